Background: an optimization exercise with open tools, aiming at small area and a short achievable clock period. Do not read the settings as production practice. RTL that was checked went through simulation tests only; none was proved equivalent to the original. Runs are listed by start time; runs that overlapped did not see each other's results, and the first one shown may already differ from the original design. Some runs may be left out. An edit can pass the tests and still lose a function that they never use. For runs 3 to 8, 15, 16, 18 to 20, 27, 29 and 36, only the layout was checked, not whether the RTL still works. Power figures rest on the tool's default switching activity, not on a simulated workload.

==> flow/design.v <==
module control(
    input logic [6:0]op_cc, 
    input logic [2:0]fun3_c, 
    input logic [6:0]fun7_c, 
    input logic calu_br, 
    output logic cmem_wr, 
    output logic cbr, 
    output logic cmem_rd, 
    output logic creg_wr, 
    output logic cmem_reg, 
    output logic [5:0] calu_op, 
    output logic [2:0] cop_a, 
    output logic cop_b, 
    output logic i_type,  
    output logic r_type,
    output logic s_type,
    output logic sb_type,
    output logic u_type,
    output logic uj_type
);
    localparam  
                R_TYPE = 7'b0110011 , 
                R_TYPEW = 7'b0111011 , 
                I_TYPEL = 7'b0000011 , 
                I_TYPE = 7'b0010011 , 
                I_TYPEW = 7'b0011011 , 
                I_TYPEJ = 7'b1100111 , 
                I_TYPEE = 7'b1100111 , 
                S_TYPE = 7'b0100011 , 
                SB_TYPE = 7'b1100011 , 
                U_TYPE = 7'b0010111 , 
                UJ_TYPE = 7'b1101111 ; 
    assign creg_wr = ( (op_cc == R_TYPE) | (op_cc == R_TYPEW) | (op_cc == I_TYPE) | (op_cc == I_TYPEW)
                        | (op_cc == I_TYPEJ) | (op_cc == I_TYPEL) | (op_cc == U_TYPE) | (op_cc == UJ_TYPE)
                        | (op_cc == 7'h37)  
                      ) ? 1'b1 : 1'b0 ;
    assign cop_a = ( (op_cc == R_TYPE) | (op_cc == R_TYPEW) | (op_cc == I_TYPE) | (op_cc == I_TYPEW) | (op_cc == I_TYPEJ)
                        | (op_cc == I_TYPEL) | (op_cc == SB_TYPE)
                    ) ? 1'b1 : 1'b0 ;
    assign cop_b = ( (op_cc == R_TYPE) | (op_cc == R_TYPEW) | (op_cc == SB_TYPE) | (op_cc == S_TYPE)
                    ) ? 1'b1 : 1'b0 ;
    assign cmem_wr = (op_cc == S_TYPE) ? 1'b1 : 1'b0 ;
    assign cmem_rd = (op_cc == I_TYPEL) ? 1'b1 : 1'b0 ;
    assign cmem_reg = (op_cc == I_TYPEL) ? 1'b1 : 1'b0 ;
    assign cbr = (op_cc == SB_TYPE) && (calu_br == 1'b1) ? 1'b1 : 1'b0 ;
    assign i_type = ( (op_cc == I_TYPE) | (op_cc == I_TYPEE) | (op_cc == I_TYPEJ) | (op_cc == I_TYPEL)
                     | (op_cc == I_TYPEW) ) ? 1'b1 : 1'b0 ; 
    assign r_type = ( (op_cc == R_TYPE) | (op_cc == R_TYPEW) ) ? 1'b1 : 1'b0 ;
    assign s_type = (op_cc == S_TYPE) ? 1'b1 : 1'b0 ;
    assign sb_type = (op_cc == SB_TYPE) ? 1'b1 : 1'b0 ;
    assign u_type = (op_cc == U_TYPE) ? 1'b1 : 1'b0 ;
    assign uj_type = (op_cc == UJ_TYPE) ? 1'b1 : 1'b0 ;
    assign calu_op =   ((op_cc == 7'h03) && (fun3_c == 3'h0)) ? 6'd1 :  
                       ((op_cc == 7'h03) && (fun3_c == 3'h1)) ? 6'd2 :   
                       ((op_cc == 7'h03) && (fun3_c == 3'h2)) ? 6'd3 :   
                       ((op_cc == 7'h03) && (fun3_c == 3'h3)) ? 6'd4 :   
                       ((op_cc == 7'h03) && (fun3_c == 3'h4)) ? 6'd5 :   
                       ((op_cc == 7'h03) && (fun3_c == 3'h5)) ? 6'd6 :   
                       ((op_cc == 7'h03) && (fun3_c == 3'h6)) ? 6'd7 :   
                       ((op_cc == 7'h13) && (fun3_c == 3'h0)) ? 6'd8 :   
                       ((op_cc == 7'h13) && (fun3_c == 3'h1) && (fun7_c == 7'h0)) ? 6'd9 :   
                       ((op_cc == 7'h13) && (fun3_c == 3'h2)) ? 6'd10 :   
                       ((op_cc == 7'h13) && (fun3_c == 3'h3)) ? 6'd11 :   
                       ((op_cc == 7'h13) && (fun3_c == 3'h4)) ? 6'd12 :   
                       ((op_cc == 7'h13) && (fun3_c == 3'h5) && (fun7_c == 7'h00)) ? 6'd13 :   
                       ((op_cc == 7'h13) && (fun3_c == 3'h5) && (fun7_c == 7'h20)) ? 6'd14 :   
                       ((op_cc == 7'h13) && (fun3_c == 3'h6)) ? 6'd15 :   
                       ((op_cc == 7'h13) && (fun3_c == 3'h7)) ? 6'd16 :   
                       ((op_cc == 7'h17)) ? 6'd17 :   
                       ((op_cc == 7'h23) && (fun3_c == 3'h0)) ? 6'd18 :   
                       ((op_cc == 7'h23) && (fun3_c == 3'h1)) ? 6'd19 :   
                       ((op_cc == 7'h23) && (fun3_c == 3'h2)) ? 6'd20 :   
                       ((op_cc == 7'h23) && (fun3_c == 3'h3)) ? 6'd21 :   
                       ((op_cc == 7'h33) && (fun3_c == 3'h0) && (fun7_c == 7'h00)) ? 6'd22 :   
                       ((op_cc == 7'h33) && (fun3_c == 3'h0) && (fun7_c == 7'h20)) ? 6'd23 :   
                       ((op_cc == 7'h33) && (fun3_c == 3'h1) && (fun7_c == 7'h00)) ? 6'd24 :   
                       ((op_cc == 7'h33) && (fun3_c == 3'h2) && (fun7_c == 7'h00)) ? 6'd25 :   
                       ((op_cc == 7'h33) && (fun3_c == 3'h3) && (fun7_c == 7'h00)) ? 6'd26 :   
                       ((op_cc == 7'h33) && (fun3_c == 3'h4) && (fun7_c == 7'h00)) ? 6'd27 :   
                       ((op_cc == 7'h33) && (fun3_c == 3'h5) && (fun7_c == 7'h00)) ? 6'd28 :   
                       ((op_cc == 7'h33) && (fun3_c == 3'h5) && (fun7_c == 7'h20)) ? 6'd29 :   
                       ((op_cc == 7'h33) && (fun3_c == 3'h6) && (fun7_c == 7'h00)) ? 6'd30 :   
                       ((op_cc == 7'h33) && (fun3_c == 3'h7) && (fun7_c == 7'h00)) ? 6'd31 :   
                       ((op_cc == 7'h37)) ? 6'd32 :   
                       ((op_cc == 7'h63) && (fun3_c == 3'h0)) ? 6'd33 :   
                       ((op_cc == 7'h63) && (fun3_c == 3'h1)) ? 6'd34 :   
                       ((op_cc == 7'h63) && (fun3_c == 3'h4)) ? 6'd35 :   
                       ((op_cc == 7'h63) && (fun3_c == 3'h5)) ? 6'd36 :   
                       ((op_cc == 7'h63) && (fun3_c == 3'h6)) ? 6'd37 :   
                       ((op_cc == 7'h63) && (fun3_c == 3'h7)) ? 6'd38 :   
                       ((op_cc == 7'h67) && (fun3_c == 3'h0)) ? 6'd39 :   
                       ((op_cc == 7'h6F)) ? 6'd40 : 6'd0 ;  
endmodule
module imm_gen(
        input logic [31:0] instr,  
        output logic [31:0] imm  
    );
    always_comb begin
        imm = 32'd0;
        if (instr[6:0] == 7'h03 || instr[6:0] == 7'h13 || instr[6:0] == 7'h1B || instr[6:0] == 7'h67 || instr[6:0] == 7'h73)begin  
            imm = {{20{instr[31]}}, {instr [31:20]}};
        end
        else if (instr[6:0] == 7'h23)begin  
            imm = { {20{instr[31]}}, {instr [31:25],instr [11:7]}};
        end
        else if (instr[6:0] == 7'h63)begin  
            imm = { {19{instr[31]}},instr[31],instr[7],instr [30:25] ,instr[11:8],1'b0 };
        end
        else if (instr[6:0] == 7'h17 || instr[6:0] == 7'h37)begin  
            imm = {instr[31:12],12'b0};
        end
        else if (instr[6:0] == 7'h6F)begin  
            imm = { {11{instr[31]}}, instr[31], instr[19:12], instr[20], instr[30:21], 1'b0};
        end
    end
endmodule
module alu(
    input logic clk,
    input logic rst,  
    input logic [31:0] aop_a,
    input logic [31:0] aop_b,
    input logic [31:0] aimm,
    input logic [5:0] alu_op,
    input logic [31:0] apc,
    output logic cond,  
    output logic branch,
    output logic [31:0] result
);
always_comb begin
    cond = 1'b0;
    if (alu_op ==  6'd33)begin  
        if (aop_a == aop_b)begin
            cond = 1'b1;
        end 
    end
    if (alu_op ==  6'd34)begin  
        if (aop_a != aop_b)begin
            cond = 1'b1;
        end 
    end
    if (alu_op == 6'd35)begin  
        if ($signed(aop_a) < $signed(aop_b))begin
            cond = 1'b1;
        end 
    end
    if (alu_op == 6'd36)begin  
        if ($signed(aop_a) >= $signed(aop_b))begin
            cond = 1'b1;
        end     
    end
    if ($unsigned(alu_op) == $unsigned(6'd37))begin  
        if (aop_a < aop_b)begin
            cond = 1'b1;
        end 
    end
    if ($unsigned(alu_op) ==  $unsigned(6'd38))begin  
        if (aop_a >= aop_b)begin
            cond = 1'b1;
        end 
    end
end
always_ff @(posedge clk) begin
    if (rst == 1'b1)begin
        result <= 32'd0;
        branch <= 1'b0;
    end
    else begin
    branch <= cond;
    if (alu_op ==  6'd1)begin  
        result <= aop_a + aimm;
    end
    if (alu_op ==  6'd2)begin  
        result <= aop_a + aimm;
    end
    if (alu_op ==  6'd3)begin  
        result <= aop_a + aimm;
    end
    if (alu_op ==  6'd4)begin  
        result <= aop_a + aimm;
    end
    if (alu_op ==  6'd5)begin  
        result <= aop_a + aimm;
    end
    if (alu_op ==  6'd6)begin  
        result <= aop_a + aimm;
    end
    if (alu_op ==  6'd7)begin  
        result <= aop_a + aimm;
    end
    if (alu_op ==  6'd8)begin  
        result <= aop_a + aimm;
    end
    if (alu_op ==  6'd9)begin  
        result <= aop_a << aimm[4:0];
    end
    if (alu_op ==  6'd10)begin  
        result <= $signed(aop_a) < $signed(aimm) ? 32'd1 : 32'd0;
    end
    if ($unsigned(alu_op) == $unsigned(6'd11))begin  
        result <= aop_a < aimm ? 32'd1 : 32'd0;
    end
    if (alu_op ==  6'd12)begin  
        result <= aop_a ^ aimm;
    end
    if (alu_op ==  6'd13)begin  
        result <= aop_a >> aimm[4:0];
    end
    if (alu_op ==  6'd14)begin  
        result <= $signed(aop_a) >>> aimm[4:0];
    end
    if (alu_op ==  6'd15)begin  
        result <= aop_a | aimm;
    end
    if (alu_op ==  6'd16)begin  
        result <= aop_a & aimm;
    end
    if (alu_op ==  6'd17)begin  
        result <= apc + aimm;
    end
    if (alu_op ==  6'd18)begin  
        result <= aop_a + aimm;
    end
    if (alu_op ==  6'd19)begin  
        result <= aop_a + aimm;
    end
    if (alu_op ==  6'd20)begin  
        result <= aop_a + aimm;
    end
    if (alu_op ==  6'd21)begin  
        result <= aop_a + aimm;
    end
    if (alu_op ==  6'd22)begin  
        result <= aop_a + aop_b;
    end
    if (alu_op ==  6'd23)begin  
        result <= aop_a - aop_b;
    end
    if (alu_op ==  6'd24)begin  
        result <= aop_a << aop_b[4:0];
    end
    if (alu_op ==  6'd25)begin  
        result <= $signed(aop_a) < $signed(aop_b) ? 32'd1 : 32'd0;
    end
    if ($unsigned(alu_op) ==  $unsigned(6'd26))begin  
        result <= aop_a < aop_b ? 32'd1 : 32'd0;
    end
    if (alu_op ==  6'd27)begin  
        result <= aop_a ^ aop_b;
    end
    if (alu_op ==  6'd28)begin  
        result <= aop_a >> aop_b[4:0];
    end
    if (alu_op ==  6'd29)begin  
        result <= $signed(aop_a) >>> aop_b[4:0];
    end
    if (alu_op ==  6'd30)begin  
        result <= aop_a | aop_b;
    end
    if (alu_op ==  6'd31)begin  
        result <= aop_a & aop_b;
    end
    if (alu_op ==  6'd32)begin  
        result <= aimm;
    end
    if (alu_op ==  6'd39)begin  
        result <= apc + 32'd4;
    end
    if (alu_op ==  6'd40)begin  
        result <= apc + 32'd4;
    end
    end
end
endmodule
module ifu(
    input logic ibranch,  
    input logic i_typej,  
    input logic sb_type,  
    input logic uj_type,  
    input logic [31:0] iop_a,  
    input logic [31:0] imm,
    input logic [31:0] pci,  
    input logic clk, 
    input logic rst,  
    output logic [31:0] pc  
);
always_ff @(posedge clk) begin
    if (rst == 1'b1)begin
    pc <= 32'd0;
    end
    else if (sb_type == 1'b1 && ibranch == 1'b1)begin  
    pc <= pci + imm;
    end
    else if (i_typej == 1'b1)begin  
    pc <= (iop_a + imm) & 32'hFFFF_FFFE;
    end
    else if (uj_type == 1'b1)begin  
    pc <= pci + imm;
    end
    else begin
        pc <= pci + 32'd4;
    end
end
endmodule
module bolt_exec(
    input logic clk,
    input logic rst,  
    input logic [31:0] instr,  
    input logic [31:0] rs1,  
    input logic [31:0] rs2,  
    input logic [31:0] pc,  
    output logic [31:0] result,  
    output logic [31:0] next_pc,  
    output logic branch,  
    output logic reg_wr,  
    output logic mem_wr,  
    output logic mem_rd  
);
    logic cmem_wr, cbr, cmem_rd, creg_wr, cmem_reg, cop_b;
    logic [2:0] cop_a;
    logic [5:0] calu_op;
    logic i_type, r_type, s_type, sb_type, u_type, uj_type;
    logic [31:0] imm;
    logic cond;
    control u_control (
        .op_cc(instr[6:0]), .fun3_c(instr[14:12]), .fun7_c(instr[31:25]), .calu_br(cond),
        .cmem_wr(cmem_wr), .cbr(cbr), .cmem_rd(cmem_rd), .creg_wr(creg_wr), .cmem_reg(cmem_reg),
        .calu_op(calu_op), .cop_a(cop_a), .cop_b(cop_b),
        .i_type(i_type), .r_type(r_type), .s_type(s_type), .sb_type(sb_type), .u_type(u_type),
        .uj_type(uj_type)
    );
    imm_gen u_imm_gen (.instr(instr), .imm(imm));
    alu u_alu (
        .clk(clk), .rst(rst), .aop_a(rs1), .aop_b(rs2), .aimm(imm), .alu_op(calu_op), .apc(pc),
        .cond(cond), .branch(branch), .result(result)
    );
    ifu u_ifu (
        .ibranch(cbr), .i_typej(calu_op == 6'd39), .sb_type(sb_type), .uj_type(calu_op == 6'd40),
        .iop_a(rs1), .imm(imm), .pci(pc), .clk(clk), .rst(rst), .pc(next_pc)
    );
    always_ff @(posedge clk) begin
        if (rst == 1'b1)begin
            reg_wr <= 1'b0;
            mem_wr <= 1'b0;
            mem_rd <= 1'b0;
        end
        else begin
            reg_wr <= creg_wr;
            mem_wr <= cmem_wr;
            mem_rd <= cmem_rd;
        end
    end
endmodule
==> flow/run.sh <==
#!/bin/bash
# synth_recipe.tcl (not shown) runs the flow's synth.tcl, then flattens the netlist and writes it again
# the make line also repeats each setting of config.mk as NAME=value (left out here)
make -C /OpenROAD-flow-scripts/flow DESIGN_CONFIG=/design/flow/config.mk WORK_HOME=/design/flow/orfs CLKGATE_MAP_FILE= SYNTH_SCRIPT=/design/flow/synth_recipe.tcl finish
==> flow/config.mk <==
export PLATFORM = sky130hd
export DESIGN_NAME = bolt_exec
export DESIGN_NICKNAME = bolt_exec
export VERILOG_FILES = /design/flow/design.v
export SDC_FILE = /design/flow/constraint.sdc
export NUM_CORES = 4
export LEC_CHECK = 0
export CAP_MARGIN = 20
export CORE_MARGIN = 2
export CORE_UTILIZATION = 28
export SETUP_SLACK_MARGIN = 0.5
export SLEW_MARGIN = 20
==> flow/constraint.sdc <==
create_clock -name core_clock -period 6.5 [get_ports {clk}]
set_input_delay 1.3000 -clock core_clock [delete_from_list [all_inputs] [get_ports {clk}]]
set_output_delay 1.3000 -clock core_clock [all_outputs]
set_load 0.01 [all_outputs]
==> parameters.txt, run 1 <==
Parameter                              Value

Timing
  Final setup violating endpoints ... 0
  Period utilisation layout ... 0.9186
  Setup repair after global routing missed its margin ... yes
  Post-route worst hold slack ... 540.7 ps
  FMAX ... about 170 MHz
  Final critical-path required period ... between 5000 and 6000 ps
  Max Slew Vio Count ... 0
  Max-Slew Margin vs Limit ... 0.1273
  Tightest Pin Transition ... approximately 1300 ps
  Final hold violations ... 0
  Worst setup skew after layout ... 0 ps

CTS
  CTS tree ... done
  Max Buffers Root-to-Sink ... 2
  Clock-pin slew reported for the worst setup and hold paths after clock tree synthesis ... 90 ps
  Root Driver ... sky130_fd_sc_hd__clkbuf_16
  TritonCTS buffer count ... 9
  Insertion delay of the later-clocked pin in the worst-skew pair ... around 400 ps
  Num Clock Sinks ... 68
  CTS hold repair buffers ... 0
  Maximum level of the CTS H-tree ... 3

Routing
  DRC violation count after routing ... 0
  Routed wire per std cell ... 44.26 um
  Post-detailed-route count of antenna-violating nets ... 0
  Vias ... 38430
  Vias per inst ... between 6 and 7
  Iteration count of the initial detailed-routing pass ... 7
  Detailed Route Iter0 Violations ... ~6400
  Overall routed net length ... approximately 250000 um

Finish
  Layout Area Growth over Synthesis ... 35.41%
  Share of cells above drive strength 1 ... 0.2309
  Count of placed standard cells in the final layout, fillers left out ... ~5600
  Layout Cell Area excl Fill ... between 30000 and 40000 um^2
  Layout fillers ... 9766
  Nets@finish ... 4808

Critical path
  Worst setup path start ... instr[5]
  Largest driver fanout on the critical path ... 12
  Biggest cell delay along the critical path ... approximately 400 ps
  Critical path required time ... just under 7000 ps
  Critical Setup Path Class ... input port to flip-flop
  Category of the worst setup path launch point ... input port
  Critical path's slowest cell ... sky130_fd_sc_hd__clkdlybuf4s50_1
  Reg-to-Reg Start ... u_alu.result[31]
  Critical path data arrival time ... between 6000 and 7000 ps
  Crit-path most repeated cell ... sky130_fd_sc_hd__buf_4
  Endpoint type of the worst setup path ... flip-flop

Synth
  Area share of and/or/nand/nor cells after synthesis ... 0.2280
  Synth Register Bits ... a little under 70
  Multiplexer fraction of the synthesized cell area ... 0.1117
  Total of warnings raised by yosys ... 4
  Cell with the most instances after synthesis ... sky130_fd_sc_hd__nor2_1
  Adder-cell area share of the yosys netlist ... 0.1235
  Share of Yosys cell area claimed by the top area cell type ... 0.1203
  Dominant combinational cell family by area after synthesis ... compound AO/OA/AOI/OAI gates
  Area leader, netlist ... sky130_fd_sc_hd__ha_1
  Main area contributors after synthesis ... sky130_fd_sc_hd__ha_1 (12%), sky130_fd_sc_hd__a21oi_1 (7.9%), sky130_fd_sc_hd__nor2_1 (6.0%)
  List of most frequent post-synthesis cells ... sky130_fd_sc_hd__nor2_1 (406), sky130_fd_sc_hd__a21oi_1 (402), sky130_fd_sc_hd__nand2_1 (322), sky130_fd_sc_hd__o21ai_0 (294), sky130_fd_sc_hd__ha_1 (245)
  Net count after synthesis ... approximately 4100
  Post-Synth XOR/XNOR Area ... 0.03884
  Post-synthesis async set-or-reset flop share ... 0
  Average instance area after synthesis ... 6.760 um^2
  Gate count of the mapped netlist ... about 3800
  Proportion of synthesized chip area in sequential cells ... 0.05343
  Synth Area in Compound Gates ... 0.3728
  Distinct cells, synth ... 106
  Mapped cell area ... roughly 25000 um^2
  Most instantiated flip-flop cell in the synthesis netlist ... sky130_fd_sc_hd__dfxtp_1
  Number of flops mapped to enable cells by yosys ... 0

Run status
  Run status ... no timing/DRC/antenna violations

GRT
  Maximum number of pins on one net before global-route repair ... 60
  Aggregate global-route resource usage ... 0.5132
  Initial antenna violation count ... 33
  Grt total ovfl ... 0
  Global-route wire length before repair ... roughly 330000 um
  Via count of the first global-routing pass ... 35870

Placement
  Placed Area ... 33550 um^2
  Cell count after placement ... approximately 5600
  Input/output buffers ... 197
  Post-DP HPWL ... about 200000 um
  Final weighted congestion in routability-driven placement ... roughly 1.1

Die
  Std-Cell Core Area ... approximately 90000 um^2
  Die width ... a little over 300 um
  Area of the die ... slightly above 90000 um^2
  Starting utilization of the core area ... 0.2826
  Boundary Pins ... approximately 200
  Cell row count ... 110
  Vert. Die Dim ... roughly 300 um

Power
  Static leakage ... ~15 nW
  Post-route total power ... 3.766 mW
  Worst vdd rail ir drop ... roughly 0.00015 V
  Pwr per Cell Area ... ~110 nW/um^2

Hold path
  Classification of the worst-slack hold path ... flip-flop to flip-flop
  Worst Hold Launch ... u_alu.result[4]

Job
  Number of maximum-capacitance constraint violations ... 0
## per-stage QoR
step / setup TNS, ps / utilization / worst slack [ps]
6_report: 0 / 0.3827 / 529.1
3_5_place_dp: -3934 / 0.3722 / -592.3
4_1_cts: 0 / 0.3779 / 401.0
5_1_grt: 0 / 0.3823 / 417.1
2_1_floorplan: 0 / - / 446.2
3_3_place_gp: -2363 / 0.3722 / -431.4
## power by group
group          internal (mW)  switching (mW)  total (mW)
logic                  0.957            1.73        2.69
registers              0.449          0.0330       0.482
clock network          0.304           0.290       0.594
## critical path, delay by kind of cell
kind            cells  cell delay [ps]
compound gates     11             2090
fa+ha+maj           1              260
buf+inv            10             1960
simple gates        4              650
## registers in the layout, summed over array words and instances, names as in the netlist
register and count:
mem_wr 1, reg_wr 1, u_alu.result 32, mem_rd 1
u_ifu.pc 32, u_alu.branch 1
## cell type report
class,instances,area [um^2],share of cell area
multi-input combinational,3246,22870,0.6628
tap,1176,1471,0.04265
clock buffer,9,225.2,0.006528
antenna,14,35.03,0.001015
timing repair buffer,947,7866,0.2280
inverter,157,594.3,0.01723
clock inverter,7,80.08,0.002321
sequential,68,1361,0.03946
## timing repair
item | 4_1_cts | 5_1_grt
setup buffers | 2 | 7
gates resized for setup | 44 | 68
cloned | 0 | 1
pin swaps | 7 | 25
endpoints found under the setup margin | 32 | 37
## cells by family (layout without fill, tap and decap cells)
kind of cell	Yosys count	after routing
xor+xnor	113	113
other cells	0	14
compound gates	1445	1445
buf+inv	455	1120
mux	202	202
flops	68	68
simple gates	1237	1237
fa+ha+maj	249	249
## per-layer routing
| layer | routed length [um] | track usage | vias up |
|---|---|---|---|
| met3 | 29340 | 0.1671 | 971 |
| li1 | - | - | 15570 |
| met1 | 90880 | 0.5998 | 18730 |
| met5 | 171 | 0 | - |
| met2 | 100600 | 0.7451 | 3144 |
| met4 | 27900 | 0.4618 | 22 |
## worst paths after layout
| path | endpoint | cells past startpoint | slack (ps) |
|---|---|---|---|
| max | u_alu.result[30] | 26 | 530 |
| min | u_alu.result[4] | 2 | 540 |
| max reg2reg | u_alu.result[31] | 4 | 5190 |
| min reg2reg | u_alu.result[4] | 2 | 540 |
## cell usage in the layout (no fill, tap or decap), types with 25 or more instances in the layout
cell type	n
sky130_fd_sc_hd__a211oi_1	119
sky130_fd_sc_hd__a21o_1	52
sky130_fd_sc_hd__a21oi_1	384
sky130_fd_sc_hd__a221oi_1	48
sky130_fd_sc_hd__a22oi_1	26
sky130_fd_sc_hd__a31oi_1	39
sky130_fd_sc_hd__and3_1	27
sky130_fd_sc_hd__buf_4	727
sky130_fd_sc_hd__clkdlybuf4s50_1	185
sky130_fd_sc_hd__dfxtp_1	68
sky130_fd_sc_hd__ha_1	238
sky130_fd_sc_hd__inv_1	147
sky130_fd_sc_hd__mux2i_1	120
sky130_fd_sc_hd__mux4_2	63
sky130_fd_sc_hd__nand2_1	319
sky130_fd_sc_hd__nand2b_1	34
sky130_fd_sc_hd__nand3_1	97
sky130_fd_sc_hd__nand4_1	28
sky130_fd_sc_hd__nor2_1	399
sky130_fd_sc_hd__nor2b_1	26
sky130_fd_sc_hd__nor3_1	131
sky130_fd_sc_hd__nor4_1	26
sky130_fd_sc_hd__o211ai_1	56
sky130_fd_sc_hd__o21a_1	37
sky130_fd_sc_hd__o21ai_0	283
sky130_fd_sc_hd__o21bai_1	25
sky130_fd_sc_hd__o221ai_1	28
sky130_fd_sc_hd__o22ai_1	38
sky130_fd_sc_hd__o31ai_1	30
sky130_fd_sc_hd__xnor2_1	68
sky130_fd_sc_hd__xor2_1	42
==> run 2, diff against run 1 <==
==> flow/design.v (replaced) <==
module bolt_exec(
    input  logic        clk,
    input  logic        rst,      
    input  logic [31:0] instr,    
    input  logic [31:0] rs1,      
    input  logic [31:0] rs2,      
    input  logic [31:0] pc,       
    output logic [31:0] result,   
    output logic [31:0] next_pc,  
    output logic        branch,   
    output logic        reg_wr,   
    output logic        mem_wr,   
    output logic        mem_rd    
);
    logic [6:0] op;
    logic [2:0] f3;
    logic [6:0] f7;
    assign op = instr[6:0];
    assign f3 = instr[14:12];
    assign f7 = instr[31:25];
    logic op03, op13, op17, op23, op33, op37, op63, op67, op6f, op1b, op3b;
    assign op03 = (op == 7'h03);
    assign op13 = (op == 7'h13);
    assign op17 = (op == 7'h17);
    assign op23 = (op == 7'h23);
    assign op33 = (op == 7'h33);
    assign op37 = (op == 7'h37);
    assign op63 = (op == 7'h63);
    assign op67 = (op == 7'h67);
    assign op6f = (op == 7'h6F);
    assign op1b = (op == 7'h1B);
    assign op3b = (op == 7'h3B);
    logic i31;
    assign i31 = instr[31];
    logic use_rs2, is_s, sub;
    assign use_rs2 = op[5] & (op[4] | (op[6] & ~op[2]));
    assign is_s    = ~op[6] & op[5] & ~op[4];
    assign sub     = (op[6] & ~op[2]) | (op[4] & ~f3[2] & f3[1])
                   | (op[4] & op[5] & ~f3[2] & ~f3[1] & ~f3[0] & instr[30]);
    logic [31:0] bv, bx;
    assign bv = use_rs2 ? rs2 : {{20{i31}}, instr[31:25], is_s ? instr[11:7] : instr[24:20]};
    assign bx = bv ^ {32{sub}};
    logic [32:0] sum;
    assign sum = {1'b0, rs1} + {1'b0, bx} + {32'd0, sub};
    logic ltu, lts, eq;
    assign ltu = ~sum[32];
    assign lts = (rs1[31] ^ bv[31]) ? rs1[31] : sum[31];
    assign eq  = (rs1 == rs2);
    logic [4:0]  sh;
    logic [31:0] shr, shl;
    assign sh  = bv[4:0];
    assign shr = $signed({instr[30] & rs1[31], rs1}) >>> sh;
    assign shl = rs1 << sh;
    logic [31:0] timm, tgt, pc4;
    assign timm[0]     = 1'b0;
    assign timm[4:1]   = ~op[6] ? 4'd0 : (op[3] ? instr[24:21] : instr[11:8]);
    assign timm[10:5]  = ~op[6] ? 6'd0 : instr[30:25];
    assign timm[11]    = ~op[6] ? 1'b0 : (op[3] ? instr[20] : instr[7]);
    assign timm[19:12] = (op[6] & ~op[3]) ? {8{i31}} : instr[19:12];
    assign timm[30:20] = ~op[6] ? instr[30:20] : {11{i31}};
    assign timm[31]    = i31;
    assign tgt = pc + timm;
    assign pc4 = pc + 32'd4;
    logic cond, taken;
    assign cond  = f3[2] ? ((f3[1] ? ltu : lts) ^ f3[0]) : (~f3[1] & (eq ^ f3[0]));
    assign taken = op63 & cond;
    logic alu_i, upd;
    assign alu_i = op13 | op33;
    always_comb begin
        upd = 1'b0;
        if (op03 && f3 != 3'd7) upd = 1'b1;
        if (op23 && !f3[2]) upd = 1'b1;
        if (op13 && (f3 != 3'd1 || f7 == 7'h00) && (f3 != 3'd5 || f7 == 7'h00 || f7 == 7'h20)) upd = 1'b1;
        if (op33 && (f7 == 7'h00 || (f7 == 7'h20 && (f3 == 3'd0 || f3 == 3'd5)))) upd = 1'b1;
        if (op17 || op37 || op6f || (op67 && f3 == 3'd0)) upd = 1'b1;
    end
    logic [31:0] rval;
    always_comb begin
        if (op17)                 rval = tgt;
        else if (op37)            rval = {instr[31:12], 12'd0};
        else if (op[6])           rval = pc4;
        else if (!alu_i)          rval = sum[31:0];
        else case (f3)
            3'd0: rval = sum[31:0];
            3'd1: rval = shl;
            3'd2: rval = {31'd0, lts};
            3'd3: rval = {31'd0, ltu};
            3'd4: rval = rs1 ^ bv;
            3'd5: rval = shr;
            3'd6: rval = rs1 | bv;
            default: rval = rs1 & bv;
        endcase
    end
    logic [31:0] npc;
    assign npc = (taken || op6f) ? tgt : (op67 && f3 == 3'd0) ? {sum[31:1], 1'b0} : pc4;
    logic wr;
    assign wr = op33 | op3b | op13 | op1b | op67 | op03 | op17 | op6f | op37;
    always_ff @(posedge clk) begin
        if (rst) begin
            result  <= 32'd0;
            next_pc <= 32'd0;
            branch  <= 1'b0;
            reg_wr  <= 1'b0;
            mem_wr  <= 1'b0;
            mem_rd  <= 1'b0;
        end else begin
            if (upd) result <= rval;
            next_pc <= npc;
            branch  <= taken;
            reg_wr  <= wr;
            mem_wr  <= op23;
            mem_rd  <= op03;
        end
    end
endmodule
==> run 2 against run 1 <==
  * First-iteration DRC count shrank 62%
  * Combinational power shrank 25%
  * Synthesized cell count shrank 45%
  * Area after synthesis shrank 43%
  * Critical path type unchanged
  * Critical endpoint is now next_pc[30]
  * Largest cell class unchanged
==> parameters.txt, run 2 <==
Parameter                              Value

Run status
  Run status ... no timing/DRC/antenna violations

Critical path
  Critical Setup Path Class ... input port to flip-flop
  Critical path's slowest cell ... sky130_fd_sc_hd__or4b_4
  Worst path top cell family by delay ... compound AO/OA/AOI/OAI gates
  Reg-to-Reg Start ... result[26]
  Critical path required time ... 6780 ps (-30 ps)
  Worst R2R Path Depth ... 5 (+1)
  Endpoint type of the worst setup path ... flip-flop
  Critical R2R Capture ... result[26]
  Category of the worst setup path launch point ... input port
  Largest driver fanout on the critical path ... 23 (+11)
  CP cell instances ... clkdlybuf4s50_1, buf_4, nand2b_2, a21oi_4, buf_4, clkbuf_16, nor2_1, a21oi_2, xnor2_1, ha_1, inv_1, or4b_4, a21oi_4, a41o_2, a311oi_1, a2111oi_4, a31oi_4, clkbuf_16, or2_2, a21oi_1
  Critical path data arrival time ... 6140 ps (-150 ps)
  Biggest cell delay along the critical path ... 570 ps (+160 ps)
  Count of buffer and inverter cells on the critical path ... 6 (-4)
  R2r setup slk ... 5070 ps (-120 ps)

Die
  Cell row count ... 83 (-25%)
  Area of the die ... 53910 um^2 (-42%)
  Boundary Pins ... 198 (unchanged)
  Vert. Die Dim ... 232.2 um (-24%)
  Starting utilization of the core area ... 0.2836 (+0.0009840)
  Die width ... 232.2 um (-24%)
  Std-Cell Core Area ... 51410 um^2 (-43%)

Timing
  Worst setup skew after layout ... 0 ps (unchanged)
  Period utilisation layout ... 0.9012 (-0.01744)
  Tightest Pin Transition ... 1134 ps (-172.4 ps)
  Max Slew Vio Count ... 0 (unchanged)
  FMAX ... 170.7 MHz (+1.9%)
  Setup repair after global routing missed its margin ... no
  Final critical-path required period ... 5858 ps (-113.3 ps)
  Setup_tns ... 0 ps (unchanged)
  Final setup violating endpoints ... 0 (unchanged)
  Max-Slew Margin vs Limit ... 0.2343 (+0.1070)
  Final hold violations ... 0 (unchanged)

Placement
  Post-DP HPWL ... 70870 um (-65%)
  Input/output buffers ... 197 (unchanged)
  Placed Area ... 17760 um^2 (-47%)
  Final weighted congestion in routability-driven placement ... 1.060 (-4.3%)

Finish
  Layout fillers ... 5497 (-44%)
  Nets@finish ... 2525 (-47%)
  Leading cell type in the layout, fill and taps excluded ... sky130_fd_sc_hd__nand2_1
  Largest registers ranked by flip-flop count ... next_pc x32, result x32
  Core utilization of the finished layout ... 0.3550 (-0.02766)
  Layout Cell Area excl Fill ... 18250 um^2 (-47%)
  Leading cell types in the layout, fill and taps excluded ... sky130_fd_sc_hd__nand2_1 (215), sky130_fd_sc_hd__clkdlybuf4s50_1 (194), sky130_fd_sc_hd__nor2_1 (191)
  Share of cells above drive strength 1 ... 0.1044 (-0.1265)
  Layout Area Growth over Synthesis ... 25.19%

GRT
  Global-route wire length before repair ... 124500 um (-62%)
  Grt total ovfl ... 0 (unchanged)
  Maximum number of pins on one net before global-route repair ... 64 (+6.7%)
  Aggregate global-route resource usage ... 0.3165 (-0.1967)
  Via count of the first global-routing pass ... 17380 (-52%)
  Initial antenna violation count ... 2 (-94%)

Synth
  Share of Yosys cell area claimed by the top area cell type ... 0.1099 (-0.01046)
  Synth Register Bits ... 68 (unchanged)
  Mapped cell area ... 14580 um^2 (-43%)
  Average instance area after synthesis ... 7.077 um^2 (+4.7%)
  Net count after synthesis ... 2320 (-44%)
  Area leader, netlist ... sky130_fd_sc_hd__ha_1
  List of most frequent post-synthesis cells ... sky130_fd_sc_hd__nand2_1 (215), sky130_fd_sc_hd__a21oi_1 (202), sky130_fd_sc_hd__nor2_1 (191), sky130_fd_sc_hd__mux2i_1 (144), sky130_fd_sc_hd__o21ai_0 (131)
  Proportion of synthesized chip area in sequential cells ... 0.09337 (+0.03994)
  Total of warnings raised by yosys ... 1 (-3)
  Gate count of the mapped netlist ... 2060 (-45%)
  Main area contributors after synthesis ... sky130_fd_sc_hd__ha_1 (11%), sky130_fd_sc_hd__mux2i_1 (9.9%), sky130_fd_sc_hd__dfxtp_1 (9.3%)
  Distinct cells, synth ... 89 (-16%)
  Most instantiated flip-flop cell in the synthesis netlist ... sky130_fd_sc_hd__dfxtp_1
  Post-synthesis async set-or-reset flop share ... 0 (unchanged)
  Number of flops mapped to enable cells by yosys ... 0 (unchanged)
  Cell with the most instances after synthesis ... sky130_fd_sc_hd__nand2_1

Routing
  Vias per inst ... 6.185 (-9.5%)
  Vias ... 18250 (-53%)
  Detailed Route Iter0 Violations ... 2427 (-62%)
  Overall routed net length ... 89110 um (-64%)
  DRC violation count after routing ... 0 (unchanged)
  Post-detailed-route count of antenna-violating nets ... 0 (unchanged)
  Met2 WL post-DR ... 38760 um (-61%)
  Routed wire length on met3 ... 8357 um (-72%)
  Highest Signal Layer ... met5
  Routed length on met1 ... 36250 um (-60%)
  Iteration count of the initial detailed-routing pass ... 6 (-1)
  Routed wire per std cell ... 30.20 um (-32%)

Power
  Net switching fraction of the power ... 0.5137 (-0.03218)
  Pwr per Cell Area ... 160.8 nW/um^2 (+47%)
  Internal power ... 1.427 mW (-17%)
  Post-route total power ... 2.934 mW (-22%)
  Portion of total power attributed to sequential cells ... 0.153 (+0.025)
  Comb pwr share ... 0.684 (-0.030)
  Portion of total power attributed to the clock network ... 0.164 (+0.006)
  Switching power total ... 1.507 mW (-27%)
  Static leakage ... 7.726 nW (-47%)
  Worst vdd rail ir drop ... 0.0001011 V (-32%)

CTS
  CTS hold repair buffers ... 0 (unchanged)
  Clock-pin slew reported for the worst setup and hold paths after clock tree synthesis ... 60 ps (-30 ps)
  Max Buffers Root-to-Sink ... 2 (unchanged)
  Num Clock Sinks ... 68 (unchanged)
  CTS tree ... done
  Insertion delay of the later-clocked pin in the worst-skew pair ... 360 ps (-40 ps)
  Root Driver ... sky130_fd_sc_hd__clkbuf_16
  TritonCTS buffer count ... 9 (unchanged)
  Maximum level of the CTS H-tree ... 3 (unchanged)

Hold path
  Classification of the worst-slack hold path ... flip-flop to flip-flop
  Hold worst-path end ... result[16]
  Worst Hold Launch ... result[16]
  Cell count of the worst hold path ... 2 (unchanged)

Job
  Number of maximum-capacitance constraint violations ... 0 (unchanged)
## run 2: changes by cell type after synthesis, sizes merged, moves of 28 or more
cell | before | now
a21oi | 404 | 204
o22ai | 38 | 8
buf | 98 | 54
nor3 | 148 | 34
ha | 245 | 128
nand2 | 325 | 215
nand2b | 34 | 6
a211oi | 129 | 35
nand3 | 99 | 46
mux4 | 63 | 7
clkbuf | 200 | 77
o21ai | 302 | 140
inv | 150 | 100
nor2 | 408 | 191
## run 2: worst max path at each step
stage / endpoint / from / cells past startpoint / slack (ps)
2_1_floorplan: next_pc[30] / instr[6] / 23 / 540
4_1_cts: next_pc[30] / instr[4] / 18 / 570
6_report: next_pc[30] / instr[2] / 20 / 640
3_3_place_gp: next_pc[30] / instr[4] / 18 / 230
3_5_place_dp: next_pc[30] / instr[4] / 18 / 210
5_1_grt: next_pc[30] / instr[2] / 21 / 490
## run 2: through the flow
step                std cells  setup slack [ps]  hold slack [ps]
detailed placement       2926             213.5            465.7
floorplan                2060             541.1            487.1
finish                   2951             642.4            493.8
global route             2950             488.5            509.9
global placement         2926             229.5            447.1
CTS                      2942             571.0            483.0
## run 2: cell families after synthesis
| kind of cell | count (synthesis) | share of synthesized area |
|---|---|---|
| adders and majority gates | 130 | 0.1126 |
| and+or+nand+nor | 600 | 0.1843 |
| xor gates and xnor gates | 148 | 0.08891 |
| muxes | 178 | 0.1305 |
| AOI/OAI and AO/OA | 702 | 0.3215 |
| DFF | 68 | 0.09337 |
| buffers and inverters | 234 | 0.06874 |
## run 2: power groups by stage
stage / registers, mW / logic [mW] / clock network [mW]
after floorplan: 0.460 / 1.15 / 0
after global placement: 0.458 / 1.92 / 0
after detailed placement: 0.458 / 1.91 / 0
after CTS: 0.448 / 1.92 / 0.481
after global routing: 0.449 / 2.11 / 0.496
final: 0.448 / 2.01 / 0.480
## run 2: worst min-delay path, cell delays in order (launching register included)
cell and delay [ps]:
sky130_fd_sc_hd__dfxtp_1 340, sky130_fd_sc_hd__a32oi_1 70, sky130_fd_sc_hd__nand2_1 60
## run 2: routing by layer
layer  vias up  global-route usage
li1       8023                   -
met1      8740              0.4121
met2      1234              0.4990
met3       254             0.04961
met4         2              0.1703
met5         -                   0
## run 2: final cells by class
class                      count  area (um^2)  share of cell area
tap                          680        850.8             0.04662
inverter                     103        389.1             0.02132
sequential                    68         1361             0.07459
clock buffer                  10        239.0             0.01309
antenna                        1        2.502           0.0001371
multi-input combinational   1758        12350              0.6764
clock inverter                 6        40.04            0.002194
timing repair buffer         325         3023              0.1656
## run 2: timing repair
action | CTS | global route
resized for setup | 0 | 28
setup endpoints to repair | 0 | 32
setup buffers | 0 | 5
==> run 3, diff against run 2 <==
==> flow/design.v (replaced) <==
module pfx #(parameter int W = 32, parameter int ARCH = 0) (
    input  logic [W-1:0] g,
    input  logic [W-1:0] p,
    output logic [W-1:0] G
);
    localparam int L  = $clog2(W);
    localparam int NL = (ARCH == 1) ? 2 * L - 1 : L;
    function automatic int partner(input int lv, input int i);
        int s;
        partner = -1;
        if (ARCH == 0) begin
            if ((i >> lv) & 1) partner = ((i >> lv) << lv) - 1;
        end else if (ARCH == 2) begin
            if (i >= (1 << lv)) partner = i - (1 << lv);
        end else begin
            if (lv < L) begin
                s = 1 << lv;
                if ((i + 1) % (2 * s) == 0) partner = i - s;
            end else begin
                s = 1 << (2 * L - 2 - lv);
                if ((i + 1) % (2 * s) == s && i > s) partner = i - s;
            end
        end
    endfunction
    function automatic logic [W-1:0] prefix(input logic [W-1:0] gi, input logic [W-1:0] pi);
        logic [W-1:0] gc, pc, gn, pn;
        gc = gi;
        pc = pi;
        for (int lv = 0; lv < NL; lv++) begin
            gn = gc;
            pn = pc;
            for (int i = 0; i < W; i++) begin
                if (partner(lv, i) >= 0) begin
                    gn[i] = gc[i] | (pc[i] & gc[partner(lv, i)]);
                    pn[i] = pc[i] & pc[partner(lv, i)];
                end
            end
            gc = gn;
            pc = pn;
        end
        prefix = gc;
    endfunction
    assign G = prefix(g, p);
endmodule
module pfx_add #(parameter int W = 32, parameter int ARCH = 0) (
    input  logic [W-1:0] p,
    input  logic [W-1:0] g,
    input  logic         cin,
    output logic [W-1:0] s,
    output logic         cout
);
    logic [W-1:0] g0, G;
    assign g0 = {g[W-1:1], g[0] | (p[0] & cin)};
    pfx #(.W(W), .ARCH(ARCH)) u_pfx (.g(g0), .p(p), .G(G));
    assign s    = p ^ {G[W-2:0], cin};
    assign cout = G[W-1];
endmodule
module bolt_exec #(parameter int ADD_ARCH = 0, parameter int TGT_ARCH = 0, parameter int INC_ARCH = 0) (
    input  logic        clk,
    input  logic        rst,      
    input  logic [31:0] instr,    
    input  logic [31:0] rs1,      
    input  logic [31:0] rs2,      
    input  logic [31:0] pc,       
    output logic [31:0] result,   
    output logic [31:0] next_pc,  
    output logic        branch,   
    output logic        reg_wr,   
    output logic        mem_wr,   
    output logic        mem_rd    
);
    logic [6:0] op;
    logic [2:0] f3;
    logic [6:0] f7;
    assign op = instr[6:0];
    assign f3 = instr[14:12];
    assign f7 = instr[31:25];
    logic op03, op13, op17, op23, op33, op37, op63, op67, op6f, op1b, op3b;
    assign op03 = (op == 7'h03);
    assign op13 = (op == 7'h13);
    assign op17 = (op == 7'h17);
    assign op23 = (op == 7'h23);
    assign op33 = (op == 7'h33);
    assign op37 = (op == 7'h37);
    assign op63 = (op == 7'h63);
    assign op67 = (op == 7'h67);
    assign op6f = (op == 7'h6F);
    assign op1b = (op == 7'h1B);
    assign op3b = (op == 7'h3B);
    logic i31, f7z, f7s;
    assign i31 = instr[31];
    assign f7z = (f7 == 7'h00);
    assign f7s = (f7 == 7'h20);
    logic use_rs2, is_s, sub;
    assign use_rs2 = op[5] & (op[4] | (op[6] & ~op[2]));
    assign is_s    = ~op[6] & op[5] & ~op[4];
    assign sub     = (op[6] & ~op[2]) | (op[4] & ~f3[2] & f3[1])
                   | (op[4] & op[5] & ~f3[2] & ~f3[1] & ~f3[0] & instr[30]);
    logic [31:0] bv, bx, ap, ag, sum;
    logic        cout;
    assign bv = use_rs2 ? rs2 : {{20{i31}}, instr[31:25], is_s ? instr[11:7] : instr[24:20]};
    assign bx = bv ^ {32{sub}};
    assign ap = rs1 ^ bx;    
    assign ag = rs1 & bx;    
    pfx_add #(.W(32), .ARCH(ADD_ARCH)) u_add (.p(ap), .g(ag), .cin(sub), .s(sum), .cout(cout));
    logic ltu, lts, eq;
    assign ltu = ~cout;
    assign lts = ltu ^ rs1[31] ^ bv[31];
    assign eq  = &ap;        
    logic        left;
    logic [31:0] shin, sho;
    logic [4:0]  sh;
    assign left = ~f3[2];
    assign sh   = bv[4:0];
    for (genvar i = 0; i < 32; i++) begin : rev
        assign shin[i] = left ? rs1[31-i] : rs1[i];
    end
    assign sho = $signed({instr[30] & rs1[31] & ~left, shin}) >>> sh;
    logic [31:0] timm, tgt, pc4;
    logic        tco;
    assign timm[0]     = 1'b0;
    assign timm[4:1]   = ~op[6] ? 4'd0 : (op[3] ? instr[24:21] : instr[11:8]);
    assign timm[10:5]  = ~op[6] ? 6'd0 : instr[30:25];
    assign timm[11]    = ~op[6] ? 1'b0 : (op[3] ? instr[20] : instr[7]);
    assign timm[19:12] = (op[6] & ~op[3]) ? {8{i31}} : instr[19:12];
    assign timm[30:20] = ~op[6] ? instr[30:20] : {11{i31}};
    assign timm[31]    = i31;
    assign tgt[0] = pc[0];
    pfx_add #(.W(31), .ARCH(TGT_ARCH)) u_tgt (.p(pc[31:1] ^ timm[31:1]), .g(pc[31:1] & timm[31:1]),
                                             .cin(1'b0), .s(tgt[31:1]), .cout(tco));
    logic ico;
    assign pc4[1:0] = pc[1:0];
    pfx_add #(.W(30), .ARCH(INC_ARCH)) u_inc (.p(pc[31:2]), .g(30'd0), .cin(1'b1), .s(pc4[31:2]), .cout(ico));
    logic cond, taken;
    assign cond  = f3[2] ? ((f3[1] ? ltu : lts) ^ f3[0]) : (~f3[1] & (eq ^ f3[0]));
    assign taken = op63 & cond;
    logic alu_i, r_ok;
    logic s_sum, s_shl, s_shr, s_slt, s_sltu, s_xor, s_or, s_and, s_tgt, s_lui, s_pc4, s_hold;
    assign alu_i = op13 | op33;
    assign r_ok  = op13 | f7z;    
    assign s_sum  = ~rst & ((op03 & (f3 != 3'd7)) | (op23 & ~f3[2])
                          | (f3 == 3'd0 & (op13 | (op33 & (f7z | f7s))))) ;
    assign s_shl  = ~rst & alu_i & (f3 == 3'd1) & f7z;
    assign s_slt  = ~rst & alu_i & (f3 == 3'd2) & r_ok;
    assign s_sltu = ~rst & alu_i & (f3 == 3'd3) & r_ok;
    assign s_xor  = ~rst & alu_i & (f3 == 3'd4) & r_ok;
    assign s_shr  = ~rst & alu_i & (f3 == 3'd5) & (f7z | f7s);
    assign s_or   = ~rst & alu_i & (f3 == 3'd6) & r_ok;
    assign s_and  = ~rst & alu_i & (f3 == 3'd7) & r_ok;
    assign s_tgt  = ~rst & op17;
    assign s_lui  = ~rst & op37;
    assign s_pc4  = ~rst & (op6f | (op67 & (f3 == 3'd0)));
    assign s_hold = ~rst & ~(s_sum | s_shl | s_slt | s_sltu | s_xor | s_shr | s_or | s_and
                             | s_tgt | s_lui | s_pc4);
    logic [31:0] rval, luiv, shl;
    assign luiv = {instr[31:12], 12'd0};
    for (genvar i = 0; i < 32; i++) begin : rshl
        assign shl[i] = sho[31-i];
    end
    assign rval = ({32{s_sum}} & sum) | ({32{s_shl}} & shl) | ({32{s_shr}} & sho)
                | ({32{s_xor}} & ap) | ({32{s_or}} & (ap | ag)) | ({32{s_and}} & ag)
                | ({32{s_tgt}} & tgt) | ({32{s_lui}} & luiv) | ({32{s_pc4}} & pc4)
                | ({32{s_hold}} & result)
                | {31'd0, (s_slt & lts) | (s_sltu & ltu)};
    logic jalr, n_tgt, n_sum, n_pc4;
    logic [31:0] nval;
    assign jalr  = op67 & (f3 == 3'd0);
    assign n_tgt = ~rst & (taken | op6f);
    assign n_sum = ~rst & jalr;
    assign n_pc4 = ~rst & ~(taken | op6f | jalr);
    assign nval  = ({32{n_tgt}} & tgt) | ({32{n_sum}} & {sum[31:1], 1'b0}) | ({32{n_pc4}} & pc4);
    logic wr;
    assign wr = op33 | op3b | op13 | op1b | op67 | op03 | op17 | op6f | op37;
    always_ff @(posedge clk) begin
        result  <= rval;
        next_pc <= nval;
        branch  <= ~rst & taken;
        reg_wr  <= ~rst & wr;
        mem_wr  <= ~rst & op23;
        mem_rd  <= ~rst & op03;
    end
endmodule
==> run 3 against run 2 <==
  * Highest routed layer is now met4
  * Worst hold slack improved by 26 ps
  * Area after synthesis fell by 24%
  * Clock power rose by 9.8%
  * Sequential cell count did not move
  * Largest cell class unchanged
  * Worst setup slack improved by 22 ps
==> parameters.txt, run 3 <==
Parameter                              Value

Run status
  Run status ... no timing/DRC/antenna violations

CTS
  TritonCTS buffer count ... 9 (unchanged)
  Max Buffers Root-to-Sink ... 2 (unchanged)
  CTS hold repair buffers ... 0 (unchanged)
  Maximum level of the CTS H-tree ... 3 (unchanged)
  Num Clock Sinks ... 68 (unchanged)
  Insertion delay of the later-clocked pin in the worst-skew pair ... 340 ps (-20 ps)
  Root Driver ... sky130_fd_sc_hd__clkbuf_16
  CTS tree ... done
  Clock-pin slew reported for the worst setup and hold paths after clock tree synthesis ... 70 ps (about the same)

Synth
  Proportion of synthesized chip area in sequential cells ... 0.1223 (+0.02897)
  Average instance area after synthesis ... 7.142 um^2 (+0.91%)
  Distinct cells, synth ... 76 (-15%)
  Main area contributors after synthesis ... sky130_fd_sc_hd__dfxtp_1 (12%), sky130_fd_sc_hd__ha_1 (11%), sky130_fd_sc_hd__mux2i_1 (7.6%)
  Synth Register Bits ... 68 (unchanged)
  Gate count of the mapped netlist ... 1558 (-24%)
  Area leader, netlist ... sky130_fd_sc_hd__dfxtp_1
  Mapped cell area ... 11130 um^2 (-24%)
  Post-synthesis async set-or-reset flop share ... 0 (unchanged)
  Most instantiated flip-flop cell in the synthesis netlist ... sky130_fd_sc_hd__dfxtp_1
  Cell with the most instances after synthesis ... sky130_fd_sc_hd__nand2_1
  Number of flops mapped to enable cells by yosys ... 0 (unchanged)
  Share of Yosys cell area claimed by the top area cell type ... 0.1223 (+0.01249)
  Net count after synthesis ... 1796 (-23%)
  Total of warnings raised by yosys ... 4 (+3)
  List of most frequent post-synthesis cells ... sky130_fd_sc_hd__nand2_1 (208), sky130_fd_sc_hd__a21oi_1 (121), sky130_fd_sc_hd__o21ai_0 (121), sky130_fd_sc_hd__nor2_1 (108), sky130_fd_sc_hd__inv_1 (99)

Critical path
  R2r setup slk ... 4930 ps (-140 ps)
  Endpoint type of the worst setup path ... flip-flop
  Reg-to-Reg Start ... result[2]
  Critical path data arrival time ... 6090 ps (-50 ps)
  Critical Setup Path Class ... input port to flip-flop
  Category of the worst setup path launch point ... input port
  Critical path required time ... 6750 ps (-30 ps)
  Worst setup path start ... instr[4]
  Critical R2R Capture ... result[2]
  Worst R2R Path Depth ... 2 (-3)
  Largest driver fanout on the critical path ... 12 (-48%)

GRT
  Via count of the first global-routing pass ... 12720 (-27%)
  Maximum number of pins on one net before global-route repair ... 61 (-4.7%)
  Grt total ovfl ... 0 (unchanged)
  Aggregate global-route resource usage ... 0.2966 (-0.01992)
  Initial antenna violation count ... 0 (-2)
  Global-route wire length before repair ... 89380 um (-28%)

Timing
  Final critical-path required period ... 5836 ps (-21.65 ps)
  FMAX ... 171.4 MHz (+0.37%)
  Final setup violating endpoints ... 0 (unchanged)
  Max Slew Vio Count ... 0 (unchanged)
  Setup_tns ... 0 ps (unchanged)
  Final hold violations ... 0 (unchanged)
  Post-route worst hold slack ... 519.6 ps (+25.80 ps)
  Max-Slew Margin vs Limit ... 0.2904 (+0.05613)
  Tightest Pin Transition ... 1059 ps (-75.57 ps)
  Setup repair after global routing missed its margin ... no
  Period utilisation layout ... 0.8978 (-0.003331)
  Worst setup skew after layout ... 0 ps (unchanged)

Hold path
  Hold worst-path end ... result[3]
  Cell count of the worst hold path ... 2 (unchanged)
  Classification of the worst-slack hold path ... flip-flop to flip-flop
  Worst Hold Launch ... result[3]

Placement
  Final weighted congestion in routability-driven placement ... 1.071 (+1.1%)
  Placed Area ... 13990 um^2 (-21%)
  Post-DP HPWL ... 52000 um (-27%)
  Input/output buffers ... 197 (unchanged)

Die
  Std-Cell Core Area ... 39460 um^2 (-23%)
  Area of the die ... 41350 um^2 (-23%)
  Boundary Pins ... 198 (unchanged)
  Die width ... 203.3 um (-12%)
  Vert. Die Dim ... 203.3 um (-12%)
  Cell row count ... 73 (-12%)
  Starting utilization of the core area ... 0.2820 (-0.001612)

Power
  Internal power ... 1.331 mW (-6.7%)
  Pwr per Cell Area ... 175.2 nW/um^2 (+9.0%)
  Static leakage ... 5.993 nW (-22%)
  Switching power total ... 1.181 mW (-22%)
  Worst vdd rail ir drop ... 0.0001323 V (+31%)
  Portion of total power attributed to sequential cells ... 0.179 (+0.026)
  Comb pwr share ... 0.612 (-0.072)
  Portion of total power attributed to the clock network ... 0.210 (+0.046)
  Net switching fraction of the power ... 0.4703 (-0.04340)

Routing
  Iteration count of the initial detailed-routing pass ... 8 (+2)
  Vias ... 13630 (-25%)
  Post-detailed-route count of antenna-violating nets ... 0 (unchanged)
  DRC violation count after routing ... 0 (unchanged)
  Vias per inst ... 6.000 (-3.0%)
  Routed wire per std cell ... 27.79 um (-8.0%)
  Overall routed net length ... 63110 um (-29%)
  Detailed Route Iter0 Violations ... 1780 (-27%)

Finish
  Leading cell types in the layout, fill and taps excluded ... sky130_fd_sc_hd__nand2_1 (208), sky130_fd_sc_hd__clkdlybuf4s50_1 (194), sky130_fd_sc_hd__a21oi_1 (120), sky130_fd_sc_hd__o21ai_0 (120), sky130_fd_sc_hd__nor2_1 (108)
  Nets@finish ... 1981 (-22%)
  Layout Cell Area excl Fill ... 14340 um^2 (-21%)
  Core utilization of the finished layout ... 0.3635 (+0.008414)
  Count of antenna diodes in the layout ... 0 (-1)
  Layout Area Growth over Synthesis ... 28.89%
  Largest registers ranked by flip-flop count ... next_pc x32, result x32
  Share of cells above drive strength 1 ... 0.09107 (-0.01334)
  Leading cell type in the layout, fill and taps excluded ... sky130_fd_sc_hd__nand2_1

Job
  Number of maximum-capacitance constraint violations ... 0 (unchanged)
run 3: power by group through the flow:
stage                     clock network [mW]  logic, mW  registers (mW)
after floorplan                            0      0.835           0.459
after global placement                     0       1.46           0.459
after detailed placement                   0       1.46           0.458
after CTS                              0.526       1.47           0.449
after global routing                   0.540       1.61           0.450
final                                  0.527       1.54           0.449
run 3: worst max-delay path by stage:
stage | end | slack (ps) | cells past startpoint
3_5_place_dp | next_pc[4] | 100 | 17
6_report | next_pc[15] | 660 | 18
3_3_place_gp | next_pc[27] | 190 | 18
2_1_floorplan | next_pc[20] | 530 | 21
4_1_cts | next_pc[4] | 670 | 17
5_1_grt | next_pc[13] | 510 | 18
run 3: cell families after synthesis:
logic type                 Yosys count  synth area share
AOI/OAI and AO/OA                  482            0.2873
adders and majority gates          108            0.1282
and+or+nand+nor                    487            0.1991
buffers and inverters              199           0.07230
xor gates and xnor gates           101           0.07950
muxes                              113            0.1112
DFF                                 68            0.1223
run 3: timing repair:
item / 4_1_cts / 5_1_grt
pin swaps: 0 / 1
setup endpoints to repair: 30 / 31
buffers inserted: 0 / 2
resized for setup: 2 / 7
run 3: critical path: stages:
cell	delay, ps
sky130_fd_sc_hd__clkdlybuf4s50_1	650
sky130_fd_sc_hd__nor3b_4	70
sky130_fd_sc_hd__buf_4	170
sky130_fd_sc_hd__nor2b_1	160
sky130_fd_sc_hd__or3_1	420
sky130_fd_sc_hd__xnor2_1	220
sky130_fd_sc_hd__fa_1	510
sky130_fd_sc_hd__nand3_1	110
sky130_fd_sc_hd__a21oi_1	110
sky130_fd_sc_hd__or3_4	420
sky130_fd_sc_hd__a221oi_4	310
sky130_fd_sc_hd__o221a_2	300
sky130_fd_sc_hd__o41ai_1	110
sky130_fd_sc_hd__or3_1	330
sky130_fd_sc_hd__nand3_2	170
sky130_fd_sc_hd__nand2_1	280
sky130_fd_sc_hd__buf_12	250
sky130_fd_sc_hd__o221ai_1	190
run 3: metal layers:
| layer | vias to the layer above | wire length, um | GRT usage | share of wire |
|---|---|---|---|---|
| met5 | - | 0 | 0 | 0 |
| met4 | 0 | 3926 | 0.1637 | 0.062 |
| met3 | 153 | 7484 | 0.05241 | 0.12 |
| met2 | 973 | 24970 | 0.4232 | 0.40 |
| met1 | 6448 | 26730 | 0.4185 | 0.42 |
| li1 | 6053 | - | - | - |
run 3: cell type report:
type                    instances  area [um^2]
repair buffers                272         2565
flip-flops and latches         68         1361
well taps                     525        656.9
inverters                     101        379.1
fillers                      4196        25120
clock buffers                  13        280.3
multi-input cells            1291         9069
clock inverters                 1        30.03
run 3: metrics by stage:
stage,std cells,setup slack [ps],total power [mW]
2_1_floorplan,1558,526.6,1.293
3_3_place_gp,2255,194.7,1.917
5_1_grt,2271,509.4,2.603
6_report,2271,664.1,2.512
3_5_place_dp,2255,100.1,1.921
4_1_cts,2269,673.6,2.447
==> run 4, diff against run 3 <==
--- a/flow/config.mk
+++ b/flow/config.mk
@@ -10,3 +10,3 @@
 export CORE_UTILIZATION = 28
-export SETUP_SLACK_MARGIN = 0.5
+export SETUP_SLACK_MARGIN = 2.5
 export SLEW_MARGIN = 20
==> run 4 against run 3 <==
  * Die area stayed put
  * Largest power group unchanged
  * Routed wire length is 7.8% higher
  * Utilization is 6.1 points higher
  * Sequential cell count stayed put
  * Non-clock buffer count is 108 higher
  * Clock power is 6.6% higher
==> parameters.txt, run 4 <==
Parameter                              Value

Timing
  Setup_tns ... 0 ps (unchanged)
  Max Slew Vio Count ... 0 (unchanged)
  Final critical-path required period ... 5027 ps (-808.8 ps)
  Worst setup margin ... 1473 ps (+808.8 ps)
  Final setup violating endpoints ... 0 (unchanged)
  Max-Slew Margin vs Limit ... 0.4052 (+0.1148)
  FMAX ... 198.9 MHz (+16%)
  Final hold violations ... 0 (unchanged)
  Setup repair after global routing missed its margin ... yes
  Tightest Pin Transition ... 882.8 ps (-175.7 ps)
  Period utilisation layout ... 0.7734 (-0.1244)
  Worst setup skew after layout ... 0 ps (unchanged)

Routing
  Post-detailed-route count of antenna-violating nets ... 0 (unchanged)
  Vias ... 14280 (+4.8%)
  Vias per inst ... 5.990 (-0.17%)
  Routed wire per std cell ... 28.53 um (+2.7%)
  DRC violation count after routing ... 0 (unchanged)
  Iteration count of the initial detailed-routing pass ... 6 (-2)
  Met2 WL post-DR ... 27950 um (+12%)
  Routed length on met1 ... 28880 um (+8.1%)
  Routed wire length on met3 ... 7271 um (-2.8%)
  Highest Signal Layer ... met4
  Overall routed net length ... 68010 um (+7.8%)
  Detailed Route Iter0 Violations ... 1703 (-4.3%)

Synth
  Most instantiated flip-flop cell in the synthesis netlist ... sky130_fd_sc_hd__dfxtp_1
  Post-synthesis async set-or-reset flop share ... 0 (unchanged)
  Area leader, netlist ... sky130_fd_sc_hd__dfxtp_1
  Cell with the most instances after synthesis ... sky130_fd_sc_hd__nand2_1
  Number of flops mapped to enable cells by yosys ... 0 (unchanged)
  Share of Yosys cell area claimed by the top area cell type ... 0.1223 (unchanged)
  Net count after synthesis ... 1796 (unchanged)
  Proportion of synthesized chip area in sequential cells ... 0.1223 (unchanged)
  Total of warnings raised by yosys ... 4 (unchanged)
  Average instance area after synthesis ... 7.142 um^2 (unchanged)
  List of most frequent post-synthesis cells ... sky130_fd_sc_hd__nand2_1 (208), sky130_fd_sc_hd__a21oi_1 (121), sky130_fd_sc_hd__o21ai_0 (121), sky130_fd_sc_hd__nor2_1 (108), sky130_fd_sc_hd__inv_1 (99)
  Main area contributors after synthesis ... sky130_fd_sc_hd__dfxtp_1 (12%), sky130_fd_sc_hd__ha_1 (11%), sky130_fd_sc_hd__mux2i_1 (7.6%)
  Synth Register Bits ... 68 (unchanged)
  Distinct cells, synth ... 76 (unchanged)
  Gate count of the mapped netlist ... 1558 (unchanged)
  Mapped cell area ... 11130 um^2 (unchanged)

Die
  Std-Cell Core Area ... 39460 um^2 (unchanged)
  Cell row count ... 73 (unchanged)
  Starting utilization of the core area ... 0.2820 (unchanged)
  Area of the die ... 41350 um^2 (unchanged)
  Vert. Die Dim ... 203.3 um (unchanged)
  Boundary Pins ... 198 (unchanged)
  Die width ... 203.3 um (unchanged)

Finish
  Layout Cell Area excl Fill ... 16740 um^2 (+17%)
  Layout Area Growth over Synthesis ... 50.46%
  Count of antenna diodes in the layout ... 0 (unchanged)
  Leading cell type in the layout, fill and taps excluded ... sky130_fd_sc_hd__nand2_1
  Largest registers ranked by flip-flop count ... next_pc x32, result x32
  Layout fillers ... 4050 (-3.5%)
  Share of cells above drive strength 1 ... 0.2561 (+0.1650)
  Nets@finish ... 2092 (+5.6%)
  Leading cell types in the layout, fill and taps excluded ... sky130_fd_sc_hd__nand2_1 (203), sky130_fd_sc_hd__clkdlybuf4s50_1 (170), sky130_fd_sc_hd__buf_4 (146)

CTS
  Root Driver ... sky130_fd_sc_hd__clkbuf_16
  TritonCTS buffer count ... 9 (unchanged)
  Clock-pin slew reported for the worst setup and hold paths after clock tree synthesis ... 70 ps (about the same)
  CTS tree ... done
  Maximum level of the CTS H-tree ... 3 (unchanged)
  Max Buffers Root-to-Sink ... 2 (unchanged)
  Insertion delay of the later-clocked pin in the worst-skew pair ... 350 ps (about the same)
  Num Clock Sinks ... 68 (unchanged)

GRT
  Via count of the first global-routing pass ... 13510 (+6.2%)
  Grt total ovfl ... 0 (unchanged)
  Initial antenna violation count ... 1 (+1)
  Global-route wire length before repair ... 95760 um (+7.1%)
  Aggregate global-route resource usage ... 0.3189 (+0.02235)
  Maximum number of pins on one net before global-route repair ... 60 (-1.6%)

Placement
  Final weighted congestion in routability-driven placement ... 1.065 (-0.60%)
  Post-DP HPWL ... 53490 um (+2.9%)
  Setup Slack @ Placement ... 173.7 ps (+73.62 ps)
  Placed Area ... 14310 um^2 (+2.2%)
  Input/output buffers ... 197 (unchanged)

Hold path
  Cell count of the worst hold path ... 2 (unchanged)
  Hold worst-path end ... result[3]
  Classification of the worst-slack hold path ... flip-flop to flip-flop
  Worst Hold Launch ... result[3]

Power
  Pwr per Cell Area ... 176.2 nW/um^2 (+0.61%)
  Static leakage ... 6.910 nW (+15%)
  Worst vdd rail ir drop ... 0.0001314 V (-0.75%)

Job
  Number of maximum-capacitance constraint violations ... 0 (unchanged)

Critical path
  Critical path data arrival time ... 5250 ps (-840 ps)
  Worst setup path start ... instr[12]
  Category of the worst setup path launch point ... input port
  Reg-to-Reg Start ... result[7]
  R2r setup slk ... 5080 ps (+150 ps)
  Worst R2R Path Depth ... 4 (+2)
  Endpoint type of the worst setup path ... flip-flop
  Critical path required time ... 6730 ps (-20 ps)
  Critical Setup Path Class ... input port to flip-flop
  Critical R2R Capture ... result[7]
  Largest driver fanout on the critical path ... 8 (-4)

Run status
  Run status ... no timing/DRC/antenna violations
==> run 4: cell counts after synthesis <==
Identical to the previous run, type by type.
==> run 4: layout make-up <==
type	instances	area [um^2]	area share
multi-input combinational	1293	10310	0.6161
timing repair buffer	380	3674	0.2194
sequential	68	1361	0.08132
tap	525	656.9	0.03924
inverter	101	401.6	0.02399
clock buffer	10	239.0	0.01427
clock inverter	6	87.58	0.005232
timing repair inverter	1	7.507	0.0004484
==> run 4: cell families (layout without fill, tap and decap cells) <==
group           after synthesis  count (layout)  synth area share
simple gates                487             488            0.1991
xor+xnor                    101             101           0.07950
mux                         113             113            0.1112
buf+inv                     199             498           0.07230
compound gates              482             483            0.2873
flops                        68              68            0.1223
fa+ha+maj                   108             108            0.1282
==> run 4: per-layer routing <==
layer | global-route usage | vias up
met4 | 0.1663 | 0
met5 | 0 | -
met2 | 0.4662 | 990
met3 | 0.06056 | 161
li1 | - | 6268
met1 | 0.4423 | 6862
==> run 4: worst max-delay path, cell delays in order <==
cell and delay [ps]:
sky130_fd_sc_hd__buf_4 100, sky130_fd_sc_hd__clkinvlp_4 180, sky130_fd_sc_hd__a31oi_4 200, sky130_fd_sc_hd__o31ai_4 90, sky130_fd_sc_hd__buf_4 160, sky130_fd_sc_hd__buf_12 120, sky130_fd_sc_hd__buf_16 140, sky130_fd_sc_hd__nor2_2 100
sky130_fd_sc_hd__a21oi_1 60, sky130_fd_sc_hd__fa_2 380, sky130_fd_sc_hd__nand3_2 90, sky130_fd_sc_hd__a21oi_2 60, sky130_fd_sc_hd__or3_4 390, sky130_fd_sc_hd__a221oi_4 320, sky130_fd_sc_hd__buf_6 150, sky130_fd_sc_hd__o221ai_4 100
sky130_fd_sc_hd__o221ai_2 250, sky130_fd_sc_hd__or3_4 180, sky130_fd_sc_hd__nand3_4 150, sky130_fd_sc_hd__buf_6 200, sky130_fd_sc_hd__and2_4 180, sky130_fd_sc_hd__a221o_1 360
==> run 4: how the worst max path moves through the flow <==
stage | endpoint | cells after the start
global placement | next_pc[27] | 17
detailed placement | next_pc[13] | 16
global route | next_pc[27] | 19
floorplan | next_pc[20] | 20
finish | next_pc[10] | 22
CTS | next_pc[27] | 19
==> run 4: stage by stage <==
| stage | cells | hold WS, ps | power (mW) | utilization |
|---|---|---|---|---|
| 6_report | 2384 | 501.4 | 2.950 | 0.4243 |
| 5_1_grt | 2384 | 531.9 | 3.047 | 0.4243 |
| 4_1_cts | 2361 | 511.6 | 2.777 | 0.4112 |
| 3_5_place_dp | 2267 | 493.4 | 1.983 | 0.3625 |
| 3_3_place_gp | 2267 | 487.2 | 1.985 | 0.3625 |
| 2_1_floorplan | 1558 | 516.5 | 1.344 | - |
==> run 4: timing repair <==
action | 4_1_cts | 5_1_grt
cloned | 9 | 0
pin swaps | 76 | 57
setup buffers | 69 | 23
hold buffers | 0 | 0
gates resized for setup | 282 | 85
setup endpoints to repair | 64 | 64
==> run 4: report_power, final <==
part | internal (mW) | switching (mW)
registers | 0.435 | 0.0139
logic | 0.793 | 1.15
clock network | 0.347 | 0.215
total | 1.57 | 1.38
==> run 5, diff against run 4 <==
--- a/flow/design.v
+++ b/flow/design.v
@@ -1,59 +1,479 @@
-module pfx #(parameter int W = 32, parameter int ARCH = 0) (
-    input  logic [W-1:0] g,
-    input  logic [W-1:0] p,
-    output logic [W-1:0] G
+module pfx_main (
+    input  logic [31:0] g,
+    input  logic [31:0] p,
+    output logic [31:0] G
 );
-    localparam int L  = $clog2(W);
-    localparam int NL = (ARCH == 1) ? 2 * L - 1 : L;
-    function automatic int partner(input int lv, input int i);
-        int s;
-        partner = -1;
-        if (ARCH == 0) begin
-            if ((i >> lv) & 1) partner = ((i >> lv) << lv) - 1;
-        end else if (ARCH == 2) begin
-            if (i >= (1 << lv)) partner = i - (1 << lv);
-        end else begin
-            if (lv < L) begin
-                s = 1 << lv;
-                if ((i + 1) % (2 * s) == 0) partner = i - s;
-            end else begin
-                s = 1 << (2 * L - 2 - lv);
-                if ((i + 1) % (2 * s) == s && i > s) partner = i - s;
-            end
-        end
-    endfunction
-    function automatic logic [W-1:0] prefix(input logic [W-1:0] gi, input logic [W-1:0] pi);
-        logic [W-1:0] gc, pc, gn, pn;
-        gc = gi;
-        pc = pi;
-        for (int lv = 0; lv < NL; lv++) begin
-            gn = gc;
-            pn = pc;
-            for (int i = 0; i < W; i++) begin
-                if (partner(lv, i) >= 0) begin
-                    gn[i] = gc[i] | (pc[i] & gc[partner(lv, i)]);
-                    pn[i] = pc[i] & pc[partner(lv, i)];
-                end
-            end
-            gc = gn;
-            pc = pn;
-        end
-        prefix = gc;
-    endfunction
-    assign G = prefix(g, p);
+    wire g1_1 = g[1] | (p[1] & g[0]);
+    wire p1_1 = p[1] & p[0];
+    wire g1_3 = g[3] | (p[3] & g[2]);
+    wire p1_3 = p[3] & p[2];
+    wire g1_5 = g[5] | (p[5] & g[4]);
+    wire p1_5 = p[5] & p[4];
+    wire g1_7 = g[7] | (p[7] & g[6]);
+    wire p1_7 = p[7] & p[6];
+    wire g1_9 = g[9] | (p[9] & g[8]);
+    wire p1_9 = p[9] & p[8];
+    wire g1_11 = g[11] | (p[11] & g[10]);
+    wire p1_11 = p[11] & p[10];
+    wire g1_13 = g[13] | (p[13] & g[12]);
+    wire p1_13 = p[13] & p[12];
+    wire g1_15 = g[15] | (p[15] & g[14]);
+    wire p1_15 = p[15] & p[14];
+    wire g1_17 = g[17] | (p[17] & g[16]);
+    wire p1_17 = p[17] & p[16];
+    wire g1_19 = g[19] | (p[19] & g[18]);
+    wire p1_19 = p[19] & p[18];
+    wire g1_21 = g[21] | (p[21] & g[20]);
+    wire p1_21 = p[21] & p[20];
+    wire g1_23 = g[23] | (p[23] & g[22]);
+    wire p1_23 = p[23] & p[22];
+    wire g1_25 = g[25] | (p[25] & g[24]);
+    wire p1_25 = p[25] & p[24];
+    wire g1_27 = g[27] | (p[27] & g[26]);
+    wire p1_27 = p[27] & p[26];
+    wire g1_29 = g[29] | (p[29] & g[28]);
+    wire p1_29 = p[29] & p[28];
+    wire g1_31 = g[31] | (p[31] & g[30]);
+    wire p1_31 = p[31] & p[30];
+    wire g2_2 = g[2] | (p[2] & g1_1);
+    wire p2_2 = p[2] & p1_1;
+    wire g2_3 = g1_3 | (p1_3 & g1_1);
+    wire p2_3 = p1_3 & p1_1;
+    wire g2_6 = g[6] | (p[6] & g1_5);
+    wire p2_6 = p[6] & p1_5;
+    wire g2_7 = g1_7 | (p1_7 & g1_5);
+    wire p2_7 = p1_7 & p1_5;
+    wire g2_10 = g[10] | (p[10] & g1_9);
+    wire p2_10 = p[10] & p1_9;
+    wire g2_11 = g1_11 | (p1_11 & g1_9);
+    wire p2_11 = p1_11 & p1_9;
+    wire g2_14 = g[14] | (p[14] & g1_13);
+    wire p2_14 = p[14] & p1_13;
+    wire g2_15 = g1_15 | (p1_15 & g1_13);
+    wire p2_15 = p1_15 & p1_13;
+    wire g2_18 = g[18] | (p[18] & g1_17);
+    wire p2_18 = p[18] & p1_17;
+    wire g2_19 = g1_19 | (p1_19 & g1_17);
+    wire p2_19 = p1_19 & p1_17;
+    wire g2_22 = g[22] | (p[22] & g1_21);
+    wire p2_22 = p[22] & p1_21;
+    wire g2_23 = g1_23 | (p1_23 & g1_21);
+    wire p2_23 = p1_23 & p1_21;
+    wire g2_26 = g[26] | (p[26] & g1_25);
+    wire p2_26 = p[26] & p1_25;
+    wire g2_27 = g1_27 | (p1_27 & g1_25);
+    wire p2_27 = p1_27 & p1_25;
+    wire g2_30 = g[30] | (p[30] & g1_29);
+    wire p2_30 = p[30] & p1_29;
+    wire g2_31 = g1_31 | (p1_31 & g1_29);
+    wire p2_31 = p1_31 & p1_29;
+    wire g3_4 = g[4] | (p[4] & g2_3);
+    wire p3_4 = p[4] & p2_3;
+    wire g3_5 = g1_5 | (p1_5 & g2_3);
+    wire p3_5 = p1_5 & p2_3;
+    wire g3_6 = g2_6 | (p2_6 & g2_3);
+    wire p3_6 = p2_6 & p2_3;
+    wire g3_7 = g2_7 | (p2_7 & g2_3);
+    wire p3_7 = p2_7 & p2_3;
+    wire g3_12 = g[12] | (p[12] & g2_11);
+    wire p3_12 = p[12] & p2_11;
+    wire g3_13 = g1_13 | (p1_13 & g2_11);
+    wire p3_13 = p1_13 & p2_11;
+    wire g3_14 = g2_14 | (p2_14 & g2_11);
+    wire p3_14 = p2_14 & p2_11;
+    wire g3_15 = g2_15 | (p2_15 & g2_11);
+    wire p3_15 = p2_15 & p2_11;
+    wire g3_20 = g[20] | (p[20] & g2_19);
+    wire p3_20 = p[20] & p2_19;
+    wire g3_21 = g1_21 | (p1_21 & g2_19);
+    wire p3_21 = p1_21 & p2_19;
+    wire g3_22 = g2_22 | (p2_22 & g2_19);
+    wire p3_22 = p2_22 & p2_19;
+    wire g3_23 = g2_23 | (p2_23 & g2_19);
+    wire p3_23 = p2_23 & p2_19;
+    wire g3_28 = g[28] | (p[28] & g2_27);
+    wire p3_28 = p[28] & p2_27;
+    wire g3_29 = g1_29 | (p1_29 & g2_27);
+    wire p3_29 = p1_29 & p2_27;
+    wire g3_30 = g2_30 | (p2_30 & g2_27);
+    wire p3_30 = p2_30 & p2_27;
+    wire g3_31 = g2_31 | (p2_31 & g2_27);
+    wire p3_31 = p2_31 & p2_27;
+    wire g4_8 = g[8] | (p[8] & g3_7);
+    wire p4_8 = p[8] & p3_7;
+    wire g4_9 = g1_9 | (p1_9 & g3_7);
+    wire p4_9 = p1_9 & p3_7;
+    wire g4_10 = g2_10 | (p2_10 & g3_7);
+    wire p4_10 = p2_10 & p3_7;
+    wire g4_11 = g2_11 | (p2_11 & g3_7);
+    wire p4_11 = p2_11 & p3_7;
+    wire g4_12 = g3_12 | (p3_12 & g3_7);
+    wire p4_12 = p3_12 & p3_7;
+    wire g4_13 = g3_13 | (p3_13 & g3_7);
+    wire p4_13 = p3_13 & p3_7;
+    wire g4_14 = g3_14 | (p3_14 & g3_7);
+    wire p4_14 = p3_14 & p3_7;
+    wire g4_15 = g3_15 | (p3_15 & g3_7);
+    wire p4_15 = p3_15 & p3_7;
+    wire g4_24 = g[24] | (p[24] & g3_23);
+    wire p4_24 = p[24] & p3_23;
+    wire g4_25 = g1_25 | (p1_25 & g3_23);
+    wire p4_25 = p1_25 & p3_23;
+    wire g4_26 = g2_26 | (p2_26 & g3_23);
+    wire p4_26 = p2_26 & p3_23;
+    wire g4_27 = g2_27 | (p2_27 & g3_23);
+    wire p4_27 = p2_27 & p3_23;
+    wire g4_28 = g3_28 | (p3_28 & g3_23);
+    wire p4_28 = p3_28 & p3_23;
+    wire g4_29 = g3_29 | (p3_29 & g3_23);
+    wire p4_29 = p3_29 & p3_23;
+    wire g4_30 = g3_30 | (p3_30 & g3_23);
+    wire p4_30 = p3_30 & p3_23;
+    wire g4_31 = g3_31 | (p3_31 & g3_23);
+    wire p4_31 = p3_31 & p3_23;
+    wire g5_16 = g[16] | (p[16] & g4_15);
+    wire p5_16 = p[16] & p4_15;
+    wire g5_17 = g1_17 | (p1_17 & g4_15);
+    wire p5_17 = p1_17 & p4_15;
+    wire g5_18 = g2_18 | (p2_18 & g4_15);
+    wire p5_18 = p2_18 & p4_15;
+    wire g5_19 = g2_19 | (p2_19 & g4_15);
+    wire p5_19 = p2_19 & p4_15;
+    wire g5_20 = g3_20 | (p3_20 & g4_15);
+    wire p5_20 = p3_20 & p4_15;
+    wire g5_21 = g3_21 | (p3_21 & g4_15);
+    wire p5_21 = p3_21 & p4_15;
+    wire g5_22 = g3_22 | (p3_22 & g4_15);
+    wire p5_22 = p3_22 & p4_15;
+    wire g5_23 = g3_23 | (p3_23 & g4_15);
+    wire p5_23 = p3_23 & p4_15;
+    wire g5_24 = g4_24 | (p4_24 & g4_15);
+    wire p5_24 = p4_24 & p4_15;
+    wire g5_25 = g4_25 | (p4_25 & g4_15);
+    wire p5_25 = p4_25 & p4_15;
+    wire g5_26 = g4_26 | (p4_26 & g4_15);
+    wire p5_26 = p4_26 & p4_15;
+    wire g5_27 = g4_27 | (p4_27 & g4_15);
+    wire p5_27 = p4_27 & p4_15;
+    wire g5_28 = g4_28 | (p4_28 & g4_15);
+    wire p5_28 = p4_28 & p4_15;
+    wire g5_29 = g4_29 | (p4_29 & g4_15);
+    wire p5_29 = p4_29 & p4_15;
+    wire g5_30 = g4_30 | (p4_30 & g4_15);
+    wire p5_30 = p4_30 & p4_15;
+    wire g5_31 = g4_31 | (p4_31 & g4_15);
+    wire p5_31 = p4_31 & p4_15;
+    assign G[0] = g[0];
+    assign G[1] = g1_1;
+    assign G[2] = g2_2;
+    assign G[3] = g2_3;
+    assign G[4] = g3_4;
+    assign G[5] = g3_5;
+    assign G[6] = g3_6;
+    assign G[7] = g3_7;
+    assign G[8] = g4_8;
+    assign G[9] = g4_9;
+    assign G[10] = g4_10;
+    assign G[11] = g4_11;
+    assign G[12] = g4_12;
+    assign G[13] = g4_13;
+    assign G[14] = g4_14;
+    assign G[15] = g4_15;
+    assign G[16] = g5_16;
+    assign G[17] = g5_17;
+    assign G[18] = g5_18;
+    assign G[19] = g5_19;
+    assign G[20] = g5_20;
+    assign G[21] = g5_21;
+    assign G[22] = g5_22;
+    assign G[23] = g5_23;
+    assign G[24] = g5_24;
+    assign G[25] = g5_25;
+    assign G[26] = g5_26;
+    assign G[27] = g5_27;
+    assign G[28] = g5_28;
+    assign G[29] = g5_29;
+    assign G[30] = g5_30;
+    assign G[31] = g5_31;
 endmodule
-module pfx_add #(parameter int W = 32, parameter int ARCH = 0) (
-    input  logic [W-1:0] p,
-    input  logic [W-1:0] g,
-    input  logic         cin,
-    output logic [W-1:0] s,
-    output logic         cout
+module pfx_tgt (
+    input  logic [30:0] g,
+    input  logic [30:0] p,
+    output logic [30:0] G
 );
-    logic [W-1:0] g0, G;
-    assign g0 = {g[W-1:1], g[0] | (p[0] & cin)};
-    pfx #(.W(W), .ARCH(ARCH)) u_pfx (.g(g0), .p(p), .G(G));
-    assign s    = p ^ {G[W-2:0], cin};
-    assign cout = G[W-1];
+    wire g1_1 = g[1] | (p[1] & g[0]);
+    wire p1_1 = p[1] & p[0];
+    wire g1_3 = g[3] | (p[3] & g[2]);
+    wire p1_3 = p[3] & p[2];
+    wire g1_5 = g[5] | (p[5] & g[4]);
+    wire p1_5 = p[5] & p[4];
+    wire g1_7 = g[7] | (p[7] & g[6]);
+    wire p1_7 = p[7] & p[6];
+    wire g1_9 = g[9] | (p[9] & g[8]);
+    wire p1_9 = p[9] & p[8];
+    wire g1_11 = g[11] | (p[11] & g[10]);
+    wire p1_11 = p[11] & p[10];
+    wire g1_13 = g[13] | (p[13] & g[12]);
+    wire p1_13 = p[13] & p[12];
+    wire g1_15 = g[15] | (p[15] & g[14]);
+    wire p1_15 = p[15] & p[14];
+    wire g1_17 = g[17] | (p[17] & g[16]);
+    wire p1_17 = p[17] & p[16];
+    wire g1_19 = g[19] | (p[19] & g[18]);
+    wire p1_19 = p[19] & p[18];
+    wire g1_21 = g[21] | (p[21] & g[20]);
+    wire p1_21 = p[21] & p[20];
+    wire g1_23 = g[23] | (p[23] & g[22]);
+    wire p1_23 = p[23] & p[22];
+    wire g1_25 = g[25] | (p[25] & g[24]);
+    wire p1_25 = p[25] & p[24];
+    wire g1_27 = g[27] | (p[27] & g[26]);
+    wire p1_27 = p[27] & p[26];
+    wire g1_29 = g[29] | (p[29] & g[28]);
+    wire p1_29 = p[29] & p[28];
+    wire g2_3 = g1_3 | (p1_3 & g1_1);
+    wire p2_3 = p1_3 & p1_1;
+    wire g2_7 = g1_7 | (p1_7 & g1_5);
+    wire p2_7 = p1_7 & p1_5;
+    wire g2_11 = g1_11 | (p1_11 & g1_9);
+    wire p2_11 = p1_11 & p1_9;
+    wire g2_15 = g1_15 | (p1_15 & g1_13);
+    wire p2_15 = p1_15 & p1_13;
+    wire g2_19 = g1_19 | (p1_19 & g1_17);
+    wire p2_19 = p1_19 & p1_17;
+    wire g2_23 = g1_23 | (p1_23 & g1_21);
+    wire p2_23 = p1_23 & p1_21;
+    wire g2_27 = g1_27 | (p1_27 & g1_25);
+    wire p2_27 = p1_27 & p1_25;
+    wire g3_7 = g2_7 | (p2_7 & g2_3);
+    wire p3_7 = p2_7 & p2_3;
+    wire g3_15 = g2_15 | (p2_15 & g2_11);
+    wire p3_15 = p2_15 & p2_11;
+    wire g3_23 = g2_23 | (p2_23 & g2_19);
+    wire p3_23 = p2_23 & p2_19;
+    wire g4_15 = g3_15 | (p3_15 & g3_7);
+    wire p4_15 = p3_15 & p3_7;
+    wire g6_23 = g3_23 | (p3_23 & g4_15);
+    wire p6_23 = p3_23 & p4_15;
+    wire g7_11 = g2_11 | (p2_11 & g3_7);
+    wire p7_11 = p2_11 & p3_7;
+    wire g7_19 = g2_19 | (p2_19 & g4_15);
+    wire p7_19 = p2_19 & p4_15;
+    wire g7_27 = g2_27 | (p2_27 & g6_23);
+    wire p7_27 = p2_27 & p6_23;
+    wire g8_5 = g1_5 | (p1_5 & g2_3);
+    wire p8_5 = p1_5 & p2_3;
+    wire g8_9 = g1_9 | (p1_9 & g3_7);
+    wire p8_9 = p1_9 & p3_7;
+    wire g8_13 = g1_13 | (p1_13 & g7_11);
+    wire p8_13 = p1_13 & p7_11;
+    wire g8_17 = g1_17 | (p1_17 & g4_15);
+    wire p8_17 = p1_17 & p4_15;
+    wire g8_21 = g1_21 | (p1_21 & g7_19);
+    wire p8_21 = p1_21 & p7_19;
+    wire g8_25 = g1_25 | (p1_25 & g6_23);
+    wire p8_25 = p1_25 & p6_23;
+    wire g8_29 = g1_29 | (p1_29 & g7_27);
+    wire p8_29 = p1_29 & p7_27;
+    wire g9_2 = g[2] | (p[2] & g1_1);
+    wire p9_2 = p[2] & p1_1;
+    wire g9_4 = g[4] | (p[4] & g2_3);
+    wire p9_4 = p[4] & p2_3;
+    wire g9_6 = g[6] | (p[6] & g8_5);
+    wire p9_6 = p[6] & p8_5;
+    wire g9_8 = g[8] | (p[8] & g3_7);
+    wire p9_8 = p[8] & p3_7;
+    wire g9_10 = g[10] | (p[10] & g8_9);
+    wire p9_10 = p[10] & p8_9;
+    wire g9_12 = g[12] | (p[12] & g7_11);
+    wire p9_12 = p[12] & p7_11;
+    wire g9_14 = g[14] | (p[14] & g8_13);
+    wire p9_14 = p[14] & p8_13;
+    wire g9_16 = g[16] | (p[16] & g4_15);
+    wire p9_16 = p[16] & p4_15;
+    wire g9_18 = g[18] | (p[18] & g8_17);
+    wire p9_18 = p[18] & p8_17;
+    wire g9_20 = g[20] | (p[20] & g7_19);
+    wire p9_20 = p[20] & p7_19;
+    wire g9_22 = g[22] | (p[22] & g8_21);
+    wire p9_22 = p[22] & p8_21;
+    wire g9_24 = g[24] | (p[24] & g6_23);
+    wire p9_24 = p[24] & p6_23;
+    wire g9_26 = g[26] | (p[26] & g8_25);
+    wire p9_26 = p[26] & p8_25;
+    wire g9_28 = g[28] | (p[28] & g7_27);
+    wire p9_28 = p[28] & p7_27;
+    wire g9_30 = g[30] | (p[30] & g8_29);
+    wire p9_30 = p[30] & p8_29;
+    assign G[0] = g[0];
+    assign G[1] = g1_1;
+    assign G[2] = g9_2;
+    assign G[3] = g2_3;
+    assign G[4] = g9_4;
+    assign G[5] = g8_5;
+    assign G[6] = g9_6;
+    assign G[7] = g3_7;
+    assign G[8] = g9_8;
+    assign G[9] = g8_9;
+    assign G[10] = g9_10;
+    assign G[11] = g7_11;
+    assign G[12] = g9_12;
+    assign G[13] = g8_13;
+    assign G[14] = g9_14;
+    assign G[15] = g4_15;
+    assign G[16] = g9_16;
+    assign G[17] = g8_17;
+    assign G[18] = g9_18;
+    assign G[19] = g7_19;
+    assign G[20] = g9_20;
+    assign G[21] = g8_21;
+    assign G[22] = g9_22;
+    assign G[23] = g6_23;
+    assign G[24] = g9_24;
+    assign G[25] = g8_25;
+    assign G[26] = g9_26;
+    assign G[27] = g7_27;
+    assign G[28] = g9_28;
+    assign G[29] = g8_29;
+    assign G[30] = g9_30;
 endmodule
-module bolt_exec #(parameter int ADD_ARCH = 0, parameter int TGT_ARCH = 0, parameter int INC_ARCH = 0) (
+module pfx_inc (
+    input  logic [29:0] g,
+    input  logic [29:0] p,
+    output logic [29:0] G
+);
+    wire g1_1 = g[1] | (p[1] & g[0]);
+    wire p1_1 = p[1] & p[0];
+    wire g1_3 = g[3] | (p[3] & g[2]);
+    wire p1_3 = p[3] & p[2];
+    wire g1_5 = g[5] | (p[5] & g[4]);
+    wire p1_5 = p[5] & p[4];
+    wire g1_7 = g[7] | (p[7] & g[6]);
+    wire p1_7 = p[7] & p[6];
+    wire g1_9 = g[9] | (p[9] & g[8]);
+    wire p1_9 = p[9] & p[8];
+    wire g1_11 = g[11] | (p[11] & g[10]);
+    wire p1_11 = p[11] & p[10];
+    wire g1_13 = g[13] | (p[13] & g[12]);
+    wire p1_13 = p[13] & p[12];
+    wire g1_15 = g[15] | (p[15] & g[14]);
+    wire p1_15 = p[15] & p[14];
+    wire g1_17 = g[17] | (p[17] & g[16]);
+    wire p1_17 = p[17] & p[16];
+    wire g1_19 = g[19] | (p[19] & g[18]);
+    wire p1_19 = p[19] & p[18];
+    wire g1_21 = g[21] | (p[21] & g[20]);
+    wire p1_21 = p[21] & p[20];
+    wire g1_23 = g[23] | (p[23] & g[22]);
+    wire p1_23 = p[23] & p[22];
+    wire g1_25 = g[25] | (p[25] & g[24]);
+    wire p1_25 = p[25] & p[24];
+    wire g1_27 = g[27] | (p[27] & g[26]);
+    wire p1_27 = p[27] & p[26];
+    wire g1_29 = g[29] | (p[29] & g[28]);
+    wire p1_29 = p[29] & p[28];
+    wire g2_3 = g1_3 | (p1_3 & g1_1);
+    wire p2_3 = p1_3 & p1_1;
+    wire g2_7 = g1_7 | (p1_7 & g1_5);
+    wire p2_7 = p1_7 & p1_5;
+    wire g2_11 = g1_11 | (p1_11 & g1_9);
+    wire p2_11 = p1_11 & p1_9;
+    wire g2_15 = g1_15 | (p1_15 & g1_13);
+    wire p2_15 = p1_15 & p1_13;
+    wire g2_19 = g1_19 | (p1_19 & g1_17);
+    wire p2_19 = p1_19 & p1_17;
+    wire g2_23 = g1_23 | (p1_23 & g1_21);
+    wire p2_23 = p1_23 & p1_21;
+    wire g2_27 = g1_27 | (p1_27 & g1_25);
+    wire p2_27 = p1_27 & p1_25;
+    wire g3_7 = g2_7 | (p2_7 & g2_3);
+    wire p3_7 = p2_7 & p2_3;
+    wire g3_15 = g2_15 | (p2_15 & g2_11);
+    wire p3_15 = p2_15 & p2_11;
+    wire g3_23 = g2_23 | (p2_23 & g2_19);
+    wire p3_23 = p2_23 & p2_19;
+    wire g4_15 = g3_15 | (p3_15 & g3_7);
+    wire p4_15 = p3_15 & p3_7;
+    wire g6_23 = g3_23 | (p3_23 & g4_15);
+    wire p6_23 = p3_23 & p4_15;
+    wire g7_11 = g2_11 | (p2_11 & g3_7);
+    wire p7_11 = p2_11 & p3_7;
+    wire g7_19 = g2_19 | (p2_19 & g4_15);
+    wire p7_19 = p2_19 & p4_15;
+    wire g7_27 = g2_27 | (p2_27 & g6_23);
+    wire p7_27 = p2_27 & p6_23;
+    wire g8_5 = g1_5 | (p1_5 & g2_3);
+    wire p8_5 = p1_5 & p2_3;
+    wire g8_9 = g1_9 | (p1_9 & g3_7);
+    wire p8_9 = p1_9 & p3_7;
+    wire g8_13 = g1_13 | (p1_13 & g7_11);
+    wire p8_13 = p1_13 & p7_11;
+    wire g8_17 = g1_17 | (p1_17 & g4_15);
+    wire p8_17 = p1_17 & p4_15;
+    wire g8_21 = g1_21 | (p1_21 & g7_19);
+    wire p8_21 = p1_21 & p7_19;
+    wire g8_25 = g1_25 | (p1_25 & g6_23);
+    wire p8_25 = p1_25 & p6_23;
+    wire g8_29 = g1_29 | (p1_29 & g7_27);
+    wire p8_29 = p1_29 & p7_27;
+    wire g9_2 = g[2] | (p[2] & g1_1);
+    wire p9_2 = p[2] & p1_1;
+    wire g9_4 = g[4] | (p[4] & g2_3);
+    wire p9_4 = p[4] & p2_3;
+    wire g9_6 = g[6] | (p[6] & g8_5);
+    wire p9_6 = p[6] & p8_5;
+    wire g9_8 = g[8] | (p[8] & g3_7);
+    wire p9_8 = p[8] & p3_7;
+    wire g9_10 = g[10] | (p[10] & g8_9);
+    wire p9_10 = p[10] & p8_9;
+    wire g9_12 = g[12] | (p[12] & g7_11);
+    wire p9_12 = p[12] & p7_11;
+    wire g9_14 = g[14] | (p[14] & g8_13);
+    wire p9_14 = p[14] & p8_13;
+    wire g9_16 = g[16] | (p[16] & g4_15);
+    wire p9_16 = p[16] & p4_15;
+    wire g9_18 = g[18] | (p[18] & g8_17);
+    wire p9_18 = p[18] & p8_17;
+    wire g9_20 = g[20] | (p[20] & g7_19);
+    wire p9_20 = p[20] & p7_19;
+    wire g9_22 = g[22] | (p[22] & g8_21);
+    wire p9_22 = p[22] & p8_21;
+    wire g9_24 = g[24] | (p[24] & g6_23);
+    wire p9_24 = p[24] & p6_23;
+    wire g9_26 = g[26] | (p[26] & g8_25);
+    wire p9_26 = p[26] & p8_25;
+    wire g9_28 = g[28] | (p[28] & g7_27);
+    wire p9_28 = p[28] & p7_27;
+    assign G[0] = g[0];
+    assign G[1] = g1_1;
+    assign G[2] = g9_2;
+    assign G[3] = g2_3;
+    assign G[4] = g9_4;
+    assign G[5] = g8_5;
+    assign G[6] = g9_6;
+    assign G[7] = g3_7;
+    assign G[8] = g9_8;
+    assign G[9] = g8_9;
+    assign G[10] = g9_10;
+    assign G[11] = g7_11;
+    assign G[12] = g9_12;
+    assign G[13] = g8_13;
+    assign G[14] = g9_14;
+    assign G[15] = g4_15;
+    assign G[16] = g9_16;
+    assign G[17] = g8_17;
+    assign G[18] = g9_18;
+    assign G[19] = g7_19;
+    assign G[20] = g9_20;
+    assign G[21] = g8_21;
+    assign G[22] = g9_22;
+    assign G[23] = g6_23;
+    assign G[24] = g9_24;
+    assign G[25] = g8_25;
+    assign G[26] = g9_26;
+    assign G[27] = g7_27;
+    assign G[28] = g9_28;
+    assign G[29] = g8_29;
+endmodule
+module bolt_exec (
     input  logic        clk,
@@ -104,3 +524,6 @@
     assign ag = rs1 & bx;    
-    pfx_add #(.W(32), .ARCH(ADD_ARCH)) u_add (.p(ap), .g(ag), .cin(sub), .s(sum), .cout(cout));
+    logic [31:0] aG;
+    pfx_main u_add (.g({ag[31:1], ag[0] | (ap[0] & sub)}), .p(ap), .G(aG));
+    assign sum  = ap ^ {aG[30:0], sub};
+    assign cout = aG[31];
     logic ltu, lts, eq;
@@ -119,3 +542,2 @@
     logic [31:0] timm, tgt, pc4;
-    logic        tco;
     assign timm[0]     = 1'b0;
@@ -128,7 +550,10 @@
     assign tgt[0] = pc[0];
-    pfx_add #(.W(31), .ARCH(TGT_ARCH)) u_tgt (.p(pc[31:1] ^ timm[31:1]), .g(pc[31:1] & timm[31:1]),
-                                             .cin(1'b0), .s(tgt[31:1]), .cout(tco));
-    logic ico;
+    logic [30:0] tp, tG;
+    assign tp = pc[31:1] ^ timm[31:1];
+    pfx_tgt u_tgt (.g(pc[31:1] & timm[31:1]), .p(tp), .G(tG));
+    assign tgt[31:1] = tp ^ {tG[29:0], 1'b0};
+    logic [29:0] iG;
     assign pc4[1:0] = pc[1:0];
-    pfx_add #(.W(30), .ARCH(INC_ARCH)) u_inc (.p(pc[31:2]), .g(30'd0), .cin(1'b1), .s(pc4[31:2]), .cout(ico));
+    pfx_inc u_inc (.g({29'd0, pc[2]}), .p(pc[31:2]), .G(iG));
+    assign pc4[31:2] = pc[31:2] ^ {iG[28:0], 1'b1};
     logic cond, taken;
--- a/flow/config.mk
+++ b/flow/config.mk
@@ -7,2 +7,3 @@
 export LEC_CHECK = 0
+export ABC_AREA = 1
 export CAP_MARGIN = 20
@@ -10,3 +11,4 @@
 export CORE_UTILIZATION = 28
-export SETUP_SLACK_MARGIN = 2.5
+export HOLD_SLACK_MARGIN = 0
+export SETUP_SLACK_MARGIN = 2.0
 export SLEW_MARGIN = 20
==> run 5 against run 4 <==
  * Still clean
  * Area after synthesis up 4.3%
  * Synthesized cell count up 29%
  * Clock skew unchanged
  * Global-route usage down 4.4 points
  * Register-to-register slack better by 360 ps
  * Largest cell class unchanged
  * Largest power group unchanged
==> parameters.txt, run 5 <==
Parameter                              Value

Timing
  Period utilisation layout ... 0.6850 (-0.08838)
  Final setup violating endpoints ... 0 (unchanged)
  Max Slew Vio Count ... 0 (unchanged)
  Tightest Pin Transition ... 1043 ps (+160.2 ps)
  Setup repair after global routing missed its margin ... yes
  Final critical-path required period ... 4453 ps (-574.5 ps)
  Worst setup margin ... 2047 ps (+574.5 ps)
  Final hold violations ... 0 (unchanged)
  FMAX ... 224.6 MHz (+13%)
  Max-Slew Margin vs Limit ... 0.3021 (-0.1032)
  Worst setup skew after layout ... 0 ps (unchanged)
  Setup_tns ... 0 ps (unchanged)

Synth
  Average instance area after synthesis ... 5.768 um^2 (-19%)
  Gate count of the mapped netlist ... 2012 (+29%)
  Synth Register Bits ... 68 (unchanged)
  Cell with the most instances after synthesis ... sky130_fd_sc_hd__nand2_1
  Number of flops mapped to enable cells by yosys ... 0 (unchanged)
  Total of warnings raised by yosys ... 1 (-3)
  Share of Yosys cell area claimed by the top area cell type ... 0.2051 (+0.08272)
  Post-synthesis async set-or-reset flop share ... 0 (unchanged)
  Area leader, netlist ... sky130_fd_sc_hd__nand2_1
  Main area contributors after synthesis ... sky130_fd_sc_hd__nand2_1 (21%), sky130_fd_sc_hd__nand3_1 (12%), sky130_fd_sc_hd__dfxtp_1 (12%)
  Proportion of synthesized chip area in sequential cells ... 0.1173 (-0.005039)
  Most instantiated flip-flop cell in the synthesis netlist ... sky130_fd_sc_hd__dfxtp_1
  List of most frequent post-synthesis cells ... sky130_fd_sc_hd__nand2_1 (634), sky130_fd_sc_hd__nand3_1 (274), sky130_fd_sc_hd__inv_1 (272), sky130_fd_sc_hd__o21ai_0 (109), sky130_fd_sc_hd__ha_1 (108)
  Net count after synthesis ... 2270 (+26%)
  Distinct cells, synth ... 50 (-34%)
  Mapped cell area ... 11600 um^2 (+4.3%)

Critical path
  Critical Setup Path Class ... input port to flip-flop
  CP cell instances ... buf_2, nor2_4, nand2_2, nor3_4, buf_4, or2_4, buf_4, xnor2_4, inv_1, ha_4, nand2_1, nor2_4, nand2_2, nand2_2, inv_1, fa_2, xnor2_2, nand2_1, o21ai_0, a211oi_2, buf_4, nand4_1
  Worst R2R Path Depth ... 3 (-1)
  Category of the worst setup path launch point ... input port
  Count of buffer and inverter cells on the critical path ... 6 (-1)
  Critical path data arrival time ... 4700 ps (-550 ps)
  Critical path required time ... 6740 ps (about the same)
  Levels on crit path ... 22 (unchanged)
  Critical path's slowest cell ... sky130_fd_sc_hd__fa_2
  Endpoint type of the worst setup path ... flip-flop
  Biggest cell delay along the critical path ... 390 ps (about the same)
  Largest driver fanout on the critical path ... 4 (-4)
  Worst path top cell family by delay ... simple AND/OR/NAND/NOR gates

GRT
  Initial antenna violation count ... 1 (unchanged)
  Maximum number of pins on one net before global-route repair ... 65 (+8.3%)
  Global-route wire length before repair ... 89830 um (-6.2%)
  Aggregate global-route resource usage ... 0.2750 (-0.04396)
  Grt total ovfl ... 0 (unchanged)
  Via count of the first global-routing pass ... 14260 (+5.6%)

Finish
  Leading cell types in the layout, fill and taps excluded ... sky130_fd_sc_hd__nand2_1 (596), sky130_fd_sc_hd__nand3_1 (265), sky130_fd_sc_hd__inv_1 (258)
  Nets@finish ... 2519 (+20%)
  Count of antenna diodes in the layout ... 0 (unchanged)
  Layout fillers ... 4319 (+6.6%)
  Largest registers ranked by flip-flop count ... next_pc x32, result x32
  Leading cell type in the layout, fill and taps excluded ... sky130_fd_sc_hd__nand2_1
  Share of cells above drive strength 1 ... 0.1717 (-0.08438)
  Layout Area Growth over Synthesis ... 41.68%

Die
  Die width ... 207.6 um (+2.1%)
  Area of the die ... 43090 um^2 (+4.2%)
  Boundary Pins ... 198 (unchanged)
  Std-Cell Core Area ... 40830 um^2 (+3.5%)
  Vert. Die Dim ... 207.6 um (+2.1%)
  Cell row count ... 74 (+1.4%)
  Starting utilization of the core area ... 0.2842 (+0.002218)

Placement
  Final weighted congestion in routability-driven placement ... 0.9755 (-8.4%)
  Setup Slack @ Placement ... 197.2 ps (+23.46 ps)
  Post-DP HPWL ... 47450 um (-11%)
  Input/output buffers ... 197 (unchanged)

CTS
  Max Buffers Root-to-Sink ... 2 (unchanged)
  CTS hold repair buffers ... 0 (unchanged)
  Insertion delay of the later-clocked pin in the worst-skew pair ... 350 ps (about the same)
  TritonCTS buffer count ... 9 (unchanged)
  Clock-pin slew reported for the worst setup and hold paths after clock tree synthesis ... 70 ps (about the same)
  Num Clock Sinks ... 68 (unchanged)
  CTS tree ... done
  Root Driver ... sky130_fd_sc_hd__clkbuf_16
  Maximum level of the CTS H-tree ... 3 (unchanged)

Power
  Static leakage ... 8.164 nW (+18%)
  Pwr per Cell Area ... 154.7 nW/um^2 (-12%)
  Worst vdd rail ir drop ... 0.0001336 V (+1.7%)

Routing
  Post-detailed-route count of antenna-violating nets ... 0 (unchanged)
  Vias ... 14830 (+3.8%)
  Vias per inst ... 5.299 (-12%)
  DRC violation count after routing ... 0 (unchanged)
  Detailed Route Iter0 Violations ... 1850 (+8.6%)
  Iteration count of the initial detailed-routing pass ... 9 (+3)
  Overall routed net length ... 60750 um (-11%)
  Routed wire per std cell ... 21.71 um (-24%)

Hold path
  Cell count of the worst hold path ... 2 (unchanged)
  Classification of the worst-slack hold path ... flip-flop to flip-flop

Run status
  Run status ... no timing/DRC/antenna violations

Job
  Number of maximum-capacitance constraint violations ... 0 (unchanged)
-- run 5: where the power goes --
| part | switching (mW) | internal, mW |
|---|---|---|
| Sequential | 0.00826 | 0.433 |
| Clock | 0.234 | 0.300 |
| Combinational | 0.948 | 0.620 |
| Total | 1.19 | 1.35 |
-- run 5: area by class of cell --
class	count	area, um^2	area share
Sequential cell	68	1361	0.08279
Timing Repair Buffer	326	3206	0.1950
Tap cell	532	665.6	0.04048
Clock inverter	7	75.07	0.004566
Multi-Input combinational cell	1569	9819	0.5972
Clock buffer	9	225.2	0.01370
Inverter	287	1090	0.06628
-- run 5: cells by family after synthesis --
family,after synthesis,share of synthesized area
xor gates and xnor gates,76,0.05736
DFF,68,0.1173
adders and majority gates,128,0.1509
buffers and inverters,377,0.1325
AOI/OAI and AO/OA,264,0.1329
and+or+nand+nor,1099,0.4089
-- run 5: final timing paths --
check	start	endpoint	slack, ps
worst max-delay path	instr[12]	result[9]	2050
worst min-delay path	result[23]	result[23]	490
worst max register to register	result[24]	result[24]	5440
worst min register to register	result[23]	result[23]	490
-- run 5: per-stage QoR --
| stage | utilization | power (mW) | hold WS, ps | std cells | cell area, um^2 |
|---|---|---|---|---|---|
| CTS | 0.3829 | 2.390 | 492.4 | 2777 | 15630 |
| floorplan | - | 1.258 | 516.7 | 2012 | 11620 |
| detailed placement | 0.3455 | 1.704 | 473.5 | 2691 | 14110 |
| global route | 0.4027 | 2.697 | 524.0 | 2798 | 16440 |
| finish | 0.4027 | 2.543 | 486.8 | 2798 | 16440 |
| global placement | 0.3455 | 1.703 | 470.4 | 2691 | 14110 |
-- run 5: metal layers --
metal,part of all wire,up-vias,GRT usage
met5,0.00016,-,0
met4,0.043,2,0.1172
met3,0.091,92,0.03918
met2,0.43,801,0.4213
met1,0.44,6925,0.3837
li1,-,7007,-
-- run 5: worst reg2reg max path, cell delays in order, from the launching register on --
cell                      delay, ps
sky130_fd_sc_hd__dfxtp_1        330
sky130_fd_sc_hd__nand2_1        160
sky130_fd_sc_hd__and3_1         340
sky130_fd_sc_hd__nand3_1        110
-- run 5: repair_timing --
| item | 4_1_cts | 5_1_grt |
|---|---|---|
| gates cloned | 5 | 0 |
| buffers inserted | 65 | 21 |
| setup endpoints to repair | 63 | 54 |
| gates resized for setup | 185 | 163 |
| pin swaps | 62 | 70 |
==> run 6, diff against run 5 <==
--- a/flow/config.mk
+++ b/flow/config.mk
@@ -12,3 +12,3 @@
 export HOLD_SLACK_MARGIN = 0
-export SETUP_SLACK_MARGIN = 2.0
+export SETUP_SLACK_MARGIN = 0.5
 export SLEW_MARGIN = 20
==> run 6 against run 5 <==
  * Critical path type unchanged
  * Global-route usage down 0.73 points
  * Design area decreased by 13%
  * Via count fell by 2.0%
  * Largest power group unchanged
  * Area after synthesis unchanged
  * Die area unchanged
  * Still clean on timing, DRC and antenna
  * First-iteration DRC count fell by 8.6%
  * Utilization shrank 5.1 points
  * Total power decreased by 12%
  * Worst setup slack got worse by 1300 ps
==> parameters.txt, run 6 <==
Parameter                              Value

Timing
  FMAX ... 174.1 MHz (-22%)
  Worst setup skew after layout ... 0 ps (unchanged)
  Max Slew Vio Count ... 0 (unchanged)
  Period utilisation layout ... 0.8835 (+0.1985)
  Setup repair after global routing missed its margin ... no
  Final critical-path required period ... 5743 ps (+1290 ps)
  Final hold violations ... 0 (unchanged)
  Final setup violating endpoints ... 0 (unchanged)
  Max-Slew Margin vs Limit ... 0.3078 (+0.005715)
  Tightest Pin Transition ... 1037 ps (-5.861 ps)
  Setup_tns ... 0 ps (unchanged)

Power
  Post-route total power ... 2.236 mW (-12%)
  Pwr per Cell Area ... 155.6 nW/um^2 (+0.56%)
  Switching power total ... 1.083 mW (-9.0%)
  Portion of total power attributed to the clock network ... 0.219 (+0.009)
  Worst vdd rail ir drop ... 0.0001012 V (-24%)
  Comb pwr share ... 0.583 (-0.034)
  Net switching fraction of the power ... 0.4844 (+0.01647)
  Static leakage ... 7.240 nW (-11%)
  Portion of total power attributed to sequential cells ... 0.198 (+0.024)
  Internal power ... 1.153 mW (-15%)

Synth
  Net count after synthesis ... 2270 (unchanged)
  Gate count of the mapped netlist ... 2012 (unchanged)
  Area leader, netlist ... sky130_fd_sc_hd__nand2_1
  Total of warnings raised by yosys ... 1 (unchanged)
  Number of flops mapped to enable cells by yosys ... 0 (unchanged)
  Main area contributors after synthesis ... sky130_fd_sc_hd__nand2_1 (21%), sky130_fd_sc_hd__nand3_1 (12%), sky130_fd_sc_hd__dfxtp_1 (12%)
  Most instantiated flip-flop cell in the synthesis netlist ... sky130_fd_sc_hd__dfxtp_1
  Share of Yosys cell area claimed by the top area cell type ... 0.2051 (unchanged)
  Proportion of synthesized chip area in sequential cells ... 0.1173 (unchanged)
  Post-synthesis async set-or-reset flop share ... 0 (unchanged)
  Synth Register Bits ... 68 (unchanged)
  Average instance area after synthesis ... 5.768 um^2 (unchanged)
  Mapped cell area ... 11600 um^2 (unchanged)
  List of most frequent post-synthesis cells ... sky130_fd_sc_hd__nand2_1 (634), sky130_fd_sc_hd__nand3_1 (274), sky130_fd_sc_hd__inv_1 (272), sky130_fd_sc_hd__o21ai_0 (109), sky130_fd_sc_hd__ha_1 (108)
  Cell with the most instances after synthesis ... sky130_fd_sc_hd__nand2_1
  Distinct cells, synth ... 50 (unchanged)

Finish
  Count of antenna diodes in the layout ... 0 (unchanged)
  Layout fillers ... 4538 (+5.1%)
  Leading cell type in the layout, fill and taps excluded ... sky130_fd_sc_hd__nand2_1
  Layout Cell Area excl Fill ... 14380 um^2 (-13%)
  Layout Area Growth over Synthesis ... 23.88%
  Leading cell types in the layout, fill and taps excluded ... sky130_fd_sc_hd__nand2_1 (634), sky130_fd_sc_hd__nand3_1 (274), sky130_fd_sc_hd__inv_1 (272)
  Largest registers ranked by flip-flop count ... next_pc x32, result x32
  Nets@finish ... 2424 (-3.8%)
  Share of cells above drive strength 1 ... 0.05067 (-0.1210)

Placement
  Post-DP HPWL ... 48440 um (+2.1%)
  Input/output buffers ... 197 (unchanged)
  Placed Area ... 14090 um^2 (-0.12%)
  Final weighted congestion in routability-driven placement ... 0.9673 (-0.84%)

Routing
  Vias ... 14530 (-2.0%)
  Overall routed net length ... 59060 um (-2.8%)
  Vias per inst ... 5.375 (+1.4%)
  Detailed Route Iter0 Violations ... 1690 (-8.6%)
  Routed length on met1 ... 27080 um (+2.2%)
  Post-detailed-route count of antenna-violating nets ... 0 (unchanged)
  Met2 WL post-DR ... 24950 um (-4.5%)
  Highest Signal Layer ... met4
  Routed wire length on met3 ... 4896 um (-11%)
  DRC violation count after routing ... 0 (unchanged)
  Routed wire per std cell ... 21.85 um (+0.64%)
  Iteration count of the initial detailed-routing pass ... 7 (-2)

Critical path
  Critical path's slowest cell ... sky130_fd_sc_hd__clkdlybuf4s50_1
  Biggest cell delay along the critical path ... 800 ps (+410 ps)
  R2r setup slk ... 5230 ps (-210 ps)
  Critical path required time ... 6730 ps (about the same)
  Critical Setup Path Class ... input port to flip-flop
  Count of buffer and inverter cells on the critical path ... 3 (-3)
  Largest driver fanout on the critical path ... 10 (+6)
  CP cell instances ... clkdlybuf4s50_1, nand3_1, nand2_1, a21oi_1, o21ai_0, o21ai_2, xnor2_1, inv_1, ha_1, nand2_1, nor2_1, nand2_1, nand2_2, nand2_1, nand2_2, inv_1, fa_1, xor2_1, o221ai_1, nor2_1, nand4_1
  Worst path top cell family by delay ... simple AND/OR/NAND/NOR gates
  Crit-path most repeated cell ... sky130_fd_sc_hd__nand2_1
  Critical path data arrival time ... 5970 ps (+1270 ps)
  Endpoint type of the worst setup path ... flip-flop
  Category of the worst setup path launch point ... input port

Run status
  Run status ... no timing/DRC/antenna violations

Die
  Boundary Pins ... 198 (unchanged)
  Area of the die ... 43090 um^2 (unchanged)
  Cell row count ... 74 (unchanged)
  Std-Cell Core Area ... 40830 um^2 (unchanged)
  Die width ... 207.6 um (unchanged)
  Vert. Die Dim ... 207.6 um (unchanged)
  Starting utilization of the core area ... 0.2842 (unchanged)

CTS
  Maximum level of the CTS H-tree ... 3 (unchanged)
  Root Driver ... sky130_fd_sc_hd__clkbuf_16
  Max Buffers Root-to-Sink ... 2 (unchanged)
  Insertion delay of the later-clocked pin in the worst-skew pair ... 350 ps (about the same)
  Num Clock Sinks ... 68 (unchanged)
  Clock-pin slew reported for the worst setup and hold paths after clock tree synthesis ... 60 ps (about the same)
  TritonCTS buffer count ... 9 (unchanged)
  CTS tree ... done
  Number of post-CTS setup repair buffers ... 0 (-100%)

Job
  Number of maximum-capacitance constraint violations ... 0 (unchanged)

GRT
  Aggregate global-route resource usage ... 0.2676 (-0.007322)
  Global-route wire length before repair ... 87310 um (-2.8%)
  Initial antenna violation count ... 1 (unchanged)
  Via count of the first global-routing pass ... 13640 (-4.3%)
  Grt total ovfl ... 0 (unchanged)
  Maximum number of pins on one net before global-route repair ... 66 (+1.5%)

Hold path
  Classification of the worst-slack hold path ... flip-flop to flip-flop
run 6: worst paths after layout:
kind | depth (start not counted) | from | endpoint
min reg2reg | 2 | result[9] | result[9]
max reg2reg | 4 | result[0] | result[0]
max | 21 | instr[6] | result[17]
min | 2 | result[9] | result[9]
run 6: worst reg2reg max path: cells and delay by family, from the launching register on:
family / cells / cell delay (ps)
simple gates: 4 / 810
flops: 1 / 320
run 6: repair_timing:
item | CTS | global route
endpoints found under the setup margin | 0 | 2
hold buffers | 0 | 0
gates resized for setup | 0 | 2
endpoints found under the hold margin | 0 | 0
run 6: power groups by stage:
stage	sequential, mW	clock, mW	combinational [mW]
floorplan	0.457	0	0.800
global placement	0.454	0	1.26
detailed placement	0.453	0	1.26
CTS	0.444	0.493	1.27
global route	0.444	0.510	1.43
finish	0.443	0.490	1.30
run 6: cell type report:
class                   instances  area, um^2  area share
well taps                     532       665.6     0.04630
flip-flops and latches         68        1361     0.09469
clock buffers                  10       239.0     0.01662
multi-input cells            1567        8717      0.6064
clock inverters                 6       38.79    0.002698
inverters                     287        1077     0.07493
repair buffers                233        2277      0.1584
run 6: through the flow:
step,worst slack (ps),hold slack (ps),std cells,util
after floorplan,1925,516.7,2012,-
after CTS,787.3,491.6,2703,0.3519
final,757.4,492.6,2703,0.3521
after global placement,371.4,478.5,2687,0.3451
after detailed placement,409.4,475.4,2687,0.3451
after global routing,538.3,524.6,2703,0.3521
run 6: routing by layer:
layer,global-route usage,vias to the layer above
li1,-,6808
met4,0.09212,0
met5,0,-
met1,0.3856,6797
met3,0.03177,73
met2,0.4100,850
run 6: cell families after synthesis:
kind of cell | synth area share
flip-flops | 0.1173
AO/OA/AOI/OAI | 0.1329
buffers and inverters | 0.1325
XOR/XNOR | 0.05736
adder cells (fa/ha/maj) | 0.1509
AND/OR/NAND/NOR | 0.4089
==> run 7, diff against run 6 <==
--- a/flow/design.v
+++ b/flow/design.v
@@ -477,2 +477,200 @@
 endmodule
+module pfx_cmp (
+    input  logic [31:0] g,
+    input  logic [31:0] p,
+    output logic [31:0] G
+);
+    wire g1_1 = g[1] | (p[1] & g[0]);
+    wire p1_1 = p[1] & p[0];
+    wire g1_3 = g[3] | (p[3] & g[2]);
+    wire p1_3 = p[3] & p[2];
+    wire g1_5 = g[5] | (p[5] & g[4]);
+    wire p1_5 = p[5] & p[4];
+    wire g1_7 = g[7] | (p[7] & g[6]);
+    wire p1_7 = p[7] & p[6];
+    wire g1_9 = g[9] | (p[9] & g[8]);
+    wire p1_9 = p[9] & p[8];
+    wire g1_11 = g[11] | (p[11] & g[10]);
+    wire p1_11 = p[11] & p[10];
+    wire g1_13 = g[13] | (p[13] & g[12]);
+    wire p1_13 = p[13] & p[12];
+    wire g1_15 = g[15] | (p[15] & g[14]);
+    wire p1_15 = p[15] & p[14];
+    wire g1_17 = g[17] | (p[17] & g[16]);
+    wire p1_17 = p[17] & p[16];
+    wire g1_19 = g[19] | (p[19] & g[18]);
+    wire p1_19 = p[19] & p[18];
+    wire g1_21 = g[21] | (p[21] & g[20]);
+    wire p1_21 = p[21] & p[20];
+    wire g1_23 = g[23] | (p[23] & g[22]);
+    wire p1_23 = p[23] & p[22];
+    wire g1_25 = g[25] | (p[25] & g[24]);
+    wire p1_25 = p[25] & p[24];
+    wire g1_27 = g[27] | (p[27] & g[26]);
+    wire p1_27 = p[27] & p[26];
+    wire g1_29 = g[29] | (p[29] & g[28]);
+    wire p1_29 = p[29] & p[28];
+    wire g1_31 = g[31] | (p[31] & g[30]);
+    wire p1_31 = p[31] & p[30];
+    wire g2_2 = g[2] | (p[2] & g1_1);
+    wire p2_2 = p[2] & p1_1;
+    wire g2_3 = g1_3 | (p1_3 & g1_1);
+    wire p2_3 = p1_3 & p1_1;
+    wire g2_6 = g[6] | (p[6] & g1_5);
+    wire p2_6 = p[6] & p1_5;
+    wire g2_7 = g1_7 | (p1_7 & g1_5);
+    wire p2_7 = p1_7 & p1_5;
+    wire g2_10 = g[10] | (p[10] & g1_9);
+    wire p2_10 = p[10] & p1_9;
+    wire g2_11 = g1_11 | (p1_11 & g1_9);
+    wire p2_11 = p1_11 & p1_9;
+    wire g2_14 = g[14] | (p[14] & g1_13);
+    wire p2_14 = p[14] & p1_13;
+    wire g2_15 = g1_15 | (p1_15 & g1_13);
+    wire p2_15 = p1_15 & p1_13;
+    wire g2_18 = g[18] | (p[18] & g1_17);
+    wire p2_18 = p[18] & p1_17;
+    wire g2_19 = g1_19 | (p1_19 & g1_17);
+    wire p2_19 = p1_19 & p1_17;
+    wire g2_22 = g[22] | (p[22] & g1_21);
+    wire p2_22 = p[22] & p1_21;
+    wire g2_23 = g1_23 | (p1_23 & g1_21);
+    wire p2_23 = p1_23 & p1_21;
+    wire g2_26 = g[26] | (p[26] & g1_25);
+    wire p2_26 = p[26] & p1_25;
+    wire g2_27 = g1_27 | (p1_27 & g1_25);
+    wire p2_27 = p1_27 & p1_25;
+    wire g2_30 = g[30] | (p[30] & g1_29);
+    wire p2_30 = p[30] & p1_29;
+    wire g2_31 = g1_31 | (p1_31 & g1_29);
+    wire p2_31 = p1_31 & p1_29;
+    wire g3_4 = g[4] | (p[4] & g2_3);
+    wire p3_4 = p[4] & p2_3;
+    wire g3_5 = g1_5 | (p1_5 & g2_3);
+    wire p3_5 = p1_5 & p2_3;
+    wire g3_6 = g2_6 | (p2_6 & g2_3);
+    wire p3_6 = p2_6 & p2_3;
+    wire g3_7 = g2_7 | (p2_7 & g2_3);
+    wire p3_7 = p2_7 & p2_3;
+    wire g3_12 = g[12] | (p[12] & g2_11);
+    wire p3_12 = p[12] & p2_11;
+    wire g3_13 = g1_13 | (p1_13 & g2_11);
+    wire p3_13 = p1_13 & p2_11;
+    wire g3_14 = g2_14 | (p2_14 & g2_11);
+    wire p3_14 = p2_14 & p2_11;
+    wire g3_15 = g2_15 | (p2_15 & g2_11);
+    wire p3_15 = p2_15 & p2_11;
+    wire g3_20 = g[20] | (p[20] & g2_19);
+    wire p3_20 = p[20] & p2_19;
+    wire g3_21 = g1_21 | (p1_21 & g2_19);
+    wire p3_21 = p1_21 & p2_19;
+    wire g3_22 = g2_22 | (p2_22 & g2_19);
+    wire p3_22 = p2_22 & p2_19;
+    wire g3_23 = g2_23 | (p2_23 & g2_19);
+    wire p3_23 = p2_23 & p2_19;
+    wire g3_28 = g[28] | (p[28] & g2_27);
+    wire p3_28 = p[28] & p2_27;
+    wire g3_29 = g1_29 | (p1_29 & g2_27);
+    wire p3_29 = p1_29 & p2_27;
+    wire g3_30 = g2_30 | (p2_30 & g2_27);
+    wire p3_30 = p2_30 & p2_27;
+    wire g3_31 = g2_31 | (p2_31 & g2_27);
+    wire p3_31 = p2_31 & p2_27;
+    wire g4_8 = g[8] | (p[8] & g3_7);
+    wire p4_8 = p[8] & p3_7;
+    wire g4_9 = g1_9 | (p1_9 & g3_7);
+    wire p4_9 = p1_9 & p3_7;
+    wire g4_10 = g2_10 | (p2_10 & g3_7);
+    wire p4_10 = p2_10 & p3_7;
+    wire g4_11 = g2_11 | (p2_11 & g3_7);
+    wire p4_11 = p2_11 & p3_7;
+    wire g4_12 = g3_12 | (p3_12 & g3_7);
+    wire p4_12 = p3_12 & p3_7;
+    wire g4_13 = g3_13 | (p3_13 & g3_7);
+    wire p4_13 = p3_13 & p3_7;
+    wire g4_14 = g3_14 | (p3_14 & g3_7);
+    wire p4_14 = p3_14 & p3_7;
+    wire g4_15 = g3_15 | (p3_15 & g3_7);
+    wire p4_15 = p3_15 & p3_7;
+    wire g4_24 = g[24] | (p[24] & g3_23);
+    wire p4_24 = p[24] & p3_23;
+    wire g4_25 = g1_25 | (p1_25 & g3_23);
+    wire p4_25 = p1_25 & p3_23;
+    wire g4_26 = g2_26 | (p2_26 & g3_23);
+    wire p4_26 = p2_26 & p3_23;
+    wire g4_27 = g2_27 | (p2_27 & g3_23);
+    wire p4_27 = p2_27 & p3_23;
+    wire g4_28 = g3_28 | (p3_28 & g3_23);
+    wire p4_28 = p3_28 & p3_23;
+    wire g4_29 = g3_29 | (p3_29 & g3_23);
+    wire p4_29 = p3_29 & p3_23;
+    wire g4_30 = g3_30 | (p3_30 & g3_23);
+    wire p4_30 = p3_30 & p3_23;
+    wire g4_31 = g3_31 | (p3_31 & g3_23);
+    wire p4_31 = p3_31 & p3_23;
+    wire g5_16 = g[16] | (p[16] & g4_15);
+    wire p5_16 = p[16] & p4_15;
+    wire g5_17 = g1_17 | (p1_17 & g4_15);
+    wire p5_17 = p1_17 & p4_15;
+    wire g5_18 = g2_18 | (p2_18 & g4_15);
+    wire p5_18 = p2_18 & p4_15;
+    wire g5_19 = g2_19 | (p2_19 & g4_15);
+    wire p5_19 = p2_19 & p4_15;
+    wire g5_20 = g3_20 | (p3_20 & g4_15);
+    wire p5_20 = p3_20 & p4_15;
+    wire g5_21 = g3_21 | (p3_21 & g4_15);
+    wire p5_21 = p3_21 & p4_15;
+    wire g5_22 = g3_22 | (p3_22 & g4_15);
+    wire p5_22 = p3_22 & p4_15;
+    wire g5_23 = g3_23 | (p3_23 & g4_15);
+    wire p5_23 = p3_23 & p4_15;
+    wire g5_24 = g4_24 | (p4_24 & g4_15);
+    wire p5_24 = p4_24 & p4_15;
+    wire g5_25 = g4_25 | (p4_25 & g4_15);
+    wire p5_25 = p4_25 & p4_15;
+    wire g5_26 = g4_26 | (p4_26 & g4_15);
+    wire p5_26 = p4_26 & p4_15;
+    wire g5_27 = g4_27 | (p4_27 & g4_15);
+    wire p5_27 = p4_27 & p4_15;
+    wire g5_28 = g4_28 | (p4_28 & g4_15);
+    wire p5_28 = p4_28 & p4_15;
+    wire g5_29 = g4_29 | (p4_29 & g4_15);
+    wire p5_29 = p4_29 & p4_15;
+    wire g5_30 = g4_30 | (p4_30 & g4_15);
+    wire p5_30 = p4_30 & p4_15;
+    wire g5_31 = g4_31 | (p4_31 & g4_15);
+    wire p5_31 = p4_31 & p4_15;
+    assign G[0] = g[0];
+    assign G[1] = g1_1;
+    assign G[2] = g2_2;
+    assign G[3] = g2_3;
+    assign G[4] = g3_4;
+    assign G[5] = g3_5;
+    assign G[6] = g3_6;
+    assign G[7] = g3_7;
+    assign G[8] = g4_8;
+    assign G[9] = g4_9;
+    assign G[10] = g4_10;
+    assign G[11] = g4_11;
+    assign G[12] = g4_12;
+    assign G[13] = g4_13;
+    assign G[14] = g4_14;
+    assign G[15] = g4_15;
+    assign G[16] = g5_16;
+    assign G[17] = g5_17;
+    assign G[18] = g5_18;
+    assign G[19] = g5_19;
+    assign G[20] = g5_20;
+    assign G[21] = g5_21;
+    assign G[22] = g5_22;
+    assign G[23] = g5_23;
+    assign G[24] = g5_24;
+    assign G[25] = g5_25;
+    assign G[26] = g5_26;
+    assign G[27] = g5_27;
+    assign G[28] = g5_28;
+    assign G[29] = g5_29;
+    assign G[30] = g5_30;
+    assign G[31] = g5_31;
+endmodule
 module bolt_exec (
@@ -516,6 +714,4 @@
     assign is_s    = ~op[6] & op[5] & ~op[4];
-    assign sub     = (op[6] & ~op[2]) | (op[4] & ~f3[2] & f3[1])
-                   | (op[4] & op[5] & ~f3[2] & ~f3[1] & ~f3[0] & instr[30]);
-    logic [31:0] bv, bx, ap, ag, sum;
-    logic        cout;
+    assign sub     = op[5] & op[4] & instr[30];
+    logic [31:0] bv, bx, ap, ag, sum, aG;
     assign bv = use_rs2 ? rs2 : {{20{i31}}, instr[31:25], is_s ? instr[11:7] : instr[24:20]};
@@ -524,10 +720,12 @@
     assign ag = rs1 & bx;    
-    logic [31:0] aG;
     pfx_main u_add (.g({ag[31:1], ag[0] | (ap[0] & sub)}), .p(ap), .G(aG));
-    assign sum  = ap ^ {aG[30:0], sub};
-    assign cout = aG[31];
+    assign sum = ap ^ {aG[30:0], sub};
+    logic [31:0] xe, cl, cG;
     logic ltu, lts, eq;
-    assign ltu = ~cout;
+    assign xe = rs1 ^ bv;
+    assign cl = xe & bv;
+    pfx_cmp u_cmp (.g(cl), .p(~xe), .G(cG));
+    assign ltu = cG[31];
     assign lts = ltu ^ rs1[31] ^ bv[31];
-    assign eq  = &ap;        
+    assign eq  = ~|xe;
     logic        left;
@@ -585,3 +783,3 @@
     assign rval = ({32{s_sum}} & sum) | ({32{s_shl}} & shl) | ({32{s_shr}} & sho)
-                | ({32{s_xor}} & ap) | ({32{s_or}} & (ap | ag)) | ({32{s_and}} & ag)
+                | ({32{s_xor | s_or}} & ap) | ({32{s_or | s_and}} & ag)
                 | ({32{s_tgt}} & tgt) | ({32{s_lui}} & luiv) | ({32{s_pc4}} & pc4)
==> flow/flow/run.sh (new file) <==
#!/bin/bash
# Layout flow: the standard layout (standard.sh), with two changes to how the
# cells are chosen:
#  - the full and half adder cells are not used, so Yosys does not pre-map adder
#    bits to them and abc maps the whole datapath itself;
#  - the buffer that buffer_ports puts on every input and output port is buf_2.
# Every tool's full output goes to standard.log (make) and the ORFS logs under orfs/logs.
set -euo pipefail
cat >> config.mk <<'CFG'
export DONT_USE_CELLS += sky130_fd_sc_hd__fa_1 sky130_fd_sc_hd__fa_2 sky130_fd_sc_hd__fa_4 sky130_fd_sc_hd__ha_1 sky130_fd_sc_hd__ha_2 sky130_fd_sc_hd__ha_4
export BUFFER_PORTS_ARGS = -buffer_cell sky130_fd_sc_hd__buf_2
CFG
bash standard.sh > standard.log 2>&1
==> flow/standard.sh (new file) <==
#!/bin/bash
# synth_recipe.tcl (not shown) runs the flow's synth.tcl, then flattens the netlist and writes it again
# the make line also repeats each setting of config.mk as NAME=value (left out here)
make -C /OpenROAD-flow-scripts/flow DESIGN_CONFIG=/design/flow/config.mk WORK_HOME=/design/flow/orfs CLKGATE_MAP_FILE= SYNTH_SCRIPT=/design/flow/synth_recipe.tcl "${@:-finish}"
--- a/flow/config.mk
+++ b/flow/config.mk
@@ -10,3 +10,3 @@
 export CORE_MARGIN = 2
-export CORE_UTILIZATION = 28
+export CORE_UTILIZATION = 40
 export HOLD_SLACK_MARGIN = 0
@@ -14 +14,3 @@
 export SLEW_MARGIN = 20
+export DONT_USE_CELLS += sky130_fd_sc_hd__fa_1 sky130_fd_sc_hd__fa_2 sky130_fd_sc_hd__fa_4 sky130_fd_sc_hd__ha_1 sky130_fd_sc_hd__ha_2 sky130_fd_sc_hd__ha_4
+export BUFFER_PORTS_ARGS = -buffer_cell sky130_fd_sc_hd__buf_2
removed: flow/run.sh
==> run 7 against run 6 <==
  * Sequential cell count unchanged
  * Count of clock-buffer cells in the layout is the same
  * Worst hold slack improved by 59 ps
  * Global-route usage up 13 points
  * Utilization increased by 11 points
  * Cell count grew 0.55%
  * Critical path depth is 3 higher
  * Area after synthesis decreased by 1.9%
  * Clock power increased by 16%
  * Critical endpoint is now next_pc[16]
==> parameters.txt, run 7 <==
Parameter                              Value

Run status
  Run status ... no timing/DRC/antenna violations

Timing
  Setup_tns ... 0 ps (unchanged)
  Final critical-path required period ... 4952 ps (-790.4 ps)
  FMAX ... 201.9 MHz (+16%)
  Max Slew Vio Count ... 0 (unchanged)
  Final hold violations ... 0 (unchanged)
  Setup repair after global routing missed its margin ... no
  Worst setup skew after layout ... 0 ps (unchanged)
  Max-Slew Margin vs Limit ... 0.2410 (-0.06674)
  Period utilisation layout ... 0.7619 (-0.1216)
  Final setup violating endpoints ... 0 (unchanged)
  Tightest Pin Transition ... 1127 ps (+89.34 ps)

Hold path
  Cell count of the worst hold path ... 2 (unchanged)
  Classification of the worst-slack hold path ... flip-flop to flip-flop

CTS
  CTS tree ... done
  Insertion delay of the later-clocked pin in the worst-skew pair ... 340 ps (about the same)
  Number of post-CTS setup repair buffers ... 0 (unchanged)
  Number of cells upsized or downsized after cts ... 0 (unchanged)
  Maximum level of the CTS H-tree ... 3 (unchanged)
  Clock-pin slew reported for the worst setup and hold paths after clock tree synthesis ... 60 ps (about the same)
  CTS hold repair buffers ... 0 (unchanged)
  Num Clock Sinks ... 68 (unchanged)
  Max Buffers Root-to-Sink ... 2 (unchanged)
  Root Driver ... sky130_fd_sc_hd__clkbuf_16
  TritonCTS buffer count ... 9 (unchanged)

Synth
  Number of flops mapped to enable cells by yosys ... 0 (unchanged)
  Proportion of synthesized chip area in sequential cells ... 0.1195 (+0.002230)
  Post-synthesis async set-or-reset flop share ... 0 (unchanged)
  Main area contributors after synthesis ... sky130_fd_sc_hd__nand2_1 (23%), sky130_fd_sc_hd__dfxtp_1 (12%), sky130_fd_sc_hd__nand3_1 (10%)
  Share of Yosys cell area claimed by the top area cell type ... 0.2307 (+0.02565)
  Average instance area after synthesis ... 5.222 um^2 (-9.5%)
  Area leader, netlist ... sky130_fd_sc_hd__nand2_1
  Cell with the most instances after synthesis ... sky130_fd_sc_hd__nand2_1
  Total of warnings raised by yosys ... 1 (unchanged)
  Synth Register Bits ... 68 (unchanged)
  Gate count of the mapped netlist ... 2181 (+8.4%)
  List of most frequent post-synthesis cells ... sky130_fd_sc_hd__nand2_1 (700), sky130_fd_sc_hd__inv_1 (293), sky130_fd_sc_hd__nand3_1 (232), sky130_fd_sc_hd__o21ai_0 (188), sky130_fd_sc_hd__nor2_1 (161)
  Most instantiated flip-flop cell in the synthesis netlist ... sky130_fd_sc_hd__dfxtp_1
  Distinct cells, synth ... 58 (+16%)
  Mapped cell area ... 11390 um^2 (-1.9%)
  Net count after synthesis ... 2311 (+1.8%)

Routing
  Vias per inst ... 5.798 (+7.9%)
  Overall routed net length ... 61040 um (+3.3%)
  Post-detailed-route count of antenna-violating nets ... 0 (unchanged)
  Routed wire per std cell ... 22.46 um (+2.8%)
  Iteration count of the initial detailed-routing pass ... 6 (-1)
  Detailed Route Iter0 Violations ... 1734 (+2.6%)
  DRC violation count after routing ... 0 (unchanged)
  Vias ... 15760 (+8.5%)

Die
  Cell row count ... 61 (-18%)
  Std-Cell Core Area ... 27930 um^2 (-32%)
  Vert. Die Dim ... 172.7 um (-17%)
  Starting utilization of the core area ... 0.4077 (+0.1235)
  Area of the die ... 29840 um^2 (-31%)
  Boundary Pins ... 198 (unchanged)
  Die width ... 172.7 um (-17%)

Power
  Static leakage ... 6.984 nW (-3.5%)
  Internal power ... 1.099 mW (-4.7%)
  Pwr per Cell Area ... 166.3 nW/um^2 (+6.9%)
  Portion of total power attributed to the clock network ... 0.263 (+0.044)
  Worst vdd rail ir drop ... 0.0001093 V (+8.1%)
  Comb pwr share ... 0.533 (-0.050)
  Portion of total power attributed to sequential cells ... 0.205 (+0.007)
  Net switching fraction of the power ... 0.4916 (+0.007174)
  Post-route total power ... 2.162 mW (-3.3%)
  Switching power total ... 1.063 mW (-1.9%)

Critical path
  Endpoint type of the worst setup path ... flip-flop
  Critical path required time ... 6780 ps (+50 ps)
  Worst R2R Path Depth ... 5 (+1)
  Critical Setup Path Class ... input port to flip-flop
  Category of the worst setup path launch point ... input port
  Critical path data arrival time ... 5230 ps (-740 ps)
  Largest driver fanout on the critical path ... 31 (+21)

Finish
  Share of cells above drive strength 1 ... 0.1335 (+0.08284)
  Nets@finish ... 2462 (+1.6%)
  Leading cell type in the layout, fill and taps excluded ... sky130_fd_sc_hd__nand2_1
  Largest registers ranked by flip-flop count ... next_pc x32, result x32
  Layout Area Growth over Synthesis ... 14.11%
  Leading cell types in the layout, fill and taps excluded ... sky130_fd_sc_hd__nand2_1 (700), sky130_fd_sc_hd__inv_1 (293), sky130_fd_sc_hd__nand3_1 (232)

Placement
  Final weighted congestion in routability-driven placement ... 1.038 (+7.3%)
  Input/output buffers ... 197 (unchanged)
  Post-DP HPWL ... 50450 um (+4.1%)

Job
  Number of maximum-capacitance constraint violations ... 0 (unchanged)

GRT
  Global-route wire length before repair ... 89660 um (+2.7%)
  Aggregate global-route resource usage ... 0.3940 (+0.1264)
  Grt total ovfl ... 0 (unchanged)
  Via count of the first global-routing pass ... 14510 (+6.4%)
  Maximum number of pins on one net before global-route repair ... 72 (+9.1%)
  Initial antenna violation count ... 4 (+3)
-- run 7: cell types whose count changed in the layout (fill, tap and decap cells not counted), moves of 33 or more --
cell,before,now
sky130_fd_sc_hd__buf_2,1,197
sky130_fd_sc_hd__o21ai_0,109,188
sky130_fd_sc_hd__xnor2_1,40,7
sky130_fd_sc_hd__nand2_1,634,700
sky130_fd_sc_hd__clkdlybuf4s50_1,195,0
sky130_fd_sc_hd__nand3_1,274,232
sky130_fd_sc_hd__nor2_1,90,159
sky130_fd_sc_hd__ha_1,108,0
-- run 7: critical path, stage by stage --
cell	delay, ps
sky130_fd_sc_hd__buf_2	250
sky130_fd_sc_hd__clkinv_2	100
sky130_fd_sc_hd__nand2_1	140
sky130_fd_sc_hd__nand3_4	330
sky130_fd_sc_hd__nand2_4	410
sky130_fd_sc_hd__o21ai_1	200
sky130_fd_sc_hd__inv_1	80
sky130_fd_sc_hd__nand2_1	120
sky130_fd_sc_hd__nand2_1	110
sky130_fd_sc_hd__inv_1	110
sky130_fd_sc_hd__nand2_1	100
sky130_fd_sc_hd__o21a_1	110
sky130_fd_sc_hd__nand2_1	50
sky130_fd_sc_hd__a21oi_1	330
sky130_fd_sc_hd__nand2_1	180
sky130_fd_sc_hd__nand2_1	110
sky130_fd_sc_hd__nand2_1	50
sky130_fd_sc_hd__nand2_1	60
sky130_fd_sc_hd__nand3_2	120
sky130_fd_sc_hd__nand2_2	590
sky130_fd_sc_hd__nand3_1	140
sky130_fd_sc_hd__nand2_1	90
sky130_fd_sc_hd__inv_1	50
sky130_fd_sc_hd__nand2_1	40
-- run 7: per-layer routing --
layer	vias to the layer above	GRT usage	wire length, um
met5	-	0	27
met4	4	0.1804	3332
met3	166	0.09389	5848
met2	885	0.6309	26670
met1	7276	0.5012	25160
li1	7428	-	-
-- run 7: layout make-up --
type                       instances  area [um^2]
fill                            3184        14940
multi-input combinational       1726         8503
sequential                        68         1361
timing repair buffer             223         1181
inverter                         304         1142
tap                              378        473.0
clock buffer                      10        239.0
clock inverter                     6        87.58
antenna                            3        7.507
-- run 7: power groups by stage --
stage	sequential [mW]	combinational, mW	clock [mW]
after detailed placement	0.451	1.11	0
after global placement	0.452	1.11	0
after CTS	0.442	1.12	0.567
after floorplan	0.456	0.724	0
after global routing	0.443	1.26	0.584
final	0.442	1.15	0.568
-- run 7: per-stage QoR --
stage / hold slack, ps / setup WS, ps / instance area, um^2 / std cells / utilization
4_1_cts: 533.3 / 1615 / 12990 / 2715 / 0.4649
5_1_grt: 594.5 / 1091 / 12990 / 2715 / 0.4649
2_1_floorplan: 528.9 / 2712 / 11390 / 2181 / -
3_3_place_gp: 522.1 / 1336 / 12660 / 2699 / 0.4532
6_report: 552.1 / 1548 / 13000 / 2718 / 0.4652
3_5_place_dp: 513.9 / 1276 / 12660 / 2699 / 0.4532
-- run 7: cells by family (layout without fill, tap and decap cells) --
| family | Yosys count | after routing | share of synthesized area |
|---|---|---|---|
| AOI/OAI and AO/OA | 419 | 419 | 0.2147 |
| xor gates and xnor gates | 73 | 73 | 0.05680 |
| buffers and inverters | 387 | 543 | 0.1357 |
| DFF | 68 | 68 | 0.1195 |
| muxes | 11 | 11 | 0.009669 |
| other | 0 | 3 | 0 |
| and+or+nand+nor | 1223 | 1223 | 0.4636 |
-- run 7: final timing paths --
kind / startpoint / to / slack [ps]
setup / recovery: instr[6] / next_pc[16] / 1550
hold / removal: result[3] / result[3] / 550
setup reg to reg: result[26] / result[26] / 5000
hold reg to reg: result[3] / result[3] / 550
==> run 8, diff against run 7 <==
--- a/flow/config.mk
+++ b/flow/config.mk
@@ -12,3 +12,3 @@
 export HOLD_SLACK_MARGIN = 0
-export SETUP_SLACK_MARGIN = 0.5
+export SETUP_SLACK_MARGIN = 2.5
 export SLEW_MARGIN = 20
==> run 8 against run 7 <==
  * Still clean on timing, DRC and antenna
  * Clock power about the same
  * First-iteration DRC count is 17% higher
  * Cell count up 2.4%
==> parameters.txt, run 8 <==
Parameter                              Value

Finish
  Share of cells above drive strength 1 ... 0.2423 (+0.1088)
  Count of placed standard cells in the final layout, fillers left out ... 2782 (+2.4%)
  Layout fillers ... 2992 (-6.0%)
  Core utilization of the finished layout ... 0.5412 (+0.07596)
  Nets@finish ... 2527 (+2.6%)
  Leading cell types in the layout, fill and taps excluded ... sky130_fd_sc_hd__nand2_1 (634), sky130_fd_sc_hd__inv_1 (286), sky130_fd_sc_hd__nand3_1 (202)
  Layout Cell Area excl Fill ... 15120 um^2 (+16%)
  Layout Area Growth over Synthesis ... 32.74%
  Leading cell type in the layout, fill and taps excluded ... sky130_fd_sc_hd__nand2_1
  Largest registers ranked by flip-flop count ... next_pc x32, result x32

CTS
  CTS tree ... done
  Root Driver ... sky130_fd_sc_hd__clkbuf_16
  Max Buffers Root-to-Sink ... 2 (unchanged)
  CTS hold repair buffers ... 0 (unchanged)
  Clock-pin slew reported for the worst setup and hold paths after clock tree synthesis ... 70 ps (about the same)
  Maximum level of the CTS H-tree ... 3 (unchanged)
  TritonCTS buffer count ... 9 (unchanged)
  Insertion delay of the later-clocked pin in the worst-skew pair ... 340 ps (about the same)
  Num Clock Sinks ... 68 (unchanged)

Synth
  Post-synthesis async set-or-reset flop share ... 0 (unchanged)
  Gate count of the mapped netlist ... 2181 (unchanged)
  Area leader, netlist ... sky130_fd_sc_hd__nand2_1
  Average instance area after synthesis ... 5.222 um^2 (unchanged)
  Mapped cell area ... 11390 um^2 (unchanged)
  Cell with the most instances after synthesis ... sky130_fd_sc_hd__nand2_1
  Number of flops mapped to enable cells by yosys ... 0 (unchanged)
  Most instantiated flip-flop cell in the synthesis netlist ... sky130_fd_sc_hd__dfxtp_1
  List of most frequent post-synthesis cells ... sky130_fd_sc_hd__nand2_1 (700), sky130_fd_sc_hd__inv_1 (293), sky130_fd_sc_hd__nand3_1 (232), sky130_fd_sc_hd__o21ai_0 (188), sky130_fd_sc_hd__nor2_1 (161)
  Share of Yosys cell area claimed by the top area cell type ... 0.2307 (unchanged)
  Synth Register Bits ... 68 (unchanged)
  Distinct cells, synth ... 58 (unchanged)
  Main area contributors after synthesis ... sky130_fd_sc_hd__nand2_1 (23%), sky130_fd_sc_hd__dfxtp_1 (12%), sky130_fd_sc_hd__nand3_1 (10%)
  Total of warnings raised by yosys ... 1 (unchanged)
  Net count after synthesis ... 2311 (unchanged)
  Proportion of synthesized chip area in sequential cells ... 0.1195 (unchanged)

Critical path
  Endpoint type of the worst setup path ... flip-flop
  Critical Setup Path Class ... input port to flip-flop
  Largest driver fanout on the critical path ... 11 (-65%)
  Critical path's slowest cell ... sky130_fd_sc_hd__o21ai_0
  CP cell instances ... buf_12, inv_6, nand2_8, nand3_4, buf_12, or2_4, nand2_8, clkbuf_16, buf_4, o21ai_0, o21ai_0, nand2_1, o21ai_0, nand2_1, nand3_1, o21ai_1, o221ai_1, nor2_1, nand3_1
  Category of the worst setup path launch point ... input port
  Biggest cell delay along the critical path ... 330 ps (-260 ps)
  Critical path data arrival time ... 4240 ps (-990 ps)
  Critical path required time ... 6730 ps (-50 ps)
  Crit-path most repeated cell ... sky130_fd_sc_hd__o21ai_0
  Worst R2R Path Depth ... 5 (unchanged)

Die
  Vert. Die Dim ... 172.7 um (unchanged)
  Die width ... 172.7 um (unchanged)
  Boundary Pins ... 198 (unchanged)
  Starting utilization of the core area ... 0.4077 (unchanged)
  Area of the die ... 29840 um^2 (unchanged)
  Std-Cell Core Area ... 27930 um^2 (unchanged)
  Cell row count ... 61 (unchanged)

Power
  Switching power total ... 1.204 mW (+13%)
  Static leakage ... 7.732 nW (+11%)
  Portion of total power attributed to sequential cells ... 0.183 (-0.022)
  Pwr per Cell Area ... 159.7 nW/um^2 (-4.0%)
  Comb pwr share ... 0.581 (+0.048)
  Portion of total power attributed to the clock network ... 0.236 (-0.027)
  Worst vdd rail ir drop ... 0.0001105 V (+1.1%)
  Internal power ... 1.210 mW (+10%)
  Post-route total power ... 2.415 mW (+12%)
  Net switching fraction of the power ... 0.4987 (+0.007162)

Placement
  Post-DP HPWL ... 50450 um (unchanged)
  Placed Area ... 12660 um^2 (unchanged)
  Cell count after placement ... 2699 (unchanged)
  Final weighted congestion in routability-driven placement ... 1.038 (unchanged)
  Input/output buffers ... 197 (unchanged)
  Setup Slack @ Placement ... 1276 ps (unchanged)

Timing
  Final setup violating endpoints ... 0 (unchanged)
  Post-route worst hold slack ... 548.4 ps (-3.706 ps)
  Worst setup margin ... 2491 ps (+943.0 ps)
  Setup repair after global routing missed its margin ... yes
  Final critical-path required period ... 4009 ps (-943.0 ps)
  Final hold violations ... 0 (unchanged)
  FMAX ... 249.4 MHz (+24%)
  Setup_tns ... 0 ps (unchanged)
  Max Slew Vio Count ... 0 (unchanged)
  Max-Slew Margin vs Limit ... 0.1967 (-0.04438)
  Worst setup skew after layout ... 0 ps (unchanged)
  Tightest Pin Transition ... 1204 ps (+77.18 ps)
  Period utilisation layout ... 0.6168 (-0.1451)

Routing
  Highest Signal Layer ... met5
  Routed wire per std cell ... 23.69 um (+5.5%)
  Overall routed net length ... 65920 um (+8.0%)
  Vias per inst ... 5.970 (+3.0%)
  DRC violation count after routing ... 0 (unchanged)
  Vias ... 16610 (+5.4%)
  Iteration count of the initial detailed-routing pass ... 9 (+3)
  Met2 WL post-DR ... 28460 um (+6.7%)
  Post-detailed-route count of antenna-violating nets ... 0 (unchanged)
  Detailed Route Iter0 Violations ... 2028 (+17%)
  Routed length on met1 ... 26270 um (+4.4%)
  Routed wire length on met3 ... 7220 um (+23%)

GRT
  Grt total ovfl ... 0 (unchanged)
  Aggregate global-route resource usage ... 0.4083 (+0.01432)
  Maximum number of pins on one net before global-route repair ... 72 (unchanged)
  Initial antenna violation count ... 3 (-1)
  Global-route wire length before repair ... 92600 um (+3.3%)
  Via count of the first global-routing pass ... 14890 (+2.6%)

Job
  Number of maximum-capacitance constraint violations ... 0 (unchanged)

Hold path
  Cell count of the worst hold path ... 2 (unchanged)
  Classification of the worst-slack hold path ... flip-flop to flip-flop

Run status
  Run status ... no timing/DRC/antenna violations
## run 8: power groups by stage
stage / clock [mW] / combinational [mW] / sequential (mW)
5_1_grt: 0.584 / 1.50 / 0.443
3_5_place_dp: 0 / 1.11 / 0.451
2_1_floorplan: 0 / 0.724 / 0.456
4_1_cts: 0.567 / 1.17 / 0.442
6_report: 0.569 / 1.40 / 0.443
3_3_place_gp: 0 / 1.11 / 0.452
## run 8: logic make-up (layout without fill, tap and decap cells)
kind of cell,Yosys count,count (layout),share of synthesized area
flops,68,68,0.1195
compound gates,419,420,0.2147
mux,11,11,0.009669
simple gates,1223,1234,0.4636
xor+xnor,73,73,0.05680
other cells,0,2,0
buf+inv,387,596,0.1357
## run 8: metal layers
metal	vias to the layer above	GRT usage
met5	-	0
met4	4	0.1977
met3	221	0.09477
met2	1056	0.6439
met1	7730	0.5248
li1	7598	-
## run 8: path summary, 6_finish.rpt
| check | startpoint | endpoint | slack, ps |
|---|---|---|---|
| worst max-delay path | instr[6] | result[30] | 2490 |
| worst min-delay path | result[3] | result[3] | 550 |
| worst max register to register | result[26] | result[26] | 5150 |
| worst min register to register | result[3] | result[3] | 550 |
## run 8: area by class of cell
cell class	instances	area [um^2]	area share
Clock inverter	6	87.58	0.005794
Multi-Input combinational cell	1738	9898	0.6548
Clock buffer	10	239.0	0.01581
Sequential cell	68	1361	0.09005
Inverter	304	1190	0.07871
Timing Repair Buffer	276	1863	0.1232
Antenna cell	2	5.005	0.0003311
Tap cell	378	473.0	0.03129
## run 8: repair_timing
item,CTS,global route
buffers inserted,11,38
pin swaps,10,50
cloned,6,10
resized for setup,91,283
setup endpoints to repair,64,63
## run 8: critical path, delay by kind of cell
family,cells,cell delay (ps)
AOI/OAI and AO/OA,5,1290
and+or+nand+nor,9,930
buffers and inverters,5,720
==> run 9, diff against run 8 <==
--- a/flow/design.v
+++ b/flow/design.v
@@ -477,200 +477,2 @@
 endmodule
-module pfx_cmp (
-    input  logic [31:0] g,
-    input  logic [31:0] p,
-    output logic [31:0] G
-);
-    wire g1_1 = g[1] | (p[1] & g[0]);
-    wire p1_1 = p[1] & p[0];
-    wire g1_3 = g[3] | (p[3] & g[2]);
-    wire p1_3 = p[3] & p[2];
-    wire g1_5 = g[5] | (p[5] & g[4]);
-    wire p1_5 = p[5] & p[4];
-    wire g1_7 = g[7] | (p[7] & g[6]);
-    wire p1_7 = p[7] & p[6];
-    wire g1_9 = g[9] | (p[9] & g[8]);
-    wire p1_9 = p[9] & p[8];
-    wire g1_11 = g[11] | (p[11] & g[10]);
-    wire p1_11 = p[11] & p[10];
-    wire g1_13 = g[13] | (p[13] & g[12]);
-    wire p1_13 = p[13] & p[12];
-    wire g1_15 = g[15] | (p[15] & g[14]);
-    wire p1_15 = p[15] & p[14];
-    wire g1_17 = g[17] | (p[17] & g[16]);
-    wire p1_17 = p[17] & p[16];
-    wire g1_19 = g[19] | (p[19] & g[18]);
-    wire p1_19 = p[19] & p[18];
-    wire g1_21 = g[21] | (p[21] & g[20]);
-    wire p1_21 = p[21] & p[20];
-    wire g1_23 = g[23] | (p[23] & g[22]);
-    wire p1_23 = p[23] & p[22];
-    wire g1_25 = g[25] | (p[25] & g[24]);
-    wire p1_25 = p[25] & p[24];
-    wire g1_27 = g[27] | (p[27] & g[26]);
-    wire p1_27 = p[27] & p[26];
-    wire g1_29 = g[29] | (p[29] & g[28]);
-    wire p1_29 = p[29] & p[28];
-    wire g1_31 = g[31] | (p[31] & g[30]);
-    wire p1_31 = p[31] & p[30];
-    wire g2_2 = g[2] | (p[2] & g1_1);
-    wire p2_2 = p[2] & p1_1;
-    wire g2_3 = g1_3 | (p1_3 & g1_1);
-    wire p2_3 = p1_3 & p1_1;
-    wire g2_6 = g[6] | (p[6] & g1_5);
-    wire p2_6 = p[6] & p1_5;
-    wire g2_7 = g1_7 | (p1_7 & g1_5);
-    wire p2_7 = p1_7 & p1_5;
-    wire g2_10 = g[10] | (p[10] & g1_9);
-    wire p2_10 = p[10] & p1_9;
-    wire g2_11 = g1_11 | (p1_11 & g1_9);
-    wire p2_11 = p1_11 & p1_9;
-    wire g2_14 = g[14] | (p[14] & g1_13);
-    wire p2_14 = p[14] & p1_13;
-    wire g2_15 = g1_15 | (p1_15 & g1_13);
-    wire p2_15 = p1_15 & p1_13;
-    wire g2_18 = g[18] | (p[18] & g1_17);
-    wire p2_18 = p[18] & p1_17;
-    wire g2_19 = g1_19 | (p1_19 & g1_17);
-    wire p2_19 = p1_19 & p1_17;
-    wire g2_22 = g[22] | (p[22] & g1_21);
-    wire p2_22 = p[22] & p1_21;
-    wire g2_23 = g1_23 | (p1_23 & g1_21);
-    wire p2_23 = p1_23 & p1_21;
-    wire g2_26 = g[26] | (p[26] & g1_25);
-    wire p2_26 = p[26] & p1_25;
-    wire g2_27 = g1_27 | (p1_27 & g1_25);
-    wire p2_27 = p1_27 & p1_25;
-    wire g2_30 = g[30] | (p[30] & g1_29);
-    wire p2_30 = p[30] & p1_29;
-    wire g2_31 = g1_31 | (p1_31 & g1_29);
-    wire p2_31 = p1_31 & p1_29;
-    wire g3_4 = g[4] | (p[4] & g2_3);
-    wire p3_4 = p[4] & p2_3;
-    wire g3_5 = g1_5 | (p1_5 & g2_3);
-    wire p3_5 = p1_5 & p2_3;
-    wire g3_6 = g2_6 | (p2_6 & g2_3);
-    wire p3_6 = p2_6 & p2_3;
-    wire g3_7 = g2_7 | (p2_7 & g2_3);
-    wire p3_7 = p2_7 & p2_3;
-    wire g3_12 = g[12] | (p[12] & g2_11);
-    wire p3_12 = p[12] & p2_11;
-    wire g3_13 = g1_13 | (p1_13 & g2_11);
-    wire p3_13 = p1_13 & p2_11;
-    wire g3_14 = g2_14 | (p2_14 & g2_11);
-    wire p3_14 = p2_14 & p2_11;
-    wire g3_15 = g2_15 | (p2_15 & g2_11);
-    wire p3_15 = p2_15 & p2_11;
-    wire g3_20 = g[20] | (p[20] & g2_19);
-    wire p3_20 = p[20] & p2_19;
-    wire g3_21 = g1_21 | (p1_21 & g2_19);
-    wire p3_21 = p1_21 & p2_19;
-    wire g3_22 = g2_22 | (p2_22 & g2_19);
-    wire p3_22 = p2_22 & p2_19;
-    wire g3_23 = g2_23 | (p2_23 & g2_19);
-    wire p3_23 = p2_23 & p2_19;
-    wire g3_28 = g[28] | (p[28] & g2_27);
-    wire p3_28 = p[28] & p2_27;
-    wire g3_29 = g1_29 | (p1_29 & g2_27);
-    wire p3_29 = p1_29 & p2_27;
-    wire g3_30 = g2_30 | (p2_30 & g2_27);
-    wire p3_30 = p2_30 & p2_27;
-    wire g3_31 = g2_31 | (p2_31 & g2_27);
-    wire p3_31 = p2_31 & p2_27;
-    wire g4_8 = g[8] | (p[8] & g3_7);
-    wire p4_8 = p[8] & p3_7;
-    wire g4_9 = g1_9 | (p1_9 & g3_7);
-    wire p4_9 = p1_9 & p3_7;
-    wire g4_10 = g2_10 | (p2_10 & g3_7);
-    wire p4_10 = p2_10 & p3_7;
-    wire g4_11 = g2_11 | (p2_11 & g3_7);
-    wire p4_11 = p2_11 & p3_7;
-    wire g4_12 = g3_12 | (p3_12 & g3_7);
-    wire p4_12 = p3_12 & p3_7;
-    wire g4_13 = g3_13 | (p3_13 & g3_7);
-    wire p4_13 = p3_13 & p3_7;
-    wire g4_14 = g3_14 | (p3_14 & g3_7);
-    wire p4_14 = p3_14 & p3_7;
-    wire g4_15 = g3_15 | (p3_15 & g3_7);
-    wire p4_15 = p3_15 & p3_7;
-    wire g4_24 = g[24] | (p[24] & g3_23);
-    wire p4_24 = p[24] & p3_23;
-    wire g4_25 = g1_25 | (p1_25 & g3_23);
-    wire p4_25 = p1_25 & p3_23;
-    wire g4_26 = g2_26 | (p2_26 & g3_23);
-    wire p4_26 = p2_26 & p3_23;
-    wire g4_27 = g2_27 | (p2_27 & g3_23);
-    wire p4_27 = p2_27 & p3_23;
-    wire g4_28 = g3_28 | (p3_28 & g3_23);
-    wire p4_28 = p3_28 & p3_23;
-    wire g4_29 = g3_29 | (p3_29 & g3_23);
-    wire p4_29 = p3_29 & p3_23;
-    wire g4_30 = g3_30 | (p3_30 & g3_23);
-    wire p4_30 = p3_30 & p3_23;
-    wire g4_31 = g3_31 | (p3_31 & g3_23);
-    wire p4_31 = p3_31 & p3_23;
-    wire g5_16 = g[16] | (p[16] & g4_15);
-    wire p5_16 = p[16] & p4_15;
-    wire g5_17 = g1_17 | (p1_17 & g4_15);
-    wire p5_17 = p1_17 & p4_15;
-    wire g5_18 = g2_18 | (p2_18 & g4_15);
-    wire p5_18 = p2_18 & p4_15;
-    wire g5_19 = g2_19 | (p2_19 & g4_15);
-    wire p5_19 = p2_19 & p4_15;
-    wire g5_20 = g3_20 | (p3_20 & g4_15);
-    wire p5_20 = p3_20 & p4_15;
-    wire g5_21 = g3_21 | (p3_21 & g4_15);
-    wire p5_21 = p3_21 & p4_15;
-    wire g5_22 = g3_22 | (p3_22 & g4_15);
-    wire p5_22 = p3_22 & p4_15;
-    wire g5_23 = g3_23 | (p3_23 & g4_15);
-    wire p5_23 = p3_23 & p4_15;
-    wire g5_24 = g4_24 | (p4_24 & g4_15);
-    wire p5_24 = p4_24 & p4_15;
-    wire g5_25 = g4_25 | (p4_25 & g4_15);
-    wire p5_25 = p4_25 & p4_15;
-    wire g5_26 = g4_26 | (p4_26 & g4_15);
-    wire p5_26 = p4_26 & p4_15;
-    wire g5_27 = g4_27 | (p4_27 & g4_15);
-    wire p5_27 = p4_27 & p4_15;
-    wire g5_28 = g4_28 | (p4_28 & g4_15);
-    wire p5_28 = p4_28 & p4_15;
-    wire g5_29 = g4_29 | (p4_29 & g4_15);
-    wire p5_29 = p4_29 & p4_15;
-    wire g5_30 = g4_30 | (p4_30 & g4_15);
-    wire p5_30 = p4_30 & p4_15;
-    wire g5_31 = g4_31 | (p4_31 & g4_15);
-    wire p5_31 = p4_31 & p4_15;
-    assign G[0] = g[0];
-    assign G[1] = g1_1;
-    assign G[2] = g2_2;
-    assign G[3] = g2_3;
-    assign G[4] = g3_4;
-    assign G[5] = g3_5;
-    assign G[6] = g3_6;
-    assign G[7] = g3_7;
-    assign G[8] = g4_8;
-    assign G[9] = g4_9;
-    assign G[10] = g4_10;
-    assign G[11] = g4_11;
-    assign G[12] = g4_12;
-    assign G[13] = g4_13;
-    assign G[14] = g4_14;
-    assign G[15] = g4_15;
-    assign G[16] = g5_16;
-    assign G[17] = g5_17;
-    assign G[18] = g5_18;
-    assign G[19] = g5_19;
-    assign G[20] = g5_20;
-    assign G[21] = g5_21;
-    assign G[22] = g5_22;
-    assign G[23] = g5_23;
-    assign G[24] = g5_24;
-    assign G[25] = g5_25;
-    assign G[26] = g5_26;
-    assign G[27] = g5_27;
-    assign G[28] = g5_28;
-    assign G[29] = g5_29;
-    assign G[30] = g5_30;
-    assign G[31] = g5_31;
-endmodule
 module bolt_exec (
@@ -714,4 +516,6 @@
     assign is_s    = ~op[6] & op[5] & ~op[4];
-    assign sub     = op[5] & op[4] & instr[30];
-    logic [31:0] bv, bx, ap, ag, sum, aG;
+    assign sub     = (op[6] & ~op[2]) | (op[4] & ~f3[2] & f3[1])
+                   | (op[4] & op[5] & ~f3[2] & ~f3[1] & ~f3[0] & instr[30]);
+    logic [31:0] bv, bx, ap, ag, sum;
+    logic        cout;
     assign bv = use_rs2 ? rs2 : {{20{i31}}, instr[31:25], is_s ? instr[11:7] : instr[24:20]};
@@ -720,12 +524,10 @@
     assign ag = rs1 & bx;    
+    logic [31:0] aG;
     pfx_main u_add (.g({ag[31:1], ag[0] | (ap[0] & sub)}), .p(ap), .G(aG));
-    assign sum = ap ^ {aG[30:0], sub};
-    logic [31:0] xe, cl, cG;
+    assign sum  = ap ^ {aG[30:0], sub};
+    assign cout = aG[31];
     logic ltu, lts, eq;
-    assign xe = rs1 ^ bv;
-    assign cl = xe & bv;
-    pfx_cmp u_cmp (.g(cl), .p(~xe), .G(cG));
-    assign ltu = cG[31];
+    assign ltu = ~cout;
     assign lts = ltu ^ rs1[31] ^ bv[31];
-    assign eq  = ~|xe;
+    assign eq  = &ap;        
     logic        left;
==> run 9 against run 8 <==
  * Area after synthesis is 3.9% lower
  * Still clean
  * Sequential power hardly changed
  * Die area is 3.8% lower
  * Critical endpoint is now next_pc[22]
  * Worst setup slack worse by 190 ps
  * Synthesized cell count is 2.8% lower
  * Register-to-register slack better by 20 ps
  * Clock power is 7.9% lower
  * Via count is 2.5% lower
  * First-iteration DRC count is 4.4% higher
  * Largest power group unchanged
  * Largest cell class unchanged
  * Critical path depth is 9 higher
  * Clock skew stayed put
  * Total power is 2.0% higher
==> parameters.txt, run 9 <==
Parameter                              Value

Critical path
  Largest driver fanout on the critical path ... 7 (-4)
  R2r setup slk ... 5170 ps (+20 ps)
  Levels on crit path ... 28 (+9)
  Critical path's slowest cell ... sky130_fd_sc_hd__nand3_4
  Critical Setup Path Class ... input port to flip-flop
  Category of the worst setup path launch point ... input port
  Count of buffer and inverter cells on the critical path ... 7 (+2)
  Biggest cell delay along the critical path ... 250 ps (-80 ps)
  Worst R2R Path Depth ... 3 (-2)
  Critical R2R Capture ... result[1]
  Capture point of the worst path ... next_pc[22]
  Crit-path most repeated cell ... sky130_fd_sc_hd__nand2_2
  Worst setup path start ... instr[14]
  Endpoint type of the worst setup path ... flip-flop
  Reg-to-Reg Start ... result[1]
  Critical path data arrival time ... 4450 ps (+210 ps)
  Critical path required time ... 6750 ps (+20 ps)
  Worst path top cell family by delay ... simple AND/OR/NAND/NOR gates

GRT
  Maximum number of pins on one net before global-route repair ... 67 (-6.9%)
  Grt total ovfl ... 0 (unchanged)
  Aggregate global-route resource usage ... 0.3957 (-0.01265)
  Via count of the first global-routing pass ... 13720 (-7.9%)
  Global-route wire length before repair ... 85130 um (-8.1%)
  Initial antenna violation count ... 3 (unchanged)

Die
  Die width ... 169.4 um (-1.9%)
  Area of the die ... 28700 um^2 (-3.8%)
  Vert. Die Dim ... 169.4 um (-1.9%)
  Starting utilization of the core area ... 0.4072 (-0.0005166)
  Std-Cell Core Area ... 26880 um^2 (-3.8%)
  Cell row count ... 60 (-1.6%)
  Boundary Pins ... 198 (unchanged)

Hold path
  Classification of the worst-slack hold path ... flip-flop to flip-flop
  Worst Hold Launch ... result[5]

Power
  Portion of total power attributed to sequential cells ... 0.179 (-0.004)
  Comb pwr share ... 0.608 (+0.027)
  Worst vdd rail ir drop ... 0.0001041 V (-5.8%)
  Net switching fraction of the power ... 0.4941 (-0.004603)
  Pwr per Cell Area ... 160.3 nW/um^2 (+0.38%)
  Static leakage ... 8.119 nW (+5.0%)
  Internal power ... 1.246 mW (+2.9%)
  Switching power total ... 1.217 mW (+1.0%)
  Portion of total power attributed to the clock network ... 0.213 (-0.023)

Synth
  Total of warnings raised by yosys ... 1 (unchanged)
  Share of Yosys cell area claimed by the top area cell type ... 0.2655 (+0.03477)
  Main area contributors after synthesis ... sky130_fd_sc_hd__nand2_1 (27%), sky130_fd_sc_hd__dfxtp_1 (12%), sky130_fd_sc_hd__inv_1 (10%)
  Cell with the most instances after synthesis ... sky130_fd_sc_hd__nand2_1
  Synth Register Bits ... 68 (unchanged)
  Area share of and/or/nand/nor cells after synthesis ... 0.4452 (-0.01840)
  Most instantiated flip-flop cell in the synthesis netlist ... sky130_fd_sc_hd__dfxtp_1
  Distinct cells, synth ... 54 (-6.9%)
  Proportion of synthesized chip area in sequential cells ... 0.1244 (+0.004866)
  Net count after synthesis ... 2249 (-2.7%)
  Synth Area in Compound Gates ... 0.2224 (+0.007709)
  Average instance area after synthesis ... 5.164 um^2 (-1.1%)
  Mapped cell area ... 10940 um^2 (-3.9%)
  List of most frequent post-synthesis cells ... sky130_fd_sc_hd__nand2_1 (774), sky130_fd_sc_hd__inv_1 (305), sky130_fd_sc_hd__o21ai_0 (190), sky130_fd_sc_hd__nand3_1 (168), sky130_fd_sc_hd__nor2_1 (120)
  Adder-cell area share of the yosys netlist ... 0 (unchanged)
  Dominant combinational cell family by area after synthesis ... simple AND/OR/NAND/NOR gates
  Gate count of the mapped netlist ... 2119 (-2.8%)
  Multiplexer fraction of the synthesized cell area ... 0.004574 (-0.005095)
  Area leader, netlist ... sky130_fd_sc_hd__nand2_1
  Number of flops mapped to enable cells by yosys ... 0 (unchanged)
  Post-Synth XOR/XNOR Area ... 0.05420 (-0.002604)
  Post-synthesis async set-or-reset flop share ... 0 (unchanged)

CTS
  Max Buffers Root-to-Sink ... 2 (unchanged)
  Clock-pin slew reported for the worst setup and hold paths after clock tree synthesis ... 70 ps (about the same)
  TritonCTS buffer count ... 9 (unchanged)
  Insertion delay of the later-clocked pin in the worst-skew pair ... 350 ps (about the same)
  CTS tree ... done
  Maximum level of the CTS H-tree ... 3 (unchanged)
  Root Driver ... sky130_fd_sc_hd__clkbuf_16
  Num Clock Sinks ... 68 (unchanged)
  CTS hold repair buffers ... 0 (unchanged)

Placement
  Post-DP HPWL ... 46490 um (-7.8%)
  Cell count after placement ... 2610 (-3.3%)
  Final weighted congestion in routability-driven placement ... 1.130 (+8.8%)
  Input/output buffers ... 197 (unchanged)

Routing
  Post-detailed-route count of antenna-violating nets ... 0 (unchanged)
  Vias ... 16200 (-2.5%)
  Iteration count of the initial detailed-routing pass ... 6 (-3)
  DRC violation count after routing ... 0 (unchanged)
  Vias per inst ... 5.852 (-2.0%)
  Detailed Route Iter0 Violations ... 2118 (+4.4%)
  Routed wire per std cell ... 22.55 um (-4.8%)
  Overall routed net length ... 62430 um (-5.3%)

Timing
  Worst setup skew after layout ... 0 ps (unchanged)
  Tightest Pin Transition ... 695.5 ps (-508.2 ps)
  Final hold violations ... 0 (unchanged)
  Setup_tns ... 0 ps (unchanged)
  Max-Slew Margin vs Limit ... 0.5328 (+0.3361)
  Period utilisation layout ... 0.6464 (+0.02964)
  Max Slew Vio Count ... 0 (unchanged)
  Final setup violating endpoints ... 0 (unchanged)
  FMAX ... 238.0 MHz (-4.6%)
  Setup repair after global routing missed its margin ... yes
  Final critical-path required period ... 4202 ps (+192.7 ps)

Finish
  Layout Area Growth over Synthesis ... 40.34%
  Share of cells above drive strength 1 ... 0.2877 (+0.04542)
  Leading cell type in the layout, fill and taps excluded ... sky130_fd_sc_hd__nand2_1
  Nets@finish ... 2551 (+0.95%)
  Layout fillers ... 2824 (-5.6%)
  Count of placed standard cells in the final layout, fillers left out ... 2768 (-0.50%)
  Largest registers ranked by flip-flop count ... next_pc x32, result x32
  Leading cell types in the layout, fill and taps excluded ... sky130_fd_sc_hd__nand2_1 (687), sky130_fd_sc_hd__inv_1 (282), sky130_fd_sc_hd__buf_2 (188)

Run status
  Run status ... no timing/DRC/antenna violations

Job
  Number of maximum-capacitance constraint violations ... 0 (unchanged)
run 9: cell count changes in the layout (fill, tap and decap cells not counted), moves of 14 or more:
cell / delta
sky130_fd_sc_hd__nand3b_1: -14
sky130_fd_sc_hd__nand3_1: -80
sky130_fd_sc_hd__nand2_2: +22
sky130_fd_sc_hd__buf_4: +83
sky130_fd_sc_hd__nand2_1: +53
sky130_fd_sc_hd__nor2_1: -31
run 9: worst min-delay path by stage:
| stage | to | slack (ps) | cells past startpoint |
|---|---|---|---|
| final | result[5] | 550 | 2 |
| after floorplan | result[0] | 510 | 2 |
| after global routing | result[5] | 570 | 2 |
| after global placement | result[5] | 530 | 2 |
| after CTS | result[5] | 540 | 2 |
| after detailed placement | result[5] | 520 | 2 |
run 9: metal layers:
layer,track usage,wire (um)
met1,0.5521,25230
met4,0.1843,4033
met5,0,24
met3,0.06856,6981
met2,0.5904,26160
run 9: through the flow:
step	hold slack (ps)	worst slack, ps	instance area (um^2)	power, mW	util
global placement	525.0	1008	12290	1.551	0.4572
finish	553.0	2298	15360	2.462	0.5714
global route	572.1	2180	15360	2.568	0.5714
detailed placement	523.8	935.7	12290	1.549	0.4572
CTS	538.8	2413	13430	2.174	0.4995
floorplan	513.9	2661	10940	1.153	-
run 9: cells by family after synthesis:
logic type | Yosys count
multiplexers | 5
AND/OR/NAND/NOR | 1164
buffers and inverters | 409
flip-flops | 68
AO/OA/AOI/OAI | 407
XOR/XNOR | 66
run 9: area by class of cell:
type | count | area (um^2) | area share
repair buffers | 368 | 2710 | 0.1765
clock buffers | 12 | 246.5 | 0.01605
multi-input cells | 1650 | 9275 | 0.6040
flip-flops and latches | 68 | 1361 | 0.08864
repair inverters | 2 | 12.51 | 0.0008147
clock inverters | 4 | 48.80 | 0.003177
inverters | 322 | 1274 | 0.08294
well taps | 341 | 426.7 | 0.02778
diodes | 1 | 2.502 | 0.0001629
run 9: worst register-to-register path: stages (launching register included):
cell                        delay (ps)
sky130_fd_sc_hd__dfxtp_1           350
sky130_fd_sc_hd__a2111oi_1         430
sky130_fd_sc_hd__buf_4             220
sky130_fd_sc_hd__o211ai_1          170
run 9: what timing repair did:
item	in CTS	in global routing
gates cloned	5	17
buffers inserted	41	78
endpoints found under the setup margin	64	64
pin swaps	19	109
endpoints found under the hold margin	0	0
gates resized for setup	125	292
run 9: power by group through the flow:
stage	sequential, mW	combinational (mW)	clock (mW)
3_3_place_gp	0.451	1.10	0
4_1_cts	0.441	1.21	0.519
6_report	0.442	1.50	0.524
2_1_floorplan	0.456	0.697	0
5_1_grt	0.442	1.59	0.537
3_5_place_dp	0.450	1.10	0
==> run 10, diff against run 9 <==
--- a/flow/config.mk
+++ b/flow/config.mk
@@ -12,3 +12,3 @@
 export HOLD_SLACK_MARGIN = 0
-export SETUP_SLACK_MARGIN = 2.5
+export SETUP_SLACK_MARGIN = 2.0
 export SLEW_MARGIN = 20
==> run 10 against run 9 <==
  * Total power fell by 12%
  * Clock skew did not move
  * Worst setup slack got worse by 180 ps
  * Global-route usage fell by 0.90 points
  * First-iteration DRC count fell by 12%
  * Die area did not move
  * Sequential power barely moved
  * Routed wire length fell by 8.0%
  * Non-clock buffer count fell by 105
==> parameters.txt, run 10 <==
Parameter                              Value

Run status
  Run status ... no timing/DRC/antenna violations

GRT
  Maximum number of pins on one net before global-route repair ... 67 (unchanged)
  Aggregate global-route resource usage ... 0.3867 (-0.009005)
  Initial antenna violation count ... 4 (+1)
  Global-route wire length before repair ... 83140 um (-2.3%)
  Grt total ovfl ... 0 (unchanged)
  Via count of the first global-routing pass ... 13420 (-2.2%)

Synth
  Share of Yosys cell area claimed by the top area cell type ... 0.2655 (unchanged)
  Proportion of synthesized chip area in sequential cells ... 0.1244 (unchanged)
  Main area contributors after synthesis ... sky130_fd_sc_hd__nand2_1 (27%), sky130_fd_sc_hd__dfxtp_1 (12%), sky130_fd_sc_hd__inv_1 (10%)
  Net count after synthesis ... 2249 (unchanged)
  List of most frequent post-synthesis cells ... sky130_fd_sc_hd__nand2_1 (774), sky130_fd_sc_hd__inv_1 (305), sky130_fd_sc_hd__o21ai_0 (190), sky130_fd_sc_hd__nand3_1 (168), sky130_fd_sc_hd__nor2_1 (120)
  Average instance area after synthesis ... 5.164 um^2 (unchanged)
  Area leader, netlist ... sky130_fd_sc_hd__nand2_1
  Cell with the most instances after synthesis ... sky130_fd_sc_hd__nand2_1
  Distinct cells, synth ... 54 (unchanged)
  Number of flops mapped to enable cells by yosys ... 0 (unchanged)
  Synth Register Bits ... 68 (unchanged)
  Gate count of the mapped netlist ... 2119 (unchanged)
  Post-synthesis async set-or-reset flop share ... 0 (unchanged)
  Total of warnings raised by yosys ... 1 (unchanged)
  Most instantiated flip-flop cell in the synthesis netlist ... sky130_fd_sc_hd__dfxtp_1
  Mapped cell area ... 10940 um^2 (unchanged)

Power
  Static leakage ... 7.250 nW (-11%)
  Worst vdd rail ir drop ... 0.00009480 V (-8.9%)
  Pwr per Cell Area ... 165.7 nW/um^2 (+3.3%)

Critical path
  Critical path's slowest cell ... sky130_fd_sc_hd__o21ai_0
  Worst setup path start ... instr[6]
  R2r setup slk ... 5200 ps (+30 ps)
  Critical Setup Path Class ... input port to flip-flop
  Critical path data arrival time ... 4680 ps (+230 ps)
  Biggest cell delay along the critical path ... 770 ps (+520 ps)
  Largest driver fanout on the critical path ... 17 (+10)
  Worst R2R Path Depth ... 3 (unchanged)
  Crit-path most repeated cell ... sky130_fd_sc_hd__o21ai_0
  Category of the worst setup path launch point ... input port
  CP cell instances ... buf_6, nand2_4, nand2_4, nand2_4, or2_2, nand2_2, clkinvlp_4, buf_4, nand2_1, o21ai_0, o21ai_0, nand2_1, o211ai_1, o21ai_0, o21ai_0, nand2_1, o2111ai_1, a21oi_1, nand3_1
  Endpoint type of the worst setup path ... flip-flop
  Capture point of the worst path ... result[26]
  Reg-to-Reg Start ... result[1]
  Critical R2R Capture ... result[1]
  Critical path required time ... 6790 ps (+40 ps)

Die
  Std-Cell Core Area ... 26880 um^2 (unchanged)
  Boundary Pins ... 198 (unchanged)
  Area of the die ... 28700 um^2 (unchanged)
  Starting utilization of the core area ... 0.4072 (unchanged)
  Die width ... 169.4 um (unchanged)
  Cell row count ... 60 (unchanged)
  Vert. Die Dim ... 169.4 um (unchanged)

Timing
  Max Slew Vio Count ... 0 (unchanged)
  Final hold violations ... 0 (unchanged)
  Final setup violating endpoints ... 0 (unchanged)
  Setup_tns ... 0 ps (unchanged)
  Worst setup skew after layout ... 0 ps (unchanged)
  Max-Slew Margin vs Limit ... 0.3746 (-0.1582)
  Worst setup margin ... 2114 ps (-183.7 ps)
  Tightest Pin Transition ... 928.3 ps (+232.8 ps)
  Period utilisation layout ... 0.6747 (+0.02826)
  FMAX ... 228.0 MHz (-4.2%)
  Final critical-path required period ... 4386 ps (+183.7 ps)
  Setup repair after global routing missed its margin ... no

CTS
  TritonCTS buffer count ... 9 (unchanged)
  Num Clock Sinks ... 68 (unchanged)
  Maximum level of the CTS H-tree ... 3 (unchanged)
  Clock-pin slew reported for the worst setup and hold paths after clock tree synthesis ... 70 ps (about the same)
  Insertion delay of the later-clocked pin in the worst-skew pair ... 350 ps (about the same)
  CTS hold repair buffers ... 0 (unchanged)
  CTS tree ... done
  Max Buffers Root-to-Sink ... 2 (unchanged)
  Root Driver ... sky130_fd_sc_hd__clkbuf_16

Finish
  FF+latch area ... 1361 um^2 (unchanged)
  Layout Area Growth over Synthesis ... 19.52%
  Share of cells above drive strength 1 ... 0.1664 (-0.1213)
  Layout fillers ... 3030 (+7.3%)
  Leading cell types in the layout, fill and taps excluded ... sky130_fd_sc_hd__nand2_1 (769), sky130_fd_sc_hd__inv_1 (301), sky130_fd_sc_hd__buf_2 (194)
  Count of antenna diodes in the layout ... 0 (-1)
  Largest registers ranked by flip-flop count ... next_pc x32, result x32
  Nets@finish ... 2439 (-4.4%)
  Leading cell type in the layout, fill and taps excluded ... sky130_fd_sc_hd__nand2_1
  Area of the multi-input gates ... 8205 um^2 (-12%)

Placement
  Post-DP HPWL ... 46490 um (unchanged)
  Setup Slack @ Placement ... 935.7 ps (unchanged)
  Input/output buffers ... 197 (unchanged)
  Final weighted congestion in routability-driven placement ... 1.130 (unchanged)

Routing
  DRC violation count after routing ... 0 (unchanged)
  Routed wire per std cell ... 21.64 um (-4.1%)
  Overall routed net length ... 57450 um (-8.0%)
  Iteration count of the initial detailed-routing pass ... 6 (unchanged)
  Vias ... 15140 (-6.5%)
  Vias per inst ... 5.702 (-2.5%)
  Detailed Route Iter0 Violations ... 1868 (-12%)
  Post-detailed-route count of antenna-violating nets ... 0 (unchanged)

Job
  Number of maximum-capacitance constraint violations ... 0 (unchanged)

Hold path
  Classification of the worst-slack hold path ... flip-flop to flip-flop
==> run 10: cell counts after synthesis <==
No cell type changed its count.
==> run 10: cells by family (layout without fill, tap and decap cells) <==
kind of cell              count (synthesis)  count (layout)  synth area share
DFF                                      68              68            0.1244
muxes                                     5               5          0.004574
AOI/OAI and AO/OA                       407             407            0.2224
xor gates and xnor gates                 66              66           0.05420
and+or+nand+nor                        1164            1167            0.4452
buffers and inverters                   409             601            0.1492
==> run 10: how the worst min path moves through the flow <==
stage	from	endpoint	depth (start not counted)
floorplan	result[0]	result[0]	2
global placement	result[5]	result[5]	2
detailed placement	result[5]	result[5]	2
CTS	result[5]	result[5]	2
global route	result[5]	result[5]	2
finish	result[5]	result[5]	2
==> run 10: worst max-delay path, delay by kind of cell <==
family,cells,cell delay [ps]
compound gates,7,1550
buf+inv,3,600
simple gates,9,1180
==> run 10: layer usage <==
layer  share of wire  global-route usage  up-vias
met5         0.00087                   0        -
met4           0.055              0.1910        8
met3            0.11             0.06903      138
met2            0.41              0.5682      976
met1            0.43              0.5411     6810
li1                -                   -     7208
==> run 10: cell type report <==
| cell class | instances | share of cell area |
|---|---|---|
| multi-input combinational | 1645 | 0.6274 |
| timing repair buffer | 263 | 0.1195 |
| sequential | 68 | 0.1041 |
| inverter | 322 | 0.09385 |
| tap | 341 | 0.03262 |
| clock buffer | 12 | 0.01885 |
| clock inverter | 4 | 0.003731 |
==> run 10: power by group <==
group	leakage [nW]	internal [mW]	switching [mW]
Sequential	0.557	0.433	0.00799
Clock	0.147	0.308	0.214
Combinational	6.55	0.347	0.856
Total	7.25	1.09	1.08
==> run 10: timing repair <==
action / 4_1_cts / 5_1_grt
buffers inserted: 15 / 11
pin swaps: 2 / 9
setup endpoints to repair: 59 / 57
gates cloned: 1 / 2
gates resized for setup: 20 / 49
==> run 10: metrics by stage <==
stage	cell area (um^2)	power, mW	std cells	hold WS [ps]	util
final	13080	2.167	2655	541.3	0.4866
after floorplan	10940	1.153	2119	513.9	-
after CTS	12780	2.086	2642	538.8	0.4756
after detailed placement	12290	1.549	2610	523.8	0.4572
after global routing	13080	2.279	2655	571.9	0.4866
after global placement	12290	1.551	2610	525.0	0.4572
==> run 11, diff against run 10 <==
--- a/flow/config.mk
+++ b/flow/config.mk
@@ -12,3 +12,3 @@
 export HOLD_SLACK_MARGIN = 0
-export SETUP_SLACK_MARGIN = 2.0
+export SETUP_SLACK_MARGIN = 1.5
 export SLEW_MARGIN = 20
==> run 11 against run 10 <==
  * Worst hold slack improved by 18 ps
  * Highest routed layer unchanged
  * Critical path type unchanged
  * Largest cell class unchanged
  * Critical endpoint is now result[10]
  * Register-to-register slack barely moved
  * Still clean
  * Total power fell by 2.6%
==> parameters.txt, run 11 <==
Parameter                              Value

Run status
  Run status ... no timing/DRC/antenna violations

Power
  Switching power total ... 1.048 mW (-2.8%)
  Post-route total power ... 2.110 mW (-2.6%)
  Comb pwr share ... 0.545 (-0.010)
  Worst vdd rail ir drop ... 0.00009361 V (-1.2%)
  Internal power ... 1.062 mW (-2.4%)
  Static leakage ... 7.055 nW (-2.7%)
  Portion of total power attributed to sequential cells ... 0.209 (+0.005)
  Net switching fraction of the power ... 0.4969 (-0.0009468)
  Portion of total power attributed to the clock network ... 0.246 (+0.005)
  Pwr per Cell Area ... 166.4 nW/um^2 (+0.43%)

GRT
  Global-route wire length before repair ... 82410 um (-0.88%)
  Maximum number of pins on one net before global-route repair ... 67 (unchanged)
  Initial antenna violation count ... 4 (unchanged)
  Aggregate global-route resource usage ... 0.3827 (-0.004004)
  Grt total ovfl ... 0 (unchanged)
  Via count of the first global-routing pass ... 13290 (-0.97%)

Finish
  Layout Cell Area excl Fill ... 12680 um^2 (-3.0%)
  Layout Area Growth over Synthesis ... 15.88%
  Core utilization of the finished layout ... 0.4718 (-0.01481)
  Share of cells above drive strength 1 ... 0.1494 (-0.01697)
  Leading cell types in the layout, fill and taps excluded ... sky130_fd_sc_hd__nand2_1 (773), sky130_fd_sc_hd__inv_1 (303), sky130_fd_sc_hd__buf_2 (196)
  Nets@finish ... 2414 (-1.0%)
  Area of the multi-input gates ... 8019 um^2 (-2.3%)
  Leading cell type in the layout, fill and taps excluded ... sky130_fd_sc_hd__nand2_1
  Layout fillers ... 3062 (+1.1%)
  Largest registers ranked by flip-flop count ... next_pc x32, result x32
  FF+latch area ... 1361 um^2 (unchanged)

Timing
  Final setup violating endpoints ... 0 (unchanged)
  Period utilisation layout ... 0.7311 (+0.05636)
  Max-Slew Margin vs Limit ... 0.3812 (+0.006626)
  Max Slew Vio Count ... 0 (unchanged)
  Tightest Pin Transition ... 918.5 ps (-9.836 ps)
  Final critical-path required period ... 4752 ps (+366.3 ps)
  FMAX ... 210.4 MHz (-7.7%)
  Post-route worst hold slack ... 558.8 ps (+17.53 ps)
  Setup repair after global routing missed its margin ... no
  Final hold violations ... 0 (unchanged)
  Worst setup skew after layout ... 0 ps (unchanged)
  Setup_tns ... 0 ps (unchanged)

Placement
  Input/output buffers ... 197 (unchanged)
  Post-DP HPWL ... 46490 um (unchanged)
  Placed Area ... 12290 um^2 (unchanged)
  Final weighted congestion in routability-driven placement ... 1.130 (unchanged)

Die
  Area of the die ... 28700 um^2 (unchanged)
  Die width ... 169.4 um (unchanged)
  Std-Cell Core Area ... 26880 um^2 (unchanged)
  Cell row count ... 60 (unchanged)
  Vert. Die Dim ... 169.4 um (unchanged)
  Starting utilization of the core area ... 0.4072 (unchanged)
  Boundary Pins ... 198 (unchanged)

Routing
  DRC violation count after routing ... 0 (unchanged)
  Iteration count of the initial detailed-routing pass ... 6 (unchanged)
  Vias per inst ... 5.684 (-0.32%)
  Overall routed net length ... 56310 um (-2.0%)
  Vias ... 14960 (-1.2%)
  Post-detailed-route count of antenna-violating nets ... 0 (unchanged)
  Detailed Route Iter0 Violations ... 1891 (+1.2%)
  Routed wire per std cell ... 21.40 um (-1.1%)

CTS
  Root Driver ... sky130_fd_sc_hd__clkbuf_16
  Clock-pin slew reported for the worst setup and hold paths after clock tree synthesis ... 60 ps (about the same)
  TritonCTS buffer count ... 9 (unchanged)
  Insertion delay of the later-clocked pin in the worst-skew pair ... 340 ps (about the same)
  Maximum level of the CTS H-tree ... 3 (unchanged)
  CTS tree ... done
  Max Buffers Root-to-Sink ... 2 (unchanged)
  Num Clock Sinks ... 68 (unchanged)

Synth
  Distinct cells, synth ... 54 (unchanged)
  Main area contributors after synthesis ... sky130_fd_sc_hd__nand2_1 (27%), sky130_fd_sc_hd__dfxtp_1 (12%), sky130_fd_sc_hd__inv_1 (10%)
  Synth Register Bits ... 68 (unchanged)
  Average instance area after synthesis ... 5.164 um^2 (unchanged)
  Mapped cell area ... 10940 um^2 (unchanged)
  List of most frequent post-synthesis cells ... sky130_fd_sc_hd__nand2_1 (774), sky130_fd_sc_hd__inv_1 (305), sky130_fd_sc_hd__o21ai_0 (190), sky130_fd_sc_hd__nand3_1 (168), sky130_fd_sc_hd__nor2_1 (120)
  Gate count of the mapped netlist ... 2119 (unchanged)
  Total of warnings raised by yosys ... 1 (unchanged)
  Number of flops mapped to enable cells by yosys ... 0 (unchanged)
  Share of Yosys cell area claimed by the top area cell type ... 0.2655 (unchanged)
  Most instantiated flip-flop cell in the synthesis netlist ... sky130_fd_sc_hd__dfxtp_1
  Area leader, netlist ... sky130_fd_sc_hd__nand2_1
  Net count after synthesis ... 2249 (unchanged)
  Post-synthesis async set-or-reset flop share ... 0 (unchanged)
  Proportion of synthesized chip area in sequential cells ... 0.1244 (unchanged)
  Cell with the most instances after synthesis ... sky130_fd_sc_hd__nand2_1

Critical path
  Critical path required time ... 6700 ps (-90 ps)
  Endpoint type of the worst setup path ... flip-flop
  Critical path data arrival time ... 4950 ps (+270 ps)
  Largest driver fanout on the critical path ... 19 (+2)
  Category of the worst setup path launch point ... input port
  Critical Setup Path Class ... input port to flip-flop

Job
  Number of maximum-capacitance constraint violations ... 0 (unchanged)

Hold path
  Classification of the worst-slack hold path ... flip-flop to flip-flop
[run 11: cell count changes in the layout (fill, tap and decap cells not counted), sizes merged]
cell      delta
inv          +2
diode        +1
clkinv       -1
buf         -22
nand2        -3
clkinvlp     -1
[run 11: routing by layer]
layer | vias to the layer above | GRT usage | wire length [um] | part of all wire
li1 | 7155 | - | - | -
met1 | 6729 | 0.5411 | 24610 | 0.44
met2 | 935 | 0.5633 | 22860 | 0.41
met3 | 130 | 0.06320 | 5853 | 0.10
met4 | 6 | 0.1806 | 2951 | 0.052
met5 | - | 0 | 32 | 0.00057
[run 11: area by class of cell]
| cell class | count | share of cell area |
|---|---|---|
| Multi-Input combinational cell | 1642 | 0.6324 |
| Sequential cell | 68 | 0.1074 |
| Timing Repair Buffer | 241 | 0.1073 |
| Inverter | 322 | 0.09591 |
| Tap cell | 341 | 0.03365 |
| Clock buffer | 12 | 0.01944 |
| Clock inverter | 4 | 0.003848 |
| Antenna cell | 1 | 0.0001973 |
[run 11: worst paths after layout]
path | startpoint | to | slack (ps) | cells past startpoint
setup / recovery | instr[6] | result[10] | 1750 | 20
hold / removal | result[5] | result[5] | 560 | 2
setup reg to reg | result[1] | result[1] | 5200 | 3
hold reg to reg | result[5] | result[5] | 560 | 2
[run 11: logic make-up after synthesis]
| family | share of synthesized area |
|---|---|
| xor gates and xnor gates | 0.05420 |
| buffers and inverters | 0.1492 |
| DFF | 0.1244 |
| and+or+nand+nor | 0.4452 |
| muxes | 0.004574 |
| AOI/OAI and AO/OA | 0.2224 |
[run 11: timing repair]
action,in CTS,in global routing
setup endpoints to repair,31,46
resized for setup,0,18
setup buffers,4,0
pin swaps,1,0
hold buffers,0,0
[run 11: worst max-delay path, cell delays in order]
cell and delay [ps]:
sky130_fd_sc_hd__clkbuf_4 280, sky130_fd_sc_hd__nand2_4 120, sky130_fd_sc_hd__nand2_2 90, sky130_fd_sc_hd__nand2_4 170
sky130_fd_sc_hd__or2_2 370, sky130_fd_sc_hd__nand2_2 130, sky130_fd_sc_hd__clkinvlp_4 320, sky130_fd_sc_hd__buf_4 280
sky130_fd_sc_hd__nand2_1 50, sky130_fd_sc_hd__o21ai_0 130, sky130_fd_sc_hd__o21ai_0 240, sky130_fd_sc_hd__inv_1 90
sky130_fd_sc_hd__nand2_1 60, sky130_fd_sc_hd__o21ai_0 120, sky130_fd_sc_hd__o21ai_0 180, sky130_fd_sc_hd__inv_1 70
sky130_fd_sc_hd__o21ai_0 440, sky130_fd_sc_hd__o21ai_0 150, sky130_fd_sc_hd__a21oi_1 180, sky130_fd_sc_hd__o221ai_1 160
[run 11: power by group through the flow]
| stage | Clock (mW) | Sequential (mW) | Combinational [mW] |
|---|---|---|---|
| after floorplan | 0 | 0.456 | 0.697 |
| after global placement | 0 | 0.451 | 1.10 |
| after detailed placement | 0 | 0.450 | 1.10 |
| after CTS | 0.519 | 0.441 | 1.11 |
| after global routing | 0.538 | 0.442 | 1.25 |
| final | 0.518 | 0.441 | 1.15 |
[run 11: metrics by stage]
| step | setup slack (ps) | std cells |
|---|---|---|
| final | 1748 | 2631 |
| after floorplan | 2661 | 2119 |
| after detailed placement | 935.7 | 2610 |
| after CTS | 1481 | 2630 |
| after global routing | 1502 | 2630 |
| after global placement | 1008 | 2610 |
==> run 12, diff against run 11 <==
--- a/flow/flow/run.sh
+++ b/flow/flow/run.sh
@@ -5,3 +5,3 @@
 #    bits to them and abc maps the whole datapath itself;
-#  - the buffer that buffer_ports puts on every input and output port is buf_2.
+#  - the buffer that buffer_ports puts on every input and output port is buf_1.
 # Every tool's full output goes to standard.log (make) and the ORFS logs under orfs/logs.
@@ -10,3 +10,3 @@
 export DONT_USE_CELLS += sky130_fd_sc_hd__fa_1 sky130_fd_sc_hd__fa_2 sky130_fd_sc_hd__fa_4 sky130_fd_sc_hd__ha_1 sky130_fd_sc_hd__ha_2 sky130_fd_sc_hd__ha_4
-export BUFFER_PORTS_ARGS = -buffer_cell sky130_fd_sc_hd__buf_2
+export BUFFER_PORTS_ARGS = -buffer_cell sky130_fd_sc_hd__buf_1
 CFG
--- a/flow/config.mk
+++ b/flow/config.mk
@@ -10,7 +10,8 @@
 export CORE_MARGIN = 2
-export CORE_UTILIZATION = 40
+export CORE_UTILIZATION = 60
+export CTS_BUF_LIST = sky130_fd_sc_hd__clkbuf_4 sky130_fd_sc_hd__clkbuf_8
 export HOLD_SLACK_MARGIN = 0
-export SETUP_SLACK_MARGIN = 1.5
+export SETUP_SLACK_MARGIN = 2.0
 export SLEW_MARGIN = 20
 export DONT_USE_CELLS += sky130_fd_sc_hd__fa_1 sky130_fd_sc_hd__fa_2 sky130_fd_sc_hd__fa_4 sky130_fd_sc_hd__ha_1 sky130_fd_sc_hd__ha_2 sky130_fd_sc_hd__ha_4
-export BUFFER_PORTS_ARGS = -buffer_cell sky130_fd_sc_hd__buf_2
+export BUFFER_PORTS_ARGS = -buffer_cell sky130_fd_sc_hd__buf_1
==> run 12 against run 11 <==
  * Still clean
  * Maximum frequency is 1.9% higher
  * First-iteration DRC count is 66% higher
  * Utilization is 23 points higher
  * Total power is 4.8% lower
  * Via count is 9.5% higher
  * Design area is 0.63% lower
  * Sequential cell count stayed put
  * Count of clock-buffer cells in the layout is 3 lower
  * Highest routed layer unchanged
==> parameters.txt, run 12 <==
Parameter                              Value

Run status
  Run status ... no timing/DRC/antenna violations

Critical path
  Critical path data arrival time ... 4990 ps (+40 ps)
  Largest driver fanout on the critical path ... 29 (+10)
  Critical Setup Path Class ... input port to flip-flop
  Count of buffer and inverter cells on the critical path ... 3 (-2)
  Critical path's slowest cell ... sky130_fd_sc_hd__nor4_2
  Worst path top cell family by delay ... simple AND/OR/NAND/NOR gates
  Category of the worst setup path launch point ... input port
  Biggest cell delay along the critical path ... 580 ps (+140 ps)
  Endpoint type of the worst setup path ... flip-flop
  Crit-path most repeated cell ... sky130_fd_sc_hd__nand2_1
  CP cell instances ... buf_1, inv_2, nand2_4, nand2_4, nand2_8, or2_2, nand2_2, clkinvlp_4, nand2_1, nand2_1, nand2_1, nand2_1, nor4_2, nand4_1, xor2_1, nor2_1, nor2_1, nand3_2, nand2_8, nand2_1, nand2_1
  Critical path required time ... 6830 ps (+130 ps)

Timing
  Tightest Pin Transition ... 890.9 ps (-27.62 ps)
  Max Slew Vio Count ... 0 (unchanged)
  Worst setup skew after layout ... 0 ps (unchanged)
  Final critical-path required period ... 4662 ps (-90.18 ps)
  Final hold violations ... 0 (unchanged)
  FMAX ... 214.5 MHz (+1.9%)
  Setup repair after global routing missed its margin ... yes
  Final setup violating endpoints ... 0 (unchanged)
  Max-Slew Margin vs Limit ... 0.3998 (+0.01861)
  Setup_tns ... 0 ps (unchanged)
  Period utilisation layout ... 0.7172 (-0.01387)

Synth
  Synth Register Bits ... 68 (unchanged)
  Net count after synthesis ... 2249 (unchanged)
  Distinct cells, synth ... 54 (unchanged)
  Number of flops mapped to enable cells by yosys ... 0 (unchanged)
  Post-synthesis async set-or-reset flop share ... 0 (unchanged)
  Area leader, netlist ... sky130_fd_sc_hd__nand2_1
  Average instance area after synthesis ... 5.164 um^2 (unchanged)
  Cell with the most instances after synthesis ... sky130_fd_sc_hd__nand2_1
  Main area contributors after synthesis ... sky130_fd_sc_hd__nand2_1 (27%), sky130_fd_sc_hd__dfxtp_1 (12%), sky130_fd_sc_hd__inv_1 (10%)
  Total of warnings raised by yosys ... 1 (unchanged)
  Gate count of the mapped netlist ... 2119 (unchanged)
  List of most frequent post-synthesis cells ... sky130_fd_sc_hd__nand2_1 (774), sky130_fd_sc_hd__inv_1 (305), sky130_fd_sc_hd__o21ai_0 (190), sky130_fd_sc_hd__nand3_1 (168), sky130_fd_sc_hd__nor2_1 (120)
  Mapped cell area ... 10940 um^2 (unchanged)
  Share of Yosys cell area claimed by the top area cell type ... 0.2655 (unchanged)
  Proportion of synthesized chip area in sequential cells ... 0.1244 (unchanged)
  Most instantiated flip-flop cell in the synthesis netlist ... sky130_fd_sc_hd__dfxtp_1

CTS
  CTS hold repair buffers ... 0 (unchanged)
  Root Driver ... sky130_fd_sc_hd__clkbuf_8
  Insertion delay of the later-clocked pin in the worst-skew pair ... 370 ps (+30 ps)
  Maximum level of the CTS H-tree ... 3 (unchanged)
  TritonCTS buffer count ... 9 (unchanged)
  CTS tree ... done
  Max Buffers Root-to-Sink ... 2 (unchanged)
  Clock-pin slew reported for the worst setup and hold paths after clock tree synthesis ... 100 ps (+40 ps)
  Num Clock Sinks ... 68 (unchanged)

Placement
  Input/output buffers ... 197 (unchanged)
  Final weighted congestion in routability-driven placement ... 1.185 (+4.9%)
  Post-DP HPWL ... 41440 um (-11%)
  Placed Area ... 11800 um^2 (-4.0%)

Hold path
  Classification of the worst-slack hold path ... flip-flop to flip-flop

Die
  Cell row count ... 49 (-18%)
  Die width ... 139.1 um (-18%)
  Area of the die ... 19330 um^2 (-33%)
  Starting utilization of the core area ... 0.6113 (+0.2041)
  Boundary Pins ... 198 (unchanged)
  Vert. Die Dim ... 139.1 um (-18%)
  Std-Cell Core Area ... 17900 um^2 (-33%)

Finish
  Layout fillers ... 1672 (-45%)
  Nets@finish ... 2432 (+0.75%)
  Leading cell types in the layout, fill and taps excluded ... sky130_fd_sc_hd__nand2_1 (767), sky130_fd_sc_hd__inv_1 (299), sky130_fd_sc_hd__buf_1 (189)
  Largest registers ranked by flip-flop count ... next_pc x32, result x32
  Layout Cell Area excl Fill ... 12600 um^2 (-0.63%)
  Layout Area Growth over Synthesis ... 15.15%
  Share of cells above drive strength 1 ... 0.08583 (-0.06358)
  Leading cell type in the layout, fill and taps excluded ... sky130_fd_sc_hd__nand2_1

GRT
  Initial antenna violation count ... 3 (-1)
  Global-route wire length before repair ... 79360 um (-3.7%)
  Grt total ovfl ... 0 (unchanged)
  Maximum number of pins on one net before global-route repair ... 67 (unchanged)
  Via count of the first global-routing pass ... 14120 (+6.3%)
  Aggregate global-route resource usage ... 0.5260 (+0.1434)

Power
  Worst vdd rail ir drop ... 0.0001267 V (+35%)
  Net switching fraction of the power ... 0.5333 (+0.03641)
  Switching power total ... 1.071 mW (+2.2%)
  Portion of total power attributed to sequential cells ... 0.219 (+0.010)
  Portion of total power attributed to the clock network ... 0.199 (-0.047)
  Static leakage ... 6.563 nW (-7.0%)
  Internal power ... 937.4 uW (-12%)
  Pwr per Cell Area ... 159.4 nW/um^2 (-4.2%)
  Comb pwr share ... 0.582 (+0.037)

Routing
  Post-detailed-route count of antenna-violating nets ... 0 (unchanged)
  Detailed Route Iter0 Violations ... 3133 (+66%)
  Overall routed net length ... 54740 um (-2.8%)
  Vias ... 16370 (+9.5%)
  DRC violation count after routing ... 0 (unchanged)
  Iteration count of the initial detailed-routing pass ... 17 (+11)
  Routed wire per std cell ... 21.57 um (+0.76%)
  Vias per inst ... 6.452 (+14%)

Job
  Number of maximum-capacitance constraint violations ... 0 (unchanged)
run 12: cell counts after synthesis:
No cell type changed its count.
run 12: tightest hold or removal path, stage by stage (launching register included):
cell and delay [ps]:
sky130_fd_sc_hd__dfxtp_1 370, sky130_fd_sc_hd__nand2_1 70, sky130_fd_sc_hd__o2111ai_1 80
run 12: cell type report:
cell class / count / area, um^2 / area share
clock buffer: 9 / 123.9 / 0.009830
timing repair inverter: 2 / 12.51 / 0.0009930
multi-input combinational: 1646 / 8220 / 0.6524
clock inverter: 7 / 75.07 / 0.005958
antenna: 2 / 5.005 / 0.0003972
inverter: 322 / 1230 / 0.09761
tap: 229 / 286.5 / 0.02274
sequential: 68 / 1361 / 0.1080
timing repair buffer: 253 / 1286 / 0.1021
run 12: metrics by stage:
step                total power [mW]  hold slack, ps    util  setup WS (ps)  std cells
floorplan                      1.153           513.9       -           2661       2119
global placement               1.465           510.2  0.6591          986.5       2489
detailed placement             1.474           517.7  0.6591          825.6       2489
CTS                            1.867           537.7  0.6777           2019       2513
global route                   2.081           566.1  0.7036           1847       2536
finish                         2.009           554.2  0.7039           1838       2538
run 12: cell families (layout without fill, tap and decap cells):
kind of cell | count (synthesis) | count (layout) | share of synthesized area
buffers and inverters | 409 | 593 | 0.1492
AOI/OAI and AO/OA | 407 | 407 | 0.2224
DFF | 68 | 68 | 0.1244
muxes | 5 | 5 | 0.004574
and+or+nand+nor | 1164 | 1168 | 0.4452
other | 0 | 2 | 0
xor gates and xnor gates | 66 | 66 | 0.05420
run 12: final timing paths:
path                    from          to  slack [ps]  depth (start not counted)
setup / recovery    instr[2]  next_pc[9]        1840                         21
hold / removal     result[8]   result[8]         550                          2
setup reg to reg  result[13]  result[13]        5130                          4
hold reg to reg    result[8]   result[8]         550                          2
run 12: timing repair:
| action | CTS | global route |
|---|---|---|
| pin swaps | 1 | 10 |
| gates resized for setup | 21 | 60 |
| endpoints found under the setup margin | 58 | 59 |
| gates cloned | 1 | 7 |
| buffers inserted | 7 | 16 |
run 12: metal layers:
layer	up-vias	global-route usage	share of wire
li1	7209	-	-
met1	7058	0.6472	0.34
met2	1635	0.7656	0.39
met3	470	0.2044	0.18
met4	2	0.3365	0.098
met5	-	0	0.00020
run 12: power by group through the flow:
stage | Clock, mW | Combinational (mW) | Sequential, mW
after global placement | 0 | 1.01 | 0.450
after floorplan | 0 | 0.697 | 0.456
after detailed placement | 0 | 1.02 | 0.450
after CTS | 0.387 | 1.04 | 0.440
after global routing | 0.402 | 1.24 | 0.441
final | 0.399 | 1.17 | 0.440
==> run 13, diff against run 12 <==
--- a/flow/design.v
+++ b/flow/design.v
@@ -516,4 +516,3 @@
     assign is_s    = ~op[6] & op[5] & ~op[4];
-    assign sub     = (op[6] & ~op[2]) | (op[4] & ~f3[2] & f3[1])
-                   | (op[4] & op[5] & ~f3[2] & ~f3[1] & ~f3[0] & instr[30]);
+    assign sub     = (op[6] & ~op[2]) | (op[4] & ~f3[2] & f3[1]) | (op[4] & op[5] & instr[30]);
     logic [31:0] bv, bx, ap, ag, sum;
--- a/flow/flow/run.sh
+++ b/flow/flow/run.sh
@@ -5,3 +5,3 @@
 #    bits to them and abc maps the whole datapath itself;
-#  - the buffer that buffer_ports puts on every input and output port is buf_1.
+#  - the buffer that buffer_ports puts on every input and output port is buf_2.
 # Every tool's full output goes to standard.log (make) and the ORFS logs under orfs/logs.
@@ -10,3 +10,3 @@
 export DONT_USE_CELLS += sky130_fd_sc_hd__fa_1 sky130_fd_sc_hd__fa_2 sky130_fd_sc_hd__fa_4 sky130_fd_sc_hd__ha_1 sky130_fd_sc_hd__ha_2 sky130_fd_sc_hd__ha_4
-export BUFFER_PORTS_ARGS = -buffer_cell sky130_fd_sc_hd__buf_1
+export BUFFER_PORTS_ARGS = -buffer_cell sky130_fd_sc_hd__buf_2
 CFG
--- a/flow/config.mk
+++ b/flow/config.mk
@@ -10,4 +10,3 @@
 export CORE_MARGIN = 2
-export CORE_UTILIZATION = 60
-export CTS_BUF_LIST = sky130_fd_sc_hd__clkbuf_4 sky130_fd_sc_hd__clkbuf_8
+export CORE_UTILIZATION = 40
 export HOLD_SLACK_MARGIN = 0
@@ -16,2 +15,2 @@
 export DONT_USE_CELLS += sky130_fd_sc_hd__fa_1 sky130_fd_sc_hd__fa_2 sky130_fd_sc_hd__fa_4 sky130_fd_sc_hd__ha_1 sky130_fd_sc_hd__ha_2 sky130_fd_sc_hd__ha_4
-export BUFFER_PORTS_ARGS = -buffer_cell sky130_fd_sc_hd__buf_1
+export BUFFER_PORTS_ARGS = -buffer_cell sky130_fd_sc_hd__buf_2
==> run 13 against run 12 <==
  * Via count shrank 9.7%
  * Non-clock buffer count shrank 13
  * Total power up 6.6%
  * Worst hold slack worse by 19 ps
  * Utilization down 23 points
  * Highest routed layer is now met4
  * Largest power group unchanged
  * Largest cell class unchanged
  * Sequential share of layout area decreased by 0.058 points
  * Global-route usage decreased by 15 points
  * Critical path type unchanged
==> parameters.txt, run 13 <==
Parameter                              Value

GRT
  Global-route wire length before repair ... 80280 um (+1.2%)
  Grt total ovfl ... 0 (unchanged)
  Initial antenna violation count ... 1 (-2)
  M3 GR Usage ... 0.06921 (-0.1352)
  Met1 GRT Util ... 0.4846 (-0.1626)
  Met2 usage in global routing ... 0.5924 (-0.1732)
  Maximum number of pins on one net before global-route repair ... 73 (+9.0%)
  Aggregate global-route resource usage ... 0.3752 (-0.1508)
  Top Usage Layer GRT ... met2
  Via count of the first global-routing pass ... 13210 (-6.4%)

CTS
  TritonCTS buffer count ... 9 (unchanged)
  Root Driver ... sky130_fd_sc_hd__clkbuf_16
  Insertion delay of the later-clocked pin in the worst-skew pair ... 350 ps (-20 ps)
  CTS tree ... done
  Clock-pin slew reported for the worst setup and hold paths after clock tree synthesis ... 70 ps (-30 ps)
  Num Clock Sinks ... 68 (unchanged)
  Max Buffers Root-to-Sink ... 2 (unchanged)
  Maximum level of the CTS H-tree ... 3 (unchanged)
  CTS hold repair buffers ... 0 (unchanged)

Routing
  Iteration count of the initial detailed-routing pass ... 6 (-11)
  Vias per inst ... 5.667 (-12%)
  Overall routed net length ... 55150 um (+0.75%)
  Routed wire per std cell ... 21.13 um (-2.0%)
  Vias ... 14790 (-9.7%)
  Detailed Route Iter0 Violations ... 1701 (-46%)
  DRC violation count after routing ... 0 (unchanged)
  Post-detailed-route count of antenna-violating nets ... 0 (unchanged)

Synth
  Share of Yosys cell area claimed by the top area cell type ... 0.2670 (+0.001528)
  Gate count of the mapped netlist ... 2099 (-0.94%)
  Average instance area after synthesis ... 5.157 um^2 (-0.14%)
  Post-synthesis async set-or-reset flop share ... 0 (unchanged)
  Mapped cell area ... 10820 um^2 (-1.1%)
  Net count after synthesis ... 2229 (-0.89%)
  Synth Register Bits ... 68 (unchanged)
  Area leader, netlist ... sky130_fd_sc_hd__nand2_1
  Number of flops mapped to enable cells by yosys ... 0 (unchanged)
  Total of warnings raised by yosys ... 1 (unchanged)
  List of most frequent post-synthesis cells ... sky130_fd_sc_hd__nand2_1 (770), sky130_fd_sc_hd__inv_1 (309), sky130_fd_sc_hd__o21ai_0 (187), sky130_fd_sc_hd__nand3_1 (149), sky130_fd_sc_hd__nor2_1 (118)
  Main area contributors after synthesis ... sky130_fd_sc_hd__nand2_1 (27%), sky130_fd_sc_hd__dfxtp_1 (13%), sky130_fd_sc_hd__inv_1 (11%)
  Distinct cells, synth ... 56 (+3.7%)
  Cell with the most instances after synthesis ... sky130_fd_sc_hd__nand2_1
  Most instantiated flip-flop cell in the synthesis netlist ... sky130_fd_sc_hd__dfxtp_1
  Proportion of synthesized chip area in sequential cells ... 0.1258 (+0.001366)

Finish
  Nets@finish ... 2394 (-1.6%)
  Largest registers ranked by flip-flop count ... next_pc x32, result x32
  Leading cell type in the layout, fill and taps excluded ... sky130_fd_sc_hd__nand2_1
  Layout fillers ... 3032 (+81%)
  FF+latch area ... 1361 um^2 (unchanged)
  Count of antenna diodes in the layout ... 0 (-2)
  Leading cell types in the layout, fill and taps excluded ... sky130_fd_sc_hd__nand2_1 (763), sky130_fd_sc_hd__inv_1 (307), sky130_fd_sc_hd__buf_2 (196)
  Area of the multi-input gates ... 7988 um^2 (-2.8%)
  Share of cells above drive strength 1 ... 0.1507 (+0.06490)
  Layout Area Growth over Synthesis ... 17.04%

Run status
  Run status ... no timing/DRC/antenna violations

Die
  Boundary Pins ... 198 (unchanged)
  Starting utilization of the core area ... 0.4050 (-0.2063)
  Vert. Die Dim ... 168.5 um (+21%)
  Cell row count ... 60 (+22%)
  Die width ... 168.5 um (+21%)
  Std-Cell Core Area ... 26730 um^2 (+49%)
  Area of the die ... 28390 um^2 (+47%)

Timing
  Period utilisation layout ... 0.6878 (-0.02940)
  Max Slew Vio Count ... 0 (unchanged)
  Setup_tns ... 0 ps (unchanged)
  Final setup violating endpoints ... 0 (unchanged)
  Max-Slew Margin vs Limit ... 0.2816 (-0.1182)
  Final hold violations ... 0 (unchanged)
  Tightest Pin Transition ... 1076 ps (+185.6 ps)
  Worst setup skew after layout ... 0 ps (unchanged)
  Final critical-path required period ... 4471 ps (-191.1 ps)
  Setup repair after global routing missed its margin ... yes
  FMAX ... 223.7 MHz (+4.3%)

Power
  Switching power total ... 1.070 mW (about the same)
  Worst vdd rail ir drop ... 0.0001430 V (+13%)
  Pwr per Cell Area ... 169.0 nW/um^2 (+6.0%)
  Net switching fraction of the power ... 0.4999 (-0.03336)
  Post-route total power ... 2.141 mW (+6.6%)
  Internal power ... 1.071 mW (+14%)
  Comb pwr share ... 0.537 (-0.045)
  Portion of total power attributed to sequential cells ... 0.205 (-0.014)
  Portion of total power attributed to the clock network ... 0.257 (+0.058)
  Static leakage ... 7.014 nW (+6.9%)

Hold path
  Hold worst-path end ... result[8]
  Worst Hold Launch ... result[8]
  Classification of the worst-slack hold path ... flip-flop to flip-flop
  Cell count of the worst hold path ... 2 (unchanged)

Critical path
  Critical Setup Path Class ... input port to flip-flop
  Category of the worst setup path launch point ... input port
  Worst R2R Path Depth ... 4 (unchanged)
  Worst setup path start ... instr[27]
  Endpoint type of the worst setup path ... flip-flop
  Critical path required time ... 6710 ps (-120 ps)
  Critical R2R Capture ... result[0]
  Critical path data arrival time ... 4690 ps (-300 ps)
  Largest driver fanout on the critical path ... 24 (-17%)
  R2r setup slk ... 4830 ps (-300 ps)
  Reg-to-Reg Start ... result[0]

Placement
  Final weighted congestion in routability-driven placement ... 1.115 (-5.9%)
  Post-DP HPWL ... 44920 um (+8.4%)
  Input/output buffers ... 197 (unchanged)

Job
  Number of maximum-capacitance constraint violations ... 0 (unchanged)
run 13: cell count changes after synthesis, moves of 6 or more:
cell	before	now
sky130_fd_sc_hd__nand3_1	168	149
sky130_fd_sc_hd__a21oi_1	71	77
sky130_fd_sc_hd__a221oi_1	24	11
sky130_fd_sc_hd__nor3_1	17	26
sky130_fd_sc_hd__buf_2	9	16
sky130_fd_sc_hd__nand2_2	18	12
run 13: stage by stage:
stage | cells | instance area (um^2) | hold slack [ps] | setup WS [ps] | utilization
2_1_floorplan | 2099 | 10820 | 525.7 | 2751 | -
3_3_place_gp | 2583 | 12070 | 508.4 | 1275 | 0.4515
3_5_place_dp | 2583 | 12070 | 521.1 | 1242 | 0.4515
4_1_cts | 2602 | 12450 | 536.0 | 2009 | 0.4660
5_1_grt | 2610 | 12670 | 572.0 | 1965 | 0.4740
6_report | 2610 | 12670 | 534.7 | 2029 | 0.4740
run 13: kinds of logic (layout without fill, tap and decap cells):
logic type / Yosys count / after routing / share of synthesized area
DFF: 68 / 68 / 0.1258
and+or+nand+nor: 1137 / 1138 / 0.4366
AOI/OAI and AO/OA: 413 / 413 / 0.2282
buffers and inverters: 410 / 579 / 0.1515
muxes: 4 / 4 / 0.003699
xor gates and xnor gates: 67 / 67 / 0.05421
run 13: area by class of cell:
class	count	share of cell area
multi-input combinational	1622	0.6305
sequential	68	0.1075
timing repair buffer	240	0.1075
inverter	322	0.09659
tap	341	0.03368
clock buffer	11	0.01916
clock inverter	5	0.004741
timing repair inverter	1	0.0003951
run 13: layer usage:
layer,vias up,part of all wire
li1,7086,-
met1,6739,0.41
met2,807,0.43
met3,158,0.094
met4,0,0.061
met5,-,0
run 13: power groups by stage:
| stage | logic, mW | clock network [mW] | registers (mW) |
|---|---|---|---|
| 2_1_floorplan | 0.693 | 0 | 0.456 |
| 6_report | 1.15 | 0.551 | 0.440 |
| 3_5_place_dp | 1.08 | 0 | 0.450 |
| 4_1_cts | 1.09 | 0.548 | 0.440 |
| 3_3_place_gp | 1.08 | 0 | 0.449 |
| 5_1_grt | 1.24 | 0.561 | 0.441 |
run 13: how the worst max path moves through the flow:
stage / endpoint / depth (start not counted)
after floorplan: next_pc[12] / 25
after global placement: next_pc[31] / 23
after detailed placement: next_pc[10] / 26
after CTS: result[27] / 14
after global routing: next_pc[22] / 23
final: result[0] / 14
run 13: timing repair:
action	4_1_cts	5_1_grt
buffers inserted	2	7
pin swaps	1	2
gates resized for setup	15	41
cloned	1	1
setup endpoints to repair	50	60
endpoints found under the hold margin	0	0
run 13: worst max-delay path, stage by stage:
cell and delay, ps:
sky130_fd_sc_hd__buf_2 250, sky130_fd_sc_hd__inv_1 210, sky130_fd_sc_hd__nand2_1 90, sky130_fd_sc_hd__nor3_1 50, sky130_fd_sc_hd__nand2_1 180, sky130_fd_sc_hd__nor2_1 90
sky130_fd_sc_hd__nor2_1 280, sky130_fd_sc_hd__nor4_2 90, sky130_fd_sc_hd__inv_1 790, sky130_fd_sc_hd__o21ai_0 170, sky130_fd_sc_hd__a211oi_1 520, sky130_fd_sc_hd__o21ai_0 210
sky130_fd_sc_hd__a21oi_2 300, sky130_fd_sc_hd__nand3_1 140
==> run 14, diff against run 13 <==
--- a/flow/config.mk
+++ b/flow/config.mk
@@ -12,3 +12,3 @@
 export HOLD_SLACK_MARGIN = 0
-export SETUP_SLACK_MARGIN = 2.0
+export SETUP_SLACK_MARGIN = 2.3
 export SLEW_MARGIN = 20
==> run 14 against run 13 <==
  * Total power grew 6.8%
  * Highest routed layer unchanged
  * Combinational power increased by 12%
  * Sequential cell count is the same
  * Sequential power hardly changed
  * Still clean
  * Critical path depth up 5
  * Die area stayed put
==> parameters.txt, run 14 <==
Parameter                              Value

Run status
  Run status ... no timing/DRC/antenna violations

Critical path
  Largest driver fanout on the critical path ... 15 (-38%)
  Critical path required time ... 6740 ps (+30 ps)
  Critical Setup Path Class ... input port to flip-flop
  R2r setup slk ... 5000 ps (+170 ps)
  Worst path top cell family by delay ... compound AO/OA/AOI/OAI gates
  Reg-to-Reg Start ... result[1]
  Count of buffer and inverter cells on the critical path ... 6 (+3)
  Worst R2R Path Depth ... 3 (-1)
  Critical path data arrival time ... 4370 ps (-320 ps)
  Crit-path most repeated cell ... sky130_fd_sc_hd__nand2_1
  CP cell instances ... buf_6, inv_2, a21oi_4, buf_12, buf_8, nand2_1, nand2_2, clkinvlp_4, buf_4, nand2_1, o21ai_0, nor2_1, o21ai_0, nand2_1, a31oi_1, a21oi_1, o21bai_1, a211oi_1, nand3_1
  Critical R2R Capture ... result[1]
  Biggest cell delay along the critical path ... 430 ps (-360 ps)
  Critical path's slowest cell ... sky130_fd_sc_hd__a21oi_1
  Category of the worst setup path launch point ... input port
  Endpoint type of the worst setup path ... flip-flop

Hold path
  Classification of the worst-slack hold path ... flip-flop to flip-flop
  Hold worst-path end ... result[8]
  Worst Hold Launch ... result[8]
  Cell count of the worst hold path ... 2 (unchanged)

Power
  Pwr per Cell Area ... 165.4 nW/um^2 (-2.1%)
  Worst vdd rail ir drop ... 0.0001441 V (+0.76%)
  Static leakage ... 7.441 nW (+6.1%)

Timing
  Period utilisation layout ... 0.6349 (-0.05290)
  Worst setup margin ... 2373 ps (+343.8 ps)
  Worst setup skew after layout ... 0 ps (unchanged)
  Max-Slew Margin vs Limit ... 0.3455 (+0.06397)
  Max Slew Vio Count ... 0 (unchanged)
  Final setup violating endpoints ... 0 (unchanged)
  Tightest Pin Transition ... 972.7 ps (-103.7 ps)
  Setup_tns ... 0 ps (unchanged)
  Final hold violations ... 0 (unchanged)
  Post-route worst hold slack ... 547.2 ps (+12.50 ps)
  FMAX ... 242.3 MHz (+8.3%)
  Setup repair after global routing missed its margin ... yes
  Final critical-path required period ... 4127 ps (-343.8 ps)

Synth
  List of most frequent post-synthesis cells ... sky130_fd_sc_hd__nand2_1 (770), sky130_fd_sc_hd__inv_1 (309), sky130_fd_sc_hd__o21ai_0 (187), sky130_fd_sc_hd__nand3_1 (149), sky130_fd_sc_hd__nor2_1 (118)
  Area leader, netlist ... sky130_fd_sc_hd__nand2_1
  Total of warnings raised by yosys ... 1 (unchanged)
  Average instance area after synthesis ... 5.157 um^2 (unchanged)
  Most instantiated flip-flop cell in the synthesis netlist ... sky130_fd_sc_hd__dfxtp_1
  Mapped cell area ... 10820 um^2 (unchanged)
  Proportion of synthesized chip area in sequential cells ... 0.1258 (unchanged)
  Main area contributors after synthesis ... sky130_fd_sc_hd__nand2_1 (27%), sky130_fd_sc_hd__dfxtp_1 (13%), sky130_fd_sc_hd__inv_1 (11%)
  Post-synthesis async set-or-reset flop share ... 0 (unchanged)
  Gate count of the mapped netlist ... 2099 (unchanged)
  Net count after synthesis ... 2229 (unchanged)
  Cell with the most instances after synthesis ... sky130_fd_sc_hd__nand2_1
  Synth Register Bits ... 68 (unchanged)
  Distinct cells, synth ... 56 (unchanged)
  Number of flops mapped to enable cells by yosys ... 0 (unchanged)
  Share of Yosys cell area claimed by the top area cell type ... 0.2670 (unchanged)

CTS
  Root Driver ... sky130_fd_sc_hd__clkbuf_16
  Insertion delay of the later-clocked pin in the worst-skew pair ... 350 ps (about the same)
  CTS tree ... done
  Max Buffers Root-to-Sink ... 2 (unchanged)
  CTS hold repair buffers ... 0 (unchanged)
  Num Clock Sinks ... 68 (unchanged)
  Clock-pin slew reported for the worst setup and hold paths after clock tree synthesis ... 70 ps (about the same)
  Maximum level of the CTS H-tree ... 3 (unchanged)
  TritonCTS buffer count ... 9 (unchanged)

Finish
  Layout Cell Area excl Fill ... 13820 um^2 (+9.1%)
  Share of cells above drive strength 1 ... 0.2187 (+0.06794)
  Count of placed standard cells in the final layout, fillers left out ... 2655 (+1.7%)
  Nets@finish ... 2439 (+1.9%)
  Leading cell types in the layout, fill and taps excluded ... sky130_fd_sc_hd__nand2_1 (698), sky130_fd_sc_hd__inv_1 (299), sky130_fd_sc_hd__buf_2 (192)
  Leading cell type in the layout, fill and taps excluded ... sky130_fd_sc_hd__nand2_1
  Count of antenna diodes in the layout ... 0 (unchanged)
  Largest registers ranked by flip-flop count ... next_pc x32, result x32
  Layout Area Growth over Synthesis ... 27.71%

GRT
  Grt total ovfl ... 0 (unchanged)
  Maximum number of pins on one net before global-route repair ... 73 (unchanged)
  Aggregate global-route resource usage ... 0.3832 (+0.007979)
  Global-route wire length before repair ... 81890 um (+2.0%)
  Via count of the first global-routing pass ... 13480 (+2.0%)
  Initial antenna violation count ... 0 (-1)

Die
  Area of the die ... 28390 um^2 (unchanged)
  Die width ... 168.5 um (unchanged)
  Vert. Die Dim ... 168.5 um (unchanged)
  Starting utilization of the core area ... 0.4050 (unchanged)
  Boundary Pins ... 198 (unchanged)
  Std-Cell Core Area ... 26730 um^2 (unchanged)
  Cell row count ... 60 (unchanged)

Routing
  Routed length on met1 ... 22880 um (+1.1%)
  Routed wire per std cell ... 21.78 um (+3.1%)
  Met2 WL post-DR ... 24920 um (+4.1%)
  Post-detailed-route count of antenna-violating nets ... 0 (unchanged)
  Vias ... 15360 (+3.8%)
  Highest Signal Layer ... met4
  DRC violation count after routing ... 0 (unchanged)
  Overall routed net length ... 57820 um (+4.9%)
  Iteration count of the initial detailed-routing pass ... 6 (unchanged)
  Vias per inst ... 5.783 (+2.1%)
  Routed wire length on met3 ... 5960 um (+15%)
  Detailed Route Iter0 Violations ... 1799 (+5.8%)

Placement
  Setup Slack @ Placement ... 1242 ps (unchanged)
  Placed Area ... 12070 um^2 (unchanged)
  Final weighted congestion in routability-driven placement ... 1.115 (unchanged)
  Post-DP HPWL ... 44920 um (unchanged)
  Cell count after placement ... 2583 (unchanged)
  Input/output buffers ... 197 (unchanged)

Job
  Number of maximum-capacitance constraint violations ... 0 (unchanged)
==> run 14: cell counts after synthesis <==
No cell type changed its count.
==> run 14: routing by layer <==
| layer | track usage | vias up |
|---|---|---|
| li1 | - | 7191 |
| met1 | 0.4917 | 7009 |
| met2 | 0.6026 | 948 |
| met3 | 0.07271 | 207 |
| met4 | 0.2196 | 0 |
| met5 | 0 | - |
==> run 14: cell families after synthesis <==
group,count (synthesis),synth area share
AOI/OAI and AO/OA,413,0.2282
xor gates and xnor gates,67,0.05421
buffers and inverters,410,0.1515
DFF,68,0.1258
muxes,4,0.003699
and+or+nand+nor,1137,0.4366
==> run 14: worst max-delay path by stage <==
stage / start / end / slack [ps] / cells after the start
after floorplan: instr[6] / next_pc[12] / 2750 / 25
after global placement: instr[6] / next_pc[31] / 1270 / 23
after detailed placement: instr[6] / next_pc[10] / 1240 / 26
after CTS: instr[2] / result[28] / 2280 / 19
after global routing: instr[2] / next_pc[10] / 2240 / 30
final: instr[5] / result[28] / 2370 / 19
==> run 14: final cells by class <==
cell class / count / area (um^2)
Timing Repair inverter: 3 / 26.28
Fill cell: 2941 / 12900
Clock buffer: 11 / 242.7
Timing Repair Buffer: 276 / 1798
Clock inverter: 5 / 60.06
Sequential cell: 68 / 1361
Tap cell: 341 / 426.7
Inverter: 322 / 1241
Multi-Input combinational cell: 1629 / 8667
==> run 14: report_power, final <==
part           total, mW  internal (mW)  leakage [nW]  switching, mW
Combinational       1.29          0.400          6.74          0.894
Clock              0.552          0.311         0.146          0.242
Sequential         0.440          0.433         0.557        0.00709
Total               2.29           1.14          7.44           1.14
==> run 14: what timing repair did <==
action,CTS,global route
gates cloned,4,12
gates resized for setup,61,186
buffers inserted,6,34
pin swaps,6,33
endpoints found under the setup margin,63,62
==> run 14: per-stage QoR <==
step                      utilization  total power, mW
after floorplan                     -            1.149
after global placement         0.4515            1.528
after detailed placement       0.4515            1.529
after CTS                      0.4748            2.099
after global routing           0.5172            2.388
final                          0.5172            2.286
==> run 14: worst register-to-register path: stages, from the launching register on <==
cell and delay (ps):
sky130_fd_sc_hd__dfxtp_1 370, sky130_fd_sc_hd__a2111oi_0 550, sky130_fd_sc_hd__buf_4 230, sky130_fd_sc_hd__o221ai_1 170
==> run 15, diff against run 14 <==
--- a/flow/design.v
+++ b/flow/design.v
@@ -477,2 +477,200 @@
 endmodule
+module pfx_cmp (
+    input  logic [31:0] g,
+    input  logic [31:0] p,
+    output logic [31:0] G
+);
+    wire g1_1 = g[1] | (p[1] & g[0]);
+    wire p1_1 = p[1] & p[0];
+    wire g1_3 = g[3] | (p[3] & g[2]);
+    wire p1_3 = p[3] & p[2];
+    wire g1_5 = g[5] | (p[5] & g[4]);
+    wire p1_5 = p[5] & p[4];
+    wire g1_7 = g[7] | (p[7] & g[6]);
+    wire p1_7 = p[7] & p[6];
+    wire g1_9 = g[9] | (p[9] & g[8]);
+    wire p1_9 = p[9] & p[8];
+    wire g1_11 = g[11] | (p[11] & g[10]);
+    wire p1_11 = p[11] & p[10];
+    wire g1_13 = g[13] | (p[13] & g[12]);
+    wire p1_13 = p[13] & p[12];
+    wire g1_15 = g[15] | (p[15] & g[14]);
+    wire p1_15 = p[15] & p[14];
+    wire g1_17 = g[17] | (p[17] & g[16]);
+    wire p1_17 = p[17] & p[16];
+    wire g1_19 = g[19] | (p[19] & g[18]);
+    wire p1_19 = p[19] & p[18];
+    wire g1_21 = g[21] | (p[21] & g[20]);
+    wire p1_21 = p[21] & p[20];
+    wire g1_23 = g[23] | (p[23] & g[22]);
+    wire p1_23 = p[23] & p[22];
+    wire g1_25 = g[25] | (p[25] & g[24]);
+    wire p1_25 = p[25] & p[24];
+    wire g1_27 = g[27] | (p[27] & g[26]);
+    wire p1_27 = p[27] & p[26];
+    wire g1_29 = g[29] | (p[29] & g[28]);
+    wire p1_29 = p[29] & p[28];
+    wire g1_31 = g[31] | (p[31] & g[30]);
+    wire p1_31 = p[31] & p[30];
+    wire g2_2 = g[2] | (p[2] & g1_1);
+    wire p2_2 = p[2] & p1_1;
+    wire g2_3 = g1_3 | (p1_3 & g1_1);
+    wire p2_3 = p1_3 & p1_1;
+    wire g2_6 = g[6] | (p[6] & g1_5);
+    wire p2_6 = p[6] & p1_5;
+    wire g2_7 = g1_7 | (p1_7 & g1_5);
+    wire p2_7 = p1_7 & p1_5;
+    wire g2_10 = g[10] | (p[10] & g1_9);
+    wire p2_10 = p[10] & p1_9;
+    wire g2_11 = g1_11 | (p1_11 & g1_9);
+    wire p2_11 = p1_11 & p1_9;
+    wire g2_14 = g[14] | (p[14] & g1_13);
+    wire p2_14 = p[14] & p1_13;
+    wire g2_15 = g1_15 | (p1_15 & g1_13);
+    wire p2_15 = p1_15 & p1_13;
+    wire g2_18 = g[18] | (p[18] & g1_17);
+    wire p2_18 = p[18] & p1_17;
+    wire g2_19 = g1_19 | (p1_19 & g1_17);
+    wire p2_19 = p1_19 & p1_17;
+    wire g2_22 = g[22] | (p[22] & g1_21);
+    wire p2_22 = p[22] & p1_21;
+    wire g2_23 = g1_23 | (p1_23 & g1_21);
+    wire p2_23 = p1_23 & p1_21;
+    wire g2_26 = g[26] | (p[26] & g1_25);
+    wire p2_26 = p[26] & p1_25;
+    wire g2_27 = g1_27 | (p1_27 & g1_25);
+    wire p2_27 = p1_27 & p1_25;
+    wire g2_30 = g[30] | (p[30] & g1_29);
+    wire p2_30 = p[30] & p1_29;
+    wire g2_31 = g1_31 | (p1_31 & g1_29);
+    wire p2_31 = p1_31 & p1_29;
+    wire g3_4 = g[4] | (p[4] & g2_3);
+    wire p3_4 = p[4] & p2_3;
+    wire g3_5 = g1_5 | (p1_5 & g2_3);
+    wire p3_5 = p1_5 & p2_3;
+    wire g3_6 = g2_6 | (p2_6 & g2_3);
+    wire p3_6 = p2_6 & p2_3;
+    wire g3_7 = g2_7 | (p2_7 & g2_3);
+    wire p3_7 = p2_7 & p2_3;
+    wire g3_12 = g[12] | (p[12] & g2_11);
+    wire p3_12 = p[12] & p2_11;
+    wire g3_13 = g1_13 | (p1_13 & g2_11);
+    wire p3_13 = p1_13 & p2_11;
+    wire g3_14 = g2_14 | (p2_14 & g2_11);
+    wire p3_14 = p2_14 & p2_11;
+    wire g3_15 = g2_15 | (p2_15 & g2_11);
+    wire p3_15 = p2_15 & p2_11;
+    wire g3_20 = g[20] | (p[20] & g2_19);
+    wire p3_20 = p[20] & p2_19;
+    wire g3_21 = g1_21 | (p1_21 & g2_19);
+    wire p3_21 = p1_21 & p2_19;
+    wire g3_22 = g2_22 | (p2_22 & g2_19);
+    wire p3_22 = p2_22 & p2_19;
+    wire g3_23 = g2_23 | (p2_23 & g2_19);
+    wire p3_23 = p2_23 & p2_19;
+    wire g3_28 = g[28] | (p[28] & g2_27);
+    wire p3_28 = p[28] & p2_27;
+    wire g3_29 = g1_29 | (p1_29 & g2_27);
+    wire p3_29 = p1_29 & p2_27;
+    wire g3_30 = g2_30 | (p2_30 & g2_27);
+    wire p3_30 = p2_30 & p2_27;
+    wire g3_31 = g2_31 | (p2_31 & g2_27);
+    wire p3_31 = p2_31 & p2_27;
+    wire g4_8 = g[8] | (p[8] & g3_7);
+    wire p4_8 = p[8] & p3_7;
+    wire g4_9 = g1_9 | (p1_9 & g3_7);
+    wire p4_9 = p1_9 & p3_7;
+    wire g4_10 = g2_10 | (p2_10 & g3_7);
+    wire p4_10 = p2_10 & p3_7;
+    wire g4_11 = g2_11 | (p2_11 & g3_7);
+    wire p4_11 = p2_11 & p3_7;
+    wire g4_12 = g3_12 | (p3_12 & g3_7);
+    wire p4_12 = p3_12 & p3_7;
+    wire g4_13 = g3_13 | (p3_13 & g3_7);
+    wire p4_13 = p3_13 & p3_7;
+    wire g4_14 = g3_14 | (p3_14 & g3_7);
+    wire p4_14 = p3_14 & p3_7;
+    wire g4_15 = g3_15 | (p3_15 & g3_7);
+    wire p4_15 = p3_15 & p3_7;
+    wire g4_24 = g[24] | (p[24] & g3_23);
+    wire p4_24 = p[24] & p3_23;
+    wire g4_25 = g1_25 | (p1_25 & g3_23);
+    wire p4_25 = p1_25 & p3_23;
+    wire g4_26 = g2_26 | (p2_26 & g3_23);
+    wire p4_26 = p2_26 & p3_23;
+    wire g4_27 = g2_27 | (p2_27 & g3_23);
+    wire p4_27 = p2_27 & p3_23;
+    wire g4_28 = g3_28 | (p3_28 & g3_23);
+    wire p4_28 = p3_28 & p3_23;
+    wire g4_29 = g3_29 | (p3_29 & g3_23);
+    wire p4_29 = p3_29 & p3_23;
+    wire g4_30 = g3_30 | (p3_30 & g3_23);
+    wire p4_30 = p3_30 & p3_23;
+    wire g4_31 = g3_31 | (p3_31 & g3_23);
+    wire p4_31 = p3_31 & p3_23;
+    wire g5_16 = g[16] | (p[16] & g4_15);
+    wire p5_16 = p[16] & p4_15;
+    wire g5_17 = g1_17 | (p1_17 & g4_15);
+    wire p5_17 = p1_17 & p4_15;
+    wire g5_18 = g2_18 | (p2_18 & g4_15);
+    wire p5_18 = p2_18 & p4_15;
+    wire g5_19 = g2_19 | (p2_19 & g4_15);
+    wire p5_19 = p2_19 & p4_15;
+    wire g5_20 = g3_20 | (p3_20 & g4_15);
+    wire p5_20 = p3_20 & p4_15;
+    wire g5_21 = g3_21 | (p3_21 & g4_15);
+    wire p5_21 = p3_21 & p4_15;
+    wire g5_22 = g3_22 | (p3_22 & g4_15);
+    wire p5_22 = p3_22 & p4_15;
+    wire g5_23 = g3_23 | (p3_23 & g4_15);
+    wire p5_23 = p3_23 & p4_15;
+    wire g5_24 = g4_24 | (p4_24 & g4_15);
+    wire p5_24 = p4_24 & p4_15;
+    wire g5_25 = g4_25 | (p4_25 & g4_15);
+    wire p5_25 = p4_25 & p4_15;
+    wire g5_26 = g4_26 | (p4_26 & g4_15);
+    wire p5_26 = p4_26 & p4_15;
+    wire g5_27 = g4_27 | (p4_27 & g4_15);
+    wire p5_27 = p4_27 & p4_15;
+    wire g5_28 = g4_28 | (p4_28 & g4_15);
+    wire p5_28 = p4_28 & p4_15;
+    wire g5_29 = g4_29 | (p4_29 & g4_15);
+    wire p5_29 = p4_29 & p4_15;
+    wire g5_30 = g4_30 | (p4_30 & g4_15);
+    wire p5_30 = p4_30 & p4_15;
+    wire g5_31 = g4_31 | (p4_31 & g4_15);
+    wire p5_31 = p4_31 & p4_15;
+    assign G[0] = g[0];
+    assign G[1] = g1_1;
+    assign G[2] = g2_2;
+    assign G[3] = g2_3;
+    assign G[4] = g3_4;
+    assign G[5] = g3_5;
+    assign G[6] = g3_6;
+    assign G[7] = g3_7;
+    assign G[8] = g4_8;
+    assign G[9] = g4_9;
+    assign G[10] = g4_10;
+    assign G[11] = g4_11;
+    assign G[12] = g4_12;
+    assign G[13] = g4_13;
+    assign G[14] = g4_14;
+    assign G[15] = g4_15;
+    assign G[16] = g5_16;
+    assign G[17] = g5_17;
+    assign G[18] = g5_18;
+    assign G[19] = g5_19;
+    assign G[20] = g5_20;
+    assign G[21] = g5_21;
+    assign G[22] = g5_22;
+    assign G[23] = g5_23;
+    assign G[24] = g5_24;
+    assign G[25] = g5_25;
+    assign G[26] = g5_26;
+    assign G[27] = g5_27;
+    assign G[28] = g5_28;
+    assign G[29] = g5_29;
+    assign G[30] = g5_30;
+    assign G[31] = g5_31;
+endmodule
 module bolt_exec (
@@ -516,3 +714,3 @@
     assign is_s    = ~op[6] & op[5] & ~op[4];
-    assign sub     = (op[6] & ~op[2]) | (op[4] & ~f3[2] & f3[1]) | (op[4] & op[5] & instr[30]);
+    assign sub     = (op[4] & ~f3[2] & f3[1]) | (op[4] & op[5] & instr[30]);
     logic [31:0] bv, bx, ap, ag, sum;
@@ -527,6 +725,12 @@
     assign cout = aG[31];
-    logic ltu, lts, eq;
+    logic ltu, lts;          
     assign ltu = ~cout;
     assign lts = ltu ^ rs1[31] ^ bv[31];
-    assign eq  = &ap;        
+    logic [31:0] bxe, bG;
+    logic bltu, blts, beq;
+    assign bxe  = rs1 ^ rs2;
+    pfx_cmp u_cmp (.g(bxe & rs2), .p(~bxe), .G(bG));
+    assign bltu = bG[31];
+    assign blts = bltu ^ rs1[31] ^ rs2[31];
+    assign beq  = ~|bxe;
     logic        left;
@@ -558,3 +762,3 @@
     logic cond, taken;
-    assign cond  = f3[2] ? ((f3[1] ? ltu : lts) ^ f3[0]) : (~f3[1] & (eq ^ f3[0]));
+    assign cond  = f3[2] ? ((f3[1] ? bltu : blts) ^ f3[0]) : (~f3[1] & (beq ^ f3[0]));
     assign taken = op63 & cond;
--- a/flow/config.mk
+++ b/flow/config.mk
@@ -12,3 +12,3 @@
 export HOLD_SLACK_MARGIN = 0
-export SETUP_SLACK_MARGIN = 2.3
+export SETUP_SLACK_MARGIN = 2.0
 export SLEW_MARGIN = 20
==> run 15 against run 14 <==
  * Design area down 3.1%
  * Die area up 8.6%
  * Critical endpoint is now result[30]
  * Cell count up 7.2%
==> parameters.txt, run 15 <==
Parameter                              Value

Finish
  Layout Cell Area excl Fill ... 13390 um^2 (-3.1%)
  Nets@finish ... 2587 (+6.1%)
  Core utilization of the finished layout ... 0.4640 (-0.05322)
  Leading cell types in the layout, fill and taps excluded ... sky130_fd_sc_hd__nand2_1 (833), sky130_fd_sc_hd__nand3_1 (340), sky130_fd_sc_hd__inv_1 (254)
  Layout Area Growth over Synthesis ... 13.67%
  Share of cells above drive strength 1 ... 0.1381 (-0.08057)
  Leading cell type in the layout, fill and taps excluded ... sky130_fd_sc_hd__nand2_1
  Largest registers ranked by flip-flop count ... next_pc x32, result x32

Routing
  Vias per inst ... 5.829 (+0.78%)
  Detailed Route Iter0 Violations ... 1843 (+2.4%)
  Routed wire per std cell ... 21.95 um (+0.78%)
  Overall routed net length ... 62490 um (+8.1%)
  DRC violation count after routing ... 0 (unchanged)
  Post-detailed-route count of antenna-violating nets ... 0 (unchanged)
  Vias ... 16590 (+8.1%)
  Iteration count of the initial detailed-routing pass ... 6 (unchanged)

GRT
  Via count of the first global-routing pass ... 15390 (+14%)
  Aggregate global-route resource usage ... 0.3962 (+0.01299)
  Maximum number of pins on one net before global-route repair ... 67 (-8.2%)
  M3 GR Usage ... 0.07316 (+0.0004457)
  Grt total ovfl ... 0 (unchanged)
  Top Usage Layer GRT ... met2
  Met2 usage in global routing ... 0.6560 (+0.05339)
  Global-route wire length before repair ... 91550 um (+12%)
  Initial antenna violation count ... 2 (+2)
  Met1 GRT Util ... 0.4898 (-0.001855)

Die
  Cell row count ... 62 (+3.3%)
  Die width ... 175.6 um (+4.2%)
  Vert. Die Dim ... 175.6 um (+4.2%)
  Std-Cell Core Area ... 28860 um^2 (+8.0%)
  Starting utilization of the core area ... 0.4082 (+0.003203)
  Boundary Pins ... 198 (unchanged)
  Area of the die ... 30840 um^2 (+8.6%)

Placement
  Input/output buffers ... 197 (unchanged)
  Placed Area ... 12970 um^2 (+7.5%)
  Post-DP HPWL ... 51480 um (+15%)
  Setup Slack @ Placement ... 1442 ps (+200.4 ps)
  Final weighted congestion in routability-driven placement ... 1.082 (-3.0%)

Timing
  FMAX ... 231.2 MHz (-4.6%)
  Max-Slew Margin vs Limit ... 0.4211 (+0.07553)
  Worst setup skew after layout ... 0 ps (unchanged)
  Setup repair after global routing missed its margin ... no
  Final critical-path required period ... 4325 ps (+198.4 ps)
  Setup_tns ... 0 ps (unchanged)
  Worst setup margin ... 2175 ps (-198.4 ps)
  Max Slew Vio Count ... 0 (unchanged)
  Final hold violations ... 0 (unchanged)
  Tightest Pin Transition ... 863.0 ps (-109.7 ps)
  Final setup violating endpoints ... 0 (unchanged)
  Period utilisation layout ... 0.6654 (+0.03053)

Power
  Switching power total ... 1.095 mW (-4.2%)
  Comb pwr share ... 0.543 (-0.023)
  Portion of total power attributed to sequential cells ... 0.204 (+0.011)
  Pwr per Cell Area ... 161.3 nW/um^2 (-2.5%)
  Portion of total power attributed to the clock network ... 0.253 (+0.011)
  Worst vdd rail ir drop ... 0.0001166 V (-19%)
  Static leakage ... 7.236 nW (-2.8%)
  Internal power ... 1.065 mW (-6.9%)
  Net switching fraction of the power ... 0.5071 (+0.007109)

Synth
  Number of flops mapped to enable cells by yosys ... 0 (unchanged)
  List of most frequent post-synthesis cells ... sky130_fd_sc_hd__nand2_1 (835), sky130_fd_sc_hd__nand3_1 (342), sky130_fd_sc_hd__inv_1 (257), sky130_fd_sc_hd__nor2_1 (161), sky130_fd_sc_hd__o21ai_0 (129)
  Proportion of synthesized chip area in sequential cells ... 0.1156 (-0.01021)
  Area leader, netlist ... sky130_fd_sc_hd__nand2_1
  Average instance area after synthesis ... 5.086 um^2 (-1.4%)
  Post-synthesis async set-or-reset flop share ... 0 (unchanged)
  Net count after synthesis ... 2446 (+9.7%)
  Distinct cells, synth ... 55 (-1.8%)
  Cell with the most instances after synthesis ... sky130_fd_sc_hd__nand2_1
  Mapped cell area ... 11780 um^2 (+8.8%)
  Main area contributors after synthesis ... sky130_fd_sc_hd__nand2_1 (27%), sky130_fd_sc_hd__nand3_1 (15%), sky130_fd_sc_hd__dfxtp_1 (12%)
  Share of Yosys cell area claimed by the top area cell type ... 0.2661 (-0.0009564)
  Most instantiated flip-flop cell in the synthesis netlist ... sky130_fd_sc_hd__dfxtp_1
  Total of warnings raised by yosys ... 1 (unchanged)
  Synth Register Bits ... 68 (unchanged)
  Gate count of the mapped netlist ... 2316 (+10%)

Critical path
  Category of the worst setup path launch point ... input port
  Critical path's slowest cell ... sky130_fd_sc_hd__clkinvlp_2
  Critical Setup Path Class ... input port to flip-flop
  Critical path data arrival time ... 4570 ps (+200 ps)
  Critical R2R Capture ... result[29]
  Biggest cell delay along the critical path ... 640 ps (+210 ps)
  Endpoint type of the worst setup path ... flip-flop
  Worst R2R Path Depth ... 8 (+5)
  Count of buffer and inverter cells on the critical path ... 5 (-1)
  Reg-to-Reg Start ... result[29]
  Crit-path most repeated cell ... sky130_fd_sc_hd__nand2_1
  CP cell instances ... clkbuf_4, inv_8, nand2_2, nand3_2, inv_4, nand2_1, nand2_1, buf_4, clkinvlp_2, nand2_1, nand3_1, nand2_1, nand2_1, nand2_1, nor2_1, nor2_1, nand4_1
  Critical path required time ... 6740 ps (about the same)
  R2r setup slk ... 5280 ps (+280 ps)
  Largest driver fanout on the critical path ... 33 (+18)
  Worst path top cell family by delay ... buffers and inverters

Hold path
  Hold worst-path end ... result[3]
  Cell count of the worst hold path ... 2 (unchanged)
  Worst Hold Launch ... result[3]
  Classification of the worst-slack hold path ... flip-flop to flip-flop

CTS
  Clock-pin slew reported for the worst setup and hold paths after clock tree synthesis ... 70 ps (about the same)
  Maximum level of the CTS H-tree ... 3 (unchanged)
  Insertion delay of the later-clocked pin in the worst-skew pair ... 360 ps (about the same)
  Root Driver ... sky130_fd_sc_hd__clkbuf_16
  Max Buffers Root-to-Sink ... 2 (unchanged)
  TritonCTS buffer count ... 9 (unchanged)
  Num Clock Sinks ... 68 (unchanged)
  CTS tree ... done

Job
  Number of maximum-capacitance constraint violations ... 0 (unchanged)

Run status
  Run status ... no timing/DRC/antenna violations
==> run 15: cell count changes after synthesis, sizes merged, moves of 21 or more <==
cell / previous run / this run
nand3: 154 / 348
inv: 318 / 274
or2: 14 / 35
o211ai: 26 / 52
o21ai: 208 / 144
nor2: 121 / 168
nand2: 784 / 847
==> run 15: routing by layer <==
layer	up-vias	routed length [um]
li1	7839	-
met5	-	0
met1	7602	24280
met3	206	6242
met2	947	28170
met4	0	3795
==> run 15: tightest hold or removal path: cells and delay by family (launching register included) <==
| kind | cells | cell delay [ps] |
|---|---|---|
| AO/OA/AOI/OAI | 2 | 200 |
| flip-flops | 1 | 360 |
==> run 15: power by group through the flow <==
| stage | combinational, mW | clock (mW) | sequential (mW) |
|---|---|---|---|
| 6_report | 1.17 | 0.546 | 0.441 |
| 5_1_grt | 1.28 | 0.558 | 0.442 |
| 4_1_cts | 1.13 | 0.544 | 0.441 |
| 3_5_place_dp | 1.13 | 0 | 0.450 |
| 3_3_place_gp | 1.12 | 0 | 0.450 |
| 2_1_floorplan | 0.752 | 0 | 0.456 |
==> run 15: cell type report <==
type / instances / area, um^2
diodes: 1 / 2.502
clock buffers: 9 / 225.2
clock inverters: 7 / 81.33
fillers: 3383 / 15470
inverters: 280 / 1081
multi-input cells: 1879 / 8984
flip-flops and latches: 68 / 1361
well taps: 384 / 480.5
repair buffers: 217 / 1162
repair inverters: 2 / 12.51
==> run 15: worst max-delay path by stage <==
stage                  start          end  slack, ps  depth (start not counted)
finish              instr[6]   result[30]       2170                         17
global route        instr[6]   result[20]       2000                         21
CTS                 instr[6]   result[20]       2050                         21
detailed placement  instr[6]   result[20]       1440                         22
global placement    instr[6]  next_pc[23]       1470                         22
floorplan           instr[4]   result[29]       3150                         23
==> run 15: what timing repair did <==
action	CTS	global route
gates cloned	0	2
setup buffers	0	1
gates resized for setup	4	23
endpoints found under the setup margin	35	54
hold buffers	0	0
==> run 15: cell families (layout without fill, tap and decap cells) <==
| family | after synthesis | after routing | share of synthesized area |
|---|---|---|---|
| DFF | 68 | 68 | 0.1156 |
| and+or+nand+nor | 1468 | 1468 | 0.5353 |
| other | 0 | 1 | 0 |
| AOI/OAI and AO/OA | 351 | 351 | 0.1784 |
| buffers and inverters | 369 | 515 | 0.1260 |
| xor gates and xnor gates | 59 | 59 | 0.04387 |
| muxes | 1 | 1 | 0.0008497 |
==> run 15: stage by stage <==
| stage | total power [mW] | instances | hold WS (ps) |
|---|---|---|---|
| CTS | 2.116 | 2843 | 580.7 |
| global placement | 1.569 | 2827 | 560.4 |
| floorplan | 1.209 | 2316 | 517.9 |
| finish | 2.160 | 2847 | 598.9 |
| detailed placement | 1.575 | 2827 | 560.2 |
| global route | 2.284 | 2846 | 622.9 |
==> run 16, diff against run 15 <==
--- a/flow/config.mk
+++ b/flow/config.mk
@@ -12,3 +12,3 @@
 export HOLD_SLACK_MARGIN = 0
-export SETUP_SLACK_MARGIN = 2.0
+export SETUP_SLACK_MARGIN = 2.6
 export SLEW_MARGIN = 20
==> run 16 against run 15 <==
  * Sequential power hardly changed
  * Sequential share of layout area is 0.57 points lower
  * Maximum frequency is 13% higher
  * Utilization is 2.8 points higher
  * Critical path depth is 4 higher
==> parameters.txt, run 16 <==
Parameter                              Value

Run status
  Run status ... no timing/DRC/antenna violations

Critical path
  Worst path top cell family by delay ... simple AND/OR/NAND/NOR gates
  Largest driver fanout on the critical path ... 22 (-33%)
  Critical path required time ... 6740 ps (about the same)
  Category of the worst setup path launch point ... input port
  R2r setup slk ... 5300 ps (+20 ps)
  Critical path's slowest cell ... sky130_fd_sc_hd__nor3_2
  Critical path data arrival time ... 4070 ps (-500 ps)
  CP cell instances ... buf_12, inv_8, nand2_2, nand3_4, buf_12, buf_16, nand2_1, o211ai_1, buf_4, nand3_2, nand2_2, nor2_1, nand2_1, nor3_2, nand2_4, nand2_8, nand3_1, nand2_1, nand2_1, nand3_2, nand3_1
  Endpoint type of the worst setup path ... flip-flop
  Crit-path most repeated cell ... sky130_fd_sc_hd__nand2_1
  Critical Setup Path Class ... input port to flip-flop
  Count of buffer and inverter cells on the critical path ... 5 (unchanged)
  Biggest cell delay along the critical path ... 280 ps (-360 ps)

CTS
  Root Driver ... sky130_fd_sc_hd__clkbuf_16
  Num Clock Sinks ... 68 (unchanged)
  Maximum level of the CTS H-tree ... 3 (unchanged)
  Insertion delay of the later-clocked pin in the worst-skew pair ... 360 ps (about the same)
  Max Buffers Root-to-Sink ... 2 (unchanged)
  Clock-pin slew reported for the worst setup and hold paths after clock tree synthesis ... 70 ps (about the same)
  TritonCTS buffer count ... 9 (unchanged)
  CTS tree ... done

Die
  Die width ... 175.6 um (unchanged)
  Std-Cell Core Area ... 28860 um^2 (unchanged)
  Cell row count ... 62 (unchanged)
  Area of the die ... 30840 um^2 (unchanged)
  Starting utilization of the core area ... 0.4082 (unchanged)
  Vert. Die Dim ... 175.6 um (unchanged)
  Boundary Pins ... 198 (unchanged)

Synth
  Cell with the most instances after synthesis ... sky130_fd_sc_hd__nand2_1
  Average instance area after synthesis ... 5.086 um^2 (unchanged)
  Total of warnings raised by yosys ... 1 (unchanged)
  Gate count of the mapped netlist ... 2316 (unchanged)
  Main area contributors after synthesis ... sky130_fd_sc_hd__nand2_1 (27%), sky130_fd_sc_hd__nand3_1 (15%), sky130_fd_sc_hd__dfxtp_1 (12%)
  Number of flops mapped to enable cells by yosys ... 0 (unchanged)
  List of most frequent post-synthesis cells ... sky130_fd_sc_hd__nand2_1 (835), sky130_fd_sc_hd__nand3_1 (342), sky130_fd_sc_hd__inv_1 (257), sky130_fd_sc_hd__nor2_1 (161), sky130_fd_sc_hd__o21ai_0 (129)
  Mapped cell area ... 11780 um^2 (unchanged)
  Most instantiated flip-flop cell in the synthesis netlist ... sky130_fd_sc_hd__dfxtp_1
  Distinct cells, synth ... 55 (unchanged)
  Synth Register Bits ... 68 (unchanged)
  Net count after synthesis ... 2446 (unchanged)
  Post-synthesis async set-or-reset flop share ... 0 (unchanged)
  Area leader, netlist ... sky130_fd_sc_hd__nand2_1
  Proportion of synthesized chip area in sequential cells ... 0.1156 (unchanged)
  Share of Yosys cell area claimed by the top area cell type ... 0.2661 (unchanged)

Finish
  Core utilization of the finished layout ... 0.4917 (+0.02771)
  Layout fillers ... 3311 (-2.1%)
  Leading cell types in the layout, fill and taps excluded ... sky130_fd_sc_hd__nand2_1 (814), sky130_fd_sc_hd__nand3_1 (335), sky130_fd_sc_hd__inv_1 (248)
  Leading cell type in the layout, fill and taps excluded ... sky130_fd_sc_hd__nand2_1
  Layout Area Growth over Synthesis ... 20.46%
  Nets@finish ... 2625 (+1.5%)
  Largest registers ranked by flip-flop count ... next_pc x32, result x32
  Share of cells above drive strength 1 ... 0.1728 (+0.03470)

Placement
  Input/output buffers ... 197 (unchanged)
  Final weighted congestion in routability-driven placement ... 1.082 (unchanged)
  Post-DP HPWL ... 51480 um (unchanged)

Timing
  Setup_tns ... 0 ps (unchanged)
  Setup repair after global routing missed its margin ... yes
  Post-route worst hold slack ... 605.5 ps (+6.606 ps)
  Tightest Pin Transition ... 853.9 ps (-9.177 ps)
  Final setup violating endpoints ... 0 (unchanged)
  Period utilisation layout ... 0.5905 (-0.07495)
  Worst setup skew after layout ... 0 ps (unchanged)
  Final hold violations ... 0 (unchanged)
  Max Slew Vio Count ... 0 (unchanged)
  Max-Slew Margin vs Limit ... 0.4272 (+0.006155)
  Final critical-path required period ... 3838 ps (-487.2 ps)
  FMAX ... 260.6 MHz (+13%)

GRT
  Global-route wire length before repair ... 92450 um (+0.98%)
  Maximum number of pins on one net before global-route repair ... 67 (unchanged)
  Via count of the first global-routing pass ... 15490 (+0.68%)
  Initial antenna violation count ... 3 (+1)
  Grt total ovfl ... 0 (unchanged)
  Aggregate global-route resource usage ... 0.4000 (+0.003848)

Power
  Pwr per Cell Area ... 159.7 nW/um^2 (-1.0%)
  Net switching fraction of the power ... 0.5066 (about the same)
  Portion of total power attributed to sequential cells ... 0.195 (-0.009)
  Worst vdd rail ir drop ... 0.0001160 V (-0.56%)
  Comb pwr share ... 0.563 (+0.020)
  Static leakage ... 7.531 nW (+4.1%)
  Switching power total ... 1.148 mW (+4.8%)
  Portion of total power attributed to the clock network ... 0.242 (-0.011)
  Internal power ... 1.118 mW (+5.0%)

Routing
  Routed wire per std cell ... 22.32 um (+1.7%)
  Detailed Route Iter0 Violations ... 2021 (+9.7%)
  Iteration count of the initial detailed-routing pass ... 7 (+1)
  DRC violation count after routing ... 0 (unchanged)
  Overall routed net length ... 64390 um (+3.0%)
  Vias per inst ... 5.894 (+1.1%)
  Vias ... 17000 (+2.5%)
  Post-detailed-route count of antenna-violating nets ... 0 (unchanged)

Job
  Number of maximum-capacitance constraint violations ... 0 (unchanged)

Hold path
  Classification of the worst-slack hold path ... flip-flop to flip-flop
-- run 16: changes by cell type in the layout (fill, tap and decap cells not counted), sizes merged --
cell,before,now
buf,216,245
clkinvlp,7,14
inv,274,268
clkbuf,10,15
clkinv,7,9
nand2,847,848
-- run 16: metrics by stage --
step	cells	setup WS (ps)	instance area, um^2	power (mW)
floorplan	2316	3146	11780	1.209
global placement	2827	1472	12970	1.569
detailed placement	2827	1442	12970	1.575
CTS	2852	2542	13520	2.147
global route	2884	2535	14190	2.384
finish	2885	2662	14190	2.265
-- run 16: cell families after synthesis --
kind of cell / after synthesis / synth area share
and+or+nand+nor: 1468 / 0.5353
DFF: 68 / 0.1156
muxes: 1 / 0.0008497
xor gates and xnor gates: 59 / 0.04387
AOI/OAI and AO/OA: 351 / 0.1784
buffers and inverters: 369 / 0.1260
-- run 16: final cells by class --
cell class	instances	area, um^2	area share
antenna	1	2.502	0.0001764
clock buffer	9	225.2	0.01587
clock inverter	7	81.33	0.005731
inverter	280	1122	0.07909
multi-input combinational	1880	9275	0.6536
sequential	68	1361	0.09594
tap	384	480.5	0.03386
timing repair buffer	251	1604	0.1130
timing repair inverter	5	37.54	0.002645
-- run 16: power groups by stage --
stage          Clock, mW  Sequential, mW  Combinational [mW]
2_1_floorplan          0           0.456               0.752
3_3_place_gp           0           0.450                1.12
3_5_place_dp           0           0.450                1.13
4_1_cts            0.544           0.441                1.16
5_1_grt            0.559           0.442                1.38
6_report           0.549           0.441                1.28
-- run 16: metal layers --
layer | track usage | vias up | part of all wire
li1 | - | 7912 | -
met1 | 0.4930 | 7855 | 0.39
met2 | 0.6655 | 1032 | 0.46
met3 | 0.07771 | 202 | 0.10
met4 | 0.1987 | 2 | 0.052
met5 | 0 | - | 0.00020
-- run 16: what timing repair did --
item	CTS	global route
pin swaps	2	19
hold buffers	0	0
endpoints found under the setup margin	62	63
setup buffers	5	25
endpoints found under the hold margin	0	0
cloned	4	7
resized for setup	51	91
-- run 16: worst paths after layout --
kind	from	end	cells past startpoint
max	instr[6]	next_pc[23]	21
min	result[5]	result[5]	3
max reg2reg	result[0]	result[0]	6
min reg2reg	result[5]	result[5]	3
-- run 16: worst register-to-register path, stage by stage, from the launching register on --
cell,delay (ps)
sky130_fd_sc_hd__dfxtp_1,370
sky130_fd_sc_hd__a21oi_1,400
sky130_fd_sc_hd__nand2_1,90
sky130_fd_sc_hd__nor2_1,100
sky130_fd_sc_hd__nand2_1,50
sky130_fd_sc_hd__inv_1,50
sky130_fd_sc_hd__nand2_1,50
==> run 17, diff against run 16 <==
==> flow/design.v: back to that of run 13 <==
--- a/flow/flow/run.sh
+++ b/flow/flow/run.sh
@@ -5,3 +5,3 @@
 #    bits to them and abc maps the whole datapath itself;
-#  - the buffer that buffer_ports puts on every input and output port is buf_2.
+#  - the buffer that buffer_ports puts on every input and output port is buf_1.
 # Every tool's full output goes to standard.log (make) and the ORFS logs under orfs/logs.
@@ -10,3 +10,3 @@
 export DONT_USE_CELLS += sky130_fd_sc_hd__fa_1 sky130_fd_sc_hd__fa_2 sky130_fd_sc_hd__fa_4 sky130_fd_sc_hd__ha_1 sky130_fd_sc_hd__ha_2 sky130_fd_sc_hd__ha_4
-export BUFFER_PORTS_ARGS = -buffer_cell sky130_fd_sc_hd__buf_2
+export BUFFER_PORTS_ARGS = -buffer_cell sky130_fd_sc_hd__buf_1
 CFG
--- a/flow/config.mk
+++ b/flow/config.mk
@@ -12,5 +12,5 @@
 export HOLD_SLACK_MARGIN = 0
-export SETUP_SLACK_MARGIN = 2.6
+export SETUP_SLACK_MARGIN = 2.0
 export SLEW_MARGIN = 20
 export DONT_USE_CELLS += sky130_fd_sc_hd__fa_1 sky130_fd_sc_hd__fa_2 sky130_fd_sc_hd__fa_4 sky130_fd_sc_hd__ha_1 sky130_fd_sc_hd__ha_2 sky130_fd_sc_hd__ha_4
-export BUFFER_PORTS_ARGS = -buffer_cell sky130_fd_sc_hd__buf_2
+export BUFFER_PORTS_ARGS = -buffer_cell sky130_fd_sc_hd__buf_1
==> run 17 against run 16 <==
  * Die area decreased by 7.9%
  * Utilization is 2.3 points lower
  * Count of clock-buffer cells in the layout stayed put
==> parameters.txt, run 17 <==
Parameter                              Value

Hold path
  Classification of the worst-slack hold path ... flip-flop to flip-flop
  Worst Hold Launch ... result[26]
  Hold worst-path end ... result[26]
  Cell count of the worst hold path ... 2 (-1)

GRT
  Initial antenna violation count ... 0 (-3)
  Global-route wire length before repair ... 80990 um (-12%)
  Via count of the first global-routing pass ... 13610 (-12%)
  Grt total ovfl ... 0 (unchanged)
  Aggregate global-route resource usage ... 0.3773 (-0.02274)
  Maximum number of pins on one net before global-route repair ... 73 (+9.0%)

Critical path
  Reg-to-Reg Start ... result[0]
  Largest driver fanout on the critical path ... 44 (+100%)
  Endpoint type of the worst setup path ... flip-flop
  Critical path data arrival time ... 4600 ps (+530 ps)
  R2r setup slk ... 4990 ps (-310 ps)
  Category of the worst setup path launch point ... input port
  Critical path required time ... 6700 ps (-40 ps)
  Critical Setup Path Class ... input port to flip-flop
  Worst R2R Path Depth ... 4 (-2)
  Critical R2R Capture ... result[0]

Die
  Die width ... 168.5 um (-4.0%)
  Cell row count ... 60 (-3.2%)
  Starting utilization of the core area ... 0.4050 (-0.003203)
  Area of the die ... 28390 um^2 (-7.9%)
  Std-Cell Core Area ... 26730 um^2 (-7.4%)
  Vert. Die Dim ... 168.5 um (-4.0%)
  Boundary Pins ... 198 (unchanged)

Routing
  Post-detailed-route count of antenna-violating nets ... 0 (unchanged)
  Vias per inst ... 5.759 (-2.3%)
  Detailed Route Iter0 Violations ... 1601 (-21%)
  Met2 WL post-DR ... 24140 um (-18%)
  Overall routed net length ... 55570 um (-14%)
  Iteration count of the initial detailed-routing pass ... 8 (+1)
  Vias ... 15080 (-11%)
  Routed wire length on met3 ... 5992 um (-7.2%)
  DRC violation count after routing ... 0 (unchanged)
  Routed wire per std cell ... 21.22 um (-4.9%)
  Routed length on met1 ... 21720 um (-13%)
  Highest Signal Layer ... met4

Synth
  Distinct cells, synth ... 56 (+1.8%)
  Net count after synthesis ... 2229 (-8.9%)
  List of most frequent post-synthesis cells ... sky130_fd_sc_hd__nand2_1 (770), sky130_fd_sc_hd__inv_1 (309), sky130_fd_sc_hd__o21ai_0 (187), sky130_fd_sc_hd__nand3_1 (149), sky130_fd_sc_hd__nor2_1 (118)
  Mapped cell area ... 10820 um^2 (-8.1%)
  Share of Yosys cell area claimed by the top area cell type ... 0.2670 (+0.0009564)
  Number of flops mapped to enable cells by yosys ... 0 (unchanged)
  Cell with the most instances after synthesis ... sky130_fd_sc_hd__nand2_1
  Main area contributors after synthesis ... sky130_fd_sc_hd__nand2_1 (27%), sky130_fd_sc_hd__dfxtp_1 (13%), sky130_fd_sc_hd__inv_1 (11%)
  Synth Register Bits ... 68 (unchanged)
  Average instance area after synthesis ... 5.157 um^2 (+1.4%)
  Proportion of synthesized chip area in sequential cells ... 0.1258 (+0.01021)
  Post-synthesis async set-or-reset flop share ... 0 (unchanged)
  Most instantiated flip-flop cell in the synthesis netlist ... sky130_fd_sc_hd__dfxtp_1
  Total of warnings raised by yosys ... 1 (unchanged)
  Gate count of the mapped netlist ... 2099 (-9.4%)
  Area leader, netlist ... sky130_fd_sc_hd__nand2_1

CTS
  TritonCTS buffer count ... 9 (unchanged)
  Root Driver ... sky130_fd_sc_hd__clkbuf_16
  CTS hold repair buffers ... 0 (unchanged)
  Insertion delay of the later-clocked pin in the worst-skew pair ... 340 ps (-20 ps)
  Clock-pin slew reported for the worst setup and hold paths after clock tree synthesis ... 70 ps (about the same)
  CTS tree ... done
  Num Clock Sinks ... 68 (unchanged)
  Max Buffers Root-to-Sink ... 2 (unchanged)
  Maximum level of the CTS H-tree ... 3 (unchanged)

Finish
  Largest registers ranked by flip-flop count ... next_pc x32, result x32
  Nets@finish ... 2403 (-8.5%)
  Layout Area Growth over Synthesis ... 15.82%
  Share of cells above drive strength 1 ... 0.07024 (-0.1026)
  Leading cell types in the layout, fill and taps excluded ... sky130_fd_sc_hd__nand2_1 (764), sky130_fd_sc_hd__inv_1 (306), sky130_fd_sc_hd__buf_1 (189)
  Core utilization of the finished layout ... 0.4691 (-0.02262)
  Area of the multi-input gates ... 8039 um^2 (-13%)
  Layout fillers ... 2977 (-10%)
  Count of antenna diodes in the layout ... 0 (-1)
  Leading cell type in the layout, fill and taps excluded ... sky130_fd_sc_hd__nand2_1
  FF+latch area ... 1361 um^2 (unchanged)

Placement
  Input/output buffers ... 197 (unchanged)
  Final weighted congestion in routability-driven placement ... 1.104 (+2.0%)
  Post-DP HPWL ... 44120 um (-14%)

Timing
  Final setup violating endpoints ... 0 (unchanged)
  Setup repair after global routing missed its margin ... yes
  Final hold violations ... 0 (unchanged)
  Worst setup skew after layout ... 0 ps (unchanged)
  Setup_tns ... 0 ps (unchanged)
  Period utilisation layout ... 0.6764 (+0.08598)
  Post-route worst hold slack ... 556.5 ps (-49.04 ps)
  FMAX ... 227.4 MHz (-13%)
  Max Slew Vio Count ... 0 (unchanged)
  Max-Slew Margin vs Limit ... 0.2261 (-0.2011)
  Tightest Pin Transition ... 1150 ps (+296.4 ps)
  Final critical-path required period ... 4397 ps (+558.9 ps)

Power
  Static leakage ... 6.448 nW (-14%)
  Worst vdd rail ir drop ... 0.0001249 V (+7.7%)
  Post-route total power ... 2.090 mW (-7.8%)
  Pwr per Cell Area ... 166.7 nW/um^2 (+4.4%)

Run status
  Run status ... no timing/DRC/antenna violations

Job
  Number of maximum-capacitance constraint violations ... 0 (unchanged)
-- run 17: cell count changes in the layout (fill, tap and decap cells not counted), sizes merged, moves of 14 or more --
| cell | change |
|---|---|
| nand3 | -194 |
| o21ai | +64 |
| nand2 | -61 |
| inv | +50 |
| nor2 | -47 |
| o211ai | -26 |
| or2 | -21 |
| o2111ai | +14 |
-- run 17: metrics by stage --
step,cells,worst slack [ps],instance area [um^2]
final,2619,2103,12540
after global routing,2619,1993,12540
after CTS,2610,2047,12280
after detailed placement,2588,1103,11860
after global placement,2588,1165,11860
after floorplan,2099,2751,10820
-- run 17: cell families (layout without fill, tap and decap cells) --
family / Yosys count / in the layout / share of synthesized area
AND/OR/NAND/NOR: 1137 / 1140 / 0.4366
AO/OA/AOI/OAI: 413 / 414 / 0.2282
buffers and inverters: 410 / 585 / 0.1515
flip-flops: 68 / 68 / 0.1258
XOR/XNOR: 67 / 67 / 0.05421
multiplexers: 4 / 4 / 0.003699
-- run 17: how the worst max path moves through the flow --
stage | cells after the start | endpoint | slack [ps] | from
2_1_floorplan | 25 | next_pc[12] | 2750 | instr[6]
3_3_place_gp | 27 | next_pc[19] | 1170 | instr[5]
3_5_place_dp | 27 | next_pc[31] | 1100 | instr[5]
4_1_cts | 24 | next_pc[27] | 2050 | instr[6]
5_1_grt | 24 | next_pc[24] | 1990 | instr[5]
6_report | 17 | result[10] | 2100 | instr[2]
-- run 17: layout make-up --
cell class,instances,share of cell area
multi-input combinational,1625,0.6412
timing repair buffer,246,0.09601
inverter,322,0.09780
clock buffer,9,0.01796
clock inverter,7,0.003992
tap,341,0.03403
sequential,68,0.1086
timing repair inverter,1,0.0003992
-- run 17: critical path: stages --
cell                        delay [ps]
sky130_fd_sc_hd__buf_1             110
sky130_fd_sc_hd__inv_2             120
sky130_fd_sc_hd__nand2_8            90
sky130_fd_sc_hd__nand2_2           120
sky130_fd_sc_hd__nand2_8           120
sky130_fd_sc_hd__or2_2             330
sky130_fd_sc_hd__nand2_2           140
sky130_fd_sc_hd__buf_8             240
sky130_fd_sc_hd__o21ai_0           170
sky130_fd_sc_hd__nand2_1            90
sky130_fd_sc_hd__o21ai_0           150
sky130_fd_sc_hd__o21ai_0           340
sky130_fd_sc_hd__o21ai_0           190
sky130_fd_sc_hd__o21ai_1           550
sky130_fd_sc_hd__nor2_1            100
sky130_fd_sc_hd__a221oi_1          260
sky130_fd_sc_hd__o2111ai_1         170
-- run 17: power breakdown --
group / internal [mW] / leakage, nW / switching [mW]
logic: 0.320 / 5.75 / 0.833
clock network: 0.261 / 0.140 / 0.234
registers: 0.433 / 0.557 / 0.00863
total: 1.01 / 6.45 / 1.08
-- run 17: timing repair --
item                       CTS  global route
setup endpoints to repair   52            57
gates resized for setup     26            46
gates cloned                 2             3
setup buffers                4             6
pin swaps                    0             6
-- run 17: layer usage --
metal / vias to the layer above / GRT usage
met4: 0 / 0.2253
met1: 6842 / 0.4882
met3: 183 / 0.05027
met2: 954 / 0.6003
met5: - / 0
li1: 7105 / -
==> run 18, diff against run 17 <==
==> flow/design.v: back to that of run 15 <==
--- a/flow/config.mk
+++ b/flow/config.mk
@@ -12,3 +12,3 @@
 export HOLD_SLACK_MARGIN = 0
-export SETUP_SLACK_MARGIN = 2.0
+export SETUP_SLACK_MARGIN = 2.8
 export SLEW_MARGIN = 20
==> run 18 against run 17 <==
  * Combinational power up 25%
  * Worst setup slack better by 700 ps
  * Still clean on timing, DRC and antenna
  * Die area up 8.6%
  * Critical endpoint is now result[24]
  * Largest power group unchanged
==> parameters.txt, run 18 <==
Parameter                              Value

Run status
  Run status ... no timing/DRC/antenna violations

Placement
  Input/output buffers ... 197 (unchanged)
  Final weighted congestion in routability-driven placement ... 1.116 (+1.1%)
  Post-DP HPWL ... 49880 um (+13%)

Timing
  FMAX ... 270.4 MHz (+19%)
  Setup_tns ... 0 ps (unchanged)
  Final hold violations ... 0 (unchanged)
  Final setup violating endpoints ... 0 (unchanged)
  Final critical-path required period ... 3698 ps (-698.6 ps)
  Period utilisation layout ... 0.5690 (-0.1075)
  Setup repair after global routing missed its margin ... yes
  Tightest Pin Transition ... 589.8 ps (-560.4 ps)
  Max-Slew Margin vs Limit ... 0.6056 (+0.3795)
  Post-route worst hold slack ... 559.5 ps (+2.991 ps)
  Worst setup skew after layout ... 0 ps (unchanged)
  Max Slew Vio Count ... 0 (unchanged)

Power
  Static leakage ... 7.519 nW (+17%)
  Worst vdd rail ir drop ... 0.0001115 V (-11%)
  Pwr per Cell Area ... 156.8 nW/um^2 (-5.9%)

Synth
  Distinct cells, synth ... 55 (-1.8%)
  Cell with the most instances after synthesis ... sky130_fd_sc_hd__nand2_1
  Average instance area after synthesis ... 5.086 um^2 (-1.4%)
  Main area contributors after synthesis ... sky130_fd_sc_hd__nand2_1 (27%), sky130_fd_sc_hd__nand3_1 (15%), sky130_fd_sc_hd__dfxtp_1 (12%)
  Number of flops mapped to enable cells by yosys ... 0 (unchanged)
  List of most frequent post-synthesis cells ... sky130_fd_sc_hd__nand2_1 (835), sky130_fd_sc_hd__nand3_1 (342), sky130_fd_sc_hd__inv_1 (257), sky130_fd_sc_hd__nor2_1 (161), sky130_fd_sc_hd__o21ai_0 (129)
  Total of warnings raised by yosys ... 1 (unchanged)
  Mapped cell area ... 11780 um^2 (+8.8%)
  Area leader, netlist ... sky130_fd_sc_hd__nand2_1
  Proportion of synthesized chip area in sequential cells ... 0.1156 (-0.01021)
  Synth Register Bits ... 68 (unchanged)
  Gate count of the mapped netlist ... 2316 (+10%)
  Most instantiated flip-flop cell in the synthesis netlist ... sky130_fd_sc_hd__dfxtp_1
  Net count after synthesis ... 2446 (+9.7%)
  Post-synthesis async set-or-reset flop share ... 0 (unchanged)
  Share of Yosys cell area claimed by the top area cell type ... 0.2661 (-0.0009564)

Finish
  Nets@finish ... 2689 (+12%)
  Share of cells above drive strength 1 ... 0.1821 (+0.1119)
  Leading cell type in the layout, fill and taps excluded ... sky130_fd_sc_hd__nand2_1
  Layout Area Growth over Synthesis ... 31.17%
  Count of antenna diodes in the layout ... 0 (unchanged)
  Largest registers ranked by flip-flop count ... next_pc x32, result x32
  Leading cell types in the layout, fill and taps excluded ... sky130_fd_sc_hd__nand2_1 (752), sky130_fd_sc_hd__nand3_1 (301), sky130_fd_sc_hd__inv_1 (239)

Critical path
  Endpoint type of the worst setup path ... flip-flop
  Critical path required time ... 6800 ps (+100 ps)
  Largest driver fanout on the critical path ... 14 (-68%)
  Critical path data arrival time ... 4000 ps (-600 ps)
  Critical Setup Path Class ... input port to flip-flop
  Category of the worst setup path launch point ... input port

GRT
  Maximum number of pins on one net before global-route repair ... 67 (-8.2%)
  Initial antenna violation count ... 5 (+5)
  Global-route wire length before repair ... 94090 um (+16%)
  Grt total ovfl ... 0 (unchanged)
  Aggregate global-route resource usage ... 0.4065 (+0.02925)
  Via count of the first global-routing pass ... 16000 (+18%)

CTS
  Clock-pin slew reported for the worst setup and hold paths after clock tree synthesis ... 70 ps (about the same)
  Insertion delay of the later-clocked pin in the worst-skew pair ... 360 ps (+20 ps)
  Num Clock Sinks ... 68 (unchanged)
  Max Buffers Root-to-Sink ... 2 (unchanged)
  Maximum level of the CTS H-tree ... 3 (unchanged)
  TritonCTS buffer count ... 9 (unchanged)
  CTS tree ... done
  Root Driver ... sky130_fd_sc_hd__clkbuf_16

Die
  Starting utilization of the core area ... 0.4082 (+0.003203)
  Cell row count ... 62 (+3.3%)
  Boundary Pins ... 198 (unchanged)
  Die width ... 175.6 um (+4.2%)
  Std-Cell Core Area ... 28860 um^2 (+8.0%)
  Vert. Die Dim ... 175.6 um (+4.2%)
  Area of the die ... 30840 um^2 (+8.6%)

Routing
  Post-detailed-route count of antenna-violating nets ... 0 (unchanged)
  Detailed Route Iter0 Violations ... 2107 (+32%)
  Overall routed net length ... 66390 um (+19%)
  DRC violation count after routing ... 0 (unchanged)
  Routed wire per std cell ... 22.52 um (+6.1%)
  Iteration count of the initial detailed-routing pass ... 6 (-2)
  Routed length on met1 ... 25380 um (+17%)
  Highest Signal Layer ... met5
  Routed wire length on met3 ... 7040 um (+17%)
  Vias ... 17610 (+17%)
  Met2 WL post-DR ... 30000 um (+24%)
  Vias per inst ... 5.973 (+3.7%)

Job
  Number of maximum-capacitance constraint violations ... 0 (unchanged)

Hold path
  Classification of the worst-slack hold path ... flip-flop to flip-flop
[run 18: logic make-up after synthesis]
group,Yosys count,synth area share
AND/OR/NAND/NOR,1468,0.5353
buffers and inverters,369,0.1260
AO/OA/AOI/OAI,351,0.1784
flip-flops,68,0.1156
XOR/XNOR,59,0.04387
multiplexers,1,0.0008497
[run 18: area by class of cell]
class	instances	area, um^2
clock inverter	7	81.33
sequential	68	1361
inverter	280	1170
timing repair inverter	9	68.82
timing repair buffer	307	1972
clock buffer	9	225.2
multi-input combinational	1884	10090
tap	384	480.5
fill	3163	13410
[run 18: metrics by stage]
step	worst slack [ps]	power (mW)	util	cells	instance area [um^2]
2_1_floorplan	3146	1.209	-	2316	11780
3_3_place_gp	1265	1.550	0.4413	2828	12730
3_5_place_dp	1207	1.557	0.4413	2828	12730
4_1_cts	2745	2.222	0.4911	2893	14170
5_1_grt	2745	2.553	0.5355	2948	15450
6_report	2802	2.423	0.5355	2948	15450
[run 18: per-layer routing]
layer / global-route usage / up-vias
met5: 0 / -
met4: 0.2159 / 6
met3: 0.08636 / 245
met2: 0.6667 / 1121
met1: 0.4989 / 8172
li1: - / 8063
[run 18: final timing paths]
path / start / end / slack (ps) / depth (start not counted)
setup / recovery: instr[6] / result[24] / 2800 / 19
hold / removal: result[2] / result[2] / 560 / 2
setup reg to reg: result[18] / result[18] / 5330 / 6
hold reg to reg: result[2] / result[2] / 560 / 2
[run 18: power breakdown]
part / internal (mW) / switching, mW / total [mW]
sequential: 0.433 / 0.00763 / 0.441
combinational: 0.460 / 0.984 / 1.44
clock: 0.303 / 0.235 / 0.538
total: 1.20 / 1.23 / 2.42
[run 18: worst max-delay path, stage by stage]
cell                         delay, ps
sky130_fd_sc_hd__buf_8             100
sky130_fd_sc_hd__buf_12            140
sky130_fd_sc_hd__nor2_4            180
sky130_fd_sc_hd__nand3_1           200
sky130_fd_sc_hd__nand2_1           120
sky130_fd_sc_hd__nand2_1           120
sky130_fd_sc_hd__nand2_4           120
sky130_fd_sc_hd__buf_12            160
sky130_fd_sc_hd__clkinvlp_4        160
sky130_fd_sc_hd__buf_4             170
sky130_fd_sc_hd__o21ai_0           200
sky130_fd_sc_hd__nand2_1           100
sky130_fd_sc_hd__nand3_1            90
sky130_fd_sc_hd__nand2_1            90
sky130_fd_sc_hd__a21oi_1           290
sky130_fd_sc_hd__nand2_1           170
sky130_fd_sc_hd__nand3b_1          140
sky130_fd_sc_hd__nor2_1             50
sky130_fd_sc_hd__nand3_1            60
[run 18: repair_timing]
action,4_1_cts,5_1_grt
pin swaps,23,56
gates cloned,15,8
hold buffers,0,0
setup endpoints to repair,64,64
setup buffers,34,47
gates resized for setup,190,226
==> run 19, diff against run 18 <==
==> flow/flow/run.sh (replaced) <==
#!/bin/bash
# Layout flow: the standard layout (standard.sh), with these changes to how the
# cells are chosen:
#  - the full and half adder cells are not used, so Yosys does not pre-map adder
#    bits to them and abc maps the whole datapath itself;
#  - the weakest (_0) variants of a few gates are not used either;
#  - the buffer that buffer_ports puts on every input and output port is buf_1.
# Every tool's full output goes to standard.log (make) and the ORFS logs under orfs/logs.
set -euo pipefail
cat >> config.mk <<'CFG'
export DONT_USE_CELLS += sky130_fd_sc_hd__fa_1 sky130_fd_sc_hd__fa_2 sky130_fd_sc_hd__fa_4 sky130_fd_sc_hd__ha_1 sky130_fd_sc_hd__ha_2 sky130_fd_sc_hd__ha_4 sky130_fd_sc_hd__a2111oi_0 sky130_fd_sc_hd__a21boi_0 sky130_fd_sc_hd__and2_0 sky130_fd_sc_hd__o21ai_0 sky130_fd_sc_hd__o311ai_0 sky130_fd_sc_hd__or2_0
export BUFFER_PORTS_ARGS = -buffer_cell sky130_fd_sc_hd__buf_1
CFG
bash standard.sh > standard.log 2>&1
--- a/flow/config.mk
+++ b/flow/config.mk
@@ -14,3 +14,3 @@
 export SLEW_MARGIN = 20
-export DONT_USE_CELLS += sky130_fd_sc_hd__fa_1 sky130_fd_sc_hd__fa_2 sky130_fd_sc_hd__fa_4 sky130_fd_sc_hd__ha_1 sky130_fd_sc_hd__ha_2 sky130_fd_sc_hd__ha_4
+export DONT_USE_CELLS += sky130_fd_sc_hd__fa_1 sky130_fd_sc_hd__fa_2 sky130_fd_sc_hd__fa_4 sky130_fd_sc_hd__ha_1 sky130_fd_sc_hd__ha_2 sky130_fd_sc_hd__ha_4 sky130_fd_sc_hd__a2111oi_0 sky130_fd_sc_hd__a21boi_0 sky130_fd_sc_hd__and2_0 sky130_fd_sc_hd__o21ai_0 sky130_fd_sc_hd__o311ai_0 sky130_fd_sc_hd__or2_0
 export BUFFER_PORTS_ARGS = -buffer_cell sky130_fd_sc_hd__buf_1
==> run 19 against run 18 <==
  * Still clean
  * Maximum frequency up 0.43%
  * Sequential power barely moved
  * Critical path depth shrank 4
  * Global-route usage rose by 0.81 points
  * Register-to-register slack improved by 60 ps
  * Cell count rose by 0.54%
  * Sequential cell count stayed put
  * Combinational power hardly changed
  * Utilization is 0.16 points higher
  * Sequential share of layout area barely moved
  * Total power decreased by 1.3%
  * Critical endpoint is now result[10]
  * Largest power group unchanged
==> parameters.txt, run 19 <==
Parameter                              Value

Run status
  Run status ... no timing/DRC/antenna violations

CTS
  Max Buffers Root-to-Sink ... 2 (unchanged)
  Maximum level of the CTS H-tree ... 3 (unchanged)
  Root Driver ... sky130_fd_sc_hd__clkbuf_16
  TritonCTS buffer count ... 9 (unchanged)
  Clock-pin slew reported for the worst setup and hold paths after clock tree synthesis ... 60 ps (about the same)
  Num Clock Sinks ... 68 (unchanged)
  Insertion delay of the later-clocked pin in the worst-skew pair ... 360 ps (about the same)
  CTS tree ... done

Timing
  Setup repair after global routing missed its margin ... yes
  FMAX ... 271.6 MHz (+0.43%)
  Final critical-path required period ... 3683 ps (-15.70 ps)
  Final hold violations ... 0 (unchanged)
  Worst setup margin ... 2817 ps (+15.70 ps)
  Max Slew Vio Count ... 0 (unchanged)
  Post-route worst hold slack ... 549.7 ps (-9.789 ps)
  Max-Slew Margin vs Limit ... 0.5773 (-0.02835)
  Final setup violating endpoints ... 0 (unchanged)
  Tightest Pin Transition ... 633.4 ps (+43.61 ps)
  Period utilisation layout ... 0.5665 (-0.002415)
  Worst setup skew after layout ... 0 ps (unchanged)
  Setup_tns ... 0 ps (unchanged)

Synth
  Average instance area after synthesis ... 5.090 um^2 (about the same)
  Distinct cells, synth ... 53 (-3.6%)
  Area leader, netlist ... sky130_fd_sc_hd__nand2_1
  Number of flops mapped to enable cells by yosys ... 0 (unchanged)
  Gate count of the mapped netlist ... 2316 (unchanged)
  List of most frequent post-synthesis cells ... sky130_fd_sc_hd__nand2_1 (842), sky130_fd_sc_hd__nand3_1 (340), sky130_fd_sc_hd__inv_1 (261), sky130_fd_sc_hd__nor2_1 (155), sky130_fd_sc_hd__o21ai_1 (139)
  Main area contributors after synthesis ... sky130_fd_sc_hd__nand2_1 (27%), sky130_fd_sc_hd__nand3_1 (14%), sky130_fd_sc_hd__dfxtp_1 (12%)
  Post-synthesis async set-or-reset flop share ... 0 (unchanged)
  Proportion of synthesized chip area in sequential cells ... 0.1155 (about the same)
  Mapped cell area ... 11790 um^2 (about the same)
  Share of Yosys cell area claimed by the top area cell type ... 0.2681 (+0.002031)
  Synth Register Bits ... 68 (unchanged)
  Cell with the most instances after synthesis ... sky130_fd_sc_hd__nand2_1
  Net count after synthesis ... 2446 (unchanged)
  Most instantiated flip-flop cell in the synthesis netlist ... sky130_fd_sc_hd__dfxtp_1
  Total of warnings raised by yosys ... 1 (unchanged)

Die
  Cell row count ... 62 (unchanged)
  Boundary Pins ... 198 (unchanged)
  Std-Cell Core Area ... 28860 um^2 (unchanged)
  Starting utilization of the core area ... 0.4085 (about the same)
  Die width ... 175.7 um (about the same)
  Vert. Die Dim ... 175.7 um (about the same)
  Area of the die ... 30860 um^2 (about the same)

Routing
  Vias per inst ... 5.839 (-2.2%)
  Overall routed net length ... 66430 um (about the same)
  Vias ... 17310 (-1.7%)
  Post-detailed-route count of antenna-violating nets ... 0 (unchanged)
  DRC violation count after routing ... 0 (unchanged)
  Iteration count of the initial detailed-routing pass ... 6 (unchanged)
  Routed wire per std cell ... 22.41 um (-0.48%)
  Detailed Route Iter0 Violations ... 1830 (-13%)

Critical path
  Critical path data arrival time ... 3910 ps (-90 ps)
  CP cell instances ... buf_1, buf_6, clkinvlp_4, nand4_1, nor2_2, nor2_4, nor4_2, buf_4, nor2_1, nand2_1, clkinvlp_4, buf_6, a21oi_2, and3_1, o211ai_1
  Endpoint type of the worst setup path ... flip-flop
  Critical path required time ... 6730 ps (-70 ps)
  Biggest cell delay along the critical path ... 300 ps (about the same)
  Critical Setup Path Class ... input port to flip-flop
  Critical path's slowest cell ... sky130_fd_sc_hd__nor4_2
  Category of the worst setup path launch point ... input port
  Largest driver fanout on the critical path ... 19 (+5)

Power
  Static leakage ... 7.550 nW (+0.41%)
  Pwr per Cell Area ... 154.3 nW/um^2 (-1.6%)
  Post-route total power ... 2.391 mW (-1.3%)
  Worst vdd rail ir drop ... 0.0001181 V (+6.0%)

Finish
  Share of cells above drive strength 1 ... 0.1907 (+0.008560)
  Largest registers ranked by flip-flop count ... next_pc x32, result x32
  Count of antenna diodes in the layout ... 0 (unchanged)
  Count of placed standard cells in the final layout, fillers left out ... 2964 (+0.54%)
  Core utilization of the finished layout ... 0.5371 (+0.001647)
  Layout Area Growth over Synthesis ... 31.48%
  Leading cell type in the layout, fill and taps excluded ... sky130_fd_sc_hd__nand2_1
  Layout Cell Area excl Fill ... 15500 um^2 (+0.31%)
  Leading cell types in the layout, fill and taps excluded ... sky130_fd_sc_hd__nand2_1 (762), sky130_fd_sc_hd__nand3_1 (287), sky130_fd_sc_hd__inv_1 (243)
  Nets@finish ... 2705 (+0.60%)

Placement
  Setup Slack @ Placement ... 1304 ps (+96.77 ps)
  Post-DP HPWL ... 51330 um (+2.9%)
  Cell count after placement ... 2842 (+0.50%)
  Placed Area ... 12830 um^2 (+0.77%)
  Final weighted congestion in routability-driven placement ... 1.051 (-5.8%)
  Input/output buffers ... 197 (unchanged)

GRT
  Global-route wire length before repair ... 95600 um (+1.6%)
  Initial antenna violation count ... 1 (-4)
  Grt total ovfl ... 0 (unchanged)
  Maximum number of pins on one net before global-route repair ... 67 (unchanged)
  Aggregate global-route resource usage ... 0.4146 (+0.008094)
  Via count of the first global-routing pass ... 15880 (-0.73%)

Hold path
  Classification of the worst-slack hold path ... flip-flop to flip-flop

Job
  Number of maximum-capacitance constraint violations ... 0 (unchanged)
-- run 19: cell count changes in the layout (fill, tap and decap cells not counted), sizes merged, moves of 4 or more --
cell	previous run	this run
buf	284	312
or2	35	31
clkinvlp	21	16
clkbuf	31	21
nand2	850	859
nor2	168	164
-- run 19: critical path: cells and delay by family --
family / cells / cell delay [ps]
and+or+nand+nor: 7 / 1330
buffers and inverters: 6 / 940
AOI/OAI and AO/OA: 2 / 320
-- run 19: path summary, 6_finish.rpt --
kind                    from          to  slack, ps  cells after the start
hold / removal     result[3]   result[3]        550                      2
setup reg to reg  result[20]  result[20]       5390                      8
hold reg to reg    result[3]   result[3]        550                      2
setup / recovery   instr[31]  result[10]       2820                     15
-- run 19: repair_timing --
action | in CTS | in global routing
pin swaps | 27 | 59
hold buffers | 0 | 0
gates cloned | 12 | 2
setup endpoints to repair | 64 | 64
hold endpoints to repair | 0 | 0
gates resized for setup | 163 | 211
buffers inserted | 37 | 55
-- run 19: area by class of cell --
class,count,area [um^2]
flip-flops and latches,68,1361
well taps,384,480.5
repair buffers,327,2088
fillers,3176,13360
inverters,282,1155
clock inverters,7,52.55
multi-input cells,1885,10120
clock buffers,9,225.2
repair inverters,2,16.27
-- run 19: kinds of logic after synthesis --
kind of cell | count (synthesis) | share of synthesized area
buffers and inverters | 369 | 0.1273
DFF | 68 | 0.1155
muxes | 1 | 0.0008491
and+or+nand+nor | 1465 | 0.5345
xor gates and xnor gates | 59 | 0.04383
AOI/OAI and AO/OA | 354 | 0.1781
-- run 19: layer usage --
layer	global-route usage	up-vias	part of all wire
li1	-	8115	-
met1	0.4958	7999	0.38
met2	0.6765	980	0.45
met3	0.1149	212	0.10
met4	0.2190	2	0.064
met5	0	-	0.00020
-- run 19: power breakdown --
group	internal, mW	switching (mW)
clock	0.260	0.235
sequential	0.433	0.00907
combinational	0.470	0.984
total	1.16	1.23
==> run 20, diff against run 19 <==
==> flow/flow/run.sh (replaced) <==
#!/bin/bash
# Layout flow: the standard layout (standard.sh), with two changes to how the
# cells are chosen:
#  - the full and half adder cells are not used, so Yosys does not pre-map adder
#    bits to them and abc maps the whole datapath itself;
#  - the buffer that buffer_ports puts on every input and output port is buf_1.
# Every tool's full output goes to standard.log (make) and the ORFS logs under orfs/logs.
set -euo pipefail
cat >> config.mk <<'CFG'
export DONT_USE_CELLS += sky130_fd_sc_hd__fa_1 sky130_fd_sc_hd__fa_2 sky130_fd_sc_hd__fa_4 sky130_fd_sc_hd__ha_1 sky130_fd_sc_hd__ha_2 sky130_fd_sc_hd__ha_4
export BUFFER_PORTS_ARGS = -buffer_cell sky130_fd_sc_hd__buf_1
CFG
bash standard.sh > standard.log 2>&1
==> flow/config.mk (replaced) <==
export PLATFORM = sky130hd
export DESIGN_NAME = bolt_exec
export DESIGN_NICKNAME = bolt_exec
export VERILOG_FILES = /design/flow/design.v
export SDC_FILE = /design/flow/constraint.sdc
export NUM_CORES = 4
export LEC_CHECK = 0
export ABC_AREA = 1
export CAP_MARGIN = 20
export CORE_MARGIN = 2
export CORE_UTILIZATION = 40
export HOLD_SLACK_MARGIN = 0
export SETUP_SLACK_MARGIN = 2.5
export SLEW_MARGIN = 20
export DONT_USE_CELLS += sky130_fd_sc_hd__fa_1 sky130_fd_sc_hd__fa_2 sky130_fd_sc_hd__fa_4 sky130_fd_sc_hd__ha_1 sky130_fd_sc_hd__ha_2 sky130_fd_sc_hd__ha_4
export BUFFER_PORTS_ARGS = -buffer_cell sky130_fd_sc_hd__buf_1
==> run 20 against run 19 <==
  * Sequential cell count did not move
  * Design area fell by 9.7%
  * Global-route usage fell by 1.8 points
  * Largest power group unchanged
==> parameters.txt, run 20 <==
Parameter                              Value

Routing
  Vias per inst ... 5.907 (+1.2%)
  Iteration count of the initial detailed-routing pass ... 6 (unchanged)
  Routed wire per std cell ... 22.28 um (-0.57%)
  DRC violation count after routing ... 0 (unchanged)
  Detailed Route Iter0 Violations ... 2087 (+14%)
  Vias ... 17060 (-1.4%)
  Post-detailed-route count of antenna-violating nets ... 0 (unchanged)
  Overall routed net length ... 64360 um (-3.1%)

CTS
  CTS tree ... done
  Maximum level of the CTS H-tree ... 3 (unchanged)
  Insertion delay of the later-clocked pin in the worst-skew pair ... 370 ps (about the same)
  TritonCTS buffer count ... 9 (unchanged)
  CTS hold repair buffers ... 0 (unchanged)
  Num Clock Sinks ... 68 (unchanged)
  Clock-pin slew reported for the worst setup and hold paths after clock tree synthesis ... 70 ps (about the same)
  Root Driver ... sky130_fd_sc_hd__clkbuf_16
  Max Buffers Root-to-Sink ... 2 (unchanged)

Die
  Cell row count ... 62 (unchanged)
  Die width ... 175.6 um (about the same)
  Area of the die ... 30840 um^2 (about the same)
  Starting utilization of the core area ... 0.4082 (about the same)
  Boundary Pins ... 198 (unchanged)
  Std-Cell Core Area ... 28860 um^2 (unchanged)
  Vert. Die Dim ... 175.6 um (about the same)

Finish
  Largest registers ranked by flip-flop count ... next_pc x32, result x32
  Layout Cell Area excl Fill ... 13990 um^2 (-9.7%)
  Layout Area Growth over Synthesis ... 18.80%
  Layout fillers ... 3322 (+4.6%)
  Leading cell type in the layout, fill and taps excluded ... sky130_fd_sc_hd__nand2_1
  Core utilization of the finished layout ... 0.4850 (-0.05216)
  Leading cell types in the layout, fill and taps excluded ... sky130_fd_sc_hd__nand2_1 (810), sky130_fd_sc_hd__nand3_1 (332), sky130_fd_sc_hd__inv_1 (248)
  Share of cells above drive strength 1 ... 0.1030 (-0.08766)
  Nets@finish ... 2629 (-2.8%)
  Count of antenna diodes in the layout ... 0 (unchanged)
  Count of placed standard cells in the final layout, fillers left out ... 2888 (-2.6%)

Placement
  Placed Area ... 12730 um^2 (-0.76%)
  Final weighted congestion in routability-driven placement ... 1.116 (+6.1%)
  Post-DP HPWL ... 49880 um (-2.8%)
  Cell count after placement ... 2828 (-0.49%)
  Input/output buffers ... 197 (unchanged)

Synth
  Net count after synthesis ... 2446 (unchanged)
  Proportion of synthesized chip area in sequential cells ... 0.1156 (about the same)
  Cell with the most instances after synthesis ... sky130_fd_sc_hd__nand2_1
  Total of warnings raised by yosys ... 1 (unchanged)
  Post-synthesis async set-or-reset flop share ... 0 (unchanged)
  Synth Register Bits ... 68 (unchanged)
  Gate count of the mapped netlist ... 2316 (unchanged)
  Most instantiated flip-flop cell in the synthesis netlist ... sky130_fd_sc_hd__dfxtp_1
  Main area contributors after synthesis ... sky130_fd_sc_hd__nand2_1 (27%), sky130_fd_sc_hd__nand3_1 (15%), sky130_fd_sc_hd__dfxtp_1 (12%)
  Mapped cell area ... 11780 um^2 (about the same)
  Area leader, netlist ... sky130_fd_sc_hd__nand2_1
  Average instance area after synthesis ... 5.086 um^2 (about the same)
  Share of Yosys cell area claimed by the top area cell type ... 0.2661 (-0.002031)
  List of most frequent post-synthesis cells ... sky130_fd_sc_hd__nand2_1 (835), sky130_fd_sc_hd__nand3_1 (342), sky130_fd_sc_hd__inv_1 (257), sky130_fd_sc_hd__nor2_1 (161), sky130_fd_sc_hd__o21ai_0 (129)
  Distinct cells, synth ... 55 (+3.8%)
  Number of flops mapped to enable cells by yosys ... 0 (unchanged)

Critical path
  Worst path top cell family by delay ... simple AND/OR/NAND/NOR gates
  Category of the worst setup path launch point ... input port
  Critical path required time ... 6730 ps (about the same)
  Count of buffer and inverter cells on the critical path ... 7 (+1)
  Critical path's slowest cell ... sky130_fd_sc_hd__bufbuf_16
  CP cell instances ... clkbuf_2, buf_8, clkinv_8, nand2_4, nand3_4, buf_12, buf_12, bufbuf_16, o21ai_2, nand2_1, nand2_1, nand2_1, nand2_2, inv_1, nand2_2, nor2_2, a21oi_4, nand2_4, nand3_1, nand3_1, nand3_1, nand3_2
  Endpoint type of the worst setup path ... flip-flop
  Largest driver fanout on the critical path ... 20 (+1)
  Biggest cell delay along the critical path ... 300 ps (about the same)
  Critical path data arrival time ... 4210 ps (+300 ps)
  Critical Setup Path Class ... input port to flip-flop

Job
  Number of maximum-capacitance constraint violations ... 0 (unchanged)

Power
  Pwr per Cell Area ... 160.9 nW/um^2 (+4.3%)
  Static leakage ... 6.954 nW (-7.9%)
  Worst vdd rail ir drop ... 0.0001139 V (-3.5%)

Hold path
  Classification of the worst-slack hold path ... flip-flop to flip-flop

Timing
  Setup_tns ... 0 ps (unchanged)
  Final hold violations ... 0 (unchanged)
  Final critical-path required period ... 3977 ps (+294.4 ps)
  Max Slew Vio Count ... 0 (unchanged)
  Worst setup skew after layout ... 0 ps (unchanged)
  Tightest Pin Transition ... 887.6 ps (+254.2 ps)
  FMAX ... 251.4 MHz (-7.4%)
  Final setup violating endpoints ... 0 (unchanged)
  Max-Slew Margin vs Limit ... 0.4046 (-0.1726)
  Period utilisation layout ... 0.6118 (+0.04530)
  Post-route worst hold slack ... 553.9 ps (+4.244 ps)
  Setup repair after global routing missed its margin ... yes

GRT
  Via count of the first global-routing pass ... 15560 (-2.1%)
  Global-route wire length before repair ... 91740 um (-4.0%)
  Aggregate global-route resource usage ... 0.3964 (-0.01821)
  Maximum number of pins on one net before global-route repair ... 67 (unchanged)
  Initial antenna violation count ... 5 (+4)
  Grt total ovfl ... 0 (unchanged)

Run status
  Run status ... no timing/DRC/antenna violations
run 20: metal layers:
metal / global-route usage / part of all wire / vias up / routed length (um)
li1: - / - / 7943 / -
met2: 0.6504 / 0.45 / 1051 / 28810
met1: 0.4870 / 0.38 / 7847 / 24650
met3: 0.08074 / 0.11 / 216 / 6983
met5: 0 / 0.00017 / - / 11
met4: 0.2138 / 0.061 / 2 / 3904
run 20: area by class of cell:
type	count	area [um^2]	area share
timing repair inverter	8	58.81	0.004202
clock inverter	7	81.33	0.005811
timing repair buffer	249	1290	0.09218
clock buffer	9	225.2	0.01609
multi-input combinational	1883	9385	0.6706
sequential	68	1361	0.09727
inverter	280	1112	0.07948
tap	384	480.5	0.03433
run 20: tightest hold or removal path: stages (launching register included):
cell	delay, ps
sky130_fd_sc_hd__dfxtp_1	340
sky130_fd_sc_hd__a21oi_1	90
sky130_fd_sc_hd__o2111ai_1	90
run 20: kinds of logic (layout without fill, tap and decap cells):
| family | Yosys count | in the layout | synth area share |
|---|---|---|---|
| AO/OA/AOI/OAI | 351 | 351 | 0.1784 |
| XOR/XNOR | 59 | 59 | 0.04387 |
| buffers and inverters | 369 | 553 | 0.1260 |
| flip-flops | 68 | 68 | 0.1156 |
| multiplexers | 1 | 1 | 0.0008497 |
| AND/OR/NAND/NOR | 1468 | 1472 | 0.5353 |
run 20: path summary, 6_finish.rpt:
check	endpoint	depth (start not counted)	slack (ps)	start
worst max-delay path	next_pc[23]	22	2520	instr[6]
worst min-delay path	result[2]	2	550	result[2]
worst max register to register	result[30]	6	5310	result[30]
worst min register to register	result[2]	2	550	result[2]
run 20: power breakdown:
group          switching, mW  internal (mW)  total [mW]
sequential           0.00763          0.433       0.441
combinational          0.901          0.365        1.27
clock                  0.242          0.303       0.545
run 20: stage by stage:
| step | power, mW | setup WS [ps] |
|---|---|---|
| after CTS | 2.136 | 2493 |
| after floorplan | 1.209 | 3146 |
| after global routing | 2.371 | 2320 |
| final | 2.252 | 2523 |
| after global placement | 1.550 | 1265 |
| after detailed placement | 1.557 | 1207 |
run 20: repair_timing:
item                       4_1_cts  5_1_grt
resized for setup               64       99
gates cloned                     9        7
pin swaps                        5       13
setup endpoints to repair       64       64
buffers inserted                 8       20
==> run 21, diff against run 20 <==
--- a/flow/design.v
+++ b/flow/design.v
@@ -712,4 +712,4 @@
     logic use_rs2, is_s, sub;
-    assign use_rs2 = op[5] & (op[4] | (op[6] & ~op[2]));
-    assign is_s    = ~op[6] & op[5] & ~op[4];
+    assign use_rs2 = op[5] & op[4];
+    assign is_s    = ~op[6] & op[5];
     assign sub     = (op[4] & ~f3[2] & f3[1]) | (op[4] & op[5] & instr[30]);
==> run 21 against run 20 <==
  * Sequential cell count unchanged
  * Utilization down 2.1 points
  * Total power down 0.23%
  * Register-to-register slack better by 50 ps
  * Die area down 1.5%
  * Clock power up 14%
  * Routed wire length down 4.3%
  * Sequential power about the same
  * Cell count down 4.9%
  * Critical path type unchanged
  * Largest cell class unchanged
  * Largest power group unchanged
==> parameters.txt, run 21 <==
Parameter                              Value

Run status
  Run status ... no timing/DRC/antenna violations

CTS
  Insertion delay of the later-clocked pin in the worst-skew pair ... 360 ps (about the same)
  Clock-pin slew reported for the worst setup and hold paths after clock tree synthesis ... 60 ps (about the same)
  Maximum level of the CTS H-tree ... 3 (unchanged)
  TritonCTS buffer count ... 9 (unchanged)
  Root Driver ... sky130_fd_sc_hd__clkbuf_16
  CTS tree ... done
  CTS hold repair buffers ... 0 (unchanged)
  Num Clock Sinks ... 68 (unchanged)
  Max Buffers Root-to-Sink ... 2 (unchanged)

Die
  Boundary Pins ... 198 (unchanged)
  Cell row count ... 62 (unchanged)
  Area of the die ... 30370 um^2 (-1.5%)
  Die width ... 174.3 um (-0.76%)
  Std-Cell Core Area ... 28630 um^2 (-0.81%)
  Vert. Die Dim ... 174.3 um (-0.76%)
  Starting utilization of the core area ... 0.4051 (-0.003063)

Finish
  Leading cell type in the layout, fill and taps excluded ... sky130_fd_sc_hd__nand2_1
  Layout Cell Area excl Fill ... 13280 um^2 (-5.1%)
  Layout Area Growth over Synthesis ... 14.51%
  Share of cells above drive strength 1 ... 0.09229 (-0.01074)
  Layout fillers ... 3261 (-1.8%)
  Nets@finish ... 2487 (-5.4%)
  Count of antenna diodes in the layout ... 0 (unchanged)
  Leading cell types in the layout, fill and taps excluded ... sky130_fd_sc_hd__nand2_1 (709), sky130_fd_sc_hd__nand3_1 (290), sky130_fd_sc_hd__inv_1 (235)
  Largest registers ranked by flip-flop count ... next_pc x32, result x32

Routing
  Vias ... 15860 (-7.0%)
  Iteration count of the initial detailed-routing pass ... 6 (unchanged)
  DRC violation count after routing ... 0 (unchanged)
  Overall routed net length ... 61570 um (-4.3%)
  Detailed Route Iter0 Violations ... 1793 (-14%)
  Vias per inst ... 5.775 (-2.2%)
  Routed wire per std cell ... 22.42 um (+0.62%)
  Post-detailed-route count of antenna-violating nets ... 0 (unchanged)

Timing
  Final hold violations ... 0 (unchanged)
  Setup repair after global routing missed its margin ... yes
  Tightest Pin Transition ... 859.9 ps (-27.63 ps)
  Period utilisation layout ... 0.6085 (-0.003314)
  Worst setup skew after layout ... 0 ps (unchanged)
  Setup_tns ... 0 ps (unchanged)
  Final critical-path required period ... 3955 ps (-21.54 ps)
  Final setup violating endpoints ... 0 (unchanged)
  FMAX ... 252.8 MHz (+0.54%)
  Max-Slew Margin vs Limit ... 0.4246 (+0.01996)
  Max Slew Vio Count ... 0 (unchanged)

Synth
  Proportion of synthesized chip area in sequential cells ... 0.1174 (+0.001820)
  Area leader, netlist ... sky130_fd_sc_hd__nand2_1
  Distinct cells, synth ... 55 (unchanged)
  Share of Yosys cell area claimed by the top area cell type ... 0.2327 (-0.03335)
  List of most frequent post-synthesis cells ... sky130_fd_sc_hd__nand2_1 (719), sky130_fd_sc_hd__nand3_1 (293), sky130_fd_sc_hd__inv_1 (239), sky130_fd_sc_hd__nor2_1 (169), sky130_fd_sc_hd__o21ai_0 (160)
  Most instantiated flip-flop cell in the synthesis netlist ... sky130_fd_sc_hd__dfxtp_1
  Net count after synthesis ... 2325 (-4.9%)
  Cell with the most instances after synthesis ... sky130_fd_sc_hd__nand2_1
  Mapped cell area ... 11600 um^2 (-1.6%)
  Synth Register Bits ... 68 (unchanged)
  Main area contributors after synthesis ... sky130_fd_sc_hd__nand2_1 (23%), sky130_fd_sc_hd__nand3_1 (13%), sky130_fd_sc_hd__dfxtp_1 (12%)
  Total of warnings raised by yosys ... 1 (unchanged)
  Number of flops mapped to enable cells by yosys ... 0 (unchanged)
  Post-synthesis async set-or-reset flop share ... 0 (unchanged)
  Average instance area after synthesis ... 5.284 um^2 (+3.9%)
  Gate count of the mapped netlist ... 2195 (-5.2%)

Critical path
  Critical path required time ... 6800 ps (+70 ps)
  Category of the worst setup path launch point ... input port
  Largest driver fanout on the critical path ... 12 (-40%)
  Endpoint type of the worst setup path ... flip-flop
  Critical path data arrival time ... 4260 ps (+50 ps)
  Critical Setup Path Class ... input port to flip-flop
  R2r setup slk ... 5360 ps (+50 ps)

GRT
  Maximum number of pins on one net before global-route repair ... 72 (+7.5%)
  Grt total ovfl ... 0 (unchanged)
  Via count of the first global-routing pass ... 13930 (-10%)
  M3 GR Usage ... 0.07524 (-0.005495)
  Global-route wire length before repair ... 88420 um (-3.6%)
  Initial antenna violation count ... 1 (-4)
  Met2 usage in global routing ... 0.5701 (-0.08032)
  Top Usage Layer GRT ... met2
  Aggregate global-route resource usage ... 0.3894 (-0.007083)
  Met1 GRT Util ... 0.5487 (+0.06167)

Placement
  Placed Area ... 12540 um^2 (-1.6%)
  Post-DP HPWL ... 49270 um (-1.2%)
  Final weighted congestion in routability-driven placement ... 1.093 (-2.0%)
  Input/output buffers ... 197 (unchanged)

Power
  Static leakage ... 6.468 nW (-7.0%)
  Pwr per Cell Area ... 169.2 nW/um^2 (+5.1%)
  Worst vdd rail ir drop ... 0.0001007 V (-12%)

Job
  Number of maximum-capacitance constraint violations ... 0 (unchanged)

Hold path
  Classification of the worst-slack hold path ... flip-flop to flip-flop
run 21: path summary, 6_finish.rpt:
| path | start | end | depth (start not counted) |
|---|---|---|---|
| max | instr[2] | result[20] | 12 |
| min | result[3] | result[3] | 2 |
| max reg2reg | result[20] | result[20] | 5 |
| min reg2reg | result[3] | result[3] | 2 |
run 21: power by group:
part | internal [mW] | total, mW | switching (mW) | leakage (nW)
logic | 0.330 | 1.19 | 0.857 | 5.74
clock network | 0.396 | 0.619 | 0.222 | 0.173
registers | 0.434 | 0.441 | 0.00731 | 0.557
total | 1.16 | 2.25 | 1.09 | 6.47
run 21: per-stage QoR:
stage / cells / hold slack [ps] / utilization / worst slack (ps) / total power, mW
after floorplan: 2195 / 528.2 / - / 3200 / 1.217
after global placement: 2717 / 498.4 / 0.4379 / 772.7 / 1.552
after detailed placement: 2717 / 500.3 / 0.4379 / 830.7 / 1.551
after CTS: 2737 / 515.0 / 0.4549 / 2483 / 2.178
after global routing: 2746 / 531.1 / 0.4639 / 2474 / 2.364
final: 2746 / 516.2 / 0.4639 / 2545 / 2.247
run 21: layout make-up:
type / instances / area [um^2] / share of cell area
Inverter: 264 / 1036 / 0.07801
Clock buffer: 12 / 256.5 / 0.01931
Tap cell: 384 / 480.5 / 0.03618
Multi-Input combinational cell: 1782 / 8999 / 0.6776
Timing Repair Buffer: 230 / 1037 / 0.07810
Clock inverter: 4 / 95.09 / 0.007160
Timing Repair inverter: 2 / 15.01 / 0.001131
Sequential cell: 68 / 1361 / 0.1025
run 21: metal layers:
layer  wire [um]  share of wire
met5           0              0
met4        3041          0.049
met3        7089           0.12
met2       25210           0.41
met1       26230           0.43
run 21: logic make-up (layout without fill, tap and decap cells):
family	after synthesis	after routing	share of synthesized area
AO/OA/AOI/OAI	365	365	0.1834
XOR/XNOR	81	81	0.06570
buffers and inverters	349	512	0.1282
flip-flops	68	68	0.1174
multiplexers	6	6	0.005179
AND/OR/NAND/NOR	1326	1330	0.5002
run 21: timing repair:
action                                  CTS  global route
endpoints found under the setup margin   63            61
hold endpoints to repair                  0             0
resized for setup                        38            52
buffers inserted                          1             6
pin swaps                                 1             5
gates cloned                              3             3
run 21: worst max-delay path, cell delays in order:
cell and delay, ps:
sky130_fd_sc_hd__buf_1 230, sky130_fd_sc_hd__nand3_1 240, sky130_fd_sc_hd__nor2_1 260, sky130_fd_sc_hd__nand2_1 180, sky130_fd_sc_hd__nor3_2 640, sky130_fd_sc_hd__inv_1 500, sky130_fd_sc_hd__o22ai_1 290, sky130_fd_sc_hd__a21oi_1 90
sky130_fd_sc_hd__nand2_1 160, sky130_fd_sc_hd__nand3b_1 210, sky130_fd_sc_hd__nor2_1 60, sky130_fd_sc_hd__nand3_1 80
==> run 22, diff against run 21 <==
--- a/flow/config.mk
+++ b/flow/config.mk
@@ -12,3 +12,3 @@
 export HOLD_SLACK_MARGIN = 0
-export SETUP_SLACK_MARGIN = 2.5
+export SETUP_SLACK_MARGIN = 2.8
 export SLEW_MARGIN = 20
==> run 22 against run 21 <==
  * Via count up 2.4%
  * Worst setup slack better by 190 ps
  * Die area unchanged
  * Count of clock-buffer cells in the layout unchanged
  * Clock skew unchanged
  * Total power up 3.7%
  * Maximum frequency up 5.1%
  * Synthesized cell count unchanged
  * First-iteration DRC count up 21%
  * Sequential power about the same
  * Combinational power up 7%
  * Design area up 6.4%
==> parameters.txt, run 22 <==
Parameter                              Value

Synth
  Area leader, netlist ... sky130_fd_sc_hd__nand2_1
  Number of flops mapped to enable cells by yosys ... 0 (unchanged)
  Main area contributors after synthesis ... sky130_fd_sc_hd__nand2_1 (23%), sky130_fd_sc_hd__nand3_1 (13%), sky130_fd_sc_hd__dfxtp_1 (12%)
  Most instantiated flip-flop cell in the synthesis netlist ... sky130_fd_sc_hd__dfxtp_1
  Proportion of synthesized chip area in sequential cells ... 0.1174 (unchanged)
  Post-synthesis async set-or-reset flop share ... 0 (unchanged)
  Net count after synthesis ... 2325 (unchanged)
  Share of Yosys cell area claimed by the top area cell type ... 0.2327 (unchanged)
  Distinct cells, synth ... 55 (unchanged)
  Synth Register Bits ... 68 (unchanged)
  Cell with the most instances after synthesis ... sky130_fd_sc_hd__nand2_1
  List of most frequent post-synthesis cells ... sky130_fd_sc_hd__nand2_1 (719), sky130_fd_sc_hd__nand3_1 (293), sky130_fd_sc_hd__inv_1 (239), sky130_fd_sc_hd__nor2_1 (169), sky130_fd_sc_hd__o21ai_0 (160)
  Mapped cell area ... 11600 um^2 (unchanged)
  Total of warnings raised by yosys ... 1 (unchanged)
  Average instance area after synthesis ... 5.284 um^2 (unchanged)
  Gate count of the mapped netlist ... 2195 (unchanged)

Timing
  Final hold violations ... 0 (unchanged)
  Final setup violating endpoints ... 0 (unchanged)
  Final critical-path required period ... 3764 ps (-191.3 ps)
  Max Slew Vio Count ... 0 (unchanged)
  Worst setup skew after layout ... 0 ps (unchanged)
  FMAX ... 265.7 MHz (+5.1%)
  Tightest Pin Transition ... 728.3 ps (-131.6 ps)
  Period utilisation layout ... 0.5791 (-0.02944)
  Setup_tns ... 0 ps (unchanged)
  Max-Slew Margin vs Limit ... 0.5139 (+0.08932)
  Setup repair after global routing missed its margin ... yes

GRT
  Maximum number of pins on one net before global-route repair ... 72 (unchanged)
  Via count of the first global-routing pass ... 14120 (+1.3%)
  Grt total ovfl ... 0 (unchanged)
  Aggregate global-route resource usage ... 0.3955 (+0.006110)
  Global-route wire length before repair ... 89750 um (+1.5%)
  Initial antenna violation count ... 0 (-1)

CTS
  Root Driver ... sky130_fd_sc_hd__clkbuf_16
  Maximum level of the CTS H-tree ... 3 (unchanged)
  Clock-pin slew reported for the worst setup and hold paths after clock tree synthesis ... 60 ps (about the same)
  TritonCTS buffer count ... 9 (unchanged)
  Insertion delay of the later-clocked pin in the worst-skew pair ... 360 ps (about the same)
  CTS tree ... done
  Num Clock Sinks ... 68 (unchanged)
  Max Buffers Root-to-Sink ... 2 (unchanged)

Finish
  Largest registers ranked by flip-flop count ... next_pc x32, result x32
  Leading cell type in the layout, fill and taps excluded ... sky130_fd_sc_hd__nand2_1
  Share of cells above drive strength 1 ... 0.1326 (+0.04029)
  Leading cell types in the layout, fill and taps excluded ... sky130_fd_sc_hd__nand2_1 (694), sky130_fd_sc_hd__nand3_1 (285), sky130_fd_sc_hd__inv_1 (229)
  Layout fillers ... 3178 (-2.5%)
  Layout Cell Area excl Fill ... 14120 um^2 (+6.4%)
  Count of antenna diodes in the layout ... 0 (unchanged)
  Layout Area Growth over Synthesis ... 21.79%
  Nets@finish ... 2531 (+1.8%)

Critical path
  R2r setup slk ... 5320 ps (-40 ps)
  Category of the worst setup path launch point ... input port
  Endpoint type of the worst setup path ... flip-flop
  Critical Setup Path Class ... input port to flip-flop
  Critical path data arrival time ... 4010 ps (-250 ps)
  Critical path required time ... 6740 ps (-60 ps)
  Largest driver fanout on the critical path ... 11 (-1)

Power
  Pwr per Cell Area ... 165.0 nW/um^2 (-2.5%)
  Post-route total power ... 2.330 mW (+3.7%)
  Static leakage ... 6.826 nW (+5.5%)
  Worst vdd rail ir drop ... 0.00009990 V (-0.81%)

Routing
  Overall routed net length ... 64140 um (+4.2%)
  Iteration count of the initial detailed-routing pass ... 6 (unchanged)
  DRC violation count after routing ... 0 (unchanged)
  Post-detailed-route count of antenna-violating nets ... 0 (unchanged)
  Vias ... 16240 (+2.4%)
  Detailed Route Iter0 Violations ... 2176 (+21%)
  Routed wire per std cell ... 22.99 um (+2.5%)
  Vias per inst ... 5.822 (+0.81%)

Die
  Area of the die ... 30370 um^2 (unchanged)
  Std-Cell Core Area ... 28630 um^2 (unchanged)
  Starting utilization of the core area ... 0.4051 (unchanged)
  Die width ... 174.3 um (unchanged)
  Cell row count ... 62 (unchanged)
  Vert. Die Dim ... 174.3 um (unchanged)
  Boundary Pins ... 198 (unchanged)

Placement
  Input/output buffers ... 197 (unchanged)
  Placed Area ... 12540 um^2 (unchanged)
  Final weighted congestion in routability-driven placement ... 1.093 (unchanged)
  Post-DP HPWL ... 49270 um (unchanged)

Run status
  Run status ... no timing/DRC/antenna violations

Hold path
  Classification of the worst-slack hold path ... flip-flop to flip-flop

Job
  Number of maximum-capacitance constraint violations ... 0 (unchanged)
==> run 22: changes by cell type in the layout (fill, tap and decap cells not counted), moves of 9 or more <==
cell                      previous run  this run
sky130_fd_sc_hd__nand2_2            28        38
sky130_fd_sc_hd__o21ai_1            27        41
sky130_fd_sc_hd__o21ai_0           148       128
sky130_fd_sc_hd__buf_4              28        54
sky130_fd_sc_hd__nand2_8             5        14
sky130_fd_sc_hd__buf_1             187       178
sky130_fd_sc_hd__nand2_1           709       694
==> run 22: repair_timing <==
item                       4_1_cts  5_1_grt
cloned                           6       11
resized for setup               92      127
setup buffers                    9       31
hold buffers                     0        0
setup endpoints to repair       63       61
pin swaps                       10       27
==> run 22: cell type report <==
| cell class | count | area (um^2) | area share |
|---|---|---|---|
| Timing Repair inverter | 4 | 31.28 | 0.002215 |
| Inverter | 264 | 1077 | 0.07627 |
| Sequential cell | 68 | 1361 | 0.09638 |
| Timing Repair Buffer | 264 | 1416 | 0.1003 |
| Multi-Input combinational cell | 1790 | 9407 | 0.6660 |
| Clock inverter | 4 | 95.09 | 0.006732 |
| Clock buffer | 12 | 256.5 | 0.01816 |
| Tap cell | 384 | 480.5 | 0.03402 |
==> run 22: where the power goes <==
group	total [mW]	switching [mW]	internal, mW
registers	0.441	0.00732	0.434
logic	1.27	0.904	0.366
clock network	0.619	0.222	0.396
total	2.33	1.13	1.20
==> run 22: cell families (layout without fill, tap and decap cells) <==
logic type,after synthesis,in the layout,synth area share
and+or+nand+nor,1326,1338,0.5002
DFF,68,68,0.1174
buffers and inverters,349,548,0.1282
AOI/OAI and AO/OA,365,365,0.1834
muxes,6,6,0.005179
xor gates and xnor gates,81,81,0.06570
==> run 22: critical path: stages <==
cell and delay (ps):
sky130_fd_sc_hd__buf_1 70, sky130_fd_sc_hd__buf_4 180, sky130_fd_sc_hd__inv_1 280, sky130_fd_sc_hd__nand4_1 330, sky130_fd_sc_hd__o22ai_2 300, sky130_fd_sc_hd__nand3_1 150, sky130_fd_sc_hd__buf_12 170, sky130_fd_sc_hd__nand4_1 70
sky130_fd_sc_hd__nor2_1 70, sky130_fd_sc_hd__nand2_2 100, sky130_fd_sc_hd__clkinv_4 100, sky130_fd_sc_hd__buf_6 160, sky130_fd_sc_hd__nand2_1 100, sky130_fd_sc_hd__nand2_1 80, sky130_fd_sc_hd__nand3b_1 290, sky130_fd_sc_hd__nor2_1 160
sky130_fd_sc_hd__nand3_1 80
==> run 22: per-layer routing <==
layer	part of all wire	vias to the layer above	GRT usage	wire, um
met5	0	-	0	0
met4	0.056	0	0.1961	3594
met3	0.12	140	0.08399	7520
met2	0.41	1053	0.5757	26220
met1	0.42	7435	0.5487	26810
li1	-	7615	-	-
==> run 22: path summary, 6_finish.rpt <==
| kind | startpoint | end | cells past startpoint |
|---|---|---|---|
| setup reg to reg | result[20] | result[20] | 5 |
| setup / recovery | instr[27] | result[20] | 17 |
| hold reg to reg | result[3] | result[3] | 2 |
| hold / removal | result[3] | result[3] | 2 |
==> run 22: stage by stage <==
| step | utilization | hold slack, ps | cells | worst slack (ps) |
|---|---|---|---|---|
| after detailed placement | 0.4379 | 500.3 | 2717 | 830.7 |
| final | 0.4934 | 514.7 | 2790 | 2736 |
| after global routing | 0.4934 | 531.1 | 2790 | 2754 |
| after CTS | 0.4652 | 515.0 | 2748 | 2804 |
| after global placement | 0.4379 | 498.4 | 2717 | 772.7 |
| after floorplan | - | 528.2 | 2195 | 3200 |
==> run 23, diff against run 22 <==
--- a/flow/config.mk
+++ b/flow/config.mk
@@ -12,3 +12,3 @@
 export HOLD_SLACK_MARGIN = 0
-export SETUP_SLACK_MARGIN = 2.8
+export SETUP_SLACK_MARGIN = 3.1
 export SLEW_MARGIN = 20
==> run 23 against run 22 <==
  * Largest cell class unchanged
  * Register-to-register slack gained 60 ps
  * Die area unchanged
  * Non-clock buffer count is 81 higher
  * Sequential share of layout area fell by 1.3 points
  * Critical path type unchanged
  * Critical endpoint is now result[17]
==> parameters.txt, run 23 <==
Parameter                              Value

Run status
  Run status ... no timing/DRC/antenna violations

Critical path
  Critical path required time ... 6800 ps (+60 ps)
  Category of the worst setup path launch point ... input port
  Reg-to-Reg Start ... result[20]
  Largest driver fanout on the critical path ... 11 (unchanged)
  Count of buffer and inverter cells on the critical path ... 2 (-4)
  Critical Setup Path Class ... input port to flip-flop
  Levels on crit path ... 15 (-2)
  R2r setup slk ... 5380 ps (+60 ps)
  Critical path's slowest cell ... sky130_fd_sc_hd__or2_2
  Endpoint type of the worst setup path ... flip-flop
  Critical path data arrival time ... 3790 ps (-220 ps)
  Biggest cell delay along the critical path ... 360 ps (+30 ps)
  Critical R2R Capture ... result[20]
  Worst R2R Path Depth ... 5 (unchanged)
  CP cell instances ... buf_2, inv_1, nand2_2, nand3_4, nand2_4, nand2_1, o21ai_0, or2_2, o211ai_1, nand3_2, nand3_2, nand2_1, o21ai_1, a21oi_1, nand3_1
  Worst path top cell family by delay ... simple AND/OR/NAND/NOR gates

Die
  Cell row count ... 62 (unchanged)
  Std-Cell Core Area ... 28630 um^2 (unchanged)
  Die width ... 174.3 um (unchanged)
  Vert. Die Dim ... 174.3 um (unchanged)
  Starting utilization of the core area ... 0.4051 (unchanged)
  Boundary Pins ... 198 (unchanged)
  Area of the die ... 30370 um^2 (unchanged)

Timing
  Final critical-path required period ... 3485 ps (-278.7 ps)
  Worst setup margin ... 3015 ps (+278.7 ps)
  Setup_tns ... 0 ps (unchanged)
  Tightest Pin Transition ... 609.9 ps (-118.4 ps)
  Final hold violations ... 0 (unchanged)
  Max Slew Vio Count ... 0 (unchanged)
  Post-route worst hold slack ... 519.5 ps (+4.818 ps)
  Worst setup skew after layout ... 0 ps (unchanged)
  Period utilisation layout ... 0.5362 (-0.04288)
  FMAX ... 286.9 MHz (+8.0%)
  Setup repair after global routing missed its margin ... yes
  Final setup violating endpoints ... 0 (unchanged)
  Max-Slew Margin vs Limit ... 0.5919 (+0.07799)

Finish
  Count of antenna diodes in the layout ... 0 (unchanged)
  Share of cells above drive strength 1 ... 0.2567 (+0.1241)
  Count of placed standard cells in the final layout, fillers left out ... 2885 (+3.4%)
  Leading cell types in the layout, fill and taps excluded ... sky130_fd_sc_hd__nand2_1 (631), sky130_fd_sc_hd__nand3_1 (249), sky130_fd_sc_hd__inv_1 (207)
  Layout Cell Area excl Fill ... 16350 um^2 (+16%)
  Layout Area Growth over Synthesis ... 41.00%
  Leading cell type in the layout, fill and taps excluded ... sky130_fd_sc_hd__nand2_1
  Core utilization of the finished layout ... 0.5712 (+0.07780)
  Nets@finish ... 2626 (+3.8%)
  Largest registers ranked by flip-flop count ... next_pc x32, result x32

Synth
  Net count after synthesis ... 2325 (unchanged)
  Proportion of synthesized chip area in sequential cells ... 0.1174 (unchanged)
  Number of flops mapped to enable cells by yosys ... 0 (unchanged)
  Area leader, netlist ... sky130_fd_sc_hd__nand2_1
  Total of warnings raised by yosys ... 1 (unchanged)
  Main area contributors after synthesis ... sky130_fd_sc_hd__nand2_1 (23%), sky130_fd_sc_hd__nand3_1 (13%), sky130_fd_sc_hd__dfxtp_1 (12%)
  List of most frequent post-synthesis cells ... sky130_fd_sc_hd__nand2_1 (719), sky130_fd_sc_hd__nand3_1 (293), sky130_fd_sc_hd__inv_1 (239), sky130_fd_sc_hd__nor2_1 (169), sky130_fd_sc_hd__o21ai_0 (160)
  Synth Area in Compound Gates ... 0.1834 (unchanged)
  Share of Yosys cell area claimed by the top area cell type ... 0.2327 (unchanged)
  Adder-cell area share of the yosys netlist ... 0 (unchanged)
  Multiplexer fraction of the synthesized cell area ... 0.005179 (unchanged)
  Synth Register Bits ... 68 (unchanged)
  Post-synthesis async set-or-reset flop share ... 0 (unchanged)
  Most instantiated flip-flop cell in the synthesis netlist ... sky130_fd_sc_hd__dfxtp_1
  Gate count of the mapped netlist ... 2195 (unchanged)
  Average instance area after synthesis ... 5.284 um^2 (unchanged)
  Area share of and/or/nand/nor cells after synthesis ... 0.5002 (unchanged)
  Post-Synth XOR/XNOR Area ... 0.06570 (unchanged)
  Distinct cells, synth ... 55 (unchanged)
  Dominant combinational cell family by area after synthesis ... simple AND/OR/NAND/NOR gates
  Mapped cell area ... 11600 um^2 (unchanged)
  Cell with the most instances after synthesis ... sky130_fd_sc_hd__nand2_1

Placement
  Cell count after placement ... 2717 (unchanged)
  Placed Area ... 12540 um^2 (unchanged)
  Final weighted congestion in routability-driven placement ... 1.093 (unchanged)
  Input/output buffers ... 197 (unchanged)
  Post-DP HPWL ... 49270 um (unchanged)
  Setup Slack @ Placement ... 830.7 ps (unchanged)

Routing
  Overall routed net length ... 69120 um (+7.8%)
  Vias per inst ... 5.960 (+2.4%)
  Vias ... 17200 (+5.9%)
  DRC violation count after routing ... 0 (unchanged)
  Iteration count of the initial detailed-routing pass ... 8 (+2)
  Routed wire per std cell ... 23.96 um (+4.2%)
  Post-detailed-route count of antenna-violating nets ... 0 (unchanged)
  Detailed Route Iter0 Violations ... 2282 (+4.9%)

Hold path
  Hold worst-path end ... result[3]
  Cell count of the worst hold path ... 2 (unchanged)
  Classification of the worst-slack hold path ... flip-flop to flip-flop
  Worst Hold Launch ... result[3]

CTS
  Max Buffers Root-to-Sink ... 2 (unchanged)
  TritonCTS buffer count ... 9 (unchanged)
  Maximum level of the CTS H-tree ... 3 (unchanged)
  Insertion delay of the later-clocked pin in the worst-skew pair ... 360 ps (about the same)
  CTS tree ... done
  Root Driver ... sky130_fd_sc_hd__clkbuf_16
  Num Clock Sinks ... 68 (unchanged)
  Clock-pin slew reported for the worst setup and hold paths after clock tree synthesis ... 70 ps (about the same)

Power
  Worst vdd rail ir drop ... 0.0001013 V (+1.4%)
  Pwr per Cell Area ... 160.6 nW/um^2 (-2.7%)
  Static leakage ... 7.683 nW (+13%)
  Post-route total power ... 2.626 mW (+13%)

GRT
  Aggregate global-route resource usage ... 0.4217 (+0.02628)
  Maximum number of pins on one net before global-route repair ... 72 (unchanged)
  Global-route wire length before repair ... 95160 um (+6.0%)
  Via count of the first global-routing pass ... 14800 (+4.9%)
  Grt total ovfl ... 0 (unchanged)
  Initial antenna violation count ... 0 (unchanged)

Job
  Number of maximum-capacitance constraint violations ... 0 (unchanged)
[run 23: cell count changes in the layout (fill, tap and decap cells not counted), moves of 14 or more]
cell,before,now
sky130_fd_sc_hd__nand2_4,18,44
sky130_fd_sc_hd__o21ai_2,18,51
sky130_fd_sc_hd__o21ai_1,41,56
sky130_fd_sc_hd__nand2_2,38,80
sky130_fd_sc_hd__nand3_2,7,38
sky130_fd_sc_hd__buf_4,54,119
sky130_fd_sc_hd__nand3_1,285,249
sky130_fd_sc_hd__nand2_1,694,631
sky130_fd_sc_hd__nor2_1,159,135
sky130_fd_sc_hd__inv_1,229,207
sky130_fd_sc_hd__o21ai_0,128,79
sky130_fd_sc_hd__inv_2,16,30
[run 23: worst max-delay path by stage]
stage,from,end,slack (ps)
floorplan,instr[14],result[27],3200
global placement,instr[5],result[29],770
detailed placement,instr[5],result[29],830
CTS,instr[1],result[20],3060
global route,instr[6],result[29],3000
finish,instr[20],result[17],3010
[run 23: where the power goes]
part	total, mW	switching (mW)	internal [mW]	leakage (nW)
logic	1.57	1.06	0.510	6.95
clock network	0.619	0.223	0.396	0.173
registers	0.441	0.00743	0.434	0.557
total	2.63	1.29	1.34	7.68
[run 23: layout make-up]
type	instances	area [um^2]
clock inverter	4	95.09
tap	384	480.5
timing repair buffer	345	2327
timing repair inverter	7	56.30
multi-input combinational	1801	10650
fill	2969	12270
inverter	264	1127
clock buffer	12	256.5
sequential	68	1361
[run 23: what timing repair did]
item,4_1_cts,5_1_grt
endpoints found under the setup margin,63,63
hold endpoints to repair,0,0
setup buffers,59,58
hold buffers,0,0
resized for setup,239,362
gates cloned,22,13
pin swaps,45,86
[run 23: cell families after synthesis]
logic type      Yosys count
compound gates          365
xor+xnor                 81
buf+inv                 349
flops                    68
mux                       6
simple gates           1326
[run 23: tightest hold or removal path: cells and delay by family (launching register included)]
kind | cells | cell delay, ps
AND/OR/NAND/NOR | 1 | 80
flip-flops | 1 | 330
AO/OA/AOI/OAI | 1 | 70
[run 23: layer usage]
layer	global-route usage	vias to the layer above	routed length, um
li1	-	7820	-
met1	0.5786	7846	27480
met2	0.6101	1277	27690
met3	0.08552	252	8666
met4	0.2412	0	5285
met5	0	-	0
==> run 24, diff against run 23 <==
--- a/flow/config.mk
+++ b/flow/config.mk
@@ -11,4 +11,5 @@
 export CORE_UTILIZATION = 40
+export CTS_BUF_LIST = sky130_fd_sc_hd__clkbuf_8
 export HOLD_SLACK_MARGIN = 0
-export SETUP_SLACK_MARGIN = 3.1
+export SETUP_SLACK_MARGIN = 2.6
 export SLEW_MARGIN = 20
==> run 24 against run 23 <==
  * Still clean
  * Clock power is 23% lower
  * Register-to-register slack worse by 20 ps
  * Combinational power is 24% lower
  * Sequential power hardly changed
  * Critical endpoint is now result[20]
  * Largest cell class unchanged
  * Highest routed layer unchanged
==> parameters.txt, run 24 <==
Parameter                              Value

Run status
  Run status ... no timing/DRC/antenna violations

CTS
  Root Driver ... sky130_fd_sc_hd__clkbuf_8
  TritonCTS buffer count ... 9 (unchanged)
  Max Buffers Root-to-Sink ... 2 (unchanged)
  Maximum level of the CTS H-tree ... 3 (unchanged)
  Num Clock Sinks ... 68 (unchanged)
  Clock-pin slew reported for the worst setup and hold paths after clock tree synthesis ... 90 ps (+20 ps)
  CTS tree ... done
  Insertion delay of the later-clocked pin in the worst-skew pair ... 390 ps (+30 ps)

Synth
  Cell with the most instances after synthesis ... sky130_fd_sc_hd__nand2_1
  Proportion of synthesized chip area in sequential cells ... 0.1174 (unchanged)
  Area leader, netlist ... sky130_fd_sc_hd__nand2_1
  Mapped cell area ... 11600 um^2 (unchanged)
  Most instantiated flip-flop cell in the synthesis netlist ... sky130_fd_sc_hd__dfxtp_1
  Gate count of the mapped netlist ... 2195 (unchanged)
  Net count after synthesis ... 2325 (unchanged)
  Synth Register Bits ... 68 (unchanged)
  Share of Yosys cell area claimed by the top area cell type ... 0.2327 (unchanged)
  Average instance area after synthesis ... 5.284 um^2 (unchanged)
  Main area contributors after synthesis ... sky130_fd_sc_hd__nand2_1 (23%), sky130_fd_sc_hd__nand3_1 (13%), sky130_fd_sc_hd__dfxtp_1 (12%)
  List of most frequent post-synthesis cells ... sky130_fd_sc_hd__nand2_1 (719), sky130_fd_sc_hd__nand3_1 (293), sky130_fd_sc_hd__inv_1 (239), sky130_fd_sc_hd__nor2_1 (169), sky130_fd_sc_hd__o21ai_0 (160)
  Total of warnings raised by yosys ... 1 (unchanged)
  Post-synthesis async set-or-reset flop share ... 0 (unchanged)
  Distinct cells, synth ... 55 (unchanged)
  Number of flops mapped to enable cells by yosys ... 0 (unchanged)

Timing
  Max Slew Vio Count ... 0 (unchanged)
  Post-route worst hold slack ... 525.0 ps (+5.461 ps)
  Setup_tns ... 0 ps (unchanged)
  Final setup violating endpoints ... 0 (unchanged)
  Final critical-path required period ... 3845 ps (+359.1 ps)
  Setup repair after global routing missed its margin ... yes
  Tightest Pin Transition ... 870.3 ps (+260.4 ps)
  Worst setup margin ... 2655 ps (-359.1 ps)
  Max-Slew Margin vs Limit ... 0.4176 (-0.1743)
  Period utilisation layout ... 0.5915 (+0.05525)
  Worst setup skew after layout ... 0 ps (unchanged)
  Final hold violations ... 0 (unchanged)
  FMAX ... 260.1 MHz (-9.3%)

Routing
  Vias ... 15820 (-8.0%)
  Overall routed net length ... 61550 um (-11%)
  DRC violation count after routing ... 0 (unchanged)
  Detailed Route Iter0 Violations ... 1926 (-16%)
  Routed wire per std cell ... 22.38 um (-6.6%)
  Iteration count of the initial detailed-routing pass ... 5 (-3)
  Post-detailed-route count of antenna-violating nets ... 0 (unchanged)
  Vias per inst ... 5.753 (-3.5%)

Critical path
  Largest driver fanout on the critical path ... 22 (+11)
  Category of the worst setup path launch point ... input port
  Critical path required time ... 6780 ps (-20 ps)
  Critical Setup Path Class ... input port to flip-flop
  Endpoint type of the worst setup path ... flip-flop
  Critical path data arrival time ... 4130 ps (+340 ps)

Power
  Post-route total power ... 2.115 mW (-19%)
  Internal power ... 1.042 mW (-22%)
  Worst vdd rail ir drop ... 0.00009277 V (-8.4%)
  Portion of total power attributed to sequential cells ... 0.208 (+0.040)
  Pwr per Cell Area ... 159.4 nW/um^2 (-0.74%)
  Static leakage ... 6.464 nW (-16%)
  Portion of total power attributed to the clock network ... 0.226 (-0.010)
  Net switching fraction of the power ... 0.5073 (+0.01781)
  Comb pwr share ... 0.565 (-0.031)
  Switching power total ... 1.073 mW (-17%)

Hold path
  Classification of the worst-slack hold path ... flip-flop to flip-flop

Placement
  Post-DP HPWL ... 49270 um (unchanged)
  Input/output buffers ... 197 (unchanged)
  Final weighted congestion in routability-driven placement ... 1.093 (unchanged)
  Setup Slack @ Placement ... 830.7 ps (unchanged)
  Placed Area ... 12540 um^2 (unchanged)

GRT
  Via count of the first global-routing pass ... 13950 (-5.8%)
  Maximum number of pins on one net before global-route repair ... 72 (unchanged)
  Global-route wire length before repair ... 88670 um (-6.8%)
  Grt total ovfl ... 0 (unchanged)
  Aggregate global-route resource usage ... 0.3905 (-0.03124)
  Initial antenna violation count ... 0 (unchanged)

Finish
  Share of cells above drive strength 1 ... 0.09594 (-0.1608)
  FF+latch area ... 1361 um^2 (unchanged)
  Leading cell type in the layout, fill and taps excluded ... sky130_fd_sc_hd__nand2_1
  Leading cell types in the layout, fill and taps excluded ... sky130_fd_sc_hd__nand2_1 (708), sky130_fd_sc_hd__nand3_1 (290), sky130_fd_sc_hd__inv_1 (236)
  Layout Area Growth over Synthesis ... 14.44%
  Largest registers ranked by flip-flop count ... next_pc x32, result x32
  Count of antenna diodes in the layout ... 0 (unchanged)
  Layout fillers ... 3279 (+10%)
  Area of the multi-input gates ... 9042 um^2 (-15%)
  Layout Cell Area excl Fill ... 13270 um^2 (-19%)
  Nets@finish ... 2491 (-5.1%)

Die
  Std-Cell Core Area ... 28630 um^2 (unchanged)
  Vert. Die Dim ... 174.3 um (unchanged)
  Area of the die ... 30370 um^2 (unchanged)
  Starting utilization of the core area ... 0.4051 (unchanged)
  Die width ... 174.3 um (unchanged)
  Boundary Pins ... 198 (unchanged)
  Cell row count ... 62 (unchanged)

Job
  Number of maximum-capacitance constraint violations ... 0 (unchanged)
run 24: path summary, 6_finish.rpt:
| path | cells after the start | start | slack, ps | to |
|---|---|---|---|---|
| worst max-delay path | 17 | instr[27] | 2660 | result[20] |
| worst min-delay path | 2 | result[3] | 520 | result[3] |
| worst max register to register | 5 | result[20] | 5360 | result[20] |
| worst min register to register | 2 | result[3] | 520 | result[3] |
run 24: kinds of logic after synthesis:
kind of cell              after synthesis  synth area share
muxes                                   6          0.005179
buffers and inverters                 349            0.1282
and+or+nand+nor                      1326            0.5002
xor gates and xnor gates               81           0.06570
AOI/OAI and AO/OA                     365            0.1834
DFF                                    68            0.1174
run 24: power by group through the flow:
| stage | sequential, mW | combinational, mW | clock (mW) |
|---|---|---|---|
| 6_report | 0.441 | 1.20 | 0.479 |
| 5_1_grt | 0.442 | 1.30 | 0.496 |
| 4_1_cts | 0.441 | 1.12 | 0.480 |
| 3_5_place_dp | 0.450 | 1.10 | 0 |
| 3_3_place_gp | 0.450 | 1.10 | 0 |
| 2_1_floorplan | 0.457 | 0.760 | 0 |
run 24: cell type report:
class	count	share of cell area
inverter	264	0.07844
timing repair inverter	2	0.001131
tap	384	0.03620
sequential	68	0.1026
clock inverter	5	0.007448
multi-input combinational	1782	0.6813
timing repair buffer	234	0.08146
clock buffer	11	0.01141
run 24: repair_timing:
action / in CTS / in global routing
setup endpoints to repair: 63 / 61
cloned: 3 / 3
gates resized for setup: 42 / 61
hold buffers: 0 / 0
pin swaps: 1 / 6
setup buffers: 2 / 9
endpoints found under the hold margin: 0 / 0
run 24: stage by stage:
stage / utilization / std cells
5_1_grt: 0.4636 / 2750
3_5_place_dp: 0.4379 / 2717
4_1_cts: 0.4524 / 2738
6_report: 0.4636 / 2750
3_3_place_gp: 0.4379 / 2717
2_1_floorplan: - / 2195
run 24: critical path, cell delays in order:
cell and delay [ps]:
sky130_fd_sc_hd__buf_1 70, sky130_fd_sc_hd__buf_4 180, sky130_fd_sc_hd__inv_1 270, sky130_fd_sc_hd__nand4_1 310, sky130_fd_sc_hd__o22ai_2 340, sky130_fd_sc_hd__nand3_1 130, sky130_fd_sc_hd__buf_6 210, sky130_fd_sc_hd__nand4_1 100
sky130_fd_sc_hd__nor2_1 50, sky130_fd_sc_hd__nand2_1 110, sky130_fd_sc_hd__inv_4 130, sky130_fd_sc_hd__buf_4 230, sky130_fd_sc_hd__nand2_1 100, sky130_fd_sc_hd__nand2_1 90, sky130_fd_sc_hd__nand3b_1 270, sky130_fd_sc_hd__nor2_1 140
sky130_fd_sc_hd__nand3_1 80
run 24: per-layer routing:
layer / routed length, um / up-vias / GRT usage
li1: - / 7508 / -
met1: 26190 / 7228 / 0.5494
met2: 25330 / 970 / 0.5762
met3: 7103 / 115 / 0.07677
met4: 2917 / 0 / 0.1674
met5: 0 / - / 0
==> run 25, diff against run 24 <==
--- a/flow/config.mk
+++ b/flow/config.mk
@@ -13,3 +13,3 @@
 export HOLD_SLACK_MARGIN = 0
-export SETUP_SLACK_MARGIN = 2.6
+export SETUP_SLACK_MARGIN = 3.0
 export SLEW_MARGIN = 20
==> run 25 against run 24 <==
  * Via count rose by 5.3%
  * Combinational power rose by 18%
  * Count of clock-buffer cells in the layout did not move
  * Utilization rose by 6.3 points
  * Sequential share of layout area fell by 1.2 points
  * Clock skew did not move
  * Still clean
  * Non-clock buffer count rose by 72
  * Critical endpoint unchanged
==> parameters.txt, run 25 <==
Parameter                              Value

Synth
  Number of flops mapped to enable cells by yosys ... 0 (unchanged)
  Most instantiated flip-flop cell in the synthesis netlist ... sky130_fd_sc_hd__dfxtp_1
  Post-synthesis async set-or-reset flop share ... 0 (unchanged)
  Synth Register Bits ... 68 (unchanged)
  Proportion of synthesized chip area in sequential cells ... 0.1174 (unchanged)
  Distinct cells, synth ... 55 (unchanged)
  Net count after synthesis ... 2325 (unchanged)
  Mapped cell area ... 11600 um^2 (unchanged)
  List of most frequent post-synthesis cells ... sky130_fd_sc_hd__nand2_1 (719), sky130_fd_sc_hd__nand3_1 (293), sky130_fd_sc_hd__inv_1 (239), sky130_fd_sc_hd__nor2_1 (169), sky130_fd_sc_hd__o21ai_0 (160)
  Total of warnings raised by yosys ... 1 (unchanged)
  Gate count of the mapped netlist ... 2195 (unchanged)
  Share of Yosys cell area claimed by the top area cell type ... 0.2327 (unchanged)
  Cell with the most instances after synthesis ... sky130_fd_sc_hd__nand2_1
  Main area contributors after synthesis ... sky130_fd_sc_hd__nand2_1 (23%), sky130_fd_sc_hd__nand3_1 (13%), sky130_fd_sc_hd__dfxtp_1 (12%)
  Area leader, netlist ... sky130_fd_sc_hd__nand2_1
  Average instance area after synthesis ... 5.284 um^2 (unchanged)

CTS
  Insertion delay of the later-clocked pin in the worst-skew pair ... 390 ps (about the same)
  Num Clock Sinks ... 68 (unchanged)
  Maximum level of the CTS H-tree ... 3 (unchanged)
  Root Driver ... sky130_fd_sc_hd__clkbuf_8
  CTS tree ... done
  Max Buffers Root-to-Sink ... 2 (unchanged)
  Clock-pin slew reported for the worst setup and hold paths after clock tree synthesis ... 90 ps (about the same)
  TritonCTS buffer count ... 9 (unchanged)

Hold path
  Classification of the worst-slack hold path ... flip-flop to flip-flop
  Hold worst-path end ... result[3]
  Cell count of the worst hold path ... 2 (unchanged)
  Worst Hold Launch ... result[3]

Routing
  Iteration count of the initial detailed-routing pass ... 6 (+1)
  Vias per inst ... 5.863 (+1.9%)
  Detailed Route Iter0 Violations ... 2239 (+16%)
  Overall routed net length ... 66670 um (+8.3%)
  Post-detailed-route count of antenna-violating nets ... 0 (unchanged)
  Vias ... 16660 (+5.3%)
  Routed wire per std cell ... 23.47 um (+4.9%)
  DRC violation count after routing ... 0 (unchanged)

Power
  Static leakage ... 7.209 nW (+12%)
  Post-route total power ... 2.341 mW (+11%)
  Pwr per Cell Area ... 155.3 nW/um^2 (-2.5%)
  Worst vdd rail ir drop ... 0.00009449 V (+1.9%)

Job
  Number of maximum-capacitance constraint violations ... 0 (unchanged)

Timing
  Max-Slew Margin vs Limit ... 0.5129 (+0.09531)
  Tightest Pin Transition ... 729.8 ps (-140.6 ps)
  Period utilisation layout ... 0.5482 (-0.04325)
  Setup repair after global routing missed its margin ... yes
  Final setup violating endpoints ... 0 (unchanged)
  Setup_tns ... 0 ps (unchanged)
  FMAX ... 280.6 MHz (+7.9%)
  Max Slew Vio Count ... 0 (unchanged)
  Worst setup skew after layout ... 0 ps (unchanged)
  Final hold violations ... 0 (unchanged)
  Final critical-path required period ... 3563 ps (-281.2 ps)

Finish
  Layout fillers ... 3128 (-4.6%)
  Share of cells above drive strength 1 ... 0.1913 (+0.09535)
  Largest registers ranked by flip-flop count ... next_pc x32, result x32
  Count of antenna diodes in the layout ... 0 (unchanged)
  Layout Area Growth over Synthesis ... 29.96%
  Leading cell type in the layout, fill and taps excluded ... sky130_fd_sc_hd__nand2_1
  Nets@finish ... 2582 (+3.7%)
  Leading cell types in the layout, fill and taps excluded ... sky130_fd_sc_hd__nand2_1 (668), sky130_fd_sc_hd__nand3_1 (269), sky130_fd_sc_hd__inv_1 (219)

Die
  Std-Cell Core Area ... 28630 um^2 (unchanged)
  Vert. Die Dim ... 174.3 um (unchanged)
  Area of the die ... 30370 um^2 (unchanged)
  Starting utilization of the core area ... 0.4051 (unchanged)
  Cell row count ... 62 (unchanged)
  Boundary Pins ... 198 (unchanged)
  Die width ... 174.3 um (unchanged)

Critical path
  Endpoint type of the worst setup path ... flip-flop
  R2r setup slk ... 5340 ps (-20 ps)
  Worst setup path start ... instr[27]
  Biggest cell delay along the critical path ... 540 ps (+200 ps)
  Critical R2R Capture ... result[20]
  Critical Setup Path Class ... input port to flip-flop
  Worst R2R Path Depth ... 5 (unchanged)
  Largest driver fanout on the critical path ... 13 (-41%)
  Critical path data arrival time ... 3910 ps (-220 ps)
  Critical path required time ... 6840 ps (+60 ps)
  Category of the worst setup path launch point ... input port
  Reg-to-Reg Start ... result[20]
  Critical path's slowest cell ... sky130_fd_sc_hd__inv_1
  CP cell instances ... buf_1, buf_4, clkinvlp_4, nand4_1, o22ai_2, buf_4, nand3_1, inv_1, a21oi_1, nand2_1, nand3b_1, nor2_1, nand3_1

GRT
  Aggregate global-route resource usage ... 0.4097 (+0.01921)
  Grt total ovfl ... 0 (unchanged)
  Global-route wire length before repair ... 92660 um (+4.5%)
  Via count of the first global-routing pass ... 14340 (+2.8%)
  Initial antenna violation count ... 0 (unchanged)
  Maximum number of pins on one net before global-route repair ... 72 (unchanged)

Placement
  Post-DP HPWL ... 49270 um (unchanged)
  Input/output buffers ... 197 (unchanged)
  Final weighted congestion in routability-driven placement ... 1.093 (unchanged)

Run status
  Run status ... no timing/DRC/antenna violations
==> run 25: layout make-up <==
| class | count | area [um^2] | area share |
|---|---|---|---|
| repair buffers | 306 | 1863 | 0.1236 |
| flip-flops and latches | 68 | 1361 | 0.09032 |
| inverters | 264 | 1102 | 0.07314 |
| clock inverters | 5 | 98.84 | 0.006558 |
| clock buffers | 11 | 151.4 | 0.01004 |
| well taps | 384 | 480.5 | 0.03188 |
| repair inverters | 8 | 57.56 | 0.003819 |
| multi-input cells | 1795 | 9957 | 0.6606 |
==> run 25: critical path, delay by kind of cell <==
family | cells | cell delay (ps)
and+or+nand+nor | 6 | 920
buffers and inverters | 5 | 1150
AOI/OAI and AO/OA | 2 | 520
==> run 25: cell families (layout without fill, tap and decap cells) <==
| group | count (synthesis) | in the layout | synth area share |
|---|---|---|---|
| flip-flops | 68 | 68 | 0.1174 |
| AND/OR/NAND/NOR | 1326 | 1343 | 0.5002 |
| multiplexers | 6 | 6 | 0.005179 |
| XOR/XNOR | 81 | 81 | 0.06570 |
| buffers and inverters | 349 | 594 | 0.1282 |
| AO/OA/AOI/OAI | 365 | 365 | 0.1834 |
==> run 25: how the worst max path moves through the flow <==
stage                            end  depth (start not counted)
after detailed placement  result[29]                         16
after CTS                 result[29]                         17
after floorplan           result[27]                         21
after global routing      result[29]                         23
final                     result[20]                         13
after global placement    result[29]                         18
==> run 25: where the power goes <==
| group | internal [mW] | switching (mW) |
|---|---|---|
| Clock | 0.274 | 0.210 |
| Combinational | 0.438 | 0.978 |
| Sequential | 0.433 | 0.00736 |
==> run 25: layer usage <==
metal	wire, um	share of wire	global-route usage
met4	4267	0.064	0.2055
met5	0	0	0
met3	8555	0.13	0.08618
met1	26510	0.40	0.5618
met2	27330	0.41	0.6043
==> run 25: what timing repair did <==
action | CTS | global route
gates cloned | 15 | 12
resized for setup | 137 | 257
endpoints found under the setup margin | 63 | 63
pin swaps | 16 | 57
buffers inserted | 16 | 65
hold endpoints to repair | 0 | 0
hold buffers | 0 | 0
==> run 25: metrics by stage <==
stage	instance area [um^2]	hold WS (ps)	utilization	instances	worst slack, ps
floorplan	11600	528.2	-	2195	3200
global placement	12540	498.4	0.4379	2717	772.7
detailed placement	12540	500.3	0.4379	2717	830.7
CTS	13500	520.5	0.4716	2764	2968
global route	15070	537.2	0.5265	2841	2915
finish	15070	526.0	0.5265	2841	2937
==> run 26, diff against run 25 <==
--- a/flow/config.mk
+++ b/flow/config.mk
@@ -13,3 +13,3 @@
 export HOLD_SLACK_MARGIN = 0
-export SETUP_SLACK_MARGIN = 3.0
+export SETUP_SLACK_MARGIN = 2.8
 export SLEW_MARGIN = 20
==> run 26 against run 25 <==
  * Sequential share of layout area rose by 0.85 points
  * Worst setup slack got worse by 99 ps
  * First-iteration DRC count fell by 7.1%
  * Highest routed layer unchanged
  * Sequential power barely moved
  * Non-clock buffer count fell by 52
  * Register-to-register slack improved by 20 ps
  * Still clean
  * Sequential cell count did not move
  * Count of clock-buffer cells in the layout did not move
  * Synthesized cell count did not move
  * Maximum frequency fell by 2.7%
  * Worst hold slack got worse by 3.4 ps
  * Total power fell by 6.8%
==> parameters.txt, run 26 <==
Parameter                              Value

Run status
  Run status ... no timing/DRC/antenna violations

Routing
  Vias ... 16230 (-2.6%)
  DRC violation count after routing ... 0 (unchanged)
  Vias per inst ... 5.844 (-0.32%)
  Overall routed net length ... 63590 um (-4.6%)
  Routed wire per std cell ... 22.90 um (-2.4%)
  Post-detailed-route count of antenna-violating nets ... 0 (unchanged)
  Iteration count of the initial detailed-routing pass ... 8 (+2)
  Detailed Route Iter0 Violations ... 2081 (-7.1%)

Synth
  Dominant combinational cell family by area after synthesis ... simple AND/OR/NAND/NOR gates
  Share of Yosys cell area claimed by the top area cell type ... 0.2327 (unchanged)
  Proportion of synthesized chip area in sequential cells ... 0.1174 (unchanged)
  List of most frequent post-synthesis cells ... sky130_fd_sc_hd__nand2_1 (719), sky130_fd_sc_hd__nand3_1 (293), sky130_fd_sc_hd__inv_1 (239), sky130_fd_sc_hd__nor2_1 (169), sky130_fd_sc_hd__o21ai_0 (160)
  Post-synthesis async set-or-reset flop share ... 0 (unchanged)
  Net count after synthesis ... 2325 (unchanged)
  Total of warnings raised by yosys ... 1 (unchanged)
  Adder-cell area share of the yosys netlist ... 0 (unchanged)
  Distinct cells, synth ... 55 (unchanged)
  Number of flops mapped to enable cells by yosys ... 0 (unchanged)
  Cell with the most instances after synthesis ... sky130_fd_sc_hd__nand2_1
  Average instance area after synthesis ... 5.284 um^2 (unchanged)
  Area share of and/or/nand/nor cells after synthesis ... 0.5002 (unchanged)
  Gate count of the mapped netlist ... 2195 (unchanged)
  Mapped cell area ... 11600 um^2 (unchanged)
  Area leader, netlist ... sky130_fd_sc_hd__nand2_1
  Post-Synth XOR/XNOR Area ... 0.06570 (unchanged)
  Most instantiated flip-flop cell in the synthesis netlist ... sky130_fd_sc_hd__dfxtp_1
  Synth Register Bits ... 68 (unchanged)
  Main area contributors after synthesis ... sky130_fd_sc_hd__nand2_1 (23%), sky130_fd_sc_hd__nand3_1 (13%), sky130_fd_sc_hd__dfxtp_1 (12%)
  Synth Area in Compound Gates ... 0.1834 (unchanged)
  Multiplexer fraction of the synthesized cell area ... 0.005179 (unchanged)

Finish
  Layout Area Growth over Synthesis ... 18.74%
  Leading cell types in the layout, fill and taps excluded ... sky130_fd_sc_hd__nand2_1 (698), sky130_fd_sc_hd__nand3_1 (287), sky130_fd_sc_hd__inv_1 (232)
  Core utilization of the finished layout ... 0.4811 (-0.04546)
  Count of antenna diodes in the layout ... 0 (unchanged)
  Share of cells above drive strength 1 ... 0.1212 (-0.07010)
  Largest registers ranked by flip-flop count ... next_pc x32, result x32
  Nets@finish ... 2518 (-2.5%)
  Leading cell type in the layout, fill and taps excluded ... sky130_fd_sc_hd__nand2_1

Timing
  Setup repair after global routing missed its margin ... yes
  Period utilisation layout ... 0.5635 (+0.01525)
  Max-Slew Margin vs Limit ... 0.5318 (+0.01884)
  Worst setup skew after layout ... 0 ps (unchanged)
  Final setup violating endpoints ... 0 (unchanged)
  Tightest Pin Transition ... 701.6 ps (-28.23 ps)
  Final critical-path required period ... 3663 ps (+99.14 ps)
  Max Slew Vio Count ... 0 (unchanged)
  Final hold violations ... 0 (unchanged)
  Setup_tns ... 0 ps (unchanged)
  FMAX ... 273.0 MHz (-2.7%)

Job
  Number of maximum-capacitance constraint violations ... 0 (unchanged)

CTS
  Insertion delay of the later-clocked pin in the worst-skew pair ... 400 ps (about the same)
  CTS hold repair buffers ... 0 (unchanged)
  Num Clock Sinks ... 68 (unchanged)
  Max Buffers Root-to-Sink ... 2 (unchanged)
  Root Driver ... sky130_fd_sc_hd__clkbuf_8
  Clock-pin slew reported for the worst setup and hold paths after clock tree synthesis ... 90 ps (about the same)
  Maximum level of the CTS H-tree ... 3 (unchanged)
  TritonCTS buffer count ... 9 (unchanged)
  CTS tree ... done

Placement
  Input/output buffers ... 197 (unchanged)
  Final weighted congestion in routability-driven placement ... 1.093 (unchanged)
  Post-DP HPWL ... 49270 um (unchanged)

Critical path
  Biggest cell delay along the critical path ... 360 ps (-180 ps)
  Category of the worst setup path launch point ... input port
  Endpoint type of the worst setup path ... flip-flop
  Largest driver fanout on the critical path ... 11 (-2)
  R2r setup slk ... 5360 ps (+20 ps)
  Crit-path most repeated cell ... sky130_fd_sc_hd__nand2_1
  Critical path required time ... 6790 ps (-50 ps)
  Critical Setup Path Class ... input port to flip-flop
  Critical path data arrival time ... 3950 ps (+40 ps)
  Critical path's slowest cell ... sky130_fd_sc_hd__a21oi_4
  CP cell instances ... buf_1, buf_4, inv_1, nand4_1, nand2_1, nand4_1, a21oi_4, nor2_1, nand2_2, clkinv_4, buf_6, nand2_1, nand2_1, nand3b_1, nor2_1, nand3_1

Die
  Starting utilization of the core area ... 0.4051 (unchanged)
  Boundary Pins ... 198 (unchanged)
  Std-Cell Core Area ... 28630 um^2 (unchanged)
  Vert. Die Dim ... 174.3 um (unchanged)
  Area of the die ... 30370 um^2 (unchanged)
  Cell row count ... 62 (unchanged)
  Die width ... 174.3 um (unchanged)

GRT
  Top Usage Layer GRT ... met2
  Grt total ovfl ... 0 (unchanged)
  M3 GR Usage ... 0.08071 (-0.005468)
  Aggregate global-route resource usage ... 0.3961 (-0.01365)
  Maximum number of pins on one net before global-route repair ... 72 (unchanged)
  Met2 usage in global routing ... 0.5800 (-0.02431)
  Initial antenna violation count ... 0 (unchanged)
  Met1 GRT Util ... 0.5516 (-0.01013)
  Global-route wire length before repair ... 89850 um (-3.0%)
  Via count of the first global-routing pass ... 14120 (-1.6%)

Power
  Worst vdd rail ir drop ... 0.00009364 V (-0.90%)
  Post-route total power ... 2.183 mW (-6.8%)
  Pwr per Cell Area ... 158.5 nW/um^2 (+2.1%)
  Static leakage ... 6.688 nW (-7.2%)

Hold path
  Classification of the worst-slack hold path ... flip-flop to flip-flop
==> run 26: worst paths after layout <==
kind,end,from,depth (start not counted)
setup / recovery,result[20],instr[27],16
hold / removal,result[3],result[3],2
setup reg to reg,result[20],result[20],5
hold reg to reg,result[3],result[3],2
==> run 26: what timing repair did <==
| action | in CTS | in global routing |
|---|---|---|
| gates cloned | 6 | 8 |
| resized for setup | 78 | 113 |
| pin swaps | 6 | 21 |
| setup endpoints to repair | 63 | 61 |
| buffers inserted | 7 | 23 |
==> run 26: cell families (layout without fill, tap and decap cells) <==
kind of cell,Yosys count,in the layout
multiplexers,6,6
flip-flops,68,68
AND/OR/NAND/NOR,1326,1336
XOR/XNOR,81,81
buffers and inverters,349,537
AO/OA/AOI/OAI,365,365
==> run 26: final cells by class <==
type / instances / area [um^2]
tap: 384 / 480.5
multi-input combinational: 1788 / 9278
clock inverter: 5 / 98.84
fill: 3219 / 14850
timing repair inverter: 3 / 20.02
sequential: 68 / 1361
clock buffer: 11 / 151.4
inverter: 264 / 1069
timing repair buffer: 254 / 1313
==> run 26: power by group <==
part	leakage (nW)	switching (mW)	total, mW	internal [mW]
logic	6.00	0.898	1.26	0.359
clock network	0.131	0.211	0.486	0.274
registers	0.557	0.00740	0.441	0.433
==> run 26: per-layer routing <==
metal	routed length, um	vias up
met5	0	-
met4	3497	0
met3	7007	134
met2	26030	1027
met1	27060	7488
li1	-	7580
==> run 26: through the flow <==
step / setup slack, ps / cell area, um^2 / hold slack [ps] / cells
floorplan: 3200 / 11600 / 528.2 / 2195
detailed placement: 830.7 / 12540 / 500.3 / 2717
finish: 2837 / 13770 / 522.6 / 2777
global placement: 772.7 / 12540 / 498.4 / 2717
CTS: 2810 / 13160 / 520.5 / 2746
global route: 2734 / 13770 / 537.3 / 2777
==> run 26: critical path, delay by kind of cell <==
kind	cells	cell delay (ps)
compound gates	1	360
buf+inv	5	770
simple gates	10	1510
==> run 27, diff against run 26 <==
--- a/flow/design.v
+++ b/flow/design.v
@@ -37,161 +37,115 @@
     wire p1_31 = p[31] & p[30];
-    wire g2_2 = g[2] | (p[2] & g1_1);
-    wire p2_2 = p[2] & p1_1;
     wire g2_3 = g1_3 | (p1_3 & g1_1);
     wire p2_3 = p1_3 & p1_1;
-    wire g2_6 = g[6] | (p[6] & g1_5);
-    wire p2_6 = p[6] & p1_5;
     wire g2_7 = g1_7 | (p1_7 & g1_5);
     wire p2_7 = p1_7 & p1_5;
-    wire g2_10 = g[10] | (p[10] & g1_9);
-    wire p2_10 = p[10] & p1_9;
     wire g2_11 = g1_11 | (p1_11 & g1_9);
     wire p2_11 = p1_11 & p1_9;
-    wire g2_14 = g[14] | (p[14] & g1_13);
-    wire p2_14 = p[14] & p1_13;
     wire g2_15 = g1_15 | (p1_15 & g1_13);
     wire p2_15 = p1_15 & p1_13;
-    wire g2_18 = g[18] | (p[18] & g1_17);
-    wire p2_18 = p[18] & p1_17;
     wire g2_19 = g1_19 | (p1_19 & g1_17);
     wire p2_19 = p1_19 & p1_17;
-    wire g2_22 = g[22] | (p[22] & g1_21);
-    wire p2_22 = p[22] & p1_21;
     wire g2_23 = g1_23 | (p1_23 & g1_21);
     wire p2_23 = p1_23 & p1_21;
-    wire g2_26 = g[26] | (p[26] & g1_25);
-    wire p2_26 = p[26] & p1_25;
     wire g2_27 = g1_27 | (p1_27 & g1_25);
     wire p2_27 = p1_27 & p1_25;
-    wire g2_30 = g[30] | (p[30] & g1_29);
-    wire p2_30 = p[30] & p1_29;
     wire g2_31 = g1_31 | (p1_31 & g1_29);
     wire p2_31 = p1_31 & p1_29;
-    wire g3_4 = g[4] | (p[4] & g2_3);
-    wire p3_4 = p[4] & p2_3;
-    wire g3_5 = g1_5 | (p1_5 & g2_3);
-    wire p3_5 = p1_5 & p2_3;
-    wire g3_6 = g2_6 | (p2_6 & g2_3);
-    wire p3_6 = p2_6 & p2_3;
     wire g3_7 = g2_7 | (p2_7 & g2_3);
     wire p3_7 = p2_7 & p2_3;
-    wire g3_12 = g[12] | (p[12] & g2_11);
-    wire p3_12 = p[12] & p2_11;
-    wire g3_13 = g1_13 | (p1_13 & g2_11);
-    wire p3_13 = p1_13 & p2_11;
-    wire g3_14 = g2_14 | (p2_14 & g2_11);
-    wire p3_14 = p2_14 & p2_11;
     wire g3_15 = g2_15 | (p2_15 & g2_11);
     wire p3_15 = p2_15 & p2_11;
-    wire g3_20 = g[20] | (p[20] & g2_19);
-    wire p3_20 = p[20] & p2_19;
-    wire g3_21 = g1_21 | (p1_21 & g2_19);
-    wire p3_21 = p1_21 & p2_19;
-    wire g3_22 = g2_22 | (p2_22 & g2_19);
-    wire p3_22 = p2_22 & p2_19;
     wire g3_23 = g2_23 | (p2_23 & g2_19);
     wire p3_23 = p2_23 & p2_19;
-    wire g3_28 = g[28] | (p[28] & g2_27);
-    wire p3_28 = p[28] & p2_27;
-    wire g3_29 = g1_29 | (p1_29 & g2_27);
-    wire p3_29 = p1_29 & p2_27;
-    wire g3_30 = g2_30 | (p2_30 & g2_27);
-    wire p3_30 = p2_30 & p2_27;
     wire g3_31 = g2_31 | (p2_31 & g2_27);
     wire p3_31 = p2_31 & p2_27;
-    wire g4_8 = g[8] | (p[8] & g3_7);
-    wire p4_8 = p[8] & p3_7;
-    wire g4_9 = g1_9 | (p1_9 & g3_7);
-    wire p4_9 = p1_9 & p3_7;
-    wire g4_10 = g2_10 | (p2_10 & g3_7);
-    wire p4_10 = p2_10 & p3_7;
-    wire g4_11 = g2_11 | (p2_11 & g3_7);
-    wire p4_11 = p2_11 & p3_7;
-    wire g4_12 = g3_12 | (p3_12 & g3_7);
-    wire p4_12 = p3_12 & p3_7;
-    wire g4_13 = g3_13 | (p3_13 & g3_7);
-    wire p4_13 = p3_13 & p3_7;
-    wire g4_14 = g3_14 | (p3_14 & g3_7);
-    wire p4_14 = p3_14 & p3_7;
     wire g4_15 = g3_15 | (p3_15 & g3_7);
     wire p4_15 = p3_15 & p3_7;
-    wire g4_24 = g[24] | (p[24] & g3_23);
-    wire p4_24 = p[24] & p3_23;
-    wire g4_25 = g1_25 | (p1_25 & g3_23);
-    wire p4_25 = p1_25 & p3_23;
-    wire g4_26 = g2_26 | (p2_26 & g3_23);
-    wire p4_26 = p2_26 & p3_23;
-    wire g4_27 = g2_27 | (p2_27 & g3_23);
-    wire p4_27 = p2_27 & p3_23;
-    wire g4_28 = g3_28 | (p3_28 & g3_23);
-    wire p4_28 = p3_28 & p3_23;
-    wire g4_29 = g3_29 | (p3_29 & g3_23);
-    wire p4_29 = p3_29 & p3_23;
-    wire g4_30 = g3_30 | (p3_30 & g3_23);
-    wire p4_30 = p3_30 & p3_23;
     wire g4_31 = g3_31 | (p3_31 & g3_23);
     wire p4_31 = p3_31 & p3_23;
-    wire g5_16 = g[16] | (p[16] & g4_15);
-    wire p5_16 = p[16] & p4_15;
-    wire g5_17 = g1_17 | (p1_17 & g4_15);
-    wire p5_17 = p1_17 & p4_15;
-    wire g5_18 = g2_18 | (p2_18 & g4_15);
-    wire p5_18 = p2_18 & p4_15;
-    wire g5_19 = g2_19 | (p2_19 & g4_15);
-    wire p5_19 = p2_19 & p4_15;
-    wire g5_20 = g3_20 | (p3_20 & g4_15);
-    wire p5_20 = p3_20 & p4_15;
-    wire g5_21 = g3_21 | (p3_21 & g4_15);
-    wire p5_21 = p3_21 & p4_15;
-    wire g5_22 = g3_22 | (p3_22 & g4_15);
-    wire p5_22 = p3_22 & p4_15;
-    wire g5_23 = g3_23 | (p3_23 & g4_15);
-    wire p5_23 = p3_23 & p4_15;
-    wire g5_24 = g4_24 | (p4_24 & g4_15);
-    wire p5_24 = p4_24 & p4_15;
-    wire g5_25 = g4_25 | (p4_25 & g4_15);
-    wire p5_25 = p4_25 & p4_15;
-    wire g5_26 = g4_26 | (p4_26 & g4_15);
-    wire p5_26 = p4_26 & p4_15;
-    wire g5_27 = g4_27 | (p4_27 & g4_15);
-    wire p5_27 = p4_27 & p4_15;
-    wire g5_28 = g4_28 | (p4_28 & g4_15);
-    wire p5_28 = p4_28 & p4_15;
-    wire g5_29 = g4_29 | (p4_29 & g4_15);
-    wire p5_29 = p4_29 & p4_15;
-    wire g5_30 = g4_30 | (p4_30 & g4_15);
-    wire p5_30 = p4_30 & p4_15;
     wire g5_31 = g4_31 | (p4_31 & g4_15);
     wire p5_31 = p4_31 & p4_15;
+    wire g6_23 = g3_23 | (p3_23 & g4_15);
+    wire p6_23 = p3_23 & p4_15;
+    wire g7_11 = g2_11 | (p2_11 & g3_7);
+    wire p7_11 = p2_11 & p3_7;
+    wire g7_19 = g2_19 | (p2_19 & g4_15);
+    wire p7_19 = p2_19 & p4_15;
+    wire g7_27 = g2_27 | (p2_27 & g6_23);
+    wire p7_27 = p2_27 & p6_23;
+    wire g8_5 = g1_5 | (p1_5 & g2_3);
+    wire p8_5 = p1_5 & p2_3;
+    wire g8_9 = g1_9 | (p1_9 & g3_7);
+    wire p8_9 = p1_9 & p3_7;
+    wire g8_13 = g1_13 | (p1_13 & g7_11);
+    wire p8_13 = p1_13 & p7_11;
+    wire g8_17 = g1_17 | (p1_17 & g4_15);
+    wire p8_17 = p1_17 & p4_15;
+    wire g8_21 = g1_21 | (p1_21 & g7_19);
+    wire p8_21 = p1_21 & p7_19;
+    wire g8_25 = g1_25 | (p1_25 & g6_23);
+    wire p8_25 = p1_25 & p6_23;
+    wire g8_29 = g1_29 | (p1_29 & g7_27);
+    wire p8_29 = p1_29 & p7_27;
+    wire g9_2 = g[2] | (p[2] & g1_1);
+    wire p9_2 = p[2] & p1_1;
+    wire g9_4 = g[4] | (p[4] & g2_3);
+    wire p9_4 = p[4] & p2_3;
+    wire g9_6 = g[6] | (p[6] & g8_5);
+    wire p9_6 = p[6] & p8_5;
+    wire g9_8 = g[8] | (p[8] & g3_7);
+    wire p9_8 = p[8] & p3_7;
+    wire g9_10 = g[10] | (p[10] & g8_9);
+    wire p9_10 = p[10] & p8_9;
+    wire g9_12 = g[12] | (p[12] & g7_11);
+    wire p9_12 = p[12] & p7_11;
+    wire g9_14 = g[14] | (p[14] & g8_13);
+    wire p9_14 = p[14] & p8_13;
+    wire g9_16 = g[16] | (p[16] & g4_15);
+    wire p9_16 = p[16] & p4_15;
+    wire g9_18 = g[18] | (p[18] & g8_17);
+    wire p9_18 = p[18] & p8_17;
+    wire g9_20 = g[20] | (p[20] & g7_19);
+    wire p9_20 = p[20] & p7_19;
+    wire g9_22 = g[22] | (p[22] & g8_21);
+    wire p9_22 = p[22] & p8_21;
+    wire g9_24 = g[24] | (p[24] & g6_23);
+    wire p9_24 = p[24] & p6_23;
+    wire g9_26 = g[26] | (p[26] & g8_25);
+    wire p9_26 = p[26] & p8_25;
+    wire g9_28 = g[28] | (p[28] & g7_27);
+    wire p9_28 = p[28] & p7_27;
+    wire g9_30 = g[30] | (p[30] & g8_29);
+    wire p9_30 = p[30] & p8_29;
     assign G[0] = g[0];
     assign G[1] = g1_1;
-    assign G[2] = g2_2;
+    assign G[2] = g9_2;
     assign G[3] = g2_3;
-    assign G[4] = g3_4;
-    assign G[5] = g3_5;
-    assign G[6] = g3_6;
+    assign G[4] = g9_4;
+    assign G[5] = g8_5;
+    assign G[6] = g9_6;
     assign G[7] = g3_7;
-    assign G[8] = g4_8;
-    assign G[9] = g4_9;
-    assign G[10] = g4_10;
-    assign G[11] = g4_11;
-    assign G[12] = g4_12;
-    assign G[13] = g4_13;
-    assign G[14] = g4_14;
+    assign G[8] = g9_8;
+    assign G[9] = g8_9;
+    assign G[10] = g9_10;
+    assign G[11] = g7_11;
+    assign G[12] = g9_12;
+    assign G[13] = g8_13;
+    assign G[14] = g9_14;
     assign G[15] = g4_15;
-    assign G[16] = g5_16;
-    assign G[17] = g5_17;
-    assign G[18] = g5_18;
-    assign G[19] = g5_19;
-    assign G[20] = g5_20;
-    assign G[21] = g5_21;
-    assign G[22] = g5_22;
-    assign G[23] = g5_23;
-    assign G[24] = g5_24;
-    assign G[25] = g5_25;
-    assign G[26] = g5_26;
-    assign G[27] = g5_27;
-    assign G[28] = g5_28;
-    assign G[29] = g5_29;
-    assign G[30] = g5_30;
+    assign G[16] = g9_16;
+    assign G[17] = g8_17;
+    assign G[18] = g9_18;
+    assign G[19] = g7_19;
+    assign G[20] = g9_20;
+    assign G[21] = g8_21;
+    assign G[22] = g9_22;
+    assign G[23] = g6_23;
+    assign G[24] = g9_24;
+    assign G[25] = g8_25;
+    assign G[26] = g9_26;
+    assign G[27] = g7_27;
+    assign G[28] = g9_28;
+    assign G[29] = g8_29;
+    assign G[30] = g9_30;
     assign G[31] = g5_31;
==> run 27 against run 26 <==
  * Clock skew unchanged
  * Critical path depth up 3
  * Area after synthesis is 7.2% lower
  * Sequential cell count unchanged
  * Die area decreased by 7.1%
  * Highest routed layer is now met5
  * Count of clock-buffer cells in the layout stayed put
  * Largest cell class unchanged
  * Largest power group unchanged
  * First-iteration DRC count shrank 4.8%
==> parameters.txt, run 27 <==
Parameter                              Value

Timing
  FMAX ... 264.7 MHz (-3.0%)
  Max-Slew Margin vs Limit ... 0.2358 (-0.2960)
  Final critical-path required period ... 3777 ps (+114.9 ps)
  Max Slew Vio Count ... 0 (unchanged)
  Period utilisation layout ... 0.5811 (+0.01768)
  Setup repair after global routing missed its margin ... yes
  Worst setup skew after layout ... 0 ps (unchanged)
  Post-route worst hold slack ... 523.4 ps (+0.8190 ps)
  Final hold violations ... 0 (unchanged)
  Tightest Pin Transition ... 1142 ps (+440.5 ps)
  Setup_tns ... 0 ps (unchanged)
  Final setup violating endpoints ... 0 (unchanged)

Routing
  Routed wire per std cell ... 24.64 um (+7.6%)
  Overall routed net length ... 63300 um (-0.46%)
  Vias ... 15530 (-4.3%)
  Post-detailed-route count of antenna-violating nets ... 0 (unchanged)
  Iteration count of the initial detailed-routing pass ... 8 (unchanged)
  Detailed Route Iter0 Violations ... 1981 (-4.8%)
  Vias per inst ... 6.044 (+3.4%)
  DRC violation count after routing ... 0 (unchanged)

Job
  Number of maximum-capacitance constraint violations ... 0 (unchanged)

Finish
  Layout fillers ... 2880 (-11%)
  Area of the multi-input gates ... 9196 um^2 (-0.88%)
  Leading cell type in the layout, fill and taps excluded ... sky130_fd_sc_hd__nand2_1
  Largest registers ranked by flip-flop count ... next_pc x32, result x32
  Count of placed standard cells in the final layout, fillers left out ... 2569 (-7.5%)
  Layout Area Growth over Synthesis ... 32.05%
  Leading cell types in the layout, fill and taps excluded ... sky130_fd_sc_hd__nand2_1 (552), sky130_fd_sc_hd__inv_1 (210), sky130_fd_sc_hd__buf_1 (175)
  Layout Cell Area excl Fill ... 14200 um^2 (+3.1%)
  Nets@finish ... 2352 (-6.6%)
  Share of cells above drive strength 1 ... 0.1994 (+0.07818)
  FF+latch area ... 1361 um^2 (unchanged)

Power
  Static leakage ... 6.514 nW (-2.6%)
  Pwr per Cell Area ... 166.1 nW/um^2 (+4.8%)
  Net switching fraction of the power ... 0.5047 (-0.006852)
  Worst vdd rail ir drop ... 0.00007536 V (-20%)
  Switching power total ... 1.190 mW (+6.6%)
  Comb pwr share ... 0.609 (+0.033)
  Internal power ... 1.168 mW (+9.6%)
  Portion of total power attributed to the clock network ... 0.204 (-0.019)
  Portion of total power attributed to sequential cells ... 0.187 (-0.015)
  Post-route total power ... 2.359 mW (+8.1%)

Hold path
  Classification of the worst-slack hold path ... flip-flop to flip-flop

Die
  Die width ... 168.0 um (-3.6%)
  Std-Cell Core Area ... 26650 um^2 (-6.9%)
  Area of the die ... 28220 um^2 (-7.1%)
  Boundary Pins ... 198 (unchanged)
  Vert. Die Dim ... 168.0 um (-3.6%)
  Starting utilization of the core area ... 0.4036 (-0.001534)
  Cell row count ... 60 (-3.2%)

GRT
  Initial antenna violation count ... 1 (+1)
  Grt total ovfl ... 0 (unchanged)
  Aggregate global-route resource usage ... 0.4259 (+0.02982)
  Via count of the first global-routing pass ... 13690 (-3.0%)
  Maximum number of pins on one net before global-route repair ... 66 (-8.3%)
  Global-route wire length before repair ... 89290 um (-0.62%)

Synth
  Total of warnings raised by yosys ... 1 (unchanged)
  Area leader, netlist ... sky130_fd_sc_hd__nand2_1
  Number of flops mapped to enable cells by yosys ... 0 (unchanged)
  Average instance area after synthesis ... 5.463 um^2 (+3.4%)
  Cell with the most instances after synthesis ... sky130_fd_sc_hd__nand2_1
  Synth Register Bits ... 68 (unchanged)
  Mapped cell area ... 10760 um^2 (-7.2%)
  Post-synthesis async set-or-reset flop share ... 0 (unchanged)
  Proportion of synthesized chip area in sequential cells ... 0.1266 (+0.009175)
  Distinct cells, synth ... 58 (+5.5%)
  Most instantiated flip-flop cell in the synthesis netlist ... sky130_fd_sc_hd__dfxtp_1
  Gate count of the mapped netlist ... 1969 (-10%)
  Share of Yosys cell area claimed by the top area cell type ... 0.2132 (-0.01950)
  Net count after synthesis ... 2099 (-9.7%)
  Main area contributors after synthesis ... sky130_fd_sc_hd__nand2_1 (21%), sky130_fd_sc_hd__dfxtp_1 (13%), sky130_fd_sc_hd__o21ai_0 (9.1%)
  List of most frequent post-synthesis cells ... sky130_fd_sc_hd__nand2_1 (611), sky130_fd_sc_hd__inv_1 (231), sky130_fd_sc_hd__o21ai_0 (195), sky130_fd_sc_hd__nor2_1 (145), sky130_fd_sc_hd__nand3_1 (115)

Placement
  Cell count after placement ... 2464 (-9.3%)
  Final weighted congestion in routability-driven placement ... 1.095 (+0.14%)
  Post-DP HPWL ... 49450 um (+0.36%)
  Input/output buffers ... 197 (unchanged)
  Placed Area ... 11800 um^2 (-5.9%)

Critical path
  Category of the worst setup path launch point ... input port
  Critical path data arrival time ... 4010 ps (+60 ps)
  Critical Setup Path Class ... input port to flip-flop
  Endpoint type of the worst setup path ... flip-flop
  Largest driver fanout on the critical path ... 27 (+16)
  Critical path required time ... 6740 ps (-50 ps)

CTS
  CTS tree ... done
  Maximum level of the CTS H-tree ... 3 (unchanged)
  Insertion delay of the later-clocked pin in the worst-skew pair ... 380 ps (-20 ps)
  Max Buffers Root-to-Sink ... 2 (unchanged)
  TritonCTS buffer count ... 9 (unchanged)
  Num Clock Sinks ... 68 (unchanged)
  Root Driver ... sky130_fd_sc_hd__clkbuf_8
  Clock-pin slew reported for the worst setup and hold paths after clock tree synthesis ... 90 ps (about the same)

Run status
  Run status ... no timing/DRC/antenna violations
==> run 27: area by class of cell <==
type,count,share of cell area
inverters,247,0.06915
diodes,1,0.0001762
clock buffers,11,0.01066
well taps,341,0.03004
repair buffers,310,0.1373
repair inverters,4,0.001850
flip-flops and latches,68,0.09584
clock inverters,5,0.007488
multi-input cells,1582,0.6475
==> run 27: cell families (layout without fill, tap and decap cells) <==
| kind of cell | Yosys count | in the layout | synth area share |
|---|---|---|---|
| AND/OR/NAND/NOR | 998 | 1002 | 0.3925 |
| AO/OA/AOI/OAI | 481 | 481 | 0.2759 |
| buffers and inverters | 323 | 577 | 0.1216 |
| XOR/XNOR | 92 | 92 | 0.07700 |
| flip-flops | 68 | 68 | 0.1266 |
| multiplexers | 7 | 7 | 0.006514 |
| other | 0 | 1 | 0 |
==> run 27: worst paths after layout <==
| check | from | end | slack (ps) | cells after the start |
|---|---|---|---|---|
| worst max register to register | result[30] | result[30] | 5220 | 4 |
| worst max-delay path | instr[27] | result[26] | 2720 | 19 |
| worst min register to register | result[2] | result[2] | 520 | 2 |
| worst min-delay path | result[2] | result[2] | 520 | 2 |
==> run 27: per-stage QoR <==
step,setup WS (ps),util
CTS,2757,0.4969
global route,2604,0.5329
finish,2723,0.5330
global placement,1181,0.4427
detailed placement,1066,0.4427
floorplan,2960,-
==> run 27: power by group through the flow <==
stage                     logic, mW  clock network (mW)  registers [mW]
after floorplan               0.701                   0           0.456
after global placement         1.11                   0           0.450
after detailed placement       1.10                   0           0.450
after CTS                      1.24               0.477           0.440
after global routing           1.52               0.492           0.441
final                          1.44               0.481           0.440
==> run 27: what timing repair did <==
item / CTS / global route
cloned: 10 / 2
endpoints found under the setup margin: 63 / 60
buffers inserted: 41 / 35
endpoints found under the hold margin: 0 / 0
pin swaps: 24 / 56
gates resized for setup: 194 / 184
hold buffers: 0 / 0
==> run 27: worst max-delay path: stages <==
cell and delay (ps):
sky130_fd_sc_hd__buf_2 170, sky130_fd_sc_hd__inv_2 170, sky130_fd_sc_hd__nand2_1 80, sky130_fd_sc_hd__nor3_1 140, sky130_fd_sc_hd__nand3_1 190, sky130_fd_sc_hd__o21ai_2 230, sky130_fd_sc_hd__nand2_1 110, sky130_fd_sc_hd__nor2_1 130
sky130_fd_sc_hd__buf_6 130, sky130_fd_sc_hd__inv_4 110, sky130_fd_sc_hd__nand3b_1 180, sky130_fd_sc_hd__nor3_4 80, sky130_fd_sc_hd__buf_8 180, sky130_fd_sc_hd__nand2_1 80, sky130_fd_sc_hd__nand2_1 120, sky130_fd_sc_hd__a211oi_2 250
sky130_fd_sc_hd__o21ai_0 130, sky130_fd_sc_hd__a21oi_1 120, sky130_fd_sc_hd__o21ai_0 90
==> run 27: per-layer routing <==
| metal | global-route usage | part of all wire | vias up |
|---|---|---|---|
| li1 | - | - | 7058 |
| met1 | 0.5874 | 0.42 | 7204 |
| met2 | 0.6285 | 0.41 | 1064 |
| met3 | 0.07522 | 0.11 | 198 |
| met4 | 0.2318 | 0.064 | 2 |
| met5 | 0 | 0.00025 | - |
==> run 28, diff against run 27 <==
==> flow/design.v: back to that of run 21 <==
==> flow/flow/run.sh (replaced) <==
#!/bin/bash
# Layout flow: the standard layout (standard.sh), with these changes to how the
# cells are chosen:
#  - the full and half adder cells are not used, so Yosys does not pre-map adder
#    bits to them and abc maps the whole datapath itself;
#  - the weakest (_0) variants of a few gates are not used either;
#  - the buffer that buffer_ports puts on every input and output port is buf_1.
# Every tool's full output goes to standard.log (make) and the ORFS logs under orfs/logs.
set -euo pipefail
cat >> config.mk <<'CFG'
export DONT_USE_CELLS += sky130_fd_sc_hd__fa_1 sky130_fd_sc_hd__fa_2 sky130_fd_sc_hd__fa_4 sky130_fd_sc_hd__ha_1 sky130_fd_sc_hd__ha_2 sky130_fd_sc_hd__ha_4 sky130_fd_sc_hd__a2111oi_0 sky130_fd_sc_hd__a21boi_0 sky130_fd_sc_hd__and2_0 sky130_fd_sc_hd__o21ai_0 sky130_fd_sc_hd__o311ai_0 sky130_fd_sc_hd__or2_0
export BUFFER_PORTS_ARGS = -buffer_cell sky130_fd_sc_hd__buf_1
CFG
bash standard.sh > standard.log 2>&1
--- a/flow/config.mk
+++ b/flow/config.mk
@@ -15,3 +15,3 @@
 export SLEW_MARGIN = 20
-export DONT_USE_CELLS += sky130_fd_sc_hd__fa_1 sky130_fd_sc_hd__fa_2 sky130_fd_sc_hd__fa_4 sky130_fd_sc_hd__ha_1 sky130_fd_sc_hd__ha_2 sky130_fd_sc_hd__ha_4
+export DONT_USE_CELLS += sky130_fd_sc_hd__fa_1 sky130_fd_sc_hd__fa_2 sky130_fd_sc_hd__fa_4 sky130_fd_sc_hd__ha_1 sky130_fd_sc_hd__ha_2 sky130_fd_sc_hd__ha_4 sky130_fd_sc_hd__a2111oi_0 sky130_fd_sc_hd__a21boi_0 sky130_fd_sc_hd__and2_0 sky130_fd_sc_hd__o21ai_0 sky130_fd_sc_hd__o311ai_0 sky130_fd_sc_hd__or2_0
 export BUFFER_PORTS_ARGS = -buffer_cell sky130_fd_sc_hd__buf_1
==> run 28 against run 27 <==
  * Clock skew is the same
  * Critical path depth grew 1
  * Still clean on timing, DRC and antenna
  * Largest power group unchanged
  * Global-route usage shrank 1.9 points
  * Design area grew 0.86%
  * Via count grew 6.0%
==> parameters.txt, run 28 <==
Parameter                              Value

Timing
  Final hold violations ... 0 (unchanged)
  Post-route worst hold slack ... 499.0 ps (-24.39 ps)
  Tightest Pin Transition ... 764.4 ps (-377.6 ps)
  Max-Slew Margin vs Limit ... 0.4898 (+0.2540)
  Worst setup skew after layout ... 0 ps (unchanged)
  Setup_tns ... 0 ps (unchanged)
  Setup repair after global routing missed its margin ... yes
  Final setup violating endpoints ... 0 (unchanged)
  Worst setup margin ... 2866 ps (+143.7 ps)
  Final critical-path required period ... 3634 ps (-143.7 ps)
  Period utilisation layout ... 0.5590 (-0.02210)
  Max Slew Vio Count ... 0 (unchanged)
  FMAX ... 275.2 MHz (+4.0%)

Routing
  Vias per inst ... 5.807 (-3.9%)
  Iteration count of the initial detailed-routing pass ... 6 (-2)
  Routed wire per std cell ... 22.97 um (-6.8%)
  Detailed Route Iter0 Violations ... 1954 (-1.4%)
  Post-detailed-route count of antenna-violating nets ... 0 (unchanged)
  Vias ... 16460 (+6.0%)
  Overall routed net length ... 65090 um (+2.8%)
  DRC violation count after routing ... 0 (unchanged)

Critical path
  Critical Setup Path Class ... input port to flip-flop
  Biggest cell delay along the critical path ... 350 ps (+100 ps)
  Endpoint type of the worst setup path ... flip-flop
  Worst path top cell family by delay ... simple AND/OR/NAND/NOR gates
  Count of buffer and inverter cells on the critical path ... 5 (unchanged)
  Crit-path most repeated cell ... sky130_fd_sc_hd__nand2_1
  Critical path's slowest cell ... sky130_fd_sc_hd__a21oi_1
  Category of the worst setup path launch point ... input port
  CP cell instances ... buf_6, inv_2, buf_12, nand2_4, nand2_1, nand3_2, nand2_4, buf_12, nand2_1, o21ai_1, inv_1, o211ai_1, nand2_1, nand2_1, nand2_1, a21oi_1, nand2_1, nand3b_1, nor2_1, nand3_1
  Critical path data arrival time ... 3980 ps (-30 ps)
  Largest driver fanout on the critical path ... 22 (-19%)
  Critical path required time ... 6840 ps (+100 ps)

CTS
  CTS tree ... done
  Max Buffers Root-to-Sink ... 2 (unchanged)
  TritonCTS buffer count ... 9 (unchanged)
  CTS hold repair buffers ... 0 (unchanged)
  Num Clock Sinks ... 68 (unchanged)
  Insertion delay of the later-clocked pin in the worst-skew pair ... 400 ps (+20 ps)
  Clock-pin slew reported for the worst setup and hold paths after clock tree synthesis ... 120 ps (+30 ps)
  Maximum level of the CTS H-tree ... 3 (unchanged)
  Root Driver ... sky130_fd_sc_hd__clkbuf_8

Finish
  Count of antenna diodes in the layout ... 0 (-1)
  Layout Area Growth over Synthesis ... 21.43%
  Layout fillers ... 3241 (+13%)
  FF+latch area ... 1361 um^2 (unchanged)
  Nets@finish ... 2575 (+9.5%)
  Layout Cell Area excl Fill ... 14330 um^2 (+0.86%)
  Leading cell type in the layout, fill and taps excluded ... sky130_fd_sc_hd__nand2_1
  Leading cell types in the layout, fill and taps excluded ... sky130_fd_sc_hd__nand2_1 (701), sky130_fd_sc_hd__nand3_1 (298), sky130_fd_sc_hd__inv_1 (247)
  Area of the multi-input gates ... 9510 um^2 (+3.4%)
  Largest registers ranked by flip-flop count ... next_pc x32, result x32
  Share of cells above drive strength 1 ... 0.1408 (-0.05856)

Power
  Worst vdd rail ir drop ... 0.00009886 V (+31%)
  Post-route total power ... 2.305 mW (-2.3%)
  Static leakage ... 6.959 nW (+6.8%)
  Pwr per Cell Area ... 160.9 nW/um^2 (-3.1%)

Placement
  Post-DP HPWL ... 52060 um (+5.3%)
  Setup Slack @ Placement ... 1472 ps (+405.6 ps)
  Placed Area ... 12770 um^2 (+8.3%)
  Final weighted congestion in routability-driven placement ... 1.095 (about the same)
  Input/output buffers ... 197 (unchanged)

GRT
  Via count of the first global-routing pass ... 14720 (+7.5%)
  Initial antenna violation count ... 1 (unchanged)
  Maximum number of pins on one net before global-route repair ... 71 (+7.6%)
  Grt total ovfl ... 0 (unchanged)
  Global-route wire length before repair ... 93140 um (+4.3%)
  Aggregate global-route resource usage ... 0.4070 (-0.01890)

Die
  Boundary Pins ... 198 (unchanged)
  Area of the die ... 30880 um^2 (+9.4%)
  Starting utilization of the core area ... 0.4088 (+0.005204)
  Std-Cell Core Area ... 28860 um^2 (+8.3%)
  Vert. Die Dim ... 175.7 um (+4.6%)
  Cell row count ... 62 (+3.3%)
  Die width ... 175.7 um (+4.6%)

Synth
  Proportion of synthesized chip area in sequential cells ... 0.1154 (-0.01117)
  Number of flops mapped to enable cells by yosys ... 0 (unchanged)
  Post-synthesis async set-or-reset flop share ... 0 (unchanged)
  Net count after synthesis ... 2365 (+13%)
  Synth Register Bits ... 68 (unchanged)
  Main area contributors after synthesis ... sky130_fd_sc_hd__nand2_1 (23%), sky130_fd_sc_hd__nand3_1 (13%), sky130_fd_sc_hd__dfxtp_1 (12%)
  Distinct cells, synth ... 56 (-3.4%)
  Gate count of the mapped netlist ... 2235 (+14%)
  Cell with the most instances after synthesis ... sky130_fd_sc_hd__nand2_1
  Average instance area after synthesis ... 5.279 um^2 (-3.4%)
  List of most frequent post-synthesis cells ... sky130_fd_sc_hd__nand2_1 (731), sky130_fd_sc_hd__nand3_1 (312), sky130_fd_sc_hd__inv_1 (258), sky130_fd_sc_hd__nor2_1 (175), sky130_fd_sc_hd__o21ai_1 (156)
  Most instantiated flip-flop cell in the synthesis netlist ... sky130_fd_sc_hd__dfxtp_1
  Total of warnings raised by yosys ... 1 (unchanged)
  Share of Yosys cell area claimed by the top area cell type ... 0.2326 (+0.01937)
  Mapped cell area ... 11800 um^2 (+9.7%)
  Area leader, netlist ... sky130_fd_sc_hd__nand2_1

Job
  Number of maximum-capacitance constraint violations ... 0 (unchanged)

Hold path
  Classification of the worst-slack hold path ... flip-flop to flip-flop

Run status
  Run status ... no timing/DRC/antenna violations
-- run 28: final timing paths --
kind              start    endpoint  slack [ps]  cells after the start
min           result[5]   result[5]         500                      2
min reg2reg   result[5]   result[5]         500                      2
max reg2reg  result[30]  result[30]        5440                      6
max            instr[6]  result[28]        2870                     20
-- run 28: layer usage --
metal,up-vias,global-route usage,share of wire
met5,-,0,0.00020
met4,2,0.1894,0.054
met3,198,0.09048,0.11
met2,1022,0.6427,0.44
met1,7510,0.5268,0.40
li1,7725,-,-
-- run 28: final cells by class --
cell class	instances	area share
multi-input cells	1812	0.6638
repair buffers	275	0.1125
flip-flops and latches	68	0.09502
inverters	275	0.07624
well taps	384	0.03354
clock buffers	9	0.008646
clock inverters	7	0.008122
repair inverters	4	0.002096
-- run 28: per-stage QoR --
stage	std cells	util
after floorplan	2235	-
after global placement	2763	0.4427
after detailed placement	2763	0.4427
after CTS	2804	0.4693
after global routing	2834	0.4964
final	2834	0.4964
-- run 28: report_power, final --
part           switching [mW]  leakage, nW  internal [mW]  total (mW)
Combinational           0.965         6.28          0.417        1.38
Clock                   0.227        0.125          0.255       0.482
Sequential            0.00843        0.557          0.433       0.442
-- run 28: logic make-up (layout without fill, tap and decap cells) --
kind of cell,Yosys count,in the layout,synth area share
flip-flops,68,68,0.1154
AND/OR/NAND/NOR,1377,1380,0.5127
AO/OA/AOI/OAI,345,345,0.1736
XOR/XNOR,84,84,0.06713
multiplexers,3,3,0.002545
buffers and inverters,358,570,0.1286
-- run 28: worst min-delay path: cells and delay by family (launching register included) --
family             cells  cell delay [ps]
and+or+nand+nor        1               60
DFF                    1              350
AOI/OAI and AO/OA      1               70
-- run 28: timing repair --
action	4_1_cts	5_1_grt
endpoints found under the setup margin	63	58
gates cloned	8	2
gates resized for setup	68	130
setup buffers	17	28
pin swaps	7	27
==> run 29, diff against run 28 <==
--- a/flow/design.v
+++ b/flow/design.v
@@ -764,21 +764,25 @@
     assign taken = op63 & cond;
-    logic alu_i, r_ok;
-    logic s_sum, s_shl, s_shr, s_slt, s_sltu, s_xor, s_or, s_and, s_tgt, s_lui, s_pc4, s_hold;
-    assign alu_i = op13 | op33;
-    assign r_ok  = op13 | f7z;    
-    assign s_sum  = ~rst & ((op03 & (f3 != 3'd7)) | (op23 & ~f3[2])
-                          | (f3 == 3'd0 & (op13 | (op33 & (f7z | f7s))))) ;
-    assign s_shl  = ~rst & alu_i & (f3 == 3'd1) & f7z;
-    assign s_slt  = ~rst & alu_i & (f3 == 3'd2) & r_ok;
-    assign s_sltu = ~rst & alu_i & (f3 == 3'd3) & r_ok;
-    assign s_xor  = ~rst & alu_i & (f3 == 3'd4) & r_ok;
-    assign s_shr  = ~rst & alu_i & (f3 == 3'd5) & (f7z | f7s);
-    assign s_or   = ~rst & alu_i & (f3 == 3'd6) & r_ok;
-    assign s_and  = ~rst & alu_i & (f3 == 3'd7) & r_ok;
-    assign s_tgt  = ~rst & op17;
-    assign s_lui  = ~rst & op37;
-    assign s_pc4  = ~rst & (op6f | (op67 & (f3 == 3'd0)));
-    assign s_hold = ~rst & ~(s_sum | s_shl | s_slt | s_sltu | s_xor | s_shr | s_or | s_and
-                             | s_tgt | s_lui | s_pc4);
-    logic [31:0] rval, luiv, shl;
+    logic upd;
+    assign upd = (op03 & (f3 != 3'd7)) | (op23 & ~f3[2])
+               | (op13 & (f3 != 3'd1 | f7z) & (f3 != 3'd5 | f7z | f7s))
+               | (op33 & (f7z | (f7s & (f3 == 3'd0 | f3 == 3'd5))))
+               | op17 | op37 | op6f | (op67 & (f3 == 3'd0));
+    logic v_alu, v_ar, v_pc;
+    logic s_sum, s_shl, s_shr, s_slt, s_sltu, s_xor, s_or, s_and, s_tgt, s_lui, s_pc4;
+    assign v_pc   = op[2];                  
+    assign v_alu  = ~op[2] & op[4];         
+    assign v_ar   = ~op[2] & ~op[4];        
+    assign s_sum  = v_ar | (v_alu & (f3 == 3'd0));
+    assign s_shl  = v_alu & (f3 == 3'd1);
+    assign s_slt  = v_alu & (f3 == 3'd2);
+    assign s_sltu = v_alu & (f3 == 3'd3);
+    assign s_xor  = v_alu & (f3 == 3'd4);
+    assign s_shr  = v_alu & (f3 == 3'd5);
+    assign s_or   = v_alu & (f3 == 3'd6);
+    assign s_and  = v_alu & (f3 == 3'd7);
+    assign s_tgt  = v_pc & ~op[6] & ~op[5];    
+    assign s_lui  = v_pc & ~op[6] & op[5];     
+    assign s_pc4  = v_pc & op[6];              
+    logic [31:0] val, rval, luiv, shl;
+    logic        r_new, r_old;
     assign luiv = {instr[31:12], 12'd0};
@@ -787,7 +791,9 @@
     end
-    assign rval = ({32{s_sum}} & sum) | ({32{s_shl}} & shl) | ({32{s_shr}} & sho)
+    assign val  = ({32{s_sum}} & sum) | ({32{s_shl}} & shl) | ({32{s_shr}} & sho)
                 | ({32{s_xor | s_or}} & ap) | ({32{s_or | s_and}} & ag)
                 | ({32{s_tgt}} & tgt) | ({32{s_lui}} & luiv) | ({32{s_pc4}} & pc4)
-                | ({32{s_hold}} & result)
                 | {31'd0, (s_slt & lts) | (s_sltu & ltu)};
+    assign r_new = ~rst & upd;
+    assign r_old = ~rst & ~upd;
+    assign rval  = ({32{r_new}} & val) | ({32{r_old}} & result);
     logic jalr, n_tgt, n_sum, n_pc4;
==> flow/flow/run.sh (replaced) <==
#!/bin/bash
# Layout flow: the standard layout (standard.sh), with two changes to how the
# cells are chosen:
#  - the full and half adder cells are not used, so Yosys does not pre-map adder
#    bits to them and abc maps the whole datapath itself;
#  - the buffer that buffer_ports puts on every input and output port is buf_1.
# Every tool's full output goes to standard.log (make) and the ORFS logs under orfs/logs.
set -euo pipefail
cat >> config.mk <<'CFG'
export DONT_USE_CELLS += sky130_fd_sc_hd__fa_1 sky130_fd_sc_hd__fa_2 sky130_fd_sc_hd__fa_4 sky130_fd_sc_hd__ha_1 sky130_fd_sc_hd__ha_2 sky130_fd_sc_hd__ha_4
export BUFFER_PORTS_ARGS = -buffer_cell sky130_fd_sc_hd__buf_1
CFG
bash standard.sh > standard.log 2>&1
--- a/flow/config.mk
+++ b/flow/config.mk
@@ -15,3 +15,3 @@
 export SLEW_MARGIN = 20
-export DONT_USE_CELLS += sky130_fd_sc_hd__fa_1 sky130_fd_sc_hd__fa_2 sky130_fd_sc_hd__fa_4 sky130_fd_sc_hd__ha_1 sky130_fd_sc_hd__ha_2 sky130_fd_sc_hd__ha_4 sky130_fd_sc_hd__a2111oi_0 sky130_fd_sc_hd__a21boi_0 sky130_fd_sc_hd__and2_0 sky130_fd_sc_hd__o21ai_0 sky130_fd_sc_hd__o311ai_0 sky130_fd_sc_hd__or2_0
+export DONT_USE_CELLS += sky130_fd_sc_hd__fa_1 sky130_fd_sc_hd__fa_2 sky130_fd_sc_hd__fa_4 sky130_fd_sc_hd__ha_1 sky130_fd_sc_hd__ha_2 sky130_fd_sc_hd__ha_4
 export BUFFER_PORTS_ARGS = -buffer_cell sky130_fd_sc_hd__buf_1
==> run 29 against run 28 <==
  * Still clean
  * Sequential cell count unchanged
  * Worst hold slack worse by 45 ps
  * Worst setup slack got worse by 82 ps
  * Total power decreased by 3.4%
  * Critical endpoint is now result[2]
==> parameters.txt, run 29 <==
Parameter                              Value

Synth
  Area leader, netlist ... sky130_fd_sc_hd__nand2_1
  Number of flops mapped to enable cells by yosys ... 0 (unchanged)
  Mapped cell area ... 11650 um^2 (-1.3%)
  Gate count of the mapped netlist ... 2222 (-0.58%)
  Total of warnings raised by yosys ... 1 (unchanged)
  Share of Yosys cell area claimed by the top area cell type ... 0.2484 (+0.01584)
  Average instance area after synthesis ... 5.243 um^2 (-0.67%)
  Distinct cells, synth ... 58 (+3.6%)
  Main area contributors after synthesis ... sky130_fd_sc_hd__nand2_1 (25%), sky130_fd_sc_hd__nand3_1 (12%), sky130_fd_sc_hd__dfxtp_1 (12%)
  Synth Register Bits ... 68 (unchanged)
  Net count after synthesis ... 2352 (-0.55%)
  List of most frequent post-synthesis cells ... sky130_fd_sc_hd__nand2_1 (771), sky130_fd_sc_hd__nand3_1 (284), sky130_fd_sc_hd__inv_1 (226), sky130_fd_sc_hd__o21ai_0 (171), sky130_fd_sc_hd__nor2_1 (147)
  Proportion of synthesized chip area in sequential cells ... 0.1169 (+0.001462)
  Most instantiated flip-flop cell in the synthesis netlist ... sky130_fd_sc_hd__dfxtp_1
  Post-synthesis async set-or-reset flop share ... 0 (unchanged)
  Cell with the most instances after synthesis ... sky130_fd_sc_hd__nand2_1

Timing
  Worst setup margin ... 2785 ps (-81.62 ps)
  Period utilisation layout ... 0.5716 (+0.01256)
  Final hold violations ... 0 (unchanged)
  Setup_tns ... 0 ps (unchanged)
  Worst setup skew after layout ... 0 ps (unchanged)
  FMAX ... 269.1 MHz (-2.2%)
  Post-route worst hold slack ... 454.2 ps (-44.88 ps)
  Max Slew Vio Count ... 0 (unchanged)
  Final setup violating endpoints ... 0 (unchanged)
  Max-Slew Margin vs Limit ... 0.3173 (-0.1725)
  Setup repair after global routing missed its margin ... yes
  Tightest Pin Transition ... 1023 ps (+258.4 ps)
  Final critical-path required period ... 3715 ps (+81.62 ps)

Power
  Portion of total power attributed to sequential cells ... 0.198 (+0.006)
  Portion of total power attributed to the clock network ... 0.158 (-0.051)
  Comb pwr share ... 0.644 (+0.045)
  Static leakage ... 6.775 nW (-2.7%)
  Net switching fraction of the power ... 0.5328 (+0.01219)
  Pwr per Cell Area ... 156.4 nW/um^2 (-2.8%)
  Post-route total power ... 2.226 mW (-3.4%)
  Worst vdd rail ir drop ... 0.00007613 V (-23%)
  Switching power total ... 1.186 mW (-1.2%)
  Internal power ... 1.040 mW (-5.9%)

Finish
  Core utilization of the finished layout ... 0.4958 (-0.0006730)
  Nets@finish ... 2551 (-0.93%)
  Layout Area Growth over Synthesis ... 22.15%
  Leading cell type in the layout, fill and taps excluded ... sky130_fd_sc_hd__nand2_1
  Layout fillers ... 3218 (-0.71%)
  Count of placed standard cells in the final layout, fillers left out ... 2812 (-0.78%)
  Largest registers ranked by flip-flop count ... next_pc x32, result x32
  Leading cell types in the layout, fill and taps excluded ... sky130_fd_sc_hd__nand2_1 (720), sky130_fd_sc_hd__nand3_1 (271), sky130_fd_sc_hd__inv_1 (213)
  Layout Cell Area excl Fill ... 14230 um^2 (-0.67%)
  Share of cells above drive strength 1 ... 0.1427 (+0.001923)

CTS
  Insertion delay of the later-clocked pin in the worst-skew pair ... 390 ps (about the same)
  Clock-pin slew reported for the worst setup and hold paths after clock tree synthesis ... 80 ps (-40 ps)
  Num Clock Sinks ... 68 (unchanged)
  Root Driver ... sky130_fd_sc_hd__clkbuf_8
  Max Buffers Root-to-Sink ... 2 (unchanged)
  Maximum level of the CTS H-tree ... 3 (unchanged)
  TritonCTS buffer count ... 9 (unchanged)
  CTS tree ... done

Job
  Number of maximum-capacitance constraint violations ... 0 (unchanged)

Critical path
  Critical Setup Path Class ... input port to flip-flop
  Category of the worst setup path launch point ... input port
  Endpoint type of the worst setup path ... flip-flop
  Critical path data arrival time ... 3990 ps (about the same)
  Critical path required time ... 6770 ps (-70 ps)
  Largest driver fanout on the critical path ... 34 (+55%)

Die
  Die width ... 174.7 um (-0.61%)
  Vert. Die Dim ... 174.7 um (-0.61%)
  Cell row count ... 62 (unchanged)
  Std-Cell Core Area ... 28700 um^2 (-0.54%)
  Boundary Pins ... 198 (unchanged)
  Starting utilization of the core area ... 0.4059 (-0.002934)
  Area of the die ... 30510 um^2 (-1.2%)

GRT
  Aggregate global-route resource usage ... 0.3983 (-0.008681)
  Initial antenna violation count ... 1 (unchanged)
  Maximum number of pins on one net before global-route repair ... 65 (-8.5%)
  Grt total ovfl ... 0 (unchanged)
  Global-route wire length before repair ... 90980 um (-2.3%)
  Via count of the first global-routing pass ... 14530 (-1.3%)

Hold path
  Classification of the worst-slack hold path ... flip-flop to flip-flop

Routing
  Vias ... 16760 (+1.8%)
  Detailed Route Iter0 Violations ... 2350 (+20%)
  Post-detailed-route count of antenna-violating nets ... 0 (unchanged)
  Vias per inst ... 5.958 (+2.6%)
  DRC violation count after routing ... 0 (unchanged)
  Routed wire per std cell ... 23.12 um (+0.66%)
  Iteration count of the initial detailed-routing pass ... 8 (+2)
  Overall routed net length ... 65010 um (-0.12%)

Placement
  Cell count after placement ... 2739 (-0.87%)
  Setup Slack @ Placement ... 1496 ps (+24.26 ps)
  Post-DP HPWL ... 49780 um (-4.4%)
  Placed Area ... 12610 um^2 (-1.3%)
  Input/output buffers ... 197 (unchanged)
  Final weighted congestion in routability-driven placement ... 1.086 (-0.84%)

Run status
  Run status ... no timing/DRC/antenna violations
-- run 29: changes by cell type after synthesis, sizes merged, moves of 14 or more --
cell,previous run,this run
o21ai,172,201
nand2,763,804
nor2,189,165
clkbuf,40,54
xor2,62,38
inv,269,245
nand3,319,287
o22ai,16,33
-- run 29: power groups by stage --
stage / clock network (mW) / registers (mW) / logic (mW)
2_1_floorplan: 0 / 0.457 / 0.818
3_3_place_gp: 0 / 0.450 / 1.20
3_5_place_dp: 0 / 0.450 / 1.20
4_1_cts: 0.354 / 0.441 / 1.27
5_1_grt: 0.369 / 0.442 / 1.53
6_report: 0.352 / 0.441 / 1.43
-- run 29: final timing paths --
kind	startpoint	end	slack, ps	cells after the start
min	result[25]	result[25]	450	2
max	instr[24]	result[2]	2780	16
min reg2reg	result[25]	result[25]	450	2
max reg2reg	result[0]	result[0]	5710	2
-- run 29: critical path: stages --
cell and delay, ps:
sky130_fd_sc_hd__clkbuf_2 140, sky130_fd_sc_hd__clkinvlp_4 190, sky130_fd_sc_hd__buf_4 210, sky130_fd_sc_hd__nand2_1 100
sky130_fd_sc_hd__nand2_1 70, sky130_fd_sc_hd__nand2_1 60, sky130_fd_sc_hd__nand2_1 60, sky130_fd_sc_hd__buf_4 260
sky130_fd_sc_hd__nor2_4 300, sky130_fd_sc_hd__clkinvlp_4 340, sky130_fd_sc_hd__nand3_1 220, sky130_fd_sc_hd__nand3_1 140
sky130_fd_sc_hd__a31oi_1 260, sky130_fd_sc_hd__o21ai_0 150, sky130_fd_sc_hd__nand2_1 90, sky130_fd_sc_hd__nand2_1 50
-- run 29: repair_timing --
item	4_1_cts	5_1_grt
pin swaps	7	29
buffers inserted	11	27
hold buffers	0	0
endpoints found under the setup margin	64	64
gates cloned	9	8
resized for setup	97	168
-- run 29: routing by layer --
metal,up-vias,GRT usage,part of all wire
li1,7706,-,-
met1,7630,0.5395,0.41
met2,1228,0.5667,0.40
met3,191,0.1127,0.13
met4,0,0.2163,0.065
met5,-,0,0
-- run 29: final cells by class --
cell class | instances | area [um^2] | area share
inverters | 252 | 1005 | 0.07061
diodes | 4 | 10.01 | 0.0007034
repair inverters | 6 | 41.29 | 0.002902
multi-input cells | 1822 | 9691 | 0.6810
clock inverters | 5 | 47.55 | 0.003341
well taps | 384 | 480.5 | 0.03376
flip-flops and latches | 68 | 1361 | 0.09567
clock buffers | 9 | 123.9 | 0.008705
repair buffers | 262 | 1470 | 0.1033
-- run 29: cells by family after synthesis --
logic type	Yosys count	share of synthesized area
simple gates	1335	0.4961
compound gates	400	0.2019
buf+inv	339	0.1193
xor+xnor	72	0.05896
flops	68	0.1169
mux	8	0.006874
==> run 30, diff against run 29 <==
==> flow/design.v: back to that of run 21 <==
--- a/flow/config.mk
+++ b/flow/config.mk
@@ -13,3 +13,3 @@
 export HOLD_SLACK_MARGIN = 0
-export SETUP_SLACK_MARGIN = 2.8
+export SETUP_SLACK_MARGIN = 2.7
 export SLEW_MARGIN = 20
==> run 30 against run 29 <==
  * Sequential cell count unchanged
  * Non-clock buffer count decreased by 24
  * Maximum frequency decreased by 1.7%
  * Count of clock-buffer cells in the layout increased by 2
  * Cell count decreased by 2.0%
  * Sequential share of layout area increased by 0.54 points
  * Synthesized cell count decreased by 1.2%
  * Largest power group unchanged
  * Highest routed layer is now met5
==> parameters.txt, run 30 <==
Parameter                              Value

Run status
  Run status ... no timing/DRC/antenna violations

Timing
  Setup repair after global routing missed its margin ... yes
  Period utilisation layout ... 0.5812 (+0.009640)
  Max Slew Vio Count ... 0 (unchanged)
  Final critical-path required period ... 3778 ps (+62.66 ps)
  Worst setup skew after layout ... 0 ps (unchanged)
  Tightest Pin Transition ... 727.7 ps (-295.1 ps)
  FMAX ... 264.7 MHz (-1.7%)
  Post-route worst hold slack ... 527.0 ps (+72.85 ps)
  Final hold violations ... 0 (unchanged)
  Setup_tns ... 0 ps (unchanged)
  Max-Slew Margin vs Limit ... 0.5143 (+0.1970)
  Final setup violating endpoints ... 0 (unchanged)

Finish
  Leading cell type in the layout, fill and taps excluded ... sky130_fd_sc_hd__nand2_1
  Largest registers ranked by flip-flop count ... next_pc x32, result x32
  Count of antenna diodes in the layout ... 0 (-4)
  Count of placed standard cells in the final layout, fillers left out ... 2757 (-2.0%)
  Leading cell types in the layout, fill and taps excluded ... sky130_fd_sc_hd__nand2_1 (703), sky130_fd_sc_hd__nand3_1 (288), sky130_fd_sc_hd__inv_1 (235)
  Core utilization of the finished layout ... 0.4708 (-0.02501)
  Nets@finish ... 2498 (-2.1%)
  Layout Area Growth over Synthesis ... 16.19%
  Share of cells above drive strength 1 ... 0.1062 (-0.03654)

Die
  Area of the die ... 30370 um^2 (-0.44%)
  Boundary Pins ... 198 (unchanged)
  Cell row count ... 62 (unchanged)
  Die width ... 174.3 um (-0.22%)
  Std-Cell Core Area ... 28630 um^2 (-0.27%)
  Starting utilization of the core area ... 0.4051 (-0.0007359)
  Vert. Die Dim ... 174.3 um (-0.22%)

Synth
  Post-synthesis async set-or-reset flop share ... 0 (unchanged)
  Net count after synthesis ... 2325 (-1.1%)
  Total of warnings raised by yosys ... 1 (unchanged)
  Distinct cells, synth ... 55 (-5.2%)
  Number of flops mapped to enable cells by yosys ... 0 (unchanged)
  Main area contributors after synthesis ... sky130_fd_sc_hd__nand2_1 (23%), sky130_fd_sc_hd__nand3_1 (13%), sky130_fd_sc_hd__dfxtp_1 (12%)
  Average instance area after synthesis ... 5.284 um^2 (+0.77%)
  Gate count of the mapped netlist ... 2195 (-1.2%)
  Share of Yosys cell area claimed by the top area cell type ... 0.2327 (-0.01570)
  Cell with the most instances after synthesis ... sky130_fd_sc_hd__nand2_1
  Area leader, netlist ... sky130_fd_sc_hd__nand2_1
  Mapped cell area ... 11600 um^2 (-0.45%)
  Proportion of synthesized chip area in sequential cells ... 0.1174 (+0.0005295)
  Most instantiated flip-flop cell in the synthesis netlist ... sky130_fd_sc_hd__dfxtp_1
  List of most frequent post-synthesis cells ... sky130_fd_sc_hd__nand2_1 (719), sky130_fd_sc_hd__nand3_1 (293), sky130_fd_sc_hd__inv_1 (239), sky130_fd_sc_hd__nor2_1 (169), sky130_fd_sc_hd__o21ai_0 (160)
  Synth Register Bits ... 68 (unchanged)

CTS
  Num Clock Sinks ... 68 (unchanged)
  Max Buffers Root-to-Sink ... 2 (unchanged)
  Maximum level of the CTS H-tree ... 3 (unchanged)
  Clock-pin slew reported for the worst setup and hold paths after clock tree synthesis ... 90 ps (about the same)
  Insertion delay of the later-clocked pin in the worst-skew pair ... 390 ps (about the same)
  TritonCTS buffer count ... 9 (unchanged)
  CTS hold repair buffers ... 0 (unchanged)
  CTS tree ... done
  Root Driver ... sky130_fd_sc_hd__clkbuf_8

Power
  Static leakage ... 6.554 nW (-3.3%)
  Pwr per Cell Area ... 159.3 nW/um^2 (+1.8%)
  Worst vdd rail ir drop ... 0.00009292 V (+22%)
  Post-route total power ... 2.147 mW (-3.6%)

GRT
  Grt total ovfl ... 0 (unchanged)
  Aggregate global-route resource usage ... 0.3929 (-0.005386)
  Maximum number of pins on one net before global-route repair ... 72 (+11%)
  Initial antenna violation count ... 1 (unchanged)
  Via count of the first global-routing pass ... 14000 (-3.6%)
  Global-route wire length before repair ... 89180 um (-2.0%)

Placement
  Cell count after placement ... 2717 (-0.80%)
  Final weighted congestion in routability-driven placement ... 1.093 (+0.69%)
  Input/output buffers ... 197 (unchanged)
  Post-DP HPWL ... 49270 um (-1.0%)

Routing
  Detailed Route Iter0 Violations ... 2079 (-12%)
  DRC violation count after routing ... 0 (unchanged)
  Post-detailed-route count of antenna-violating nets ... 0 (unchanged)
  Vias ... 15920 (-5.0%)
  Iteration count of the initial detailed-routing pass ... 9 (+1)
  Vias per inst ... 5.773 (-3.1%)
  Routed wire per std cell ... 22.78 um (-1.5%)
  Overall routed net length ... 62790 um (-3.4%)

Critical path
  Category of the worst setup path launch point ... input port
  Critical path data arrival time ... 4070 ps (+80 ps)
  R2r setup slk ... 5360 ps (-350 ps)
  Critical path required time ... 6790 ps (+20 ps)
  Endpoint type of the worst setup path ... flip-flop
  Largest driver fanout on the critical path ... 27 (-21%)
  Critical Setup Path Class ... input port to flip-flop

Hold path
  Classification of the worst-slack hold path ... flip-flop to flip-flop

Job
  Number of maximum-capacitance constraint violations ... 0 (unchanged)
[run 30: cell types whose count changed after synthesis, moves of 5 or more]
cell and delta:
sky130_fd_sc_hd__clkbuf_1 -12, sky130_fd_sc_hd__xnor2_1 -10, sky130_fd_sc_hd__inv_1 +13, sky130_fd_sc_hd__xor2_1 +18, sky130_fd_sc_hd__nand2_1 -52, sky130_fd_sc_hd__or2_2 +13, sky130_fd_sc_hd__o22ai_1 -14, sky130_fd_sc_hd__nor3_1 -5
sky130_fd_sc_hd__nor2_1 +22, sky130_fd_sc_hd__nand4_1 +6, sky130_fd_sc_hd__o21ai_0 -11, sky130_fd_sc_hd__nand3_1 +9, sky130_fd_sc_hd__xor2_2 +6
[run 30: report_power, final]
group	internal (mW)	switching (mW)	leakage, nW
combinational	0.346	0.879	5.87
clock	0.274	0.208	0.131
sequential	0.433	0.00737	0.557
[run 30: worst paths after layout]
kind                            startpoint          to  cells after the start
worst min register to register   result[3]   result[3]                      2
worst min-delay path             result[3]   result[3]                      2
worst max register to register  result[20]  result[20]                      5
worst max-delay path              instr[6]  result[20]                     20
[run 30: timing repair]
action                                  4_1_cts  5_1_grt
buffers inserted                              2       12
endpoints found under the setup margin       63       61
pin swaps                                     3       16
cloned                                        4        6
hold endpoints to repair                      0        0
gates resized for setup                      59       88
[run 30: cell type report]
class	count	area, um^2
Tap cell	384	480.5
Clock inverter	5	98.84
Timing Repair Buffer	238	1140
Multi-Input combinational cell	1785	9178
Fill cell	3248	15150
Sequential cell	68	1361
Inverter	264	1051
Clock buffer	11	151.4
Timing Repair inverter	2	15.01
[run 30: per-stage QoR]
stage	worst slack (ps)	area, um^2
2_1_floorplan	3200	11600
3_3_place_gp	772.7	12540
3_5_place_dp	830.7	12540
4_1_cts	2667	13010
5_1_grt	2638	13480
6_report	2722	13480
[run 30: cell families (layout without fill, tap and decap cells)]
group,Yosys count,after routing,synth area share
xor+xnor,81,81,0.06570
flops,68,68,0.1174
compound gates,365,365,0.1834
buf+inv,349,520,0.1282
mux,6,6,0.005179
simple gates,1326,1333,0.5002
[run 30: worst max-delay path: stages]
cell and delay (ps):
sky130_fd_sc_hd__clkbuf_2 150, sky130_fd_sc_hd__buf_12 190, sky130_fd_sc_hd__inv_16 130, sky130_fd_sc_hd__nand2_1 80, sky130_fd_sc_hd__inv_2 110, sky130_fd_sc_hd__nand2_2 110
sky130_fd_sc_hd__nor2_4 130, sky130_fd_sc_hd__inv_1 110, sky130_fd_sc_hd__nor2_1 220, sky130_fd_sc_hd__nand3_4 200, sky130_fd_sc_hd__nand4_1 140, sky130_fd_sc_hd__nor2_1 50
sky130_fd_sc_hd__nand2_1 140, sky130_fd_sc_hd__inv_6 120, sky130_fd_sc_hd__buf_6 180, sky130_fd_sc_hd__nand2_1 100, sky130_fd_sc_hd__nand2_1 90, sky130_fd_sc_hd__nand3b_1 260
sky130_fd_sc_hd__nor2_1 130, sky130_fd_sc_hd__nand3_1 80
[run 30: per-layer routing]
layer  share of wire  GRT usage  vias to the layer above  wire [um]
li1                -          -                     7528          -
met4           0.049     0.1733                        2       3073
met3            0.12    0.07918                      131       7260
met5         0.00021          0                        -         13
met2            0.41     0.5784                      961      25930
met1            0.42     0.5508                     7293      26510
==> run 31, diff against run 30 <==
--- a/flow/config.mk
+++ b/flow/config.mk
@@ -13,3 +13,3 @@
 export HOLD_SLACK_MARGIN = 0
-export SETUP_SLACK_MARGIN = 2.7
+export SETUP_SLACK_MARGIN = 2.9
 export SLEW_MARGIN = 20
==> run 31 against run 30 <==
  * Routed wire length rose by 3.3%
  * Global-route usage rose by 0.69 points
  * Clock skew did not move
  * Synthesized cell count did not move
  * Maximum frequency rose by 3.2%
  * Critical path type unchanged
  * Critical endpoint unchanged
==> parameters.txt, run 31 <==
Parameter                              Value

Timing
  Final setup violating endpoints ... 0 (unchanged)
  Max Slew Vio Count ... 0 (unchanged)
  Final critical-path required period ... 3661 ps (-117.1 ps)
  FMAX ... 273.2 MHz (+3.2%)
  Setup repair after global routing missed its margin ... no
  Period utilisation layout ... 0.5632 (-0.01802)
  Final hold violations ... 0 (unchanged)
  Setup_tns ... 0 ps (unchanged)
  Tightest Pin Transition ... 737.2 ps (+9.466 ps)
  Max-Slew Margin vs Limit ... 0.5080 (-0.006318)
  Worst setup skew after layout ... 0 ps (unchanged)

Synth
  Synth Register Bits ... 68 (unchanged)
  Proportion of synthesized chip area in sequential cells ... 0.1174 (unchanged)
  Area leader, netlist ... sky130_fd_sc_hd__nand2_1
  Net count after synthesis ... 2325 (unchanged)
  Average instance area after synthesis ... 5.284 um^2 (unchanged)
  Total of warnings raised by yosys ... 1 (unchanged)
  Number of flops mapped to enable cells by yosys ... 0 (unchanged)
  Most instantiated flip-flop cell in the synthesis netlist ... sky130_fd_sc_hd__dfxtp_1
  Main area contributors after synthesis ... sky130_fd_sc_hd__nand2_1 (23%), sky130_fd_sc_hd__nand3_1 (13%), sky130_fd_sc_hd__dfxtp_1 (12%)
  Share of Yosys cell area claimed by the top area cell type ... 0.2327 (unchanged)
  Mapped cell area ... 11600 um^2 (unchanged)
  Distinct cells, synth ... 55 (unchanged)
  Cell with the most instances after synthesis ... sky130_fd_sc_hd__nand2_1
  List of most frequent post-synthesis cells ... sky130_fd_sc_hd__nand2_1 (719), sky130_fd_sc_hd__nand3_1 (293), sky130_fd_sc_hd__inv_1 (239), sky130_fd_sc_hd__nor2_1 (169), sky130_fd_sc_hd__o21ai_0 (160)
  Post-synthesis async set-or-reset flop share ... 0 (unchanged)
  Gate count of the mapped netlist ... 2195 (unchanged)

Finish
  Layout Area Growth over Synthesis ... 23.51%
  Leading cell type in the layout, fill and taps excluded ... sky130_fd_sc_hd__nand2_1
  Core utilization of the finished layout ... 0.5004 (+0.02963)
  Share of cells above drive strength 1 ... 0.1489 (+0.04267)
  Count of antenna diodes in the layout ... 0 (unchanged)
  Count of placed standard cells in the final layout, fillers left out ... 2809 (+1.9%)
  Largest registers ranked by flip-flop count ... next_pc x32, result x32
  Nets@finish ... 2550 (+2.1%)
  Leading cell types in the layout, fill and taps excluded ... sky130_fd_sc_hd__nand2_1 (688), sky130_fd_sc_hd__nand3_1 (282), sky130_fd_sc_hd__inv_1 (228)
  Layout fillers ... 3192 (-1.7%)

CTS
  TritonCTS buffer count ... 9 (unchanged)
  Num Clock Sinks ... 68 (unchanged)
  Max Buffers Root-to-Sink ... 2 (unchanged)
  Maximum level of the CTS H-tree ... 3 (unchanged)
  Insertion delay of the later-clocked pin in the worst-skew pair ... 400 ps (about the same)
  CTS tree ... done
  CTS hold repair buffers ... 0 (unchanged)
  Clock-pin slew reported for the worst setup and hold paths after clock tree synthesis ... 90 ps (about the same)
  Root Driver ... sky130_fd_sc_hd__clkbuf_8

Routing
  Routed wire per std cell ... 23.10 um (+1.4%)
  Iteration count of the initial detailed-routing pass ... 7 (-2)
  Vias ... 16420 (+3.2%)
  Overall routed net length ... 64890 um (+3.3%)
  DRC violation count after routing ... 0 (unchanged)
  Vias per inst ... 5.847 (+1.3%)
  Post-detailed-route count of antenna-violating nets ... 0 (unchanged)
  Detailed Route Iter0 Violations ... 2257 (+8.6%)

Power
  Worst vdd rail ir drop ... 0.00009405 V (+1.2%)
  Static leakage ... 6.916 nW (+5.5%)
  Pwr per Cell Area ... 156.5 nW/um^2 (-1.8%)

Die
  Die width ... 174.3 um (unchanged)
  Starting utilization of the core area ... 0.4051 (unchanged)
  Cell row count ... 62 (unchanged)
  Boundary Pins ... 198 (unchanged)
  Std-Cell Core Area ... 28630 um^2 (unchanged)
  Vert. Die Dim ... 174.3 um (unchanged)
  Area of the die ... 30370 um^2 (unchanged)

Critical path
  Critical path's slowest cell ... sky130_fd_sc_hd__nor3_4
  Biggest cell delay along the critical path ... 470 ps (+210 ps)
  Critical path required time ... 6840 ps (+50 ps)
  Worst R2R Path Depth ... 5 (unchanged)
  Crit-path most repeated cell ... sky130_fd_sc_hd__nand2_1
  Worst path top cell family by delay ... simple AND/OR/NAND/NOR gates
  Count of buffer and inverter cells on the critical path ... 2 (-5)
  Critical R2R Capture ... result[20]
  Endpoint type of the worst setup path ... flip-flop
  CP cell instances ... buf_1, nand3_2, nor2_2, nand2_1, nor3_4, inv_1, o22ai_1, a21oi_1, nand2_1, nand3b_1, nor2_1, nand3_1
  Category of the worst setup path launch point ... input port
  Reg-to-Reg Start ... result[20]
  Critical path data arrival time ... 4000 ps (-70 ps)
  Critical Setup Path Class ... input port to flip-flop
  R2r setup slk ... 5310 ps (-50 ps)
  Largest driver fanout on the critical path ... 12 (-56%)

Placement
  Input/output buffers ... 197 (unchanged)
  Post-DP HPWL ... 49270 um (unchanged)
  Final weighted congestion in routability-driven placement ... 1.093 (unchanged)
  Cell count after placement ... 2717 (unchanged)

GRT
  Top Usage Layer GRT ... met2
  Maximum number of pins on one net before global-route repair ... 72 (unchanged)
  Met1 GRT Util ... 0.5639 (+0.01306)
  Via count of the first global-routing pass ... 14160 (+1.2%)
  Aggregate global-route resource usage ... 0.3998 (+0.006850)
  Initial antenna violation count ... 0 (-1)
  Grt total ovfl ... 0 (unchanged)
  Global-route wire length before repair ... 90680 um (+1.7%)
  M3 GR Usage ... 0.06299 (-0.01619)
  Met2 usage in global routing ... 0.5880 (+0.009590)

Hold path
  Classification of the worst-slack hold path ... flip-flop to flip-flop
  Hold worst-path end ... result[3]
  Cell count of the worst hold path ... 2 (unchanged)
  Worst Hold Launch ... result[3]

Job
  Number of maximum-capacitance constraint violations ... 0 (unchanged)

Run status
  Run status ... no timing/DRC/antenna violations
## run 31: metrics by stage
step                      hold slack [ps]  total power [mW]  cell area (um^2)  setup slack (ps)
after CTS                           520.5             2.071             13250              2892
after global routing                537.3             2.352             14320              2864
after global placement              498.4             1.552             12540             772.7
after floorplan                     528.2             1.217             11600              3200
after detailed placement            500.3             1.551             12540             830.7
final                               524.9             2.242             14320              2839
## run 31: worst max-delay path by stage
stage	slack (ps)	from	cells past startpoint	to
6_report	2840	instr[2]	12	result[20]
5_1_grt	2860	instr[0]	16	result[20]
4_1_cts	2890	instr[3]	18	result[30]
3_5_place_dp	830	instr[5]	16	result[29]
3_3_place_gp	770	instr[5]	18	result[29]
2_1_floorplan	3200	instr[14]	21	result[27]
## run 31: logic make-up (layout without fill, tap and decap cells)
logic type	count (synthesis)	in the layout	synth area share
XOR/XNOR	81	81	0.06570
AO/OA/AOI/OAI	365	365	0.1834
AND/OR/NAND/NOR	1326	1339	0.5002
buffers and inverters	349	566	0.1282
flip-flops	68	68	0.1174
multiplexers	6	6	0.005179
## run 31: power by group
part	internal, mW	total (mW)	switching (mW)
Sequential	0.433	0.441	0.00742
Clock	0.274	0.483	0.209
Combinational	0.394	1.32	0.924
Total	1.10	2.24	1.14
## run 31: worst reg2reg max path, cell delays in order (launching register included)
cell	delay, ps
sky130_fd_sc_hd__dfxtp_1	360
sky130_fd_sc_hd__nand2_1	110
sky130_fd_sc_hd__nand2_1	90
sky130_fd_sc_hd__nand3b_1	300
sky130_fd_sc_hd__nor2_1	160
sky130_fd_sc_hd__nand3_1	80
## run 31: what timing repair did
item                       4_1_cts  5_1_grt
gates resized for setup         99      165
gates cloned                     8       11
setup endpoints to repair       63       62
setup buffers                   10       47
pin swaps                       11       36
## run 31: cell type report
type	count	area (um^2)	area share
multi-input combinational	1791	9533	0.6655
inverter	264	1071	0.07477
sequential	68	1361	0.09504
timing repair buffer	282	1600	0.1117
tap	384	480.5	0.03354
clock buffer	11	151.4	0.01057
clock inverter	5	98.84	0.006901
timing repair inverter	4	27.53	0.001922
## run 31: metal layers
metal  up-vias  wire length (um)
met2      1151             26360
met1      7442             26840
met5         -                 0
met4         0              4037
li1       7662                 -
met3       168              7644
==> run 32, diff against run 31 <==
--- a/flow/config.mk
+++ b/flow/config.mk
@@ -13,4 +13,5 @@
 export HOLD_SLACK_MARGIN = 0
-export SETUP_SLACK_MARGIN = 2.9
+export SETUP_SLACK_MARGIN = 2.8
 export SLEW_MARGIN = 20
+export TNS_END_PERCENT = 20
 export DONT_USE_CELLS += sky130_fd_sc_hd__fa_1 sky130_fd_sc_hd__fa_2 sky130_fd_sc_hd__fa_4 sky130_fd_sc_hd__ha_1 sky130_fd_sc_hd__ha_2 sky130_fd_sc_hd__ha_4
==> run 32 against run 31 <==
  * Global-route usage fell by 0.37 points
  * Sequential power is essentially flat
  * Largest cell class unchanged
  * Combinational power shrank 5%
  * Cell count fell by 1.2%
  * First-iteration DRC count fell by 13%
  * Critical path depth increased by 4
  * Area after synthesis stayed put
  * Utilization shrank 2.0 points
  * Count of clock-buffer cells in the layout unchanged
  * Sequential cell count unchanged
  * Synthesized cell count stayed put
  * Still clean on timing, DRC and antenna
==> parameters.txt, run 32 <==
Parameter                              Value

Timing
  FMAX ... 270.7 MHz (-0.88%)
  Worst setup skew after layout ... 0 ps (unchanged)
  Period utilisation layout ... 0.5682 (+0.005020)
  Max-Slew Margin vs Limit ... 0.5270 (+0.01905)
  Setup repair after global routing missed its margin ... yes
  Final setup violating endpoints ... 0 (unchanged)
  Tightest Pin Transition ... 708.6 ps (-28.55 ps)
  Max Slew Vio Count ... 0 (unchanged)
  Final critical-path required period ... 3694 ps (+32.63 ps)
  Final hold violations ... 0 (unchanged)
  Setup_tns ... 0 ps (unchanged)

Synth
  Mapped cell area ... 11600 um^2 (unchanged)
  List of most frequent post-synthesis cells ... sky130_fd_sc_hd__nand2_1 (719), sky130_fd_sc_hd__nand3_1 (293), sky130_fd_sc_hd__inv_1 (239), sky130_fd_sc_hd__nor2_1 (169), sky130_fd_sc_hd__o21ai_0 (160)
  Post-synthesis async set-or-reset flop share ... 0 (unchanged)
  Number of flops mapped to enable cells by yosys ... 0 (unchanged)
  Average instance area after synthesis ... 5.284 um^2 (unchanged)
  Share of Yosys cell area claimed by the top area cell type ... 0.2327 (unchanged)
  Net count after synthesis ... 2325 (unchanged)
  Area leader, netlist ... sky130_fd_sc_hd__nand2_1
  Main area contributors after synthesis ... sky130_fd_sc_hd__nand2_1 (23%), sky130_fd_sc_hd__nand3_1 (13%), sky130_fd_sc_hd__dfxtp_1 (12%)
  Total of warnings raised by yosys ... 1 (unchanged)
  Proportion of synthesized chip area in sequential cells ... 0.1174 (unchanged)
  Most instantiated flip-flop cell in the synthesis netlist ... sky130_fd_sc_hd__dfxtp_1
  Distinct cells, synth ... 55 (unchanged)
  Gate count of the mapped netlist ... 2195 (unchanged)
  Synth Register Bits ... 68 (unchanged)
  Cell with the most instances after synthesis ... sky130_fd_sc_hd__nand2_1

Finish
  Layout fillers ... 3223 (+0.97%)
  Layout Area Growth over Synthesis ... 18.59%
  Largest registers ranked by flip-flop count ... next_pc x32, result x32
  Count of antenna diodes in the layout ... 0 (unchanged)
  Leading cell type in the layout, fill and taps excluded ... sky130_fd_sc_hd__nand2_1
  Share of cells above drive strength 1 ... 0.1200 (-0.02883)
  Leading cell types in the layout, fill and taps excluded ... sky130_fd_sc_hd__nand2_1 (698), sky130_fd_sc_hd__nand3_1 (287), sky130_fd_sc_hd__inv_1 (232)
  Count of placed standard cells in the final layout, fillers left out ... 2775 (-1.2%)
  Nets@finish ... 2516 (-1.3%)

Die
  Starting utilization of the core area ... 0.4051 (unchanged)
  Std-Cell Core Area ... 28630 um^2 (unchanged)
  Vert. Die Dim ... 174.3 um (unchanged)
  Cell row count ... 62 (unchanged)
  Area of the die ... 30370 um^2 (unchanged)
  Boundary Pins ... 198 (unchanged)
  Die width ... 174.3 um (unchanged)

Power
  Static leakage ... 6.677 nW (-3.4%)
  Internal power ... 1.064 mW (-3.3%)
  Net switching fraction of the power ... 0.5104 (+0.001615)
  Portion of total power attributed to the clock network ... 0.222 (+0.006)
  Switching power total ... 1.110 mW (-2.7%)
  Portion of total power attributed to sequential cells ... 0.203 (+0.006)
  Comb pwr share ... 0.575 (-0.013)
  Worst vdd rail ir drop ... 0.00009351 V (-0.58%)
  Pwr per Cell Area ... 158.1 nW/um^2 (+0.99%)
  Post-route total power ... 2.174 mW (-3.0%)

CTS
  Clock-pin slew reported for the worst setup and hold paths after clock tree synthesis ... 90 ps (about the same)
  TritonCTS buffer count ... 9 (unchanged)
  Max Buffers Root-to-Sink ... 2 (unchanged)
  Root Driver ... sky130_fd_sc_hd__clkbuf_8
  Insertion delay of the later-clocked pin in the worst-skew pair ... 400 ps (about the same)
  CTS tree ... done
  Maximum level of the CTS H-tree ... 3 (unchanged)
  CTS hold repair buffers ... 0 (unchanged)
  Num Clock Sinks ... 68 (unchanged)

GRT
  Global-route wire length before repair ... 89850 um (-0.91%)
  Via count of the first global-routing pass ... 14120 (-0.33%)
  Maximum number of pins on one net before global-route repair ... 72 (unchanged)
  Met2 usage in global routing ... 0.5800 (-0.007937)
  Grt total ovfl ... 0 (unchanged)
  M3 GR Usage ... 0.08071 (+0.01772)
  Top Usage Layer GRT ... met2
  Initial antenna violation count ... 0 (unchanged)
  Aggregate global-route resource usage ... 0.3961 (-0.003703)
  Met1 GRT Util ... 0.5516 (-0.01226)

Critical path
  Category of the worst setup path launch point ... input port
  Largest driver fanout on the critical path ... 27 (+15)
  Endpoint type of the worst setup path ... flip-flop
  Critical path required time ... 6800 ps (-40 ps)
  Critical Setup Path Class ... input port to flip-flop
  Critical path data arrival time ... 3990 ps (about the same)

Routing
  Detailed Route Iter0 Violations ... 1955 (-13%)
  Vias per inst ... 5.800 (-0.79%)
  DRC violation count after routing ... 0 (unchanged)
  Vias ... 16100 (-2.0%)
  Iteration count of the initial detailed-routing pass ... 9 (+2)
  Overall routed net length ... 63340 um (-2.4%)
  Routed wire per std cell ... 22.82 um (-1.2%)
  Post-detailed-route count of antenna-violating nets ... 0 (unchanged)

Placement
  Post-DP HPWL ... 49270 um (unchanged)
  Final weighted congestion in routability-driven placement ... 1.093 (unchanged)
  Input/output buffers ... 197 (unchanged)
  Cell count after placement ... 2717 (unchanged)

Run status
  Run status ... no timing/DRC/antenna violations

Hold path
  Classification of the worst-slack hold path ... flip-flop to flip-flop

Job
  Number of maximum-capacitance constraint violations ... 0 (unchanged)
[run 32: cell counts after synthesis]
Identical to the previous run, type by type.
[run 32: repair_timing]
item	4_1_cts	5_1_grt
pin swaps	6	20
gates resized for setup	76	110
cloned	6	8
setup buffers	7	21
setup endpoints to repair	63	61
[run 32: metrics by stage]
step           area (um^2)  setup WS [ps]  hold WS, ps    util
2_1_floorplan        11600           3200        528.2       -
3_3_place_gp         12540          772.7        498.4  0.4379
3_5_place_dp         12540          830.7        500.3  0.4379
4_1_cts              13150           2793        520.5  0.4593
5_1_grt              13750           2737        537.3  0.4805
6_report             13750           2806        528.9  0.4805
[run 32: area by class of cell]
type                       instances  area (um^2)  area share
multi-input combinational       1788         9274      0.6743
sequential                        68         1361     0.09898
timing repair buffer             252         1299     0.09443
inverter                         264         1069     0.07769
tap                              384        480.5     0.03493
clock buffer                      11        151.4     0.01101
clock inverter                     5        98.84    0.007187
timing repair inverter             3        20.02    0.001456
[run 32: metal layers]
| metal | share of wire | vias up |
|---|---|---|
| li1 | - | 7577 |
| met1 | 0.42 | 7318 |
| met2 | 0.41 | 1068 |
| met3 | 0.11 | 133 |
| met4 | 0.055 | 0 |
| met5 | 0 | - |
[run 32: path summary, 6_finish.rpt]
kind              start          to  slack (ps)  depth (start not counted)
max            instr[6]  result[15]        2810                         16
max reg2reg  result[20]  result[20]        5360                          5
min reg2reg   result[3]   result[3]         530                          2
min           result[3]   result[3]         530                          2
[run 32: cells by family after synthesis]
kind of cell	count (synthesis)	synth area share
XOR/XNOR	81	0.06570
multiplexers	6	0.005179
buffers and inverters	349	0.1282
AO/OA/AOI/OAI	365	0.1834
AND/OR/NAND/NOR	1326	0.5002
flip-flops	68	0.1174
[run 32: worst max-delay path, cell delays in order]
cell and delay, ps:
sky130_fd_sc_hd__buf_2 170, sky130_fd_sc_hd__buf_12 170, sky130_fd_sc_hd__clkinv_16 120, sky130_fd_sc_hd__nand2_8 110
sky130_fd_sc_hd__nand2_1 100, sky130_fd_sc_hd__nand3_4 150, sky130_fd_sc_hd__nand2_2 170, sky130_fd_sc_hd__nand2_1 90
sky130_fd_sc_hd__o21ai_0 110, sky130_fd_sc_hd__o21ai_0 470, sky130_fd_sc_hd__mux2i_1 210, sky130_fd_sc_hd__o211ai_1 400
sky130_fd_sc_hd__nand3_1 140, sky130_fd_sc_hd__nand3_1 100, sky130_fd_sc_hd__nor2_1 60, sky130_fd_sc_hd__o211ai_1 110
[run 32: power groups by stage]
| stage | registers [mW] | clock network [mW] | logic (mW) |
|---|---|---|---|
| after floorplan | 0.457 | 0 | 0.760 |
| after CTS | 0.441 | 0.480 | 1.14 |
| after global placement | 0.450 | 0 | 1.10 |
| after global routing | 0.442 | 0.495 | 1.35 |
| final | 0.441 | 0.483 | 1.25 |
| after detailed placement | 0.450 | 0 | 1.10 |
==> run 33, diff against run 32 <==
--- a/flow/config.mk
+++ b/flow/config.mk
@@ -15,3 +15,3 @@
 export SLEW_MARGIN = 20
-export TNS_END_PERCENT = 20
+export TNS_END_PERCENT = 50
 export DONT_USE_CELLS += sky130_fd_sc_hd__fa_1 sky130_fd_sc_hd__fa_2 sky130_fd_sc_hd__fa_4 sky130_fd_sc_hd__ha_1 sky130_fd_sc_hd__ha_2 sky130_fd_sc_hd__ha_4
==> run 33 against run 32 <==
  * Clock power is essentially flat
  * Routed wire length is 0.29% higher
  * Die area unchanged
  * Sequential share of layout area about the same
  * Register-to-register slack about the same
  * Total power grew 0.18%
  * Synthesized cell count is the same
  * Critical path depth increased by 1
  * Area after synthesis is the same
  * Sequential cell count is the same
  * First-iteration DRC count grew 6.6%
  * Design area rose by 0.15%
  * Critical path type unchanged
  * Critical endpoint is now result[20]
  * Largest power group unchanged
==> parameters.txt, run 33 <==
Parameter                              Value

Run status
  Run status ... no timing/DRC/antenna violations

Die
  Die width ... 174.3 um (unchanged)
  Cell row count ... 62 (unchanged)
  Area of the die ... 30370 um^2 (unchanged)
  Boundary Pins ... 198 (unchanged)
  Starting utilization of the core area ... 0.4051 (unchanged)
  Vert. Die Dim ... 174.3 um (unchanged)
  Std-Cell Core Area ... 28630 um^2 (unchanged)

CTS
  TritonCTS buffer count ... 9 (unchanged)
  CTS tree ... done
  Max Buffers Root-to-Sink ... 2 (unchanged)
  Insertion delay of the later-clocked pin in the worst-skew pair ... 390 ps (about the same)
  Maximum level of the CTS H-tree ... 3 (unchanged)
  Clock-pin slew reported for the worst setup and hold paths after clock tree synthesis ... 90 ps (about the same)
  CTS hold repair buffers ... 0 (unchanged)
  Root Driver ... sky130_fd_sc_hd__clkbuf_8
  Num Clock Sinks ... 68 (unchanged)

Power
  Post-route total power ... 2.178 mW (+0.18%)
  Worst vdd rail ir drop ... 0.00009347 V (about the same)
  Pwr per Cell Area ... 158.1 nW/um^2 (about the same)
  Static leakage ... 6.689 nW (+0.17%)

Routing
  Iteration count of the initial detailed-routing pass ... 5 (-4)
  Routed wire per std cell ... 22.87 um (+0.22%)
  Vias per inst ... 5.844 (+0.76%)
  Post-detailed-route count of antenna-violating nets ... 0 (unchanged)
  Routed length on met1 ... 26810 um (+0.50%)
  Vias ... 16230 (+0.83%)
  Highest Signal Layer ... met4
  Overall routed net length ... 63520 um (+0.29%)
  DRC violation count after routing ... 0 (unchanged)
  Met2 WL post-DR ... 25890 um (about the same)
  Detailed Route Iter0 Violations ... 2085 (+6.6%)
  Routed wire length on met3 ... 7214 um (-0.80%)

GRT
  Via count of the first global-routing pass ... 14120 (unchanged)
  Maximum number of pins on one net before global-route repair ... 72 (unchanged)
  Grt total ovfl ... 0 (unchanged)
  Aggregate global-route resource usage ... 0.3961 (unchanged)
  Global-route wire length before repair ... 89850 um (unchanged)
  Initial antenna violation count ... 0 (unchanged)

Critical path
  Worst R2R Path Depth ... 5 (unchanged)
  Category of the worst setup path launch point ... input port
  Endpoint type of the worst setup path ... flip-flop
  Critical Setup Path Class ... input port to flip-flop
  Critical path data arrival time ... 3990 ps (about the same)
  Worst setup path start ... instr[27]
  Largest driver fanout on the critical path ... 17 (-37%)
  Critical R2R Capture ... result[20]
  Critical path required time ... 6790 ps (about the same)
  Reg-to-Reg Start ... result[20]
  R2r setup slk ... 5370 ps (about the same)

Finish
  Share of cells above drive strength 1 ... 0.1212 (+0.001153)
  Largest registers ranked by flip-flop count ... next_pc x32, result x32
  Layout Area Growth over Synthesis ... 18.77%
  Layout fillers ... 3218 (-0.16%)
  Area of the multi-input gates ... 9278 um^2 (about the same)
  Count of placed standard cells in the final layout, fillers left out ... 2777 (+0.072%)
  Count of antenna diodes in the layout ... 0 (unchanged)
  FF+latch area ... 1361 um^2 (unchanged)
  Layout Cell Area excl Fill ... 13770 um^2 (+0.15%)
  Nets@finish ... 2518 (+0.079%)
  Leading cell types in the layout, fill and taps excluded ... sky130_fd_sc_hd__nand2_1 (698), sky130_fd_sc_hd__nand3_1 (287), sky130_fd_sc_hd__inv_1 (232)
  Leading cell type in the layout, fill and taps excluded ... sky130_fd_sc_hd__nand2_1

Synth
  Proportion of synthesized chip area in sequential cells ... 0.1174 (unchanged)
  Distinct cells, synth ... 55 (unchanged)
  Average instance area after synthesis ... 5.284 um^2 (unchanged)
  Cell with the most instances after synthesis ... sky130_fd_sc_hd__nand2_1
  Gate count of the mapped netlist ... 2195 (unchanged)
  Main area contributors after synthesis ... sky130_fd_sc_hd__nand2_1 (23%), sky130_fd_sc_hd__nand3_1 (13%), sky130_fd_sc_hd__dfxtp_1 (12%)
  Total of warnings raised by yosys ... 1 (unchanged)
  Number of flops mapped to enable cells by yosys ... 0 (unchanged)
  Post-synthesis async set-or-reset flop share ... 0 (unchanged)
  Synth Register Bits ... 68 (unchanged)
  List of most frequent post-synthesis cells ... sky130_fd_sc_hd__nand2_1 (719), sky130_fd_sc_hd__nand3_1 (293), sky130_fd_sc_hd__inv_1 (239), sky130_fd_sc_hd__nor2_1 (169), sky130_fd_sc_hd__o21ai_0 (160)
  Area leader, netlist ... sky130_fd_sc_hd__nand2_1
  Net count after synthesis ... 2325 (unchanged)
  Mapped cell area ... 11600 um^2 (unchanged)
  Most instantiated flip-flop cell in the synthesis netlist ... sky130_fd_sc_hd__dfxtp_1
  Share of Yosys cell area claimed by the top area cell type ... 0.2327 (unchanged)

Timing
  Final hold violations ... 0 (unchanged)
  Max-Slew Margin vs Limit ... 0.5102 (-0.01681)
  Setup_tns ... 0 ps (unchanged)
  Period utilisation layout ... 0.5699 (+0.001649)
  Final setup violating endpoints ... 0 (unchanged)
  Setup repair after global routing missed its margin ... yes
  Max Slew Vio Count ... 0 (unchanged)
  FMAX ... 270.0 MHz (-0.29%)
  Final critical-path required period ... 3704 ps (+10.72 ps)
  Worst setup skew after layout ... 0 ps (unchanged)
  Worst setup margin ... 2796 ps (-10.72 ps)
  Tightest Pin Transition ... 733.8 ps (+25.18 ps)

Placement
  Final weighted congestion in routability-driven placement ... 1.093 (unchanged)
  Post-DP HPWL ... 49270 um (unchanged)
  Input/output buffers ... 197 (unchanged)
  Setup Slack @ Placement ... 830.7 ps (unchanged)
  Placed Area ... 12540 um^2 (unchanged)
  Cell count after placement ... 2717 (unchanged)

Hold path
  Cell count of the worst hold path ... 2 (unchanged)
  Worst Hold Launch ... result[3]
  Classification of the worst-slack hold path ... flip-flop to flip-flop
  Hold worst-path end ... result[3]

Job
  Number of maximum-capacitance constraint violations ... 0 (unchanged)
==> run 33: cell count changes in the layout (fill, tap and decap cells not counted), sizes merged <==
cell | previous run | this run
buf | 241 | 242
clkbuf | 22 | 23
==> run 33: area by class of cell <==
type                       instances  area share
timing repair inverter             3    0.001453
inverter                         264     0.07757
clock buffer                      11     0.01099
multi-input combinational       1788      0.6735
timing repair buffer             254     0.09556
sequential                        68     0.09883
tap                              384     0.03488
clock inverter                     5    0.007176
==> run 33: how the worst max path moves through the flow <==
stage | to | slack (ps) | cells past startpoint
floorplan | result[27] | 3200 | 21
global route | result[23] | 2730 | 19
finish | result[20] | 2800 | 17
CTS | next_pc[25] | 2790 | 22
detailed placement | result[29] | 830 | 16
global placement | result[29] | 770 | 18
==> run 33: kinds of logic after synthesis <==
logic type,count (synthesis),share of synthesized area
flip-flops,68,0.1174
multiplexers,6,0.005179
AND/OR/NAND/NOR,1326,0.5002
buffers and inverters,349,0.1282
AO/OA/AOI/OAI,365,0.1834
XOR/XNOR,81,0.06570
==> run 33: per-stage QoR <==
stage	hold slack, ps	utilization
after floorplan	528.2	-
after global placement	498.4	0.4379
after detailed placement	500.3	0.4379
after CTS	520.5	0.4593
after global routing	537.3	0.4812
final	524.8	0.4812
==> run 33: repair_timing <==
item / in CTS / in global routing
buffers inserted: 7 / 23
cloned: 6 / 8
gates resized for setup: 76 / 115
pin swaps: 6 / 21
endpoints found under the setup margin: 63 / 61
==> run 33: where the power goes <==
group	internal, mW	switching, mW	leakage, nW
sequential	0.433	0.00737	0.557
clock	0.274	0.208	0.131
combinational	0.359	0.896	6.00
==> run 33: worst max-delay path, stage by stage <==
cell                       delay [ps]
sky130_fd_sc_hd__buf_1             70
sky130_fd_sc_hd__buf_4            180
sky130_fd_sc_hd__inv_1            270
sky130_fd_sc_hd__nand4_1          340
sky130_fd_sc_hd__o22ai_2          300
sky130_fd_sc_hd__nand3_1          150
sky130_fd_sc_hd__buf_12           200
sky130_fd_sc_hd__nand4_1           80
sky130_fd_sc_hd__nor2_1            60
sky130_fd_sc_hd__nand2_2          120
sky130_fd_sc_hd__clkinv_4          90
sky130_fd_sc_hd__buf_6            160
sky130_fd_sc_hd__nand2_1           90
sky130_fd_sc_hd__nand2_1           80
sky130_fd_sc_hd__nand3b_1         260
sky130_fd_sc_hd__nor2_1           130
sky130_fd_sc_hd__nand3_1           80
==> run 33: metal layers <==
metal / GRT usage / vias to the layer above
met3: 0.08071 / 154
met4: 0.1891 / 0
met2: 0.5800 / 1058
met1: 0.5516 / 7434
met5: 0 / -
li1: - / 7584
==> run 34, diff against run 33 <==
--- a/flow/config.mk
+++ b/flow/config.mk
@@ -10,3 +10,3 @@
 export CORE_MARGIN = 2
-export CORE_UTILIZATION = 40
+export CORE_UTILIZATION = 50
 export CTS_BUF_LIST = sky130_fd_sc_hd__clkbuf_8
@@ -15,3 +15,2 @@
 export SLEW_MARGIN = 20
-export TNS_END_PERCENT = 50
 export DONT_USE_CELLS += sky130_fd_sc_hd__fa_1 sky130_fd_sc_hd__fa_2 sky130_fd_sc_hd__fa_4 sky130_fd_sc_hd__ha_1 sky130_fd_sc_hd__ha_2 sky130_fd_sc_hd__ha_4
==> run 34 against run 33 <==
  * Still clean on timing, DRC and antenna
  * Register-to-register slack got worse by 40 ps
  * Via count rose by 1.9%
  * Sequential power barely moved
  * First-iteration DRC count rose by 21%
  * Maximum frequency rose by 0.68%
  * Critical endpoint is now result[27]
==> parameters.txt, run 34 <==
Parameter                              Value

CTS
  Maximum level of the CTS H-tree ... 3 (unchanged)
  Insertion delay of the later-clocked pin in the worst-skew pair ... 400 ps (about the same)
  TritonCTS buffer count ... 9 (unchanged)
  Max Buffers Root-to-Sink ... 2 (unchanged)
  Root Driver ... sky130_fd_sc_hd__clkbuf_8
  CTS tree ... done
  CTS hold repair buffers ... 0 (unchanged)
  Clock-pin slew reported for the worst setup and hold paths after clock tree synthesis ... 100 ps (about the same)
  Num Clock Sinks ... 68 (unchanged)

Critical path
  Biggest cell delay along the critical path ... 410 ps (+70 ps)
  Worst setup path start ... instr[5]
  Worst path top cell family by delay ... simple AND/OR/NAND/NOR gates
  Critical R2R Capture ... result[23]
  Count of buffer and inverter cells on the critical path ... 6 (unchanged)
  Reg-to-Reg Start ... result[23]
  Category of the worst setup path launch point ... input port
  Largest driver fanout on the critical path ... 16 (-1)
  Critical Setup Path Class ... input port to flip-flop
  Critical path data arrival time ... 3970 ps (-20 ps)
  Critical path required time ... 6790 ps (about the same)
  Critical path's slowest cell ... sky130_fd_sc_hd__o21ai_0
  CP cell instances ... buf_1, buf_12, nand2_8, inv_4, nand2_1, nand2_2, buf_12, clkinvlp_4, buf_4, o21ai_0, o21ai_0, o21ai_0, nand2_1, nand3_1, nand4_1, nor2_1, nand3_1
  Crit-path most repeated cell ... sky130_fd_sc_hd__o21ai_0
  Endpoint type of the worst setup path ... flip-flop
  Worst R2R Path Depth ... 5 (unchanged)
  Levels on crit path ... 17 (unchanged)
  Capture point of the worst path ... result[27]
  R2r setup slk ... 5330 ps (-40 ps)

Timing
  Tightest Pin Transition ... 658.5 ps (-75.32 ps)
  Period utilisation layout ... 0.5660 (-0.003875)
  Setup_tns ... 0 ps (unchanged)
  Final critical-path required period ... 3679 ps (-25.19 ps)
  Worst setup margin ... 2821 ps (+25.19 ps)
  Setup repair after global routing missed its margin ... yes
  Final hold violations ... 0 (unchanged)
  Worst setup skew after layout ... 0 ps (unchanged)
  Final setup violating endpoints ... 0 (unchanged)
  FMAX ... 271.8 MHz (+0.68%)
  Post-route worst hold slack ... 521.3 ps (-3.484 ps)
  Max-Slew Margin vs Limit ... 0.5605 (+0.05027)
  Max Slew Vio Count ... 0 (unchanged)

Placement
  Setup Slack @ Placement ... 1249 ps (+418.3 ps)
  Placed Area ... 12350 um^2 (-1.5%)
  Final weighted congestion in routability-driven placement ... 1.100 (+0.63%)
  Input/output buffers ... 197 (unchanged)
  Post-DP HPWL ... 45190 um (-8.3%)

Synth
  Gate count of the mapped netlist ... 2195 (unchanged)
  Main area contributors after synthesis ... sky130_fd_sc_hd__nand2_1 (23%), sky130_fd_sc_hd__nand3_1 (13%), sky130_fd_sc_hd__dfxtp_1 (12%)
  Average instance area after synthesis ... 5.284 um^2 (unchanged)
  Post-synthesis async set-or-reset flop share ... 0 (unchanged)
  Total of warnings raised by yosys ... 1 (unchanged)
  Post-Synth XOR/XNOR Area ... 0.06570 (unchanged)
  Dominant combinational cell family by area after synthesis ... simple AND/OR/NAND/NOR gates
  Distinct cells, synth ... 55 (unchanged)
  Most instantiated flip-flop cell in the synthesis netlist ... sky130_fd_sc_hd__dfxtp_1
  List of most frequent post-synthesis cells ... sky130_fd_sc_hd__nand2_1 (719), sky130_fd_sc_hd__nand3_1 (293), sky130_fd_sc_hd__inv_1 (239), sky130_fd_sc_hd__nor2_1 (169), sky130_fd_sc_hd__o21ai_0 (160)
  Share of Yosys cell area claimed by the top area cell type ... 0.2327 (unchanged)
  Multiplexer fraction of the synthesized cell area ... 0.005179 (unchanged)
  Cell with the most instances after synthesis ... sky130_fd_sc_hd__nand2_1
  Synth Register Bits ... 68 (unchanged)
  Area leader, netlist ... sky130_fd_sc_hd__nand2_1
  Area share of and/or/nand/nor cells after synthesis ... 0.5002 (unchanged)
  Mapped cell area ... 11600 um^2 (unchanged)
  Synth Area in Compound Gates ... 0.1834 (unchanged)
  Adder-cell area share of the yosys netlist ... 0 (unchanged)
  Number of flops mapped to enable cells by yosys ... 0 (unchanged)
  Net count after synthesis ... 2325 (unchanged)
  Proportion of synthesized chip area in sequential cells ... 0.1174 (unchanged)

Die
  Cell row count ... 55 (-11%)
  Vert. Die Dim ... 156.3 um (-10%)
  Boundary Pins ... 198 (unchanged)
  Die width ... 156.3 um (-10%)
  Std-Cell Core Area ... 22710 um^2 (-21%)
  Starting utilization of the core area ... 0.5107 (+0.1055)
  Area of the die ... 24430 um^2 (-20%)

Finish
  Layout Cell Area excl Fill ... 13710 um^2 (-0.49%)
  Layout Area Growth over Synthesis ... 18.19%
  Leading cell type in the layout, fill and taps excluded ... sky130_fd_sc_hd__nand2_1
  Core utilization of the finished layout ... 0.6036 (+0.1224)
  Share of cells above drive strength 1 ... 0.1247 (+0.003500)
  Nets@finish ... 2523 (+0.20%)
  Largest registers ranked by flip-flop count ... next_pc x32, result x32
  Leading cell types in the layout, fill and taps excluded ... sky130_fd_sc_hd__nand2_1 (698), sky130_fd_sc_hd__nand3_1 (283), sky130_fd_sc_hd__inv_1 (231)

Routing
  Detailed Route Iter0 Violations ... 2526 (+21%)
  Routed wire per std cell ... 21.97 um (-3.9%)
  Vias per inst ... 6.160 (+5.4%)
  Iteration count of the initial detailed-routing pass ... 9 (+4)
  DRC violation count after routing ... 0 (unchanged)
  Vias ... 16540 (+1.9%)
  Overall routed net length ... 59000 um (-7.1%)
  Post-detailed-route count of antenna-violating nets ... 0 (unchanged)

GRT
  Via count of the first global-routing pass ... 14520 (+2.8%)
  Initial antenna violation count ... 3 (+3)
  Maximum number of pins on one net before global-route repair ... 72 (unchanged)
  Global-route wire length before repair ... 83630 um (-6.9%)
  Aggregate global-route resource usage ... 0.4561 (+0.06000)
  Grt total ovfl ... 0 (unchanged)

Power
  Static leakage ... 6.675 nW (-0.21%)
  Portion of total power attributed to the clock network ... 0.195 (-0.027)
  Pwr per Cell Area ... 154.6 nW/um^2 (-2.2%)
  Portion of total power attributed to sequential cells ... 0.208 (+0.006)
  Worst vdd rail ir drop ... 0.0001000 V (+7.0%)
  Comb pwr share ... 0.597 (+0.021)
  Net switching fraction of the power ... 0.5323 (+0.02196)
  Switching power total ... 1.128 mW (+1.5%)
  Internal power ... 991.2 uW (-7.1%)

Hold path
  Classification of the worst-slack hold path ... flip-flop to flip-flop
  Cell count of the worst hold path ... 2 (unchanged)

Run status
  Run status ... no timing/DRC/antenna violations

Job
  Number of maximum-capacitance constraint violations ... 0 (unchanged)
[run 34: cell count changes in the layout (fill, tap and decap cells not counted), moves of 4 or more]
cell and delta:
sky130_fd_sc_hd__inv_6 +5, sky130_fd_sc_hd__buf_12 +4, sky130_fd_sc_hd__buf_4 +5, sky130_fd_sc_hd__buf_1 +4
sky130_fd_sc_hd__xor2_1 -4, sky130_fd_sc_hd__buf_6 -5, sky130_fd_sc_hd__nand3_1 -4, sky130_fd_sc_hd__xor2_2 +4
[run 34: worst register-to-register path: cells and delay by family, from the launching register on]
| kind | cells | cell delay [ps] |
|---|---|---|
| flops | 1 | 350 |
| simple gates | 5 | 700 |
[run 34: layer usage]
layer	part of all wire	GRT usage
met1	0.37	0.5604
met2	0.43	0.7267
met3	0.13	0.1072
met4	0.078	0.2682
met5	0.00020	0
[run 34: worst min path at each step]
| stage | startpoint | to | slack (ps) |
|---|---|---|---|
| floorplan | result[3] | result[3] | 530 |
| global placement | result[3] | result[3] | 490 |
| detailed placement | result[3] | result[3] | 490 |
| CTS | result[3] | result[3] | 510 |
| global route | result[3] | result[3] | 570 |
| finish | result[3] | result[3] | 520 |
[run 34: power groups by stage]
stage          Combinational, mW  Clock (mW)  Sequential [mW]
2_1_floorplan              0.760           0            0.457
3_3_place_gp                1.07           0            0.450
3_5_place_dp                1.08           0            0.450
4_1_cts                     1.12       0.406            0.440
5_1_grt                     1.36       0.425            0.442
6_report                    1.27       0.413            0.440
[run 34: kinds of logic after synthesis]
group | Yosys count
AO/OA/AOI/OAI | 365
multiplexers | 6
buffers and inverters | 349
flip-flops | 68
AND/OR/NAND/NOR | 1326
XOR/XNOR | 81
[run 34: area by class of cell]
type	instances	area (um^2)
inverter	264	1042
timing repair buffer	258	1354
sequential	68	1361
antenna	2	5.005
multi-input combinational	1789	9360
timing repair inverter	3	21.27
tap	285	356.6
fill	2378	9002
clock inverter	7	82.58
clock buffer	9	123.9
[run 34: repair_timing]
item / CTS / global route
pin swaps: 4 / 24
setup buffers: 9 / 33
setup endpoints to repair: 63 / 63
gates resized for setup: 69 / 112
cloned: 6 / 9
hold endpoints to repair: 0 / 0
[run 34: metrics by stage]
stage	instances	total power, mW
2_1_floorplan	2195	1.217
3_3_place_gp	2610	1.518
3_5_place_dp	2610	1.527
4_1_cts	2641	1.968
5_1_grt	2683	2.224
6_report	2685	2.119
==> run 35, diff against run 34 <==
--- a/flow/config.mk
+++ b/flow/config.mk
@@ -10,5 +10,6 @@
 export CORE_MARGIN = 2
-export CORE_UTILIZATION = 50
+export CORE_UTILIZATION = 40
 export CTS_BUF_LIST = sky130_fd_sc_hd__clkbuf_8
 export HOLD_SLACK_MARGIN = 0
+export PLACE_DENSITY = 0.75
 export SETUP_SLACK_MARGIN = 2.8
==> run 35 against run 34 <==
  * Still clean
  * Sequential power barely moved
  * Register-to-register slack improved by 40 ps
  * Synthesized cell count did not move
  * Worst hold slack got worse by 5.5 ps
  * First-iteration DRC count fell by 6.0%
  * Largest power group unchanged
  * Worst setup slack got worse by 0.91 ps
  * Largest cell class unchanged
  * Global-route usage fell by 7.6 points
  * Critical endpoint is now result[22]
==> parameters.txt, run 35 <==
Parameter                              Value

GRT
  Aggregate global-route resource usage ... 0.3802 (-0.07587)
  Grt total ovfl ... 0 (unchanged)
  Maximum number of pins on one net before global-route repair ... 48 (-33%)
  Initial antenna violation count ... 1 (-2)
  Global-route wire length before repair ... 87390 um (+4.5%)
  Via count of the first global-routing pass ... 14460 (-0.37%)

Critical path
  Category of the worst setup path launch point ... input port
  Critical path data arrival time ... 4010 ps (+40 ps)
  Reg-to-Reg Start ... result[20]
  R2r setup slk ... 5370 ps (+40 ps)
  Critical path required time ... 6830 ps (+40 ps)
  Largest driver fanout on the critical path ... 12 (-4)
  Endpoint type of the worst setup path ... flip-flop
  Critical Setup Path Class ... input port to flip-flop
  Worst R2R Path Depth ... 5 (unchanged)
  Critical R2R Capture ... result[20]

CTS
  Maximum level of the CTS H-tree ... 3 (unchanged)
  Insertion delay of the later-clocked pin in the worst-skew pair ... 410 ps (about the same)
  TritonCTS buffer count ... 9 (unchanged)
  Clock-pin slew reported for the worst setup and hold paths after clock tree synthesis ... 80 ps (-20 ps)
  CTS tree ... done
  Max Buffers Root-to-Sink ... 2 (unchanged)
  CTS hold repair buffers ... 0 (unchanged)
  Num Clock Sinks ... 68 (unchanged)
  Root Driver ... sky130_fd_sc_hd__clkbuf_8

Synth
  Multiplexer fraction of the synthesized cell area ... 0.005179 (unchanged)
  Number of flops mapped to enable cells by yosys ... 0 (unchanged)
  Area leader, netlist ... sky130_fd_sc_hd__nand2_1
  Share of Yosys cell area claimed by the top area cell type ... 0.2327 (unchanged)
  Cell with the most instances after synthesis ... sky130_fd_sc_hd__nand2_1
  Total of warnings raised by yosys ... 1 (unchanged)
  Proportion of synthesized chip area in sequential cells ... 0.1174 (unchanged)
  Gate count of the mapped netlist ... 2195 (unchanged)
  Average instance area after synthesis ... 5.284 um^2 (unchanged)
  Net count after synthesis ... 2325 (unchanged)
  Most instantiated flip-flop cell in the synthesis netlist ... sky130_fd_sc_hd__dfxtp_1
  Synth Area in Compound Gates ... 0.1834 (unchanged)
  Area share of and/or/nand/nor cells after synthesis ... 0.5002 (unchanged)
  Dominant combinational cell family by area after synthesis ... simple AND/OR/NAND/NOR gates
  Adder-cell area share of the yosys netlist ... 0 (unchanged)
  Main area contributors after synthesis ... sky130_fd_sc_hd__nand2_1 (23%), sky130_fd_sc_hd__nand3_1 (13%), sky130_fd_sc_hd__dfxtp_1 (12%)
  Mapped cell area ... 11600 um^2 (unchanged)
  Distinct cells, synth ... 55 (unchanged)
  List of most frequent post-synthesis cells ... sky130_fd_sc_hd__nand2_1 (719), sky130_fd_sc_hd__nand3_1 (293), sky130_fd_sc_hd__inv_1 (239), sky130_fd_sc_hd__nor2_1 (169), sky130_fd_sc_hd__o21ai_0 (160)
  Post-Synth XOR/XNOR Area ... 0.06570 (unchanged)
  Synth Register Bits ... 68 (unchanged)
  Post-synthesis async set-or-reset flop share ... 0 (unchanged)

Finish
  Leading cell type in the layout, fill and taps excluded ... sky130_fd_sc_hd__nand2_1
  Layout Area Growth over Synthesis ... 17.47%
  Share of cells above drive strength 1 ... 0.1189 (-0.005759)
  Layout fillers ... 3144 (+32%)
  Leading cell types in the layout, fill and taps excluded ... sky130_fd_sc_hd__nand2_1 (704), sky130_fd_sc_hd__nand3_1 (288), sky130_fd_sc_hd__inv_1 (233)
  Layout Cell Area excl Fill ... 13620 um^2 (-0.61%)
  Nets@finish ... 2513 (-0.40%)
  Count of antenna diodes in the layout ... 0 (-2)
  Count of placed standard cells in the final layout, fillers left out ... 2772 (+3.2%)
  Largest registers ranked by flip-flop count ... next_pc x32, result x32

Run status
  Run status ... no timing/DRC/antenna violations

Die
  Std-Cell Core Area ... 28630 um^2 (+26%)
  Starting utilization of the core area ... 0.4051 (-0.1055)
  Area of the die ... 30370 um^2 (+24%)
  Cell row count ... 62 (+13%)
  Die width ... 174.3 um (+12%)
  Vert. Die Dim ... 174.3 um (+12%)
  Boundary Pins ... 198 (unchanged)

Routing
  Detailed Route Iter0 Violations ... 2375 (-6.0%)
  Vias ... 16440 (-0.57%)
  Iteration count of the initial detailed-routing pass ... 6 (-3)
  Routed wire per std cell ... 22.16 um (+0.85%)
  Post-detailed-route count of antenna-violating nets ... 0 (unchanged)
  DRC violation count after routing ... 0 (unchanged)
  Overall routed net length ... 61430 um (+4.1%)
  Vias per inst ... 5.932 (-3.7%)

Power
  Static leakage ... 6.631 nW (-0.65%)
  Pwr per Cell Area ... 154.5 nW/um^2 (about the same)
  Worst vdd rail ir drop ... 0.00007991 V (-20%)
  Post-route total power ... 2.105 mW (-0.67%)

Hold path
  Worst Hold Launch ... result[3]
  Cell count of the worst hold path ... 2 (unchanged)
  Classification of the worst-slack hold path ... flip-flop to flip-flop
  Hold worst-path end ... result[3]

Job
  Number of maximum-capacitance constraint violations ... 0 (unchanged)

Timing
  Setup repair after global routing missed its margin ... yes
  FMAX ... 271.7 MHz (about the same)
  Tightest Pin Transition ... 904.4 ps (+245.9 ps)
  Worst setup skew after layout ... 0 ps (unchanged)
  Max-Slew Margin vs Limit ... 0.3970 (-0.1635)
  Post-route worst hold slack ... 515.8 ps (-5.513 ps)
  Final hold violations ... 0 (unchanged)
  Final setup violating endpoints ... 0 (unchanged)
  Final critical-path required period ... 3680 ps (+0.9100 ps)
  Max Slew Vio Count ... 0 (unchanged)
  Period utilisation layout ... 0.5662 (about the same)
  Setup_tns ... 0 ps (unchanged)

Placement
  Input/output buffers ... 197 (unchanged)
  Post-DP HPWL ... 47970 um (+6.2%)
  Placed Area ... 12550 um^2 (+1.6%)
  Cell count after placement ... 2718 (+4.1%)
  Final weighted congestion in routability-driven placement ... 1.049 (-4.6%)
[run 35: repair_timing]
item | in CTS | in global routing
buffers inserted | 2 | 24
setup endpoints to repair | 63 | 63
gates cloned | 4 | 8
gates resized for setup | 67 | 109
pin swaps | 3 | 15
[run 35: worst max path at each step]
stage               startpoint         end  slack (ps)  depth (start not counted)
global placement      instr[5]  result[27]        1320                         17
floorplan            instr[14]  result[27]        3200                         21
global route             pc[3]  result[25]        2740                         18
CTS                  instr[14]  result[25]        2800                         18
detailed placement    instr[5]  result[22]        1240                         15
finish               instr[30]  result[22]        2820                         18
[run 35: cells by family after synthesis]
kind of cell	count (synthesis)
simple gates	1326
flops	68
xor+xnor	81
compound gates	365
mux	6
buf+inv	349
[run 35: metal layers]
layer,up-vias,track usage,routed length [um]
met1,7449,0.5163,25150
met3,214,0.09668,7772
met4,0,0.1947,3882
met5,-,0,0
li1,7546,-,-
met2,1235,0.5522,24620
[run 35: cell type report]
class / count / area [um^2] / share of cell area
multi-input cells: 1785 / 9189 / 0.6745
flip-flops and latches: 68 / 1361 / 0.09993
repair buffers: 251 / 1309 / 0.09607
inverters: 264 / 1046 / 0.07678
well taps: 384 / 480.5 / 0.03527
clock buffers: 12 / 165.2 / 0.01212
clock inverters: 4 / 47.55 / 0.003490
repair inverters: 4 / 25.02 / 0.001837
[run 35: critical path: stages]
cell                      delay (ps)
sky130_fd_sc_hd__buf_1            90
sky130_fd_sc_hd__buf_6           160
sky130_fd_sc_hd__nand3_4         240
sky130_fd_sc_hd__nand2_4         240
sky130_fd_sc_hd__xnor2_1         140
sky130_fd_sc_hd__nand2_1         240
sky130_fd_sc_hd__nand2_1         220
sky130_fd_sc_hd__o21ai_1         100
sky130_fd_sc_hd__nand2_1         100
sky130_fd_sc_hd__nand2_1         140
sky130_fd_sc_hd__a21oi_4         280
sky130_fd_sc_hd__nand2_8         120
sky130_fd_sc_hd__buf_4           170
sky130_fd_sc_hd__nand2_1          50
sky130_fd_sc_hd__nand2_1          50
sky130_fd_sc_hd__xnor2_1         190
sky130_fd_sc_hd__nand2_1          80
sky130_fd_sc_hd__nand3_1          80
[run 35: stage by stage]
step,setup WS (ps),util
2_1_floorplan,3200,-
3_3_place_gp,1323,0.4383
3_5_place_dp,1240,0.4383
4_1_cts,2801,0.4540
5_1_grt,2737,0.4759
6_report,2820,0.4759
[run 35: where the power goes]
| group | internal, mW | total, mW | leakage, nW | switching, mW |
|---|---|---|---|---|
| clock | 0.208 | 0.419 | 0.114 | 0.211 |
| combinational | 0.360 | 1.24 | 5.96 | 0.884 |
| sequential | 0.433 | 0.442 | 0.557 | 0.00835 |
| total | 1.00 | 2.11 | 6.63 | 1.10 |
==> run 36, diff against run 35 <==
==> flow/design.v: back to that of run 29 <==
--- a/flow/config.mk
+++ b/flow/config.mk
@@ -13,4 +13,3 @@
 export HOLD_SLACK_MARGIN = 0
-export PLACE_DENSITY = 0.75
-export SETUP_SLACK_MARGIN = 2.8
+export SETUP_SLACK_MARGIN = 2.6
 export SLEW_MARGIN = 20
==> run 36 against run 35 <==
  * Sequential power about the same
  * Global-route usage increased by 1.3 points
  * Register-to-register slack improved by 350 ps
  * Design area fell by 0.87%
  * Cell count increased by 0.40%
  * Largest cell class unchanged
  * Die area grew 0.44%
  * First-iteration DRC count unchanged
==> parameters.txt, run 36 <==
Parameter                              Value

Run status
  Run status ... no timing/DRC/antenna violations

Finish
  Layout Area Growth over Synthesis ... 15.92%
  Largest registers ranked by flip-flop count ... next_pc x32, result x32
  Leading cell types in the layout, fill and taps excluded ... sky130_fd_sc_hd__nand2_1 (753), sky130_fd_sc_hd__nand3_1 (275), sky130_fd_sc_hd__inv_1 (220)
  Layout Cell Area excl Fill ... 13500 um^2 (-0.87%)
  Area of the multi-input gates ... 9278 um^2 (+0.97%)
  Share of cells above drive strength 1 ... 0.1051 (-0.01384)
  Leading cell type in the layout, fill and taps excluded ... sky130_fd_sc_hd__nand2_1
  Nets@finish ... 2525 (+0.48%)
  Layout fillers ... 3292 (+4.7%)
  FF+latch area ... 1361 um^2 (unchanged)

Timing
  Final hold violations ... 0 (unchanged)
  FMAX ... 259.8 MHz (-4.4%)
  Setup repair after global routing missed its margin ... yes
  Final setup violating endpoints ... 0 (unchanged)
  Period utilisation layout ... 0.5923 (+0.02610)
  Tightest Pin Transition ... 1177 ps (+272.2 ps)
  Setup_tns ... 0 ps (unchanged)
  Max Slew Vio Count ... 0 (unchanged)
  Worst setup margin ... 2650 ps (-169.7 ps)
  Worst setup skew after layout ... 0 ps (unchanged)
  Final critical-path required period ... 3850 ps (+169.7 ps)
  Post-route worst hold slack ... 454.6 ps (-61.25 ps)
  Max-Slew Margin vs Limit ... 0.2148 (-0.1823)

Routing
  DRC violation count after routing ... 0 (unchanged)
  Detailed Route Iter0 Violations ... 2375 (unchanged)
  Iteration count of the initial detailed-routing pass ... 8 (+2)
  Post-detailed-route count of antenna-violating nets ... 0 (unchanged)
  Routed wire per std cell ... 22.66 um (+2.2%)
  Vias per inst ... 5.881 (-0.86%)
  Overall routed net length ... 63050 um (+2.6%)
  Vias ... 16370 (-0.47%)

Die
  Die width ... 174.7 um (+0.22%)
  Cell row count ... 62 (unchanged)
  Area of the die ... 30510 um^2 (+0.44%)
  Std-Cell Core Area ... 28700 um^2 (+0.27%)
  Boundary Pins ... 198 (unchanged)
  Vert. Die Dim ... 174.7 um (+0.22%)
  Starting utilization of the core area ... 0.4059 (+0.0007359)

GRT
  Via count of the first global-routing pass ... 14230 (-1.6%)
  Initial antenna violation count ... 1 (unchanged)
  Grt total ovfl ... 0 (unchanged)
  Maximum number of pins on one net before global-route repair ... 65 (+35%)
  Aggregate global-route resource usage ... 0.3928 (+0.01266)
  Global-route wire length before repair ... 89670 um (+2.6%)

Critical path
  Critical path data arrival time ... 4150 ps (+140 ps)
  Critical Setup Path Class ... input port to flip-flop
  R2r setup slk ... 5720 ps (+350 ps)
  Largest driver fanout on the critical path ... 22 (+10)
  Critical path required time ... 6800 ps (-30 ps)
  Worst setup path start ... instr[2]
  Endpoint type of the worst setup path ... flip-flop
  Reg-to-Reg Start ... result[0]
  Critical R2R Capture ... result[0]
  Worst R2R Path Depth ... 2 (-3)
  Category of the worst setup path launch point ... input port
  Capture point of the worst path ... result[0]

Synth
  Mapped cell area ... 11650 um^2 (+0.45%)
  Main area contributors after synthesis ... sky130_fd_sc_hd__nand2_1 (25%), sky130_fd_sc_hd__nand3_1 (12%), sky130_fd_sc_hd__dfxtp_1 (12%)
  Most instantiated flip-flop cell in the synthesis netlist ... sky130_fd_sc_hd__dfxtp_1
  Number of flops mapped to enable cells by yosys ... 0 (unchanged)
  Average instance area after synthesis ... 5.243 um^2 (-0.77%)
  Synth Register Bits ... 68 (unchanged)
  Total of warnings raised by yosys ... 1 (unchanged)
  Gate count of the mapped netlist ... 2222 (+1.2%)
  Distinct cells, synth ... 58 (+5.5%)
  Cell with the most instances after synthesis ... sky130_fd_sc_hd__nand2_1
  Share of Yosys cell area claimed by the top area cell type ... 0.2484 (+0.01570)
  Net count after synthesis ... 2352 (+1.2%)
  List of most frequent post-synthesis cells ... sky130_fd_sc_hd__nand2_1 (771), sky130_fd_sc_hd__nand3_1 (284), sky130_fd_sc_hd__inv_1 (226), sky130_fd_sc_hd__o21ai_0 (171), sky130_fd_sc_hd__nor2_1 (147)
  Proportion of synthesized chip area in sequential cells ... 0.1169 (-0.0005295)
  Area leader, netlist ... sky130_fd_sc_hd__nand2_1
  Post-synthesis async set-or-reset flop share ... 0 (unchanged)

Power
  Post-route total power ... 2.135 mW (+1.4%)
  Pwr per Cell Area ... 158.1 nW/um^2 (+2.3%)
  Internal power ... 995.9 uW (-0.57%)
  Comb pwr share ... 0.628 (+0.037)
  Switching power total ... 1.139 mW (+3.2%)
  Worst vdd rail ir drop ... 0.00007481 V (-6.4%)
  Static leakage ... 6.527 nW (-1.6%)
  Portion of total power attributed to the clock network ... 0.166 (-0.033)
  Portion of total power attributed to sequential cells ... 0.207 (-0.003)
  Net switching fraction of the power ... 0.5335 (+0.009313)

Placement
  Final weighted congestion in routability-driven placement ... 1.086 (+3.4%)
  Placed Area ... 12610 um^2 (+0.55%)
  Setup Slack @ Placement ... 1496 ps (+255.9 ps)
  Input/output buffers ... 197 (unchanged)
  Post-DP HPWL ... 49780 um (+3.8%)

CTS
  Clock-pin slew reported for the worst setup and hold paths after clock tree synthesis ... 90 ps (about the same)
  Num Clock Sinks ... 68 (unchanged)
  Insertion delay of the later-clocked pin in the worst-skew pair ... 400 ps (about the same)
  TritonCTS buffer count ... 9 (unchanged)
  Maximum level of the CTS H-tree ... 3 (unchanged)
  Root Driver ... sky130_fd_sc_hd__clkbuf_8
  Max Buffers Root-to-Sink ... 2 (unchanged)
  CTS tree ... done

Job
  Number of maximum-capacitance constraint violations ... 0 (unchanged)

Hold path
  Classification of the worst-slack hold path ... flip-flop to flip-flop
[run 36: cell count changes in the layout (fill, tap and decap cells not counted), moves of 5 or more]
cell,before,now
sky130_fd_sc_hd__nand2_1,704,753
sky130_fd_sc_hd__o21ai_0,129,153
sky130_fd_sc_hd__xor2_1,53,35
sky130_fd_sc_hd__nor2_1,158,142
sky130_fd_sc_hd__o22ai_1,18,33
sky130_fd_sc_hd__inv_1,233,220
sky130_fd_sc_hd__nand3_1,288,275
sky130_fd_sc_hd__or2_2,30,17
sky130_fd_sc_hd__xnor2_1,17,28
sky130_fd_sc_hd__buf_4,43,34
sky130_fd_sc_hd__o21ai_1,43,35
sky130_fd_sc_hd__nand4_1,28,22
sky130_fd_sc_hd__xor2_2,8,3
[run 36: per-stage QoR]
step	cells	util
final	2783	0.4705
after global routing	2782	0.4704
after CTS	2764	0.4544
after detailed placement	2739	0.4395
after global placement	2739	0.4395
after floorplan	2222	-
[run 36: worst min-delay path by stage]
stage               slack (ps)         end  cells after the start        from
finish                     450  result[24]                      2  result[24]
global route               470  result[15]                      2  result[15]
CTS                        460  result[11]                      2  result[11]
detailed placement         440  result[24]                      2  result[24]
global placement           430  result[13]                      2  result[13]
floorplan                  480   result[0]                      2   result[0]
[run 36: layer usage]
metal	track usage	routed length, um
met1	0.5368	25980
met4	0.1955	3935
met5	0	0
met2	0.5641	24740
met3	0.1079	8403
[run 36: layout make-up]
class,instances,share of cell area
repair buffers,240,0.08783
well taps,384,0.03558
diodes,1,0.0001853
repair inverters,5,0.002409
clock inverters,5,0.003521
flip-flops and latches,68,0.1008
clock buffers,9,0.009173
inverters,252,0.07347
multi-input cells,1819,0.6870
[run 36: power groups by stage]
| stage | Sequential, mW | Clock (mW) | Combinational [mW] |
|---|---|---|---|
| global placement | 0.450 | 0 | 1.20 |
| global route | 0.442 | 0.369 | 1.44 |
| floorplan | 0.457 | 0 | 0.818 |
| CTS | 0.441 | 0.354 | 1.23 |
| finish | 0.441 | 0.354 | 1.34 |
| detailed placement | 0.450 | 0 | 1.20 |
[run 36: critical path: stages]
cell	delay, ps
sky130_fd_sc_hd__buf_1	290
sky130_fd_sc_hd__nor2_1	150
sky130_fd_sc_hd__inv_1	150
sky130_fd_sc_hd__nor3_2	50
sky130_fd_sc_hd__buf_4	240
sky130_fd_sc_hd__inv_1	480
sky130_fd_sc_hd__a21oi_1	80
sky130_fd_sc_hd__a2111oi_0	830
sky130_fd_sc_hd__nand2_1	150
sky130_fd_sc_hd__nor2_1	170
sky130_fd_sc_hd__o21ai_1	80
sky130_fd_sc_hd__inv_1	50
sky130_fd_sc_hd__nand2_1	50
sky130_fd_sc_hd__nand2_1	50
sky130_fd_sc_hd__nand2_1	50
[run 36: timing repair]
action / in CTS / in global routing
pin swaps: 3 / 9
setup endpoints to repair: 63 / 64
hold buffers: 0 / 0
resized for setup: 39 / 99
gates cloned: 5 / 5
buffers inserted: 6 / 13
[run 36: cell families (layout without fill, tap and decap cells)]
kind of cell / count (synthesis) / count (layout) / synth area share
xor gates and xnor gates: 72 / 72 / 0.05896
muxes: 8 / 8 / 0.006874
buffers and inverters: 339 / 511 / 0.1193
other: 0 / 1 / 0
DFF: 68 / 68 / 0.1169
AOI/OAI and AO/OA: 400 / 400 / 0.2019
and+or+nand+nor: 1335 / 1339 / 0.4961
==> run 37, diff against run 36 <==
==> flow/design.v: back to that of run 21 <==
--- a/flow/config.mk
+++ b/flow/config.mk
@@ -13,3 +13,4 @@
 export HOLD_SLACK_MARGIN = 0
-export SETUP_SLACK_MARGIN = 2.6
+export PLACE_DENSITY = 0.85
+export SETUP_SLACK_MARGIN = 2.8
 export SLEW_MARGIN = 20
==> run 37 against run 36 <==
  * Still clean on timing, DRC and antenna
  * Routed wire length shrank 7.8%
  * Clock skew did not move
  * Sequential cell count unchanged
  * Sequential power hardly changed
  * Worst setup slack better by 69 ps
  * Critical path type unchanged
  * Largest cell class unchanged
==> parameters.txt, run 37 <==
Parameter                              Value

Synth
  Cell with the most instances after synthesis ... sky130_fd_sc_hd__nand2_1
  Number of flops mapped to enable cells by yosys ... 0 (unchanged)
  Area leader, netlist ... sky130_fd_sc_hd__nand2_1
  Share of Yosys cell area claimed by the top area cell type ... 0.2327 (-0.01570)
  Proportion of synthesized chip area in sequential cells ... 0.1174 (+0.0005295)
  Post-synthesis async set-or-reset flop share ... 0 (unchanged)
  Synth Register Bits ... 68 (unchanged)
  Main area contributors after synthesis ... sky130_fd_sc_hd__nand2_1 (23%), sky130_fd_sc_hd__nand3_1 (13%), sky130_fd_sc_hd__dfxtp_1 (12%)
  Gate count of the mapped netlist ... 2195 (-1.2%)
  Average instance area after synthesis ... 5.284 um^2 (+0.77%)
  Net count after synthesis ... 2325 (-1.1%)
  List of most frequent post-synthesis cells ... sky130_fd_sc_hd__nand2_1 (719), sky130_fd_sc_hd__nand3_1 (293), sky130_fd_sc_hd__inv_1 (239), sky130_fd_sc_hd__nor2_1 (169), sky130_fd_sc_hd__o21ai_0 (160)
  Distinct cells, synth ... 55 (-5.2%)
  Most instantiated flip-flop cell in the synthesis netlist ... sky130_fd_sc_hd__dfxtp_1
  Mapped cell area ... 11600 um^2 (-0.45%)
  Total of warnings raised by yosys ... 1 (unchanged)

Timing
  Final setup violating endpoints ... 0 (unchanged)
  Period utilisation layout ... 0.5816 (-0.01064)
  FMAX ... 264.5 MHz (+1.8%)
  Worst setup skew after layout ... 0 ps (unchanged)
  Setup repair after global routing missed its margin ... yes
  Final hold violations ... 0 (unchanged)
  Max Slew Vio Count ... 0 (unchanged)
  Final critical-path required period ... 3781 ps (-69.13 ps)
  Max-Slew Margin vs Limit ... 0.5226 (+0.3078)
  Tightest Pin Transition ... 709.6 ps (-467.0 ps)
  Setup_tns ... 0 ps (unchanged)

Hold path
  Classification of the worst-slack hold path ... flip-flop to flip-flop

CTS
  CTS tree ... done
  Root Driver ... sky130_fd_sc_hd__clkbuf_8
  Maximum level of the CTS H-tree ... 3 (unchanged)
  Max Buffers Root-to-Sink ... 2 (unchanged)
  Clock-pin slew reported for the worst setup and hold paths after clock tree synthesis ... 100 ps (about the same)
  Insertion delay of the later-clocked pin in the worst-skew pair ... 390 ps (about the same)
  CTS hold repair buffers ... 0 (unchanged)
  TritonCTS buffer count ... 9 (unchanged)
  Num Clock Sinks ... 68 (unchanged)

Critical path
  Worst setup path start ... instr[6]
  Critical path required time ... 6840 ps (+40 ps)
  R2r setup slk ... 5380 ps (-340 ps)
  Capture point of the worst path ... result[7]
  Endpoint type of the worst setup path ... flip-flop
  Category of the worst setup path launch point ... input port
  Critical path data arrival time ... 4120 ps (-30 ps)
  Reg-to-Reg Start ... result[20]
  Critical Setup Path Class ... input port to flip-flop
  Largest driver fanout on the critical path ... 19 (-14%)
  Worst R2R Path Depth ... 5 (+3)
  Critical R2R Capture ... result[20]

Finish
  Count of placed standard cells in the final layout, fillers left out ... 2787 (+0.14%)
  Core utilization of the finished layout ... 0.4826 (+0.01207)
  Leading cell type in the layout, fill and taps excluded ... sky130_fd_sc_hd__nand2_1
  Share of cells above drive strength 1 ... 0.1303 (+0.02522)
  Largest registers ranked by flip-flop count ... next_pc x32, result x32
  Leading cell types in the layout, fill and taps excluded ... sky130_fd_sc_hd__nand2_1 (690), sky130_fd_sc_hd__nand3_1 (289), sky130_fd_sc_hd__inv_1 (232)
  Nets@finish ... 2527 (+0.079%)
  Layout Area Growth over Synthesis ... 19.11%

Power
  Pwr per Cell Area ... 153.6 nW/um^2 (-2.8%)
  Worst vdd rail ir drop ... 0.0001028 V (+37%)
  Static leakage ... 6.731 nW (+3.1%)

Routing
  Vias per inst ... 5.998 (+2.0%)
  Detailed Route Iter0 Violations ... 2948 (+24%)
  Overall routed net length ... 58140 um (-7.8%)
  DRC violation count after routing ... 0 (unchanged)
  Vias ... 16720 (+2.1%)
  Iteration count of the initial detailed-routing pass ... 9 (+1)
  Post-detailed-route count of antenna-violating nets ... 0 (unchanged)
  Routed wire per std cell ... 20.86 um (-7.9%)

GRT
  Met1 GRT Util ... 0.4807 (-0.05612)
  Via count of the first global-routing pass ... 13930 (-2.1%)
  Global-route wire length before repair ... 81930 um (-8.6%)
  Grt total ovfl ... 0 (unchanged)
  Initial antenna violation count ... 2 (+1)
  Maximum number of pins on one net before global-route repair ... 41 (-37%)
  Top Usage Layer GRT ... met2
  Met2 usage in global routing ... 0.4967 (-0.06737)
  M3 GR Usage ... 0.09843 (-0.009495)
  Aggregate global-route resource usage ... 0.3511 (-0.04177)

Job
  Number of maximum-capacitance constraint violations ... 0 (unchanged)

Placement
  Final weighted congestion in routability-driven placement ... 1.149 (+5.8%)
  Post-DP HPWL ... 44480 um (-11%)
  Input/output buffers ... 197 (unchanged)
  Cell count after placement ... 2720 (-0.69%)

Die
  Cell row count ... 62 (unchanged)
  Std-Cell Core Area ... 28630 um^2 (-0.27%)
  Vert. Die Dim ... 174.3 um (-0.22%)
  Starting utilization of the core area ... 0.4051 (-0.0007359)
  Boundary Pins ... 198 (unchanged)
  Die width ... 174.3 um (-0.22%)
  Area of the die ... 30370 um^2 (-0.44%)

Run status
  Run status ... no timing/DRC/antenna violations
## run 37: cell count changes after synthesis, moves of 6 or more
cell / change
sky130_fd_sc_hd__clkbuf_1: -12
sky130_fd_sc_hd__inv_1: +13
sky130_fd_sc_hd__nand2_1: -52
sky130_fd_sc_hd__nand3_1: +9
sky130_fd_sc_hd__nand4_1: +6
sky130_fd_sc_hd__nor2_1: +22
sky130_fd_sc_hd__o21ai_0: -11
sky130_fd_sc_hd__o22ai_1: -14
sky130_fd_sc_hd__or2_2: +13
sky130_fd_sc_hd__xnor2_1: -10
sky130_fd_sc_hd__xor2_1: +18
sky130_fd_sc_hd__xor2_2: +6
## run 37: logic make-up after synthesis
family	after synthesis	share of synthesized area
XOR/XNOR	81	0.06570
multiplexers	6	0.005179
AND/OR/NAND/NOR	1326	0.5002
buffers and inverters	349	0.1282
flip-flops	68	0.1174
AO/OA/AOI/OAI	365	0.1834
## run 37: cell type report
type	count	area (um^2)
clock buffer	9	123.9
clock inverter	7	75.07
multi-input combinational	1785	9219
fill	3026	14810
sequential	68	1361
inverter	264	1045
antenna	1	2.502
timing repair inverter	2	15.01
timing repair buffer	267	1491
tap	384	480.5
## run 37: worst min-delay path by stage
| stage | start | to | slack [ps] | cells past startpoint |
|---|---|---|---|---|
| floorplan | result[3] | result[3] | 530 | 2 |
| global placement | result[3] | result[3] | 510 | 2 |
| detailed placement | result[3] | result[3] | 530 | 2 |
| CTS | result[3] | result[3] | 560 | 2 |
| global route | result[3] | result[3] | 570 | 2 |
| finish | result[3] | result[3] | 560 | 2 |
## run 37: worst max-delay path, stage by stage
cell and delay, ps:
sky130_fd_sc_hd__clkbuf_2 150, sky130_fd_sc_hd__buf_4 310, sky130_fd_sc_hd__nand3_1 160, sky130_fd_sc_hd__nor2_1 220
sky130_fd_sc_hd__nand3_1 190, sky130_fd_sc_hd__nor2_1 130, sky130_fd_sc_hd__buf_4 280, sky130_fd_sc_hd__nor2_1 90
sky130_fd_sc_hd__inv_1 290, sky130_fd_sc_hd__buf_4 310, sky130_fd_sc_hd__nand3_1 160, sky130_fd_sc_hd__o21ai_0 120
sky130_fd_sc_hd__a31oi_1 90, sky130_fd_sc_hd__o211ai_1 140, sky130_fd_sc_hd__inv_1 70, sky130_fd_sc_hd__nand4_1 80
## run 37: per-layer routing
metal / up-vias / wire length (um) / share of wire
met5: - / 96 / 0.0017
met3: 284 / 9245 / 0.16
met1: 7314 / 22180 / 0.38
met4: 6 / 4085 / 0.070
met2: 1532 / 22530 / 0.39
li1: 7581 / - / -
## run 37: repair_timing
action,in CTS,in global routing
setup buffers,4,33
gates resized for setup,48,139
pin swaps,3,18
endpoints found under the setup margin,63,59
gates cloned,3,10
## run 37: stage by stage
step                hold WS (ps)  setup WS, ps  total power, mW  instance area [um^2]
finish                     557.3          2719            2.122                 13810
floorplan                  528.2          3200            1.217                 11600
global route               573.9          2714            2.218                 13810
detailed placement         531.5          1771            1.528                 12560
global placement           513.4          1720            1.528                 12560
CTS                        556.9          2794            1.942                 12970
## run 37: power breakdown
group	total [mW]	internal (mW)	leakage, nW	switching [mW]
combinational	1.28	0.379	6.07	0.897
sequential	0.442	0.433	0.557	0.00817
clock	0.404	0.181	0.104	0.224
total	2.12	0.993	6.73	1.13
==> run 38, diff against run 37 <==
--- a/flow/config.mk
+++ b/flow/config.mk
@@ -12,4 +12,5 @@
 export CTS_BUF_LIST = sky130_fd_sc_hd__clkbuf_8
+export GPL_ROUTABILITY_DRIVEN = 0
 export HOLD_SLACK_MARGIN = 0
-export PLACE_DENSITY = 0.85
+export PLACE_DENSITY = 0.75
 export SETUP_SLACK_MARGIN = 2.8
==> run 38 against run 37 <==
  * Count of clock-buffer cells in the layout unchanged
  * Highest routed layer unchanged
  * Critical path type unchanged
  * Total power shrank 2.1%
  * Largest power group unchanged
  * Synthesized cell count did not move
==> parameters.txt, run 38 <==
Parameter                              Value

Critical path
  Largest driver fanout on the critical path ... 27 (+8)
  Reg-to-Reg Start ... result[2]
  CP cell instances ... clkbuf_4, buf_12, clkinv_16, nand2_1, inv_2, nand2_1, nor3_4, buf_4, inv_1, o22ai_1, a221oi_1, nand2_1, a21oi_2, o211ai_1
  Critical path data arrival time ... 4130 ps (about the same)
  Category of the worst setup path launch point ... input port
  Critical R2R Capture ... result[2]
  Worst R2R Path Depth ... 4 (-1)
  Worst setup path start ... instr[6]
  Crit-path most repeated cell ... sky130_fd_sc_hd__nand2_1
  Critical path required time ... 6730 ps (-110 ps)
  Critical path's slowest cell ... sky130_fd_sc_hd__inv_1
  Biggest cell delay along the critical path ... 480 ps (+170 ps)
  R2r setup slk ... 5230 ps (-150 ps)
  Endpoint type of the worst setup path ... flip-flop
  Critical Setup Path Class ... input port to flip-flop

Run status
  Run status ... no timing/DRC/antenna violations

Synth
  Main area contributors after synthesis ... sky130_fd_sc_hd__nand2_1 (23%), sky130_fd_sc_hd__nand3_1 (13%), sky130_fd_sc_hd__dfxtp_1 (12%)
  Share of Yosys cell area claimed by the top area cell type ... 0.2327 (unchanged)
  Area leader, netlist ... sky130_fd_sc_hd__nand2_1
  List of most frequent post-synthesis cells ... sky130_fd_sc_hd__nand2_1 (719), sky130_fd_sc_hd__nand3_1 (293), sky130_fd_sc_hd__inv_1 (239), sky130_fd_sc_hd__nor2_1 (169), sky130_fd_sc_hd__o21ai_0 (160)
  Cell with the most instances after synthesis ... sky130_fd_sc_hd__nand2_1
  Most instantiated flip-flop cell in the synthesis netlist ... sky130_fd_sc_hd__dfxtp_1
  Distinct cells, synth ... 55 (unchanged)
  Post-synthesis async set-or-reset flop share ... 0 (unchanged)
  Mapped cell area ... 11600 um^2 (unchanged)
  Total of warnings raised by yosys ... 1 (unchanged)
  Synth Register Bits ... 68 (unchanged)
  Average instance area after synthesis ... 5.284 um^2 (unchanged)
  Gate count of the mapped netlist ... 2195 (unchanged)
  Net count after synthesis ... 2325 (unchanged)
  Proportion of synthesized chip area in sequential cells ... 0.1174 (unchanged)
  Number of flops mapped to enable cells by yosys ... 0 (unchanged)

GRT
  Global-route wire length before repair ... 79570 um (-2.9%)
  Maximum number of pins on one net before global-route repair ... 50 (+22%)
  Initial antenna violation count ... 1 (-1)
  Via count of the first global-routing pass ... 14510 (+4.1%)
  Grt total ovfl ... 0 (unchanged)
  Aggregate global-route resource usage ... 0.3365 (-0.01455)

CTS
  TritonCTS buffer count ... 9 (unchanged)
  CTS tree ... done
  Max Buffers Root-to-Sink ... 2 (unchanged)
  Clock-pin slew reported for the worst setup and hold paths after clock tree synthesis ... 100 ps (about the same)
  Num Clock Sinks ... 68 (unchanged)
  Root Driver ... sky130_fd_sc_hd__clkbuf_8
  CTS hold repair buffers ... 0 (unchanged)
  Insertion delay of the later-clocked pin in the worst-skew pair ... 410 ps (+20 ps)
  Maximum level of the CTS H-tree ... 3 (unchanged)

Routing
  Routed wire per std cell ... 20.37 um (-2.4%)
  Post-detailed-route count of antenna-violating nets ... 0 (unchanged)
  Vias ... 16930 (+1.3%)
  Overall routed net length ... 56360 um (-3.1%)
  Iteration count of the initial detailed-routing pass ... 11 (+2)
  Detailed Route Iter0 Violations ... 3617 (+23%)
  Vias per inst ... 6.120 (+2.0%)
  DRC violation count after routing ... 0 (unchanged)

Hold path
  Classification of the worst-slack hold path ... flip-flop to flip-flop
  Cell count of the worst hold path ... 2 (unchanged)
  Hold worst-path end ... result[3]
  Worst Hold Launch ... result[3]

Power
  Portion of total power attributed to sequential cells ... 0.212 (+0.004)
  Portion of total power attributed to the clock network ... 0.191 (about the same)
  Static leakage ... 6.616 nW (-1.7%)
  Net switching fraction of the power ... 0.5334 (+0.001382)
  Switching power total ... 1.108 mW (-1.9%)
  Comb pwr share ... 0.597 (-0.004)
  Pwr per Cell Area ... 151.8 nW/um^2 (-1.2%)
  Internal power ... 968.8 uW (-2.4%)
  Worst vdd rail ir drop ... 0.00009996 V (-2.8%)
  Post-route total power ... 2.077 mW (-2.1%)

Die
  Boundary Pins ... 198 (unchanged)
  Std-Cell Core Area ... 28630 um^2 (unchanged)
  Vert. Die Dim ... 174.3 um (unchanged)
  Die width ... 174.3 um (unchanged)
  Starting utilization of the core area ... 0.4051 (unchanged)
  Area of the die ... 30370 um^2 (unchanged)
  Cell row count ... 62 (unchanged)

Timing
  Period utilisation layout ... 0.5993 (+0.01771)
  Final hold violations ... 0 (unchanged)
  Worst setup skew after layout ... 0 ps (unchanged)
  Final critical-path required period ... 3896 ps (+115.1 ps)
  Max Slew Vio Count ... 0 (unchanged)
  Tightest Pin Transition ... 820.8 ps (+111.2 ps)
  Setup_tns ... 0 ps (unchanged)
  Max-Slew Margin vs Limit ... 0.4470 (-0.07555)
  FMAX ... 256.7 MHz (-3.0%)
  Setup repair after global routing missed its margin ... yes
  Final setup violating endpoints ... 0 (unchanged)
  Post-route worst hold slack ... 521.9 ps (-35.43 ps)
  Worst setup margin ... 2604 ps (-115.1 ps)

Finish
  Count of antenna diodes in the layout ... 0 (-1)
  Count of placed standard cells in the final layout, fillers left out ... 2767 (-0.72%)
  Share of cells above drive strength 1 ... 0.1162 (-0.01407)
  Largest registers ranked by flip-flop count ... next_pc x32, result x32
  Nets@finish ... 2508 (-0.75%)
  Leading cell type in the layout, fill and taps excluded ... sky130_fd_sc_hd__nand2_1
  Layout Area Growth over Synthesis ... 17.94%
  Layout fillers ... 2993 (-1.1%)
  Leading cell types in the layout, fill and taps excluded ... sky130_fd_sc_hd__nand2_1 (694), sky130_fd_sc_hd__nand3_1 (288), sky130_fd_sc_hd__inv_1 (234)

Placement
  Setup Slack @ Placement ... 1228 ps (-543.3 ps)
  Input/output buffers ... 197 (unchanged)
  Cell count after placement ... 2707 (-0.48%)
  Post-DP HPWL ... 41920 um (-5.8%)

Job
  Number of maximum-capacitance constraint violations ... 0 (unchanged)
run 38: cell counts after synthesis:
No cell type changed its count.
run 38: routing by layer:
layer / global-route usage / vias to the layer above / wire [um]
met1: 0.4239 / 7354 / 19710
li1: - / 7541 / -
met5: 0.02083 / - / 216
met3: 0.1457 / 419 / 10420
met2: 0.4636 / 1611 / 21030
met4: 0.2122 / 8 / 4973
run 38: worst max path at each step:
stage	to	slack [ps]	depth (start not counted)
floorplan	result[27]	3200	21
global placement	result[16]	1360	12
detailed placement	result[16]	1230	16
CTS	result[30]	2770	18
global route	result[2]	2630	18
finish	result[2]	2600	14
run 38: power by group through the flow:
stage / registers [mW] / logic, mW / clock network [mW]
4_1_cts: 0.441 / 1.07 / 0.386
3_5_place_dp: 0.450 / 1.04 / 0
5_1_grt: 0.442 / 1.31 / 0.406
2_1_floorplan: 0.457 / 0.760 / 0
6_report: 0.441 / 1.24 / 0.397
3_3_place_gp: 0.450 / 1.02 / 0
run 38: critical path: cells and delay by family:
family	cells	cell delay, ps
AO/OA/AOI/OAI	4	1030
buffers and inverters	6	1260
AND/OR/NAND/NOR	4	500
run 38: area by class of cell:
class	instances	area, um^2	share of cell area
Clock inverter	7	67.56	0.004940
Inverter	264	1069	0.07812
Timing Repair Buffer	245	1287	0.09413
Timing Repair inverter	2	15.01	0.001098
Multi-Input combinational cell	1788	9274	0.6780
Sequential cell	68	1361	0.09952
Tap cell	384	480.5	0.03513
Clock buffer	9	123.9	0.009056
run 38: cell families (layout without fill, tap and decap cells):
kind of cell	Yosys count	in the layout	synth area share
flip-flops	68	68	0.1174
buffers and inverters	349	527	0.1282
AND/OR/NAND/NOR	1326	1336	0.5002
multiplexers	6	6	0.005179
XOR/XNOR	81	81	0.06570
AO/OA/AOI/OAI	365	365	0.1834
run 38: metrics by stage:
step | utilization | area [um^2]
3_3_place_gp | 0.4353 | 12460
4_1_cts | 0.4521 | 12940
2_1_floorplan | - | 11600
3_5_place_dp | 0.4353 | 12460
5_1_grt | 0.4778 | 13680
6_report | 0.4778 | 13680
run 38: timing repair:
action / in CTS / in global routing
gates resized for setup: 57 / 122
setup endpoints to repair: 63 / 62
pin swaps: 4 / 22
setup buffers: 8 / 21
gates cloned: 4 / 11

[static timing again, ports no longer ideal]
In the flow no input, the clock included, has a driving cell. The finished layouts below were timed again as built, in two steps.
Step 1: set_driving_cell puts a clkbuf_16 on clk and a buf_2 on each other input, an assumption about the parent block.
Step 2 times the ports against the registers' clock, not the clock port: input delays grow and output delays shrink by t, the midpoint of the rising clock arrivals with the driver on.
a / b / c = ideal ports / drivers / drivers and shift; a / b = the first two.
run | t, ns | setup WS [ns] | hold slack, ns | worst setup path after step 2 | worst register clock-pin slew, ns
run 1 | 0.456 | 0.529 / 0.564 / 0.108 | 0.541 / 0.541 / 0.541 | input to register | 0.09 / 0.09
run 2 | 0.402 | 0.642 / 0.669 / 0.267 | 0.494 / 0.494 / 0.494 | input to register | 0.07 / 0.07
run 3 | 0.389 | 0.664 / 0.685 / 0.296 | 0.520 / 0.520 / 0.520 | input to register | 0.07 / 0.07
run 4 | 0.391 | 1.473 / 1.487 / 1.096 | 0.501 / 0.501 / 0.501 | input to register | 0.07 / 0.07
run 5 | 0.411 | 2.047 / 2.067 / 1.656 | 0.487 / 0.487 / 0.487 | input to register | 0.07 / 0.07
run 6 | 0.407 | 0.757 / 0.763 / 0.356 | 0.493 / 0.493 / 0.493 | input to register | 0.07 / 0.07
run 7 | 0.385 | 1.548 / 1.573 / 1.189 | 0.552 / 0.552 / 0.552 | input to register | 0.07 / 0.07
run 8 | 0.384 | 2.491 / 2.479 / 2.095 | 0.548 / 0.548 / 0.548 | input to register | 0.07 / 0.07
run 9 | 0.394 | 2.298 / 2.278 / 1.885 | 0.553 / 0.553 / 0.553 | input to register | 0.07 / 0.07
run 10 | 0.391 | 2.114 / 2.123 / 1.732 | 0.541 / 0.541 / 0.541 | input to register | 0.07 / 0.07
run 11 | 0.388 | 1.748 / 1.770 / 1.382 | 0.559 / 0.559 / 0.559 | input to register | 0.07 / 0.07
run 12 | 0.431 | 1.838 / 1.857 / 1.426 | 0.554 / 0.554 / 0.554 | input to register | 0.10 / 0.10
run 13 | 0.402 | 2.029 / 2.058 / 1.656 | 0.535 / 0.535 / 0.535 | input to register | 0.07 / 0.07
run 14 | 0.402 | 2.373 / 2.372 / 1.970 | 0.547 / 0.547 / 0.547 | input to register | 0.07 / 0.07
run 15 | 0.407 | 2.175 / 2.196 / 1.789 | 0.599 / 0.599 / 0.599 | input to register | 0.07 / 0.07
run 16 | 0.407 | 2.662 / 2.644 / 2.237 | 0.606 / 0.606 / 0.606 | input to register | 0.08 / 0.08
run 17 | 0.402 | 2.103 / 2.134 / 1.732 | 0.556 / 0.556 / 0.556 | input to register | 0.07 / 0.07
run 18 | 0.403 | 2.802 / 2.794 / 2.391 | 0.559 / 0.559 / 0.559 | input to register | 0.07 / 0.07
run 19 | 0.408 | 2.817 / 2.842 / 2.434 | 0.550 / 0.550 / 0.550 | input to register | 0.07 / 0.07
run 20 | 0.408 | 2.523 / 2.540 / 2.132 | 0.554 / 0.554 / 0.554 | input to register | 0.07 / 0.07
run 21 | 0.405 | 2.545 / 2.567 / 2.162 | 0.516 / 0.516 / 0.516 | input to register | 0.07 / 0.07
run 22 | 0.400 | 2.736 / 2.762 / 2.362 | 0.515 / 0.515 / 0.515 | input to register | 0.07 / 0.07
run 23 | 0.402 | 3.015 / 3.026 / 2.624 | 0.519 / 0.519 / 0.519 | input to register | 0.07 / 0.07
run 24 | 0.438 | 2.655 / 2.673 / 2.236 | 0.525 / 0.525 / 0.525 | input to register | 0.10 / 0.10
run 25 | 0.442 | 2.937 / 2.963 / 2.522 | 0.526 / 0.526 / 0.526 | input to register | 0.11 / 0.11
run 26 | 0.443 | 2.837 / 2.863 / 2.420 | 0.523 / 0.523 / 0.523 | input to register | 0.10 / 0.10
run 27 | 0.400 | 2.723 / 2.716 / 2.316 | 0.523 / 0.523 / 0.523 | input to register | 0.10 / 0.10
run 28 | 0.433 | 2.866 / 2.877 / 2.443 | 0.499 / 0.499 / 0.499 | input to register | 0.12 / 0.12
run 29 | 0.428 | 2.785 / 2.770 / 2.342 | 0.454 / 0.454 / 0.454 | input to register | 0.09 / 0.09
run 30 | 0.436 | 2.722 / 2.746 / 2.310 | 0.527 / 0.527 / 0.527 | input to register | 0.10 / 0.10
run 31 | 0.439 | 2.839 / 2.857 / 2.418 | 0.525 / 0.525 / 0.525 | input to register | 0.10 / 0.10
run 32 | 0.440 | 2.806 / 2.832 / 2.392 | 0.529 / 0.529 / 0.529 | input to register | 0.10 / 0.10
run 33 | 0.441 | 2.796 / 2.822 / 2.382 | 0.525 / 0.525 / 0.525 | input to register | 0.10 / 0.10
run 34 | 0.436 | 2.821 / 2.835 / 2.399 | 0.521 / 0.521 / 0.521 | input to register | 0.11 / 0.11
run 35 | 0.440 | 2.820 / 2.840 / 2.401 | 0.516 / 0.516 / 0.516 | input to register | 0.10 / 0.10
run 36 | 0.429 | 2.650 / 2.669 / 2.240 | 0.455 / 0.455 / 0.455 | input to register | 0.09 / 0.09
run 37 | 0.440 | 2.719 / 2.739 / 2.300 | 0.557 / 0.557 / 0.557 | input to register | 0.12 / 0.12
run 38 | 0.444 | 2.604 / 2.617 / 2.174 | 0.522 / 0.522 / 0.522 | input to register | 0.11 / 0.11
After both steps every run listed still meets setup and hold. For run 29, which loses most, drivers alone change the setup slack by -0.015 ns; drivers and shift together by -0.443 ns.
